From an optimization exercise on the open Yosys and OpenROAD flow, aimed at small area, a short achievable clock period and few clock cycles; shortcuts taken in it are not production practice.
Where RTL was checked, it was by simulation tests only, not by an equivalence proof against the original.
Runs are listed by start time; runs that overlapped did not see each other's results, and the first one shown may already differ from the original design.
The series may have gaps, and a smaller design here may also do less where the tests do not look.
Function not checked in runs 1, 10 to 12, 18, 19, 28, 33, 34 and 36: the RTL went through the layout flow alone.
No activity file was given, so power comes from the tool's default toggle rates.

File: flow/run.sh
#!/bin/bash
# synth_recipe.tcl (not shown) runs the flow's synth.tcl, then flattens the netlist and writes it again
# the make line also repeats each setting of config.mk as NAME=value (left out here)
make -C /OpenROAD-flow-scripts/flow DESIGN_CONFIG=/design/flow/config.mk WORK_HOME=/design/flow/orfs CLKGATE_MAP_FILE= SYNTH_SCRIPT=/design/flow/synth_recipe.tcl finish
File: flow/config.mk
export PLATFORM = sky130hd
export DESIGN_NAME = LASER
export DESIGN_NICKNAME = LASER
export VERILOG_FILES = /design/flow/design.v
export SDC_FILE = /design/flow/constraint.sdc
export NUM_CORES = 4
export LEC_CHECK = 0
export CAP_MARGIN = 20
export CORE_MARGIN = 2
export CORE_UTILIZATION = 40
export SLEW_MARGIN = 20
File: flow/constraint.sdc
create_clock -name core_clock -period 11.0 [get_ports {CLK}]
set_input_delay 2.2000 -clock core_clock [delete_from_list [all_inputs] [get_ports {CLK}]]
set_output_delay 2.2000 -clock core_clock [all_outputs]
set_load 0.01 [all_outputs]
File: flow/design.v
module LASER (
    input CLK,
    input RST,
    input  [3:0] X,
    input  [3:0] Y,
    output reg [3:0] C1X,
    output reg [3:0] C1Y,
    output reg [3:0] C2X,
    output reg [3:0] C2Y,
    output reg DONE
);
reg [2:0] current_state, next_state;
localparam READ     = 3'd0;
localparam FIND_C1  = 3'd1;
localparam FIND_C2  = 3'd2;
localparam CHECK    = 3'd3; 
localparam FINISH   = 3'd4;
reg last_find_state;
localparam FROM_C1 = 1'b0;
localparam FROM_C2 = 1'b1;
reg  [5:0] cnt_input;
wire cnt_done = (cnt_input == 6'd39);
reg [3:0] mem_x [0:39];
reg [3:0] mem_y [0:39];
wire [3:0] current_x = mem_x[cnt_input];
wire [3:0] current_y = mem_y[cnt_input];
reg [3:0] scan_x, scan_y;
wire scan_done_row = (scan_x == 4'd15);
wire scan_done_all = (scan_y == 4'd15 && scan_x == 4'd15);  
wire [7:0] coord = {scan_y, scan_x};
reg [3:0] abs_x, abs_y;
reg [8:0] dist_sq;
wire is_inside_scan;
reg [7:0] coordinate1;
reg [7:0] coordinate2;
reg [7:0] best_coord_temp;
wire [3:0] fixed_x = (current_state == FIND_C1) ? coordinate2[3:0] : coordinate1[3:0];
wire [3:0] fixed_y = (current_state == FIND_C1) ? coordinate2[7:4] : coordinate1[7:4];
reg [3:0] dist_x_fixed, dist_y_fixed;
reg [8:0] dist_sq_fixed;
wire is_in_fixed;
reg [5:0] union_sum;
wire [5:0] union_sum_next;
reg [5:0] best_union_sum;
reg [5:0] prev_best_union_sum;
reg change_update; 
always @(posedge CLK) begin
    if (RST)
        current_state <= READ;
    else
        current_state <= next_state;
end
always @(*) begin
    case (current_state)
        READ:    next_state = cnt_done ? FIND_C1 : READ;
        FIND_C1: begin
            if (scan_done_all && cnt_done)
                next_state = CHECK;
            else
                next_state = FIND_C1;
        end
        FIND_C2: begin
            if (scan_done_all && cnt_done)
                next_state = CHECK;
            else
                next_state = FIND_C2;
        end
        CHECK: begin
            if (change_update) begin
                if (last_find_state == FROM_C1)
                    next_state = FIND_C2;
                else
                    next_state = FIND_C1;
            end else
                next_state = FINISH;
        end
        FINISH:  next_state = READ;
        default: next_state = READ;
    endcase
end
always @(posedge CLK) begin
    if (RST) 
        change_update <= 0;
    else if ((current_state == FIND_C1 || current_state == FIND_C2) && 
             (scan_x == 0 && scan_y == 0 && cnt_input == 0)) begin
        change_update <= 0;
    end else if ((current_state == FIND_C1 || current_state == FIND_C2) && 
        cnt_done && (union_sum_next > prev_best_union_sum)) begin
        change_update <= 1;
    end
end
always @(posedge CLK) begin
    if (RST)
        last_find_state <= FROM_C1;
    else if (current_state == FIND_C1 && next_state == CHECK)
        last_find_state <= FROM_C1;
    else if (current_state == FIND_C2 && next_state == CHECK)
        last_find_state <= FROM_C2;
end
always @(posedge CLK) begin
    if (RST) begin
        for (int i=0; i<40; i=i+1) begin
            mem_x[i] <= 0;
            mem_y[i] <= 0;      
        end
    end else if (current_state == READ) begin
        mem_x[cnt_input] <= X;
        mem_y[cnt_input] <= Y;
    end
end
always @(posedge CLK) begin
    if (RST)
        cnt_input <= 0;
    else if (current_state == READ || current_state == FIND_C1 || current_state == FIND_C2) begin
        if (cnt_done)
            cnt_input <= 0;
        else
            cnt_input <= cnt_input + 1;
    end else
        cnt_input <= 0;
end
always @(posedge CLK) begin
    if (RST) begin
        scan_x <= 0;
        scan_y <= 0;
    end else if (current_state == FIND_C1 || current_state == FIND_C2) begin 
        if (scan_done_all && cnt_done) begin  
            scan_x <= 0;
            scan_y <= 0;
        end else if (scan_done_row && cnt_done) begin
            scan_x <= 0;
            scan_y <= scan_y + 1;
        end else if (cnt_done)
            scan_x <= scan_x + 1;
    end else if (current_state == CHECK) begin
        scan_x <= 0;
        scan_y <= 0;
    end
end
always @(*) begin
    abs_x = (current_x > scan_x) ? (current_x - scan_x) : (scan_x - current_x);
    abs_y = (current_y > scan_y) ? (current_y - scan_y) : (scan_y - current_y);
    dist_sq = abs_x * abs_x + abs_y * abs_y;
end
assign is_inside_scan = (dist_sq <= 9'd16);
always @(*) begin
    dist_x_fixed = (current_x > fixed_x) ? (current_x - fixed_x) : (fixed_x - current_x);
    dist_y_fixed = (current_y > fixed_y) ? (current_y - fixed_y) : (fixed_y - current_y);
    dist_sq_fixed = dist_x_fixed * dist_x_fixed + dist_y_fixed * dist_y_fixed;
end
assign is_in_fixed = (dist_sq_fixed <= 9'd16);
wire valid = (is_inside_scan || is_in_fixed);
assign union_sum_next = union_sum + valid;
always @(posedge CLK) begin
    if (RST)
        union_sum <= 0;
    else if (current_state == FIND_C1 || current_state == FIND_C2) begin
        if (cnt_done) 
            union_sum <= 0;
        else
            union_sum <= union_sum_next;   
    end else
        union_sum <= 0;
end
always @(posedge CLK) begin
    if (RST) begin
        best_union_sum <= 0;
        best_coord_temp <= 0;
    end else if (current_state == FIND_C1 || current_state == FIND_C2) begin
        if (scan_x == 0 && scan_y == 0 && cnt_input == 0) begin
            best_union_sum <= 0;
            best_coord_temp <= 0;
        end else if (cnt_done && (union_sum_next > best_union_sum)) begin
            best_union_sum <= union_sum_next;
            best_coord_temp <= coord;
        end
    end
end
always @(posedge CLK) begin
    if (RST) begin
        coordinate1 <= 8'h00; 
        coordinate2 <= 8'h00;
        prev_best_union_sum <= 0;
    end else if (current_state == READ) begin
        coordinate1 <= 8'h00;
        coordinate2 <= 8'h00;
        prev_best_union_sum <= 0;
    end else if (current_state == CHECK) begin
        if (last_find_state == FROM_C1) begin
            if (best_coord_temp != coordinate1) begin
                coordinate1 <= best_coord_temp;
                prev_best_union_sum <= best_union_sum;
            end
        end else begin
            if (best_coord_temp != coordinate2) begin
                coordinate2 <= best_coord_temp;
                prev_best_union_sum <= best_union_sum;
            end
        end
    end
end
always @(posedge CLK) begin
    if (RST) begin
        C1X <= 0; C1Y <= 0;
        C2X <= 0; C2Y <= 0;
    end else if (current_state == FINISH) begin
        C1X <= coordinate1[3:0];
        C1Y <= coordinate1[7:4];
        C2X <= coordinate2[3:0];
        C2Y <= coordinate2[7:4];
    end
end
always @(posedge CLK) begin
    if (RST)
        DONE <= 0;
    else if (current_state == FINISH)
        DONE <= 1;
    else
        DONE <= 0;
end
endmodule
==> results of run 1 <==
metrics by stage:
stage / utilization [%] / cell area (sq um) / hold slack [ns] / std cells
after floorplan: - / 28500 / 0.464 / 2182
after global placement: 42.5 / 29900 / 0.443 / 3095
after detailed placement: 42.5 / 29900 / 0.447 / 3095
after CTS: 45.6 / 32000 / 0.456 / 3212
after global routing: 45.7 / 32100 / 0.470 / 3217
final: 45.7 / 32100 / 0.455 / 3218
metal layers:
layer  wire (um)  vias to the layer above  track usage (%)
met5          10                        -                0
met3        6610                      171             4.98
met4        2910                        2             7.71
met1       32500                     9106             28.3
li1            -                     8070                -
met2       38200                      791             35.7
cells in the mapped netlist (9+ instances only):
| cell type | count | area share (%) |
|---|---|---|
| a22oi_1 | 35 | 0.92 |
| mux2i_1 | 86 | 3.0 |
| mux2_2 | 26 | 1.0 |
| ha_1 | 83 | 3.6 |
| nand3_1 | 12 | 0.21 |
| and3_1 | 9 | 0.20 |
| o21a_1 | 9 | 0.24 |
| o21ai_0 | 34 | 0.60 |
| buf_2 | 26 | 0.46 |
| a221oi_1 | 48 | 1.5 |
| edfxtp_1 | 512 | 54 |
| o22ai_1 | 21 | 0.46 |
| and2_1 | 335 | 7.4 |
| a21oi_1 | 80 | 1.4 |
| xor2_1 | 16 | 0.49 |
| or2_2 | 48 | 1.1 |
| fa_1 | 30 | 2.1 |
| dfxtp_1 | 78 | 5.5 |
| nor2b_1 | 15 | 0.33 |
| nand4_1 | 14 | 0.31 |
| nor2_1 | 166 | 2.2 |
| clkbuf_1 | 80 | 1.1 |
| a22o_1 | 13 | 0.40 |
| inv_1 | 86 | 1.1 |
| mux4_2 | 52 | 4.1 |
| a21o_1 | 18 | 0.47 |
| xnor2_1 | 19 | 0.58 |
| nand2b_1 | 11 | 0.24 |
| nor3_1 | 11 | 0.19 |
| nand2_1 | 82 | 1.1 |
layout make-up:
cell class | instances | area (sq um) | share of cell area [%]
Timing Repair Buffer | 104 | 862 | 2.68
Clock buffer | 68 | 1550 | 4.83
Antenna cell | 1 | 2.50 | 0.00779
Tap cell | 940 | 1180 | 3.66
Inverter | 89 | 334 | 1.04
Sequential cell | 590 | 16900 | 52.7
Multi-Input combinational cell | 1378 | 10700 | 33.2
Clock inverter | 48 | 598 | 1.86
how the worst max path moves through the flow:
stage | start | end | cells after the start
2_1_floorplan | cnt_input[1]$_SDFF_PP0_ | best_union_sum[3]$_SDFFE_PP0P_ | 34
3_3_place_gp | cnt_input[0]$_SDFF_PP0_ | best_union_sum[2]$_SDFFE_PP0P_ | 34
3_5_place_dp | cnt_input[1]$_SDFF_PP0_ | best_union_sum[4]$_SDFFE_PP0P_ | 33
4_1_cts | cnt_input[1]$_SDFF_PP0_ | best_union_sum[4]$_SDFFE_PP0P_ | 35
5_1_grt | cnt_input[0]$_SDFF_PP0_ | best_union_sum[4]$_SDFFE_PP0P_ | 36
6_report | cnt_input[1]$_SDFF_PP0_ | best_union_sum[4]$_SDFFE_PP0P_ | 35
power by group through the flow:
stage               Clock (W)  Sequential (W)  Combinational, W
finish                0.00222         0.00250           0.00140
detailed placement          0         0.00255           0.00139
global placement            0         0.00255           0.00135
floorplan                   0         0.00253           0.00100
global route          0.00233         0.00250           0.00157
CTS                   0.00224         0.00250           0.00140
timing repair:
item	in CTS	in global routing
gates resized for setup	1	8
setup endpoints to repair	10	14
buffers inserted	1	5
state kept, by name, indices dropped and copies added (netlist names), 6 cells and up:
signal	flops
best_coord_temp	8
best_union_sum	6
cnt_input	6
coordinate1	8
coordinate2	8
mem_x	256
mem_y	256
prev_best_union_sum	6
union_sum	6
worst min-delay path, stage by stage (launching register included):
cell and delay (ns):
dfxtp_1 0.31, nand2_1 0.05, a21oi_1 0.05
layout by cell type, fill, tap and decap left out, drive strengths merged, types with 15 or more instances in the layout:
master	instances
o21ai	38
o22ai	21
a221oi	50
dfxtp	78
nand2	82
mux4	52
clkdlybuf4s50	17
xnor2	19
a22oi	35
edfxtp	512
ha	83
inv	91
xor2	16
clkbuf	68
fa	30
buf	87
nor2b	15
mux2i	86
clkinv	28
a21o	18
nor2	166
or2	49
and2	335
mux2	32
a21oi	81
cells by family after synthesis:
kind of cell / count (synthesis) / synth area share, %
buffers and inverters: 214 / 3.22
adders and majority gates: 113 / 5.75
muxes: 170 / 8.40
DFF: 590 / 59.5
and+or+nand+nor: 743 / 14.3
xor gates and xnor gates: 35 / 1.08
AOI/OAI and AO/OA: 317 / 7.77
==> run notes, run 1 <==
clk sinks 590; First-pass DRT Iterations 6; setup TNS 0 ns; Worst EP arrival 11.16 ns; Post-CTS Hold Fix Bufs 0; fin crit share 96.1%; CTS tree yes; clk root buf clkbuf_16; Hold Path Cell Cnt 2; fill count 6224; peak supply drop 0.000180 V; Syn Inst Count ~2200; initial DRC count 1869; Post-DRT Antenna Nets 0; Final Skew 0.0250 ns; clock latency (worst-skew pair) about 0.66 ns; min-delay src C1Y[2]$_SDFFE_PP0P_; Post-DP HPWL 53.2 mm; crit-path max FO 33; Leak between 10 and 15 nW; die width 271 um; Seq/Total Area, Yosys 59.5%; power per standard cell area about 190 mW/mm^2; ys async rst share 0%; P_int 0.00435 W; fin crit period approximately 11 ns; via count 18140; Worst-Margin Slew approximately 1.1 ns; total of max-cap violations 0; Final WS setup 0.432 ns; Core Region 0.0703 sq mm; Setup crit end kind flop; switching portion of total power 28.9%; # setup viols final 0; largest net degree at the start of global routing a little over 80; Nets about 2300; first-pass GRT wire length around 120 mm; aggregate global routing overflow 0; die height 271 um; clock buffer depth 3; Place WS -0.0334 ns; worst min path class flop to flop; row cnt 97; initial antenna violation count 1; io pins 27; Primary FF master, synth edfxtp_1; DRC 0; Routed Wire Length about 80 mm; post-synthesis net count approximately 2300; worst r2r path cells 35; Gate power share a little under a quarter; H-Tree Level Count 2; NetSw 0.00176 W; #FFs+latches synth 590; Tot Pwr 0.00611 W; Starting Density 40.5%; Crit path required time 11.59 ns; peak per-stage delay on the critical path just under 0.6 ns; Cell Area, Synth between 0.02 and 0.03 sq mm; Flop pwr share about 41%; placer congestion estimate 0.895; Hold EP C1Y[2]$_SDFFE_PP0P_; syn avg cell area 13.1 sq um; type of the worst setup path flop to flop; clock share of power 36.3%; status complete, no violations; Worst path slowest cell dfxtp_4; share of cells above drive strength 1 14.8%; Via density 5.64; vias in the first global route 18552; R2R Setup Slk 0.43 ns; CP delay by family, top adder cells; total track usage 21.8%; CP bufs+invs 2; Die ar. 0.0734 sq mm; Rel. slew slack between 20% and 30%; Area Growth Syn to Fin 12.8%; RSZ-0062 raised after global routing no; fmax approximately 95 MHz; Critical R2R Capture best_union_sum[4]$_SDFFE_PP0P_; final hold violations 0; cell mode on critical path ha_1; Warnings, synthesis 1; Worst-path clk slew 0.07 ns; max-slew violations 0; IO Port Bufs 26; TritonCTS Buffers 61; worst r2r src cnt_input[1]$_SDFF_PP0_; DR WL/cell 25.0 um; Startpoint Class flop; Netlist cell types 73; EDFF count, synth 512
==> run 2, diff against run 1 <==
==> flow/design.v (replaced) <==
module LASER (
    input CLK,
    input RST,
    input  [3:0] X,
    input  [3:0] Y,
    output [3:0] C1X,
    output [3:0] C1Y,
    output [3:0] C2X,
    output [3:0] C2Y,
    output reg DONE
);
reg        scan;           
reg  [5:0] cnt;            
reg        first;          
reg        force_chg;      
reg        pv;             
reg        role;           
reg  [7:0] A;              
reg  [7:0] F;              
wire       read_last = ~scan & (cnt == 6'd39);
wire       t_last    = scan & (cnt == 6'd16);
wire [3:0] t         = cnt[3:0];
wire       rot       = scan & ~cnt[4];           
reg [15:0] B [0:15];       
reg  [5:0] best_val;
reg  [7:0] best_pos;
reg  [5:0] mcur;
wire       change = force_chg | (best_val > mcur);
wire       stop   = scan & (cnt == 6'd0) & ~first & ~change;
integer i;
always @(posedge CLK) begin
    for (i = 0; i < 16; i = i + 1) begin
        if (RST | stop)
            B[i] <= 16'd0;
        else if (rot)
            B[i] <= B[(i + 1) % 16];
        else if (~scan && Y == i)
            B[i] <= B[i] | (16'd1 << X);
    end
end
wire [15:0] win [0:8];
genvar gd, gc;
generate
for (gd = 0; gd < 9; gd = gd + 1) begin : g_row
    localparam integer D = gd - 4;
    wire [5:0] lr = {2'b00, t} + (D + 16);                
    wire [5:0] fr = {2'b01, F[7:4]};
    wire valid = (lr[5:4] == 2'b01);
    wire [5:0] ae = (lr > fr) ? (lr - fr) : (fr - lr);
    wire s4 = (ae == 6'd0);
    wire s3 = (ae == 6'd1) | (ae == 6'd2);
    wire s2 = (ae == 6'd3);
    wire s0 = (ae == 6'd4);
    for (gc = 0; gc < 16; gc = gc + 1) begin : g_col
        wire [3:0] adx = (F[3:0] > gc) ? (F[3:0] - gc) : (gc - F[3:0]);
        wire covf = (s4 & (adx <= 4)) | (s3 & (adx <= 3)) |
                    (s2 & (adx <= 2)) | (s0 & (adx == 0));
        assign win[gd][gc] = B[(D + 16) % 16][gc] & valid & ~covf;
    end
end
endgenerate
wire [3:0] S0 [0:15];
wire [3:0] S2 [0:15];
wire [3:0] S3 [0:15];
wire [3:0] S4 [0:15];
generate
for (gc = 0; gc < 16; gc = gc + 1) begin : g_vs
    assign S0[gc] = {3'd0, win[4][gc]};
    assign S2[gc] = win[2][gc] + win[3][gc] + win[4][gc] + win[5][gc] + win[6][gc];
    assign S3[gc] = S2[gc] + win[1][gc] + win[7][gc];
    assign S4[gc] = S3[gc] + win[0][gc] + win[8][gc];
end
endgenerate
wire [3:0] P0 [0:23];
wire [3:0] P2 [0:23];
wire [3:0] P3 [0:23];
wire [3:0] P4 [0:23];
generate
for (gc = 0; gc < 24; gc = gc + 1) begin : g_pad
    if (gc < 4 || gc > 19) begin : g_z
        assign P0[gc] = 4'd0; assign P2[gc] = 4'd0;
        assign P3[gc] = 4'd0; assign P4[gc] = 4'd0;
    end else begin : g_v
        assign P0[gc] = S0[gc - 4]; assign P2[gc] = S2[gc - 4];
        assign P3[gc] = S3[gc - 4]; assign P4[gc] = S4[gc - 4];
    end
end
endgenerate
reg [5:0] cov_r [0:15];
wire [5:0] cov [0:15];
generate
for (gc = 0; gc < 16; gc = gc + 1) begin : g_cov
    assign cov[gc] = P4[gc + 4] + P3[gc + 3] + P3[gc + 5]
                   + P3[gc + 2] + P3[gc + 6] + P2[gc + 1]
                   + P2[gc + 7] + P0[gc] + P0[gc + 8];
end
endgenerate
reg [3:0] row_r;            
always @(posedge CLK) begin
    if (rot) begin
        for (i = 0; i < 16; i = i + 1)
            cov_r[i] <= cov[i];
        row_r <= t;
    end
end
reg [15:0] alive;
reg [5:0]  rmax;
reg [3:0]  rarg;
reg [15:0] hit;
integer b, k;
always @(*) begin
    alive = 16'hffff;
    for (b = 5; b >= 0; b = b - 1) begin
        for (k = 0; k < 16; k = k + 1)
            hit[k] = alive[k] & cov_r[k][b];
        rmax[b] = |hit;
        if (|hit) alive = hit;
    end
    rarg = 4'd0;
    for (k = 15; k >= 0; k = k - 1)
        if (alive[k]) rarg = k[3:0];
end
wire       s2_on    = scan & (cnt != 6'd0);                  
wire       take     = (cnt == 6'd1) | (rmax > best_val);
wire [7:0] best_pos_n = take ? {row_r, rarg} : best_pos;
always @(posedge CLK) begin
    if (s2_on) begin
        if (take) begin
            best_val <= rmax;
            best_pos <= {row_r, rarg};
        end
        if (row_r == A[7:4])
            mcur <= cov_r[A[3:0]];
    end
end
always @(posedge CLK) begin
    if (RST) begin
        scan <= 1'b0;
        cnt  <= 6'd0;
        DONE <= 1'b0;
    end else begin
        DONE <= stop;
        if (~scan) begin
            cnt  <= read_last ? 6'd0 : cnt + 6'd1;
            scan <= read_last;
        end else if (stop) begin
            cnt  <= 6'd0;
            scan <= 1'b0;
        end else begin
            cnt  <= t_last ? 6'd0 : cnt + 6'd1;
        end
    end
end
always @(posedge CLK) begin
    if (~scan) begin
        A <= 8'd0; F <= 8'd0; role <= 1'b0;
        first <= 1'b1; pv <= 1'b0; force_chg <= 1'b0;
    end else if (t_last) begin
        F         <= best_pos_n;
        A         <= F;
        role      <= ~role;
        first     <= 1'b0;
        pv        <= pv | (best_pos_n != A);
        force_chg <= ~pv;
    end
end
assign C1X = role ? F[3:0] : A[3:0];
assign C1Y = role ? F[7:4] : A[7:4];
assign C2X = role ? A[3:0] : F[3:0];
assign C2Y = role ? A[7:4] : F[7:4];
endmodule
==> run 2 against run 1 <==
Compared with the run above:
- critical endpoint is now cov_r[11][5]$_DFFE_PP_
- clock power decreased by 23%
- via count increased by 95%
- hold slack got worse by 0.0022 ns
- critical path type unchanged
==> run notes, run 2 <==
status complete, no violations; final hold violations 0 (unchanged); largest net degree at the start of global routing 209 (+150%); H-Tree Level Count 2 (unchanged); #FFs+latches synth 404 (-32%); share of cells above drive strength 1 6.94% (-7.9 points); TritonCTS Buffers 49 (-20%); ANT cells 0 (-1); Worst EP arrival 10.78 ns (-0.38 ns); Largest Register B; Worst-Margin Slew 1.23 ns (+0.155 ns); cell mode on critical path inv_1; commonest non-fill, non-tap cell in the layout nor2_1; Top Registers B: 256 flops, cov_r: 96 flops; Netlist cell types 84 (+15%); Area Growth Syn to Fin 10.1%; crit-path max FO 12 (-64%); Die ar. 0.0967 sq mm (+32%); initial DRC count 4591 (+150%); fill count 9356 (+50%); DR WL/cell 28.5 um (+14%); Leak 17.7 nW (+51%); Synth top area share 18.1% (-36 points); Rel. slew slack 17.0% (-11 points); type of the worst setup path flop to flop; setup TNS 0 ns (unchanged); worst min path class flop to flop; Core Region 0.0933 sq mm (+33%); Seq/Total Area, Yosys 24.6% (-35 points); met1 global-route usage 47.0% (+19 points); row cnt 112 (+15%); fin crit period 10.40 ns (-0.172 ns); ys async rst share 0% (unchanged); total of max-cap violations 0 (unchanged); IO Port Bufs 26 (unchanged); First-pass DRT Iterations 6 (unchanged); commonest cells after routing, fill and taps aside 586 x nor2_1, 577 x inv_1, 385 x a21oi_1, 340 x fa_1, 290 x nand2_1; peak supply drop 0.000122 V (-32%); clock buffer depth 3 (unchanged); peak per-stage delay on the critical path 0.61 ns (+0.02 ns); Crit path required time 11.39 ns (-0.20 ns); # setup viols final 0 (unchanged); clk root buf clkbuf_16; placer congestion estimate 1.14 (+27%); most crowded layer after global routing met2; CTS tree yes; Startpoint Class flop; Post-DRT Antenna Nets 0 (unchanged); max-slew violations 0 (unchanged); Post-DP HPWL 131 mm (+150%); clk sinks 404 (-32%); clock latency (worst-skew pair) 0.67 ns (about the same); die width 311 um (+15%); Final Skew 0.0595 ns (+0.0346 ns); aggregate global routing overflow 0 (unchanged); io pins 27 (unchanged); biggest area consumer among synthesized cells fa_1; top post-synthesis cells by area fa_1 18%, dfxtp_1 15%, edfxtp_1 9.6%, ha_1 7.3%, nor2_1 5.8%; initial antenna violation count 7 (+6); commonest cells in the netlist 586 x nor2_1, 578 x inv_1, 385 x a21oi_1; fmax 96.2 MHz (+1.7%); first-pass GRT wire length 241 mm (+100%); setup bufs post-CTS 0 (-1); post-synthesis net count 5117 (+120%); most frequent cell after synthesis nor2_1; worst r2r src cnt[2]$_SDFF_PP0_; Post-CTS Hold Fix Bufs 0 (unchanged); Warnings, synthesis 3 (+2); die height 311 um (+15%); met3 global-route usage 8.00% (+3.0 points); GR Layer Usage met2 49.0% (+13 points); vias in the first global route 33944 (+83%); Via density 6.09 (+8.0%); Syn Inst Count 4547 (+110%); Crit. Startpoint cnt[2]$_SDFF_PP0_; Nets 5099 (+120%); max reg flops 256; Cell Area, Synth 0.0377 sq mm (+32%); Primary FF master, synth dfxtp_1; total track usage 33.9% (+12 points); Routed Wire Length 166 mm (+110%); cts repair resizes 0 (-1); fin crit share 94.5% (-1.6 points); syn avg cell area 8.29 sq um (-36%); min-delay src first$_SDFFE_PN1P_; Worst-path clk slew 0.07 ns (about the same); power per standard cell area 96.4 mW/mm^2 (-49%); Worst path slowest cell a311oi_1; EDFF count, synth 120 (-77%); DRC 0 (unchanged); post-route cell area 0.0415 sq mm (+29%); dpl cell area 0.0398 sq mm (+33%); Setup crit end kind flop; RSZ-0062 raised after global routing no; Starting Density 40.4% (-0.14 points); via count 35459 (+95%)
run 2: cell count changes after synthesis, moves of 135 or more:
cell      delta
nand2_1    +208
a21oi_1    +305
nor3_1     +135
o22ai_1    +178
o21ai_0    +139
and2_1     -316
inv_1      +492
nor2_1     +420
clkbuf_1   +144
ha_1       +137
fa_1       +310
edfxtp_1   -392
dfxtp_1    +206
run 2: per-stage QoR:
step / utilization [%] / cells / hold WS, ns / setup slack [ns] / power [W]
after floorplan: - / 4547 / 0.423 / 1.48 / 0.00198
after global placement: 42.6 / 5731 / 0.435 / 0.956 / 0.00229
after detailed placement: 42.6 / 5732 / 0.439 / 0.750 / 0.00228
after CTS: 44.5 / 5824 / 0.451 / 0.734 / 0.00399
after global routing: 44.5 / 5824 / 0.472 / 0.0369 / 0.00411
final: 44.5 / 5824 / 0.453 / 0.605 / 0.00400
run 2: where the power goes:
group          total [W]  switching, W  internal, W
sequential       0.00154    0.00000520      0.00153
clock            0.00171      0.000724     0.000982
combinational   0.000759      0.000546     0.000212
total            0.00400       0.00128      0.00273
run 2: metal layers:
metal,vias up,routed length (um)
met5,-,51
met2,2055,69000
li1,15636,-
met4,6,10000
met3,434,17300
met1,17328,69700
run 2: worst paths after layout:
kind                       endpoint  slack (ns)  cells after the start
min reg2reg      first$_SDFFE_PN1P_        0.45                      2
max          cov_r[11][5]$_DFFE_PP_        0.60                     34
min              first$_SDFFE_PN1P_        0.45                      2
max reg2reg  cov_r[11][5]$_DFFE_PP_        0.60                     34
run 2: logic make-up after synthesis:
group           Yosys count  share of synthesized area (%)
simple gates           1302                           15.4
compound gates         1235                           20.9
buf+inv                 837                           8.50
fa+ha+maj               570                           25.6
flops                   404                           24.6
xor+xnor                138                           3.21
mux                      61                           1.68
run 2: critical path: cells and delay by family (launching register included):
kind	cells	cell delay, ns
fa+ha+maj	12	5.62
compound gates	7	1.42
simple gates	2	0.98
buf+inv	10	0.93
flops	1	0.48
mux	1	0.33
xor+xnor	2	0.32
run 2: layout make-up:
type	count	area, sq um	share of cell area, %
multi-input combinational	3306	25300	60.9
sequential	404	9290	22.4
tap	1254	1570	3.78
inverter	583	2190	5.28
clock inverter	24	260	0.627
clock buffer	68	1450	3.49
timing repair buffer	185	1470	3.53
Testbench counts for the RTL of run 2, summed over its fixed seeds: cycles 11,941.
==> run 3, diff against run 2 <==
==> flow/design.v (replaced) <==
module LASER (
    input CLK,
    input RST,
    input  [3:0] X,
    input  [3:0] Y,
    output [3:0] C1X,
    output [3:0] C1Y,
    output [3:0] C2X,
    output [3:0] C2Y,
    output reg DONE
);
reg        scan;           
reg  [5:0] cnt;            
reg  [3:0] ph;             
reg        first;          
reg        pv;             
reg        role;           
reg  [7:0] A;              
reg  [7:0] F;              
wire       read_last = ~scan & (cnt == 6'd39);
wire       t_last    = scan & (cnt == 6'd18);
reg  [5:0] best_val;
reg  [7:0] best_pos;
reg  [5:0] mcur;
reg        eqA;            
wire       change = ~pv | (best_val > mcur);
wire       stop   = scan & (cnt == 6'd0) & ~first & ~change;
wire       clr    = RST | stop;
reg  [15:0] B [0:15];
wire [3:0]  yrow = Y - ph - 4'd1;      
integer i;
always @(posedge CLK) begin
    for (i = 0; i < 16; i = i + 1) begin
        if (clr)
            B[i] <= 16'd0;
        else
            B[i] <= B[(i + 1) % 16] | ((~scan && yrow == i) ? (16'd1 << X) : 16'd0);
    end
end
wire [4:0] dfy = {1'b0, ph} - {1'b0, F[7:4]};         
wire [16:0] h;                                        
genvar gd, gc, gk;
generate
for (gk = 0; gk < 17; gk = gk + 1) begin : g_h
    assign h[gk] = (dfy == ((gk - 8) & 31));
end
endgenerate
wire [8:0] B_w [0:15];                               
generate
for (gd = 0; gd < 9; gd = gd + 1) begin : g_row
    localparam integer D = gd - 4;
    wire valid = (D < 0) ? (ph >= -D) : (ph <= 15 - D);
    wire s4 = h[8 - D];
    wire s3 = h[8 - D + 1] | h[8 - D - 1] | h[8 - D + 2] | h[8 - D - 2];
    wire s2 = h[8 - D + 3] | h[8 - D - 3];
    wire s0 = ((8 - D + 4) <= 16 ? h[(8 - D + 4) % 17] : 1'b0) |
              ((8 - D - 4) >= 0  ? h[(8 - D - 4 + 17) % 17] : 1'b0);
    for (gc = 0; gc < 16; gc = gc + 1) begin : g_col
        wire le4 = (F[3:0] + 4 >= gc) && (F[3:0] <= gc + 4);
        wire le3 = (F[3:0] + 3 >= gc) && (F[3:0] <= gc + 3);
        wire le2 = (F[3:0] + 2 >= gc) && (F[3:0] <= gc + 2);
        wire le0 = (F[3:0] == gc);
        wire covf = (s4 & le4) | (s3 & le3) | (s2 & le2) | (s0 & le0);
        assign B_w[gc][gd] = B[(D + 16) % 16][gc] & valid & ~covf;
    end
end
endgenerate
function [1:0] fa;             
    input a, b, c;
    fa = {(a & b) | (a & c) | (b & c), a ^ b ^ c};
endfunction
function [1:0] ha;
    input a, b;
    ha = {a & b, a ^ b};
endfunction
wire [2:0] S2n [0:15];
wire [2:0] S3n [0:15];
generate
for (gc = 0; gc < 16; gc = gc + 1) begin : g_vs
    wire [8:0] w = B_w[gc];
    wire [1:0] f1 = fa(w[2], w[3], w[5]);
    wire [1:0] f2 = fa(f1[0], w[4], w[6]);
    wire [1:0] h1 = ha(f1[1], f2[1]);
    assign S2n[gc] = {h1[1], h1[0], f2[0]};
    wire [1:0] f3 = fa(f2[0], w[1], w[7]);
    wire [1:0] h2 = ha(h1[0], f3[1]);
    assign S3n[gc] = {h1[1] | h2[1], h2[0], f3[0]};
end
endgenerate
reg [2:0] S2 [0:15];
reg [2:0] S3 [0:15];
reg [8:0] V_w [0:15];      
reg [3:0] row1;            
reg       wr1;             
reg [3:0] r0;              
always @(posedge CLK) begin
    for (i = 0; i < 16; i = i + 1) begin
        S2[i]  <= S2n[i];
        S3[i]  <= S3n[i];
        V_w[i] <= B_w[i] & 9'b100010001;
    end
    row1 <= ph;
    wr1  <= (cnt != 6'd0) && (ph < r0);
    if (cnt == 6'd0)
        r0 <= ph;
end
wire [5:0] cov [0:15];
generate
for (gc = 0; gc < 16; gc = gc + 1) begin : g_cov
    wire [15:0] c1;   
    wire [15:0] c2;   
    wire [15:0] c4;   
    assign c1[0] = S3[gc][0];
    assign c1[1] = V_w[gc][0];
    assign c1[2] = V_w[gc][8];
    assign c1[3] = (gc >= 1)  ? S3[(gc + 15) % 16][0] : 1'b0;
    assign c1[4] = (gc <= 14) ? S3[(gc + 1) % 16][0]  : 1'b0;
    assign c1[5] = (gc >= 2)  ? S3[(gc + 14) % 16][0] : 1'b0;
    assign c1[6] = (gc <= 13) ? S3[(gc + 2) % 16][0]  : 1'b0;
    assign c1[7] = (gc >= 3)  ? S2[(gc + 13) % 16][0] : 1'b0;
    assign c1[8] = (gc <= 12) ? S2[(gc + 3) % 16][0]  : 1'b0;
    assign c1[9] = (gc >= 4)  ? V_w[(gc + 12) % 16][4] : 1'b0;
    assign c1[10] = (gc <= 11) ? V_w[(gc + 4) % 16][4] : 1'b0;
    assign c1[15:11] = 5'd0;
    assign c2[0] = S3[gc][1];
    assign c2[1] = (gc >= 1)  ? S3[(gc + 15) % 16][1] : 1'b0;
    assign c2[2] = (gc <= 14) ? S3[(gc + 1) % 16][1]  : 1'b0;
    assign c2[3] = (gc >= 2)  ? S3[(gc + 14) % 16][1] : 1'b0;
    assign c2[4] = (gc <= 13) ? S3[(gc + 2) % 16][1]  : 1'b0;
    assign c2[5] = (gc >= 3)  ? S2[(gc + 13) % 16][1] : 1'b0;
    assign c2[6] = (gc <= 12) ? S2[(gc + 3) % 16][1]  : 1'b0;
    assign c2[15:7] = 9'd0;
    assign c4[0] = S3[gc][2];
    assign c4[1] = (gc >= 1)  ? S3[(gc + 15) % 16][2] : 1'b0;
    assign c4[2] = (gc <= 14) ? S3[(gc + 1) % 16][2]  : 1'b0;
    assign c4[3] = (gc >= 2)  ? S3[(gc + 14) % 16][2] : 1'b0;
    assign c4[4] = (gc <= 13) ? S3[(gc + 2) % 16][2]  : 1'b0;
    assign c4[5] = (gc >= 3)  ? S2[(gc + 13) % 16][2] : 1'b0;
    assign c4[6] = (gc <= 12) ? S2[(gc + 3) % 16][2]  : 1'b0;
    assign c4[15:7] = 9'd0;
    wire [1:0] a1 = fa(c1[0], c1[1], c1[2]);
    wire [1:0] a2 = fa(c1[3], c1[4], c1[5]);
    wire [1:0] a3 = fa(c1[6], c1[7], c1[8]);
    wire [1:0] a4 = fa(c1[9], c1[10], a1[0]);
    wire [1:0] a5 = fa(a2[0], a3[0], a4[0]);        
    wire [1:0] b1 = fa(c2[0], c2[1], c2[2]);
    wire [1:0] b2 = fa(c2[3], c2[4], c2[5]);
    wire [1:0] b3 = fa(c2[6], a1[1], a2[1]);
    wire [1:0] b4 = fa(a3[1], a4[1], a5[1]);
    wire [1:0] b5 = fa(b1[0], b2[0], b3[0]);
    wire [1:0] b6 = ha(b4[0], b5[0]);               
    wire [1:0] e1 = fa(c4[0], c4[1], c4[2]);
    wire [1:0] e2 = fa(c4[3], c4[4], c4[5]);
    wire [1:0] e3 = fa(c4[6], b1[1], b2[1]);
    wire [1:0] e4 = fa(b3[1], b4[1], b5[1]);
    wire [1:0] e5 = fa(e1[0], e2[0], e3[0]);
    wire [1:0] e6 = fa(e4[0], e5[0], b6[1]);        
    wire [1:0] g1 = fa(e1[1], e2[1], e3[1]);
    wire [1:0] g2 = fa(e4[1], e5[1], e6[1]);
    wire [1:0] g3 = ha(g1[0], g2[0]);               
    wire [1:0] k1 = fa(g1[1], g2[1], g3[1]);        
    assign cov[gc] = {k1[1], k1[0], g3[0], e6[0], b6[0], a5[0]};
end
endgenerate
reg [5:0] cov_r [0:15];
reg [3:0] row2;
reg       wr2;
always @(posedge CLK) begin
    for (i = 0; i < 16; i = i + 1)
        cov_r[i] <= cov[i];
    row2 <= row1;
    wr2  <= wr1;
end
function [7:0] pick;           
    input [7:0] a, b;
    pick = (b[7:2] > a[7:2]) ? b : a;
endfunction
reg [5:0] gv_r [0:3];
reg [1:0] gi_r [0:3];
reg [3:0] row3;
reg       wr3;
genvar gg;
generate
for (gg = 0; gg < 4; gg = gg + 1) begin : g_grp
    wire [7:0] p01 = pick({cov_r[4*gg],     2'd0}, {cov_r[4*gg + 1], 2'd1});
    wire [7:0] p23 = pick({cov_r[4*gg + 2], 2'd2}, {cov_r[4*gg + 3], 2'd3});
    wire [7:0] p   = pick(p01, p23);
    always @(posedge CLK) begin
        gv_r[gg] <= p[7:2];
        gi_r[gg] <= p[1:0];
    end
end
endgenerate
always @(posedge CLK) begin
    row3 <= row2;
    wr3  <= wr2;
    if (scan && cnt >= 6'd2 && row2 == A[7:4])
        mcur <= cov_r[A[3:0]];
end
function [9:0] pick4;          
    input [9:0] a, b;
    pick4 = (b[9:4] > a[9:4]) ? b : a;
endfunction
wire [9:0] q01  = pick4({gv_r[0], 2'd0, gi_r[0]}, {gv_r[1], 2'd1, gi_r[1]});
wire [9:0] q23  = pick4({gv_r[2], 2'd2, gi_r[2]}, {gv_r[3], 2'd3, gi_r[3]});
wire [9:0] q    = pick4(q01, q23);
wire [5:0] rmax = q[9:4];
wire [3:0] rarg = q[3:0];
reg        best_wr;        
wire       tb       = wr3 & ~best_wr;
wire       s2_on    = scan & (cnt >= 6'd3);                  
wire       take     = (cnt == 6'd3) | ({rmax, tb} > {best_val, 1'b0});
wire [7:0] best_pos_n = take ? {row3, rarg} : best_pos;
always @(posedge CLK) begin
    if (s2_on && take) begin
        best_val <= rmax;
        best_pos <= {row3, rarg};
        best_wr  <= wr3;
        eqA      <= ({row3, rarg} == A);
    end
end
always @(posedge CLK) begin
    if (RST) begin
        scan <= 1'b0;
        cnt  <= 6'd0;
        DONE <= 1'b0;
        ph   <= 4'd0;
    end else begin
        DONE <= stop;
        ph   <= ph + 4'd1;
        if (~scan) begin
            cnt  <= read_last ? 6'd0 : cnt + 6'd1;
            scan <= read_last;
        end else if (stop) begin
            cnt  <= 6'd0;
            scan <= 1'b0;
        end else begin
            cnt  <= t_last ? 6'd0 : cnt + 6'd1;
        end
    end
end
always @(posedge CLK) begin
    if (~scan) begin
        A <= 8'd0; F <= 8'd0; role <= 1'b0;
        first <= 1'b1; pv <= 1'b0;
    end else begin
        if (cnt == 6'd0 && ~first)
            pv <= pv | ~eqA;
        if (t_last) begin
            F     <= best_pos_n;
            A     <= F;
            role  <= ~role;
            first <= 1'b0;
        end
    end
end
assign C1X = role ? F[3:0] : A[3:0];
assign C1Y = role ? F[7:4] : A[7:4];
assign C2X = role ? A[3:0] : F[3:0];
assign C2Y = role ? A[7:4] : F[7:4];
endmodule
==> run 3 against run 2 <==
Compared with the run above:
- sequential power is about 50% higher
- final cell count is 16% lower
- via count is 23% lower
- critical path depth is 17 lower
- non-clock buffer count is 103 lower
- critical endpoint is now S3[0][1]$_DFF_P_
- largest power group is now sequential cells
==> run notes, run 3 <==
Starting Density 40.2% (-0.20 points); Cell Chain, Critical Path inv_1 > ha_1 > inv_1 > fa_1 > a21o_1 > nor3b_4 > nand3_4 > a21oi_2 > a211o_1 > o22a_1 > a211oi_1 > fa_1 > fa_1 > inv_1 > fa_1 > inv_1 > fa_1; Primary FF master, synth dfxtp_1; type of the worst setup path flop to flop; Setup crit end kind flop; Die ar. 0.0908 sq mm (-6.1%); Hold Path Cell Cnt 0 (-2); fin crit share 54.4% (-40 points); worst r2r src ph[0]$_SDFF_PP0_; max reg flops 256 (unchanged); aggregate global routing overflow 0 (unchanged); Critical R2R Capture S3[0][1]$_DFF_P_; IO Port Bufs 26 (unchanged); power per standard cell area 139 mW/mm^2 (+45%); R2R Setup Slk 5.02 ns (+4.41 ns); commonest non-fill, non-tap cell in the layout dfxtp_1; Hold EP row2[1]$_DFF_P_; setup bufs post-CTS 0 (unchanged); number of cells on the critical path 17 (-50%); die width 301 um (-3.1%); Largest Register B; Gate power share 15.4% (-3.6 points); clk root buf clkbuf_16; Crit. Startpoint ph[0]$_SDFF_PP0_; #FFs+latches synth 600 (+49%); TritonCTS Buffers 68 (+39%); io pins 27 (unchanged); DRC 0 (unchanged); Crit path required time 11.49 ns (+0.10 ns); commonest cells after routing, fill and taps aside 574 x dfxtp_1, 511 x inv_1, 403 x nor2_1, 351 x a21oi_1, 326 x fa_1; Core Region 0.0880 sq mm (-5.7%); Rel. slew slack 22.6% (+5.6 points); clock buffer depth 3 (unchanged); switching portion of total power 28.7% (-3.2 points); Area Growth Syn to Fin 10.6%; First-pass DRT Iterations 6 (unchanged); worst r2r path cells 17 (-50%); setup TNS 0 ns (unchanged); peak per-stage delay on the critical path 0.88 ns (+0.27 ns); Seq/Total Area, Yosys 34.7% (+10 points); Via density 5.55 (-8.8%); EDFF count, synth 26 (-78%); largest net degree at the start of global routing 223 (+6.7%); fill count 8420 (-10%); syn avg cell area 9.55 sq um (+15%); final hold violations 0 (unchanged); ys async rst share 0% (unchanged); clk sinks 600 (+49%); # setup viols final 0 (unchanged); status complete, no violations; Nets 4232 (-17%); Routed Wire Length 115 mm (-31%); area of the multi-input gates 0.0204 sq mm (-19%); most frequent cell after synthesis dfxtp_1; row cnt 109 (-2.7%); P_int 0.00389 W (+43%); Worst EP arrival 6.47 ns (-4.31 ns); RSZ-0062 raised after global routing no; post-synthesis net count 4260 (-17%); worst min path class flop to flop; fin crit period 5.98 ns (-4.41 ns); cts repair resizes 0 (unchanged); commonest cells in the netlist 574 x dfxtp_1, 511 x inv_1, 403 x nor2_1; Post-DP HPWL 90.6 mm (-31%); placer congestion estimate 1.03 (-9.6%); FF/Latch Area 0.0123 sq mm (+32%); Top Registers B: 256 flops, cov_r: 96 flops; DR WL/cell 23.4 um (-18%); H-Tree Level Count 3 (+1); Startpoint Class flop; die height 301 um (-3.1%); biggest area consumer among synthesized cells dfxtp_1; Post-DRT Antenna Nets 0 (unchanged); initial DRC count 3058 (-33%); peak supply drop 0.000119 V (-2.9%); CP delay by family, top adder cells; total of max-cap violations 0 (unchanged); clock share of power 42.3% (-0.3 points); Worst-path clk slew 0.06 ns (about the same); fmax 167 MHz (+74%); CP bufs+invs 4 (-6); max-slew violations 0 (unchanged); Worst path slowest cell a21oi_2; cell mode on critical path fa_1; Final Skew 0.0437 ns (-0.0158 ns); CTS tree yes; top post-synthesis cells by area dfxtp_1 33%, fa_1 18%, ha_1 7.8%, inv_1 5.4%, a21oi_1 5.0%; final hold slack 0.326 ns (-0.127 ns); Synth top area share 32.5% (+14 points); Post-CTS Hold Fix Bufs 0 (unchanged); min-delay src row1[1]$_DFF_P_; crit-path max FO 17 (+5); clock latency (worst-skew pair) 0.65 ns (-0.02 ns); Netlist cell types 90 (+7.1%); NetSw 0.00156 W (+22%); vias in the first global route 26785 (-21%); first-pass GRT wire length 172 mm (-29%); via count 27176 (-23%); initial antenna violation count 0 (-7); Cell Area, Synth 0.0354 sq mm (-6.2%); Warnings, synthesis 8 (+5); Worst-Margin Slew 1.16 ns (-0.0747 ns); Leak 16.6 nW (-6.2%); Syn Inst Count 3704 (-19%); share of cells above drive strength 1 7.03% (+0.089 points); Flop pwr share 42.3% (+3.9 points); total track usage 25.3% (-8.7 points)
## run 3: cells by family (layout without fill, tap and decap cells)
family / Yosys count / in the layout / synth area share, %
muxes: 109 / 109 / 3.25
AOI/OAI and AO/OA: 881 / 881 / 16.8
and+or+nand+nor: 841 / 841 / 10.5
other: 0 / 1 / 0
DFF: 600 / 600 / 34.7
buffers and inverters: 694 / 719 / 7.66
adders and majority gates: 546 / 546 / 26.2
xor gates and xnor gates: 33 / 33 / 0.839
## run 3: worst max path at each step
stage,end,slack [ns]
2_1_floorplan,best_pos[0]$_DFFE_PP_,5.96
3_3_place_gp,best_pos[4]$_DFFE_PP_,4.97
3_5_place_dp,best_pos[7]$_DFFE_PP_,4.89
4_1_cts,best_pos[7]$_DFFE_PP_,4.85
5_1_grt,best_pos[7]$_DFFE_PP_,4.68
6_report,S3[0][1]$_DFF_P_,5.02
## run 3: through the flow
stage,std cells,setup slack (ns),instance area (sq um),total power (W),utilization [%]
2_1_floorplan,3704,5.96,35400,0.00291,-
3_3_place_gp,4770,4.97,36800,0.00318,41.8
3_5_place_dp,4771,4.89,36800,0.00317,41.8
4_1_cts,4894,4.85,39100,0.00548,44.4
5_1_grt,4894,4.68,39100,0.00565,44.4
6_report,4895,5.02,39100,0.00545,44.4
## run 3: routing by layer
metal	global-route usage, %	up-vias	wire length [um]
met2	38.6	1334	49900
met5	0	-	0
met1	34.5	12974	50100
li1	-	12515	-
met3	4.88	353	8650
met4	11.8	0	5890
## run 3: worst reg2reg max path, delay by kind of cell, from the launching register on
kind / cells / cell delay, ns
AND/OR/NAND/NOR: 2 / 0.50
flip-flops: 1 / 0.39
adder cells (fa/ha/maj): 6 / 2.51
AO/OA/AOI/OAI: 5 / 2.10
buffers and inverters: 4 / 0.37
## run 3: layout make-up
type                    count  area share [%]
multi-input cells        2410            52.3
flip-flops and latches    600            31.4
clock buffers              93            5.01
inverters                 514            4.94
well taps                1165            3.73
repair buffers             82            1.77
clock inverters            30           0.842
diodes                      1         0.00640
## run 3: power groups by stage
stage	clock network [W]	registers, W	logic [W]
floorplan	0	0.00233	0.000583
global placement	0	0.00235	0.000827
detailed placement	0	0.00235	0.000820
CTS	0.00235	0.00231	0.000824
global route	0.00243	0.00231	0.000912
finish	0.00230	0.00231	0.000841
Testbench counts for the RTL of run 3, summed over its fixed seeds: cycles 12,767.
==> run 4, diff against run 3 <==
--- a/flow/design.v
+++ b/flow/design.v
@@ -13,17 +13,21 @@
 reg  [5:0] cnt;            
 reg  [3:0] ph;             
-reg        first;          
+reg  [3:0] icnt;           
+reg        isid;           
+reg  [3:0] r0;             
+reg  [7:0] Fm;             
 reg        pv;             
 reg        role;           
 reg  [7:0] A;              
 reg  [7:0] F;              
+reg        dec;            
 wire       read_last = ~scan & (cnt == 6'd39);
-wire       t_last    = scan & (cnt == 6'd18);
 reg  [5:0] best_val;
 reg  [7:0] best_pos;
-reg  [5:0] mcur;
+reg  [5:0] mcur;           
+reg  [5:0] mprev;          
 reg        eqA;            
-wire       change = ~pv | (best_val > mcur);
-wire       stop   = scan & (cnt == 6'd0) & ~first & ~change;
+wire       change = ~pv | (best_val > mprev);
+wire       stop   = dec & ~change;
 wire       clr    = RST | stop;
 reg  [15:0] B [0:15];
@@ -38,5 +42,5 @@
     end
 end
-wire [4:0] dfy = {1'b0, ph} - {1'b0, F[7:4]};         
+wire [4:0] dfy = {1'b0, ph} - {1'b0, Fm[7:4]};         
 wire [16:0] h;                                        
 genvar gd, gc, gk;
@@ -57,8 +61,8 @@
               ((8 - D - 4) >= 0  ? h[(8 - D - 4 + 17) % 17] : 1'b0);
     for (gc = 0; gc < 16; gc = gc + 1) begin : g_col
-        wire le4 = (F[3:0] + 4 >= gc) && (F[3:0] <= gc + 4);
-        wire le3 = (F[3:0] + 3 >= gc) && (F[3:0] <= gc + 3);
-        wire le2 = (F[3:0] + 2 >= gc) && (F[3:0] <= gc + 2);
-        wire le0 = (F[3:0] == gc);
+        wire le4 = (Fm[3:0] + 4 >= gc) && (Fm[3:0] <= gc + 4);
+        wire le3 = (Fm[3:0] + 3 >= gc) && (Fm[3:0] <= gc + 3);
+        wire le2 = (Fm[3:0] + 2 >= gc) && (Fm[3:0] <= gc + 2);
+        wire le0 = (Fm[3:0] == gc);
         wire covf = (s4 & le4) | (s3 & le3) | (s2 & le2) | (s0 & le0);
         assign B_w[gc][gd] = B[(D + 16) % 16][gc] & valid & ~covf;
@@ -92,6 +96,6 @@
 reg [8:0] V_w [0:15];      
 reg [3:0] row1;            
-reg       wr1;             
-reg [3:0] r0;              
+reg       v1, sid1, fst1, lst1, wr1;    
+wire      restart;
 always @(posedge CLK) begin
     for (i = 0; i < 16; i = i + 1) begin
@@ -101,6 +105,10 @@
     end
     row1 <= ph;
-    wr1  <= (cnt != 6'd0) && (ph < r0);
-    if (cnt == 6'd0)
+    v1   <= scan & ~clr & ~restart;
+    sid1 <= isid;
+    fst1 <= (icnt == 4'd0);
+    lst1 <= (icnt == 4'd15);
+    wr1  <= (icnt != 4'd0) && (ph < r0);
+    if (icnt == 4'd0)
         r0 <= ph;
 end
@@ -165,10 +173,11 @@
 reg [5:0] cov_r [0:15];
 reg [3:0] row2;
-reg       wr2;
+reg       v2, sid2, fst2, lst2, wr2;
 always @(posedge CLK) begin
     for (i = 0; i < 16; i = i + 1)
         cov_r[i] <= cov[i];
     row2 <= row1;
-    wr2  <= wr1;
+    v2   <= v1 & ~clr & ~(restart & (sid1 == isid));
+    sid2 <= sid1; fst2 <= fst1; lst2 <= lst1; wr2 <= wr1;
 end
 function [7:0] pick;           
@@ -192,9 +201,12 @@
 end
 endgenerate
+reg       v3, sid3, fst3, lst3;
+wire [7:0] Ac = (v3 & lst3) ? F : A;
 always @(posedge CLK) begin
     row3 <= row2;
-    wr3  <= wr2;
-    if (scan && cnt >= 6'd2 && row2 == A[7:4])
-        mcur <= cov_r[A[3:0]];
+    v3   <= v2 & ~clr & ~(restart & (sid2 == isid));
+    sid3 <= sid2; fst3 <= fst2; lst3 <= lst2; wr3 <= wr2;
+    if (v2 && row2 == Ac[7:4])
+        mcur <= cov_r[Ac[3:0]];
 end
 function [9:0] pick4;          
@@ -209,9 +221,9 @@
 reg        best_wr;        
 wire       tb       = wr3 & ~best_wr;
-wire       s2_on    = scan & (cnt >= 6'd3);                  
-wire       take     = (cnt == 6'd3) | ({rmax, tb} > {best_val, 1'b0});
+wire       take     = v3 & (fst3 | ({rmax, tb} > {best_val, 1'b0}));
 wire [7:0] best_pos_n = take ? {row3, rarg} : best_pos;
-always @(posedge CLK) begin
-    if (s2_on && take) begin
+assign     restart  = take & (sid3 != isid);
+always @(posedge CLK) begin
+    if (take) begin
         best_val <= rmax;
         best_pos <= {row3, rarg};
@@ -226,15 +238,14 @@
         DONE <= 1'b0;
         ph   <= 4'd0;
+        dec  <= 1'b0;
     end else begin
         DONE <= stop;
         ph   <= ph + 4'd1;
+        dec  <= v3 & lst3 & ~stop;
         if (~scan) begin
             cnt  <= read_last ? 6'd0 : cnt + 6'd1;
             scan <= read_last;
         end else if (stop) begin
-            cnt  <= 6'd0;
             scan <= 1'b0;
-        end else begin
-            cnt  <= t_last ? 6'd0 : cnt + 6'd1;
         end
     end
@@ -242,14 +253,29 @@
 always @(posedge CLK) begin
     if (~scan) begin
-        A <= 8'd0; F <= 8'd0; role <= 1'b0;
-        first <= 1'b1; pv <= 1'b0;
+        icnt <= 4'd0;
+        isid <= 1'b0;
+        Fm   <= 8'd0;
+    end else if (restart) begin
+        icnt <= 4'd0;
+        Fm   <= best_pos_n;
     end else begin
-        if (cnt == 6'd0 && ~first)
+        icnt <= icnt + 4'd1;
+        if (icnt == 4'd15) begin
+            isid <= ~isid;
+            Fm   <= best_pos_n;        
+        end
+    end
+end
+always @(posedge CLK) begin
+    if (~scan) begin
+        A <= 8'd0; F <= 8'd0; role <= 1'b0; pv <= 1'b0;
+    end else begin
+        if (dec)
             pv <= pv | ~eqA;
-        if (t_last) begin
+        if (v3 & lst3) begin
             F     <= best_pos_n;
             A     <= F;
             role  <= ~role;
-            first <= 1'b0;
+            mprev <= mcur;
         end
     end
--- a/flow/config.mk
+++ b/flow/config.mk
@@ -9,3 +9,4 @@
 export CORE_MARGIN = 2
 export CORE_UTILIZATION = 40
+export SETUP_SLACK_MARGIN = 5
 export SLEW_MARGIN = 20
==> run 4 against run 3 <==
Compared with the run above:
- largest cell class unchanged
- worst setup slack gained 0.16 ns
- maximum frequency increased by 2.7%
- final cell count rose by 3.2%
- register-to-register slack gained 0.16 ns
- hold slack better by 0.0020 ns
- largest power group is now the clock network
==> run notes, run 4 <==
status complete, no violations; Worst EP arrival 6.33 ns (-0.14 ns); Worst-path clk slew 0.06 ns (about the same); worst min path class flop to flop; Post-DP HPWL 95.6 mm (+5.6%); commonest cells in the netlist 607 x dfxtp_1, 523 x inv_1, 411 x nor2_1; initial DRC count 2804 (-8.3%); Cell Area, Synth 0.0367 sq mm (+3.8%); ys async rst share 0% (unchanged); via count 28355 (+4.3%); share of cells above drive strength 1 7.97% (+0.94 points); final hold violations 0 (unchanged); fill count 8680 (+3.1%); io pins 27 (unchanged); power per standard cell area 147 mW/mm^2 (+5.1%); Worst-Margin Slew 1.18 ns (+0.0176 ns); total track usage 26.2% (+0.91 points); die height 307 um (+1.8%); Die ar. 0.0942 sq mm (+3.7%); clock buffer depth 3 (unchanged); Seq/Total Area, Yosys 35.1% (+0.38 points); Hold Path Cell Cnt 0 (unchanged); worst r2r path cells 12 (-5); DR WL/cell 24.4 um (+4.4%); DRC 0 (unchanged); Adder-Cell Fraction of Synth Area 25.3% (-0.99 points); post-synthesis simple-gate area fraction 10.6% (+0.096 points); die width 307 um (+1.8%); fin crit share 53.0% (-1.4 points); main combinational cell family by area after synthesis adder cells; max reg flops 256 (unchanged); Startpoint Class flop; top post-synthesis cells by area dfxtp_1 33%, fa_1 18%, ha_1 7.5%, inv_1 5.4%, a21oi_1 4.7%; min-delay src lst2$_DFF_P_; Core Region 0.0912 sq mm (+3.7%); post-synthesis net count 4382 (+2.9%); crit-path max FO 16 (-1); xor and xnor fraction of the mapped netlist area 0.877% (+0.038 points); Post-CTS Hold Fix Bufs 0 (unchanged); fmax 172 MHz (+2.7%); Leak 17.5 nW (+5.4%); fin crit period 5.82 ns (-0.158 ns); Post-DRT Antenna Nets 0 (unchanged); Rel. slew slack 21.5% (-1.1 points); IO Port Bufs 26 (unchanged); Setup crit end kind flop; Crit path required time 11.51 ns (+0.02 ns); H-Tree Level Count 3 (unchanged); First-pass DRT Iterations 6 (unchanged); aggregate global routing overflow 0 (unchanged); initial antenna violation count 5 (+5); commonest cells after routing, fill and taps aside 607 x dfxtp_1, 523 x inv_1, 402 x nor2_1, 343 x a21oi_1, 326 x fa_1; Nets 4366 (+3.2%); Routed Wire Length 123 mm (+7.7%); peak supply drop 0.000149 V (+25%); CTS tree yes; clk root buf clkbuf_16; placer congestion estimate 1.01 (-1.7%); Largest Register B; commonest non-fill, non-tap cell in the layout dfxtp_1; most frequent cell after synthesis dfxtp_1; row cnt 111 (+1.8%); Area Growth Syn to Fin 11.1%; #FFs+latches synth 631 (+5.2%); type of the worst setup path flop to flop; Starting Density 40.2% (about the same); Critical R2R Capture S3[7][1]$_DFF_P_; vias in the first global route 28106 (+4.9%); compound-gate portion of the synthesized area 17.4% (+0.66 points); total of max-cap violations 0 (unchanged); Hold EP lst3$_DFF_P_; dpl cell area 0.0382 sq mm (+3.9%); # setup viols final 0 (unchanged); EDFF count, synth 24 (-7.7%); clock latency (worst-skew pair) 0.65 ns (about the same); largest net degree at the start of global routing 218 (-2.2%); Syn Inst Count 3827 (+3.3%); first-pass GRT wire length 184 mm (+6.8%); post-route cell area 0.0408 sq mm (+4.3%); R2R Setup Slk 5.18 ns (+0.16 ns); max-slew violations 0 (unchanged); Top Registers B: 256 flops, cov_r: 96 flops; clk sinks 631 (+5.2%); Via density 5.61 (+1.1%); Synth top area share 33.1% (+0.62 points); syn avg cell area 9.59 sq um (+0.43%); mux contribution to synthesized area 3.11% (-0.15 points); Netlist cell types 101 (+12%); TritonCTS Buffers 70 (+2.9%); setup TNS 0 ns (unchanged); biggest area consumer among synthesized cells dfxtp_1; Warnings, synthesis 8 (unchanged); RSZ-0062 raised after global routing no; Final Skew 0.0390 ns (-0.00470 ns); worst r2r src ph[3]$_SDFF_PP0_; Primary FF master, synth dfxtp_1
run 4: changes by cell type in the layout (fill, tap and decap cells not counted), moves of 13 or more:
cell / before / now
a211oi_1: 34 / 55
a22oi_1: 7 / 47
and2_1: 15 / 30
dfxtp_1: 574 / 607
nand2_1: 211 / 236
nor3_1: 32 / 12
o2111ai_1: 80 / 30
o221ai_2: 0 / 13
or3_1: 7 / 20
run 4: area by class of cell:
class	count	area (sq um)	share of cell area, %
clock inverters	37	512	1.26
repair buffers	94	796	1.95
clock buffers	89	1910	4.70
well taps	1186	1480	3.64
inverters	528	1980	4.87
flip-flops and latches	631	12900	31.6
diodes	1	2.50	0.00614
multi-input cells	2486	21200	52.0
run 4: kinds of logic after synthesis:
family,count (synthesis)
compound gates,918
xor+xnor,32
fa+ha+maj,545
buf+inv,710
flops,631
mux,109
simple gates,882
run 4: worst max-delay path by stage:
stage	startpoint	end	slack (ns)
after floorplan	gv_r[2][4]$_DFF_P_	Fm[2]$_SDFFE_PN0P_	6.02
after global placement	gv_r[2][4]$_DFF_P_	Fm[4]$_SDFFE_PN0P_	4.71
after detailed placement	ph[0]$_SDFF_PP0_	S3[10][1]$_DFF_P_	4.90
after CTS	gv_r[2][4]$_DFF_P_	F[4]$_SDFFE_PN0P_	5.13
after global routing	ph[0]$_SDFF_PP0_	S3[10][1]$_DFF_P_	5.04
final	ph[3]$_SDFF_PP0_	S3[7][1]$_DFF_P_	5.18
run 4: timing repair:
action                                  4_1_cts  5_1_grt
setup buffers                                 1        4
cloned                                        0        0
resized for setup                             1        8
endpoints found under the setup margin       16       55
run 4: worst max-delay path, stage by stage (launching register included):
cell       delay [ns]
dfxtp_1          0.62
ha_1             0.62
nor2b_1          0.23
a21boi_0         0.54
a2111oi_2        0.12
nand2_1          0.89
o22ai_1          0.18
or3_1            0.42
fa_1             0.58
inv_1            0.08
fa_1             0.50
fa_1             0.45
fa_1             0.45
run 4: metal layers:
metal	part of all wire (%)	up-vias	track usage, %
met3	7.0	374	4.56
met1	43	13761	35.1
met5	0.019	-	0
li1	-	12959	-
met4	5.2	4	12.3
met2	45	1257	41.2
run 4: through the flow:
stage          hold WS, ns  setup WS, ns  std cells  total power [W]  utilization, %
4_1_cts              0.329          5.13       5047          0.00601            44.6
6_report             0.328          5.18       5052          0.00597            44.7
2_1_floorplan        0.310          6.02       3827          0.00319               -
3_5_place_dp         0.313          4.90       4920          0.00355            41.9
5_1_grt              0.332          5.04       5051          0.00621            44.7
3_3_place_gp         0.313          4.71       4919          0.00355            41.9
run 4: where the power goes:
group	leakage (nW)	switching, W	total [W]	internal, W
Clock	1.18	0.00102	0.00245	0.00143
Sequential	5.14	0.0000495	0.00242	0.00237
Combinational	11.2	0.000729	0.00111	0.000379
Testbench counts for the RTL of run 4, summed over its fixed seeds: cycles 11,958.
==> run 5, diff against run 4 <==
--- a/flow/design.v
+++ b/flow/design.v
@@ -42,12 +42,31 @@
     end
 end
-wire [4:0] dfy = {1'b0, ph} - {1'b0, Fm[7:4]};         
-wire [16:0] h;                                        
-genvar gd, gc, gk;
-generate
-for (gk = 0; gk < 17; gk = gk + 1) begin : g_h
-    assign h[gk] = (dfy == ((gk - 8) & 31));
-end
-endgenerate
+reg  [16:0] h;
+reg  [15:0] fxh;           
+genvar gd, gc;
+function [16:0] hdec;          
+    input [3:0] p, fy;
+    reg [4:0] d;
+    integer k;
+    begin
+        d = {1'b0, p} - {1'b0, fy};
+        for (k = 0; k < 17; k = k + 1)
+            hdec[k] = (d == ((k - 8) & 31));
+    end
+endfunction
+function gt6;
+    input [5:0] a, b;
+    reg [5:0] g, l;
+    reg g10, l10, g32, l32, g54, l54, g30, l30;
+    begin
+        g = a & ~b;
+        l = ~a & b;
+        g10 = g[1] | (~l[1] & g[0]);  l10 = l[1] | (~g[1] & l[0]);
+        g32 = g[3] | (~l[3] & g[2]);  l32 = l[3] | (~g[3] & l[2]);
+        g54 = g[5] | (~l[5] & g[4]);  l54 = l[5] | (~g[5] & l[4]);
+        g30 = g32 | (~l32 & g10);     l30 = l32 | (~g32 & l10);
+        gt6 = g54 | (~l54 & g30);
+    end
+endfunction
 wire [8:0] B_w [0:15];                               
 generate
@@ -61,8 +80,8 @@
               ((8 - D - 4) >= 0  ? h[(8 - D - 4 + 17) % 17] : 1'b0);
     for (gc = 0; gc < 16; gc = gc + 1) begin : g_col
-        wire le4 = (Fm[3:0] + 4 >= gc) && (Fm[3:0] <= gc + 4);
-        wire le3 = (Fm[3:0] + 3 >= gc) && (Fm[3:0] <= gc + 3);
-        wire le2 = (Fm[3:0] + 2 >= gc) && (Fm[3:0] <= gc + 2);
-        wire le0 = (Fm[3:0] == gc);
+        wire le0 = fxh[gc];
+        wire le2 = |(fxh & (32'h1f << gc) >> 2);
+        wire le3 = |(fxh & (32'h7f << gc) >> 3);
+        wire le4 = |(fxh & (32'h1ff << gc) >> 4);
         wire covf = (s4 & le4) | (s3 & le3) | (s2 & le2) | (s0 & le0);
         assign B_w[gc][gd] = B[(D + 16) % 16][gc] & valid & ~covf;
@@ -181,21 +200,38 @@
     sid2 <= sid1; fst2 <= fst1; lst2 <= lst1; wr2 <= wr1;
 end
-function [7:0] pick;           
-    input [7:0] a, b;
-    pick = (b[7:2] > a[7:2]) ? b : a;
+function gt6c;
+    input [5:0] a, b;
+    input c;
+    reg [5:0] g, l;
+    reg g10, l10, g32, l32, g54, l54, g30, l30;
+    begin
+        g = a & ~b;
+        l = ~a & b;
+        g10 = g[1] | (~l[1] & (g[0] | (~l[0] & c)));  l10 = l[1] | (~g[1] & l[0]);
+        g32 = g[3] | (~l[3] & g[2]);  l32 = l[3] | (~g[3] & l[2]);
+        g54 = g[5] | (~l[5] & g[4]);  l54 = l[5] | (~g[5] & l[4]);
+        g30 = g32 | (~l32 & g10);     l30 = l32 | (~g32 & l10);
+        gt6c = g54 | (~l54 & g30);
+    end
 endfunction
-reg [5:0] gv_r [0:3];
-reg [1:0] gi_r [0:3];
+function [9:0] pick;           
+    input [9:0] a, b;
+    pick = gt6(b[9:4], a[9:4]) ? b : a;
+endfunction
+reg [5:0] gv_r [0:1];
+reg [2:0] gi_r [0:1];
 reg [3:0] row3;
 reg       wr3;
 genvar gg;
 generate
-for (gg = 0; gg < 4; gg = gg + 1) begin : g_grp
-    wire [7:0] p01 = pick({cov_r[4*gg],     2'd0}, {cov_r[4*gg + 1], 2'd1});
-    wire [7:0] p23 = pick({cov_r[4*gg + 2], 2'd2}, {cov_r[4*gg + 3], 2'd3});
-    wire [7:0] p   = pick(p01, p23);
+for (gg = 0; gg < 2; gg = gg + 1) begin : g_half
+    wire [9:0] p0 = pick({cov_r[8*gg],     4'd0}, {cov_r[8*gg + 1], 4'd1});
+    wire [9:0] p1 = pick({cov_r[8*gg + 2], 4'd2}, {cov_r[8*gg + 3], 4'd3});
+    wire [9:0] p2 = pick({cov_r[8*gg + 4], 4'd4}, {cov_r[8*gg + 5], 4'd5});
+    wire [9:0] p3 = pick({cov_r[8*gg + 6], 4'd6}, {cov_r[8*gg + 7], 4'd7});
+    wire [9:0] p  = pick(pick(p0, p1), pick(p2, p3));
     always @(posedge CLK) begin
-        gv_r[gg] <= p[7:2];
-        gi_r[gg] <= p[1:0];
+        gv_r[gg] <= p[9:4];
+        gi_r[gg] <= p[2:0];
     end
 end
@@ -210,16 +246,12 @@
         mcur <= cov_r[Ac[3:0]];
 end
-function [9:0] pick4;          
-    input [9:0] a, b;
-    pick4 = (b[9:4] > a[9:4]) ? b : a;
-endfunction
-wire [9:0] q01  = pick4({gv_r[0], 2'd0, gi_r[0]}, {gv_r[1], 2'd1, gi_r[1]});
-wire [9:0] q23  = pick4({gv_r[2], 2'd2, gi_r[2]}, {gv_r[3], 2'd3, gi_r[3]});
-wire [9:0] q    = pick4(q01, q23);
-wire [5:0] rmax = q[9:4];
-wire [3:0] rarg = q[3:0];
+wire       hi   = gt6(gv_r[1], gv_r[0]);
+wire [5:0] rmax = hi ? gv_r[1] : gv_r[0];
+wire [3:0] rarg = hi ? {1'b1, gi_r[1]} : {1'b0, gi_r[0]};
 reg        best_wr;        
 wire       tb       = wr3 & ~best_wr;
-wire       take     = v3 & (fst3 | ({rmax, tb} > {best_val, 1'b0}));
+wire       w0       = gt6c(gv_r[0], best_val, tb);
+wire       w1       = gt6c(gv_r[1], best_val, tb);
+wire       take     = v3 & (fst3 | (hi ? w1 : w0));
 wire [7:0] best_pos_n = take ? {row3, rarg} : best_pos;
 assign     restart  = take & (sid3 != isid);
@@ -251,4 +283,26 @@
     end
 end
+wire       fm_load = restart | (icnt == 4'd15);
+wire [3:0] ph1 = ph + 4'd1;
+always @(posedge CLK) begin
+    if (~scan)
+        fxh <= 16'd1;
+    else if (take & fm_load)
+        fxh <= 16'd1 << rarg;
+    else if (icnt == 4'd15)
+        fxh <= 16'd1 << best_pos[3:0];
+    else
+        fxh <= fxh;
+end
+always @(posedge CLK) begin
+    if (~scan)
+        h <= hdec(ph1, 4'd0);
+    else if (take & fm_load)
+        h <= hdec(ph1, row3);
+    else if (icnt == 4'd15)
+        h <= hdec(ph1, best_pos[7:4]);
+    else
+        h <= hdec(ph1, Fm[7:4]);
+end
 always @(posedge CLK) begin
     if (~scan) begin
==> run 5 against run 4 <==
Compared with the run above:
- final cell count decreased by 0.20%
- maximum frequency up 16%
- register-to-register slack better by 0.81 ns
- total power decreased by 10%
- sequential power rose by 2%
- die area shrank 1.9%
- via count down 2.7%
- sequential share of layout area is 1.6 points higher
- combinational power down 46%
- global-route usage decreased by 2.6 points
- largest cell class unchanged
==> run notes, run 5 <==
clock buffer depth 3 (unchanged); commonest non-fill, non-tap cell in the layout dfxtp_1; cts repair resizes 0 (-1); IO Port Bufs 26 (unchanged); #FFs+latches synth 646 (+2.4%); syn avg cell area 9.29 sq um (-3.0%); most frequent cell after synthesis dfxtp_1; Die ar. 0.0923 sq mm (-1.9%); Setup crit end kind flop; initial antenna violation count 2 (-3); worst min path class flop to flop; clock share of power 42.6% (+1.6 points); total of max-cap violations 0 (unchanged); worst r2r path cells 11 (-1); R2R Setup Slk 5.99 ns (+0.81 ns); Post-Layout Cell Count 5042 (-0.20%); Core Util, Final 44.7% (+0.067 points); fin crit period 5.01 ns (-0.813 ns); biggest area consumer among synthesized cells dfxtp_1; Worst path slowest cell nor2_1; peak per-stage delay on the critical path 0.60 ns (-0.29 ns); Largest Register B; Rel. slew slack 19.3% (-2.2 points); fmax 200 MHz (+16%); switching portion of total power 26.8% (-3.3 points); Starting Density 40.5% (+0.30 points); setup bufs post-CTS 0 (-1); clk sinks 646 (+2.4%); Worst-path clk slew 0.06 ns (about the same); Critical R2R Capture S3[4][1]$_DFF_P_; max-slew violations 0 (unchanged); Primary FF master, synth dfxtp_1; power per standard cell area 135 mW/mm^2 (-8.0%); status complete, no violations; crit-path max FO 15 (-1); Seq/Total Area, Yosys 36.6% (+1.5 points); crit path to S3[4][1]$_DFF_P_; placer congestion estimate 0.999 (-1.1%); Tot Pwr 0.00535 W (-10%); io pins 27 (unchanged); Synth top area share 34.6% (+1.5 points); largest net degree at the start of global routing 257 (+18%); Post-CTS Hold Fix Bufs 0 (unchanged); Crit path required time 11.48 ns (-0.03 ns); worst r2r src fxh[3]$_SDFFE_PN0P_; Startpoint Class flop; Crit. Startpoint fxh[3]$_SDFFE_PN0P_; Leak 17.0 nW (-3.3%); fin crit share 45.6% (-7.4 points); Post-DRT Antenna Nets 0 (unchanged); DR WL/cell 21.9 um (-11%); die height 304 um (-0.98%); Nets 4279 (-2.0%); vias in the first global route 26799 (-4.7%); Routed Wire Length 110 mm (-11%); aggregate global routing overflow 0 (unchanged); share of cells above drive strength 1 6.81% (-1.2 points); Flop pwr share 46.3% (+5.8 points); peak supply drop 0.000146 V (-1.5%); ys async rst share 0% (unchanged); fill count 8480 (-2.3%); clock latency (worst-skew pair) 0.63 ns (-0.02 ns); Area Growth Syn to Fin 10.4%; Cell Chain, Critical Path nor2_1 > nand2_1 > nor2_1 > nand2_1 > or2_2 > a221o_1 > fa_1 > fa_1 > fa_1 > inv_1 > fa_1; setup TNS 0 ns (unchanged); cell mode on critical path fa_1; top post-synthesis cells by area dfxtp_1 35%, fa_1 18%, inv_1 5.8%, a21oi_1 5.2%, nor2_1 4.5%; total track usage 23.6% (-2.6 points); RSZ-0062 raised after global routing no; post-synthesis net count 4322 (-1.4%); type of the worst setup path flop to flop; NetSw 0.00144 W (-20%); Syn Inst Count 3869 (+1.1%); Cell Area, Synth 0.0360 sq mm (-2.0%); commonest cells in the netlist 622 x dfxtp_1, 554 x inv_1, 434 x nor2_1; final hold violations 0 (unchanged); Worst EP arrival 5.49 ns (-0.84 ns); clk root buf clkbuf_16; First-pass DRT Iterations 8 (+2); H-Tree Level Count 3 (unchanged); DRC 0 (unchanged); die width 304 um (-0.98%); dpl cells 4920 (unchanged); Via density 5.47 (-2.5%); TritonCTS Buffers 67 (-4.3%); Worst-Margin Slew 1.20 ns (+0.0241 ns); Post-DP HPWL 86.8 mm (-9.2%); initial DRC count 2773 (-1.1%); P_int 0.00392 W (-6.2%); first-pass GRT wire length 168 mm (-8.9%); Gate power share 11.1% (-7.5 points); via count 27600 (-2.7%); Final Skew 0.0303 ns (-0.00875 ns); Netlist cell types 88 (-13%); EDFF count, synth 24 (unchanged); commonest cells after routing, fill and taps aside 622 x dfxtp_1, 554 x inv_1, 433 x nor2_1, 371 x a21oi_1, 328 x fa_1; Top Registers B: 256 flops, cov_r: 96 flops; Warnings, synthesis 8 (unchanged); row cnt 109 (-1.8%); # setup viols final 0 (unchanged); Core Region 0.0888 sq mm (-2.7%); CTS tree yes; max reg flops 256 (unchanged)
-- run 5: how the worst min path moves through the flow --
| stage | start | endpoint | cells after the start |
|---|---|---|---|
| after global placement | row1[1]$_DFF_P_ | row2[1]$_DFF_P_ | 0 |
| after CTS | fst2$_DFF_P_ | fst3$_DFF_P_ | 0 |
| after global routing | fst2$_DFF_P_ | fst3$_DFF_P_ | 0 |
| after floorplan | fst1$_DFF_P_ | fst2$_DFF_P_ | 0 |
| after detailed placement | fst2$_DFF_P_ | fst3$_DFF_P_ | 0 |
| final | fst2$_DFF_P_ | fst3$_DFF_P_ | 0 |
-- run 5: power groups by stage --
| stage | Clock, W | Sequential (W) | Combinational [W] |
|---|---|---|---|
| floorplan | 0 | 0.00249 | 0.000404 |
| global placement | 0 | 0.00253 | 0.000582 |
| detailed placement | 0 | 0.00253 | 0.000582 |
| CTS | 0.00233 | 0.00248 | 0.000584 |
| global route | 0.00241 | 0.00248 | 0.000645 |
| finish | 0.00228 | 0.00248 | 0.000594 |
-- run 5: cells by family (layout without fill, tap and decap cells) --
logic type	after synthesis	in the layout	share of synthesized area, %
buffers and inverters	755	762	7.90
adder cells (fa/ha/maj)	477	477	23.2
multiplexers	82	82	2.40
AO/OA/AOI/OAI	902	902	17.2
AND/OR/NAND/NOR	976	976	11.9
flip-flops	646	646	36.6
other	0	1	0
XOR/XNOR	31	31	0.755
-- run 5: layout make-up --
type | count | area (sq um) | area share (%)
repair buffers | 85 | 736 | 1.85
clock inverters | 21 | 193 | 0.485
flip-flops and latches | 646 | 13200 | 33.2
multi-input cells | 2468 | 20000 | 50.5
inverters | 558 | 2100 | 5.28
diodes | 1 | 2.50 | 0.00630
well taps | 1165 | 1460 | 3.67
clock buffers | 98 | 2010 | 5.05
-- run 5: through the flow --
stage,hold slack (ns),instance area (sq um),worst slack [ns]
5_1_grt,0.327,39700,5.74
3_5_place_dp,0.314,37400,6.13
2_1_floorplan,0.310,36000,6.53
3_3_place_gp,0.311,37400,6.13
6_report,0.324,39700,5.99
4_1_cts,0.324,39600,6.10
-- run 5: routing by layer --
layer	GRT usage (%)	vias up	wire length [um]
met5	0	-	11
met4	8.78	2	4410
met3	3.41	263	6870
met2	36.4	1075	48400
met1	33.5	13317	50400
li1	-	12943	-
-- run 5: critical path: cells and delay by family, from the launching register on --
family / cells / cell delay, ns
and+or+nand+nor: 5 / 1.94
buffers and inverters: 1 / 0.11
AOI/OAI and AO/OA: 1 / 0.40
DFF: 1 / 0.51
adders and majority gates: 4 / 1.90
Testbench counts for the RTL of run 5, summed over its fixed seeds: cycles 11,958.
==> run 6, diff against run 5 <==
--- a/flow/design.v
+++ b/flow/design.v
@@ -21,14 +21,12 @@
 reg  [7:0] A;              
 reg  [7:0] F;              
-reg        dec;            
 wire       read_last = ~scan & (cnt == 6'd39);
 reg  [5:0] best_val;
 reg  [7:0] best_pos;
 reg  [5:0] mcur;           
-reg  [5:0] mprev;          
 reg        eqA;            
-wire       change = ~pv | (best_val > mprev);
-wire       stop   = dec & ~change;
-wire       clr    = RST | stop;
+wire       stop;           
+wire       flush  = RST | stop;
+wire       clr    = RST | DONE;    
 reg  [15:0] B [0:15];
 wire [3:0]  yrow = Y - ph - 4'd1;      
@@ -36,8 +34,5 @@
 always @(posedge CLK) begin
     for (i = 0; i < 16; i = i + 1) begin
-        if (clr)
-            B[i] <= 16'd0;
-        else
-            B[i] <= B[(i + 1) % 16] | ((~scan && yrow == i) ? (16'd1 << X) : 16'd0);
+        B[i] <= (clr ? 16'd0 : B[(i + 1) % 16]) | ((~scan && ~RST && yrow == i) ? (16'd1 << X) : 16'd0);
     end
 end
@@ -124,5 +119,5 @@
     end
     row1 <= ph;
-    v1   <= scan & ~clr & ~restart;
+    v1   <= scan & ~flush & ~restart;
     sid1 <= isid;
     fst1 <= (icnt == 4'd0);
@@ -169,23 +164,20 @@
     wire [1:0] a2 = fa(c1[3], c1[4], c1[5]);
     wire [1:0] a3 = fa(c1[6], c1[7], c1[8]);
-    wire [1:0] a4 = fa(c1[9], c1[10], a1[0]);
-    wire [1:0] a5 = fa(a2[0], a3[0], a4[0]);        
     wire [1:0] b1 = fa(c2[0], c2[1], c2[2]);
     wire [1:0] b2 = fa(c2[3], c2[4], c2[5]);
-    wire [1:0] b3 = fa(c2[6], a1[1], a2[1]);
-    wire [1:0] b4 = fa(a3[1], a4[1], a5[1]);
-    wire [1:0] b5 = fa(b1[0], b2[0], b3[0]);
-    wire [1:0] b6 = ha(b4[0], b5[0]);               
     wire [1:0] e1 = fa(c4[0], c4[1], c4[2]);
     wire [1:0] e2 = fa(c4[3], c4[4], c4[5]);
-    wire [1:0] e3 = fa(c4[6], b1[1], b2[1]);
-    wire [1:0] e4 = fa(b3[1], b4[1], b5[1]);
-    wire [1:0] e5 = fa(e1[0], e2[0], e3[0]);
-    wire [1:0] e6 = fa(e4[0], e5[0], b6[1]);        
+    wire [1:0] a4 = fa(a1[0], a2[0], a3[0]);
+    wire [1:0] b3 = fa(b1[0], b2[0], c2[6]);
+    wire [1:0] b4 = fa(a1[1], a2[1], a3[1]);
+    wire [1:0] e3 = fa(e1[0], e2[0], c4[6]);
+    wire [1:0] a5 = fa(a4[0], c1[9], c1[10]);       
+    wire [1:0] b5 = fa(b3[0], b4[0], a4[1]);
+    wire [1:0] e4 = fa(e3[0], b1[1], b2[1]);
     wire [1:0] g1 = fa(e1[1], e2[1], e3[1]);
-    wire [1:0] g2 = fa(e4[1], e5[1], e6[1]);
-    wire [1:0] g3 = ha(g1[0], g2[0]);               
-    wire [1:0] k1 = fa(g1[1], g2[1], g3[1]);        
-    assign cov[gc] = {k1[1], k1[0], g3[0], e6[0], b6[0], a5[0]};
+    wire [1:0] e5 = fa(e4[0], b3[1], b4[1]);
+    wire [1:0] g2 = fa(g1[0], e4[1], e5[1]);
+    wire [4:0] hsum = {g1[1], g2[0], e5[0], b5[0]} + {g2[1], 1'b0, b5[1], a5[1]};
+    assign cov[gc] = {hsum, a5[0]};
 end
 endgenerate
@@ -197,5 +189,5 @@
         cov_r[i] <= cov[i];
     row2 <= row1;
-    v2   <= v1 & ~clr & ~(restart & (sid1 == isid));
+    v2   <= v1 & ~flush & ~(restart & (sid1 == isid));
     sid2 <= sid1; fst2 <= fst1; lst2 <= lst1; wr2 <= wr1;
 end
@@ -241,5 +233,5 @@
 always @(posedge CLK) begin
     row3 <= row2;
-    v3   <= v2 & ~clr & ~(restart & (sid2 == isid));
+    v3   <= v2 & ~flush & ~(restart & (sid2 == isid));
     sid3 <= sid2; fst3 <= fst2; lst3 <= lst2; wr3 <= wr2;
     if (v2 && row2 == Ac[7:4])
@@ -256,4 +248,9 @@
 wire [7:0] best_pos_n = take ? {row3, rarg} : best_pos;
 assign     restart  = take & (sid3 != isid);
+wire       m0       = gt6(gv_r[0], mcur);
+wire       m1       = gt6(gv_r[1], mcur);
+wire       change   = ~pv | gt6(best_val, mcur) | (take & (hi ? m1 : m0));
+wire       eqA_n    = take ? ({row3, rarg} == A) : eqA;
+assign     stop     = v3 & lst3 & ~change;
 always @(posedge CLK) begin
     if (take) begin
@@ -270,9 +267,7 @@
         DONE <= 1'b0;
         ph   <= 4'd0;
-        dec  <= 1'b0;
     end else begin
         DONE <= stop;
         ph   <= ph + 4'd1;
-        dec  <= v3 & lst3 & ~stop;
         if (~scan) begin
             cnt  <= read_last ? 6'd0 : cnt + 6'd1;
@@ -325,11 +320,9 @@
         A <= 8'd0; F <= 8'd0; role <= 1'b0; pv <= 1'b0;
     end else begin
-        if (dec)
-            pv <= pv | ~eqA;
         if (v3 & lst3) begin
+            pv    <= pv | ~eqA_n;
             F     <= best_pos_n;
             A     <= F;
             role  <= ~role;
-            mprev <= mcur;
         end
     end
==> run 6 against run 5 <==
Compared with the run above:
- register-to-register slack improved by 0.21 ns
- non-clock buffer count decreased by 24
- sequential cell count decreased by 7
- utilization decreased by 0.34 points
==> run notes, run 6 <==
status complete, no violations; setup TNS 0 ns (unchanged); post-synthesis net count 4215 (-2.5%); fin crit share 43.6% (-1.9 points); most frequent cell after synthesis dfxtp_1; total track usage 24.2% (+0.66 points); Seq/Total Area, Yosys 35.7% (-0.93 points); Largest Register B; TritonCTS Buffers 68 (+1.5%); IO Port Bufs 26 (unchanged); crit path to S3[4][1]$_DFF_P_; Flop pwr share 44.5% (-1.8 points); commonest cells in the netlist 622 x dfxtp_1, 534 x inv_1, 372 x nand2_1; Warnings, synthesis 8 (unchanged); Leak 16.7 nW (-1.5%); peak supply drop 0.000118 V (-19%); Gate power share 11.3% (+0.2 points); main combinational cell family by area after synthesis adder cells; worst r2r src fxh[3]$_SDFFE_PN0P_; Startpoint Class flop; Worst-Margin Slew 1.24 ns (+0.0425 ns); clock latency (worst-skew pair) 0.65 ns (+0.02 ns); Primary FF master, synth dfxtp_1; Worst EP arrival 5.30 ns (-0.19 ns); max reg flops 256 (unchanged); crit-path max FO 15 (unchanged); Core Region 0.0900 sq mm (+1.4%); R2R Setup Slk 6.20 ns (+0.21 ns); Crit path required time 11.50 ns (+0.02 ns); commonest non-fill, non-tap cell in the layout dfxtp_1; post-synthesis simple-gate area fraction 10.3% (-1.6 points); switching portion of total power 26.8% (-0.054 points); #FFs+latches synth 639 (-1.1%); Critical R2R Capture S3[4][1]$_DFF_P_; Rel. slew slack 17.2% (-2.1 points); cell mode on critical path fa_1; die height 305 um (+0.48%); syn avg cell area 9.64 sq um (+3.7%); Syn Inst Count 3768 (-2.6%); Final Skew 0.0409 ns (+0.0106 ns); CTS tree yes; commonest cells after routing, fill and taps aside 622 x dfxtp_1, 533 x inv_1, 372 x nand2_1, 312 x fa_1, 215 x nor2_1; placer congestion estimate 0.972 (-2.7%); type of the worst setup path flop to flop; Worst-path clk slew 0.07 ns (about the same); aggregate global routing overflow 0 (unchanged); biggest area consumer among synthesized cells dfxtp_1; Starting Density 40.3% (-0.17 points); Cell Chain, Critical Path nor2_1 > nand2_1 > nor2_1 > nand2_1 > or2_2 > a221o_1 > fa_1 > fa_1 > fa_1 > inv_1 > fa_1; Netlist cell types 93 (+5.7%); fin crit period 4.80 ns (-0.212 ns); Nets 4136 (-3.3%); Tot Pwr 0.00545 W (+1.9%); max-slew violations 0 (unchanged); total of max-cap violations 0 (unchanged); EDFF count, synth 17 (-29%); clock share of power 44.2% (+1.6 points); largest net degree at the start of global routing 257 (unchanged); P_int 0.00399 W (+1.9%); via count 27520 (-0.29%); DR WL/cell 23.2 um (+6.0%); top post-synthesis cells by area dfxtp_1 34%, fa_1 17%, inv_1 5.5%, a22o_1 4.5%, ha_1 4.3%; row cnt 110 (+0.92%); die width 305 um (+0.48%); Synth top area share 34.3% (-0.33 points); xor and xnor fraction of the mapped netlist area 1.50% (+0.74 points); peak per-stage delay on the critical path 0.57 ns (-0.03 ns); mux contribution to synthesized area 2.39% (-0.0092 points); compound-gate portion of the synthesized area 19.8% (+2.7 points); initial antenna violation count 3 (+1); share of cells above drive strength 1 7.24% (+0.43 points); Adder-Cell Fraction of Synth Area 22.6% (-0.66 points); CP delay by family, top adder cells; clk sinks 639 (-1.1%); power per standard cell area 136 mW/mm^2 (+1.2%); first-pass GRT wire length 172 mm (+2.6%); Crit. Startpoint fxh[3]$_SDFFE_PN0P_; final hold violations 0 (unchanged); Post-DP HPWL 90.0 mm (+3.7%); RSZ-0062 raised after global routing no; Post-DRT Antenna Nets 0 (unchanged); CP bufs+invs 1 (unchanged); DRC 0 (unchanged); NetSw 0.00146 W (+1.7%); vias in the first global route 26682 (-0.44%); worst r2r path cells 11 (unchanged); Post-CTS Hold Fix Bufs 0 (unchanged); cts repair resizes 0 (unchanged); number of cells on the critical path 11 (unchanged); worst min path class flop to flop; Routed Wire Length 114 mm (+3.4%); First-pass DRT Iterations 8 (unchanged); Cell Area, Synth 0.0363 sq mm (+0.97%); Die ar. 0.0932 sq mm (+0.95%); H-Tree Level Count 3 (unchanged); Area Growth Syn to Fin 10.0%; Via density 5.59 (+2.2%); io pins 27 (unchanged); fmax 208 MHz (+4.4%); Top Registers B: 256 flops, cov_r: 96 flops; clk root buf clkbuf_16; clock buffer depth 3 (unchanged); setup bufs post-CTS 0 (unchanged); Setup crit end kind flop; Worst path slowest cell fa_1; ys async rst share 0% (unchanged); initial DRC count 3427 (+24%); # setup viols final 0 (unchanged)
[run 6: cell count changes after synthesis, moves of 16 or more]
cell / before / now
a22o_1: 15 / 187
o21ai_0: 65 / 146
nor2_1: 434 / 224
fa_1: 328 / 312
a21oi_1: 371 / 96
xor2_1: 15 / 41
nand2_1: 282 / 372
inv_1: 554 / 534
o21ai_1: 24 / 6
[run 6: kinds of logic after synthesis]
group                    Yosys count
AO/OA/AOI/OAI                    931
AND/OR/NAND/NOR                  838
buffers and inverters            745
flip-flops                       639
adder cells (fa/ha/maj)          473
multiplexers                      80
XOR/XNOR                          62
[run 6: how the worst min path moves through the flow]
stage / slack [ns] / startpoint / cells after the start / end
6_report: 0.33 / lst2$_DFF_P_ / 0 / lst3$_DFF_P_
5_1_grt: 0.33 / row1[3]$_DFF_P_ / 0 / row2[3]$_DFF_P_
4_1_cts: 0.33 / lst1$_DFF_P_ / 0 / lst2$_DFF_P_
3_5_place_dp: 0.31 / lst1$_DFF_P_ / 0 / lst2$_DFF_P_
3_3_place_gp: 0.31 / lst2$_DFF_P_ / 0 / lst3$_DFF_P_
2_1_floorplan: 0.31 / fst1$_DFF_P_ / 0 / fst2$_DFF_P_
[run 6: power by group through the flow]
stage | Sequential, W | Clock [W] | Combinational [W]
finish | 0.00243 | 0.00241 | 0.000614
global route | 0.00243 | 0.00254 | 0.000660
CTS | 0.00243 | 0.00245 | 0.000603
detailed placement | 0.00248 | 0 | 0.000600
global placement | 0.00248 | 0 | 0.000602
floorplan | 0.00245 | 0 | 0.000428
[run 6: layout make-up]
| type | instances | area [sq um] |
|---|---|---|
| multi-input combinational | 2384 | 20600 |
| clock buffer | 84 | 1890 |
| antenna | 3 | 7.51 |
| timing repair buffer | 61 | 536 |
| inverter | 535 | 2010 |
| fill | 8609 | 50100 |
| sequential | 639 | 13000 |
| clock inverter | 39 | 473 |
| tap | 1176 | 1470 |
[run 6: per-layer routing]
| metal | share of wire, % | up-vias | GRT usage, % | wire length [um] |
|---|---|---|---|---|
| met1 | 45 | 13258 | 34.1 | 51000 |
| li1 | - | 12853 | - | - |
| met4 | 4.0 | 2 | 8.86 | 4510 |
| met5 | 0.011 | - | 0 | 13 |
| met2 | 44 | 1167 | 37.4 | 50100 |
| met3 | 7.3 | 240 | 4.04 | 8340 |
[run 6: through the flow]
stage,instance area (sq um),setup WS [ns],cells,utilization [%],hold WS (ns)
finish,40000,6.20,4921,44.4,0.326
global route,39900,5.95,4918,44.4,0.330
CTS,39900,6.30,4916,44.4,0.327
detailed placement,37600,5.79,4793,41.7,0.312
global placement,37600,5.87,4793,41.7,0.311
floorplan,36300,6.90,3768,-,0.310
Testbench counts for the RTL of run 6, summed over its fixed seeds: cycles 11,859.
==> run 7, diff against run 6 <==
--- a/flow/design.v
+++ b/flow/design.v
@@ -21,5 +21,5 @@
 reg  [7:0] A;              
 reg  [7:0] F;              
-wire       read_last = ~scan & (cnt == 6'd39);
+wire       read_last = ~scan & (cnt == 6'd40);    
 reg  [5:0] best_val;
 reg  [7:0] best_pos;
@@ -28,15 +28,28 @@
 wire       stop;           
 wire       flush  = RST | stop;
-wire       clr    = RST | DONE;    
+reg        RSTr;           
+wire       clr    = RSTr | DONE;   
 reg  [15:0] B [0:15];
-wire [3:0]  yrow = Y - ph - 4'd1;      
+reg  [3:0]  Xr, Yr;        
+reg         pt;            
+wire [3:0]  yrow = Yr - ph - 4'd1;     
 integer i;
 always @(posedge CLK) begin
+    RSTr <= RST;
+    Xr <= X;
+    Yr <= Y;
+    pt <= ~RST & ~scan & (cnt != 6'd40);
     for (i = 0; i < 16; i = i + 1) begin
-        B[i] <= (clr ? 16'd0 : B[(i + 1) % 16]) | ((~scan && ~RST && yrow == i) ? (16'd1 << X) : 16'd0);
+        B[i] <= (clr ? 16'd0 : B[(i + 1) % 16]) | ((pt && yrow == i) ? (16'd1 << Xr) : 16'd0);
     end
 end
 reg  [16:0] h;
 reg  [15:0] fxh;           
+reg  [8:0]  vrow;          
+wire [3:0]  ph_n = ph + 4'd1;
+integer vd;
+always @(posedge CLK)
+    for (vd = 0; vd < 9; vd = vd + 1)
+        vrow[vd] <= ({2'b00, ph_n} + vd >= 4) && ({2'b00, ph_n} + vd <= 19);
 genvar gd, gc;
 function [16:0] hdec;          
@@ -68,5 +81,5 @@
 for (gd = 0; gd < 9; gd = gd + 1) begin : g_row
     localparam integer D = gd - 4;
-    wire valid = (D < 0) ? (ph >= -D) : (ph <= 15 - D);
+    wire valid = vrow[gd];
     wire s4 = h[8 - D];
     wire s3 = h[8 - D + 1] | h[8 - D - 1] | h[8 - D + 2] | h[8 - D - 2];
==> flow/flow/run.sh (new file) <==
#!/bin/bash
set -e
cp standard.sh standard.sh.log.txt 2>/dev/null || true
sed -i 's/^export SETUP_SLACK_MARGIN.*$//' config.mk
echo "export SETUP_SLACK_MARGIN = ${MARGIN:-7}" >> config.mk
bash standard.sh > standard.log 2>&1
==> flow/standard.sh (new file) <==
#!/bin/bash
# synth_recipe.tcl (not shown) runs the flow's synth.tcl, then flattens the netlist and writes it again
# the make line also repeats each setting of config.mk as NAME=value (left out here)
make -C /OpenROAD-flow-scripts/flow DESIGN_CONFIG=/design/flow/config.mk WORK_HOME=/design/flow/orfs CLKGATE_MAP_FILE= SYNTH_SCRIPT=/design/flow/synth_recipe.tcl "${@:-finish}"
--- a/flow/config.mk
+++ b/flow/config.mk
@@ -9,4 +9,4 @@
 export CORE_MARGIN = 2
 export CORE_UTILIZATION = 40
-export SETUP_SLACK_MARGIN = 5
 export SLEW_MARGIN = 20
+export SETUP_SLACK_MARGIN = 7
removed: flow/run.sh
==> run 7 against run 6 <==
Compared with the run above:
- non-clock buffer count rose by 75
- sequential power rose by 5%
- count of clock-buffer cells in the layout rose by 9
- register-to-register slack improved by 0.82 ns
- final cell count rose by 5.2%
- critical path depth fell by 1
==> run notes, run 7 <==
initial DRC count 3210 (-6.3%); DR WL/cell 22.6 um (-2.3%); met3 global-route usage 3.89% (-0.15 points); Seq/Total Area, Yosys 35.7% (about the same); clock latency (worst-skew pair) 0.63 ns (-0.02 ns); power per standard cell area 140 mW/mm^2 (+2.2%); met1 global-route usage 33.4% (-0.70 points); peak supply drop 0.000123 V (+4.0%); Worst EP arrival 4.47 ns (-0.83 ns); RSZ-0062 raised after global routing yes; Leak 17.8 nW (+6.8%); total track usage 24.1% (-0.096 points); Rel. slew slack 19.3% (+2.0 points); TritonCTS Buffers 71 (+4.4%); Netlist cell types 83 (-11%); status complete, no violations; fmax 251 MHz (+21%); #FFs+latches synth 658 (+3.0%); fin crit share 36.2% (-7.4 points); EDFF count, synth 17 (unchanged); type of the worst setup path flop to flop; first-pass GRT wire length 175 mm (+2.0%); CTS tree yes; initial antenna violation count 2 (-1); Largest Register B; clock buffer depth 3 (unchanged); Top Registers B: 256 flops, cov_r: 96 flops; most crowded layer after global routing met2; fill count 8724 (+1.3%); Worst-path clk slew 0.07 ns (about the same); fin crit period 3.98 ns (-0.817 ns); Warnings, synthesis 8 (unchanged); Cell Area, Synth 0.0373 sq mm (+2.8%); GR Layer Usage met2 36.8% (-0.65 points); Post-DRT Antenna Nets 0 (unchanged); die width 310 um (+1.4%); Area Growth Syn to Fin 13.6%; Syn Inst Count 3886 (+3.1%); crit-path max FO 10 (-5); total of max-cap violations 0 (unchanged); setup TNS 0 ns (unchanged); Post-DP HPWL 90.0 mm (about the same); placer congestion estimate 1.01 (+3.7%); max reg flops 256 (unchanged); Via density 5.60 (+0.14%); commonest non-fill, non-tap cell in the layout dfxtp_1; most frequent cell after synthesis dfxtp_1; max-slew violations 0 (unchanged); clk root buf clkbuf_16; Final WS setup 7.02 ns (+0.817 ns); commonest cells in the netlist 641 x dfxtp_1, 537 x inv_1, 386 x nand2_1; Crit path required time 11.49 ns (about the same); Starting Density 40.2% (-0.15 points); commonest cells after routing, fill and taps aside 610 x dfxtp_1, 537 x inv_1, 377 x nand2_1, 312 x fa_1, 188 x a22o_1; Core Region 0.0929 sq mm (+3.2%); IO Port Bufs 26 (unchanged); top post-synthesis cells by area dfxtp_1 34%, fa_1 17%, inv_1 5.4%, ha_1 4.9%, a22o_1 4.4%; io pins 27 (unchanged); share of cells above drive strength 1 11.2% (+4.0 points); H-Tree Level Count 3 (unchanged); Routed Wire Length 117 mm (+2.8%); Final Skew 0.0333 ns (-0.00761 ns); vias in the first global route 27805 (+4.2%); Tot Pwr 0.00592 W (+8.5%); final hold violations 0 (unchanged); row cnt 112 (+1.8%); aggregate global routing overflow 0 (unchanged); Nets 4338 (+4.9%); Core Util, Final 45.6% (+1.3 points); post-synthesis net count 4354 (+3.3%); First-pass DRT Iterations 7 (-1); clk sinks 658 (+3.0%); Synth top area share 34.4% (+0.071 points); Startpoint Class flop; Place WS 6.01 ns (+0.220 ns); worst min path class flop to flop; die height 310 um (+1.4%); # setup viols final 0 (unchanged); worst r2r path cells 10 (-1); biggest area consumer among synthesized cells dfxtp_1; ANT cells 0 (-3); Hold Path Cell Cnt 0 (unchanged); via count 28997 (+5.4%); Die ar. 0.0958 sq mm (+2.8%); Primary FF master, synth dfxtp_1; final hold slack 0.325 ns (-0.000261 ns); largest net degree at the start of global routing 112 (-56%); ys async rst share 0% (unchanged); Setup crit end kind flop; syn avg cell area 9.61 sq um (-0.28%); DRC 0 (unchanged); Worst-Margin Slew 1.21 ns (-0.0319 ns)
[run 7: area by class of cell]
cell class / instances / area (sq um) / area share (%)
clock buffer: 93 / 1980 / 4.67
sequential: 658 / 13400 / 31.6
inverter: 540 / 2030 / 4.79
timing repair buffer: 136 / 1140 / 2.69
tap: 1254 / 1570 / 3.70
clock inverter: 34 / 534 / 1.26
multi-input combinational: 2463 / 21700 / 51.3
[run 7: through the flow]
stage          std cells  instance area, sq um
5_1_grt             5178                 42400
4_1_cts             5124                 41700
6_report            5178                 42400
3_5_place_dp        4976                 38700
3_3_place_gp        4976                 38700
2_1_floorplan       3886                 37400
[run 7: cell families (layout without fill, tap and decap cells)]
kind of cell	count (synthesis)	after routing	share of synthesized area, %
AOI/OAI and AO/OA	971	971	19.8
xor gates and xnor gates	69	69	1.62
adders and majority gates	497	497	22.7
buffers and inverters	765	803	7.73
DFF	658	658	35.7
muxes	79	79	2.27
and+or+nand+nor	847	847	10.2
[run 7: critical path, cell delays in order, from the launching register on]
cell and delay [ns]:
dfxtp_4 0.38, or2_4 0.29, nor4_4 0.45, buf_4 0.22
nand3_4 0.15, a221o_1 0.40, fa_1 0.56, fa_1 0.45
fa_1 0.42, inv_1 0.09, fa_1 0.42
[run 7: power breakdown]
part           internal, W  switching (W)
combinational     0.000299       0.000492
sequential         0.00245      0.0000975
clock              0.00154        0.00103
total              0.00429        0.00162
[run 7: final timing paths]
check	from	end	slack, ns
max	fxh[11]$_SDFFE_PN0P_	S3[10][1]$_DFF_P_	7.02
min	fst2$_DFF_P_	fst3$_DFF_P_	0.33
max reg2reg	fxh[11]$_SDFFE_PN0P_	S3[10][1]$_DFF_P_	7.02
min reg2reg	fst2$_DFF_P_	fst3$_DFF_P_	0.33
[run 7: timing repair]
action,CTS,global route
pin swaps,7,27
resized for setup,113,80
buffers inserted,21,51
hold buffers,0,0
gates cloned,0,2
endpoints found under the setup margin,109,54
[run 7: per-layer routing]
layer	vias to the layer above	routed length (um)	part of all wire [%]
met4	2	6190	5.3
li1	13407	-	-
met3	396	8450	7.2
met2	1418	50800	43
met5	-	13	0.011
met1	13774	51800	44
Testbench counts for the RTL of run 7, summed over its fixed seeds: cycles 11,952.
==> run 8, diff against run 7 <==
==> flow/run.sh (new file) <==
#!/bin/bash
# synth_recipe.tcl (not shown) runs the flow's synth.tcl, then flattens the netlist and writes it again
# the make line also repeats each setting of config.mk as NAME=value (left out here)
make -C /OpenROAD-flow-scripts/flow DESIGN_CONFIG=/design/flow/config.mk WORK_HOME=/design/flow/orfs CLKGATE_MAP_FILE= SYNTH_SCRIPT=/design/flow/synth_recipe.tcl finish
--- a/flow/config.mk
+++ b/flow/config.mk
@@ -9,4 +9,4 @@
 export CORE_MARGIN = 2
 export CORE_UTILIZATION = 40
+export SETUP_SLACK_MARGIN = 5
 export SLEW_MARGIN = 20
-export SETUP_SLACK_MARGIN = 7
removed: flow/flow/run.sh
removed: flow/standard.sh
==> run 8 against run 7 <==
Compared with the run above:
- clock power decreased by 4%
- combinational power decreased by 7.0%
- hold slack got worse by 0.0096 ns
- design area decreased by 2.9%
- largest cell class unchanged
- synthesized cell count unchanged
- first-iteration DRC count decreased by 1.3%
- critical path type unchanged
- via count decreased by 0.71%
- total power decreased by 2.8%
- final cell count decreased by 1.1%
- non-clock buffer count decreased by 60
==> run notes, run 8 <==
Nets 4279 (-1.4%); Top Registers B: 256 flops, cov_r: 96 flops; first-pass GRT wire length 181 mm (+3.3%); clock latency (worst-skew pair) 0.64 ns (about the same); Core Util, Final 44.3% (-1.3 points); Worst-Margin Slew 1.22 ns (+0.0117 ns); max-slew violations 0 (unchanged); biggest area consumer among synthesized cells dfxtp_1; clock buffer depth 3 (unchanged); cts repair resizes 0 (-100%); fin crit period 5.23 ns (+1.25 ns); TritonCTS Buffers 72 (+1.4%); Largest Register B; DRC 0 (unchanged); setup bufs post-CTS 0 (-100%); vias in the first global route 27866 (+0.22%); die height 310 um (unchanged); Post-CTS Hold Fix Bufs 0 (unchanged); Worst EP arrival 5.74 ns (+1.27 ns); # setup viols final 0 (unchanged); Syn Inst Count 3886 (unchanged); Setup crit end kind flop; placer congestion estimate 1.00 (-0.78%); syn avg cell area 9.61 sq um (unchanged); Cell Area, Synth 0.0373 sq mm (unchanged); ys async rst share 0% (unchanged); post-synthesis net count 4354 (unchanged); Hold Path Cell Cnt 0 (unchanged); Worst-path clk slew 0.06 ns (about the same); EDFF count, synth 17 (unchanged); final hold violations 0 (unchanged); Warnings, synthesis 8 (unchanged); crit-path max FO 17 (+7); type of the worst setup path flop to flop; Core Region 0.0929 sq mm (unchanged); max reg flops 256 (unchanged); worst r2r path cells 10 (unchanged); clk root buf clkbuf_16; RSZ-0062 raised after global routing no; io pins 27 (unchanged); share of cells above drive strength 1 6.98% (-4.3 points); fin crit share 47.6% (+11 points); status complete, no violations; IO Port Bufs 26 (unchanged); Final Skew 0.0399 ns (+0.00655 ns); commonest non-fill, non-tap cell in the layout dfxtp_1; row cnt 112 (unchanged); DR WL/cell 23.6 um (+4.4%); #FFs+latches synth 658 (unchanged); Post-DP HPWL 94.4 mm (+4.9%); via count 28792 (-0.71%); Post-DRT Antenna Nets 0 (unchanged); Crit path required time 11.51 ns (+0.02 ns); power per standard cell area 140 mW/mm^2 (about the same); top post-synthesis cells by area dfxtp_1 34%, fa_1 17%, inv_1 5.4%, ha_1 4.9%, a22o_1 4.4%; worst min path class flop to flop; initial DRC count 3168 (-1.3%); CTS tree yes; Starting Density 40.2% (unchanged); Seq/Total Area, Yosys 35.7% (unchanged); commonest cells in the netlist 641 x dfxtp_1, 537 x inv_1, 386 x nand2_1; total of max-cap violations 0 (unchanged); Primary FF master, synth dfxtp_1; Startpoint Class flop; peak supply drop 0.000121 V (-1.7%); commonest cells after routing, fill and taps aside 641 x dfxtp_1, 537 x inv_1, 386 x nand2_1, 312 x fa_1, 188 x a22o_1; Leak 17.3 nW (-3.3%); Rel. slew slack 18.5% (-0.78 points); setup TNS 0 ns (unchanged); Synth top area share 34.4% (unchanged); most frequent cell after synthesis dfxtp_1; Via density 5.62 (+0.40%); Netlist cell types 83 (unchanged); initial antenna violation count 0 (-2); die width 310 um (unchanged); Routed Wire Length 121 mm (+3.2%); First-pass DRT Iterations 6 (-1); total track usage 25.2% (+1.1 points); H-Tree Level Count 3 (unchanged); Die ar. 0.0958 sq mm (unchanged); aggregate global routing overflow 0 (unchanged); clk sinks 658 (unchanged); fmax 191 MHz (-24%); Area Growth Syn to Fin 10.3%; largest net degree at the start of global routing 117 (+4.5%); Tot Pwr 0.00575 W (-2.8%)
-- run 8: cell counts after synthesis --
No cell type changed its count.
-- run 8: final timing paths --
| path | start | to | slack (ns) |
|---|---|---|---|
| worst min register to register | lst1$_DFF_P_ | lst2$_DFF_P_ | 0.32 |
| worst max-delay path | fxh[8]$_SDFFE_PN0P_ | S3[9][1]$_DFF_P_ | 5.77 |
| worst min-delay path | lst1$_DFF_P_ | lst2$_DFF_P_ | 0.32 |
| worst max register to register | fxh[8]$_SDFFE_PN0P_ | S3[9][1]$_DFF_P_ | 5.77 |
-- run 8: per-stage QoR --
| step | setup WS (ns) | instance area, sq um | hold WS (ns) | cells |
|---|---|---|---|---|
| detailed placement | 5.88 | 38700 | 0.312 | 4988 |
| global route | 5.56 | 41200 | 0.316 | 5120 |
| finish | 5.77 | 41200 | 0.316 | 5121 |
| CTS | 5.87 | 41100 | 0.313 | 5117 |
| floorplan | 6.66 | 37300 | 0.310 | 3886 |
| global placement | 5.99 | 38700 | 0.311 | 4988 |
-- run 8: worst max-delay path: stages, from the launching register on --
cell     delay [ns]
dfxtp_1        0.51
nor3_1         0.59
nor2b_1        0.72
nand2_1        0.38
or3_1          0.53
a221o_1        0.42
fa_1           0.57
fa_1           0.46
fa_1           0.43
inv_1          0.08
fa_1           0.41
-- run 8: area by class of cell --
class / instances / area (sq um)
diodes: 1 / 2.50
clock buffers: 98 / 2070
clock inverters: 31 / 338
fillers: 8891 / 51700
inverters: 540 / 2030
multi-input cells: 2463 / 21200
flip-flops and latches: 658 / 13300
well taps: 1254 / 1570
repair buffers: 76 / 639
-- run 8: power breakdown --
group	switching, W	internal, W	total [W]
clock	0.00102	0.00145	0.00247
combinational	0.000482	0.000254	0.000736
sequential	0.0000920	0.00245	0.00255
-- run 8: metal layers --
metal | GRT usage (%) | share of wire [%] | vias to the layer above
met5 | 0 | 0 | -
met4 | 11.5 | 5.2 | 0
met3 | 4.71 | 6.8 | 338
met2 | 38.5 | 44 | 1208
met1 | 34.6 | 44 | 13952
li1 | - | - | 13294
-- run 8: cell families after synthesis --
group	after synthesis	share of synthesized area (%)
adders and majority gates	497	22.7
buffers and inverters	765	7.73
DFF	658	35.7
xor gates and xnor gates	69	1.62
muxes	79	2.27
AOI/OAI and AO/OA	971	19.8
and+or+nand+nor	847	10.2
==> run 9, diff against run 8 <==
==> flow/flow/run.sh (new file) <==
#!/bin/bash
set -e
cp standard.sh standard.sh.log.txt 2>/dev/null || true
sed -i 's/^export SETUP_SLACK_MARGIN.*$//' config.mk
echo "export SETUP_SLACK_MARGIN = ${MARGIN:-8}" >> config.mk
bash standard.sh > standard.log 2>&1
==> flow/standard.sh (new file) <==
#!/bin/bash
# synth_recipe.tcl (not shown) runs the flow's synth.tcl, then flattens the netlist and writes it again
# the make line also repeats each setting of config.mk as NAME=value (left out here)
make -C /OpenROAD-flow-scripts/flow DESIGN_CONFIG=/design/flow/config.mk WORK_HOME=/design/flow/orfs CLKGATE_MAP_FILE= SYNTH_SCRIPT=/design/flow/synth_recipe.tcl "${@:-finish}"
--- a/flow/config.mk
+++ b/flow/config.mk
@@ -9,4 +9,4 @@
 export CORE_MARGIN = 2
 export CORE_UTILIZATION = 40
-export SETUP_SLACK_MARGIN = 5
 export SLEW_MARGIN = 20
+export SETUP_SLACK_MARGIN = 8
removed: flow/run.sh
==> run 9 against run 8 <==
Compared with the run above:
- clock power shrank 3%
- synthesized cell count is the same
- first-iteration DRC count shrank 1.1%
- clock skew shrank 0.0015 ns
- sequential cell count is the same
- global-route usage grew 2.3 points
- largest power group unchanged
==> run notes, run 9 <==
type of the worst setup path flop to flop; H-Tree Level Count 3 (unchanged); xor and xnor fraction of the mapped netlist area 1.62% (unchanged); commonest cells after routing, fill and taps aside 537 x dfxtp_1, 447 x inv_1, 350 x nand2_1, 236 x buf_4, 221 x fa_1; worst min path class flop to flop; Routed Wire Length 136 mm (+12%); Post-DRT Antenna Nets 0 (unchanged); Worst-path clk slew 0.06 ns (about the same); ANT cells 0 (-1); DR WL/cell 24.9 um (+5.4%); post-synthesis net count 4354 (unchanged); Largest Register B; placer congestion estimate 0.998 (-0.23%); most frequent cell after synthesis dfxtp_1; status complete, no violations; TritonCTS Buffers 71 (-1.4%); fin crit share 34.2% (-13 points); #FFs+latches synth 658 (unchanged); mux contribution to synthesized area 2.27% (unchanged); syn avg cell area 9.61 sq um (unchanged); clock latency (worst-skew pair) 0.65 ns (about the same); Worst EP arrival 4.22 ns (-1.52 ns); Tot Pwr 0.00616 W (+7.1%); share of cells above drive strength 1 30.8% (+24 points); setup TNS 0 ns (unchanged); Nets 4613 (+7.8%); Cell Area, Synth 0.0373 sq mm (unchanged); aggregate global routing overflow 0 (unchanged); Core Region 0.0929 sq mm (unchanged); total of max-cap violations 0 (unchanged); Seq/Total Area, Yosys 35.7% (unchanged); Netlist cell types 83 (unchanged); Via density 5.71 (+1.6%); fin crit period 3.76 ns (-1.47 ns); top post-synthesis cells by area dfxtp_1 34%, fa_1 17%, inv_1 5.4%, ha_1 4.9%, a22o_1 4.4%; EDFF count, synth 17 (unchanged); Warnings, synthesis 8 (unchanged); Die ar. 0.0958 sq mm (unchanged); peak supply drop 0.000143 V (+19%); Crit path required time 11.46 ns (-0.05 ns); CTS tree yes; final hold violations 0 (unchanged); power per standard cell area 128 mW/mm^2 (-8.6%); Top Registers B: 256 flops, cov_r: 96 flops; via count 31169 (+8.3%); ys async rst share 0% (unchanged); main combinational cell family by area after synthesis adder cells; vias in the first global route 29954 (+7.5%); io pins 27 (unchanged); # setup viols final 0 (unchanged); max-slew violations 0 (unchanged); Adder-Cell Fraction of Synth Area 22.7% (unchanged); Final Skew 0.0384 ns (-0.00151 ns); first-pass GRT wire length 196 mm (+8.1%); Area Growth Syn to Fin 29.3%; Starting Density 40.2% (unchanged); IO Port Bufs 26 (unchanged); DRC 0 (unchanged); die width 310 um (unchanged); Worst-Margin Slew 1.27 ns (+0.0459 ns); die height 310 um (unchanged); Post-DP HPWL 96.1 mm (+1.8%); Setup crit end kind flop; RSZ-0062 raised after global routing yes; post-route cell area 0.0483 sq mm (+17%); max reg flops 256 (unchanged); Leak 19.6 nW (+14%); largest net degree at the start of global routing 211 (+80%); Rel. slew slack 15.4% (-3.1 points); fill count 8202 (-7.7%); Syn Inst Count 3886 (unchanged); dpl cell area 0.0396 sq mm (+2.2%); Startpoint Class flop; row cnt 112 (unchanged); total track usage 27.5% (+2.3 points); initial antenna violation count 1 (+1); clock buffer depth 3 (unchanged); initial DRC count 3134 (-1.1%); commonest cells in the netlist 641 x dfxtp_1, 537 x inv_1, 386 x nand2_1; fmax 266 MHz (+39%); commonest non-fill, non-tap cell in the layout dfxtp_1; Synth top area share 34.4% (unchanged); clk root buf clkbuf_16; post-synthesis simple-gate area fraction 10.2% (unchanged); clk sinks 658 (unchanged); First-pass DRT Iterations 6 (unchanged); crit-path max FO 5 (-12); compound-gate portion of the synthesized area 19.8% (unchanged); biggest area consumer among synthesized cells dfxtp_1; Primary FF master, synth dfxtp_1
[run 9: cell count changes in the layout (fill, tap and decap cells not counted), moves of 38 or more]
| cell | before | now |
|---|---|---|
| a21oi_1 | 128 | 88 |
| buf_4 | 49 | 236 |
| buf_6 | 1 | 109 |
| dfxtp_1 | 641 | 537 |
| dfxtp_2 | 0 | 62 |
| dfxtp_4 | 0 | 42 |
| fa_1 | 312 | 221 |
| fa_2 | 0 | 91 |
| inv_1 | 537 | 447 |
| inv_2 | 0 | 84 |
| nor2_1 | 183 | 133 |
| nor2_4 | 1 | 39 |
[run 9: final cells by class]
cell class | instances | area [sq um] | area share, %
Inverter | 540 | 2050 | 4.25
Clock inverter | 26 | 284 | 0.588
Clock buffer | 102 | 2060 | 4.26
Multi-Input combinational cell | 2472 | 24700 | 51.1
Tap cell | 1254 | 1570 | 3.25
Sequential cell | 658 | 13600 | 28.1
Timing Repair Buffer | 402 | 4060 | 8.41
[run 9: per-layer routing]
metal | wire [um] | track usage [%]
met1 | 56000 | 36.1
met2 | 60500 | 43.5
met3 | 9850 | 4.47
met4 | 9330 | 14.5
met5 | 13 | 0
[run 9: repair_timing]
action / 4_1_cts / 5_1_grt
endpoints found under the setup margin: 477 / 408
pin swaps: 295 / 206
hold buffers: 0 / 0
gates cloned: 14 / 2
gates resized for setup: 632 / 254
setup buffers: 244 / 97
[run 9: final timing paths]
check,startpoint,depth (start not counted),slack (ns),to
min reg2reg,wr2$_DFF_P_,0,0.33,wr3$_DFF_P_
max reg2reg,cov_r[12][0]$_DFF_P_,15,7.24,gv_r[1][3]$_DFF_P_
min,wr2$_DFF_P_,0,0.33,wr3$_DFF_P_
max,cov_r[12][0]$_DFF_P_,15,7.24,gv_r[1][3]$_DFF_P_
[run 9: cells by family (layout without fill, tap and decap cells)]
kind of cell    Yosys count  count (layout)
xor+xnor                 69              69
buf+inv                 765            1070
flops                   658             658
fa+ha+maj               497             499
compound gates          971             971
mux                      79              79
simple gates            847             854
[run 9: worst max-delay path: stages (launching register included)]
cell      delay, ns
dfxtp_2        0.39
nand4b_1       0.30
a211oi_2       0.34
buf_4          0.17
o31a_1         0.18
a211oi_1       0.07
maj3_2         0.35
a211oi_4       0.26
buf_6          0.14
mux2i_4        0.30
o211ai_1       0.14
a21o_1         0.21
buf_6          0.13
a21oi_4        0.18
nor4_4         0.05
a211o_1        0.39
[run 9: report_power, final]
group / total [W] / internal, W / switching (W)
combinational: 0.00119 / 0.000537 / 0.000654
sequential: 0.00257 / 0.00245 / 0.000115
clock: 0.00240 / 0.00139 / 0.00102
total: 0.00616 / 0.00437 / 0.00178
[run 9: through the flow]
step / utilization, % / cells / hold slack (ns) / worst slack [ns]
6_report: 52.0 / 5454 / 0.326 / 7.24
5_1_grt: 52.0 / 5454 / 0.331 / 7.12
4_1_cts: 49.9 / 5354 / 0.326 / 7.22
3_5_place_dp: 42.6 / 4968 / 0.312 / 6.34
3_3_place_gp: 42.6 / 4968 / 0.312 / 6.37
2_1_floorplan: - / 3886 / 0.310 / 7.22
==> run 10, diff against run 9 <==
--- a/flow/design.v
+++ b/flow/design.v
@@ -341,7 +341,17 @@
     end
 end
-assign C1X = role ? F[3:0] : A[3:0];
-assign C1Y = role ? F[7:4] : A[7:4];
-assign C2X = role ? A[3:0] : F[3:0];
-assign C2Y = role ? A[7:4] : F[7:4];
+reg [7:0] C1r, C2r;
+always @(posedge CLK) begin
+    if (~scan) begin
+        C1r <= 8'd0;
+        C2r <= 8'd0;
+    end else if (v3 & lst3) begin
+        if (role) C2r <= best_pos_n;
+        else      C1r <= best_pos_n;
+    end
+end
+assign C1X = C1r[3:0];
+assign C1Y = C1r[7:4];
+assign C2X = C2r[3:0];
+assign C2Y = C2r[7:4];
 endmodule
==> flow/flow/run.sh (replaced) <==
#!/bin/bash
set -e
cp standard.sh standard.sh.log.txt 2>/dev/null || true
sed -i 's/^export SETUP_SLACK_MARGIN.*$//' config.mk
echo "export SETUP_SLACK_MARGIN = ${MARGIN:-7}" >> config.mk
bash standard.sh > standard.log 2>&1
--- a/flow/config.mk
+++ b/flow/config.mk
@@ -10,3 +10,3 @@
 export CORE_UTILIZATION = 40
 export SLEW_MARGIN = 20
-export SETUP_SLACK_MARGIN = 8
+export SETUP_SLACK_MARGIN = 7
==> run 10 against run 9 <==
Compared with the run above:
- still clean
- hold slack worse by 0.00080 ns
- die area up 0.65%
- utilization shrank 6.6 points
- total power shrank 1.7%
- register-to-register slack got worse by 0.20 ns
- sequential cell count increased by 16
- clock power up about 10%
- combinational power down 35%
- non-clock buffer count is 318 lower
- largest cell class unchanged
==> run notes, run 10 <==
io pins 27 (unchanged); Rel. slew slack 20.1% (+4.7 points); Worst EP arrival 4.47 ns (+0.25 ns); Hold EP fst3$_DFF_P_; Routed Wire Length 114 mm (-16%); dpl cell area 0.0389 sq mm (-1.7%); total track usage 23.0% (-4.4 points); Core Util, Final 45.4% (-6.6 points); Top Registers B: 256 flops, cov_r: 96 flops; syn avg cell area 9.68 sq um (+0.74%); Post-CTS Hold Fix Bufs 0 (unchanged); min-delay src fst2$_DFF_P_; Cell Chain, Critical Path or2_4 > nor4_1 > buf_4 > nand2_4 > or3_4 > a221o_1 > fa_1 > fa_1 > fa_1 > inv_1 > fa_1; Crit path required time 11.51 ns (+0.05 ns); Post-DP HPWL 89.0 mm (-7.3%); crit-path max FO 13 (+8); clk sinks 674 (+2.4%); Area Growth Syn to Fin 12.5%; top post-synthesis cells by area dfxtp_1 35%, fa_1 17%, inv_1 5.3%, ha_1 4.6%, a22o_1 4.5%; post-route cell area 0.0423 sq mm (-12%); commonest non-fill, non-tap cell in the layout dfxtp_1; TritonCTS Buffers 75 (+5.6%); die height 311 um (+0.33%); fin crit period 3.96 ns (+0.199 ns); largest net degree at the start of global routing 240 (+14%); # setup viols final 0 (unchanged); Nets 4284 (-7.1%); #FFs+latches synth 674 (+2.4%); first-pass GRT wire length 172 mm (-12%); ys async rst share 0% (unchanged); vias in the first global route 27725 (-7.4%); share of cells above drive strength 1 9.51% (-21 points); Flop pwr share 43.6% (+1.9 points); Cell Area, Synth 0.0376 sq mm (+0.66%); Via density 5.52 (-3.4%); Syn Inst Count 3883 (-0.077%); Gate power share 12.8% (-6.5 points); met3 global-route usage 3.48% (-0.98 points); RSZ-0062 raised after global routing yes; status complete, no violations; most crowded layer after global routing met2; Leak 17.5 nW (-11%); Setup crit end kind flop; DR WL/cell 22.1 um (-11%); commonest cells after routing, fill and taps aside 636 x dfxtp_1, 528 x inv_1, 377 x nand2_1, 312 x fa_1, 193 x a22o_1; EDFF count, synth 17 (unchanged); type of the worst setup path flop to flop; IO Port Bufs 26 (unchanged); max reg flops 256 (unchanged); post-synthesis net count 4344 (-0.23%); initial antenna violation count 2 (+1); Tot Pwr 0.00606 W (-1.7%); Worst-path clk slew 0.06 ns (about the same); aggregate global routing overflow 0 (unchanged); total of max-cap violations 0 (unchanged); via count 28355 (-9.0%); Final Skew 0.0306 ns (-0.00774 ns); Synth top area share 35.0% (+0.63 points); max-slew violations 0 (unchanged); clock buffer depth 3 (unchanged); NetSw 0.00169 W (-5.4%); placer congestion estimate 0.970 (-2.8%); setup TNS 0 ns (unchanged); biggest area consumer among synthesized cells dfxtp_1; Worst-Margin Slew 1.20 ns (-0.0696 ns); Die ar. 0.0964 sq mm (+0.65%); die width 311 um (+0.33%); row cnt 112 (unchanged); worst r2r path cells 11 (-4); Warnings, synthesis 8 (unchanged); Final WS setup 7.04 ns (-0.199 ns); fin crit share 36.0% (+1.8 points); Startpoint Class flop; clk root buf clkbuf_16; clock share of power 43.6% (+4.6 points); Critical R2R Capture S3[7][1]$_DFF_P_; Starting Density 40.3% (+0.14 points); Largest Register B; DRC 0 (unchanged); met1 global-route usage 32.3% (-3.7 points); worst min path class flop to flop; H-Tree Level Count 3 (unchanged); P_int 0.00437 W (-0.15%); First-pass DRT Iterations 8 (+2); initial DRC count 2704 (-14%); clock latency (worst-skew pair) 0.65 ns (about the same); most frequent cell after synthesis dfxtp_1; Post-DRT Antenna Nets 0 (unchanged); peak per-stage delay on the critical path 0.56 ns (+0.17 ns); power per standard cell area 143 mW/mm^2 (+12%); final hold violations 0 (unchanged); GR Layer Usage met2 35.0% (-8.5 points); Seq/Total Area, Yosys 36.3% (+0.62 points); R2R Setup Slk 7.04 ns (-0.20 ns); peak supply drop 0.000136 V (-5.0%); Netlist cell types 93 (+12%); Core Region 0.0932 sq mm (+0.30%); CTS tree yes; Place WS 6.04 ns (-0.307 ns); fmax 252 MHz (-5.0%); Worst path slowest cell fa_1; worst r2r src fxh[11]$_SDFFE_PN0P_; Primary FF master, synth dfxtp_1; cell mode on critical path fa_1; Hold Path Cell Cnt 0 (unchanged); commonest cells in the netlist 657 x dfxtp_1, 529 x inv_1, 387 x nand2_1; switching portion of total power 27.9% (-1.1 points)
==> run 10: how the worst max path moves through the flow <==
stage,from,end,slack (ns)
final,fxh[11]$_SDFFE_PN0P_,S3[7][1]$_DFF_P_,7.04
after global routing,fxh[11]$_SDFFE_PN0P_,S3[7][1]$_DFF_P_,6.96
after CTS,fxh[10]$_SDFFE_PN0P_,S3[7][1]$_DFF_P_,6.86
after detailed placement,fxh[3]$_SDFFE_PN0P_,S3[5][1]$_DFF_P_,6.04
after global placement,fxh[3]$_SDFFE_PN0P_,S3[5][1]$_DFF_P_,6.12
after floorplan,fxh[10]$_SDFFE_PN0P_,S3[7][1]$_DFF_P_,7.01
==> run 10: layout make-up <==
class | instances | area, sq um
Fill cell | 8857 | 50900
Antenna cell | 1 | 2.50
Sequential cell | 674 | 13700
Inverter | 530 | 1990
Timing Repair Buffer | 84 | 736
Clock inverter | 33 | 504
Tap cell | 1254 | 1570
Multi-Input combinational cell | 2458 | 21700
Clock buffer | 102 | 2140
==> run 10: critical path: cells and delay by family, from the launching register on <==
kind | cells | cell delay [ns]
adder cells (fa/ha/maj) | 4 | 1.83
buffers and inverters | 2 | 0.25
flip-flops | 1 | 0.39
AO/OA/AOI/OAI | 1 | 0.36
AND/OR/NAND/NOR | 4 | 0.98
==> run 10: logic make-up after synthesis <==
family	after synthesis	synth area share (%)
adders and majority gates	485	22.2
muxes	60	1.70
buffers and inverters	751	7.53
AOI/OAI and AO/OA	981	20.3
xor gates and xnor gates	70	1.63
DFF	674	36.3
and+or+nand+nor	862	10.3
==> run 10: power groups by stage <==
stage               Clock, W  Combinational [W]  Sequential, W
floorplan                  0           0.000546        0.00261
global placement           0           0.000704        0.00269
detailed placement         0           0.000704        0.00269
CTS                  0.00269           0.000731        0.00263
global route         0.00279           0.000839        0.00264
finish               0.00264           0.000775        0.00264
==> run 10: repair_timing <==
action | 4_1_cts | 5_1_grt
hold endpoints to repair | 0 | 0
resized for setup | 65 | 56
setup buffers | 11 | 15
pin swaps | 8 | 13
endpoints found under the setup margin | 72 | 60
==> run 10: per-stage QoR <==
stage	cells	hold WS, ns
2_1_floorplan	3883	0.310
3_3_place_gp	4973	0.313
3_5_place_dp	4973	0.312
4_1_cts	5119	0.327
5_1_grt	5135	0.331
6_report	5136	0.325
==> run 10: per-layer routing <==
| metal | wire (um) | up-vias |
|---|---|---|
| li1 | - | 13339 |
| met1 | 52600 | 13622 |
| met2 | 49100 | 1097 |
| met3 | 6450 | 297 |
| met4 | 5380 | 0 |
| met5 | 0 | - |
==> run 11, diff against run 10 <==
--- a/flow/config.mk
+++ b/flow/config.mk
@@ -8,5 +8,5 @@
 export CAP_MARGIN = 20
 export CORE_MARGIN = 2
-export CORE_UTILIZATION = 40
+export CORE_UTILIZATION = 65
 export SLEW_MARGIN = 20
 export SETUP_SLACK_MARGIN = 7
==> run 11 against run 10 <==
Compared with the run above:
- combinational power is 3.1% higher
- wire length is 8.2% higher
- maximum frequency is 0.76% lower
- clock skew is 0.0081 ns higher
- sequential cell count stayed put
- sequential power hardly changed
- sequential share of layout area is 0.58 points higher
- critical path type unchanged
==> run notes, run 11 <==
max reg flops 256 (unchanged); P_int 0.00429 W (-1.7%); Routed Wire Length 123 mm (+8.2%); final hold violations 0 (unchanged); aggregate global routing overflow 0 (unchanged); final hold slack 0.328 ns (+0.00268 ns); Setup crit end kind flop; main combinational cell family by area after synthesis adder cells; NetSw 0.00167 W (-1.3%); initial antenna violation count 2 (unchanged); Core Util, Final 72.4% (+27 points); IO Port Bufs 26 (unchanged); die width 244 um (-21%); max-slew violations 0 (unchanged); clock latency (worst-skew pair) 0.63 ns (-0.02 ns); crit-path max FO 5 (-8); RSZ-0062 raised after global routing yes; # setup viols final 0 (unchanged); Place WS 6.21 ns (+0.178 ns); Starting Density 65.4% (+25 points); Crit path required time 11.49 ns (-0.02 ns); Primary FF master, synth dfxtp_1; post-synthesis net count 4344 (unchanged); Final Skew 0.0387 ns (+0.00806 ns); io pins 27 (unchanged); clock share of power 42.2% (-1.4 points); via count 30669 (+8.2%); Area Growth Syn to Fin 10.7%; Worst EP arrival 4.48 ns (about the same); total of max-cap violations 0 (unchanged); ys async rst share 0% (unchanged); clock buffer depth 3 (unchanged); Netlist cell types 93 (unchanged); dpl cell area 0.0383 sq mm (-1.7%); initial DRC count 3738 (+38%); top post-synthesis cells by area dfxtp_1 35%, fa_1 17%, inv_1 5.3%, ha_1 4.6%, a22o_1 4.5%; setup TNS 0 ns (unchanged); switching portion of total power 28.0% (+0.084 points); most frequent cell after synthesis dfxtp_1; Largest Register B; Syn Inst Count 3883 (unchanged); vias in the first global route 31065 (+12%); post-synthesis simple-gate area fraction 10.3% (unchanged); mux contribution to synthesized area 1.70% (unchanged); DR WL/cell 26.4 um (+20%); compound-gate portion of the synthesized area 20.3% (unchanged); EDFF count, synth 17 (unchanged); fmax 251 MHz (-0.76%); worst r2r path cells 14 (+3); Final WS setup 7.01 ns (-0.0304 ns); Adder-Cell Fraction of Synth Area 22.2% (unchanged); xor and xnor fraction of the mapped netlist area 1.63% (unchanged); row cnt 88 (-21%); Synth top area share 35.0% (unchanged); Via density 6.60 (+20%); commonest non-fill, non-tap cell in the layout dfxtp_1; placer congestion estimate 1.07 (+11%); biggest area consumer among synthesized cells dfxtp_1; first-pass GRT wire length 185 mm (+7.3%); Seq/Total Area, Yosys 36.3% (unchanged); DRC 0 (unchanged); power per standard cell area 143 mW/mm^2 (about the same); Hold Path Cell Cnt 0 (unchanged); H-Tree Level Count 3 (unchanged); Gate power share 13.4% (+0.6 points); Cell Area, Synth 0.0376 sq mm (unchanged); Warnings, synthesis 8 (unchanged); commonest cells in the netlist 657 x dfxtp_1, 529 x inv_1, 387 x nand2_1; Rel. slew slack 18.0% (-2.1 points); Post-CTS Hold Fix Bufs 0 (unchanged); worst min path class flop to flop; Post-DP HPWL 92.4 mm (+3.8%); largest net degree at the start of global routing 120 (-50%); Core Region 0.0575 sq mm (-38%); fin crit share 36.3% (+0.28 points); clk root buf clkbuf_16; First-pass DRT Iterations 7 (-1); Flop pwr share 44.4% (+0.8 points); Worst-Margin Slew 1.23 ns (+0.0304 ns); Startpoint Class flop; type of the worst setup path flop to flop; Leak 17.4 nW (-0.29%); #FFs+latches synth 674 (unchanged); syn avg cell area 9.68 sq um (unchanged); Nets 4288 (+0.093%); peak supply drop 0.000144 V (+5.7%); Worst-path clk slew 0.06 ns (about the same); CTS tree yes; Die ar. 0.0598 sq mm (-38%); TritonCTS Buffers 70 (-6.7%); Post-DRT Antenna Nets 0 (unchanged); clk sinks 674 (unchanged); commonest cells after routing, fill and taps aside 627 x dfxtp_1, 528 x inv_1, 379 x nand2_1, 312 x fa_1, 193 x a22o_1; die height 244 um (-21%); share of cells above drive strength 1 9.79% (+0.28 points); fin crit period 3.99 ns (+0.0304 ns); post-route cell area 0.0416 sq mm (-1.7%); status complete, no violations; Top Registers B: 256 flops, cov_r: 96 flops; total track usage 40.6% (+18 points)
[run 11: final timing paths]
check | startpoint | to | slack, ns
setup / recovery | cov_r[0][0]$_DFF_P_ | gv_r[0][0]$_DFF_P_ | 7.01
setup reg to reg | cov_r[0][0]$_DFF_P_ | gv_r[0][0]$_DFF_P_ | 7.01
hold reg to reg | fst1$_DFF_P_ | fst2$_DFF_P_ | 0.33
hold / removal | fst1$_DFF_P_ | fst2$_DFF_P_ | 0.33
[run 11: kinds of logic (layout without fill, tap and decap cells)]
logic type / after synthesis / count (layout)
mux: 60 / 60
flops: 674 / 674
other cells: 0 / 1
simple gates: 862 / 862
compound gates: 981 / 982
xor+xnor: 70 / 70
buf+inv: 751 / 748
fa+ha+maj: 485 / 485
[run 11: worst max-delay path, stage by stage (launching register included)]
cell and delay, ns:
dfxtp_2 0.35, nand2b_1 0.15, maj3_2 0.34, o211a_4 0.28, nor2_4 0.17, mux2_4 0.34
maj3_2 0.31, maj3_2 0.34, o21ai_4 0.19, buf_4 0.15, mux2_2 0.34, a22oi_2 0.23
o32ai_4 0.16, buf_4 0.17, mux2_4 0.33
[run 11: cell type report]
type	instances	area, sq um
multi-input combinational	2459	21700
fill	3922	15900
sequential	674	13700
clock buffer	95	2000
inverter	530	1990
tap	765	957
timing repair buffer	92	806
clock inverter	31	448
antenna	1	2.50
[run 11: through the flow]
step / cells / total power, W
after detailed placement: 4480 / 0.00339
final: 4647 / 0.00596
after floorplan: 3883 / 0.00315
after CTS: 4628 / 0.00591
after global placement: 4480 / 0.00337
after global routing: 4646 / 0.00612
[run 11: per-layer routing]
layer | global-route usage, % | routed length, um | vias up
li1 | - | - | 13368
met1 | 51.0 | 47400 | 14949
met2 | 66.5 | 57100 | 1853
met3 | 7.54 | 10400 | 499
met4 | 22.5 | 8040 | 0
met5 | 0 | 0 | -
[run 11: power by group through the flow]
stage / clock (W) / sequential [W] / combinational, W
2_1_floorplan: 0 / 0.00261 / 0.000546
3_3_place_gp: 0 / 0.00269 / 0.000679
3_5_place_dp: 0 / 0.00269 / 0.000701
4_1_cts: 0.00252 / 0.00264 / 0.000747
5_1_grt: 0.00262 / 0.00265 / 0.000853
6_report: 0.00251 / 0.00265 / 0.000799
[run 11: timing repair]
| action | in CTS | in global routing |
|---|---|---|
| gates resized for setup | 81 | 62 |
| pin swaps | 10 | 18 |
| gates cloned | 0 | 2 |
| setup endpoints to repair | 84 | 66 |
| setup buffers | 22 | 16 |
==> run 12, diff against run 11 <==
--- a/flow/design.v
+++ b/flow/design.v
@@ -231,12 +231,23 @@
 generate
 for (gg = 0; gg < 2; gg = gg + 1) begin : g_half
-    wire [9:0] p0 = pick({cov_r[8*gg],     4'd0}, {cov_r[8*gg + 1], 4'd1});
-    wire [9:0] p1 = pick({cov_r[8*gg + 2], 4'd2}, {cov_r[8*gg + 3], 4'd3});
-    wire [9:0] p2 = pick({cov_r[8*gg + 4], 4'd4}, {cov_r[8*gg + 5], 4'd5});
-    wire [9:0] p3 = pick({cov_r[8*gg + 6], 4'd6}, {cov_r[8*gg + 7], 4'd7});
-    wire [9:0] p  = pick(pick(p0, p1), pick(p2, p3));
+    reg [7:0] alive, hit;
+    reg [5:0] mx;
+    reg [2:0] ix;
+    integer bb, kk;
+    always @(*) begin
+        alive = 8'hff;
+        for (bb = 5; bb >= 0; bb = bb - 1) begin
+            for (kk = 0; kk < 8; kk = kk + 1)
+                hit[kk] = alive[kk] & cov_r[8*gg + kk][bb];
+            mx[bb] = |hit;
+            if (|hit) alive = hit;
+        end
+        ix = 3'd0;
+        for (kk = 7; kk >= 0; kk = kk - 1)
+            if (alive[kk]) ix = kk[2:0];
+    end
     always @(posedge CLK) begin
-        gv_r[gg] <= p[9:4];
-        gi_r[gg] <= p[2:0];
+        gv_r[gg] <= mx;
+        gi_r[gg] <= ix;
     end
 end
--- a/flow/config.mk
+++ b/flow/config.mk
@@ -8,5 +8,5 @@
 export CAP_MARGIN = 20
 export CORE_MARGIN = 2
-export CORE_UTILIZATION = 65
+export CORE_UTILIZATION = 40
 export SLEW_MARGIN = 20
 export SETUP_SLACK_MARGIN = 7
==> run 12 against run 11 <==
Compared with the run above:
- first-iteration DRC count decreased by 20%
- worst setup slack got worse by 0.80 ns
- die area increased by 59%
- critical endpoint is now gi_r[1][0]$_SDFF_PP0_
==> run notes, run 12 <==
clock latency (worst-skew pair) 0.65 ns (+0.02 ns); commonest non-fill, non-tap cell in the layout dfxtp_1; Crit path required time 11.57 ns (+0.08 ns); DRC 0 (unchanged); CTS tree yes; worst r2r path cells 20 (+6); P_int 0.00437 W (+1.9%); Syn Inst Count 3779 (-2.7%); Area Growth Syn to Fin 19.0%; Worst-path clk slew 0.06 ns (about the same); Worst EP arrival 5.37 ns (+0.89 ns); Setup crit end kind flop; Post-DP HPWL 92.1 mm (-0.34%); biggest area consumer among synthesized cells dfxtp_1; max-slew violations 0 (unchanged); Primary FF master, synth dfxtp_1; Nets 4331 (+1.0%); die width 308 um (+26%); commonest cells after routing, fill and taps aside 625 x dfxtp_1, 522 x inv_1, 344 x nand2_1, 304 x fa_1, 189 x a22o_1; Rel. slew slack 24.1% (+6.1 points); Leak 18.7 nW (+7.3%); fin crit share 43.6% (+7.3 points); TritonCTS Buffers 73 (+4.3%); R2R Setup Slk 6.20 ns (-0.80 ns); final hold violations 0 (unchanged); Top Registers B: 256 flops, cov_r: 96 flops; Die ar. 0.0949 sq mm (+59%); setup TNS 0 ns (unchanged); Starting Density 40.3% (-25 points); ys async rst share 0% (unchanged); power per standard cell area 139 mW/mm^2 (-3.1%); aggregate global routing overflow 0 (unchanged); vias in the first global route 28235 (-9.1%); worst min path class flop to flop; max reg flops 256 (unchanged); clk root buf clkbuf_16; Cell Area, Synth 0.0370 sq mm (-1.7%); total track usage 25.3% (-15 points); initial antenna violation count 4 (+2); share of cells above drive strength 1 17.3% (+7.5 points); Hold EP fst2$_DFF_P_; Synth top area share 35.6% (+0.59 points); Flop pwr share 43.0% (-1.4 points); #FFs+latches synth 674 (unchanged); H-Tree Level Count 3 (unchanged); first-pass GRT wire length 182 mm (-1.4%); dpl cell area 0.0383 sq mm (+0.16%); RSZ-0062 raised after global routing yes; worst r2r src cov_r[13][5]$_DFF_P_; Gate power share 15.6% (+2.2 points); DR WL/cell 23.7 um (-10%); Final Skew 0.0324 ns (-0.00627 ns); ANT cells 0 (-1); post-route cell area 0.0440 sq mm (+5.7%); fmax 209 MHz (-17%); IO Port Bufs 26 (unchanged); EDFF count, synth 17 (unchanged); Startpoint Class flop; clk sinks 674 (unchanged); clock buffer depth 3 (unchanged); crit-path max FO 8 (+3); Via density 5.69 (-14%); die height 308 um (+26%); most frequent cell after synthesis dfxtp_1; status complete, no violations; NetSw 0.00173 W (+3.9%); Hold Path Cell Cnt 0 (unchanged); Core Region 0.0917 sq mm (+59%); total of max-cap violations 0 (unchanged); peak supply drop 0.000112 V (-22%); Seq/Total Area, Yosys 37.0% (+0.61 points); switching portion of total power 28.4% (+0.39 points); # setup viols final 0 (unchanged); row cnt 111 (+26%); Worst-Margin Slew 1.13 ns (-0.0947 ns); placer congestion estimate 1.00 (-6.8%); post-synthesis net count 4240 (-2.4%); First-pass DRT Iterations 7 (unchanged); type of the worst setup path flop to flop; largest net degree at the start of global routing 97 (-19%); initial DRC count 2980 (-20%); Critical R2R Capture gi_r[1][0]$_SDFF_PP0_; via count 29082 (-5.2%); io pins 27 (unchanged); Routed Wire Length 121 mm (-1.3%); min-delay src fst1$_DFF_P_; commonest cells in the netlist 657 x dfxtp_1, 534 x inv_1, 367 x nand2_1; Warnings, synthesis 8 (unchanged); fin crit period 4.80 ns (+0.804 ns); clock share of power 41.4% (-0.8 points); Largest Register B; Netlist cell types 96 (+3.2%); Post-DRT Antenna Nets 0 (unchanged); syn avg cell area 9.78 sq um (+1.0%); top post-synthesis cells by area dfxtp_1 36%, fa_1 17%, inv_1 5.4%, ha_1 4.7%, a22o_1 4.5%
## run 12: cell types whose count changed in the layout (fill, tap and decap cells not counted), moves of 15 or more
cell,change
a21oi_1,-50
a221o_1,-15
buf_4,+113
buf_6,+28
dfxtp_4,+16
mux2_2,-15
mux2i_1,-19
nand2_1,-35
nand2b_1,-26
nor2_1,-45
o2111ai_1,-25
o211a_1,+21
## run 12: cell families after synthesis
group	after synthesis	share of synthesized area (%)
xor gates and xnor gates	69	1.63
buffers and inverters	776	8.06
AOI/OAI and AO/OA	954	20.2
and+or+nand+nor	810	10.3
adders and majority gates	478	22.3
DFF	674	37.0
muxes	18	0.494
## run 12: worst max-delay path by stage
| stage | from | endpoint | slack, ns | depth (start not counted) |
|---|---|---|---|---|
| after global placement | cov_r[3][5]$_DFF_P_ | gi_r[0][0]$_SDFF_PP0_ | 5.40 | 18 |
| after detailed placement | cov_r[3][5]$_DFF_P_ | gi_r[0][0]$_SDFF_PP0_ | 5.40 | 18 |
| after CTS | cov_r[0][5]$_DFF_P_ | gi_r[0][1]$_SDFF_PP0_ | 6.35 | 19 |
| after global routing | cov_r[8][5]$_DFF_P_ | gi_r[1][0]$_SDFF_PP0_ | 6.07 | 18 |
| after floorplan | cov_r[15][5]$_DFF_P_ | gi_r[1][0]$_SDFF_PP0_ | 6.49 | 21 |
| final | cov_r[13][5]$_DFF_P_ | gi_r[1][0]$_SDFF_PP0_ | 6.20 | 20 |
## run 12: per-stage QoR
step                hold slack (ns)  instances  utilization, %  setup WS (ns)  total power (W)
global route                  0.330       5115            48.0           6.07          0.00631
detailed placement            0.312       4792            41.8           5.40          0.00337
global placement              0.310       4792            41.8           5.40          0.00337
CTS                           0.325       5035            46.5           6.35          0.00602
finish                        0.325       5115            48.0           6.20          0.00610
floorplan                     0.310       3779               -           6.49          0.00315
## run 12: repair_timing
action                                  4_1_cts  5_1_grt
endpoints found under the setup margin      126       95
resized for setup                           227      153
setup buffers                               103       80
hold buffers                                  0        0
gates cloned                                  6        0
pin swaps                                    89      112
## run 12: area by class of cell
cell class | count | area (sq um)
timing repair buffer | 248 | 2260
fill | 8427 | 47700
clock inverter | 37 | 459
tap | 1186 | 1480
clock buffer | 97 | 2070
multi-input combinational | 2334 | 21900
sequential | 674 | 13800
inverter | 539 | 2030
## run 12: worst max-delay path, stage by stage, from the launching register on
cell and delay (ns):
dfxtp_4 0.36, or4_4 0.58, buf_12 0.16, nor2_8 0.12, o21ai_1 0.09, nor4_1 0.22, nor4_1 0.11, buf_4 0.16
and4_4 0.22, o211a_1 0.25, a2111oi_4 0.33, and4_4 0.34, o221a_2 0.27, a22oi_1 0.10, and4_4 0.22, o211a_4 0.26
a2111oi_4 0.33, buf_6 0.19, o221ai_4 0.11, a21boi_2 0.19, a2bb2oi_2 0.13
## run 12: metal layers
layer / GRT usage, % / routed length, um
met1: 34.6 / 52800
met2: 40.1 / 54300
met3: 4.13 / 8480
met4: 9.59 / 5720
met5: 0 / 13
## run 12: power groups by stage
stage / Sequential [W] / Clock, W / Combinational [W]
6_report: 0.00262 / 0.00253 / 0.000954
5_1_grt: 0.00262 / 0.00267 / 0.00102
4_1_cts: 0.00262 / 0.00258 / 0.000828
3_5_place_dp: 0.00268 / 0 / 0.000695
3_3_place_gp: 0.00268 / 0 / 0.000695
2_1_floorplan: 0.00261 / 0 / 0.000546
==> run 13, diff against run 12 <==
--- a/flow/design.v
+++ b/flow/design.v
@@ -19,6 +19,7 @@
 reg        pv;             
 reg        role;           
-reg  [7:0] A;              
-reg  [7:0] F;              
+reg  [7:0] C1r, C2r;       
+wire [7:0] A = role ? C2r : C1r;
+wire [7:0] F = role ? C1r : C2r;
 wire       read_last = ~scan & (cnt == 6'd40);    
 reg  [5:0] best_val;
@@ -45,5 +46,6 @@
 end
 reg  [16:0] h;
-reg  [15:0] fxh;           
+reg  [15:1] fxt;           
+wire [31:0] fge = {8'h00, fxt, 9'h1ff};
 reg  [8:0]  vrow;          
 wire [3:0]  ph_n = ph + 4'd1;
@@ -88,8 +90,8 @@
               ((8 - D - 4) >= 0  ? h[(8 - D - 4 + 17) % 17] : 1'b0);
     for (gc = 0; gc < 16; gc = gc + 1) begin : g_col
-        wire le0 = fxh[gc];
-        wire le2 = |(fxh & (32'h1f << gc) >> 2);
-        wire le3 = |(fxh & (32'h7f << gc) >> 3);
-        wire le4 = |(fxh & (32'h1ff << gc) >> 4);
+        wire le0 = fge[gc + 8]     & ~fge[gc + 8 + 1];
+        wire le2 = fge[gc + 8 - 2] & ~fge[gc + 8 + 3];
+        wire le3 = fge[gc + 8 - 3] & ~fge[gc + 8 + 4];
+        wire le4 = fge[gc + 8 - 4] & ~fge[gc + 8 + 5];
         wire covf = (s4 & le4) | (s3 & le3) | (s2 & le2) | (s0 & le0);
         assign B_w[gc][gd] = B[(D + 16) % 16][gc] & valid & ~covf;
@@ -122,7 +124,6 @@
 reg [2:0] S3 [0:15];
 reg [8:0] V_w [0:15];      
-reg [3:0] row1;            
 reg       v1, sid1, fst1, lst1, wr1;    
-wire      restart;
+reg       restart;         
 always @(posedge CLK) begin
     for (i = 0; i < 16; i = i + 1) begin
@@ -131,5 +132,4 @@
         V_w[i] <= B_w[i] & 9'b100010001;
     end
-    row1 <= ph;
     v1   <= scan & ~flush & ~restart;
     sid1 <= isid;
@@ -196,10 +196,9 @@
 endgenerate
 reg [5:0] cov_r [0:15];
-reg [3:0] row2;
+wire [3:0] row2 = ph - 4'd2;    
 reg       v2, sid2, fst2, lst2, wr2;
 always @(posedge CLK) begin
     for (i = 0; i < 16; i = i + 1)
         cov_r[i] <= cov[i];
-    row2 <= row1;
     v2   <= v1 & ~flush & ~(restart & (sid1 == isid));
     sid2 <= sid1; fst2 <= fst1; lst2 <= lst1; wr2 <= wr1;
@@ -226,35 +225,23 @@
 reg [5:0] gv_r [0:1];
 reg [2:0] gi_r [0:1];
-reg [3:0] row3;
+wire [3:0] row3 = ph - 4'd3;
 reg       wr3;
 genvar gg;
 generate
 for (gg = 0; gg < 2; gg = gg + 1) begin : g_half
-    reg [7:0] alive, hit;
-    reg [5:0] mx;
-    reg [2:0] ix;
-    integer bb, kk;
-    always @(*) begin
-        alive = 8'hff;
-        for (bb = 5; bb >= 0; bb = bb - 1) begin
-            for (kk = 0; kk < 8; kk = kk + 1)
-                hit[kk] = alive[kk] & cov_r[8*gg + kk][bb];
-            mx[bb] = |hit;
-            if (|hit) alive = hit;
-        end
-        ix = 3'd0;
-        for (kk = 7; kk >= 0; kk = kk - 1)
-            if (alive[kk]) ix = kk[2:0];
-    end
+    wire [9:0] p0 = pick({cov_r[8*gg],     4'd0}, {cov_r[8*gg + 1], 4'd1});
+    wire [9:0] p1 = pick({cov_r[8*gg + 2], 4'd2}, {cov_r[8*gg + 3], 4'd3});
+    wire [9:0] p2 = pick({cov_r[8*gg + 4], 4'd4}, {cov_r[8*gg + 5], 4'd5});
+    wire [9:0] p3 = pick({cov_r[8*gg + 6], 4'd6}, {cov_r[8*gg + 7], 4'd7});
+    wire [9:0] p  = pick(pick(p0, p1), pick(p2, p3));
     always @(posedge CLK) begin
-        gv_r[gg] <= mx;
-        gi_r[gg] <= ix;
+        gv_r[gg] <= p[9:4];
+        gi_r[gg] <= p[2:0];
     end
 end
 endgenerate
 reg       v3, sid3, fst3, lst3;
-wire [7:0] Ac = (v3 & lst3) ? F : A;
+wire [7:0] Ac = (v3e & lst3) ? F : A;
 always @(posedge CLK) begin
-    row3 <= row2;
     v3   <= v2 & ~flush & ~(restart & (sid2 == isid));
     sid3 <= sid2; fst3 <= fst2; lst3 <= lst2; wr3 <= wr2;
@@ -269,12 +256,14 @@
 wire       w0       = gt6c(gv_r[0], best_val, tb);
 wire       w1       = gt6c(gv_r[1], best_val, tb);
-wire       take     = v3 & (fst3 | (hi ? w1 : w0));
+wire       v3e      = v3 & ~(restart & (sid3 == isid));
+wire       take     = v3e & (fst3 | (hi ? w1 : w0));
 wire [7:0] best_pos_n = take ? {row3, rarg} : best_pos;
-assign     restart  = take & (sid3 != isid);
+always @(posedge CLK)
+    restart <= scan & ~flush & take & ((sid3 != isid) | (icnt == 4'd15));
 wire       m0       = gt6(gv_r[0], mcur);
 wire       m1       = gt6(gv_r[1], mcur);
 wire       change   = ~pv | gt6(best_val, mcur) | (take & (hi ? m1 : m0));
 wire       eqA_n    = take ? ({row3, rarg} == A) : eqA;
-assign     stop     = v3 & lst3 & ~change;
+assign     stop     = v3e & lst3 & ~change;
 always @(posedge CLK) begin
     if (take) begin
@@ -306,18 +295,13 @@
 always @(posedge CLK) begin
     if (~scan)
-        fxh <= 16'd1;
-    else if (take & fm_load)
-        fxh <= 16'd1 << rarg;
-    else if (icnt == 4'd15)
-        fxh <= 16'd1 << best_pos[3:0];
-    else
-        fxh <= fxh;
+        fxt <= 15'd0;
+    else if (fm_load)
+        for (vd = 1; vd < 16; vd = vd + 1)
+            fxt[vd] <= (best_pos[3:0] >= vd);
 end
 always @(posedge CLK) begin
     if (~scan)
         h <= hdec(ph1, 4'd0);
-    else if (take & fm_load)
-        h <= hdec(ph1, row3);
-    else if (icnt == 4'd15)
+    else if (fm_load)
         h <= hdec(ph1, best_pos[7:4]);
     else
@@ -331,10 +315,10 @@
     end else if (restart) begin
         icnt <= 4'd0;
-        Fm   <= best_pos_n;
+        Fm   <= best_pos;
     end else begin
         icnt <= icnt + 4'd1;
         if (icnt == 4'd15) begin
             isid <= ~isid;
-            Fm   <= best_pos_n;        
+            Fm   <= best_pos;          
         end
     end
@@ -342,20 +326,17 @@
 always @(posedge CLK) begin
     if (~scan) begin
-        A <= 8'd0; F <= 8'd0; role <= 1'b0; pv <= 1'b0;
+        role <= 1'b0; pv <= 1'b0;
     end else begin
-        if (v3 & lst3) begin
+        if (v3e & lst3) begin
             pv    <= pv | ~eqA_n;
-            F     <= best_pos_n;
-            A     <= F;
             role  <= ~role;
         end
     end
 end
-reg [7:0] C1r, C2r;
 always @(posedge CLK) begin
     if (~scan) begin
         C1r <= 8'd0;
         C2r <= 8'd0;
-    end else if (v3 & lst3) begin
+    end else if (v3e & lst3) begin
         if (role) C2r <= best_pos_n;
         else      C1r <= best_pos_n;
==> flow/flow/run.sh (replaced) <==
#!/bin/bash
set -e
cp standard.sh standard.sh.log.txt 2>/dev/null || true
sed -i 's/^export SETUP_SLACK_MARGIN.*$//' config.mk
echo "export SETUP_SLACK_MARGIN = ${MARGIN:-7.5}" >> config.mk
bash standard.sh > standard.log 2>&1
--- a/flow/config.mk
+++ b/flow/config.mk
@@ -10,3 +10,3 @@
 export CORE_UTILIZATION = 40
 export SLEW_MARGIN = 20
-export SETUP_SLACK_MARGIN = 7
+export SETUP_SLACK_MARGIN = 7.5
==> run 13 against run 12 <==
Compared with the run above:
- critical endpoint is now gv_r[0][0]$_DFF_P_
- synthesized area is 0.95% higher
- largest power group unchanged
- count of clock-buffer cells in the layout down 3
- design area rose by 1.5%
- maximum frequency increased by 29%
- utilization is 0.073 points higher
- clock skew rose by 0.00087 ns
==> run notes, run 13 <==
clk sinks 646 (-4.2%); P_int 0.00428 W (-2.1%); fill count 8677 (+3.0%); crit-path max FO 9 (+1); DR WL/cell 26.3 um (+11%); Post-DRT Antenna Nets 0 (unchanged); most frequent cell after synthesis dfxtp_1; clock buffer depth 3 (unchanged); IO Port Bufs 26 (unchanged); row cnt 112 (+0.90%); Worst EP arrival 4.24 ns (-1.13 ns); io pins 27 (unchanged); clock latency (worst-skew pair) 0.66 ns (about the same); peak supply drop 0.000203 V (+81%); fin crit share 33.9% (-9.7 points); Area Growth Syn to Fin 19.6%; Cell Area, Synth 0.0373 sq mm (+0.95%); share of cells above drive strength 1 19.1% (+1.8 points); setup TNS 0 ns (unchanged); Startpoint Class flop; First-pass DRT Iterations 6 (-1); Nets 4474 (+3.3%); H-Tree Level Count 3 (unchanged); Primary FF master, synth dfxtp_1; Rel. slew slack 12.8% (-11 points); commonest non-fill, non-tap cell in the layout dfxtp_1; initial DRC count 2847 (-4.5%); TritonCTS Buffers 70 (-4.1%); clock share of power 41.0% (-0.4 points); status complete, no violations; total track usage 28.4% (+3.1 points); Final Skew 0.0333 ns (+0.000865 ns); first-pass GRT wire length 201 mm (+10%); Synth top area share 33.7% (-1.8 points); peak per-stage delay on the critical path 0.43 ns (-0.15 ns); via count 30562 (+5.1%); largest net degree at the start of global routing 114 (+18%); total of max-cap violations 0 (unchanged); max-slew violations 0 (unchanged); Worst path slowest cell mux2i_2; Die ar. 0.0958 sq mm (+0.94%); cell mode on critical path a2111oi_4; Core Region 0.0929 sq mm (+1.4%); biggest area consumer among synthesized cells dfxtp_1; CTS tree yes; Routed Wire Length 140 mm (+15%); switching portion of total power 29.2% (+0.88 points); die height 309 um (+0.47%); Worst-path clk slew 0.06 ns (about the same); power per standard cell area 136 mW/mm^2 (-2.3%); Netlist cell types 108 (+13%); type of the worst setup path flop to flop; vias in the first global route 29648 (+5.0%); dpl cells 5056 (+5.5%); CP delay by family, top compound AO/OA/AOI/OAI gates; max reg flops 256 (unchanged); Starting Density 40.2% (-0.16 points); Gate power share 17.2% (+1.6 points); die width 309 um (+0.47%); initial antenna violation count 3 (-1); fmax 268 MHz (+29%); CP bufs+invs 0 (-3); Crit path required time 11.51 ns (-0.06 ns); Leak 18.3 nW (-2.2%); Largest Register B; NetSw 0.00177 W (+2.2%); Seq/Total Area, Yosys 35.1% (-1.9 points); syn avg cell area 9.50 sq um (-2.9%); most crowded layer after global routing met2; placer congestion estimate 1.01 (+0.69%); Tot Pwr 0.00605 W (-0.84%); worst min path class flop to flop; post-synthesis net count 4389 (+3.5%); commonest cells in the netlist 629 x dfxtp_1, 525 x inv_1, 311 x fa_1; Setup crit end kind flop; aggregate global routing overflow 0 (unchanged); Top Registers B: 256 flops, cov_r: 96 flops; top post-synthesis cells by area dfxtp_1 34%, fa_1 17%, inv_1 5.3%, ha_1 4.7%, a22o_1 4.5%; Via density 5.74 (+0.94%); Flop pwr share 41.8% (-1.2 points); DRC 0 (unchanged); fin crit period 3.73 ns (-1.06 ns); Cell Chain, Critical Path nand2b_1 > a21bo_1 > o22a_1 > nor2b_2 > a2111oi_4 > a2111oi_4 > a211oi_4 > mux2i_2 > o21ai_2 > maj3_2 > a31oi_4 > and2_4 > mux2_4; Post-Layout Cell Count 5325 (+4.1%); Warnings, synthesis 8 (unchanged); Worst-Margin Slew 1.28 ns (+0.142 ns); met1 global-route usage 37.2% (+2.6 points); final hold violations 0 (unchanged); Syn Inst Count 3928 (+3.9%); GR Layer Usage met2 44.7% (+4.6 points); #FFs+latches synth 646 (-4.2%); clk root buf clkbuf_16; Post-CTS Hold Fix Bufs 0 (unchanged); # setup viols final 0 (unchanged); ys async rst share 0% (unchanged); met3 global-route usage 4.30% (+0.17 points); RSZ-0062 raised after global routing yes; EDFF count, synth 17 (unchanged); commonest cells after routing, fill and taps aside 532 x dfxtp_1, 504 x inv_1, 294 x nand2_1, 287 x fa_1, 240 x nor2_1; Post-DP HPWL 105 mm (+14%)
run 13: path summary, 6_finish.rpt:
| kind | cells past startpoint | startpoint | endpoint | slack [ns] |
|---|---|---|---|---|
| min reg2reg | 0 | lst1$_DFF_P_ | lst2$_DFF_P_ | 0.33 |
| max | 13 | cov_r[2][5]$_DFF_P_ | gv_r[0][0]$_DFF_P_ | 7.27 |
| max reg2reg | 13 | cov_r[2][5]$_DFF_P_ | gv_r[0][0]$_DFF_P_ | 7.27 |
| min | 0 | lst1$_DFF_P_ | lst2$_DFF_P_ | 0.33 |
run 13: area by class of cell:
class,count,area (sq um),share of cell area [%]
Multi-Input combinational cell,2534,22900,51.3
Sequential cell,646,13300,29.9
Tap cell,1254,1570,3.51
Clock inverter,35,470,1.05
Inverter,533,2060,4.61
Timing Repair Buffer,228,2360,5.29
Clock buffer,94,1960,4.40
Antenna cell,1,2.50,0.00560
run 13: per-layer routing:
layer / part of all wire, % / vias to the layer above
met5: 0.0093 / -
met4: 7.0 / 2
met3: 6.8 / 436
met2: 45 / 1438
met1: 42 / 14967
li1: - / 13719
run 13: timing repair:
action,in CTS,in global routing
gates cloned,3,6
gates resized for setup,346,274
pin swaps,60,111
setup endpoints to repair,350,207
buffers inserted,76,53
run 13: power groups by stage:
stage          Sequential, W  Clock (W)  Combinational (W)
6_report             0.00253    0.00248            0.00104
5_1_grt              0.00253    0.00261            0.00109
4_1_cts              0.00253    0.00252           0.000880
3_5_place_dp         0.00258          0           0.000719
3_3_place_gp         0.00258          0           0.000721
2_1_floorplan        0.00250          0           0.000533
run 13: logic make-up (layout without fill, tap and decap cells):
kind of cell    count (synthesis)  in the layout  synth area share, %
other cells                     0              1                    0
flops                         646            646                 35.1
simple gates                  879            879                 11.0
compound gates               1028           1028                 20.3
fa+ha+maj                     489            489                 22.4
mux                            65             65                 1.83
buf+inv                       748            890                 7.63
xor+xnor                       73             73                 1.71
run 13: through the flow:
stage                     setup slack, ns  area, sq um  hold WS (ns)  utilization [%]
final                                7.27        44600         0.327             48.1
after global routing                 7.17        44600         0.338             48.1
after CTS                            7.36        43000         0.330             46.3
after detailed placement             6.76        38900         0.318             41.8
after global placement               6.73        38900         0.313             41.8
after floorplan                      7.32        37300         0.310                -
Testbench counts for the RTL of run 13, summed over its fixed seeds: cycles 12,021.
==> run 14, diff against run 13 <==
==> flow/flow/run.sh (replaced) <==
#!/bin/bash
set -e
cp standard.sh standard.sh.log.txt 2>/dev/null || true
sed -i 's/^export SETUP_SLACK_MARGIN.*$//' config.mk
echo "export SETUP_SLACK_MARGIN = ${MARGIN:-7}" >> config.mk
bash standard.sh > standard.log 2>&1
--- a/flow/config.mk
+++ b/flow/config.mk
@@ -10,3 +10,3 @@
 export CORE_UTILIZATION = 40
 export SLEW_MARGIN = 20
-export SETUP_SLACK_MARGIN = 7.5
+export SETUP_SLACK_MARGIN = 7
==> run 14 against run 13 <==
Compared with the run above:
- critical path type is now flop to output pin
- count of clock-buffer cells in the layout grew 9
- wire length fell by 8.3%
- register-to-register slack lost 0.22 ns
==> run notes, run 14 <==
Post-DRT Antenna Nets 0 (unchanged); Core Region 0.0929 sq mm (unchanged); clk sinks 646 (unchanged); row cnt 112 (unchanged); Area Growth Syn to Fin 11.3%; # setup viols final 0 (unchanged); peak per-stage delay on the critical path 0.61 ns (+0.18 ns); Final Skew 0.0258 ns (-0.00750 ns); Die ar. 0.0958 sq mm (unchanged); crit-path max FO 2 (-7); Worst-path clk slew 0.06 ns (about the same); Crit path required time 8.80 ns (-2.71 ns); share of cells above drive strength 1 8.72% (-10 points); commonest cells in the netlist 629 x dfxtp_1, 525 x inv_1, 311 x fa_1; vias in the first global route 28338 (-4.4%); H-Tree Level Count 3 (unchanged); total of max-cap violations 0 (unchanged); worst min path class flop to flop; commonest non-fill, non-tap cell in the layout dfxtp_1; Worst path slowest cell clkdlybuf4s50_1; Routed Wire Length 128 mm (-8.3%); clock buffer depth 3 (unchanged); main combinational cell family by area after synthesis adder cells; Warnings, synthesis 8 (unchanged); first-pass GRT wire length 189 mm (-5.5%); Leak 17.2 nW (-5.9%); DR WL/cell 24.7 um (-6.0%); CP bufs+invs 1 (+1); Netlist cell types 108 (unchanged); DRC 0 (unchanged); fmax 252 MHz (-6.0%); commonest cells after routing, fill and taps aside 619 x dfxtp_1, 525 x inv_1, 311 x fa_1, 298 x nand2_1, 261 x nor2_1; clock latency (worst-skew pair) 0.65 ns (about the same); compound-gate portion of the synthesized area 20.3% (unchanged); die height 309 um (unchanged); fin crit share 36.1% (+2.2 points); die width 309 um (unchanged); io pins 27 (unchanged); biggest area consumer among synthesized cells dfxtp_1; Post-DP HPWL 101 mm (-3.4%); status complete, no violations; Core Util, Final 44.7% (-3.3 points); Setup crit end kind output pin; aggregate global routing overflow 0 (unchanged); post-synthesis net count 4389 (unchanged); max-slew violations 0 (unchanged); CP delay by family, top buffers and inverters; Startpoint Class flop; Cell Area, Synth 0.0373 sq mm (unchanged); top post-synthesis cells by area dfxtp_1 34%, fa_1 17%, inv_1 5.3%, ha_1 4.7%, a22o_1 4.5%; max reg flops 256 (unchanged); IO Port Bufs 26 (unchanged); initial antenna violation count 3 (unchanged); Adder-Cell Fraction of Synth Area 22.4% (unchanged); TritonCTS Buffers 72 (+2.9%); Primary FF master, synth dfxtp_1; final hold violations 0 (unchanged); Largest Register B; clk root buf clkbuf_16; syn avg cell area 9.50 sq um (unchanged); Top Registers B: 256 flops, cov_r: 96 flops; EDFF count, synth 17 (unchanged); via count 29317 (-4.1%); total track usage 26.7% (-1.7 points); First-pass DRT Iterations 6 (unchanged); xor and xnor fraction of the mapped netlist area 1.71% (unchanged); ANT cells 0 (-1); Worst EP arrival 1.77 ns (-2.47 ns); Rel. slew slack 18.4% (+5.6 points); peak supply drop 0.000140 V (-31%); most frequent cell after synthesis dfxtp_1; Nets 4347 (-2.8%); Syn Inst Count 3928 (unchanged); Post-Layout Cell Count 5197 (-2.4%); dpl cells 5057 (+0.020%); mux contribution to synthesized area 1.83% (unchanged); initial DRC count 3334 (+17%); Cell Chain, Critical Path clkdlybuf4s50_1; type of the worst setup path flop to output pin; ys async rst share 0% (unchanged); power per standard cell area 138 mW/mm^2 (+1.7%); fin crit period 3.97 ns (+0.239 ns); Worst-Margin Slew 1.22 ns (-0.0556 ns); #FFs+latches synth 646 (unchanged); largest net degree at the start of global routing 226 (+98%); Seq/Total Area, Yosys 35.1% (unchanged); RSZ-0062 raised after global routing yes; Starting Density 40.2% (unchanged); setup TNS 0 ns (unchanged); placer congestion estimate 1.01 (+0.32%); Synth top area share 33.7% (unchanged); Via density 5.64 (-1.7%); post-synthesis simple-gate area fraction 11.0% (unchanged); CTS tree yes
==> run 14: cell counts after synthesis <==
Identical to the previous run, type by type.
==> run 14: worst paths after layout <==
path | startpoint | slack (ns) | end | depth (start not counted)
max | DONE$_SDFF_PP0_ | 7.03 | DONE | 1
min | fst2$_DFF_P_ | 0.33 | fst3$_DFF_P_ | 0
max reg2reg | h[5]$_SDFF_PN0_ | 7.05 | S3[14][1]$_DFF_P_ | 9
min reg2reg | fst2$_DFF_P_ | 0.33 | fst3$_DFF_P_ | 0
==> run 14: stage by stage <==
step / power, W / cell area, sq um / worst slack, ns / hold slack, ns
2_1_floorplan: 0.00302 / 37300 / 7.27 / 0.310
3_3_place_gp: 0.00328 / 38900 / 6.72 / 0.311
3_5_place_dp: 0.00328 / 38900 / 6.70 / 0.314
4_1_cts: 0.00574 / 41300 / 6.93 / 0.326
5_1_grt: 0.00592 / 41500 / 6.87 / 0.331
6_report: 0.00573 / 41500 / 7.03 / 0.326
==> run 14: routing by layer <==
layer | track usage (%) | share of wire (%) | up-vias
met2 | 41.6 | 44 | 1259
met3 | 4.26 | 6.5 | 398
li1 | - | - | 13439
met1 | 35.6 | 43 | 14217
met4 | 14.3 | 6.3 | 4
met5 | 0 | 0.023 | -
==> run 14: cell type report <==
cell class,count,area (sq um)
well taps,1254,1570
inverters,533,2000
flip-flops and latches,646,13100
multi-input cells,2534,21600
repair buffers,99,825
fillers,8940,51400
clock inverters,28,287
clock buffers,103,2140
==> run 14: worst reg2reg max path: stages (launching register included) <==
cell	delay [ns]
dfxtp_1	0.30
buf_4	0.23
inv_1	0.31
nand2_1	0.50
a221o_1	0.51
a221o_1	0.42
fa_1	0.58
fa_1	0.44
inv_1	0.12
fa_1	0.43
==> run 14: power by group <==
part	internal [W]	switching [W]
registers	0.00241	0.000113
logic	0.000272	0.000473
clock network	0.00144	0.00102
==> run 14: timing repair <==
item / 4_1_cts / 5_1_grt
hold buffers: 0 / 0
setup endpoints to repair: 102 / 83
gates cloned: 0 / 0
gates resized for setup: 12 / 44
pin swaps: 1 / 5
setup buffers: 0 / 9
hold endpoints to repair: 0 / 0
==> run 14: cells by family after synthesis <==
| kind of cell | count (synthesis) |
|---|---|
| AO/OA/AOI/OAI | 1028 |
| XOR/XNOR | 73 |
| adder cells (fa/ha/maj) | 489 |
| buffers and inverters | 748 |
| flip-flops | 646 |
| multiplexers | 65 |
| AND/OR/NAND/NOR | 879 |
==> run 15, diff against run 14 <==
--- a/flow/config.mk
+++ b/flow/config.mk
@@ -9,4 +9,5 @@
 export CORE_MARGIN = 2
 export CORE_UTILIZATION = 40
+export CTS_BUF_LIST = sky130_fd_sc_hd__clkbuf_4
 export SLEW_MARGIN = 20
 export SETUP_SLACK_MARGIN = 7
==> run 15 against run 14 <==
Compared with the run above:
- sequential power is essentially flat
- largest power group unchanged
- still clean on timing, DRC and antenna
- final cell count grew 3.1%
- global-route usage increased by 0.30 points
- critical path depth up 8
- synthesized area stayed put
==> run notes, run 15 <==
status complete, no violations; via count 30054 (+2.5%); Netlist cell types 108 (unchanged); Core Util, Final 44.5% (-0.25 points); total of max-cap violations 0 (unchanged); share of cells above drive strength 1 12.2% (+3.5 points); clock buffer depth 3 (unchanged); Gate power share 13.8% (+0.8 points); clock latency (worst-skew pair) 1.05 ns (+0.40 ns); row cnt 112 (unchanged); most crowded layer after global routing met2; met3 global-route usage 5.55% (+1.3 points); switching portion of total power 30.1% (+2.0 points); fin crit share 36.3% (+0.23 points); fmax 250 MHz (-0.64%); max-slew violations 0 (unchanged); clk root buf clkbuf_4; io pins 27 (unchanged); GR Layer Usage met2 41.7% (+0.052 points); Top Registers B: 256 flops, cov_r: 96 flops; CTS tree yes; Core Region 0.0929 sq mm (unchanged); fin crit period 4.00 ns (+0.0257 ns); biggest area consumer among synthesized cells dfxtp_1; first-pass GRT wire length 191 mm (+0.80%); # setup viols final 0 (unchanged); Nets 4447 (+2.3%); Crit path required time 11.91 ns (+3.11 ns); met1 global-route usage 35.4% (-0.22 points); Startpoint Class flop; die height 309 um (unchanged); Worst-Margin Slew 1.24 ns (+0.0178 ns); clock share of power 39.8% (-3.1 points); P_int 0.00380 W (-7.8%); Area Growth Syn to Fin 10.7%; Flop pwr share 46.4% (+2.3 points); Synth top area share 33.7% (unchanged); placer congestion estimate 1.01 (unchanged); Cell Area, Synth 0.0373 sq mm (unchanged); Syn Inst Count 3928 (unchanged); Post-CTS Hold Fix Bufs 0 (unchanged); TritonCTS Buffers 170 (+140%); total track usage 27.0% (+0.30 points); final hold slack 0.291 ns (-0.0350 ns); power per standard cell area 132 mW/mm^2 (-4.6%); largest net degree at the start of global routing 226 (unchanged); First-pass DRT Iterations 5 (-1); DRC 0 (unchanged); fill count 9045 (+1.2%); type of the worst setup path flop to flop; EDFF count, synth 17 (unchanged); initial DRC count 3274 (-1.8%); peak supply drop 0.000101 V (-27%); Leak 17.4 nW (+0.93%); Worst-path clk slew 0.07 ns (about the same); Routed Wire Length 130 mm (+1.0%); ys async rst share 0% (unchanged); NetSw 0.00163 W (+1.6%); worst min path class flop to flop; Final WS setup 7.00 ns (-0.0257 ns); vias in the first global route 29099 (+2.7%); RSZ-0062 raised after global routing yes; IO Port Bufs 26 (unchanged); top post-synthesis cells by area dfxtp_1 34%, fa_1 17%, inv_1 5.3%, ha_1 4.7%, a22o_1 4.5%; Warnings, synthesis 8 (unchanged); Via density 5.61 (-0.57%); clk sinks 646 (unchanged); Largest Register B; commonest non-fill, non-tap cell in the layout dfxtp_1; Final Skew 0.102 ns (+0.0762 ns); Starting Density 40.2% (unchanged); Post-DRT Antenna Nets 0 (unchanged); setup TNS 0 ns (unchanged); initial antenna violation count 6 (+3); Seq/Total Area, Yosys 35.1% (unchanged); Post-DP HPWL 101 mm (unchanged); commonest cells after routing, fill and taps aside 609 x dfxtp_1, 525 x inv_1, 311 x fa_1, 298 x nand2_1, 260 x nor2_1; Worst EP arrival 4.90 ns (+3.13 ns); Setup crit end kind flop; DR WL/cell 24.2 um (-2.0%); commonest cells in the netlist 629 x dfxtp_1, 525 x inv_1, 311 x fa_1; H-Tree Level Count 4 (+1); crit-path max FO 19 (+17); syn avg cell area 9.50 sq um (unchanged); Rel. slew slack 17.2% (-1.2 points); most frequent cell after synthesis dfxtp_1; Tot Pwr 0.00543 W (-5.1%); Primary FF master, synth dfxtp_1; post-synthesis net count 4389 (unchanged); max reg flops 256 (unchanged); final hold violations 0 (unchanged); die width 309 um (unchanged); Die ar. 0.0958 sq mm (unchanged); #FFs+latches synth 646 (unchanged); Place WS 6.70 ns (unchanged); aggregate global routing overflow 0 (unchanged)
## run 15: cell counts after synthesis
Identical to the previous run, type by type.
## run 15: metrics by stage
stage | cells | area [sq um]
4_1_cts | 5344 | 41100
3_5_place_dp | 5057 | 38900
2_1_floorplan | 3928 | 37300
6_report | 5358 | 41300
5_1_grt | 5357 | 41300
3_3_place_gp | 5057 | 38900
## run 15: worst max-delay path: stages, from the launching register on
cell and delay [ns]:
dfxtp_1 0.30, buf_4 0.23, inv_1 0.29, nand2_1 0.52
a221o_1 0.51, a221o_1 0.42, fa_1 0.58, fa_1 0.44
inv_1 0.11, fa_1 0.42
## run 15: path summary, 6_finish.rpt
path,from,to,slack [ns],cells past startpoint
min,lst1$_DFF_P_,lst2$_DFF_P_,0.29,0
min reg2reg,lst1$_DFF_P_,lst2$_DFF_P_,0.29,0
max,h[5]$_SDFF_PN0_,S3[14][1]$_DFF_P_,7.00,9
max reg2reg,h[5]$_SDFF_PN0_,S3[14][1]$_DFF_P_,7.00,9
## run 15: timing repair
| item | CTS | global route |
|---|---|---|
| pin swaps | 0 | 6 |
| setup buffers | 0 | 11 |
| resized for setup | 49 | 54 |
| gates cloned | 0 | 0 |
| endpoints found under the setup margin | 144 | 49 |
## run 15: cell type report
cell class                 count  area, sq um  share of cell area, %
clock buffer                 236         1770                   4.29
sequential                   646        13200                   31.8
clock inverter                51          409                  0.990
antenna                        3         7.51                 0.0182
multi-input combinational   2534        21600                   52.3
inverter                     533         2000                   4.85
tap                         1254         1570                   3.80
timing repair buffer         101          808                   1.96
## run 15: cells by family (layout without fill, tap and decap cells)
family                   Yosys count  count (layout)  synth area share, %
XOR/XNOR                          73              73                 1.71
multiplexers                      65              65                 1.83
other                              0               3                    0
adder cells (fa/ha/maj)          489             489                 22.4
AND/OR/NAND/NOR                  879             879                 11.0
buffers and inverters            748             921                 7.63
flip-flops                       646             646                 35.1
AO/OA/AOI/OAI                   1028            1028                 20.3
## run 15: power groups by stage
stage	combinational, W	clock (W)	sequential [W]
CTS	0.000707	0.00221	0.00252
detailed placement	0.000701	0	0.00257
floorplan	0.000527	0	0.00249
finish	0.000748	0.00216	0.00252
global placement	0.000704	0	0.00257
global route	0.000798	0.00234	0.00252
## run 15: per-layer routing
layer / part of all wire [%] / wire [um]
met5: 0.027 / 35
met2: 44 / 57500
met4: 5.9 / 7670
met3: 6.9 / 8890
met1: 43 / 55600
==> run 16, diff against run 15 <==
==> flow/flow/run.sh (replaced) <==
#!/bin/bash
set -e
sed -i 's/^export SETUP_SLACK_MARGIN.*$//' config.mk
echo "export SETUP_SLACK_MARGIN = 7" >> config.mk
echo "export BUFFER_PORTS_ARGS = -buffer_cell sky130_fd_sc_hd__buf_2" >> config.mk
bash standard.sh > standard.log 2>&1
--- a/flow/config.mk
+++ b/flow/config.mk
@@ -9,5 +9,7 @@
 export CORE_MARGIN = 2
 export CORE_UTILIZATION = 40
-export CTS_BUF_LIST = sky130_fd_sc_hd__clkbuf_4
+export CTS_BUF_LIST = sky130_fd_sc_hd__clkbuf_8
+export CTS_CLUSTER_SIZE = 30
 export SLEW_MARGIN = 20
 export SETUP_SLACK_MARGIN = 7
+export BUFFER_PORTS_ARGS = -buffer_cell sky130_fd_sc_hd__buf_2
==> run 16 against run 15 <==
Compared with the run above:
- final cell count down 1.8%
- largest power group unchanged
- hold slack better by 0.027 ns
- sequential cell count unchanged
- die area unchanged
- still clean on timing, DRC and antenna
- critical path type unchanged
- first-iteration DRC count down 1.3%
- sequential share of layout area down 0.13 points
- count of clock-buffer cells in the layout down 112
- highest routed layer unchanged
==> run notes, run 16 <==
crit-path max FO 22 (+3); top post-synthesis cells by area dfxtp_1 34%, fa_1 17%, inv_1 5.3%, ha_1 4.7%, a22o_1 4.5%; peak supply drop 0.000132 V (+30%); Cell Chain, Critical Path buf_4 > nor2_1 > o211ai_1 > a221oi_1 > o21ai_0 > fa_1 > fa_1 > inv_1 > fa_1; Hold Path Cell Cnt 0 (unchanged); initial DRC count 3231 (-1.3%); dpl cells 5050 (-0.14%); min-delay src lst1$_DFF_P_; Primary FF master, synth dfxtp_1; H-Tree Level Count 3 (-1); TritonCTS Buffers 103 (-39%); biggest area consumer among synthesized cells dfxtp_1; Worst-Margin Slew 1.29 ns (+0.0569 ns); worst r2r path cells 9 (unchanged); #FFs+latches synth 646 (unchanged); clk root buf clkbuf_8; ys async rst share 0% (unchanged); Post-Layout Cell Count 5259 (-1.8%); Leak 17.4 nW (about the same); Crit path required time 11.62 ns (-0.29 ns); Setup crit end kind flop; Largest Register B; Nets 4381 (-1.5%); Core Region 0.0929 sq mm (unchanged); commonest cells in the netlist 629 x dfxtp_1, 525 x inv_1, 311 x fa_1; Starting Density 40.2% (unchanged); First-pass DRT Iterations 8 (+3); setup TNS 0 ns (unchanged); RSZ-0062 raised after global routing yes; EDFF count, synth 17 (unchanged); post-synthesis net count 4389 (unchanged); R2R Setup Slk 6.97 ns (-0.03 ns); Critical R2R Capture S3[7][1]$_DFF_P_; Cell Area, Synth 0.0373 sq mm (unchanged); Startpoint Class flop; Worst path slowest cell nor2_1; max-slew violations 0 (unchanged); share of cells above drive strength 1 10.6% (-1.6 points); power per standard cell area 136 mW/mm^2 (+3.1%); DR WL/cell 24.6 um (+1.6%); Warnings, synthesis 8 (unchanged); Syn Inst Count 3928 (unchanged); vias in the first global route 28731 (-1.3%); Worst-path clk slew 0.07 ns (about the same); Die ar. 0.0958 sq mm (unchanged); Top Registers B: 256 flops, cov_r: 96 flops; fmax 248 MHz (-0.82%); total track usage 27.0% (about the same); clock latency (worst-skew pair) 0.77 ns (-0.28 ns); max reg flops 256 (unchanged); Post-DP HPWL 101 mm (-0.29%); Seq/Total Area, Yosys 35.1% (unchanged); type of the worst setup path flop to flop; via count 29555 (-1.7%); IO Port Bufs 26 (unchanged); Post-DRT Antenna Nets 0 (unchanged); die width 309 um (unchanged); io pins 27 (unchanged); CTS tree yes; worst r2r src h[10]$_DFF_P_; Synth top area share 33.7% (unchanged); initial antenna violation count 4 (-2); Final Skew 0.0318 ns (-0.0702 ns); status complete, no violations; Hold EP lst2$_DFF_P_; Area Growth Syn to Fin 11.0%; # setup viols final 0 (unchanged); cell mode on critical path fa_1; Worst EP arrival 4.65 ns (-0.25 ns); clk sinks 646 (unchanged); total of max-cap violations 0 (unchanged); Via density 5.62 (+0.19%); most frequent cell after synthesis dfxtp_1; first-pass GRT wire length 192 mm (+0.54%); fin crit period 4.03 ns (+0.0332 ns); placer congestion estimate 1.06 (+4.9%); fin crit share 36.6% (+0.30 points); commonest cells after routing, fill and taps aside 612 x dfxtp_1, 556 x inv_1, 311 x fa_1, 297 x nand2_1, 259 x nor2_1; Routed Wire Length 129 mm (-0.28%); final hold violations 0 (unchanged); DRC 0 (unchanged); Post-CTS Hold Fix Bufs 0 (unchanged); peak per-stage delay on the critical path 1.01 ns (+0.43 ns); Netlist cell types 108 (unchanged); worst min path class flop to flop; commonest non-fill, non-tap cell in the layout dfxtp_1; clock buffer depth 3 (unchanged); syn avg cell area 9.50 sq um (unchanged); Rel. slew slack 13.4% (-3.8 points); largest net degree at the start of global routing 256 (+13%); Tot Pwr 0.00562 W (+3.4%); row cnt 112 (unchanged); die height 309 um (unchanged); aggregate global routing overflow 0 (unchanged)
## run 16: cell types whose count changed in the layout (fill, tap and decap cells not counted), moves of 5 or more
cell | before | now
inv_1 | 525 | 556
dfxtp_4 | 9 | 1
dfxtp_2 | 11 | 16
clkinv_1 | 29 | 2
buf_2 | 0 | 26
dlygate4sd2_1 | 8 | 0
clkbuf_8 | 0 | 124
clkbuf_4 | 236 | 0
clkdlybuf4s50_1 | 9 | 0
bufinv_16 | 5 | 11
## run 16: how the worst max path moves through the flow
stage / slack (ns) / to / startpoint
global placement: 6.76 / C2r[5]$_SDFFE_PN0P_ / gv_r[1][0]$_DFF_P_
CTS: 7.00 / S3[14][1]$_DFF_P_ / h[7]$_SDFF_PN0_
global route: 6.97 / gi_r[1][0]$_DFF_P_ / cov_r[11][2]$_DFF_P_
floorplan: 7.27 / gv_r[0][0]$_DFF_P_ / cov_r[7][4]$_DFF_P_
detailed placement: 6.77 / C2r[5]$_SDFFE_PN0P_ / gv_r[1][0]$_DFF_P_
finish: 6.97 / S3[7][1]$_DFF_P_ / h[10]$_DFF_P_
## run 16: layout make-up
cell class / instances / area (sq um)
diodes: 2 / 5.00
clock buffers: 124 / 1710
clock inverters: 64 / 628
fillers: 9011 / 51500
inverters: 533 / 2010
multi-input cells: 2534 / 21600
flip-flops and latches: 646 / 13100
well taps: 1254 / 1570
repair buffers: 102 / 717
## run 16: report_power, final
group	leakage (nW)	switching (W)	internal [W]	total, W
combinational	10.8	0.000487	0.000284	0.000771
sequential	5.24	0.000112	0.00241	0.00252
clock	1.31	0.00103	0.00129	0.00232
## run 16: cell families after synthesis
group / count (synthesis) / synth area share (%)
adder cells (fa/ha/maj): 489 / 22.4
AND/OR/NAND/NOR: 879 / 11.0
AO/OA/AOI/OAI: 1028 / 20.3
buffers and inverters: 748 / 7.63
flip-flops: 646 / 35.1
XOR/XNOR: 73 / 1.71
multiplexers: 65 / 1.83
## run 16: per-stage QoR
step	worst slack, ns	util (%)	hold WS, ns	cell area [sq um]
final	6.97	44.6	0.318	41400
after global routing	6.97	44.6	0.323	41400
after CTS	7.00	44.2	0.316	41000
after detailed placement	6.77	41.6	0.314	38700
after global placement	6.76	41.6	0.311	38700
after floorplan	7.27	-	0.310	37300
## run 16: repair_timing
action,in CTS,in global routing
endpoints found under the hold margin,0,0
endpoints found under the setup margin,96,49
pin swaps,1,12
buffers inserted,1,17
gates resized for setup,14,57
## run 16: per-layer routing
metal / up-vias / routed length [um] / part of all wire (%) / track usage [%]
met3: 399 / 8470 / 6.5 / 4.86
li1: 13523 / - / - / -
met5: - / 12 / 0.0093 / 0
met2: 1281 / 57200 / 44 / 41.9
met1: 14350 / 55500 / 43 / 35.6
met4: 2 / 8290 / 6.4 / 15.3
## run 16: critical path, delay by kind of cell, from the launching register on
kind,cells,cell delay [ns]
buffers and inverters,2,0.31
flip-flops,1,0.30
AND/OR/NAND/NOR,1,1.01
adder cells (fa/ha/maj),3,1.39
AO/OA/AOI/OAI,3,0.89
==> run 17, diff against run 16 <==
--- a/flow/config.mk
+++ b/flow/config.mk
@@ -9,6 +9,4 @@
 export CORE_MARGIN = 2
 export CORE_UTILIZATION = 40
-export CTS_BUF_LIST = sky130_fd_sc_hd__clkbuf_8
-export CTS_CLUSTER_SIZE = 30
 export SLEW_MARGIN = 20
 export SETUP_SLACK_MARGIN = 7
==> run 17 against run 16 <==
Compared with the run above:
- still clean
- final cell count decreased by 1.2%
- sequential power about the same
- hold slack improved by 0.010 ns
- worst setup slack improved by 0.0034 ns
- synthesized area unchanged
- die area unchanged
- total power increased by 4.0%
- critical endpoint unchanged
==> run notes, run 17 <==
status complete, no violations; die height 309 um (unchanged); clock buffer depth 3 (unchanged); Die ar. 0.0958 sq mm (unchanged); share of cells above drive strength 1 9.74% (-0.85 points); # setup viols final 0 (unchanged); type of the worst setup path flop to flop; Core Region 0.0929 sq mm (unchanged); total track usage 27.0% (-0.076 points); peak supply drop 0.000122 V (-7.1%); worst min path class flop to flop; setup TNS 0 ns (unchanged); H-Tree Level Count 3 (unchanged); Largest Register B; Post-Layout Cell Count 5196 (-1.2%); area of the multi-input gates 0.0216 sq mm (about the same); Post-CTS Hold Fix Bufs 0 (unchanged); power per standard cell area 141 mW/mm^2 (+3.7%); dpl cell area 0.0387 sq mm (unchanged); Worst EP arrival 4.53 ns (-0.12 ns); CTS tree yes; fin crit period 4.03 ns (-0.00341 ns); Leak 17.3 nW (-0.55%); Via density 5.64 (+0.39%); clk root buf clkbuf_16; ys async rst share 0% (unchanged); aggregate global routing overflow 0 (unchanged); Top Registers B: 256 flops, cov_r: 96 flops; via count 29315 (-0.81%); Final WS setup 6.97 ns (+0.00341 ns); Nets 4348 (-0.75%); final hold violations 0 (unchanged); max reg flops 256 (unchanged); clock latency (worst-skew pair) 0.64 ns (-0.13 ns); post-route cell area 0.0416 sq mm (+0.36%); Cell Area, Synth 0.0373 sq mm (unchanged); DR WL/cell 24.8 um (+0.94%); placer congestion estimate 1.06 (unchanged); EDFF count, synth 17 (unchanged); DRC 0 (unchanged); commonest non-fill, non-tap cell in the layout dfxtp_1; vias in the first global route 28505 (-0.79%); Crit path required time 11.50 ns (-0.12 ns); largest net degree at the start of global routing 256 (unchanged); top post-synthesis cells by area dfxtp_1 34%, fa_1 17%, inv_1 5.3%, ha_1 4.7%, a22o_1 4.5%; Area Growth Syn to Fin 11.4%; GR Layer Usage met2 41.9% (about the same); total of max-cap violations 0 (unchanged); most frequent cell after synthesis dfxtp_1; die width 309 um (unchanged); crit-path max FO 22 (unchanged); clk sinks 646 (unchanged); row cnt 112 (unchanged); Post-DP HPWL 101 mm (unchanged); Starting Density 40.2% (unchanged); initial antenna violation count 1 (-3); IO Port Bufs 26 (unchanged); biggest area consumer among synthesized cells dfxtp_1; First-pass DRT Iterations 9 (+1); Warnings, synthesis 8 (unchanged); Setup crit end kind flop; Rel. slew slack 14.6% (+1.2 points); final hold slack 0.328 ns (+0.0103 ns); fill count 8973 (-0.42%); Routed Wire Length 129 mm (-0.27%); Worst-path clk slew 0.06 ns (about the same); Synth top area share 33.7% (unchanged); fin crit share 36.6% (about the same); #FFs+latches synth 646 (unchanged); Worst-Margin Slew 1.28 ns (-0.0180 ns); dpl cells 5050 (unchanged); syn avg cell area 9.50 sq um (unchanged); first-pass GRT wire length 192 mm (-0.25%); fmax 248 MHz (about the same); Netlist cell types 108 (unchanged); post-synthesis net count 4389 (unchanged); most crowded layer after global routing met2; initial DRC count 3232 (+0.031%); max-slew violations 0 (unchanged); RSZ-0062 raised after global routing yes; Startpoint Class flop; Place WS 6.77 ns (unchanged); met3 global-route usage 4.65% (-0.21 points); io pins 27 (unchanged); Final Skew 0.0290 ns (-0.00283 ns); met1 global-route usage 35.7% (+0.15 points); FF/Latch Area 0.0131 sq mm (unchanged); commonest cells in the netlist 629 x dfxtp_1, 525 x inv_1, 311 x fa_1; Seq/Total Area, Yosys 35.1% (unchanged); commonest cells after routing, fill and taps aside 612 x dfxtp_1, 524 x inv_1, 311 x fa_1, 297 x nand2_1, 259 x nor2_1; TritonCTS Buffers 70 (-32%); Post-DRT Antenna Nets 0 (unchanged); Syn Inst Count 3928 (unchanged); Primary FF master, synth dfxtp_1
==> run 17: cell types whose count changed in the layout (fill, tap and decap cells not counted), sizes merged <==
cell / delta
clkbuf: -30
bufinv: -1
clkinvlp: -1
clkinv: +2
diode: -1
inv: -32
==> run 17: metrics by stage <==
stage / total power [W] / utilization (%)
final: 0.00584 / 44.7
after CTS: 0.00583 / 44.4
after floorplan: 0.00302 / -
after global placement: 0.00328 / 41.6
after detailed placement: 0.00328 / 41.6
after global routing: 0.00603 / 44.7
==> run 17: final timing paths <==
kind / from / to / slack, ns / depth (start not counted)
min reg2reg: fst1$_DFF_P_ / fst2$_DFF_P_ / 0.33 / 0
max reg2reg: h[10]$_DFF_P_ / S3[7][1]$_DFF_P_ / 6.97 / 9
min: fst1$_DFF_P_ / fst2$_DFF_P_ / 0.33 / 0
max: h[10]$_DFF_P_ / S3[7][1]$_DFF_P_ / 6.97 / 9
==> run 17: routing by layer <==
layer,part of all wire (%),vias up,wire length [um]
li1,-,13446,-
met1,43,14191,55100
met2,44,1286,56700
met3,6.8,390,8810
met4,6.6,2,8490
met5,0.0093,-,12
==> run 17: cell type report <==
class	count	share of cell area, %
repair buffers	102	1.73
inverters	533	4.84
clock inverters	32	1.22
multi-input cells	2534	52.1
well taps	1254	3.78
clock buffers	94	4.78
flip-flops and latches	646	31.6
diodes	1	0.00602
==> run 17: power breakdown <==
group / switching (W) / internal, W
registers: 0.000112 / 0.00241
logic: 0.000487 / 0.000284
clock network: 0.00103 / 0.00152
total: 0.00163 / 0.00422
==> run 17: timing repair <==
action | CTS | global route
pin swaps | 2 | 9
buffers inserted | 2 | 16
setup endpoints to repair | 105 | 46
cloned | 0 | 0
gates resized for setup | 15 | 56
hold endpoints to repair | 0 | 0
==> run 17: worst max-delay path: stages, from the launching register on <==
cell	delay (ns)
dfxtp_1	0.30
buf_4	0.23
nor2_1	1.01
o211ai_1	0.22
a221oi_1	0.43
o21ai_0	0.23
fa_1	0.53
fa_1	0.44
inv_1	0.08
fa_1	0.42
==> run 17: cell families after synthesis <==
kind of cell,synth area share (%)
buffers and inverters,7.63
AOI/OAI and AO/OA,20.3
muxes,1.83
adders and majority gates,22.4
xor gates and xnor gates,1.71
and+or+nand+nor,11.0
DFF,35.1
==> run 18, diff against run 17 <==
--- a/flow/design.v
+++ b/flow/design.v
@@ -22,5 +22,5 @@
 wire [7:0] A = role ? C2r : C1r;
 wire [7:0] F = role ? C1r : C2r;
-wire       read_last = ~scan & (cnt == 6'd40);    
+wire       read_last = ~scan & (cnt == 6'd39);
 reg  [5:0] best_val;
 reg  [7:0] best_pos;
@@ -32,15 +32,10 @@
 wire       clr    = RSTr | DONE;   
 reg  [15:0] B [0:15];
-reg  [3:0]  Xr, Yr;        
-reg         pt;            
-wire [3:0]  yrow = Yr - ph - 4'd1;     
+wire [3:0]  yrow = Y - ph - 4'd1;      
 integer i;
 always @(posedge CLK) begin
     RSTr <= RST;
-    Xr <= X;
-    Yr <= Y;
-    pt <= ~RST & ~scan & (cnt != 6'd40);
     for (i = 0; i < 16; i = i + 1) begin
-        B[i] <= (clr ? 16'd0 : B[(i + 1) % 16]) | ((pt && yrow == i) ? (16'd1 << Xr) : 16'd0);
+        B[i] <= (clr ? 16'd0 : B[(i + 1) % 16]) | ((~scan && yrow == i) ? (16'd1 << X) : 16'd0);
     end
 end
--- a/flow/config.mk
+++ b/flow/config.mk
@@ -6,4 +6,5 @@
 export NUM_CORES = 4
 export LEC_CHECK = 0
+export ABC_AREA = 1
 export CAP_MARGIN = 20
 export CORE_MARGIN = 2
==> run 18 against run 17 <==
Compared with the run above:
- still clean on timing, DRC and antenna
- die area is 2.2% lower
- maximum frequency is 0.57% lower
- wire length is 3.1% lower
- final cell count is 6.7% higher
- worst setup slack worse by 0.023 ns
- non-clock buffer count is 23 lower
- via count is 1.1% higher
- critical endpoint is now S3[4][1]$_DFF_P_
==> run notes, run 18 <==
io pins 27 (unchanged); Primary FF master, synth dfxtp_1; Largest Register B; clk root buf clkbuf_16; met1 global-route usage 35.7% (-0.048 points); top post-synthesis cells by area dfxtp_1 34%, fa_1 17%, inv_1 9.9%, o22ai_1 5.9%, nand2_1 5.6%; commonest non-fill, non-tap cell in the layout inv_1; fmax 247 MHz (-0.57%); xor and xnor fraction of the mapped netlist area 1.34% (-0.37 points); Post-CTS Hold Fix Bufs 0 (unchanged); Worst-Margin Slew 1.24 ns (-0.0360 ns); clock latency (worst-skew pair) 0.64 ns (about the same); first-pass GRT wire length 185 mm (-3.2%); Via density 5.35 (-5.2%); TritonCTS Buffers 70 (unchanged); post-synthesis net count 4781 (+8.9%); # setup viols final 0 (unchanged); type of the worst setup path flop to flop; Tot Pwr 0.00655 W (+12%); syn avg cell area 8.44 sq um (-11%); Worst EP arrival 4.55 ns (+0.02 ns); Post-DP HPWL 96.0 mm (-4.9%); ANT cells 0 (-1); total of max-cap violations 0 (unchanged); Core Region 0.0901 sq mm (-3.0%); Core Util, Final 45.2% (+0.45 points); H-Tree Level Count 3 (unchanged); commonest cells in the netlist 962 x inv_1, 620 x dfxtp_1, 545 x nand2_1; row cnt 110 (-1.8%); met3 global-route usage 5.53% (+0.88 points); area of the multi-input gates 0.0195 sq mm (-10%); #FFs+latches synth 637 (-1.4%); most frequent cell after synthesis inv_1; Cell Area, Synth 0.0365 sq mm (-2.2%); max reg flops 256 (unchanged); IO Port Bufs 26 (unchanged); die width 306 um (-1.1%); compound-gate portion of the synthesized area 16.5% (-3.7 points); share of cells above drive strength 1 8.79% (-0.95 points); largest net degree at the start of global routing 115 (-55%); FF/Latch Area 0.0129 sq mm (-1.4%); Starting Density 40.5% (+0.31 points); total track usage 26.5% (-0.44 points); Place WS 6.22 ns (-0.556 ns); via count 29651 (+1.1%); commonest cells after routing, fill and taps aside 947 x inv_1, 609 x dfxtp_1, 538 x nand2_1, 344 x o22ai_1, 311 x fa_1; clock buffer depth 3 (unchanged); max-slew violations 0 (unchanged); fin crit period 4.05 ns (+0.0231 ns); most crowded layer after global routing met2; fin crit share 36.8% (+0.21 points); main combinational cell family by area after synthesis adder cells; Synth top area share 34.0% (+0.27 points); aggregate global routing overflow 0 (unchanged); Top Registers B: 256 flops, cov_r: 96 flops; Final WS setup 6.95 ns (-0.0231 ns); post-synthesis simple-gate area fraction 12.8% (+1.8 points); Setup crit end kind flop; ys async rst share 0% (unchanged); RSZ-0062 raised after global routing yes; final hold violations 0 (unchanged); DRC 0 (unchanged); Syn Inst Count 4323 (+10%); Post-DRT Antenna Nets 0 (unchanged); status complete, no violations; biggest area consumer among synthesized cells dfxtp_1; die height 306 um (-1.1%); setup TNS 0 ns (unchanged); EDFF count, synth 17 (unchanged); Area Growth Syn to Fin 11.6%; Startpoint Class flop; Routed Wire Length 125 mm (-3.1%); clk sinks 637 (-1.4%); CTS tree yes; placer congestion estimate 1.04 (-1.5%); Rel. slew slack 17.3% (+2.7 points); mux contribution to synthesized area 0.123% (-1.7 points); initial antenna violation count 11 (+10); DR WL/cell 22.5 um (-9.2%); Final Skew 0.0235 ns (-0.00548 ns); peak supply drop 0.000125 V (+2.5%); Netlist cell types 63 (-42%); Nets 4770 (+9.7%); vias in the first global route 29075 (+2.0%); R2R Setup Slk 6.95 ns (-0.02 ns); GR Layer Usage met2 41.0% (-0.91 points); fill count 8813 (-1.8%); Crit path required time 11.50 ns (about the same); Seq/Total Area, Yosys 35.4% (+0.31 points); power per standard cell area 161 mW/mm^2 (+14%); Warnings, synthesis 8 (unchanged); crit-path max FO 12 (-45%); First-pass DRT Iterations 7 (-2); Adder-Cell Fraction of Synth Area 21.8% (-0.68 points); Die ar. 0.0936 sq mm (-2.2%); worst min path class flop to flop; initial DRC count 3126 (-3.3%); Worst-path clk slew 0.07 ns (about the same); Leak 17.1 nW (-0.85%)
==> run 18: changes by cell type after synthesis, sizes merged, moves of 54 or more <==
| cell | previous run | this run |
|---|---|---|
| inv | 529 | 980 |
| o22ai | 37 | 344 |
| nand2 | 301 | 580 |
| a22o | 190 | 4 |
| nand2b | 72 | 0 |
| o2111ai | 18 | 82 |
| o211ai | 87 | 28 |
| nand3 | 35 | 89 |
==> run 18: worst max-delay path, stage by stage (launching register included) <==
cell and delay, ns:
dfxtp_1 0.38, nor2_1 0.41, inv_1 0.48, nand2_1 0.16
o2111ai_1 0.13, a221oi_1 1.00, fa_1 0.61, inv_1 0.10
fa_1 0.17, inv_1 0.05, fa_1 0.42
==> run 18: cell families after synthesis <==
group           Yosys count
buf+inv                1163
simple gates           1076
mux                       4
xor+xnor                 56
compound gates          939
flops                   637
fa+ha+maj               448
==> run 18: per-layer routing <==
metal,wire length (um),vias up,part of all wire (%)
li1,-,14038,-
met1,54800,14089,44
met2,54200,1178,43
met3,9650,338,7.7
met4,6280,8,5.0
met5,57,-,0.046
==> run 18: final timing paths <==
path / from / endpoint / cells past startpoint
worst max-delay path: h[12]$_DFF_P_ / S3[4][1]$_DFF_P_ / 10
worst min-delay path: fst1$_DFF_P_ / fst2$_DFF_P_ / 0
worst max register to register: h[12]$_DFF_P_ / S3[4][1]$_DFF_P_ / 10
worst min register to register: fst1$_DFF_P_ / fst2$_DFF_P_ / 0
==> run 18: area by class of cell <==
| cell class | instances | area share (%) |
|---|---|---|
| well taps | 1176 | 3.61 |
| inverters | 1001 | 9.41 |
| multi-input cells | 2523 | 47.8 |
| repair buffers | 79 | 1.43 |
| clock buffers | 93 | 4.99 |
| flip-flops and latches | 637 | 31.8 |
| clock inverters | 36 | 1.00 |
==> run 18: per-stage QoR <==
step	hold slack (ns)	instances	area (sq um)
detailed placement	0.312	5392	37700
global route	0.343	5545	40700
finish	0.320	5545	40700
floorplan	0.310	4323	36500
global placement	0.310	5392	37700
CTS	0.323	5528	40300
==> run 18: report_power, final <==
group | internal [W] | total [W] | switching, W
sequential | 0.00242 | 0.00254 | 0.000125
clock | 0.00144 | 0.00246 | 0.00102
combinational | 0.000454 | 0.00155 | 0.00109
total | 0.00431 | 0.00655 | 0.00224
==> run 18: repair_timing <==
item | in CTS | in global routing
buffers inserted | 7 | 15
endpoints found under the setup margin | 58 | 150
resized for setup | 43 | 61
==> run 19, diff against run 18 <==
==> flow/flow/run.sh (replaced) <==
#!/bin/bash
set -e
cp standard.sh standard.sh.log.txt 2>/dev/null || true
sed -i 's/^export SETUP_SLACK_MARGIN.*$//' config.mk
echo "export SETUP_SLACK_MARGIN = ${MARGIN:-7}" >> config.mk
bash standard.sh > standard.log 2>&1
--- a/flow/config.mk
+++ b/flow/config.mk
@@ -12,3 +12,2 @@
 export SLEW_MARGIN = 20
 export SETUP_SLACK_MARGIN = 7
-export BUFFER_PORTS_ARGS = -buffer_cell sky130_fd_sc_hd__buf_2
==> run 19 against run 18 <==
Compared with the run above:
- still clean
- hold slack gained 0.0052 ns
- wire length shrank 2.4%
- synthesized area is the same
- global-route usage shrank 0.67 points
- non-clock buffer count grew 22
- sequential power is essentially flat
==> run notes, run 19 <==
Leak 17.2 nW (+0.79%); # setup viols final 0 (unchanged); DR WL/cell 21.9 um (-2.8%); initial antenna violation count 5 (-6); Startpoint Class input pin; Cell Chain, Critical Path clkdlybuf4s50_1 > ha_1 > inv_1 > fa_1 > inv_1 > nor3_4 > nand2_2 > o22ai_1; Largest Register B; Post-Layout Cell Count 5563 (+0.32%); setup TNS 0 ns (unchanged); via count 29609 (-0.14%); WL met1 53.6 mm (-2.2%); initial DRC count 2914 (-6.8%); biggest area consumer among synthesized cells dfxtp_1; largest net degree at the start of global routing 103 (-10%); Routed Wire Length 122 mm (-2.4%); commonest cells after routing, fill and taps aside 947 x inv_1, 614 x dfxtp_1, 525 x nand2_1, 344 x o22ai_1, 311 x fa_1; post-synthesis net count 4781 (unchanged); IO Port Bufs 26 (unchanged); Rel. slew slack 31.6% (+14 points); Post-CTS Hold Fix Bufs 0 (unchanged); Area Growth Syn to Fin 12.5%; dpl cells 5401 (+0.17%); top sig layer met5; io pins 27 (unchanged); Die ar. 0.0936 sq mm (unchanged); crit-path max FO 16 (+4); H-Tree Level Count 3 (unchanged); commonest cells in the netlist 962 x inv_1, 620 x dfxtp_1, 545 x nand2_1; Via density 5.32 (-0.46%); EDFF count, synth 17 (unchanged); syn avg cell area 8.44 sq um (unchanged); Seq/Total Area, Yosys 35.4% (unchanged); ys async rst share 0% (unchanged); Worst EP arrival 4.57 ns (+0.02 ns); top post-synthesis cells by area dfxtp_1 34%, fa_1 17%, inv_1 9.9%, o22ai_1 5.9%, nand2_1 5.6%; vias in the first global route 28655 (-1.4%); first-pass GRT wire length 182 mm (-1.8%); fin crit share 36.8% (-0.040 points); Post-DP HPWL 94.7 mm (-1.4%); peak supply drop 0.000161 V (+28%); cell mode on critical path inv_1; clk sinks 637 (unchanged); Nets 4791 (+0.44%); DRC 0 (unchanged); type of the worst setup path input pin to flop; Worst-path clk slew 0.06 ns (about the same); row cnt 110 (unchanged); status complete, no violations; CP bufs+invs 3 (unchanged); peak per-stage delay on the critical path 0.68 ns (-0.32 ns); fill count 8716 (-1.1%); Met3 Routed Length 9.41 mm (-2.4%); Cell Area, Synth 0.0365 sq mm (unchanged); min-delay src lst1$_DFF_P_; power per standard cell area 158 mW/mm^2 (-2.0%); Worst path slowest cell fa_1; clock buffer depth 3 (unchanged); First-pass DRT Iterations 6 (-1); TritonCTS Buffers 69 (-1.4%); Top Registers B: 256 flops, cov_r: 96 flops; met2 routed WL 53.5 mm (-1.3%); Final Skew 0.0340 ns (+0.0105 ns); placer congestion estimate 1.05 (+0.18%); final hold violations 0 (unchanged); worst r2r src fxt[6]$_SDFFE_PN0N_; die height 306 um (unchanged); Setup crit end kind flop; CP delay by family, top adder cells; Core Region 0.0901 sq mm (unchanged); total of max-cap violations 0 (unchanged); Crit. Startpoint Y[0]; fmax 247 MHz (+0.11%); worst min path class flop to flop; Worst-Margin Slew 1.02 ns (-0.222 ns); die width 306 um (unchanged); commonest non-fill, non-tap cell in the layout inv_1; max reg flops 256 (unchanged); CTS tree yes; Starting Density 40.5% (unchanged); Syn Inst Count 4323 (unchanged); #FFs+latches synth 637 (unchanged); aggregate global routing overflow 0 (unchanged); Crit path required time 11.53 ns (+0.03 ns); Synth top area share 34.0% (unchanged); most frequent cell after synthesis inv_1; clk root buf clkbuf_16; Post-DRT Antenna Nets 0 (unchanged); share of cells above drive strength 1 8.87% (+0.080 points); Primary FF master, synth dfxtp_1; RSZ-0062 raised after global routing yes; total track usage 25.8% (-0.67 points); max-slew violations 0 (unchanged); Warnings, synthesis 8 (unchanged); clock latency (worst-skew pair) 0.64 ns (about the same); Netlist cell types 63 (unchanged); fin crit period 4.04 ns (-0.00436 ns)
run 19: cell count changes in the layout (fill, tap and decap cells not counted), sizes merged, moves of 3 or more:
cell	change
buf	-4
inv	+3
clkdlybuf4s50	+26
clkinvlp	+4
clkinv	-10
run 19: power breakdown:
group	total (W)	internal (W)	switching, W
Clock	0.00235	0.00136	0.000991
Combinational	0.00159	0.000476	0.00112
Sequential	0.00252	0.00242	0.000105
Total	0.00647	0.00426	0.00221
run 19: final timing paths:
kind                                    endpoint  slack (ns)  cells past startpoint
worst min-delay path                lst2$_DFF_P_        0.32                      0
worst max register to register  S3[2][1]$_DFF_P_        7.05                     10
worst min register to register      lst2$_DFF_P_        0.32                      0
worst max-delay path            B[13][0]$_DFF_P_        6.96                      8
run 19: timing repair:
action / in CTS / in global routing
endpoints found under the setup margin: 307 / 282
setup buffers: 12 / 23
gates resized for setup: 55 / 80
pin swaps: 0 / 4
run 19: stage by stage:
step           total power (W)  utilization (%)  cell area [sq um]  hold slack (ns)  setup slack, ns
6_report               0.00647             45.5              41100            0.325             6.96
5_1_grt                0.00679             45.5              41100            0.337             6.86
4_1_cts                0.00647             44.9              40500            0.327             6.82
3_5_place_dp           0.00411             42.1              37900            0.312             6.06
3_3_place_gp           0.00410             42.0              37900            0.310             6.08
2_1_floorplan          0.00360                -              36500            0.310             7.16
run 19: final cells by class:
class	count	area, sq um	area share, %
multi-input cells	2523	19600	47.7
flip-flops and latches	637	12900	31.5
inverters	1001	3830	9.34
clock buffers	92	1950	4.76
well taps	1176	1470	3.58
repair buffers	101	935	2.28
clock inverters	32	347	0.844
diodes	1	2.50	0.00610
run 19: worst reg2reg max path, stage by stage (launching register included):
cell and delay (ns):
dfxtp_1 0.31, buf_4 0.29, clkinvlp_4 0.34, buf_4 0.22
a221oi_1 0.30, o2111ai_1 0.20, fa_1 0.72, fa_1 0.52
fa_1 0.44, inv_1 0.09, fa_1 0.41
run 19: layer usage:
metal,GRT usage [%],vias to the layer above
met3,6.13,310
li1,-,14098
met4,10.7,2
met2,40.0,1164
met1,34.7,14035
met5,0,-
run 19: cells by family (layout without fill, tap and decap cells):
kind of cell	after synthesis	after routing	share of synthesized area, %
AO/OA/AOI/OAI	939	939	16.5
buffers and inverters	1163	1226	12.0
AND/OR/NAND/NOR	1076	1076	12.8
adder cells (fa/ha/maj)	448	448	21.8
other	0	1	0
XOR/XNOR	56	56	1.34
flip-flops	637	637	35.4
multiplexers	4	4	0.123
==> run 20, diff against run 19 <==
--- a/flow/design.v
+++ b/flow/design.v
@@ -22,5 +22,5 @@
 wire [7:0] A = role ? C2r : C1r;
 wire [7:0] F = role ? C1r : C2r;
-wire       read_last = ~scan & (cnt == 6'd39);
+wire       read_last = ~scan & (cnt == 6'd40);    
 reg  [5:0] best_val;
 reg  [7:0] best_pos;
@@ -32,10 +32,15 @@
 wire       clr    = RSTr | DONE;   
 reg  [15:0] B [0:15];
-wire [3:0]  yrow = Y - ph - 4'd1;      
+reg  [3:0]  Xr, Yr;        
+reg         pt;            
+wire [3:0]  yrow = Yr - ph - 4'd1;     
 integer i;
 always @(posedge CLK) begin
     RSTr <= RST;
+    Xr <= X;
+    Yr <= Y;
+    pt <= ~RST & ~scan & (cnt != 6'd40);
     for (i = 0; i < 16; i = i + 1) begin
-        B[i] <= (clr ? 16'd0 : B[(i + 1) % 16]) | ((~scan && yrow == i) ? (16'd1 << X) : 16'd0);
+        B[i] <= (clr ? 16'd0 : B[(i + 1) % 16]) | ((pt && yrow == i) ? (16'd1 << Xr) : 16'd0);
     end
 end
==> run 20 against run 19 <==
Compared with the run above:
- critical path type is now flop to flop
- clock power up 8%
- largest cell class unchanged
- clock skew up 0.016 ns
- utilization down 0.79 points
- first-iteration DRC count down 3.5%
- largest power group is now the clock network
- register-to-register slack better by 0.02 ns
- design area down 0.24%
- sequential power about the same
- worst setup slack better by 0.12 ns
==> run notes, run 20 <==
CP bufs+invs 5 (+2); Die ar. 0.0946 sq mm (+0.98%); Hold Path Cell Cnt 0 (unchanged); commonest non-fill, non-tap cell in the layout inv_1; Setup crit end kind flop; RSZ-0062 raised after global routing yes; die height 308 um (+0.49%); syn avg cell area 8.32 sq um (-1.5%); peak per-stage delay on the critical path 0.61 ns (-0.07 ns); CP delay by family, top adder cells; min-delay src fst1$_DFF_P_; final hold violations 0 (unchanged); Crit path required time 11.50 ns (-0.03 ns); DR WL/cell 22.1 um (+0.83%); Hold EP fst2$_DFF_P_; EDFF count, synth 17 (unchanged); First-pass DRT Iterations 6 (unchanged); Via density 5.33 (+0.11%); via count 30094 (+1.6%); worst r2r src h[8]$_DFF_P_; status complete, no violations; initial DRC count 2812 (-3.5%); Core Region 0.0915 sq mm (+1.5%); row cnt 111 (+0.91%); ys async rst share 0% (unchanged); # setup viols final 0 (unchanged); fmax 255 MHz (+3.0%); IO Port Bufs 26 (unchanged); Seq/Total Area, Yosys 35.6% (+0.14 points); most frequent cell after synthesis inv_1; fill count 9021 (+3.5%); Critical R2R Capture S3[5][1]$_DFF_P_; H-Tree Level Count 3 (unchanged); Cell Area, Synth 0.0368 sq mm (+0.99%); clk root buf clkbuf_16; post-synthesis net count 4892 (+2.3%); biggest area consumer among synthesized cells dfxtp_1; max-slew violations 0 (unchanged); peak supply drop 0.000124 V (-23%); worst r2r path cells 12 (+2); Cell Chain, Critical Path buf_4 > nor4_1 > buf_4 > clkinvlp_4 > buf_4 > a21oi_1 > nand4_1 > fa_1 > fa_1 > fa_1 > inv_1 > fa_1; Netlist cell types 61 (-3.2%); Starting Density 40.3% (-0.21 points); aggregate global routing overflow 0 (unchanged); cell mode on critical path fa_1; Top Registers B: 256 flops, cov_r: 96 flops; commonest cells in the netlist 989 x inv_1, 629 x dfxtp_1, 616 x nand2_1; fin crit period 3.93 ns (-0.117 ns); Worst EP arrival 4.42 ns (-0.15 ns); Synth top area share 34.2% (+0.15 points); clock buffer depth 3 (unchanged); share of cells above drive strength 1 6.48% (-2.4 points); fin crit share 35.7% (-1.1 points); clk sinks 646 (+1.4%); Post-DRT Antenna Nets 0 (unchanged); Final Skew 0.0501 ns (+0.0161 ns); total track usage 26.2% (+0.39 points); total of max-cap violations 0 (unchanged); first-pass GRT wire length 185 mm (+1.6%); #FFs+latches synth 646 (+1.4%); largest net degree at the start of global routing 104 (+0.97%); Post-DP HPWL 95.1 mm (+0.45%); Startpoint Class flop; Syn Inst Count 4431 (+2.5%); Warnings, synthesis 8 (unchanged); CTS tree yes; number of cells on the critical path 12 (+4); top post-synthesis cells by area dfxtp_1 34%, fa_1 17%, inv_1 10%, nand2_1 6.3%, o22ai_1 6.2%; TritonCTS Buffers 71 (+2.9%); die width 308 um (+0.49%); Rel. slew slack 19.3% (-12 points); type of the worst setup path flop to flop; final hold slack 0.324 ns (-0.000330 ns); Routed Wire Length 125 mm (+2.4%); commonest cells after routing, fill and taps aside 986 x inv_1, 626 x dfxtp_1, 612 x nand2_1, 368 x o22ai_1, 310 x fa_1; clock latency (worst-skew pair) 0.65 ns (about the same); Worst-Margin Slew 1.21 ns (+0.191 ns); DRC 0 (unchanged); R2R Setup Slk 7.07 ns (+0.02 ns); max reg flops 256 (unchanged); Leak 17.1 nW (-0.64%); setup TNS 0 ns (unchanged); vias in the first global route 29034 (+1.3%); worst min path class flop to flop; Worst-path clk slew 0.06 ns (about the same); crit-path max FO 21 (+5); Area Growth Syn to Fin 11.2%; Largest Register B; placer congestion estimate 1.02 (-2.4%); Worst path slowest cell fa_1; io pins 27 (unchanged); initial antenna violation count 3 (-2); Primary FF master, synth dfxtp_1; Nets 4867 (+1.6%); power per standard cell area 150 mW/mm^2 (-4.8%)
## run 20: cell count changes in the layout (fill, tap and decap cells not counted), sizes merged, moves of 19 or more
cell,change
a22oi,-19
buf,-37
inv,+37
nand2,+64
nand4,+64
nor2,+23
o2111ai,-54
o21ai,-40
o22ai,+24
## run 20: cell families (layout without fill, tap and decap cells)
| group | Yosys count | in the layout | share of synthesized area, % |
|---|---|---|---|
| fa+ha+maj | 451 | 451 | 21.6 |
| simple gates | 1242 | 1242 | 14.7 |
| compound gates | 841 | 841 | 14.4 |
| mux | 6 | 6 | 0.177 |
| flops | 646 | 646 | 35.6 |
| buf+inv | 1187 | 1217 | 12.1 |
| xor+xnor | 58 | 58 | 1.38 |
| other cells | 0 | 1 | 0 |
## run 20: worst max path at each step
| stage | from | end | slack [ns] |
|---|---|---|---|
| floorplan | h[9]$_DFF_P_ | S3[15][1]$_DFF_P_ | 7.11 |
| global placement | h[9]$_DFF_P_ | S3[13][1]$_DFF_P_ | 6.32 |
| detailed placement | h[9]$_DFF_P_ | S3[11][1]$_DFF_P_ | 6.29 |
| CTS | h[8]$_DFF_P_ | S3[15][1]$_DFF_P_ | 6.98 |
| global route | h[8]$_DFF_P_ | S3[9][1]$_DFF_P_ | 6.98 |
| finish | h[8]$_DFF_P_ | S3[5][1]$_DFF_P_ | 7.07 |
## run 20: routing by layer
| metal | track usage [%] | share of wire (%) | vias to the layer above |
|---|---|---|---|
| li1 | - | - | 14258 |
| met1 | 36.4 | 45 | 14211 |
| met2 | 40.2 | 44 | 1291 |
| met3 | 4.18 | 6.9 | 334 |
| met4 | 12.0 | 4.8 | 0 |
| met5 | 0 | 0 | - |
## run 20: timing repair
item,in CTS,in global routing
gates resized for setup,25,33
endpoints found under the setup margin,53,34
pin swaps,0,0
buffers inserted,0,7
hold buffers,0,0
## run 20: through the flow
step	instances	area [sq um]	power [W]	setup slack (ns)	utilization (%)
after global routing	5647	41000	0.00640	6.98	44.7
after detailed placement	5512	38200	0.00364	6.29	41.8
final	5648	41000	0.00615	7.07	44.8
after global placement	5512	38200	0.00363	6.32	41.8
after floorplan	4431	36800	0.00326	7.11	-
after CTS	5640	40800	0.00617	6.98	44.6
## run 20: final cells by class
cell class              count  area [sq um]  share of cell area, %
diodes                      1          2.50                0.00611
clock buffers              88          1940                   4.74
clock inverters            40           558                   1.36
inverters                1025          3890                   9.51
multi-input cells        2598         19400                   47.4
flip-flops and latches    646         13100                   32.0
well taps                1186          1480                   3.62
repair buffers             64           558                   1.36
## run 20: where the power goes
group	switching, W	total [W]	internal, W
registers	0.0000969	0.00252	0.00242
clock network	0.00103	0.00254	0.00151
logic	0.000781	0.00109	0.000311
total	0.00190	0.00615	0.00424
Testbench counts for the RTL of run 20, summed over its fixed seeds: cycles 12,021.
==> run 21, diff against run 20 <==
==> flow/flow/run.sh (replaced) <==
#!/bin/bash
set -e
cp standard.sh standard.sh.log.txt 2>/dev/null || true
sed -i 's/^export SETUP_SLACK_MARGIN.*$//' config.mk
echo "export SETUP_SLACK_MARGIN = ${MARGIN:-7.25}" >> config.mk
bash standard.sh > standard.log 2>&1
--- a/flow/config.mk
+++ b/flow/config.mk
@@ -11,3 +11,3 @@
 export CORE_UTILIZATION = 40
 export SLEW_MARGIN = 20
-export SETUP_SLACK_MARGIN = 7
+export SETUP_SLACK_MARGIN = 7.25
==> run 21 against run 20 <==
Compared with the run above:
- design area up 1.1%
- clock skew up 0.011 ns
- final cell count up 0.46%
- total power up 1.1%
- non-clock buffer count up 21
- sequential power about the same
- clock power up 2%
- utilization up 0.47 points
- count of clock-buffer cells in the layout up 8
- global-route usage down 0.13 points
- critical path depth down 3
- highest routed layer is now met5
==> run notes, run 21 <==
status complete, no violations; RSZ-0062 raised after global routing yes; Core Region 0.0915 sq mm (unchanged); Post-DP HPWL 94.1 mm (-1.1%); worst r2r src fxt[8]$_SDFFE_PN0N_; CTS tree yes; aggregate global routing overflow 0 (unchanged); setup TNS 0 ns (unchanged); Primary FF master, synth dfxtp_1; clk root buf clkbuf_16; die height 308 um (unchanged); Starting Density 40.3% (unchanged); clock latency (worst-skew pair) 0.66 ns (about the same); Via density 5.36 (+0.53%); clock buffer depth 3 (unchanged); initial antenna violation count 3 (unchanged); total of max-cap violations 0 (unchanged); fin crit share 34.1% (-1.6 points); Post-CTS Hold Fix Bufs 0 (unchanged); Warnings, synthesis 8 (unchanged); Seq/Total Area, Yosys 35.6% (unchanged); first-pass GRT wire length 184 mm (-0.46%); total track usage 26.1% (-0.13 points); Top Registers B: 256 flops, cov_r: 96 flops; Worst-path clk slew 0.06 ns (about the same); commonest cells in the netlist 989 x inv_1, 629 x dfxtp_1, 616 x nand2_1; final hold violations 0 (unchanged); Worst-Margin Slew 1.27 ns (+0.0603 ns); post-route cell area 0.0414 sq mm (+1.1%); io pins 27 (unchanged); type of the worst setup path flop to flop; TritonCTS Buffers 72 (+1.4%); Final Skew 0.0610 ns (+0.0110 ns); DRC 0 (unchanged); min-delay src fst1$_DFF_P_; DR WL/cell 22.0 um (-0.38%); Tot Pwr 0.00621 W (+1.1%); worst r2r path cells 9 (-3); Routed Wire Length 125 mm (about the same); commonest non-fill, non-tap cell in the layout inv_1; biggest area consumer among synthesized cells dfxtp_1; worst min path class flop to flop; post-synthesis net count 4892 (unchanged); fill count 8905 (-1.3%); post-synthesis simple-gate area fraction 14.7% (unchanged); die width 308 um (unchanged); max-slew violations 0 (unchanged); Hold Path Cell Cnt 0 (unchanged); Crit. Startpoint fxt[8]$_SDFFE_PN0N_; Post-DRT Antenna Nets 0 (unchanged); Setup crit end kind flop; Nets 4890 (+0.47%); Syn Inst Count 4431 (unchanged); Cell Area, Synth 0.0368 sq mm (unchanged); IO Port Bufs 26 (unchanged); placer congestion estimate 1.02 (+0.29%); Startpoint Class flop; #FFs+latches synth 646 (unchanged); R2R Setup Slk 7.25 ns (+0.18 ns); peak supply drop 0.000121 V (-2.5%); Worst EP arrival 4.24 ns (-0.18 ns); fmax 267 MHz (+4.8%); First-pass DRT Iterations 8 (+2); Synth top area share 34.2% (unchanged); fin crit period 3.75 ns (-0.180 ns); row cnt 111 (unchanged); crit-path max FO 16 (-24%); EDFF count, synth 17 (unchanged); compound-gate portion of the synthesized area 14.4% (unchanged); top post-synthesis cells by area dfxtp_1 34%, fa_1 17%, inv_1 10%, nand2_1 6.3%, o22ai_1 6.2%; ys async rst share 0% (unchanged); Hold EP fst2$_DFF_P_; Leak 17.3 nW (+1.2%); max reg flops 256 (unchanged); syn avg cell area 8.32 sq um (unchanged); share of cells above drive strength 1 8.05% (+1.6 points); most frequent cell after synthesis inv_1; Crit path required time 11.49 ns (about the same); mux contribution to synthesized area 0.177% (unchanged); dpl cell area 0.0383 sq mm (+0.16%); via count 30392 (+0.99%); main combinational cell family by area after synthesis adder cells; Rel. slew slack 15.3% (-4.0 points); H-Tree Level Count 3 (unchanged); Netlist cell types 61 (unchanged); vias in the first global route 29158 (+0.43%); Largest Register B; clk sinks 646 (unchanged); power per standard cell area 150 mW/mm^2 (about the same); largest net degree at the start of global routing 215 (+110%); # setup viols final 0 (unchanged); Critical R2R Capture S3[8][1]$_DFF_P_; Area Growth Syn to Fin 12.3%; Adder-Cell Fraction of Synth Area 21.6% (unchanged); initial DRC count 2888 (+2.7%); Die ar. 0.0946 sq mm (unchanged); commonest cells after routing, fill and taps aside 979 x inv_1, 614 x dfxtp_1, 609 x nand2_1, 368 x o22ai_1, 305 x fa_1; xor and xnor fraction of the mapped netlist area 1.38% (unchanged)
==> run 21: changes by cell type in the layout (fill, tap and decap cells not counted), moves of 8 or more <==
cell	previous run	this run
buf_4	37	53
dfxtp_1	626	614
clkdlybuf4s50_1	26	16
dlygate4sd2_1	0	10
nor2_1	274	265
dfxtp_2	3	11
==> run 21: per-stage QoR <==
stage | setup WS, ns | cells | hold slack, ns | util [%]
after CTS | 7.21 | 5652 | 0.328 | 44.8
final | 7.25 | 5674 | 0.324 | 45.2
after global placement | 6.27 | 5518 | 0.312 | 41.8
after detailed placement | 6.24 | 5518 | 0.314 | 41.8
after global routing | 7.17 | 5673 | 0.340 | 45.2
after floorplan | 7.43 | 4431 | 0.310 | -
==> run 21: logic make-up (layout without fill, tap and decap cells) <==
logic type                 count (synthesis)  in the layout
adders and majority gates                451            451
buffers and inverters                   1187           1243
other                                      0              1
AOI/OAI and AO/OA                        841            841
DFF                                      646            646
xor gates and xnor gates                  58             58
and+or+nand+nor                         1242           1242
muxes                                      6              6
==> run 21: worst max-delay path by stage <==
stage	end	slack, ns
floorplan	S3[15][1]$_DFF_P_	7.43
CTS	S3[13][1]$_DFF_P_	7.21
finish	S3[8][1]$_DFF_P_	7.25
global route	S3[8][1]$_DFF_P_	7.17
global placement	S3[15][1]$_DFF_P_	6.27
detailed placement	S3[13][1]$_DFF_P_	6.24
==> run 21: critical path, stage by stage, from the launching register on <==
cell,delay [ns]
dfxtp_4,0.51
clkinvlp_4,0.28
nor2_1,0.54
nand2_1,0.11
nand4_1,0.15
fa_2,0.52
fa_1,0.53
fa_1,0.44
inv_1,0.08
fa_1,0.42
==> run 21: report_power, final <==
part | leakage, nW | switching, W | internal [W]
sequential | 5.25 | 0.0000990 | 0.00242
clock | 1.25 | 0.00103 | 0.00155
combinational | 10.8 | 0.000790 | 0.000319
total | 17.3 | 0.00192 | 0.00429
==> run 21: timing repair <==
item	CTS	global route
gates resized for setup	67	68
gates cloned	0	2
pin swaps	4	16
buffers inserted	2	19
endpoints found under the setup margin	108	32
==> run 21: area by class of cell <==
| type | instances | area (sq um) | share of cell area (%) |
|---|---|---|---|
| multi-input combinational | 2598 | 19500 | 47.2 |
| sequential | 646 | 13100 | 31.7 |
| inverter | 1025 | 3930 | 9.50 |
| clock buffer | 96 | 2080 | 5.02 |
| tap | 1186 | 1480 | 3.59 |
| timing repair buffer | 85 | 747 | 1.80 |
| clock inverter | 36 | 473 | 1.14 |
| timing repair inverter | 1 | 5.00 | 0.0121 |
| antenna | 1 | 2.50 | 0.00605 |
==> run 21: per-layer routing <==
layer | part of all wire [%] | global-route usage (%)
met1 | 44 | 35.7
met2 | 43 | 40.1
met3 | 8.2 | 5.29
met4 | 4.7 | 11.1
met5 | 0.010 | 0
==> run 22, diff against run 21 <==
==> flow/flow/run.sh (replaced) <==
#!/bin/bash
set -e
cp standard.sh standard.sh.log.txt 2>/dev/null || true
sed -i 's/^export SETUP_SLACK_MARGIN.*$//' config.mk
echo "export SETUP_SLACK_MARGIN = ${MARGIN:-7.5}" >> config.mk
bash standard.sh > standard.log 2>&1
--- a/flow/config.mk
+++ b/flow/config.mk
@@ -11,3 +11,3 @@
 export CORE_UTILIZATION = 40
 export SLEW_MARGIN = 20
-export SETUP_SLACK_MARGIN = 7.25
+export SETUP_SLACK_MARGIN = 7.5
==> run 22 against run 21 <==
Compared with the run above:
- still clean on timing, DRC and antenna
- sequential cell count unchanged
- via count increased by 0.44%
- wire length is 3.8% higher
- combinational power rose by 5%
- synthesized cell count did not move
- non-clock buffer count increased by 34
- clock power down 4%
- clock skew fell by 0.025 ns
- critical path type unchanged
- critical endpoint is now S3[5][1]$_DFF_P_
- largest power group is now sequential cells
==> run notes, run 22 <==
#FFs+latches synth 646 (unchanged); TritonCTS Buffers 69 (-4.2%); Hold EP wr3$_DFF_P_; Worst-Margin Slew 1.26 ns (-0.00873 ns); aggregate global routing overflow 0 (unchanged); fin crit share 32.1% (-1.9 points); # setup viols final 0 (unchanged); Top Registers B: 256 flops, cov_r: 96 flops; Post-CTS Hold Fix Bufs 0 (unchanged); die height 308 um (unchanged); fill count 8921 (+0.18%); top post-synthesis cells by area dfxtp_1 34%, fa_1 17%, inv_1 10%, nand2_1 6.3%, o22ai_1 6.2%; Final Skew 0.0362 ns (-0.0248 ns); Hold Path Cell Cnt 0 (unchanged); worst r2r path cells 12 (+3); Starting Density 40.3% (unchanged); min-delay src wr2$_DFF_P_; Area Growth Syn to Fin 14.2%; status complete, no violations; Worst-path clk slew 0.06 ns (about the same); Tot Pwr 0.00615 W (-0.94%); Critical R2R Capture S3[5][1]$_DFF_P_; H-Tree Level Count 3 (unchanged); Die ar. 0.0946 sq mm (unchanged); Rel. slew slack 15.8% (+0.58 points); row cnt 111 (unchanged); First-pass DRT Iterations 6 (-2); R2R Setup Slk 7.47 ns (+0.21 ns); via count 30527 (+0.44%); Startpoint Class flop; Place WS 6.19 ns (-0.0511 ns); worst min path class flop to flop; final hold slack 0.328 ns (+0.00394 ns); power per standard cell area 146 mW/mm^2 (-2.6%); DR WL/cell 22.8 um (+3.4%); io pins 27 (unchanged); EDFF count, synth 17 (unchanged); setup TNS 0 ns (unchanged); vias in the first global route 29403 (+0.84%); Nets 4921 (+0.63%); final hold violations 0 (unchanged); Warnings, synthesis 8 (unchanged); area of the multi-input gates 0.0198 sq mm (+1.5%); Routed Wire Length 130 mm (+3.8%); Cell Area, Synth 0.0368 sq mm (unchanged); Worst EP arrival 4.03 ns (-0.21 ns); clk root buf clkbuf_16; RSZ-0062 raised after global routing yes; IO Port Bufs 26 (unchanged); Seq/Total Area, Yosys 35.6% (unchanged); placer congestion estimate 0.995 (-2.8%); fmax 283 MHz (+6.1%); max-slew violations 0 (unchanged); clock latency (worst-skew pair) 0.64 ns (-0.02 ns); initial DRC count 2788 (-3.5%); commonest non-fill, non-tap cell in the layout inv_1; clk sinks 646 (unchanged); total track usage 27.2% (+1.1 points); max reg flops 256 (unchanged); Largest Register B; Synth top area share 34.2% (unchanged); type of the worst setup path flop to flop; peak supply drop 0.000117 V (-3.1%); fin crit period 3.53 ns (-0.214 ns); biggest area consumer among synthesized cells dfxtp_1; ANT cells 0 (-1); Post-DRT Antenna Nets 0 (unchanged); CTS tree yes; Leak 17.6 nW (+1.3%); first-pass GRT wire length 191 mm (+3.6%); Primary FF master, synth dfxtp_1; largest net degree at the start of global routing 221 (+2.8%); Setup crit end kind flop; total of max-cap violations 0 (unchanged); Netlist cell types 61 (unchanged); most frequent cell after synthesis inv_1; crit-path max FO 6 (-10); commonest cells in the netlist 989 x inv_1, 629 x dfxtp_1, 616 x nand2_1; die width 308 um (unchanged); DRC 0 (unchanged); Syn Inst Count 4431 (unchanged); Via density 5.36 (about the same); Core Region 0.0915 sq mm (unchanged); post-synthesis net count 4892 (unchanged); Final WS setup 7.47 ns (+0.214 ns); FF/Latch Area 0.0132 sq mm (+0.51%); share of cells above drive strength 1 10.5% (+2.4 points); worst r2r src h[8]$_DFF_P_; ys async rst share 0% (unchanged); syn avg cell area 8.32 sq um (unchanged); initial antenna violation count 4 (+1); clock buffer depth 3 (unchanged); Post-DP HPWL 97.4 mm (+3.6%); commonest cells after routing, fill and taps aside 963 x inv_1, 607 x nand2_1, 589 x dfxtp_1, 362 x o22ai_1, 287 x fa_1; Crit path required time 11.50 ns (about the same)
## run 22: cell counts after synthesis
No cell type changed its count.
## run 22: critical path, cell delays in order, from the launching register on
cell and delay (ns):
dfxtp_4 0.36, buf_12 0.14, buf_12 0.13, clkinvlp_4 0.11, nand3_4 0.12, buf_6 0.17, a21oi_2 0.15, nand4_1 0.15
fa_1 0.65, fa_2 0.49, fa_1 0.44, inv_1 0.08, fa_1 0.41
## run 22: logic make-up after synthesis
logic type	synth area share, %
adders and majority gates	21.6
muxes	0.177
xor gates and xnor gates	1.38
AOI/OAI and AO/OA	14.4
and+or+nand+nor	14.7
buffers and inverters	12.1
DFF	35.6
## run 22: where the power goes
part	switching, W	internal [W]	leakage, nW
combinational	0.000812	0.000350	11.1
sequential	0.000110	0.00242	5.27
clock	0.000999	0.00147	1.16
total	0.00192	0.00423	17.6
## run 22: timing repair
item,in CTS,in global routing
buffers inserted,22,34
cloned,1,3
pin swaps,16,80
endpoints found under the setup margin,161,89
gates resized for setup,170,143
## run 22: worst max path at each step
stage	start	to	slack, ns	depth (start not counted)
floorplan	h[7]$_SDFF_PN0_	S3[4][1]$_DFF_P_	7.58	9
global placement	h[9]$_DFF_P_	S3[13][1]$_DFF_P_	6.25	11
detailed placement	h[9]$_DFF_P_	S3[13][1]$_DFF_P_	6.19	11
CTS	isid$_SDFFE_PN0P_	mcur[2]$_DFFE_PP_	7.39	16
global route	h[8]$_DFF_P_	S3[14][1]$_DFF_P_	7.39	12
finish	h[8]$_DFF_P_	S3[5][1]$_DFF_P_	7.47	12
## run 22: area by class of cell
class | instances | area share, %
timing repair inverter | 1 | 0.0119
clock buffer | 95 | 4.73
sequential | 646 | 31.4
clock inverter | 27 | 0.939
timing repair buffer | 119 | 2.81
tap | 1186 | 3.53
inverter | 1025 | 9.49
multi-input combinational | 2598 | 47.1
## run 22: metal layers
| layer | track usage (%) | routed length (um) | up-vias |
|---|---|---|---|
| met1 | 37.2 | 56800 | 14499 |
| met4 | 12.3 | 6560 | 0 |
| met2 | 42.2 | 56600 | 1300 |
| li1 | - | - | 14373 |
| met3 | 4.69 | 9730 | 355 |
| met5 | 0 | 0 | - |
## run 22: stage by stage
step           std cells  cell area (sq um)  utilization (%)
3_3_place_gp        5515              38300             41.8
5_1_grt             5697              42100             46.0
4_1_cts             5660              41300             45.1
6_report            5697              42100             46.0
2_1_floorplan       4431              36900                -
3_5_place_dp        5515              38300             41.8
==> run 23, diff against run 22 <==
--- a/flow/design.v
+++ b/flow/design.v
@@ -112,11 +112,12 @@
 for (gc = 0; gc < 16; gc = gc + 1) begin : g_vs
     wire [8:0] w = B_w[gc];
-    wire [1:0] f1 = fa(w[2], w[3], w[5]);
-    wire [1:0] f2 = fa(f1[0], w[4], w[6]);
+    wire [1:0] f1 = fa(w[2], w[3], w[4]);
+    wire [1:0] f2 = fa(f1[0], w[5], w[6]);
     wire [1:0] h1 = ha(f1[1], f2[1]);
     assign S2n[gc] = {h1[1], h1[0], f2[0]};
-    wire [1:0] f3 = fa(f2[0], w[1], w[7]);
-    wire [1:0] h2 = ha(h1[0], f3[1]);
-    assign S3n[gc] = {h1[1] | h2[1], h2[0], f3[0]};
+    wire [1:0] f3 = fa(w[1], w[7], w[5]);
+    wire [1:0] f4 = fa(f1[0], f3[0], w[6]);
+    wire [1:0] f5 = fa(f1[1], f3[1], f4[1]);
+    assign S3n[gc] = {f5[1], f5[0], f4[0]};
 end
 endgenerate
==> flow/flow/run.sh (replaced) <==
#!/bin/bash
set -e
cp standard.sh standard.sh.log.txt 2>/dev/null || true
sed -i 's/^export SETUP_SLACK_MARGIN.*$//' config.mk
echo "export SETUP_SLACK_MARGIN = ${MARGIN:-7.25}" >> config.mk
bash standard.sh > standard.log 2>&1
--- a/flow/config.mk
+++ b/flow/config.mk
@@ -11,3 +11,3 @@
 export CORE_UTILIZATION = 40
 export SLEW_MARGIN = 20
-export SETUP_SLACK_MARGIN = 7.5
+export SETUP_SLACK_MARGIN = 7.25
==> run 23 against run 22 <==
Compared with the run above:
- highest routed layer is now met5
- synthesized cell count rose by 1.6%
- critical endpoint is now S3[3][1]$_DFF_P_
- clock power is essentially flat
- final cell count is 1.5% higher
- wire length down 3.7%
- maximum frequency is 6.9% lower
- critical path type unchanged
==> run notes, run 23 <==
R2R Setup Slk 7.21 ns (-0.26 ns); Worst-path clk slew 0.06 ns (about the same); Critical R2R Capture S3[3][1]$_DFF_P_; status complete, no violations; dpl cells 5648 (+2.4%); NetSw 0.00192 W (-0.29%); crit-path max FO 21 (+15); syn avg cell area 8.32 sq um (about the same); die width 310 um (+0.81%); clk root buf clkbuf_16; cell mode on critical path fa_1; Post-DRT Antenna Nets 0 (unchanged); Cell Area, Synth 0.0375 sq mm (+1.6%); post-synthesis net count 4979 (+1.8%); worst r2r path cells 9 (-3); peak supply drop 0.000127 V (+8.2%); Top Registers B: 256 flops, cov_r: 96 flops; min-delay src fst2$_DFF_P_; IO Port Bufs 26 (unchanged); fin crit share 34.5% (+2.4 points); max reg flops 256 (unchanged); clk sinks 646 (unchanged); Gate power share 18.5% (-0.4 points); die height 310 um (+0.81%); io pins 27 (unchanged); Starting Density 40.3% (about the same); Seq/Total Area, Yosys 35.0% (-0.58 points); fill count 9199 (+3.1%); commonest non-fill, non-tap cell in the layout inv_1; number of cells on the critical path 9 (-3); Netlist cell types 60 (-1.6%); Routed Wire Length 125 mm (-3.7%); clock latency (worst-skew pair) 0.64 ns (about the same); worst r2r src h[7]$_SDFF_PN0_; Crit path required time 11.49 ns (about the same); CP delay by family, top adder cells; dpl cell area 0.0389 sq mm (+1.6%); max-slew violations 0 (unchanged); total of max-cap violations 0 (unchanged); Primary FF master, synth dfxtp_1; DRC 0 (unchanged); Worst EP arrival 4.28 ns (+0.25 ns); Synth top area share 33.6% (-0.55 points); worst min path class flop to flop; clock share of power 40.3% (+0.2 points); fmax 264 MHz (-6.9%); Worst path slowest cell a221oi_1; fin crit period 3.79 ns (+0.261 ns); total track usage 26.0% (-1.2 points); #FFs+latches synth 646 (unchanged); Warnings, synthesis 8 (unchanged); TritonCTS Buffers 71 (+2.9%); EDFF count, synth 17 (unchanged); Flop pwr share 41.2% (about the same); Largest Register B; RSZ-0062 raised after global routing yes; Hold Path Cell Cnt 0 (unchanged); P_int 0.00419 W (-1.1%); Via density 5.23 (-2.4%); type of the worst setup path flop to flop; share of cells above drive strength 1 6.31% (-4.2 points); clock buffer depth 3 (unchanged); Startpoint Class flop; Final Skew 0.0222 ns (-0.0141 ns); Core Region 0.0930 sq mm (+1.7%); H-Tree Level Count 3 (unchanged); peak per-stage delay on the critical path 0.63 ns (-0.02 ns); Setup crit end kind flop; via count 30245 (-0.92%); switching portion of total power 31.4% (+0.18 points); Post-Layout Cell Count 5785 (+1.5%); power per standard cell area 147 mW/mm^2 (+0.57%); first-pass GRT wire length 186 mm (-2.8%); most frequent cell after synthesis inv_1; Nets 4954 (+0.67%); DR WL/cell 21.6 um (-5.2%); commonest cells in the netlist 1046 x inv_1, 629 x dfxtp_1, 545 x nand2_1; top post-synthesis cells by area dfxtp_1 34%, fa_1 17%, inv_1 10%, o22ai_1 5.7%, nand2_1 5.5%; Post-CTS Hold Fix Bufs 0 (unchanged); Post-DP HPWL 98.4 mm (+0.98%); Worst-Margin Slew 1.22 ns (-0.0433 ns); Area Growth Syn to Fin 10.8%; CTS tree yes; initial DRC count 2970 (+6.5%); final hold violations 0 (unchanged); Leak 17.5 nW (-0.31%); placer congestion estimate 1.05 (+5.1%); aggregate global routing overflow 0 (unchanged); biggest area consumer among synthesized cells dfxtp_1; initial antenna violation count 4 (unchanged); commonest cells after routing, fill and taps aside 1037 x inv_1, 611 x dfxtp_1, 541 x nand2_1, 371 x nor2_1, 343 x o22ai_1; # setup viols final 0 (unchanged); ys async rst share 0% (unchanged); largest net degree at the start of global routing 165 (-25%); First-pass DRT Iterations 6 (unchanged); Core Util, Final 44.6% (-1.4 points); Cell Chain, Critical Path buf_4 > nor2_1 > inv_2 > nand2_1 > o2111ai_1 > a221oi_1 > fa_1 > fa_1 > fa_1; setup TNS 0 ns (unchanged); Syn Inst Count 4502 (+1.6%); Die ar. 0.0961 sq mm (+1.6%); CP bufs+invs 2 (-3); Hold EP fst3$_DFF_P_; vias in the first global route 29020 (-1.3%); Rel. slew slack 18.2% (+2.3 points); post-route cell area 0.0415 sq mm (-1.4%); row cnt 112 (+0.90%)
## run 23: changes by cell type in the layout (fill, tap and decap cells not counted), sizes merged, moves of 33 or more
| cell | delta |
|---|---|
| nor2 | +93 |
| nand2 | -70 |
| nand4 | -63 |
| buf | -58 |
| inv | +48 |
| a21oi | -39 |
| a211oi | +33 |
## run 23: cells by family after synthesis
| kind of cell | Yosys count | share of synthesized area, % |
|---|---|---|
| compound gates | 856 | 14.7 |
| xor+xnor | 57 | 1.33 |
| fa+ha+maj | 467 | 22.2 |
| buf+inv | 1228 | 12.4 |
| flops | 646 | 35.0 |
| mux | 5 | 0.147 |
| simple gates | 1243 | 14.3 |
## run 23: final cells by class
type	count	area [sq um]	area share (%)
antenna	1	2.50	0.00603
sequential	646	13100	31.6
clock inverter	37	415	1.00
inverter	1071	4060	9.79
timing repair buffer	59	512	1.23
clock buffer	89	1980	4.76
multi-input combinational	2628	19800	47.8
tap	1254	1570	3.78
## run 23: power by group through the flow
stage	combinational [W]	clock, W	sequential [W]
floorplan	0.000790	0	0.00251
global placement	0.00110	0	0.00257
detailed placement	0.00111	0	0.00256
CTS	0.00111	0.00251	0.00251
global route	0.00124	0.00260	0.00252
finish	0.00113	0.00246	0.00251
## run 23: per-stage QoR
stage	setup WS, ns	hold WS [ns]	power [W]
after floorplan	7.64	0.310	0.00330
after global placement	6.69	0.312	0.00367
after detailed placement	6.81	0.312	0.00367
after CTS	7.26	0.326	0.00614
after global routing	7.15	0.330	0.00635
final	7.21	0.326	0.00610
## run 23: per-layer routing
| metal | track usage, % | part of all wire [%] | wire length [um] |
|---|---|---|---|
| met4 | 12.2 | 5.4 | 6760 |
| met3 | 4.60 | 7.3 | 9080 |
| met1 | 35.5 | 44 | 55100 |
| met2 | 39.9 | 43 | 53800 |
| met5 | 0 | 0.037 | 46 |
## run 23: worst max-delay path by stage
stage                                    from                    to
final                         h[7]$_SDFF_PN0_      S3[3][1]$_DFF_P_
after global routing      fxt[7]$_SDFFE_PN0N_      S3[7][1]$_DFF_P_
after CTS                     h[7]$_SDFF_PN0_      S3[2][1]$_DFF_P_
after detailed placement  fxt[9]$_SDFFE_PN0N_      S3[9][1]$_DFF_P_
after global placement       ph[0]$_SDFF_PP0_         h[10]$_DFF_P_
after floorplan             S3[11][2]$_DFF_P_  cov_r[10][5]$_DFF_P_
## run 23: repair_timing
action,4_1_cts,5_1_grt
endpoints found under the hold margin,0,0
resized for setup,33,30
buffers inserted,4,6
setup endpoints to repair,163,75
Testbench counts for the RTL of run 23, summed over its fixed seeds: cycles 12,021.
==> run 24, diff against run 23 <==
--- a/flow/design.v
+++ b/flow/design.v
@@ -112,12 +112,11 @@
 for (gc = 0; gc < 16; gc = gc + 1) begin : g_vs
     wire [8:0] w = B_w[gc];
-    wire [1:0] f1 = fa(w[2], w[3], w[4]);
-    wire [1:0] f2 = fa(f1[0], w[5], w[6]);
+    wire [1:0] f1 = fa(w[2], w[3], w[5]);
+    wire [1:0] f2 = fa(f1[0], w[4], w[6]);
     wire [1:0] h1 = ha(f1[1], f2[1]);
     assign S2n[gc] = {h1[1], h1[0], f2[0]};
-    wire [1:0] f3 = fa(w[1], w[7], w[5]);
-    wire [1:0] f4 = fa(f1[0], f3[0], w[6]);
-    wire [1:0] f5 = fa(f1[1], f3[1], f4[1]);
-    assign S3n[gc] = {f5[1], f5[0], f4[0]};
+    wire [1:0] f3 = fa(f2[0], w[1], w[7]);
+    wire [1:0] h2 = ha(h1[0], f3[1]);
+    assign S3n[gc] = {h1[1] | h2[1], h2[0], f3[0]};
 end
 endgenerate
==> flow/flow/run.sh (replaced) <==
#!/bin/bash
set -e
cp standard.sh standard.sh.log.txt 2>/dev/null || true
sed -i 's/^export SETUP_SLACK_MARGIN.*$//' config.mk
echo "export SETUP_SLACK_MARGIN = ${MARGIN:-8}" >> config.mk
bash standard.sh > standard.log 2>&1
--- a/flow/config.mk
+++ b/flow/config.mk
@@ -11,3 +11,3 @@
 export CORE_UTILIZATION = 40
 export SLEW_MARGIN = 20
-export SETUP_SLACK_MARGIN = 7.25
+export SETUP_SLACK_MARGIN = 8
==> run 24 against run 23 <==
Compared with the run above:
- non-clock buffer count up 162
- sequential power about the same
- die area decreased by 1.6%
- largest cell class unchanged
- synthesized cell count down 1.6%
- total power is 4.2% higher
- hold slack worse by 0.0013 ns
==> run notes, run 24 <==
Tot Pwr 0.00635 W (+4.2%); max-slew violations 0 (unchanged); syn avg cell area 8.32 sq um (about the same); commonest cells in the netlist 989 x inv_1, 629 x dfxtp_1, 616 x nand2_1; Netlist cell types 61 (+1.7%); crit-path max FO 4 (-81%); largest net degree at the start of global routing 93 (-44%); setup TNS 0 ns (unchanged); Syn Inst Count 4431 (-1.6%); Largest Register B; Final Skew 0.0420 ns (+0.0198 ns); EDFF count, synth 17 (unchanged); Synth top area share 34.2% (+0.55 points); IO Port Bufs 26 (unchanged); Cell Area, Synth 0.0368 sq mm (-1.6%); vias in the first global route 30162 (+3.9%); Rel. slew slack 25.8% (+7.6 points); Hold EP fst3$_DFF_P_; Nets 5031 (+1.6%); Cell Chain, Critical Path fa_1 > fa_1 > inv_2 > fa_1 > fa_2 > inv_2 > ha_4 > nand2_2 > inv_2 > nor2_1 > nor2_1 > xor2_1; peak per-stage delay on the critical path 0.59 ns (-0.04 ns); Startpoint Class flop; final hold violations 0 (unchanged); top post-synthesis cells by area dfxtp_1 34%, fa_1 17%, inv_1 10%, nand2_1 6.3%, o22ai_1 6.2%; commonest non-fill, non-tap cell in the layout inv_1; DRC 0 (unchanged); CP bufs+invs 3 (+1); # setup viols final 0 (unchanged); Worst path slowest cell fa_2; Seq/Total Area, Yosys 35.6% (+0.58 points); max reg flops 256 (unchanged); dpl cell area 0.0386 sq mm (-0.82%); DR WL/cell 22.6 um (+4.8%); Hold Path Cell Cnt 0 (unchanged); Top Registers B: 256 flops, cov_r: 96 flops; Starting Density 40.3% (about the same); CP delay by family, top adder cells; total track usage 27.5% (+1.5 points); commonest cells after routing, fill and taps aside 887 x inv_1, 577 x nand2_1, 550 x dfxtp_1, 350 x o22ai_1, 226 x nor2_1; die height 308 um (-0.80%); initial DRC count 3063 (+3.1%); final hold slack 0.324 ns (-0.00126 ns); via count 31251 (+3.3%); Crit path required time 11.50 ns (about the same); Final WS setup 7.56 ns (+0.358 ns); fin crit share 31.2% (-3.3 points); RSZ-0062 raised after global routing yes; Die ar. 0.0946 sq mm (-1.6%); CTS tree yes; worst r2r path cells 12 (+3); ANT cells 0 (-1); placer congestion estimate 1.02 (-2.8%); min-delay src fst2$_DFF_P_; Warnings, synthesis 8 (unchanged); Via density 5.38 (+2.8%); Post-CTS Hold Fix Bufs 0 (unchanged); fin crit period 3.44 ns (-0.358 ns); post-synthesis net count 4892 (-1.7%); clk sinks 646 (unchanged); first-pass GRT wire length 194 mm (+4.7%); row cnt 111 (-0.89%); Post-DP HPWL 96.3 mm (-2.1%); Routed Wire Length 131 mm (+5.3%); Crit. Startpoint S3[7][2]$_DFF_P_; Core Region 0.0915 sq mm (-1.6%); Worst EP arrival 3.93 ns (-0.35 ns); Place WS 6.40 ns (-0.407 ns); ys async rst share 0% (unchanged); R2R Setup Slk 7.56 ns (+0.36 ns); fmax 291 MHz (+10%); total of max-cap violations 0 (unchanged); Worst-Margin Slew 1.11 ns (-0.107 ns); clk root buf clkbuf_16; First-pass DRT Iterations 6 (unchanged); Area Growth Syn to Fin 21.4%; clock buffer depth 3 (unchanged); aggregate global routing overflow 0 (unchanged); Critical R2R Capture cov_r[7][4]$_DFF_P_; biggest area consumer among synthesized cells dfxtp_1; most frequent cell after synthesis inv_1; type of the worst setup path flop to flop; clock latency (worst-skew pair) 0.66 ns (+0.02 ns); worst r2r src S3[7][2]$_DFF_P_; Post-DRT Antenna Nets 0 (unchanged); Worst-path clk slew 0.06 ns (about the same); #FFs+latches synth 646 (unchanged); worst min path class flop to flop; Primary FF master, synth dfxtp_1; io pins 27 (unchanged); power per standard cell area 142 mW/mm^2 (-3.4%); initial antenna violation count 2 (-2); TritonCTS Buffers 71 (unchanged); die width 308 um (-0.80%); Leak 18.3 nW (+4.2%); post-route cell area 0.0447 sq mm (+7.9%); H-Tree Level Count 3 (unchanged); Setup crit end kind flop; share of cells above drive strength 1 20.4% (+14 points); peak supply drop 0.000131 V (+3.2%); status complete, no violations
[run 24: worst max-delay path by stage]
| stage | endpoint | depth (start not counted) |
|---|---|---|
| detailed placement | S3[7][1]$_DFF_P_ | 9 |
| CTS | cov_r[7][4]$_DFF_P_ | 12 |
| global placement | S3[7][1]$_DFF_P_ | 9 |
| floorplan | S3[10][1]$_DFF_P_ | 11 |
| finish | cov_r[7][4]$_DFF_P_ | 12 |
| global route | cov_r[7][4]$_DFF_P_ | 12 |
[run 24: metal layers]
metal / GRT usage, % / part of all wire, %
met5: 0 / 0.0099
met1: 37.3 / 43
met4: 12.2 / 5.2
met2: 42.3 / 44
met3: 5.48 / 8.0
[run 24: layout make-up]
| cell class | count | area, sq um |
|---|---|---|
| multi-input cells | 2601 | 21200 |
| repair inverters | 4 | 35.0 |
| flip-flops and latches | 646 | 13300 |
| well taps | 1186 | 1480 |
| inverters | 1025 | 4070 |
| fillers | 8507 | 46800 |
| clock buffers | 103 | 2170 |
| repair buffers | 221 | 2180 |
| clock inverters | 27 | 350 |
[run 24: logic make-up (layout without fill, tap and decap cells)]
family                   count (synthesis)  count (layout)  synth area share, %
AND/OR/NAND/NOR                       1242            1245                 14.7
buffers and inverters                 1187            1380                 12.1
AO/OA/AOI/OAI                          841             841                 14.4
flip-flops                             646             646                 35.6
adder cells (fa/ha/maj)                451             451                 21.6
XOR/XNOR                                58              58                 1.38
multiplexers                             6               6                0.177
[run 24: metrics by stage]
step                utilization [%]  cells
floorplan                         -   4431
global placement               42.1   5509
detailed placement             42.1   5509
CTS                            47.5   5752
global route                   48.9   5813
finish                         48.9   5813
[run 24: where the power goes]
part	leakage, nW	internal [W]	switching, W	total [W]
clock	1.24	0.00151	0.00103	0.00254
combinational	11.7	0.000436	0.000880	0.00132
sequential	5.29	0.00241	0.0000824	0.00250
[run 24: what timing repair did]
| action | 4_1_cts | 5_1_grt |
|---|---|---|
| pin swaps | 137 | 131 |
| setup endpoints to repair | 471 | 374 |
| gates cloned | 5 | 3 |
| resized for setup | 467 | 224 |
| buffers inserted | 108 | 58 |
Testbench counts for the RTL of run 24, summed over its fixed seeds: cycles 12,021.
==> run 25, diff against run 24 <==
--- a/flow/design.v
+++ b/flow/design.v
@@ -112,11 +112,12 @@
 for (gc = 0; gc < 16; gc = gc + 1) begin : g_vs
     wire [8:0] w = B_w[gc];
-    wire [1:0] f1 = fa(w[2], w[3], w[5]);
-    wire [1:0] f2 = fa(f1[0], w[4], w[6]);
+    wire [1:0] f1 = fa(w[2], w[3], w[4]);
+    wire [1:0] f2 = fa(f1[0], w[5], w[6]);
     wire [1:0] h1 = ha(f1[1], f2[1]);
     assign S2n[gc] = {h1[1], h1[0], f2[0]};
-    wire [1:0] f3 = fa(f2[0], w[1], w[7]);
-    wire [1:0] h2 = ha(h1[0], f3[1]);
-    assign S3n[gc] = {h1[1] | h2[1], h2[0], f3[0]};
+    wire [1:0] f3 = fa(w[1], w[7], w[5]);
+    wire [1:0] f4 = fa(f1[0], f3[0], w[6]);
+    wire [1:0] f5 = fa(f1[1], f3[1], f4[1]);
+    assign S3n[gc] = {f5[1], f5[0], f4[0]};
 end
 endgenerate
==> run 25 against run 24 <==
Compared with the run above:
- clock skew down 0.015 ns
- largest cell class unchanged
- count of clock-buffer cells in the layout decreased by 5
- sequential cell count unchanged
- die area up 1.6%
- synthesized area rose by 1.6%
- wire length decreased by 1.0%
- critical path type unchanged
- still clean on timing, DRC and antenna
- critical path depth decreased by 1
==> run notes, run 25 <==
Final Skew 0.0268 ns (-0.0152 ns); Worst EP arrival 3.87 ns (-0.06 ns); first-pass GRT wire length 192 mm (-1.3%); Primary FF master, synth dfxtp_1; Core Region 0.0930 sq mm (+1.7%); GR Layer Usage met2 41.7% (-0.54 points); final hold slack 0.324 ns (-0.000132 ns); Leak 18.6 nW (+1.6%); status complete, no violations; Netlist cell types 60 (-1.6%); power per standard cell area 137 mW/mm^2 (-3.5%); First-pass DRT Iterations 6 (unchanged); die width 310 um (+0.81%); Seq/Total Area, Yosys 35.0% (-0.58 points); met1 global-route usage 36.4% (-0.92 points); final hold violations 0 (unchanged); TritonCTS Buffers 73 (+2.8%); peak supply drop 0.000143 V (+9.3%); post-synthesis net count 4979 (+1.8%); Cell Area, Synth 0.0375 sq mm (+1.6%); clk sinks 646 (unchanged); Via density 5.27 (-2.0%); CTS tree yes; DR WL/cell 21.7 um (-3.8%); placer congestion estimate 1.02 (+0.47%); NetSw 0.00197 W (-1.1%); initial DRC count 2976 (-2.8%); Final WS setup 7.65 ns (+0.0837 ns); Hold Path Cell Cnt 0 (unchanged); share of cells above drive strength 1 21.2% (+0.82 points); commonest cells in the netlist 1046 x inv_1, 629 x dfxtp_1, 545 x nand2_1; Post-CTS Hold Fix Bufs 0 (unchanged); crit-path max FO 5 (+1); Die ar. 0.0961 sq mm (+1.6%); Post-DRT Antenna Nets 0 (unchanged); Worst-Margin Slew 1.14 ns (+0.0248 ns); top post-synthesis cells by area dfxtp_1 34%, fa_1 17%, inv_1 10%, o22ai_1 5.7%, nand2_1 5.5%; commonest non-fill, non-tap cell in the layout inv_1; fin crit period 3.35 ns (-0.0837 ns); setup TNS 0 ns (unchanged); Warnings, synthesis 8 (unchanged); largest net degree at the start of global routing 104 (+12%); most frequent cell after synthesis inv_1; Top Registers B: 256 flops, cov_r: 96 flops; io pins 27 (unchanged); RSZ-0062 raised after global routing yes; worst r2r path cells 11 (-1); total track usage 26.7% (-0.71 points); clock buffer depth 3 (unchanged); die height 310 um (+0.81%); Rel. slew slack 23.7% (-2.1 points); H-Tree Level Count 3 (unchanged); met3 global-route usage 4.28% (-1.2 points); worst min path class flop to flop; initial antenna violation count 4 (+2); Nets 5155 (+2.5%); clk root buf clkbuf_16; type of the worst setup path flop to flop; fmax 298 MHz (+2.5%); commonest cells after routing, fill and taps aside 939 x inv_1, 532 x dfxtp_1, 511 x nand2_1, 333 x o22ai_1, 330 x nor2_1; peak per-stage delay on the critical path 0.57 ns (-0.02 ns); Place WS 6.98 ns (+0.576 ns); aggregate global routing overflow 0 (unchanged); biggest area consumer among synthesized cells dfxtp_1; via count 31525 (+0.88%); DRC 0 (unchanged); vias in the first global route 29953 (-0.69%); Cell Chain, Critical Path buf_6 > fa_1 > fa_1 > inv_1 > fa_1 > fa_2 > inv_2 > ha_4 > a21oi_2 > nor2_1 > xor2_1; Flop pwr share 40.1% (+0.8 points); clock share of power 39.2% (-0.8 points); Gate power share 20.7% (about the same); Syn Inst Count 4502 (+1.6%); Area Growth Syn to Fin 22.0%; row cnt 112 (+0.90%); syn avg cell area 8.32 sq um (about the same); P_int 0.00429 W (-1.5%); Largest Register B; Startpoint Class flop; most crowded layer after global routing met2; Routed Wire Length 130 mm (-1.0%); Post-DP HPWL 99.5 mm (+3.3%); EDFF count, synth 17 (unchanged); cell mode on critical path fa_1; switching portion of total power 31.5% (+0.085 points); Setup crit end kind flop; Starting Density 40.3% (about the same); Crit path required time 11.52 ns (+0.02 ns); # setup viols final 0 (unchanged); ANT cells 0 (unchanged); total of max-cap violations 0 (unchanged); max reg flops 256 (unchanged); fin crit share 30.5% (-0.76 points); post-route cell area 0.0457 sq mm (+2.1%); Worst-path clk slew 0.06 ns (about the same); Worst path slowest cell fa_2; IO Port Bufs 26 (unchanged); dpl cell area 0.0392 sq mm (+1.6%); max-slew violations 0 (unchanged); clock latency (worst-skew pair) 0.63 ns (-0.03 ns); Synth top area share 33.6% (-0.55 points); #FFs+latches synth 646 (unchanged); ys async rst share 0% (unchanged)
==> run 25: cell count changes after synthesis, moves of 22 or more <==
cell	delta
inv_1	+57
nor4_1	+22
a21oi_1	-40
o22ai_1	-25
nor2_1	+92
nand4_1	-63
nor3_1	+27
nand2_1	-71
a211oi_1	+33
==> run 25: per-layer routing <==
layer	vias to the layer above	part of all wire [%]
met5	-	0.0069
met2	1268	44
met4	2	5.5
met1	15083	44
met3	362	6.3
li1	14810	-
==> run 25: through the flow <==
| stage | power (W) | instances | utilization, % |
|---|---|---|---|
| 6_report | 0.00626 | 5984 | 49.1 |
| 3_3_place_gp | 0.00363 | 5656 | 42.1 |
| 5_1_grt | 0.00652 | 5984 | 49.1 |
| 2_1_floorplan | 0.00329 | 4502 | - |
| 3_5_place_dp | 0.00363 | 5657 | 42.1 |
| 4_1_cts | 0.00622 | 5918 | 47.7 |
==> run 25: critical path: cells and delay by family, from the launching register on <==
family / cells / cell delay [ns]
fa+ha+maj: 5 / 2.24
flops: 1 / 0.40
buf+inv: 3 / 0.25
xor+xnor: 1 / 0.16
compound gates: 1 / 0.12
simple gates: 1 / 0.07
==> run 25: final cells by class <==
cell class                      instances  area [sq um]
Clock buffer                           98          2110
Clock inverter                         29           282
Fill cell                            8868         47300
Inverter                             1071          4150
Multi-Input combinational cell       2631         21800
Sequential cell                       646         13300
Tap cell                             1254          1570
Timing Repair Buffer                  254          2520
Timing Repair inverter                  1          5.00
==> run 25: power by group through the flow <==
stage	combinational [W]	clock, W	sequential [W]
global placement	0.00107	0	0.00256
CTS	0.00120	0.00250	0.00251
detailed placement	0.00107	0	0.00256
finish	0.00130	0.00245	0.00251
global route	0.00141	0.00260	0.00251
floorplan	0.000790	0	0.00250
==> run 25: cell families after synthesis <==
logic type                 synth area share [%]
and+or+nand+nor                            14.3
buffers and inverters                      12.4
AOI/OAI and AO/OA                          14.7
DFF                                        35.0
adders and majority gates                  22.2
xor gates and xnor gates                   1.33
muxes                                     0.147
==> run 25: worst paths after layout <==
kind | endpoint | slack [ns] | start
setup / recovery | cov_r[5][4]$_DFF_P_ | 7.65 | S3[7][2]$_DFF_P_
hold reg to reg | fst2$_DFF_P_ | 0.32 | fst1$_DFF_P_
hold / removal | fst2$_DFF_P_ | 0.32 | fst1$_DFF_P_
setup reg to reg | cov_r[5][4]$_DFF_P_ | 7.65 | S3[7][2]$_DFF_P_
==> run 25: what timing repair did <==
| action | CTS | global route |
|---|---|---|
| pin swaps | 156 | 125 |
| gates resized for setup | 547 | 226 |
| setup endpoints to repair | 507 | 449 |
| gates cloned | 5 | 3 |
| setup buffers | 129 | 63 |
Testbench counts for the RTL of run 25, summed over its fixed seeds: cycles 12,021.
==> run 26, diff against run 25 <==
==> flow/flow/run.sh (replaced) <==
#!/bin/bash
set -e
sed -i 's/^export SETUP_SLACK_MARGIN.*$//' config.mk
echo "export SETUP_SLACK_MARGIN = 7.75" >> config.mk
echo "export BUFFER_PORTS_ARGS = -buffer_cell sky130_fd_sc_hd__buf_2" >> config.mk
bash standard.sh > standard.log 2>&1
--- a/flow/config.mk
+++ b/flow/config.mk
@@ -11,3 +11,4 @@
 export CORE_UTILIZATION = 40
 export SLEW_MARGIN = 20
-export SETUP_SLACK_MARGIN = 8
+export SETUP_SLACK_MARGIN = 7.75
+export BUFFER_PORTS_ARGS = -buffer_cell sky130_fd_sc_hd__buf_2
==> run 26 against run 25 <==
Compared with the run above:
- count of clock-buffer cells in the layout down 9
- clock skew up 0.0091 ns
- critical endpoint is now cov_r[7][4]$_DFF_P_
- via count down 1.6%
- largest cell class unchanged
==> run notes, run 26 <==
status complete, no violations; clk sinks 646 (unchanged); Starting Density 40.3% (unchanged); max-slew violations 0 (unchanged); Cell Chain, Critical Path buf_4 > fa_1 > fa_1 > inv_2 > fa_1 > fa_2 > fa_2 > nor2_1 > xor2_1; Netlist cell types 60 (unchanged); Leak 18.1 nW (-2.5%); Startpoint Class flop; max reg flops 256 (unchanged); Worst-path clk slew 0.06 ns (about the same); fin crit period 3.38 ns (+0.0263 ns); #FFs+latches synth 646 (unchanged); Area Growth Syn to Fin 17.5%; row cnt 112 (unchanged); Cell Area, Synth 0.0375 sq mm (unchanged); IO Port Bufs 26 (unchanged); commonest non-fill, non-tap cell in the layout inv_1; H-Tree Level Count 3 (unchanged); Post-CTS Hold Fix Bufs 0 (unchanged); commonest cells after routing, fill and taps aside 986 x inv_1, 571 x dfxtp_1, 533 x nand2_1, 343 x o22ai_1, 340 x nor2_1; Seq/Total Area, Yosys 35.0% (unchanged); setup TNS 0 ns (unchanged); Post-DP HPWL 98.6 mm (-0.91%); Critical R2R Capture cov_r[7][4]$_DFF_P_; ANT cells 0 (unchanged); worst r2r path cells 9 (-2); area of the multi-input gates 0.0209 sq mm (-3.7%); type of the worst setup path flop to flop; EDFF count, synth 17 (unchanged); most frequent cell after synthesis inv_1; initial DRC count 2975 (-0.034%); Crit path required time 11.49 ns (-0.03 ns); Core Region 0.0930 sq mm (unchanged); crit-path max FO 5 (unchanged); aggregate global routing overflow 0 (unchanged); commonest cells in the netlist 1046 x inv_1, 629 x dfxtp_1, 545 x nand2_1; met1 global-route usage 37.0% (+0.56 points); RSZ-0062 raised after global routing yes; TritonCTS Buffers 71 (-2.7%); # setup viols final 0 (unchanged); share of cells above drive strength 1 15.3% (-5.9 points); Nets 5070 (-1.6%); Top Registers B: 256 flops, cov_r: 96 flops; Die ar. 0.0961 sq mm (unchanged); io pins 27 (unchanged); cell mode on critical path fa_1; post-route cell area 0.0440 sq mm (-3.7%); GR Layer Usage met2 40.8% (-0.92 points); Syn Inst Count 4502 (unchanged); Post-DRT Antenna Nets 0 (unchanged); Routed Wire Length 130 mm (-0.33%); placer congestion estimate 1.06 (+3.5%); initial antenna violation count 0 (-4); peak supply drop 0.000147 V (+2.5%); Final Skew 0.0359 ns (+0.00915 ns); top post-synthesis cells by area dfxtp_1 34%, fa_1 17%, inv_1 10%, o22ai_1 5.7%, nand2_1 5.5%; fill count 9079 (+2.4%); CTS tree yes; Final WS setup 7.62 ns (-0.0263 ns); post-synthesis net count 4979 (unchanged); via count 31013 (-1.6%); Core Util, Final 47.3% (-1.8 points); Worst path slowest cell fa_2; R2R Setup Slk 7.62 ns (-0.03 ns); vias in the first global route 29721 (-0.77%); biggest area consumer among synthesized cells dfxtp_1; Place WS 6.85 ns (-0.130 ns); die width 310 um (unchanged); Synth top area share 33.6% (unchanged); first-pass GRT wire length 192 mm (-0.15%); worst r2r src S3[9][2]$_DFF_P_; min-delay src lst1$_DFF_P_; Setup crit end kind flop; Primary FF master, synth dfxtp_1; DRC 0 (unchanged); final hold slack 0.326 ns (+0.00163 ns); die height 310 um (unchanged); Crit. Startpoint S3[9][2]$_DFF_P_; final hold violations 0 (unchanged); clock buffer depth 3 (unchanged); Worst EP arrival 3.87 ns (about the same); ys async rst share 0% (unchanged); total track usage 26.8% (+0.087 points); Hold EP lst2$_DFF_P_; fmax 296 MHz (-0.78%); most crowded layer after global routing met2; FF/Latch Area 0.0132 sq mm (-0.52%); clk root buf clkbuf_16; largest net degree at the start of global routing 193 (+86%); DR WL/cell 22.0 um (+1.1%); Worst-Margin Slew 0.958 ns (-0.177 ns); power per standard cell area 141 mW/mm^2 (+3.0%); Warnings, synthesis 8 (unchanged); Hold Path Cell Cnt 0 (unchanged); fin crit share 30.7% (+0.24 points); Rel. slew slack 35.9% (+12 points); dpl cell area 0.0389 sq mm (-0.86%); syn avg cell area 8.32 sq um (unchanged); Via density 5.26 (-0.24%); worst min path class flop to flop; total of max-cap violations 0 (unchanged); First-pass DRT Iterations 6 (unchanged); met3 global-route usage 4.01% (-0.27 points); Largest Register B; peak per-stage delay on the critical path 0.60 ns (+0.03 ns); clock latency (worst-skew pair) 0.64 ns (about the same)
==> run 26: routing by layer <==
metal  share of wire [%]  up-vias
li1                    -    14628
met1                  44    14679
met2                  43     1305
met3                 6.6      401
met4                 6.0        0
met5                   0        -
==> run 26: cell type report <==
type                    instances  area share, %
well taps                    1254           3.56
flip-flops and latches        646           30.1
clock buffers                  89           4.47
multi-input cells            2628           47.6
inverters                    1071           9.35
repair buffers                175           3.87
clock inverters                38           1.06
==> run 26: worst max path at each step <==
stage          slack, ns  cells past startpoint                   end
4_1_cts             7.65                     13   cov_r[9][4]$_DFF_P_
5_1_grt             7.54                     13  cov_r[12][4]$_DFF_P_
2_1_floorplan       7.75                     12   cov_r[4][4]$_DFF_P_
3_5_place_dp        6.85                     13         h[11]$_DFF_P_
6_report            7.62                      9   cov_r[7][4]$_DFF_P_
3_3_place_gp        6.63                     12         h[11]$_DFF_P_
==> run 26: through the flow <==
step / total power (W) / cells
6_report: 0.00621 / 5901
4_1_cts: 0.00619 / 5864
5_1_grt: 0.00645 / 5901
2_1_floorplan: 0.00330 / 4502
3_5_place_dp: 0.00366 / 5653
3_3_place_gp: 0.00366 / 5653
==> run 26: timing repair <==
item                       CTS  global route
setup buffers               83            37
resized for setup          258           159
pin swaps                  119           129
setup endpoints to repair  457           234
hold endpoints to repair     0             0
gates cloned                 1             0
==> run 26: cells by family (layout without fill, tap and decap cells) <==
| group | Yosys count | after routing | share of synthesized area [%] |
|---|---|---|---|
| AND/OR/NAND/NOR | 1243 | 1243 | 14.3 |
| buffers and inverters | 1228 | 1373 | 12.4 |
| AO/OA/AOI/OAI | 856 | 856 | 14.7 |
| flip-flops | 646 | 646 | 35.0 |
| adder cells (fa/ha/maj) | 467 | 467 | 22.2 |
| XOR/XNOR | 57 | 57 | 1.33 |
| multiplexers | 5 | 5 | 0.147 |
==> run 26: worst max-delay path, delay by kind of cell, from the launching register on <==
family,cells,cell delay [ns]
fa+ha+maj,5,2.41
simple gates,1,0.07
xor+xnor,1,0.17
flops,1,0.39
buf+inv,2,0.19
==> run 26: power by group <==
group	leakage (nW)	switching [W]	total, W	internal, W
Clock	1.18	0.00101	0.00250	0.00149
Sequential	5.28	0.0000998	0.00252	0.00242
Combinational	11.6	0.000829	0.00119	0.000363
==> run 27, diff against run 26 <==
==> flow/flow/run.sh (replaced) <==
#!/bin/bash
set -e
cp standard.sh standard.sh.log.txt 2>/dev/null || true
sed -i 's/^export SETUP_SLACK_MARGIN.*$//' config.mk
echo "export SETUP_SLACK_MARGIN = ${MARGIN:-7.5}" >> config.mk
bash standard.sh > standard.log 2>&1
--- a/flow/config.mk
+++ b/flow/config.mk
@@ -11,4 +11,3 @@
 export CORE_UTILIZATION = 40
 export SLEW_MARGIN = 20
-export SETUP_SLACK_MARGIN = 7.75
-export BUFFER_PORTS_ARGS = -buffer_cell sky130_fd_sc_hd__buf_2
+export SETUP_SLACK_MARGIN = 7.5
==> run 27 against run 26 <==
Compared with the run above:
- design area is 4.4% lower
- still clean on timing, DRC and antenna
- sequential cell count unchanged
- total power fell by 1.4%
- synthesized area is the same
==> run notes, run 27 <==
Final Skew 0.0224 ns (-0.0135 ns); Critical R2R Capture S3[8][1]$_DFF_P_; xor and xnor fraction of the mapped netlist area 1.33% (unchanged); Post-DRT Antenna Nets 0 (unchanged); io pins 27 (unchanged); crit-path max FO 21 (+16); commonest cells in the netlist 1046 x inv_1, 629 x dfxtp_1, 545 x nand2_1; status complete, no violations; R2R Setup Slk 7.52 ns (-0.10 ns); placer congestion estimate 1.05 (-1.1%); total of max-cap violations 0 (unchanged); syn avg cell area 8.32 sq um (unchanged); Leak 17.6 nW (-2.5%); DR WL/cell 21.6 um (-1.6%); Cell Chain, Critical Path buf_4 > nor2_2 > clkinvlp_4 > buf_4 > a22oi_1 > o2111ai_1 > a21oi_2 > fa_1 > fa_1 > fa_1; max-slew violations 0 (unchanged); Post-CTS Hold Fix Bufs 0 (unchanged); Synth top area share 33.6% (unchanged); ys async rst share 0% (unchanged); FF/Latch Area 0.0132 sq mm (-0.40%); Primary FF master, synth dfxtp_1; Area Growth Syn to Fin 12.3%; H-Tree Level Count 3 (unchanged); #FFs+latches synth 646 (unchanged); clk root buf clkbuf_16; final hold slack 0.326 ns (-0.000161 ns); Worst-path clk slew 0.06 ns (about the same); cell mode on critical path fa_1; Setup crit end kind flop; post-synthesis simple-gate area fraction 14.3% (unchanged); aggregate global routing overflow 0 (unchanged); First-pass DRT Iterations 6 (unchanged); worst r2r path cells 10 (+1); final hold violations 0 (unchanged); Nets 4976 (-1.9%); IO Port Bufs 26 (unchanged); Core Region 0.0930 sq mm (unchanged); total track usage 26.0% (-0.83 points); Worst-Margin Slew 1.21 ns (+0.249 ns); initial DRC count 2931 (-1.5%); most frequent cell after synthesis inv_1; vias in the first global route 29038 (-2.3%); Worst path slowest cell fa_1; post-route cell area 0.0421 sq mm (-4.4%); max reg flops 256 (unchanged); Startpoint Class flop; setup TNS 0 ns (unchanged); top post-synthesis cells by area dfxtp_1 34%, fa_1 17%, inv_1 10%, o22ai_1 5.7%, nand2_1 5.5%; mux contribution to synthesized area 0.147% (unchanged); Post-DP HPWL 98.4 mm (-0.19%); Crit. Startpoint h[7]$_SDFF_PN0_; commonest cells after routing, fill and taps aside 1028 x inv_1, 593 x dfxtp_1, 539 x nand2_1, 367 x nor2_1, 343 x o22ai_1; clk sinks 646 (unchanged); die width 310 um (unchanged); dpl cell area 0.0389 sq mm (about the same); clock latency (worst-skew pair) 0.64 ns (about the same); Netlist cell types 60 (unchanged); first-pass GRT wire length 186 mm (-2.9%); Largest Register B; initial antenna violation count 3 (+3); fill count 9143 (+0.70%); Seq/Total Area, Yosys 35.0% (unchanged); peak per-stage delay on the critical path 0.49 ns (-0.11 ns); power per standard cell area 146 mW/mm^2 (+3.2%); main combinational cell family by area after synthesis adder cells; post-synthesis net count 4979 (unchanged); Adder-Cell Fraction of Synth Area 22.2% (unchanged); share of cells above drive strength 1 8.46% (-6.9 points); Warnings, synthesis 8 (unchanged); EDFF count, synth 17 (unchanged); compound-gate portion of the synthesized area 14.7% (unchanged); Via density 5.23 (-0.48%); largest net degree at the start of global routing 165 (-15%); Die ar. 0.0961 sq mm (unchanged); worst min path class flop to flop; area of the multi-input gates 0.0201 sq mm (-4.2%); fin crit period 3.48 ns (+0.103 ns); peak supply drop 0.000127 V (-14%); via count 30367 (-2.1%); DRC 0 (unchanged); fmax 287 MHz (-3.0%); Starting Density 40.3% (unchanged); clock buffer depth 3 (unchanged); row cnt 112 (unchanged); RSZ-0062 raised after global routing yes; biggest area consumer among synthesized cells dfxtp_1; type of the worst setup path flop to flop; Top Registers B: 256 flops, cov_r: 96 flops; Syn Inst Count 4502 (unchanged); fin crit share 31.7% (+0.94 points); commonest non-fill, non-tap cell in the layout inv_1; Crit path required time 11.51 ns (+0.02 ns); ANT cells 0 (unchanged); die height 310 um (unchanged); Routed Wire Length 126 mm (-3.2%); Rel. slew slack 18.8% (-17 points); TritonCTS Buffers 71 (unchanged); Worst EP arrival 3.99 ns (+0.12 ns); # setup viols final 0 (unchanged); Cell Area, Synth 0.0375 sq mm (unchanged); worst r2r src h[7]$_SDFF_PN0_; CTS tree yes; crit path to S3[8][1]$_DFF_P_
## run 27: cell counts after synthesis
Identical to the previous run, type by type.
## run 27: power breakdown
part           internal [W]  switching [W]  total (W)
logic              0.000337       0.000818    0.00116
clock network       0.00144        0.00101    0.00246
registers           0.00242      0.0000966    0.00251
total               0.00420        0.00193    0.00613
## run 27: worst min-delay path by stage
| stage | startpoint | end | slack (ns) | depth (start not counted) |
|---|---|---|---|---|
| after floorplan | fst1$_DFF_P_ | fst2$_DFF_P_ | 0.31 | 0 |
| after global placement | lst1$_DFF_P_ | lst2$_DFF_P_ | 0.31 | 0 |
| after detailed placement | lst1$_DFF_P_ | lst2$_DFF_P_ | 0.31 | 0 |
| after CTS | lst1$_DFF_P_ | lst2$_DFF_P_ | 0.33 | 0 |
| after global routing | fst2$_DFF_P_ | fst3$_DFF_P_ | 0.33 | 0 |
| final | fst2$_DFF_P_ | fst3$_DFF_P_ | 0.33 | 0 |
## run 27: timing repair
action	CTS	global route
pin swaps	3	18
gates resized for setup	100	90
hold endpoints to repair	0	0
cloned	0	2
setup buffers	15	15
setup endpoints to repair	409	97
## run 27: final cells by class
| class | instances | share of cell area [%] |
|---|---|---|
| Multi-Input combinational cell | 2628 | 47.7 |
| Sequential cell | 646 | 31.4 |
| Inverter | 1071 | 9.73 |
| Clock buffer | 89 | 4.70 |
| Tap cell | 1254 | 3.73 |
| Timing Repair Buffer | 79 | 1.78 |
| Clock inverter | 37 | 0.987 |
| Timing Repair inverter | 2 | 0.0238 |
## run 27: logic make-up after synthesis
kind of cell             Yosys count
adder cells (fa/ha/maj)          467
AND/OR/NAND/NOR                 1243
buffers and inverters           1228
XOR/XNOR                          57
multiplexers                       5
flip-flops                       646
AO/OA/AOI/OAI                    856
## run 27: layer usage
layer / track usage [%] / vias up / part of all wire [%]
met1: 35.5 / 14328 / 44
met3: 4.55 / 356 / 6.8
met2: 39.9 / 1248 / 43
met5: 0 / - / 0.037
met4: 12.5 / 6 / 5.5
li1: - / 14429 / -
## run 27: worst max-delay path: cells and delay by family (launching register included)
kind | cells | cell delay (ns)
buf+inv | 3 | 0.59
flops | 1 | 0.30
fa+ha+maj | 3 | 1.36
simple gates | 1 | 0.39
compound gates | 3 | 0.69
## run 27: stage by stage
step / setup slack, ns / std cells / total power, W / util [%]
after detailed placement: 6.81 / 5648 / 0.00367 / 41.8
after CTS: 7.47 / 5789 / 0.00614 / 44.7
after global placement: 6.69 / 5648 / 0.00367 / 41.8
final: 7.52 / 5806 / 0.00613 / 45.2
after floorplan: 7.64 / 4502 / 0.00330 / -
after global routing: 7.50 / 5806 / 0.00638 / 45.2
==> run 28, diff against run 27 <==
--- a/flow/design.v
+++ b/flow/design.v
@@ -45,5 +45,14 @@
     end
 end
-reg  [16:0] h;
+reg  [16:0] hn;
+reg  [8:0]  sc4, sc3, sc2, sc0;
+integer sd;
+always @(posedge CLK)
+    for (sd = 0; sd < 9; sd = sd + 1) begin
+        sc4[sd] <= hn[12 - sd];
+        sc3[sd] <= hn[12 - sd + 1] | hn[12 - sd - 1] | hn[12 - sd + 2] | hn[12 - sd - 2];
+        sc2[sd] <= hn[12 - sd + 3] | hn[12 - sd - 3];
+        sc0[sd] <= hn[16 - sd] | hn[8 - sd];
+    end
 reg  [15:1] fxt;           
 wire [31:0] fge = {8'h00, fxt, 9'h1ff};
@@ -84,9 +93,8 @@
     localparam integer D = gd - 4;
     wire valid = vrow[gd];
-    wire s4 = h[8 - D];
-    wire s3 = h[8 - D + 1] | h[8 - D - 1] | h[8 - D + 2] | h[8 - D - 2];
-    wire s2 = h[8 - D + 3] | h[8 - D - 3];
-    wire s0 = ((8 - D + 4) <= 16 ? h[(8 - D + 4) % 17] : 1'b0) |
-              ((8 - D - 4) >= 0  ? h[(8 - D - 4 + 17) % 17] : 1'b0);
+    wire s4 = sc4[gd];
+    wire s3 = sc3[gd];
+    wire s2 = sc2[gd];
+    wire s0 = sc0[gd];
     for (gc = 0; gc < 16; gc = gc + 1) begin : g_col
         wire le0 = fge[gc + 8]     & ~fge[gc + 8 + 1];
@@ -301,11 +309,11 @@
             fxt[vd] <= (best_pos[3:0] >= vd);
 end
-always @(posedge CLK) begin
+always @(*) begin
     if (~scan)
-        h <= hdec(ph1, 4'd0);
+        hn = hdec(ph1, 4'd0);
     else if (fm_load)
-        h <= hdec(ph1, best_pos[7:4]);
+        hn = hdec(ph1, best_pos[7:4]);
     else
-        h <= hdec(ph1, Fm[7:4]);
+        hn = hdec(ph1, Fm[7:4]);
 end
 always @(posedge CLK) begin
==> run 28 against run 27 <==
Compared with the run above:
- synthesized area increased by 0.77%
- final cell count rose by 0.43%
- maximum frequency decreased by 4.2%
- sequential share of layout area rose by 0.51 points
- clock skew up 0.021 ns
- worst setup slack got worse by 0.15 ns
- hold slack improved by 0.0017 ns
- synthesized cell count is 0.38% lower
- critical path type unchanged
- critical endpoint is now S3[5][1]$_DFF_P_
- largest cell class unchanged
- largest power group unchanged
==> run notes, run 28 <==
IO Port Bufs 26 (unchanged); syn avg cell area 8.42 sq um (+1.2%); clock buffer depth 3 (unchanged); fin crit period 3.64 ns (+0.153 ns); Rel. slew slack 22.2% (+3.3 points); Die ar. 0.0968 sq mm (+0.76%); cell mode on critical path fa_1; total of max-cap violations 0 (unchanged); min-delay src fst1$_DFF_P_; dpl cells 5664 (+0.28%); commonest non-fill, non-tap cell in the layout inv_1; largest net degree at the start of global routing 97 (-41%); Starting Density 40.4% (+0.13 points); Setup crit end kind flop; fmax 275 MHz (-4.2%); most frequent cell after synthesis inv_1; Top Registers B: 256 flops, cov_r: 96 flops; H-Tree Level Count 3 (unchanged); peak supply drop 0.000145 V (+15%); Final Skew 0.0439 ns (+0.0215 ns); EDFF count, synth 17 (unchanged); Crit path required time 11.50 ns (about the same); Via density 5.27 (+0.70%); top post-synthesis cells by area dfxtp_1 34%, fa_1 17%, inv_1 11%, o22ai_1 6.4%, nand2_1 5.5%; fin crit share 33.1% (+1.4 points); worst r2r src fxt[3]$_SDFFE_PN0N_; DRC 0 (unchanged); max reg flops 256 (unchanged); CP bufs+invs 2 (-1); setup TNS 0 ns (unchanged); Nets 4993 (+0.34%); die height 311 um (+0.38%); share of cells above drive strength 1 8.85% (+0.39 points); #FFs+latches synth 665 (+2.9%); First-pass DRT Iterations 6 (unchanged); Primary FF master, synth dfxtp_1; Netlist cell types 61 (+1.7%); RSZ-0062 raised after global routing yes; Worst EP arrival 4.13 ns (+0.14 ns); R2R Setup Slk 7.36 ns (-0.15 ns); final hold violations 0 (unchanged); biggest area consumer among synthesized cells dfxtp_1; CTS tree yes; Area Growth Syn to Fin 12.8%; initial DRC count 3035 (+3.5%); dpl cell area 0.0394 sq mm (+1.3%); worst min path class flop to flop; first-pass GRT wire length 194 mm (+4.3%); Worst path slowest cell a2111oi_1; post-synthesis net count 4962 (-0.34%); initial antenna violation count 1 (-2); ys async rst share 0% (unchanged); Largest Register B; max-slew violations 0 (unchanged); Crit. Startpoint fxt[3]$_SDFFE_PN0N_; Post-DP HPWL 104 mm (+5.3%); peak per-stage delay on the critical path 0.90 ns (+0.41 ns); Synth top area share 34.4% (+0.75 points); Core Region 0.0935 sq mm (+0.45%); Worst-Margin Slew 1.14 ns (-0.0695 ns); TritonCTS Buffers 74 (+4.2%); Cell Area, Synth 0.0377 sq mm (+0.77%); vias in the first global route 29395 (+1.2%); io pins 27 (unchanged); fill count 9222 (+0.86%); total track usage 26.7% (+0.67 points); Seq/Total Area, Yosys 35.7% (+0.74 points); Post-DRT Antenna Nets 0 (unchanged); aggregate global routing overflow 0 (unchanged); # setup viols final 0 (unchanged); die width 311 um (+0.38%); DR WL/cell 22.5 um (+3.8%); commonest cells in the netlist 1068 x inv_1, 648 x dfxtp_1, 556 x nand2_1; commonest cells after routing, fill and taps aside 1051 x inv_1, 614 x dfxtp_1, 546 x nand2_1, 385 x o22ai_1, 323 x fa_1; crit-path max FO 10 (-52%); Leak 18.0 nW (+2.0%); type of the worst setup path flop to flop; clk root buf clkbuf_16; Worst-path clk slew 0.06 ns (about the same); power per standard cell area 147 mW/mm^2 (+0.65%); Warnings, synthesis 8 (unchanged); via count 30710 (+1.1%); row cnt 112 (unchanged); post-route cell area 0.0426 sq mm (+1.2%); Routed Wire Length 131 mm (+4.3%); Syn Inst Count 4485 (-0.38%); placer congestion estimate 0.999 (-4.4%); clock latency (worst-skew pair) 0.65 ns (about the same); Startpoint Class flop; Post-Layout Cell Count 5831 (+0.43%); status complete, no violations; Cell Chain, Critical Path inv_4 > nor2_1 > inv_1 > o221ai_1 > a2111oi_1 > fa_1 > fa_1 > fa_1; CP delay by family, top adder cells; clk sinks 665 (+2.9%)
## run 28: layout make-up
cell class	instances	area (sq um)	area share (%)
antenna	1	2.50	0.00588
clock buffer	94	2010	4.72
clock inverter	42	534	1.26
inverter	1105	4200	9.86
multi-input combinational	2563	19800	46.5
sequential	665	13600	31.9
tap	1254	1570	3.69
timing repair buffer	106	905	2.13
timing repair inverter	1	5.00	0.0118
## run 28: cells by family (layout without fill, tap and decap cells)
logic type,Yosys count,count (layout),share of synthesized area [%]
AO/OA/AOI/OAI,913,913,15.4
XOR/XNOR,56,56,1.30
adder cells (fa/ha/maj),467,467,22.0
buffers and inverters,1257,1348,12.5
flip-flops,665,665,35.7
multiplexers,6,6,0.169
other,0,1,0
AND/OR/NAND/NOR,1121,1121,12.9
## run 28: worst reg2reg max path: stages (launching register included)
cell and delay [ns]:
dfxtp_1 0.43, inv_4 0.25, nor2_1 0.15, inv_1 0.23, o221ai_1 0.14, a2111oi_1 0.90
fa_1 0.59, fa_1 0.40, fa_1 0.43
## run 28: what timing repair did
item | in CTS | in global routing
endpoints found under the setup margin | 104 | 122
hold buffers | 0 | 0
setup buffers | 1 | 27
pin swaps | 0 | 16
gates cloned | 0 | 1
gates resized for setup | 91 | 67
## run 28: power by group
group / switching, W / leakage, nW / total (W) / internal [W]
Clock: 0.00106 / 1.22 / 0.00258 / 0.00152
Combinational: 0.000743 / 11.3 / 0.00105 / 0.000306
Sequential: 0.000114 / 5.43 / 0.00261 / 0.00250
Total: 0.00191 / 18.0 / 0.00624 / 0.00432
## run 28: per-layer routing
layer / vias to the layer above / global-route usage [%] / part of all wire, %
met1: 14620 / 37.3 / 45
li1: 14491 / - / -
met2: 1275 / 40.5 / 43
met5: - / 0 / 0
met3: 324 / 4.41 / 6.8
met4: 0 / 12.0 / 5.1
## run 28: per-stage QoR
step	utilization (%)	hold slack, ns	total power [W]	worst slack [ns]
3_5_place_dp	42.2	0.314	0.00368	6.85
6_report	45.5	0.327	0.00624	7.36
3_3_place_gp	42.1	0.311	0.00368	6.97
5_1_grt	45.5	0.336	0.00650	7.44
4_1_cts	45.1	0.328	0.00627	7.50
2_1_floorplan	-	0.310	0.00331	7.64
## run 28: worst paths after layout
kind,to,cells past startpoint
max,S3[5][1]$_DFF_P_,8
min,fst2$_DFF_P_,0
min reg2reg,fst2$_DFF_P_,0
max reg2reg,S3[5][1]$_DFF_P_,8
==> run 29, diff against run 28 <==
--- a/flow/design.v
+++ b/flow/design.v
@@ -45,14 +45,5 @@
     end
 end
-reg  [16:0] hn;
-reg  [8:0]  sc4, sc3, sc2, sc0;
-integer sd;
-always @(posedge CLK)
-    for (sd = 0; sd < 9; sd = sd + 1) begin
-        sc4[sd] <= hn[12 - sd];
-        sc3[sd] <= hn[12 - sd + 1] | hn[12 - sd - 1] | hn[12 - sd + 2] | hn[12 - sd - 2];
-        sc2[sd] <= hn[12 - sd + 3] | hn[12 - sd - 3];
-        sc0[sd] <= hn[16 - sd] | hn[8 - sd];
-    end
+reg  [16:0] h;
 reg  [15:1] fxt;           
 wire [31:0] fge = {8'h00, fxt, 9'h1ff};
@@ -93,8 +84,9 @@
     localparam integer D = gd - 4;
     wire valid = vrow[gd];
-    wire s4 = sc4[gd];
-    wire s3 = sc3[gd];
-    wire s2 = sc2[gd];
-    wire s0 = sc0[gd];
+    wire s4 = h[8 - D];
+    wire s3 = h[8 - D + 1] | h[8 - D - 1] | h[8 - D + 2] | h[8 - D - 2];
+    wire s2 = h[8 - D + 3] | h[8 - D - 3];
+    wire s0 = ((8 - D + 4) <= 16 ? h[(8 - D + 4) % 17] : 1'b0) |
+              ((8 - D - 4) >= 0  ? h[(8 - D - 4 + 17) % 17] : 1'b0);
     for (gc = 0; gc < 16; gc = gc + 1) begin : g_col
         wire le0 = fge[gc + 8]     & ~fge[gc + 8 + 1];
@@ -309,11 +301,11 @@
             fxt[vd] <= (best_pos[3:0] >= vd);
 end
-always @(*) begin
+always @(posedge CLK) begin
     if (~scan)
-        hn = hdec(ph1, 4'd0);
+        h <= hdec(ph1, 4'd0);
     else if (fm_load)
-        hn = hdec(ph1, best_pos[7:4]);
+        h <= hdec(ph1, best_pos[7:4]);
     else
-        hn = hdec(ph1, Fm[7:4]);
+        h <= hdec(ph1, Fm[7:4]);
 end
 always @(posedge CLK) begin
--- a/flow/config.mk
+++ b/flow/config.mk
@@ -10,4 +10,6 @@
 export CORE_MARGIN = 2
 export CORE_UTILIZATION = 40
+export CTS_CLUSTER_DIAMETER = 100
+export CTS_CLUSTER_SIZE = 24
 export SLEW_MARGIN = 20
 export SETUP_SLACK_MARGIN = 7.5
==> run 29 against run 28 <==
Compared with the run above:
- worst setup slack better by 0.093 ns
- largest cell class unchanged
- sequential share of layout area increased by 0.38 points
- critical endpoint is now S3[8][1]$_DFF_P_
- synthesized area fell by 0.76%
- largest power group unchanged
- global-route usage decreased by 0.98 points
- non-clock buffer count down 18
- sequential power is 4% lower
- critical path depth did not move
- design area down 3.8%
- total power fell by 16%
- synthesized cell count rose by 0.38%
- via count is 2.3% lower
- maximum frequency rose by 2.6%
==> run notes, run 29 <==
H-Tree Level Count 2 (-1); fin crit share 32.2% (-0.84 points); switching portion of total power 33.8% (+3.1 points); total track usage 25.7% (-0.98 points); Worst EP arrival 4.02 ns (-0.11 ns); Largest Register B; power per standard cell area 128 mW/mm^2 (-13%); dpl cell area 0.0389 sq mm (-1.3%); via count 30002 (-2.3%); placer congestion estimate 1.05 (+4.6%); crit-path max FO 21 (+11); largest net degree at the start of global routing 165 (+70%); Starting Density 40.3% (-0.13 points); Final WS setup 7.46 ns (+0.0926 ns); die width 310 um (-0.38%); die height 310 um (-0.38%); worst r2r path cells 8 (unchanged); NetSw 0.00177 W (-7.5%); Place WS 6.81 ns (-0.0439 ns); Post-CTS Hold Fix Bufs 0 (unchanged); # setup viols final 0 (unchanged); Flop pwr share 47.9% (+6.1 points); RSZ-0062 raised after global routing yes; status complete, no violations; EDFF count, synth 17 (unchanged); Worst-Margin Slew 1.23 ns (+0.0934 ns); Core Util, Final 44.0% (-1.5 points); DRC 0 (unchanged); clock buffer depth 3 (unchanged); Seq/Total Area, Yosys 35.0% (-0.74 points); DR WL/cell 21.6 um (-3.6%); Die ar. 0.0961 sq mm (-0.75%); fin crit period 3.54 ns (-0.0926 ns); commonest non-fill, non-tap cell in the layout inv_1; Netlist cell types 60 (-1.6%); Rel. slew slack 17.2% (-4.9 points); P_int 0.00347 W (-20%); Warnings, synthesis 8 (unchanged); clock latency (worst-skew pair) 0.62 ns (-0.03 ns); biggest area consumer among synthesized cells dfxtp_1; Syn Inst Count 4502 (+0.38%); CTS tree yes; max reg flops 256 (unchanged); Crit. Startpoint h[7]$_SDFF_PN0_; Startpoint Class flop; aggregate global routing overflow 0 (unchanged); clk root buf clkbuf_16; Via density 5.22 (-0.84%); TritonCTS Buffers 37 (-50%); Final Skew 0.0381 ns (-0.00575 ns); syn avg cell area 8.32 sq um (-1.1%); IO Port Bufs 26 (unchanged); clock share of power 30.0% (-11 points); First-pass DRT Iterations 6 (unchanged); Leak 17.1 nW (-4.9%); initial antenna violation count 2 (+1); post-synthesis net count 4979 (+0.34%); share of cells above drive strength 1 7.28% (-1.6 points); Synth top area share 33.6% (-0.75 points); Post-DP HPWL 98.4 mm (-5.0%); Top Registers B: 256 flops, cov_r: 96 flops; Critical R2R Capture S3[8][1]$_DFF_P_; peak supply drop 0.000145 V (-0.16%); total of max-cap violations 0 (unchanged); R2R Setup Slk 7.46 ns (+0.09 ns); Worst-path clk slew 0.10 ns (+0.04 ns); Routed Wire Length 124 mm (-5.1%); final hold violations 0 (unchanged); max-slew violations 0 (unchanged); worst min path class flop to flop; io pins 27 (unchanged); vias in the first global route 28543 (-2.9%); Core Region 0.0930 sq mm (-0.45%); first-pass GRT wire length 184 mm (-5.1%); setup TNS 0 ns (unchanged); Area Growth Syn to Fin 9.28%; crit path to S3[8][1]$_DFF_P_; Gate power share 22.1% (+5.3 points); Crit path required time 11.48 ns (-0.02 ns); commonest cells after routing, fill and taps aside 1027 x inv_1, 591 x dfxtp_1, 539 x nand2_1, 364 x nor2_1, 343 x o22ai_1; #FFs+latches synth 646 (-2.9%); row cnt 112 (unchanged); final hold slack 0.334 ns (+0.00639 ns); Primary FF master, synth dfxtp_1; top post-synthesis cells by area dfxtp_1 34%, fa_1 17%, inv_1 10%, o22ai_1 5.7%, nand2_1 5.5%; Setup crit end kind flop; Nets 4951 (-0.84%); initial DRC count 2969 (-2.2%); min-delay src lst1$_DFF_P_; post-route cell area 0.0409 sq mm (-3.8%); fmax 282 MHz (+2.6%); clk sinks 646 (-2.9%); commonest cells in the netlist 1046 x inv_1, 629 x dfxtp_1, 545 x nand2_1; Cell Area, Synth 0.0375 sq mm (-0.76%); ys async rst share 0% (unchanged); worst r2r src h[7]$_SDFF_PN0_; Post-DRT Antenna Nets 0 (unchanged); most frequent cell after synthesis inv_1; type of the worst setup path flop to flop
==> run 29: cell count changes after synthesis, sizes merged, moves of 19 or more <==
| cell | before | now |
|---|---|---|
| nor2 | 297 | 392 |
| o22ai | 385 | 343 |
| a211oi | 9 | 49 |
| a2111oi | 41 | 2 |
| a221oi | 8 | 43 |
| inv | 1091 | 1056 |
| o221ai | 31 | 7 |
| nand2 | 595 | 574 |
| a21oi | 144 | 124 |
| dfxtp | 648 | 629 |
| o21ai | 186 | 167 |
==> run 29: power by group through the flow <==
stage          clock network (W)  registers (W)  logic [W]
2_1_floorplan                  0        0.00251   0.000790
3_3_place_gp                   0        0.00257    0.00110
3_5_place_dp                   0        0.00256    0.00111
4_1_cts                  0.00161        0.00251    0.00112
5_1_grt                  0.00169        0.00252    0.00127
6_report                 0.00157        0.00251    0.00116
==> run 29: area by class of cell <==
cell class	count	area (sq um)
Tap cell	1254	1570
Fill cell	9259	52100
Timing Repair Buffer	88	783
Multi-Input combinational cell	2628	20100
Antenna cell	1	2.50
Inverter	1071	4100
Clock buffer	44	1030
Clock inverter	11	178
Sequential cell	646	13200
Timing Repair inverter	2	10.0
==> run 29: stage by stage <==
stage                     cells  power (W)
after floorplan            4502    0.00330
after global placement     5648    0.00367
after detailed placement   5648    0.00367
after CTS                  5721    0.00524
after global routing       5744    0.00547
final                      5745    0.00524
==> run 29: what timing repair did <==
item,4_1_cts,5_1_grt
setup buffers,18,21
gates resized for setup,103,85
endpoints found under the setup margin,418,99
pin swaps,5,25
gates cloned,0,2
==> run 29: worst min-delay path by stage <==
stage / slack [ns] / end / cells past startpoint
6_report: 0.33 / lst2$_DFF_P_ / 0
5_1_grt: 0.34 / fst3$_DFF_P_ / 0
4_1_cts: 0.33 / lst2$_DFF_P_ / 0
3_5_place_dp: 0.31 / lst2$_DFF_P_ / 0
3_3_place_gp: 0.31 / lst2$_DFF_P_ / 0
2_1_floorplan: 0.31 / fst2$_DFF_P_ / 0
==> run 29: metal layers <==
layer / track usage, % / wire, um
met3: 3.97 / 8490
met2: 39.8 / 54200
met4: 11.2 / 6200
met1: 35.6 / 55400
met5: 0 / 13
==> run 29: cells by family after synthesis <==
logic type,after synthesis,synth area share (%)
AOI/OAI and AO/OA,856,14.7
xor gates and xnor gates,57,1.33
adders and majority gates,467,22.2
buffers and inverters,1228,12.4
DFF,646,35.0
muxes,5,0.147
and+or+nand+nor,1243,14.3
==> run 29: critical path, stage by stage (launching register included) <==
cell and delay (ns):
dfxtp_1 0.31, buf_4 0.25, nor4_1 0.35, buf_4 0.28, inv_1 0.20, a211oi_1 0.58, fa_1 0.55, fa_1 0.43
fa_1 0.43
Testbench counts for the RTL of run 29, summed over its fixed seeds: cycles 12,021.
==> run 30, diff against run 29 <==
--- a/flow/config.mk
+++ b/flow/config.mk
@@ -11,5 +11,5 @@
 export CORE_UTILIZATION = 40
 export CTS_CLUSTER_DIAMETER = 100
-export CTS_CLUSTER_SIZE = 24
+export CTS_CLUSTER_SIZE = 20
 export SLEW_MARGIN = 20
 export SETUP_SLACK_MARGIN = 7.5
==> run 30 against run 29 <==
Compared with the run above:
- largest cell class unchanged
- critical path depth is 1 higher
- worst setup slack better by 0.050 ns
- critical endpoint unchanged
- still clean
- synthesized cell count did not move
- utilization is essentially flat
- non-clock buffer count grew 1
==> run notes, run 30 <==
status complete, no violations; final hold violations 0 (unchanged); io pins 27 (unchanged); Flop pwr share 47.9% (about the same); Starting Density 40.3% (unchanged); peak supply drop 0.000105 V (-27%); Post-DRT Antenna Nets 0 (unchanged); Worst-path clk slew 0.09 ns (about the same); max reg flops 256 (unchanged); Post-CTS Hold Fix Bufs 0 (unchanged); TritonCTS Buffers 41 (+11%); CTS tree yes; power per standard cell area 128 mW/mm^2 (about the same); Die ar. 0.0961 sq mm (unchanged); # setup viols final 0 (unchanged); IO Port Bufs 26 (unchanged); DRC 0 (unchanged); Top Registers B: 256 flops, cov_r: 96 flops; largest net degree at the start of global routing 165 (unchanged); total track usage 25.7% (+0.066 points); Post-DP HPWL 98.4 mm (unchanged); Setup crit end kind flop; Startpoint Class flop; final hold slack 0.321 ns (-0.0122 ns); worst min path class flop to flop; Crit path required time 11.47 ns (about the same); Worst-Margin Slew 1.17 ns (-0.0603 ns); CP bufs+invs 3 (unchanged); CP delay by family, top adder cells; Cell Area, Synth 0.0375 sq mm (unchanged); die width 310 um (unchanged); Synth top area share 33.6% (unchanged); clock latency (worst-skew pair) 0.62 ns (about the same); EDFF count, synth 17 (unchanged); total of max-cap violations 0 (unchanged); Worst EP arrival 3.97 ns (-0.05 ns); RSZ-0062 raised after global routing yes; Primary FF master, synth dfxtp_1; syn avg cell area 8.32 sq um (unchanged); placer congestion estimate 1.05 (unchanged); ys async rst share 0% (unchanged); top post-synthesis cells by area dfxtp_1 34%, fa_1 17%, inv_1 10%, o22ai_1 5.7%, nand2_1 5.5%; First-pass DRT Iterations 6 (unchanged); row cnt 112 (unchanged); clk sinks 646 (unchanged); Nets 4956 (+0.10%); commonest cells after routing, fill and taps aside 1028 x inv_1, 590 x dfxtp_1, 539 x nand2_1, 364 x nor2_1, 343 x o22ai_1; post-synthesis net count 4979 (unchanged); Cell Chain, Critical Path clkinvlp_4 > buf_4 > nor2_1 > inv_1 > o2111ai_1 > a21oi_1 > fa_1 > fa_1 > fa_1; first-pass GRT wire length 184 mm (+0.28%); Worst path slowest cell fa_1; max-slew violations 0 (unchanged); R2R Setup Slk 7.51 ns (+0.05 ns); die height 310 um (unchanged); switching portion of total power 33.5% (-0.26 points); Netlist cell types 60 (unchanged); fin crit period 3.49 ns (-0.0497 ns); setup TNS 0 ns (unchanged); Seq/Total Area, Yosys 35.0% (unchanged); aggregate global routing overflow 0 (unchanged); Final Skew 0.0410 ns (+0.00289 ns); Rel. slew slack 21.3% (+4.1 points); Routed Wire Length 124 mm (about the same); clk root buf clkbuf_16; via count 30145 (+0.48%); initial antenna violation count 4 (+2); share of cells above drive strength 1 7.41% (+0.13 points); crit-path max FO 12 (-43%); fin crit share 31.8% (-0.45 points); fmax 286 MHz (+1.4%); Largest Register B; Area Growth Syn to Fin 9.34% (about the same); biggest area consumer among synthesized cells dfxtp_1; Syn Inst Count 4502 (unchanged); Warnings, synthesis 8 (unchanged); cell mode on critical path fa_1; ANT cells 0 (-1); Gate power share 22.0% (about the same); #FFs+latches synth 646 (unchanged); vias in the first global route 28613 (+0.25%); H-Tree Level Count 2 (unchanged); Leak 17.1 nW (about the same); clock buffer depth 3 (unchanged); type of the worst setup path flop to flop; Via density 5.25 (+0.44%); commonest non-fill, non-tap cell in the layout inv_1; initial DRC count 2909 (-2.0%); peak per-stage delay on the critical path 0.55 ns (-0.03 ns); NetSw 0.00176 W (-0.76%); Core Region 0.0930 sq mm (unchanged); P_int 0.00348 W (+0.40%); most frequent cell after synthesis inv_1; commonest cells in the netlist 1046 x inv_1, 629 x dfxtp_1, 545 x nand2_1; DR WL/cell 21.6 um (about the same); clock share of power 30.1% (about the same)
## run 30: worst paths after layout
| kind | startpoint | endpoint | cells after the start |
|---|---|---|---|
| min | fst1$_DFF_P_ | fst2$_DFF_P_ | 0 |
| max | fxt[4]$_SDFFE_PN0N_ | S3[8][1]$_DFF_P_ | 9 |
| min reg2reg | fst1$_DFF_P_ | fst2$_DFF_P_ | 0 |
| max reg2reg | fxt[4]$_SDFFE_PN0N_ | S3[8][1]$_DFF_P_ | 9 |
## run 30: repair_timing
action                                  CTS  global route
setup buffers                            19            21
endpoints found under the setup margin  413            96
gates cloned                              0             2
resized for setup                       108            85
hold endpoints to repair                  0             0
pin swaps                                 3            28
## run 30: area by class of cell
cell class	instances	area [sq um]
clock buffer	48	1100
clock inverter	9	96.3
fill	9272	52100
inverter	1071	4100
multi-input combinational	2628	20100
sequential	646	13200
tap	1254	1570
timing repair buffer	89	795
timing repair inverter	2	10.0
## run 30: cell families (layout without fill, tap and decap cells)
group           after synthesis  after routing  synth area share, %
compound gates              856            856                 14.7
xor+xnor                     57             57                 1.33
fa+ha+maj                   467            467                 22.2
buf+inv                    1228           1219                 12.4
flops                       646            646                 35.0
mux                           5              5                0.147
simple gates               1243           1243                 14.3
## run 30: per-stage QoR
| step | instance area [sq um] | cells | utilization (%) | setup slack (ns) | total power [W] |
|---|---|---|---|---|---|
| 3_3_place_gp | 38900 | 5648 | 41.8 | 6.69 | 0.00367 |
| 3_5_place_dp | 38900 | 5648 | 41.8 | 6.81 | 0.00367 |
| 6_report | 41000 | 5747 | 44.0 | 7.51 | 0.00524 |
| 5_1_grt | 41000 | 5747 | 44.0 | 7.48 | 0.00547 |
| 2_1_floorplan | 37500 | 4502 | - | 7.64 | 0.00330 |
| 4_1_cts | 40500 | 5724 | 43.5 | 7.47 | 0.00524 |
## run 30: worst register-to-register path, delay by kind of cell, from the launching register on
kind / cells / cell delay (ns)
adder cells (fa/ha/maj): 3 / 1.41
buffers and inverters: 3 / 0.54
flip-flops: 1 / 0.53
AO/OA/AOI/OAI: 2 / 0.50
AND/OR/NAND/NOR: 1 / 0.37
## run 30: per-layer routing
metal	part of all wire (%)	GRT usage, %
met3	6.9	4.25
met4	5.5	11.5
met2	43	39.8
met5	0.047	0
met1	44	35.5
## run 30: power by group through the flow
stage | combinational [W] | sequential [W] | clock (W)
after floorplan | 0.000790 | 0.00251 | 0
after global placement | 0.00110 | 0.00257 | 0
after detailed placement | 0.00111 | 0.00256 | 0
after CTS | 0.00112 | 0.00251 | 0.00161
after global routing | 0.00127 | 0.00251 | 0.00169
final | 0.00115 | 0.00251 | 0.00158
==> run 31, diff against run 30 <==
--- a/flow/config.mk
+++ b/flow/config.mk
@@ -10,6 +10,6 @@
 export CORE_MARGIN = 2
 export CORE_UTILIZATION = 40
-export CTS_CLUSTER_DIAMETER = 100
-export CTS_CLUSTER_SIZE = 20
+export CTS_CLUSTER_DIAMETER = 80
+export CTS_CLUSTER_SIZE = 16
 export SLEW_MARGIN = 20
 export SETUP_SLACK_MARGIN = 7.5
==> run 31 against run 30 <==
Compared with the run above:
- wire length up 0.52%
- critical endpoint unchanged
- clock power up 12%
- still clean on timing, DRC and antenna
- utilization up 0.31 points
- die area unchanged
==> run notes, run 31 <==
fmax 283 MHz (-1.3%); Routed Wire Length 125 mm (+0.52%); Leak 17.2 nW (+0.68%); Cell Chain, Critical Path clkinvlp_4 > buf_4 > nor2_1 > inv_1 > o2111ai_1 > a21oi_2 > fa_1 > fa_1 > fa_1; Post-DRT Antenna Nets 0 (unchanged); peak supply drop 0.000137 V (+31%); worst min path class flop to flop; ys async rst share 0% (unchanged); Syn Inst Count 4502 (unchanged); main combinational cell family by area after synthesis adder cells; commonest cells in the netlist 1046 x inv_1, 629 x dfxtp_1, 545 x nand2_1; clock share of power 32.5% (+2.4 points); Flop pwr share 46.2% (-1.7 points); Critical R2R Capture S3[8][1]$_DFF_P_; initial antenna violation count 3 (-1); fin crit share 32.2% (+0.42 points); Core Region 0.0930 sq mm (unchanged); Adder-Cell Fraction of Synth Area 22.2% (unchanged); Die ar. 0.0961 sq mm (unchanged); Post-CTS Hold Fix Bufs 0 (unchanged); Gate power share 21.3% (-0.7 points); commonest cells after routing, fill and taps aside 1028 x inv_1, 590 x dfxtp_1, 539 x nand2_1, 365 x nor2_1, 343 x o22ai_1; most frequent cell after synthesis inv_1; row cnt 112 (unchanged); Hold EP lst2$_DFF_P_; top post-synthesis cells by area dfxtp_1 34%, fa_1 17%, inv_1 10%, o22ai_1 5.7%, nand2_1 5.5%; clock buffer depth 3 (unchanged); TritonCTS Buffers 50 (+22%); clock latency (worst-skew pair) 0.63 ns (about the same); Core Util, Final 44.3% (+0.31 points); commonest non-fill, non-tap cell in the layout inv_1; die width 310 um (unchanged); via count 30194 (+0.16%); max reg flops 256 (unchanged); crit-path max FO 12 (unchanged); largest net degree at the start of global routing 165 (unchanged); placer congestion estimate 1.05 (unchanged); clk root buf clkbuf_16; Rel. slew slack 17.4% (-3.9 points); # setup viols final 0 (unchanged); P_int 0.00363 W (+4.3%); First-pass DRT Iterations 6 (unchanged); Post-DP HPWL 98.4 mm (unchanged); total of max-cap violations 0 (unchanged); Worst-path clk slew 0.07 ns (-0.02 ns); setup TNS 0 ns (unchanged); dpl cell area 0.0389 sq mm (unchanged); Seq/Total Area, Yosys 35.0% (unchanged); Synth top area share 33.6% (unchanged); Top Registers B: 256 flops, cov_r: 96 flops; first-pass GRT wire length 185 mm (+0.16%); area of the multi-input gates 0.0201 sq mm (about the same); power per standard cell area 132 mW/mm^2 (+3.0%); clk sinks 646 (unchanged); peak per-stage delay on the critical path 0.54 ns (about the same); CTS tree yes; post-synthesis simple-gate area fraction 14.3% (unchanged); IO Port Bufs 26 (unchanged); xor and xnor fraction of the mapped netlist area 1.33% (unchanged); compound-gate portion of the synthesized area 14.7% (unchanged); Startpoint Class flop; post-route cell area 0.0412 sq mm (+0.70%); worst r2r path cells 9 (unchanged); share of cells above drive strength 1 7.70% (+0.29 points); final hold violations 0 (unchanged); Worst-Margin Slew 1.23 ns (+0.0581 ns); Warnings, synthesis 8 (unchanged); io pins 27 (unchanged); aggregate global routing overflow 0 (unchanged); Area Growth Syn to Fin 10.1%; worst r2r src fxt[4]$_SDFFE_PN0N_; initial DRC count 2970 (+2.1%); fill count 9213 (-0.64%); Worst path slowest cell dfxtp_2; status complete, no violations; #FFs+latches synth 646 (unchanged); EDFF count, synth 17 (unchanged); Final Skew 0.0358 ns (-0.00521 ns); biggest area consumer among synthesized cells dfxtp_1; Nets 4965 (+0.18%); cell mode on critical path fa_1; Final WS setup 7.46 ns (-0.0458 ns); Via density 5.24 (about the same); DRC 0 (unchanged); Setup crit end kind flop; H-Tree Level Count 2 (unchanged); syn avg cell area 8.32 sq um (unchanged); Tot Pwr 0.00543 W (+3.7%); post-synthesis net count 4979 (unchanged); vias in the first global route 28755 (+0.50%); die height 310 um (unchanged); Place WS 6.81 ns (unchanged); fin crit period 3.54 ns (+0.0458 ns); Crit path required time 11.49 ns (+0.02 ns); type of the worst setup path flop to flop; Worst EP arrival 4.03 ns (+0.06 ns); min-delay src lst1$_DFF_P_; total track usage 25.8% (about the same); Starting Density 40.3% (unchanged); FF/Latch Area 0.0132 sq mm (about the same); DR WL/cell 21.7 um (+0.26%); mux contribution to synthesized area 0.147% (unchanged); Largest Register B; Hold Path Cell Cnt 0 (unchanged); RSZ-0062 raised after global routing yes; switching portion of total power 33.2% (-0.34 points); max-slew violations 0 (unchanged); NetSw 0.00180 W (+2.7%); Netlist cell types 60 (unchanged); R2R Setup Slk 7.46 ns (-0.05 ns); Cell Area, Synth 0.0375 sq mm (unchanged); Primary FF master, synth dfxtp_1
run 31: cell counts after synthesis:
No cell type changed its count.
run 31: metrics by stage:
step	instances	hold WS (ns)
2_1_floorplan	4502	0.310
3_3_place_gp	5648	0.312
3_5_place_dp	5648	0.312
4_1_cts	5738	0.324
5_1_grt	5761	0.332
6_report	5762	0.323
run 31: area by class of cell:
class                      count  share of cell area, %
timing repair inverter         1                 0.0121
sequential                   646                   32.0
antenna                        1                0.00607
clock buffer                  60                   3.20
multi-input combinational   2628                   48.7
inverter                    1071                   9.92
timing repair buffer          90                   2.02
tap                         1254                   3.80
clock inverter                11                  0.343
run 31: worst max-delay path by stage:
stage	from	slack (ns)	cells after the start	end
after global placement	ph[0]$_SDFF_PP0_	6.69	12	h[10]$_DFF_P_
after floorplan	S3[11][2]$_DFF_P_	7.64	9	cov_r[10][5]$_DFF_P_
after detailed placement	fxt[9]$_SDFFE_PN0N_	6.81	9	S3[9][1]$_DFF_P_
after global routing	S3[8][2]$_DFF_P_	7.46	13	cov_r[10][4]$_DFF_P_
final	fxt[4]$_SDFFE_PN0N_	7.46	9	S3[8][1]$_DFF_P_
after CTS	DONE$_SDFF_PP0_	7.50	1	DONE
run 31: routing by layer:
metal	track usage [%]	up-vias	routed length, um
met3	4.07	323	8620
li1	-	14373	-
met4	12.2	4	6670
met1	35.5	14278	55200
met2	39.7	1216	54500
met5	0	-	27
run 31: critical path: cells and delay by family (launching register included):
| kind | cells | cell delay [ns] |
|---|---|---|
| buffers and inverters | 3 | 0.55 |
| AO/OA/AOI/OAI | 2 | 0.53 |
| adder cells (fa/ha/maj) | 3 | 1.39 |
| AND/OR/NAND/NOR | 1 | 0.37 |
| flip-flops | 1 | 0.54 |
run 31: logic make-up after synthesis:
group                    count (synthesis)
XOR/XNOR                                57
buffers and inverters                 1228
flip-flops                             646
AND/OR/NAND/NOR                       1243
adder cells (fa/ha/maj)                467
AO/OA/AOI/OAI                          856
multiplexers                             5
run 31: repair_timing:
item	4_1_cts	5_1_grt
endpoints found under the hold margin	0	0
pin swaps	4	22
setup buffers	19	22
gates cloned	0	1
setup endpoints to repair	412	96
resized for setup	117	85
run 31: power by group through the flow:
stage          clock network [W]  logic (W)  registers, W
4_1_cts                  0.00180    0.00112       0.00251
3_3_place_gp                   0    0.00110       0.00257
2_1_floorplan                  0   0.000790       0.00251
5_1_grt                  0.00188    0.00127       0.00251
3_5_place_dp                   0    0.00111       0.00256
6_report                 0.00177    0.00116       0.00251
==> run 32, diff against run 31 <==
==> flow/flow/run.sh (replaced) <==
#!/bin/bash
set -e
sed -i 's/^export SETUP_SLACK_MARGIN.*$//' config.mk
echo "export SETUP_SLACK_MARGIN = 7.5" >> config.mk
echo "export BUFFER_PORTS_ARGS = -buffer_cell sky130_fd_sc_hd__buf_2" >> config.mk
bash standard.sh > standard.log 2>&1
--- a/flow/config.mk
+++ b/flow/config.mk
@@ -10,6 +10,7 @@
 export CORE_MARGIN = 2
 export CORE_UTILIZATION = 40
-export CTS_CLUSTER_DIAMETER = 80
-export CTS_CLUSTER_SIZE = 16
+export CTS_CLUSTER_DIAMETER = 100
+export CTS_CLUSTER_SIZE = 20
 export SLEW_MARGIN = 20
 export SETUP_SLACK_MARGIN = 7.5
+export BUFFER_PORTS_ARGS = -buffer_cell sky130_fd_sc_hd__buf_2
==> run 32 against run 31 <==
Compared with the run above:
- combinational power is essentially flat
- synthesized area is the same
- largest power group unchanged
- non-clock buffer count grew 3
- still clean
- critical path type unchanged
- largest cell class unchanged
- maximum frequency is essentially flat
- register-to-register slack is essentially flat
- worst setup slack lost 0.0018 ns
- utilization shrank 0.40 points
- first-iteration DRC count shrank 9.9%
==> run notes, run 32 <==
Core Region 0.0930 sq mm (unchanged); top post-synthesis cells by area dfxtp_1 34%, fa_1 17%, inv_1 10%, o22ai_1 5.7%, nand2_1 5.5%; power per standard cell area 129 mW/mm^2 (-1.9%); Worst EP arrival 4.00 ns (-0.03 ns); worst min path class flop to flop; Post-DRT Antenna Nets 0 (unchanged); Post-CTS Hold Fix Bufs 0 (unchanged); Syn Inst Count 4502 (unchanged); die width 310 um (unchanged); fin crit period 3.54 ns (+0.00182 ns); syn avg cell area 8.32 sq um (unchanged); fmax 282 MHz (about the same); via count 30153 (-0.14%); fin crit share 32.2% (about the same); Setup crit end kind flop; Nets 4959 (-0.12%); area of the multi-input gates 0.0201 sq mm (+0.19%); Seq/Total Area, Yosys 35.0% (unchanged); Synth top area share 33.6% (unchanged); status complete, no violations; DR WL/cell 22.0 um (+1.2%); CP bufs+invs 5 (+2); vias in the first global route 28868 (+0.39%); post-synthesis net count 4979 (unchanged); Leak 17.1 nW (-0.51%); DRC 0 (unchanged); Final Skew 0.0478 ns (+0.0119 ns); io pins 27 (unchanged); Crit path required time 11.46 ns (-0.03 ns); Routed Wire Length 126 mm (+1.1%); peak per-stage delay on the critical path 0.63 ns (+0.09 ns); dpl cells 5653 (+0.089%); Post-DP HPWL 98.9 mm (+0.55%); Worst-path clk slew 0.09 ns (+0.02 ns); type of the worst setup path flop to flop; largest net degree at the start of global routing 102 (-38%); commonest cells after routing, fill and taps aside 1031 x inv_1, 598 x dfxtp_1, 537 x nand2_1, 363 x nor2_1, 343 x o22ai_1; aggregate global routing overflow 0 (unchanged); Warnings, synthesis 8 (unchanged); final hold violations 0 (unchanged); row cnt 112 (unchanged); setup TNS 0 ns (unchanged); die height 310 um (unchanged); initial antenna violation count 2 (-1); Die ar. 0.0961 sq mm (unchanged); total of max-cap violations 0 (unchanged); Post-Layout Cell Count 5753 (-0.16%); total track usage 26.2% (+0.44 points); #FFs+latches synth 646 (unchanged); H-Tree Level Count 2 (unchanged); clock latency (worst-skew pair) 0.62 ns (about the same); Rel. slew slack 30.0% (+13 points); Top Registers B: 256 flops, cov_r: 96 flops; most frequent cell after synthesis inv_1; fill count 9185 (-0.30%); CTS tree yes; initial DRC count 2675 (-9.9%); RSZ-0062 raised after global routing yes; biggest area consumer among synthesized cells dfxtp_1; first-pass GRT wire length 187 mm (+1.4%); placer congestion estimate 1.03 (-1.1%); FF/Latch Area 0.0132 sq mm (-0.15%); # setup viols final 0 (unchanged); TritonCTS Buffers 41 (-18%); Netlist cell types 60 (unchanged); First-pass DRT Iterations 6 (unchanged); cell mode on critical path fa_1; peak supply drop 0.000133 V (-3.4%); max reg flops 256 (unchanged); clk sinks 646 (unchanged); crit-path max FO 22 (+10); clk root buf clkbuf_16; commonest cells in the netlist 1046 x inv_1, 629 x dfxtp_1, 545 x nand2_1; commonest non-fill, non-tap cell in the layout inv_1; CP delay by family, top adder cells; Worst path slowest cell fa_1; Worst-Margin Slew 1.05 ns (-0.179 ns); Area Growth Syn to Fin 9.12%; Startpoint Class flop; Cell Area, Synth 0.0375 sq mm (unchanged); ys async rst share 0% (unchanged); Largest Register B; IO Port Bufs 26 (unchanged); Via density 5.24 (about the same); share of cells above drive strength 1 7.85% (+0.15 points); EDFF count, synth 17 (unchanged); Primary FF master, synth dfxtp_1; max-slew violations 0 (unchanged); clock buffer depth 3 (unchanged); Cell Chain, Critical Path buf_6 > nor4_4 > buf_6 > clkinvlp_4 > buf_4 > a21oi_2 > nand4_1 > fa_1 > inv_1 > fa_1 > fa_1; Starting Density 40.3% (unchanged)
[run 32: cell types whose count changed in the layout (fill, tap and decap cells not counted), moves of 7 or more]
cell,delta
buf_2,+26
buf_4,+8
clkbuf_16,-7
clkdlybuf4s15_1,-7
clkdlybuf4s50_1,-9
dfxtp_1,+8
[run 32: final timing paths]
check | start | end | slack, ns | depth (start not counted)
max | h[8]$_DFF_P_ | S3[9][1]$_DFF_P_ | 7.46 | 11
min | fst2$_DFF_P_ | fst3$_DFF_P_ | 0.33 | 0
max reg2reg | h[8]$_DFF_P_ | S3[9][1]$_DFF_P_ | 7.46 | 11
min reg2reg | fst2$_DFF_P_ | fst3$_DFF_P_ | 0.33 | 0
[run 32: layer usage]
layer | wire, um | track usage [%] | up-vias
met1 | 55800 | 35.8 | 14244
met4 | 6430 | 11.9 | 2
li1 | - | - | 14368
met3 | 8840 | 4.39 | 322
met5 | 13 | 0 | -
met2 | 55200 | 40.7 | 1217
[run 32: cells by family (layout without fill, tap and decap cells)]
group	count (synthesis)	after routing	synth area share, %
fa+ha+maj	467	467	22.2
compound gates	856	856	14.7
mux	5	5	0.147
xor+xnor	57	57	1.33
flops	646	646	35.0
other cells	0	2	0
buf+inv	1228	1223	12.4
simple gates	1243	1243	14.3
[run 32: through the flow]
step | area [sq um] | power [W] | util (%) | setup slack (ns) | hold WS, ns
floorplan | 37500 | 0.00330 | - | 7.64 | 0.310
global placement | 38800 | 0.00368 | 41.7 | 6.71 | 0.312
detailed placement | 38800 | 0.00369 | 41.7 | 6.81 | 0.313
CTS | 40400 | 0.00529 | 43.4 | 7.50 | 0.333
global route | 40900 | 0.00552 | 43.9 | 7.45 | 0.349
finish | 40900 | 0.00528 | 43.9 | 7.46 | 0.332
[run 32: final cells by class]
cell class | instances | area share (%)
flip-flops and latches | 646 | 32.3
multi-input cells | 2628 | 49.2
clock inverters | 10 | 0.373
inverters | 1071 | 9.99
diodes | 2 | 0.0122
repair inverters | 1 | 0.0122
well taps | 1254 | 3.84
repair buffers | 93 | 1.63
clock buffers | 48 | 2.68
[run 32: where the power goes]
part	leakage [nW]	switching, W	internal, W
Sequential	5.27	0.0000856	0.00241
Combinational	11.3	0.000839	0.000334
Clock	0.609	0.000841	0.000768
Total	17.1	0.00177	0.00352
[run 32: repair_timing]
| action | in CTS | in global routing |
|---|---|---|
| endpoints found under the setup margin | 386 | 150 |
| gates resized for setup | 68 | 85 |
| setup buffers | 15 | 24 |
| gates cloned | 0 | 1 |
| pin swaps | 1 | 22 |
==> run 33, diff against run 32 <==
--- a/flow/design.v
+++ b/flow/design.v
@@ -45,5 +45,14 @@
     end
 end
-reg  [16:0] h;
+reg  [16:0] hn;
+reg  [8:0]  sc4, sc3, sc2, sc0;
+integer sd;
+always @(posedge CLK)
+    for (sd = 0; sd < 9; sd = sd + 1) begin
+        sc4[sd] <= hn[12 - sd];
+        sc3[sd] <= hn[12 - sd + 1] | hn[12 - sd - 1] | hn[12 - sd + 2] | hn[12 - sd - 2];
+        sc2[sd] <= hn[12 - sd + 3] | hn[12 - sd - 3];
+        sc0[sd] <= hn[16 - sd] | hn[8 - sd];
+    end
 reg  [15:1] fxt;           
 wire [31:0] fge = {8'h00, fxt, 9'h1ff};
@@ -84,9 +93,8 @@
     localparam integer D = gd - 4;
     wire valid = vrow[gd];
-    wire s4 = h[8 - D];
-    wire s3 = h[8 - D + 1] | h[8 - D - 1] | h[8 - D + 2] | h[8 - D - 2];
-    wire s2 = h[8 - D + 3] | h[8 - D - 3];
-    wire s0 = ((8 - D + 4) <= 16 ? h[(8 - D + 4) % 17] : 1'b0) |
-              ((8 - D - 4) >= 0  ? h[(8 - D - 4 + 17) % 17] : 1'b0);
+    wire s4 = sc4[gd];
+    wire s3 = sc3[gd];
+    wire s2 = sc2[gd];
+    wire s0 = sc0[gd];
     for (gc = 0; gc < 16; gc = gc + 1) begin : g_col
         wire le0 = fge[gc + 8]     & ~fge[gc + 8 + 1];
@@ -301,11 +309,11 @@
             fxt[vd] <= (best_pos[3:0] >= vd);
 end
-always @(posedge CLK) begin
+always @(*) begin
     if (~scan)
-        h <= hdec(ph1, 4'd0);
+        hn = hdec(ph1, 4'd0);
     else if (fm_load)
-        h <= hdec(ph1, best_pos[7:4]);
+        hn = hdec(ph1, best_pos[7:4]);
     else
-        h <= hdec(ph1, Fm[7:4]);
+        hn = hdec(ph1, Fm[7:4]);
 end
 always @(posedge CLK) begin
==> run 33 against run 32 <==
Compared with the run above:
- hold slack about the same
- register-to-register slack worse by 0.04 ns
- clock skew down 0.0023 ns
- first-iteration DRC count up 29%
- design area up 0.17%
- synthesized area up 0.77%
- utilization down 0.12 points
- critical path depth down 3
- maximum frequency down 1.0%
- final cell count down 0.30%
- critical path type unchanged
==> run notes, run 33 <==
Worst EP arrival 4.07 ns (+0.07 ns); clk root buf clkbuf_16; fin crit share 32.5% (+0.34 points); Cell Area, Synth 0.0377 sq mm (+0.77%); most frequent cell after synthesis inv_1; commonest non-fill, non-tap cell in the layout inv_1; Hold Path Cell Cnt 0 (unchanged); Nets 4947 (-0.24%); Final Skew 0.0455 ns (-0.00225 ns); IO Port Bufs 26 (unchanged); #FFs+latches synth 665 (+2.9%); vias in the first global route 29094 (+0.78%); R2R Setup Slk 7.42 ns (-0.04 ns); max-slew violations 0 (unchanged); Synth top area share 34.4% (+0.75 points); Rel. slew slack 12.5% (-17 points); Post-Layout Cell Count 5736 (-0.30%); top post-synthesis cells by area dfxtp_1 34%, fa_1 17%, inv_1 11%, o22ai_1 6.4%, nand2_1 5.5%; peak supply drop 0.000112 V (-16%); setup TNS 0 ns (unchanged); First-pass DRT Iterations 8 (+2); Leak 17.2 nW (+0.58%); ys async rst share 0% (unchanged); worst r2r path cells 8 (-3); CTS tree yes; worst r2r src sc4[1]$_DFF_P_; commonest cells in the netlist 1068 x inv_1, 648 x dfxtp_1, 556 x nand2_1; placer congestion estimate 1.05 (+1.6%); Critical R2R Capture S3[1][1]$_DFF_P_; DR WL/cell 22.0 um (+0.33%); clock latency (worst-skew pair) 0.63 ns (about the same); Starting Density 40.4% (+0.13 points); largest net degree at the start of global routing 90 (-12%); initial DRC count 3451 (+29%); die height 311 um (+0.38%); max reg flops 256 (unchanged); fin crit period 3.58 ns (+0.0374 ns); first-pass GRT wire length 188 mm (+0.18%); via count 30332 (+0.59%); type of the worst setup path flop to flop; area of the multi-input gates 0.0198 sq mm (-1.6%); Die ar. 0.0968 sq mm (+0.76%); Worst-Margin Slew 1.28 ns (+0.228 ns); final hold violations 0 (unchanged); biggest area consumer among synthesized cells dfxtp_1; min-delay src fst2$_DFF_P_; fmax 279 MHz (-1.0%); Top Registers B: 256 flops, cov_r: 96 flops; syn avg cell area 8.42 sq um (+1.2%); Via density 5.29 (+0.89%); clock buffer depth 3 (unchanged); Primary FF master, synth dfxtp_1; Worst-path clk slew 0.08 ns (about the same); Place WS 6.97 ns (+0.162 ns); Post-DP HPWL 99.9 mm (+0.96%); FF/Latch Area 0.0136 sq mm (+2.8%); crit-path max FO 13 (-41%); status complete, no violations; TritonCTS Buffers 41 (unchanged); post-synthesis net count 4962 (-0.34%); Hold EP fst3$_DFF_P_; io pins 27 (unchanged); Setup crit end kind flop; Final WS setup 7.42 ns (-0.0374 ns); die width 311 um (+0.38%); EDFF count, synth 17 (unchanged); total track usage 25.6% (-0.63 points); power per standard cell area 128 mW/mm^2 (-1.1%); Area Growth Syn to Fin 8.47%; worst min path class flop to flop; Routed Wire Length 126 mm (about the same); Crit path required time 11.49 ns (+0.03 ns); DRC 0 (unchanged); Startpoint Class flop; H-Tree Level Count 2 (unchanged); ANT cells 0 (-2); row cnt 112 (unchanged); Netlist cell types 61 (+1.7%); Core Util, Final 43.8% (-0.12 points); clk sinks 665 (+2.9%); RSZ-0062 raised after global routing yes; initial antenna violation count 4 (+2); Largest Register B; fill count 9313 (+1.4%); commonest cells after routing, fill and taps aside 1045 x inv_1, 618 x dfxtp_1, 550 x nand2_1, 385 x o22ai_1, 322 x fa_1; Syn Inst Count 4485 (-0.38%); aggregate global routing overflow 0 (unchanged); # setup viols final 0 (unchanged); total of max-cap violations 0 (unchanged); share of cells above drive strength 1 7.56% (-0.29 points); Warnings, synthesis 8 (unchanged); Post-DRT Antenna Nets 0 (unchanged); Seq/Total Area, Yosys 35.7% (+0.74 points); Core Region 0.0935 sq mm (+0.45%); dpl cells 5649 (-0.071%)
[run 33: cell count changes in the layout (fill, tap and decap cells not counted), sizes merged, moves of 20 or more]
| cell | delta |
|---|---|
| o221ai | +24 |
| nand2 | +21 |
| a221oi | -35 |
| a21oi | +20 |
| nor2 | -95 |
| a2111oi | +39 |
| a211oi | -40 |
| inv | +32 |
| o22ai | +42 |
[run 33: logic make-up after synthesis]
group | count (synthesis) | share of synthesized area, %
buffers and inverters | 1257 | 12.5
muxes | 6 | 0.169
AOI/OAI and AO/OA | 913 | 15.4
and+or+nand+nor | 1121 | 12.9
DFF | 665 | 35.7
adders and majority gates | 467 | 22.0
xor gates and xnor gates | 56 | 1.30
[run 33: cell type report]
class	count	share of cell area, %
timing repair inverter	2	0.0244
timing repair buffer	92	1.54
tap	1254	3.83
clock inverter	10	0.324
clock buffer	45	2.54
multi-input combinational	2563	48.3
sequential	665	33.1
inverter	1105	10.3
[run 33: per-stage QoR]
stage	cell area, sq um	power, W	hold slack, ns
after global routing	40900	0.00546	0.347
after detailed placement	39200	0.00367	0.314
after CTS	40500	0.00524	0.335
after floorplan	37700	0.00331	0.310
after global placement	39100	0.00367	0.313
final	40900	0.00523	0.332
[run 33: worst max-delay path by stage]
stage | startpoint | end | slack, ns | cells past startpoint
4_1_cts | fxt[7]$_SDFFE_PN0N_ | S3[3][1]$_DFF_P_ | 7.51 | 10
3_3_place_gp | ph[1]$_SDFF_PP0_ | sc3[4]$_DFF_P_ | 6.98 | 19
6_report | sc4[1]$_DFF_P_ | S3[1][1]$_DFF_P_ | 7.42 | 8
5_1_grt | sc2[2]$_DFF_P_ | S3[13][1]$_DFF_P_ | 7.48 | 6
2_1_floorplan | S3[11][2]$_DFF_P_ | cov_r[10][5]$_DFF_P_ | 7.64 | 9
3_5_place_dp | ph[1]$_SDFF_PP0_ | sc3[4]$_DFF_P_ | 6.97 | 19
[run 33: power breakdown]
group | leakage [nW] | total, W | switching (W) | internal [W]
Sequential | 5.43 | 0.00261 | 0.000119 | 0.00249
Clock | 0.575 | 0.00158 | 0.000867 | 0.000716
Combinational | 11.2 | 0.00104 | 0.000733 | 0.000304
[run 33: critical path: stages, from the launching register on]
cell,delay (ns)
dfxtp_1,0.45
inv_1,0.58
o22ai_1,0.16
a21oi_1,0.15
o21ai_0,0.11
nor3_1,0.60
fa_1,0.55
fa_1,0.38
fa_1,0.45
[run 33: routing by layer]
metal,GRT usage [%],wire length [um]
met1,35.5,56100
met2,38.5,53300
met3,4.99,10100
met4,11.7,6810
met5,0,41
[run 33: timing repair]
action                                  CTS  global route
resized for setup                        51            80
endpoints found under the setup margin   89           157
cloned                                    0             2
setup buffers                             2            28
hold buffers                              0             0
pin swaps                                 0            15
==> run 34, diff against run 33 <==
--- a/flow/design.v
+++ b/flow/design.v
@@ -13,4 +13,5 @@
 reg  [5:0] cnt;            
 reg  [3:0] ph;             
+reg  [3:0] ph1;            
 reg  [3:0] icnt;           
 reg        isid;           
@@ -289,7 +290,9 @@
         DONE <= 1'b0;
         ph   <= 4'd0;
+        ph1  <= 4'd1;
     end else begin
         DONE <= stop;
         ph   <= ph + 4'd1;
+        ph1  <= ph1 + 4'd1;
         if (~scan) begin
             cnt  <= read_last ? 6'd0 : cnt + 6'd1;
@@ -301,5 +304,4 @@
 end
 wire       fm_load = restart | (icnt == 4'd15);
-wire [3:0] ph1 = ph + 4'd1;
 always @(posedge CLK) begin
     if (~scan)
==> run 34 against run 33 <==
Compared with the run above:
- sequential cell count grew 4
- clock power is essentially flat
- clock skew increased by 0.0039 ns
- die area is 0.57% higher
- final cell count increased by 0.44%
- critical endpoint is now S2[14][1]$_DFF_P_
- hold slack better by 0.0024 ns
- total power increased by 3.6%
- maximum frequency shrank 0.64%
- critical path depth decreased by 2
- still clean
- combinational power increased by 13%
==> run notes, run 34 <==
fin crit period 3.60 ns (+0.0230 ns); commonest cells in the netlist 1081 x inv_1, 652 x dfxtp_1, 553 x nand2_1; clock buffer depth 3 (unchanged); row cnt 112 (unchanged); Leak 17.4 nW (+0.97%); Largest Register B; clk root buf clkbuf_16; Critical R2R Capture S2[14][1]$_DFF_P_; Routed Wire Length 138 mm (+8.8%); Starting Density 40.5% (+0.11 points); Met3 Routed Length 9.59 mm (-5.1%); via count 30469 (+0.45%); Crit. Startpoint sc0[3]$_DFF_P_; Cell Area, Synth 0.0380 sq mm (+0.58%); Top Registers B: 256 flops, cov_r: 96 flops; Worst-Margin Slew 1.16 ns (-0.123 ns); Core Region 0.0937 sq mm (+0.30%); aggregate global routing overflow 0 (unchanged); fin crit share 32.7% (+0.21 points); commonest non-fill, non-tap cell in the layout inv_1; top post-synthesis cells by area dfxtp_1 34%, fa_1 17%, inv_1 11%, o22ai_1 6.4%, nand2_1 5.5%; Area Growth Syn to Fin 8.61%; post-synthesis net count 4991 (+0.58%); total track usage 27.7% (+2.1 points); die width 312 um (+0.29%); clk sinks 669 (+0.60%); Hold Path Cell Cnt 0 (unchanged); Post-DRT Antenna Nets 0 (unchanged); # setup viols final 0 (unchanged); Tot Pwr 0.00542 W (+3.6%); power per standard cell area 131 mW/mm^2 (+2.8%); worst r2r path cells 6 (-2); final hold slack 0.334 ns (+0.00243 ns); syn avg cell area 8.41 sq um (about the same); Final Skew 0.0494 ns (+0.00394 ns); crit-path max FO 9 (-4); Rel. slew slack 22.8% (+10 points); die height 312 um (+0.29%); worst min path class flop to flop; fmax 278 MHz (-0.64%); largest net degree at the start of global routing 198 (+120%); initial antenna violation count 3 (-1); Primary FF master, synth dfxtp_1; crit path to S2[14][1]$_DFF_P_; io pins 27 (unchanged); Warnings, synthesis 8 (unchanged); DRC 0 (unchanged); Worst EP arrival 4.06 ns (about the same); Die ar. 0.0974 sq mm (+0.57%); status complete, no violations; commonest cells after routing, fill and taps aside 1058 x inv_1, 622 x dfxtp_1, 552 x nand2_1, 389 x o22ai_1, 318 x fa_1; Nets 4968 (+0.42%); Syn Inst Count 4515 (+0.67%); EDFF count, synth 17 (unchanged); share of cells above drive strength 1 7.46% (-0.11 points); Via density 5.29 (about the same); type of the worst setup path flop to flop; worst r2r src sc0[3]$_DFF_P_; vias in the first global route 29483 (+1.3%); clock latency (worst-skew pair) 0.61 ns (-0.02 ns); H-Tree Level Count 2 (unchanged); RSZ-0062 raised after global routing yes; biggest area consumer among synthesized cells dfxtp_1; Netlist cell types 59 (-3.3%); R2R Setup Slk 7.40 ns (-0.02 ns); ys async rst share 0% (unchanged); setup TNS 0 ns (unchanged); peak supply drop 0.000113 V (+1.0%); total of max-cap violations 0 (unchanged); Seq/Total Area, Yosys 35.7% (about the same); final hold violations 0 (unchanged); max-slew violations 0 (unchanged); WL met1 60.8 mm (+8.4%); DR WL/cell 23.9 um (+8.4%); top sig layer met5; Setup crit end kind flop; First-pass DRT Iterations 6 (-2); most frequent cell after synthesis inv_1; Synth top area share 34.4% (about the same); Post-Layout Cell Count 5761 (+0.44%); max reg flops 256 (unchanged); Startpoint Class flop; Post-DP HPWL 106 mm (+6.4%); met2 routed WL 59.0 mm (+11%); first-pass GRT wire length 200 mm (+6.5%); CTS tree yes; dpl cells 5682 (+0.58%); placer congestion estimate 1.04 (-1.4%); Crit path required time 11.46 ns (-0.03 ns); fill count 9300 (-0.14%); #FFs+latches synth 669 (+0.60%); TritonCTS Buffers 42 (+2.4%); initial DRC count 3070 (-11%); Worst-path clk slew 0.09 ns (about the same); IO Port Bufs 26 (unchanged)
run 34: changes by cell type in the layout (fill, tap and decap cells not counted), sizes merged, moves of 5 or more:
| cell | previous run | this run |
|---|---|---|
| a211oi | 9 | 14 |
| o221ai | 31 | 18 |
| a21oi | 144 | 154 |
| nand4 | 34 | 26 |
| clkinvlp | 19 | 25 |
| nand3 | 74 | 87 |
| buf | 92 | 85 |
run 34: report_power, final:
part	internal (W)	switching [W]	total, W
logic	0.000323	0.000847	0.00117
registers	0.00251	0.000122	0.00263
clock network	0.000748	0.000867	0.00161
run 34: cell families after synthesis:
logic type,share of synthesized area [%]
multiplexers,0.198
flip-flops,35.7
buffers and inverters,12.6
AND/OR/NAND/NOR,12.9
XOR/XNOR,1.29
AO/OA/AOI/OAI,15.5
adder cells (fa/ha/maj),21.8
run 34: layout make-up:
| type | instances | area, sq um | share of cell area [%] |
|---|---|---|---|
| antenna | 2 | 5.00 | 0.0121 |
| timing repair buffer | 85 | 623 | 1.51 |
| inverter | 1110 | 4250 | 10.3 |
| clock inverter | 8 | 123 | 0.297 |
| timing repair inverter | 3 | 15.0 | 0.0364 |
| clock buffer | 49 | 1100 | 2.66 |
| tap | 1254 | 1570 | 3.81 |
| multi-input combinational | 2581 | 19900 | 48.3 |
| sequential | 669 | 13600 | 33.1 |
run 34: what timing repair did:
action	CTS	global route
buffers inserted	6	11
resized for setup	44	77
gates cloned	0	3
endpoints found under the setup margin	76	93
hold buffers	0	0
pin swaps	0	16
run 34: metrics by stage:
step	instance area, sq um	setup slack (ns)	utilization [%]
floorplan	38000	7.57	-
global placement	39400	7.02	42.0
detailed placement	39400	7.02	42.1
CTS	40800	7.50	43.5
global route	41200	7.44	44.0
finish	41200	7.40	44.0
run 34: worst min path at each step:
stage | from | to | slack [ns]
after floorplan | fst1$_DFF_P_ | fst2$_DFF_P_ | 0.31
after global placement | fst2$_DFF_P_ | fst3$_DFF_P_ | 0.31
after CTS | wr2$_DFF_P_ | wr3$_DFF_P_ | 0.33
after global routing | fst1$_DFF_P_ | fst2$_DFF_P_ | 0.34
after detailed placement | wr2$_DFF_P_ | wr3$_DFF_P_ | 0.31
final | wr2$_DFF_P_ | wr3$_DFF_P_ | 0.33
run 34: routing by layer:
layer	GRT usage, %	vias to the layer above
li1	-	14423
met1	38.2	14441
met2	42.4	1238
met3	4.66	365
met4	13.2	2
met5	0	-
run 34: worst max-delay path, cell delays in order (launching register included):
cell	delay (ns)
dfxtp_1	0.79
clkinv_1	0.73
o2111ai_1	0.65
fa_1	0.55
fa_1	0.43
inv_1	0.06
ha_1	0.22
==> run 35, diff against run 34 <==
--- a/flow/design.v
+++ b/flow/design.v
@@ -13,5 +13,4 @@
 reg  [5:0] cnt;            
 reg  [3:0] ph;             
-reg  [3:0] ph1;            
 reg  [3:0] icnt;           
 reg        isid;           
@@ -46,14 +45,5 @@
     end
 end
-reg  [16:0] hn;
-reg  [8:0]  sc4, sc3, sc2, sc0;
-integer sd;
-always @(posedge CLK)
-    for (sd = 0; sd < 9; sd = sd + 1) begin
-        sc4[sd] <= hn[12 - sd];
-        sc3[sd] <= hn[12 - sd + 1] | hn[12 - sd - 1] | hn[12 - sd + 2] | hn[12 - sd - 2];
-        sc2[sd] <= hn[12 - sd + 3] | hn[12 - sd - 3];
-        sc0[sd] <= hn[16 - sd] | hn[8 - sd];
-    end
+reg  [16:0] h;
 reg  [15:1] fxt;           
 wire [31:0] fge = {8'h00, fxt, 9'h1ff};
@@ -94,8 +84,9 @@
     localparam integer D = gd - 4;
     wire valid = vrow[gd];
-    wire s4 = sc4[gd];
-    wire s3 = sc3[gd];
-    wire s2 = sc2[gd];
-    wire s0 = sc0[gd];
+    wire s4 = h[8 - D];
+    wire s3 = h[8 - D + 1] | h[8 - D - 1] | h[8 - D + 2] | h[8 - D - 2];
+    wire s2 = h[8 - D + 3] | h[8 - D - 3];
+    wire s0 = ((8 - D + 4) <= 16 ? h[(8 - D + 4) % 17] : 1'b0) |
+              ((8 - D - 4) >= 0  ? h[(8 - D - 4 + 17) % 17] : 1'b0);
     for (gc = 0; gc < 16; gc = gc + 1) begin : g_col
         wire le0 = fge[gc + 8]     & ~fge[gc + 8 + 1];
@@ -290,9 +281,7 @@
         DONE <= 1'b0;
         ph   <= 4'd0;
-        ph1  <= 4'd1;
     end else begin
         DONE <= stop;
         ph   <= ph + 4'd1;
-        ph1  <= ph1 + 4'd1;
         if (~scan) begin
             cnt  <= read_last ? 6'd0 : cnt + 6'd1;
@@ -304,4 +293,5 @@
 end
 wire       fm_load = restart | (icnt == 4'd15);
+wire [3:0] ph1 = ph + 4'd1;
 always @(posedge CLK) begin
     if (~scan)
@@ -311,11 +301,11 @@
             fxt[vd] <= (best_pos[3:0] >= vd);
 end
-always @(*) begin
+always @(posedge CLK) begin
     if (~scan)
-        hn = hdec(ph1, 4'd0);
+        h <= hdec(ph1, 4'd0);
     else if (fm_load)
-        hn = hdec(ph1, best_pos[7:4]);
+        h <= hdec(ph1, best_pos[7:4]);
     else
-        hn = hdec(ph1, Fm[7:4]);
+        h <= hdec(ph1, Fm[7:4]);
 end
 always @(posedge CLK) begin
==> flow/flow/run.sh (replaced) <==
#!/bin/bash
set -e
cp standard.sh standard.sh.log.txt 2>/dev/null || true
sed -i 's/^export SETUP_SLACK_MARGIN.*$//' config.mk
echo "export SETUP_SLACK_MARGIN = ${MARGIN:-7.5}" >> config.mk
bash standard.sh > standard.log 2>&1
--- a/flow/config.mk
+++ b/flow/config.mk
@@ -7,10 +7,9 @@
 export LEC_CHECK = 0
 export ABC_AREA = 1
-export CAP_MARGIN = 20
+export CAP_MARGIN = 50
 export CORE_MARGIN = 2
 export CORE_UTILIZATION = 40
 export CTS_CLUSTER_DIAMETER = 100
 export CTS_CLUSTER_SIZE = 20
-export SLEW_MARGIN = 20
+export SLEW_MARGIN = 50
 export SETUP_SLACK_MARGIN = 7.5
-export BUFFER_PORTS_ARGS = -buffer_cell sky130_fd_sc_hd__buf_2
==> run 35 against run 34 <==
Compared with the run above:
- still clean
- hold slack got worse by 0.012 ns
- final cell count about the same
- sequential share of layout area decreased by 1.0 points
- critical endpoint is now S2[8][1]$_DFF_P_
- largest cell class unchanged
- largest power group unchanged
==> run notes, run 35 <==
TritonCTS Buffers 42 (unchanged); most frequent cell after synthesis inv_1; Die ar. 0.0961 sq mm (-1.3%); #FFs+latches synth 646 (-3.4%); fin crit period 3.51 ns (-0.0892 ns); die width 310 um (-0.66%); Post-DP HPWL 98.9 mm (-6.9%); Tot Pwr 0.00525 W (-3.1%); clk sinks 646 (-3.4%); IO Port Bufs 26 (unchanged); CP bufs+invs 4 (+2); cell mode on critical path inv_1; vias in the first global route 28727 (-2.6%); Leak 17.3 nW (-0.66%); Netlist cell types 60 (+1.7%); fmax 285 MHz (+2.5%); Final Skew 0.0432 ns (-0.00626 ns); ys async rst share 0% (unchanged); peak per-stage delay on the critical path 0.54 ns (-0.25 ns); Worst EP arrival 3.98 ns (-0.08 ns); share of cells above drive strength 1 7.90% (+0.44 points); Final WS setup 7.49 ns (+0.0892 ns); Warnings, synthesis 8 (unchanged); commonest non-fill, non-tap cell in the layout inv_1; Largest Register B; clock share of power 30.2% (+0.4 points); worst min path class flop to flop; max reg flops 256 (unchanged); aggregate global routing overflow 0 (unchanged); Via density 5.24 (-0.89%); H-Tree Level Count 2 (unchanged); EDFF count, synth 17 (unchanged); Top Registers B: 256 flops, cov_r: 96 flops; Startpoint Class flop; Primary FF master, synth dfxtp_1; io pins 27 (unchanged); CP delay by family, top adder cells; commonest cells in the netlist 1046 x inv_1, 629 x dfxtp_1, 545 x nand2_1; first-pass GRT wire length 184 mm (-7.7%); ANT cells 0 (-2); Gate power share 22.0% (+0.4 points); Worst-Margin Slew 0.779 ns (-0.377 ns); Core Util, Final 44.3% (+0.29 points); power per standard cell area 127 mW/mm^2 (-3.1%); final hold slack 0.322 ns (-0.0124 ns); fin crit share 31.9% (-0.81 points); # setup viols final 0 (unchanged); syn avg cell area 8.32 sq um (-1.0%); row cnt 112 (unchanged); max-slew violations 0 (unchanged); top post-synthesis cells by area dfxtp_1 34%, fa_1 17%, inv_1 10%, o22ai_1 5.7%, nand2_1 5.5%; Rel. slew slack 47.9% (+25 points); Seq/Total Area, Yosys 35.0% (-0.75 points); total of max-cap violations 0 (unchanged); Flop pwr share 47.8% (-0.8 points); Nets 4971 (+0.060%); via count 30207 (-0.86%); status complete, no violations; DRC 0 (unchanged); crit-path max FO 12 (+3); Syn Inst Count 4502 (-0.29%); die height 310 um (-0.66%); R2R Setup Slk 7.49 ns (+0.09 ns); post-synthesis net count 4979 (-0.24%); type of the worst setup path flop to flop; largest net degree at the start of global routing 165 (-17%); First-pass DRT Iterations 6 (unchanged); setup TNS 0 ns (unchanged); Place WS 6.86 ns (-0.162 ns); biggest area consumer among synthesized cells dfxtp_1; clk root buf clkbuf_16; P_int 0.00349 W (-2.7%); commonest cells after routing, fill and taps aside 1032 x inv_1, 591 x dfxtp_1, 526 x nand2_1, 365 x nor2_1, 343 x o22ai_1; Worst-path clk slew 0.09 ns (about the same); Core Region 0.0930 sq mm (-0.75%); final hold violations 0 (unchanged); switching portion of total power 33.6% (-0.32 points); Area Growth Syn to Fin 9.98%; Routed Wire Length 124 mm (-9.6%); clock buffer depth 3 (unchanged); clock latency (worst-skew pair) 0.61 ns (about the same); initial antenna violation count 5 (+2); Crit path required time 11.47 ns (about the same); CTS tree yes; DR WL/cell 21.6 um (-9.6%); Worst path slowest cell dfxtp_2; Cell Chain, Critical Path clkinvlp_4 > nor2_1 > inv_1 > o22ai_1 > a21oi_1 > nand4_1 > fa_2 > buf_4 > fa_1 > inv_1 > ha_1; peak supply drop 0.000101 V (-10%); Synth top area share 33.6% (-0.76 points); initial DRC count 2853 (-7.1%); total track usage 25.7% (-2.0 points); NetSw 0.00176 W (-4.0%); Setup crit end kind flop; Cell Area, Synth 0.0375 sq mm (-1.3%); placer congestion estimate 1.05 (+0.94%); Post-DRT Antenna Nets 0 (unchanged); RSZ-0062 raised after global routing no; Starting Density 40.3% (-0.24 points)
==> run 35: what timing repair did <==
item	4_1_cts	5_1_grt
setup buffers	10	20
hold buffers	0	0
resized for setup	92	82
pin swaps	2	26
cloned	0	1
endpoints found under the setup margin	350	91
==> run 35: final cells by class <==
type / count / area (sq um)
flip-flops and latches: 646 / 13200
inverters: 1071 / 4080
repair inverters: 1 / 5.00
multi-input cells: 2628 / 20100
repair buffers: 104 / 973
well taps: 1254 / 1570
clock buffers: 49 / 1110
fillers: 9299 / 51900
clock inverters: 10 / 119
==> run 35: power by group through the flow <==
stage | Sequential (W) | Combinational (W) | Clock [W]
global placement | 0.00257 | 0.00110 | 0
finish | 0.00251 | 0.00116 | 0.00158
detailed placement | 0.00256 | 0.00112 | 0
floorplan | 0.00251 | 0.000790 | 0
global route | 0.00252 | 0.00127 | 0.00170
CTS | 0.00251 | 0.00113 | 0.00163
==> run 35: per-stage QoR <==
| step | cell area [sq um] | cells |
|---|---|---|
| floorplan | 37500 | 4502 |
| global placement | 38900 | 5648 |
| detailed placement | 39100 | 5666 |
| CTS | 40600 | 5735 |
| global route | 41200 | 5763 |
| finish | 41200 | 5763 |
==> run 35: cells by family after synthesis <==
family / synth area share [%]
simple gates: 14.3
fa+ha+maj: 22.2
compound gates: 14.7
xor+xnor: 1.33
flops: 35.0
mux: 0.147
buf+inv: 12.4
==> run 35: worst register-to-register path: cells and delay by family, from the launching register on <==
kind	cells	cell delay, ns
adder cells (fa/ha/maj)	3	1.14
buffers and inverters	4	0.74
AND/OR/NAND/NOR	2	0.68
flip-flops	1	0.54
AO/OA/AOI/OAI	2	0.27
==> run 35: final timing paths <==
check                                         start                to  cells past startpoint
worst min-delay path                   fst1$_DFF_P_      fst2$_DFF_P_                      0
worst min register to register         fst1$_DFF_P_      fst2$_DFF_P_                      0
worst max register to register  fxt[4]$_SDFFE_PN0N_  S2[8][1]$_DFF_P_                     11
worst max-delay path            fxt[4]$_SDFFE_PN0N_  S2[8][1]$_DFF_P_                     11
==> run 35: layer usage <==
metal	GRT usage, %	up-vias	share of wire [%]
met5	0	-	0.051
met4	12.1	8	5.4
met3	3.49	324	6.5
met2	39.7	1196	43
met1	35.8	14270	45
li1	-	14409	-
Testbench counts for the RTL of run 35, summed over its fixed seeds: cycles 12,021.
==> run 36, diff against run 35 <==
--- a/flow/design.v
+++ b/flow/design.v
@@ -13,4 +13,5 @@
 reg  [5:0] cnt;            
 reg  [3:0] ph;             
+reg  [3:0] ph1;            
 reg  [3:0] icnt;           
 reg        isid;           
@@ -45,5 +46,14 @@
     end
 end
-reg  [16:0] h;
+reg  [16:0] hn;
+reg  [8:0]  sc4, sc3, sc2, sc0;
+integer sd;
+always @(posedge CLK)
+    for (sd = 0; sd < 9; sd = sd + 1) begin
+        sc4[sd] <= hn[12 - sd];
+        sc3[sd] <= hn[12 - sd + 1] | hn[12 - sd - 1] | hn[12 - sd + 2] | hn[12 - sd - 2];
+        sc2[sd] <= hn[12 - sd + 3] | hn[12 - sd - 3];
+        sc0[sd] <= hn[16 - sd] | hn[8 - sd];
+    end
 reg  [15:1] fxt;           
 wire [31:0] fge = {8'h00, fxt, 9'h1ff};
@@ -84,9 +94,8 @@
     localparam integer D = gd - 4;
     wire valid = vrow[gd];
-    wire s4 = h[8 - D];
-    wire s3 = h[8 - D + 1] | h[8 - D - 1] | h[8 - D + 2] | h[8 - D - 2];
-    wire s2 = h[8 - D + 3] | h[8 - D - 3];
-    wire s0 = ((8 - D + 4) <= 16 ? h[(8 - D + 4) % 17] : 1'b0) |
-              ((8 - D - 4) >= 0  ? h[(8 - D - 4 + 17) % 17] : 1'b0);
+    wire s4 = sc4[gd];
+    wire s3 = sc3[gd];
+    wire s2 = sc2[gd];
+    wire s0 = sc0[gd];
     for (gc = 0; gc < 16; gc = gc + 1) begin : g_col
         wire le0 = fge[gc + 8]     & ~fge[gc + 8 + 1];
@@ -281,7 +290,9 @@
         DONE <= 1'b0;
         ph   <= 4'd0;
+        ph1  <= 4'd1;
     end else begin
         DONE <= stop;
         ph   <= ph + 4'd1;
+        ph1  <= ph1 + 4'd1;
         if (~scan) begin
             cnt  <= read_last ? 6'd0 : cnt + 6'd1;
@@ -293,5 +304,4 @@
 end
 wire       fm_load = restart | (icnt == 4'd15);
-wire [3:0] ph1 = ph + 4'd1;
 always @(posedge CLK) begin
     if (~scan)
@@ -301,11 +311,11 @@
             fxt[vd] <= (best_pos[3:0] >= vd);
 end
-always @(posedge CLK) begin
+always @(*) begin
     if (~scan)
-        h <= hdec(ph1, 4'd0);
+        hn = hdec(ph1, 4'd0);
     else if (fm_load)
-        h <= hdec(ph1, best_pos[7:4]);
+        hn = hdec(ph1, best_pos[7:4]);
     else
-        h <= hdec(ph1, Fm[7:4]);
+        hn = hdec(ph1, Fm[7:4]);
 end
 always @(posedge CLK) begin
==> run 36 against run 35 <==
Compared with the run above:
- still clean on timing, DRC and antenna
- maximum frequency shrank 0.77%
- critical endpoint is now S3[0][1]$_DFF_P_
- die area up 1.3%
- critical path depth fell by 4
- sequential power is 5% higher
- count of clock-buffer cells in the layout did not move
- hold slack better by 0.0096 ns
- synthesized cell count is 0.29% higher
- design area rose by 1.3%
- synthesized area is 1.4% higher
==> run notes, run 36 <==
Final Skew 0.0584 ns (+0.0153 ns); EDFF count, synth 17 (unchanged); final hold violations 0 (unchanged); Warnings, synthesis 8 (unchanged); CP delay by family, top adder cells; syn avg cell area 8.41 sq um (+1.1%); Leak 17.6 nW (+2.0%); total track usage 27.1% (+1.4 points); First-pass DRT Iterations 6 (unchanged); fmax 283 MHz (-0.77%); dpl cell area 0.0399 sq mm (+2.0%); H-Tree Level Count 2 (unchanged); Routed Wire Length 135 mm (+8.6%); Netlist cell types 59 (-1.7%); commonest cells in the netlist 1081 x inv_1, 652 x dfxtp_1, 553 x nand2_1; Cell Chain, Critical Path clkinvlp_4 > o22ai_1 > a21oi_1 > and2_1 > fa_1 > fa_1 > fa_1; initial DRC count 3070 (+7.6%); biggest area consumer among synthesized cells dfxtp_1; clock latency (worst-skew pair) 0.63 ns (+0.02 ns); Syn Inst Count 4515 (+0.29%); min-delay src fst2$_DFF_P_; Core Util, Final 44.5% (+0.26 points); vias in the first global route 29668 (+3.3%); most frequent cell after synthesis inv_1; largest net degree at the start of global routing 100 (-39%); TritonCTS Buffers 43 (+2.4%); ANT cells 0 (unchanged); commonest non-fill, non-tap cell in the layout inv_1; Crit path required time 11.48 ns (about the same); Worst-Margin Slew 0.809 ns (+0.0298 ns); Top Registers B: 256 flops, cov_r: 96 flops; type of the worst setup path flop to flop; DR WL/cell 23.3 um (+8.1%); Crit. Startpoint sc3[5]$_DFF_P_; worst min path class flop to flop; clk sinks 669 (+3.6%); Largest Register B; Worst path slowest cell dfxtp_1; worst r2r src sc3[5]$_DFF_P_; ys async rst share 0% (unchanged); crit-path max FO 11 (-1); Startpoint Class flop; Setup crit end kind flop; total of max-cap violations 0 (unchanged); Starting Density 40.5% (+0.24 points); final hold slack 0.332 ns (+0.00962 ns); io pins 27 (unchanged); aggregate global routing overflow 0 (unchanged); CTS tree yes; clock buffer depth 3 (unchanged); post-route cell area 0.0417 sq mm (+1.3%); Post-DP HPWL 105 mm (+6.0%); max-slew violations 0 (unchanged); Area Growth Syn to Fin 9.97% (about the same); commonest cells after routing, fill and taps aside 1050 x inv_1, 616 x dfxtp_1, 539 x nand2_1, 389 x o22ai_1, 318 x fa_1; Worst EP arrival 4.02 ns (+0.04 ns); die height 312 um (+0.67%); # setup viols final 0 (unchanged); DRC 0 (unchanged); IO Port Bufs 26 (unchanged); die width 312 um (+0.67%); Primary FF master, synth dfxtp_1; initial antenna violation count 4 (-1); RSZ-0062 raised after global routing yes; via count 30806 (+2.0%); Seq/Total Area, Yosys 35.7% (+0.75 points); Post-Layout Cell Count 5790 (+0.47%); Nets 4997 (+0.52%); dpl cells 5706 (+0.71%); row cnt 112 (unchanged); Synth top area share 34.4% (+0.76 points); cell mode on critical path fa_1; Via density 5.32 (+1.5%); Worst-path clk slew 0.09 ns (about the same); top post-synthesis cells by area dfxtp_1 34%, fa_1 17%, inv_1 11%, o22ai_1 6.4%, nand2_1 5.5%; post-synthesis net count 4991 (+0.24%); clk root buf clkbuf_16; R2R Setup Slk 7.46 ns (-0.03 ns); first-pass GRT wire length 197 mm (+6.7%); placer congestion estimate 1.05 (+0.84%); power per standard cell area 131 mW/mm^2 (+2.5%); max reg flops 256 (unchanged); Core Region 0.0937 sq mm (+0.75%); Cell Area, Synth 0.0380 sq mm (+1.4%); status complete, no violations; Rel. slew slack 46.0% (-1.9 points); fin crit period 3.54 ns (+0.0273 ns); peak per-stage delay on the critical path 0.86 ns (+0.32 ns); Die ar. 0.0974 sq mm (+1.3%); CP bufs+invs 1 (-3); setup TNS 0 ns (unchanged); fin crit share 32.2% (+0.25 points); share of cells above drive strength 1 8.49% (+0.59 points); peak supply drop 0.000139 V (+37%); #FFs+latches synth 669 (+3.6%); Post-DRT Antenna Nets 0 (unchanged)
run 36: changes by cell type in the layout (fill, tap and decap cells not counted), sizes merged, moves of 30 or more:
cell     before  now
a221oi       43   10
o22ai       343  389
a21oi       124  154
a2111oi       2   45
nor2        392  301
a211oi       49   14
run 36: kinds of logic (layout without fill, tap and decap cells):
kind of cell               count (synthesis)  count (layout)  synth area share (%)
muxes                                      7               7                 0.198
and+or+nand+nor                         1125            1125                  12.9
xor gates and xnor gates                  56              56                  1.29
DFF                                      669             669                  35.7
AOI/OAI and AO/OA                        927             927                  15.5
adders and majority gates                466             466                  21.8
buffers and inverters                   1265            1286                  12.6
run 36: final timing paths:
kind	endpoint	cells after the start
max	S3[0][1]$_DFF_P_	7
min	fst3$_DFF_P_	0
max reg2reg	S3[0][1]$_DFF_P_	7
min reg2reg	fst3$_DFF_P_	0
run 36: routing by layer:
| layer | up-vias | global-route usage (%) | part of all wire, % |
|---|---|---|---|
| li1 | 14475 | - | - |
| met1 | 14545 | 37.2 | 43 |
| met2 | 1373 | 41.5 | 43 |
| met3 | 407 | 4.95 | 8.2 |
| met4 | 6 | 12.9 | 5.5 |
| met5 | - | 0 | 0.034 |
run 36: worst reg2reg max path, delay by kind of cell, from the launching register on:
kind | cells | cell delay [ns]
adders and majority gates | 3 | 1.36
DFF | 1 | 0.86
and+or+nand+nor | 1 | 0.20
buffers and inverters | 1 | 0.61
AOI/OAI and AO/OA | 2 | 0.35
run 36: layout make-up:
| cell class | instances | area [sq um] |
|---|---|---|
| repair buffers | 114 | 982 |
| clock inverters | 11 | 163 |
| repair inverters | 2 | 10.0 |
| fillers | 9223 | 52000 |
| clock buffers | 49 | 1120 |
| inverters | 1110 | 4220 |
| multi-input cells | 2581 | 20000 |
| well taps | 1254 | 1570 |
| flip-flops and latches | 669 | 13600 |
run 36: what timing repair did:
action,CTS,global route
gates resized for setup,68,56
hold buffers,0,0
buffers inserted,11,5
gates cloned,1,1
setup endpoints to repair,76,87
pin swaps,2,24
run 36: report_power, final:
part	switching [W]	internal, W
Sequential	0.000124	0.00251
Clock	0.000885	0.000768
Combinational	0.000836	0.000327
Total	0.00184	0.00361
run 36: stage by stage:
step | total power (W) | worst slack, ns
after floorplan | 0.00340 | 7.57
after global placement | 0.00380 | 7.11
after detailed placement | 0.00382 | 7.08
after CTS | 0.00546 | 7.50
after global routing | 0.00567 | 7.34
final | 0.00545 | 7.46
==> run 37, diff against run 36 <==
--- a/flow/design.v
+++ b/flow/design.v
@@ -13,5 +13,4 @@
 reg  [5:0] cnt;            
 reg  [3:0] ph;             
-reg  [3:0] ph1;            
 reg  [3:0] icnt;           
 reg        isid;           
@@ -46,14 +45,5 @@
     end
 end
-reg  [16:0] hn;
-reg  [8:0]  sc4, sc3, sc2, sc0;
-integer sd;
-always @(posedge CLK)
-    for (sd = 0; sd < 9; sd = sd + 1) begin
-        sc4[sd] <= hn[12 - sd];
-        sc3[sd] <= hn[12 - sd + 1] | hn[12 - sd - 1] | hn[12 - sd + 2] | hn[12 - sd - 2];
-        sc2[sd] <= hn[12 - sd + 3] | hn[12 - sd - 3];
-        sc0[sd] <= hn[16 - sd] | hn[8 - sd];
-    end
+reg  [16:0] h;
 reg  [15:1] fxt;           
 wire [31:0] fge = {8'h00, fxt, 9'h1ff};
@@ -94,8 +84,9 @@
     localparam integer D = gd - 4;
     wire valid = vrow[gd];
-    wire s4 = sc4[gd];
-    wire s3 = sc3[gd];
-    wire s2 = sc2[gd];
-    wire s0 = sc0[gd];
+    wire s4 = h[8 - D];
+    wire s3 = h[8 - D + 1] | h[8 - D - 1] | h[8 - D + 2] | h[8 - D - 2];
+    wire s2 = h[8 - D + 3] | h[8 - D - 3];
+    wire s0 = ((8 - D + 4) <= 16 ? h[(8 - D + 4) % 17] : 1'b0) |
+              ((8 - D - 4) >= 0  ? h[(8 - D - 4 + 17) % 17] : 1'b0);
     for (gc = 0; gc < 16; gc = gc + 1) begin : g_col
         wire le0 = fge[gc + 8]     & ~fge[gc + 8 + 1];
@@ -290,9 +281,7 @@
         DONE <= 1'b0;
         ph   <= 4'd0;
-        ph1  <= 4'd1;
     end else begin
         DONE <= stop;
         ph   <= ph + 4'd1;
-        ph1  <= ph1 + 4'd1;
         if (~scan) begin
             cnt  <= read_last ? 6'd0 : cnt + 6'd1;
@@ -304,4 +293,5 @@
 end
 wire       fm_load = restart | (icnt == 4'd15);
+wire [3:0] ph1 = ph + 4'd1;
 always @(posedge CLK) begin
     if (~scan)
@@ -311,11 +301,11 @@
             fxt[vd] <= (best_pos[3:0] >= vd);
 end
-always @(*) begin
+always @(posedge CLK) begin
     if (~scan)
-        hn = hdec(ph1, 4'd0);
+        h <= hdec(ph1, 4'd0);
     else if (fm_load)
-        hn = hdec(ph1, best_pos[7:4]);
+        h <= hdec(ph1, best_pos[7:4]);
     else
-        hn = hdec(ph1, Fm[7:4]);
+        h <= hdec(ph1, Fm[7:4]);
 end
 always @(posedge CLK) begin
==> flow/flow/run.sh (replaced) <==
#!/bin/bash
set -e
cp standard.sh standard.sh.log.txt 2>/dev/null || true
sed -i 's/^export SETUP_SLACK_MARGIN.*$//' config.mk
echo "export SETUP_SLACK_MARGIN = ${MARGIN:-7.4}" >> config.mk
bash standard.sh > standard.log 2>&1
--- a/flow/config.mk
+++ b/flow/config.mk
@@ -7,9 +7,9 @@
 export LEC_CHECK = 0
 export ABC_AREA = 1
-export CAP_MARGIN = 50
+export CAP_MARGIN = 20
 export CORE_MARGIN = 2
 export CORE_UTILIZATION = 40
 export CTS_CLUSTER_DIAMETER = 100
 export CTS_CLUSTER_SIZE = 20
-export SLEW_MARGIN = 50
-export SETUP_SLACK_MARGIN = 7.5
+export SLEW_MARGIN = 20
+export SETUP_SLACK_MARGIN = 7.4
==> run 37 against run 36 <==
Compared with the run above:
- critical endpoint is now S3[8][1]$_DFF_P_
- final cell count down 0.98%
- non-clock buffer count down 38
- wire length down 8.0%
- design area down 2.6%
==> run notes, run 37 <==
fin crit share 33.1% (+0.92 points); Leak 17.1 nW (-3.2%); Syn Inst Count 4502 (-0.29%); IO Port Bufs 26 (unchanged); Hold EP fst2$_DFF_P_; Warnings, synthesis 8 (unchanged); Place WS 6.81 ns (-0.276 ns); status complete, no violations; setup TNS 0 ns (unchanged); first-pass GRT wire length 184 mm (-6.6%); Startpoint Class flop; power per standard cell area 129 mW/mm^2 (-1.5%); Hold Path Cell Cnt 0 (unchanged); via count 30053 (-2.4%); worst min path class flop to flop; R2R Setup Slk 7.36 ns (-0.10 ns); # setup viols final 0 (unchanged); syn avg cell area 8.32 sq um (-1.0%); max-slew violations 0 (unchanged); commonest cells after routing, fill and taps aside 1035 x inv_1, 602 x dfxtp_1, 539 x nand2_1, 366 x nor2_1, 343 x o22ai_1; share of cells above drive strength 1 6.07% (-2.4 points); aggregate global routing overflow 0 (unchanged); area of the multi-input gates 0.0200 sq mm (-0.44%); vias in the first global route 28517 (-3.9%); initial antenna violation count 2 (-2); row cnt 112 (unchanged); dpl cell area 0.0389 sq mm (-2.5%); #FFs+latches synth 646 (-3.4%); Rel. slew slack 16.6% (-29 points); Crit path required time 11.47 ns (about the same); clk root buf clkbuf_16; crit-path max FO 21 (+10); Nets 4942 (-1.1%); fill count 9285 (+0.67%); Setup crit end kind flop; Worst-Margin Slew 1.24 ns (+0.433 ns); Via density 5.24 (-1.5%); Worst EP arrival 4.11 ns (+0.09 ns); Final WS setup 7.36 ns (-0.101 ns); ANT cells 0 (unchanged); clk sinks 646 (-3.4%); placer congestion estimate 1.05 (-0.83%); biggest area consumer among synthesized cells dfxtp_1; fmax 275 MHz (-2.8%); fin crit period 3.64 ns (+0.101 ns); Synth top area share 33.6% (-0.76 points); io pins 27 (unchanged); Netlist cell types 60 (+1.7%); Starting Density 40.3% (-0.24 points); Final Skew 0.0416 ns (-0.0168 ns); Post-DRT Antenna Nets 0 (unchanged); peak supply drop 0.000102 V (-26%); Primary FF master, synth dfxtp_1; clock buffer depth 3 (unchanged); worst r2r path cells 9 (+2); commonest cells in the netlist 1046 x inv_1, 629 x dfxtp_1, 545 x nand2_1; die width 310 um (-0.66%); First-pass DRT Iterations 9 (+3); FF/Latch Area 0.0132 sq mm (-3.5%); initial DRC count 2851 (-7.1%); H-Tree Level Count 2 (unchanged); Critical R2R Capture S3[8][1]$_DFF_P_; Core Util, Final 43.7% (-0.84 points); TritonCTS Buffers 41 (-4.7%); total of max-cap violations 0 (unchanged); Post-DP HPWL 98.4 mm (-6.2%); Top Registers B: 256 flops, cov_r: 96 flops; ys async rst share 0% (unchanged); DR WL/cell 21.7 um (-7.1%); die height 310 um (-0.66%); most frequent cell after synthesis inv_1; commonest non-fill, non-tap cell in the layout inv_1; DRC 0 (unchanged); largest net degree at the start of global routing 165 (+65%); Seq/Total Area, Yosys 35.0% (-0.75 points); CTS tree yes; Routed Wire Length 124 mm (-8.0%); RSZ-0062 raised after global routing yes; post-route cell area 0.0407 sq mm (-2.6%); post-synthesis net count 4979 (-0.24%); final hold violations 0 (unchanged); total track usage 25.7% (-1.5 points); Die ar. 0.0961 sq mm (-1.3%); max reg flops 256 (unchanged); Largest Register B; Cell Area, Synth 0.0375 sq mm (-1.3%); top post-synthesis cells by area dfxtp_1 34%, fa_1 17%, inv_1 10%, o22ai_1 5.7%, nand2_1 5.5%; clock latency (worst-skew pair) 0.62 ns (about the same); type of the worst setup path flop to flop; Core Region 0.0930 sq mm (-0.75%); min-delay src fst1$_DFF_P_; Worst-path clk slew 0.10 ns (about the same); EDFF count, synth 17 (unchanged); Area Growth Syn to Fin 8.53%; worst r2r src h[7]$_SDFF_PN0_
run 37: timing repair:
item                                    in CTS  in global routing
buffers inserted                            11                 15
endpoints found under the setup margin     289                 77
pin swaps                                    0                  7
hold buffers                                 0                  0
gates resized for setup                     68                 55
gates cloned                                 0                  2
run 37: worst max-delay path by stage:
stage	to	start	depth (start not counted)	slack, ns
detailed placement	S3[9][1]$_DFF_P_	fxt[9]$_SDFFE_PN0N_	9	6.81
floorplan	cov_r[10][5]$_DFF_P_	S3[11][2]$_DFF_P_	9	7.64
global placement	h[10]$_DFF_P_	ph[0]$_SDFF_PP0_	12	6.69
finish	S3[8][1]$_DFF_P_	h[7]$_SDFF_PN0_	9	7.36
CTS	S3[10][1]$_DFF_P_	fxt[7]$_SDFFE_PN0N_	8	7.40
global route	S3[11][1]$_DFF_P_	h[7]$_SDFF_PN0_	9	7.36
run 37: critical path, stage by stage, from the launching register on:
cell	delay [ns]
dfxtp_1	0.31
buf_4	0.24
nor2_2	0.34
inv_1	0.34
a22oi_1	0.26
o2111ai_1	0.19
a21oi_1	0.43
fa_1	0.52
fa_1	0.43
fa_1	0.43
run 37: final cells by class:
type	instances	share of cell area, %
clock buffer	48	2.72
sequential	646	32.4
multi-input combinational	2628	49.1
timing repair inverter	1	0.0123
clock inverter	9	0.237
inverter	1071	10.0
timing repair buffer	76	1.64
tap	1254	3.86
run 37: layer usage:
layer | global-route usage [%] | vias to the layer above | routed length (um)
met5 | 0 | - | 13
met4 | 11.3 | 2 | 6160
li1 | - | 14327 | -
met2 | 39.7 | 1224 | 54200
met1 | 35.6 | 14197 | 55600
met3 | 3.92 | 303 | 8340
run 37: metrics by stage:
stage	hold WS (ns)	instances	total power (W)
2_1_floorplan	0.310	4502	0.00330
3_3_place_gp	0.312	5648	0.00367
3_5_place_dp	0.312	5648	0.00367
4_1_cts	0.329	5716	0.00524
5_1_grt	0.329	5733	0.00547
6_report	0.321	5733	0.00523
run 37: where the power goes:
group | leakage [nW] | internal, W | switching (W)
Clock | 0.595 | 0.000729 | 0.000844
Combinational | 11.2 | 0.000334 | 0.000813
Sequential | 5.26 | 0.00242 | 0.0000954
Total | 17.1 | 0.00348 | 0.00175
run 37: kinds of logic after synthesis:
group           Yosys count  share of synthesized area, %
simple gates           1243                          14.3
buf+inv                1228                          12.4
compound gates          856                          14.7
flops                   646                          35.0
fa+ha+maj               467                          22.2
xor+xnor                 57                          1.33
mux                       5                         0.147
Testbench counts for the RTL of run 37, summed over its fixed seeds: cycles 12,021.
==> run 38, diff against run 37 <==
==> flow/flow/run.sh (replaced) <==
#!/bin/bash
set -e
cp standard.sh standard.sh.log.txt 2>/dev/null || true
sed -i 's/^export SETUP_SLACK_MARGIN.*$//' config.mk
echo "export SETUP_SLACK_MARGIN = ${MARGIN:-7.6}" >> config.mk
bash standard.sh > standard.log 2>&1
--- a/flow/config.mk
+++ b/flow/config.mk
@@ -13,3 +13,3 @@
 export CTS_CLUSTER_SIZE = 20
 export SLEW_MARGIN = 20
-export SETUP_SLACK_MARGIN = 7.4
+export SETUP_SLACK_MARGIN = 7.6
==> run 38 against run 37 <==
Compared with the run above:
- non-clock buffer count grew 49
- clock skew is essentially flat
- synthesized area is the same
- critical endpoint is now S3[11][1]$_DFF_P_
==> run notes, run 38 <==
IO Port Bufs 26 (unchanged); Tot Pwr 0.00525 W (+0.36%); io pins 27 (unchanged); Top Registers B: 256 flops, cov_r: 96 flops; Worst-Margin Slew 1.19 ns (-0.0505 ns); commonest cells after routing, fill and taps aside 1015 x inv_1, 579 x dfxtp_1, 535 x nand2_1, 357 x nor2_1, 343 x o22ai_1; Via density 5.24 (about the same); Post-DRT Antenna Nets 0 (unchanged); CP delay by family, top adder cells; CP bufs+invs 1 (-1); setup TNS 0 ns (unchanged); Flop pwr share 47.7% (-0.3 points); ys async rst share 0% (unchanged); clock latency (worst-skew pair) 0.62 ns (about the same); clock share of power 30.0% (about the same); ANT cells 0 (unchanged); clock buffer depth 3 (unchanged); placer congestion estimate 1.05 (unchanged); row cnt 112 (unchanged); total track usage 25.8% (+0.17 points); Worst path slowest cell dfxtp_1; peak per-stage delay on the critical path 0.77 ns (+0.25 ns); Worst-path clk slew 0.10 ns (about the same); crit-path max FO 10 (-52%); #FFs+latches synth 646 (unchanged); die width 310 um (unchanged); worst min path class flop to flop; Area Growth Syn to Fin 10.8%; Syn Inst Count 4502 (unchanged); worst r2r path cells 5 (-4); Gate power share 22.3% (+0.4 points); Post-DP HPWL 98.4 mm (unchanged); type of the worst setup path flop to flop; Startpoint Class flop; fin crit period 3.45 ns (-0.192 ns); largest net degree at the start of global routing 165 (unchanged); NetSw 0.00176 W (+0.56%); CTS tree yes; Post-CTS Hold Fix Bufs 0 (unchanged); number of cells on the critical path 5 (-4); first-pass GRT wire length 185 mm (+0.69%); EDFF count, synth 17 (unchanged); Nets 4992 (+1.0%); Primary FF master, synth dfxtp_1; share of cells above drive strength 1 10.0% (+4.0 points); Core Region 0.0930 sq mm (unchanged); clk sinks 646 (unchanged); vias in the first global route 28836 (+1.1%); RSZ-0062 raised after global routing yes; DR WL/cell 21.7 um (about the same); status complete, no violations; syn avg cell area 8.32 sq um (unchanged); max-slew violations 0 (unchanged); H-Tree Level Count 2 (unchanged); Synth top area share 33.6% (unchanged); top post-synthesis cells by area dfxtp_1 34%, fa_1 17%, inv_1 10%, o22ai_1 5.7%, nand2_1 5.5%; Starting Density 40.3% (unchanged); commonest non-fill, non-tap cell in the layout inv_1; peak supply drop 0.000104 V (+1.7%); post-synthesis net count 4979 (unchanged); First-pass DRT Iterations 6 (-3); final hold violations 0 (unchanged); Crit path required time 11.47 ns (about the same); Leak 17.3 nW (+1.4%); fin crit share 31.4% (-1.7 points); P_int 0.00349 W (+0.26%); Cell Area, Synth 0.0375 sq mm (unchanged); Rel. slew slack 20.0% (+3.4 points); initial antenna violation count 4 (+2); Routed Wire Length 125 mm (+0.94%); Final Skew 0.0411 ns (-0.000466 ns); Netlist cell types 60 (unchanged); Die ar. 0.0961 sq mm (unchanged); Setup crit end kind flop; TritonCTS Buffers 41 (unchanged); cell mode on critical path fa_1; # setup viols final 0 (unchanged); via count 30294 (+0.80%); Warnings, synthesis 8 (unchanged); biggest area consumer among synthesized cells dfxtp_1; total of max-cap violations 0 (unchanged); die height 310 um (unchanged); max reg flops 256 (unchanged); clk root buf clkbuf_16; aggregate global routing overflow 0 (unchanged); Worst EP arrival 3.92 ns (-0.19 ns); DRC 0 (unchanged); Largest Register B; initial DRC count 2835 (-0.56%); power per standard cell area 126 mW/mm^2 (-1.7%); Seq/Total Area, Yosys 35.0% (unchanged); most frequent cell after synthesis inv_1; commonest cells in the netlist 1046 x inv_1, 629 x dfxtp_1, 545 x nand2_1; fmax 290 MHz (+5.6%); Cell Chain, Critical Path clkinv_1 > nor3_1 > fa_1 > fa_1 > fa_1; Hold Path Cell Cnt 0 (unchanged); switching portion of total power 33.6% (+0.067 points)
run 38: power groups by stage:
| stage | logic [W] | registers [W] | clock network (W) |
|---|---|---|---|
| 2_1_floorplan | 0.000790 | 0.00251 | 0 |
| 3_3_place_gp | 0.00110 | 0.00257 | 0 |
| 3_5_place_dp | 0.00111 | 0.00256 | 0 |
| 4_1_cts | 0.00114 | 0.00251 | 0.00161 |
| 5_1_grt | 0.00128 | 0.00251 | 0.00169 |
| 6_report | 0.00117 | 0.00251 | 0.00157 |
run 38: stage by stage:
step           hold WS [ns]  cell area [sq um]  util [%]  std cells  worst slack [ns]
2_1_floorplan         0.310              37500         -       4502              7.64
3_3_place_gp          0.312              38900      41.8       5648              6.69
3_5_place_dp          0.312              38900      41.8       5648              6.81
4_1_cts               0.329              40800      43.9       5748              7.55
5_1_grt               0.329              41500      44.6       5783              7.55
6_report              0.321              41500      44.6       5783              7.55
run 38: timing repair:
action	CTS	global route
resized for setup	191	130
gates cloned	0	2
buffers inserted	43	33
endpoints found under the setup margin	447	141
pin swaps	20	64
hold endpoints to repair	0	0
run 38: path summary, 6_finish.rpt:
kind	startpoint	endpoint	slack, ns
worst max-delay path	vrow[7]$_DFF_P_	S3[11][1]$_DFF_P_	7.55
worst min register to register	fst1$_DFF_P_	fst2$_DFF_P_	0.32
worst min-delay path	fst1$_DFF_P_	fst2$_DFF_P_	0.32
worst max register to register	vrow[7]$_DFF_P_	S3[11][1]$_DFF_P_	7.55
run 38: metal layers:
layer | vias up | GRT usage, % | share of wire (%)
met4 | 6 | 11.4 | 5.1
met3 | 327 | 4.22 | 6.9
met5 | - | 0 | 0.033
met2 | 1228 | 40.0 | 44
li1 | 14432 | - | -
met1 | 14301 | 35.6 | 44
run 38: kinds of logic after synthesis:
logic type | synth area share, %
AOI/OAI and AO/OA | 14.7
xor gates and xnor gates | 1.33
adders and majority gates | 22.2
buffers and inverters | 12.4
DFF | 35.0
muxes | 0.147
and+or+nand+nor | 14.3
run 38: final cells by class:
| class | instances | area (sq um) |
|---|---|---|
| fill | 9207 | 51500 |
| sequential | 646 | 13200 |
| multi-input combinational | 2628 | 20300 |
| tap | 1254 | 1570 |
| timing repair inverter | 2 | 10.0 |
| clock buffer | 48 | 1100 |
| inverter | 1071 | 4100 |
| timing repair buffer | 125 | 1100 |
| clock inverter | 9 | 96.3 |
run 38: worst reg2reg max path, stage by stage, from the launching register on:
cell      delay [ns]
dfxtp_1         0.77
clkinv_1        0.64
nor3_1          0.52
fa_1            0.50
fa_1            0.41
fa_1            0.46
==> run 39, diff against run 38 <==
==> flow/flow/run.sh (replaced) <==
#!/bin/bash
set -e
cp standard.sh standard.sh.log.txt 2>/dev/null || true
sed -i 's/^export SETUP_SLACK_MARGIN.*$//' config.mk
echo "export SETUP_SLACK_MARGIN = ${MARGIN:-7.8}" >> config.mk
bash standard.sh > standard.log 2>&1
--- a/flow/config.mk
+++ b/flow/config.mk
@@ -13,3 +13,3 @@
 export CTS_CLUSTER_SIZE = 20
 export SLEW_MARGIN = 20
-export SETUP_SLACK_MARGIN = 7.6
+export SETUP_SLACK_MARGIN = 7.8
==> run 39 against run 38 <==
Compared with the run above:
- total power is 0.98% higher
- sequential power hardly changed
- count of clock-buffer cells in the layout is 3 lower
- critical endpoint is now cov_r[11][2]$_DFF_P_
==> run notes, run 39 <==
Core Util, Final 47.2% (+2.6 points); type of the worst setup path flop to flop; fmax 297 MHz (+2.3%); Startpoint Class flop; status complete, no violations; Top Registers B: 256 flops, cov_r: 96 flops; top sig layer met4; crit-path max FO 4 (-6); Crit. Startpoint S3[9][2]$_DFF_P_; Post-DP HPWL 99.5 mm (+1.1%); Worst EP arrival 3.87 ns (-0.05 ns); aggregate global routing overflow 0 (unchanged); Starting Density 40.3% (unchanged); TritonCTS Buffers 41 (unchanged); clock buffer depth 3 (unchanged); WL met1 57.8 mm (+4.1%); vias in the first global route 29684 (+2.9%); Leak 17.9 nW (+3.2%); die width 310 um (unchanged); peak supply drop 0.000118 V (+14%); crit path to cov_r[11][2]$_DFF_P_; Nets 5092 (+2.0%); Cell Area, Synth 0.0375 sq mm (unchanged); Worst path slowest cell fa_1; clock latency (worst-skew pair) 0.66 ns (+0.04 ns); via count 31221 (+3.1%); fin crit period 3.37 ns (-0.0778 ns); Cell Chain, Critical Path buf_4 > fa_1 > fa_1 > inv_1 > fa_1 > fa_2 > buf_4 > fa_2 > inv_1; first-pass GRT wire length 192 mm (+3.5%); Critical R2R Capture cov_r[11][2]$_DFF_P_; Die ar. 0.0961 sq mm (unchanged); Area Growth Syn to Fin 17.2%; placer congestion estimate 1.03 (-1.9%); Final Skew 0.0690 ns (+0.0279 ns); Warnings, synthesis 8 (unchanged); ys async rst share 0% (unchanged); max reg flops 256 (unchanged); share of cells above drive strength 1 17.0% (+6.9 points); CTS tree yes; commonest non-fill, non-tap cell in the layout inv_1; worst r2r src S3[9][2]$_DFF_P_; Crit path required time 11.50 ns (+0.03 ns); First-pass DRT Iterations 6 (unchanged); die height 310 um (unchanged); Worst-Margin Slew 1.10 ns (-0.0877 ns); initial DRC count 2976 (+5.0%); total track usage 26.9% (+1.0 points); commonest cells in the netlist 1046 x inv_1, 629 x dfxtp_1, 545 x nand2_1; power per standard cell area 121 mW/mm^2 (-4.5%); Post-DRT Antenna Nets 0 (unchanged); largest net degree at the start of global routing 100 (-39%); fin crit share 30.6% (-0.71 points); Via density 5.31 (+1.3%); Syn Inst Count 4502 (unchanged); Worst-path clk slew 0.09 ns (about the same); max-slew violations 0 (unchanged); #FFs+latches synth 646 (unchanged); syn avg cell area 8.32 sq um (unchanged); Routed Wire Length 133 mm (+5.7%); # setup viols final 0 (unchanged); total of max-cap violations 0 (unchanged); clk sinks 646 (unchanged); Setup crit end kind flop; Rel. slew slack 26.4% (+6.4 points); peak per-stage delay on the critical path 0.53 ns (-0.24 ns); IO Port Bufs 26 (unchanged); DRC 0 (unchanged); final hold slack 0.329 ns (+0.00827 ns); biggest area consumer among synthesized cells dfxtp_1; commonest cells after routing, fill and taps aside 968 x inv_1, 564 x dfxtp_1, 519 x nand2_1, 339 x o22ai_1, 335 x nor2_1; Largest Register B; setup TNS 0 ns (unchanged); H-Tree Level Count 2 (unchanged); io pins 27 (unchanged); clk root buf clkbuf_16; RSZ-0062 raised after global routing yes; Core Region 0.0930 sq mm (unchanged); cell mode on critical path fa_1; DR WL/cell 22.6 um (+4.0%); post-synthesis net count 4979 (unchanged); Post-CTS Hold Fix Bufs 0 (unchanged); R2R Setup Slk 7.63 ns (+0.08 ns); Primary FF master, synth dfxtp_1; final hold violations 0 (unchanged); fill count 9074 (-1.4%); Place WS 6.78 ns (-0.0246 ns); Synth top area share 33.6% (unchanged); top post-synthesis cells by area dfxtp_1 34%, fa_1 17%, inv_1 10%, o22ai_1 5.7%, nand2_1 5.5%; Seq/Total Area, Yosys 35.0% (unchanged); row cnt 112 (unchanged); worst min path class flop to flop; Final WS setup 7.63 ns (+0.0778 ns); EDFF count, synth 17 (unchanged); Met3 Routed Length 9.96 mm (+15%); worst r2r path cells 9 (+4); initial antenna violation count 4 (unchanged); Netlist cell types 60 (unchanged); most frequent cell after synthesis inv_1; met2 routed WL 58.4 mm (+6.6%)
==> run 39: cell counts after synthesis <==
Identical to the previous run, type by type.
==> run 39: where the power goes <==
part | internal, W | total, W | switching [W]
Sequential | 0.00241 | 0.00250 | 0.0000874
Combinational | 0.000391 | 0.00125 | 0.000859
Clock | 0.000695 | 0.00155 | 0.000858
==> run 39: worst min-delay path by stage <==
| stage | startpoint | to | slack (ns) | cells past startpoint |
|---|---|---|---|---|
| finish | sid1$_DFF_P_ | sid2$_DFF_P_ | 0.33 | 0 |
| global route | fst1$_DFF_P_ | fst2$_DFF_P_ | 0.34 | 0 |
| CTS | lst1$_DFF_P_ | lst2$_DFF_P_ | 0.33 | 0 |
| detailed placement | lst1$_DFF_P_ | lst2$_DFF_P_ | 0.31 | 0 |
| global placement | lst1$_DFF_P_ | lst2$_DFF_P_ | 0.31 | 0 |
| floorplan | fst1$_DFF_P_ | fst2$_DFF_P_ | 0.31 | 0 |
==> run 39: cell type report <==
cell class              instances  area, sq um  area share [%]
repair buffers                225         2280            5.19
flip-flops and latches        646        13300            30.2
inverters                    1071         4140            9.43
diodes                          1         2.50         0.00570
multi-input cells            2629        21500            48.9
clock inverters                10          135           0.308
clock buffers                  45         1040            2.37
repair inverters                1         5.00          0.0114
well taps                    1254         1570            3.58
==> run 39: critical path, delay by kind of cell (launching register included) <==
kind / cells / cell delay, ns
flops: 1 / 0.39
fa+ha+maj: 5 / 2.47
buf+inv: 4 / 0.38
==> run 39: kinds of logic after synthesis <==
logic type / share of synthesized area (%)
adders and majority gates: 22.2
AOI/OAI and AO/OA: 14.7
muxes: 0.147
and+or+nand+nor: 14.3
DFF: 35.0
buffers and inverters: 12.4
xor gates and xnor gates: 1.33
==> run 39: routing by layer <==
metal	track usage, %	vias up
met5	0	-
met4	11.2	0
met3	4.13	319
met2	42.1	1337
met1	37.1	14927
li1	-	14638
==> run 39: stage by stage <==
step | cell area [sq um] | cells | power (W)
after global routing | 43900 | 5881 | 0.00553
after floorplan | 37500 | 4502 | 0.00330
final | 43900 | 5882 | 0.00530
after CTS | 42200 | 5807 | 0.00525
after detailed placement | 39000 | 5653 | 0.00366
after global placement | 39000 | 5653 | 0.00366
==> run 39: repair_timing <==
action | 4_1_cts | 5_1_grt
resized for setup | 389 | 255
pin swaps | 114 | 172
buffers inserted | 97 | 70
gates cloned | 2 | 4
endpoints found under the setup margin | 477 | 393
==> run 40, diff against run 39 <==
==> flow/flow/run.sh (replaced) <==
#!/bin/bash
set -e
cp standard.sh standard.sh.log.txt 2>/dev/null || true
sed -i 's/^export SETUP_SLACK_MARGIN.*$//' config.mk
echo "export SETUP_SLACK_MARGIN = ${MARGIN:-7.7}" >> config.mk
bash standard.sh > standard.log 2>&1
--- a/flow/config.mk
+++ b/flow/config.mk
@@ -13,3 +13,3 @@
 export CTS_CLUSTER_SIZE = 20
 export SLEW_MARGIN = 20
-export SETUP_SLACK_MARGIN = 7.8
+export SETUP_SLACK_MARGIN = 7.7
==> run 40 against run 39 <==
Compared with the run above:
- still clean on timing, DRC and antenna
- critical path depth is 2 higher
- utilization is 1.7 points lower
- sequential power hardly changed
- wire length is 2.5% lower
- clock skew is 0.020 ns lower
- synthesized area stayed put
- maximum frequency is 1.2% higher
- final cell count is 1.3% lower
- design area is 3.6% lower
- critical endpoint is now cov_r[5][4]$_DFF_P_
- largest cell class unchanged
==> run notes, run 40 <==
status complete, no violations; DRC 0 (unchanged); aggregate global routing overflow 0 (unchanged); RSZ-0062 raised after global routing yes; Core Region 0.0930 sq mm (unchanged); # setup viols final 0 (unchanged); Synth top area share 33.6% (unchanged); Place WS 6.83 ns (+0.0488 ns); commonest cells in the netlist 1046 x inv_1, 629 x dfxtp_1, 545 x nand2_1; Cell Area, Synth 0.0375 sq mm (unchanged); Syn Inst Count 4502 (unchanged); fmax 300 MHz (+1.2%); crit-path max FO 4 (unchanged); Die ar. 0.0961 sq mm (unchanged); final hold violations 0 (unchanged); peak supply drop 0.000109 V (-8.1%); CP delay by family, top adder cells; First-pass DRT Iterations 6 (unchanged); Via density 5.27 (-0.67%); fin crit period 3.33 ns (-0.0398 ns); placer congestion estimate 1.05 (+2.4%); Primary FF master, synth dfxtp_1; Cell Chain, Critical Path buf_12 > fa_1 > fa_1 > inv_1 > fa_1 > fa_2 > inv_2 > ha_4 > a21oi_2 > nor2_1 > xor2_1; fin crit share 30.3% (-0.36 points); CP bufs+invs 3 (-1); Netlist cell types 60 (unchanged); commonest cells after routing, fill and taps aside 993 x inv_1, 572 x dfxtp_1, 525 x nand2_1, 345 x nor2_1, 343 x o22ai_1; Worst-Margin Slew 1.20 ns (+0.0977 ns); power per standard cell area 126 mW/mm^2 (+3.9%); Warnings, synthesis 8 (unchanged); clk root buf clkbuf_16; CTS tree yes; biggest area consumer among synthesized cells dfxtp_1; most frequent cell after synthesis inv_1; Final Skew 0.0491 ns (-0.0199 ns); via count 30615 (-1.9%); Rel. slew slack 19.9% (-6.4 points); Largest Register B; worst min path class flop to flop; H-Tree Level Count 2 (unchanged); switching portion of total power 33.0% (-1.0 points); Crit path required time 11.53 ns (+0.03 ns); post-synthesis net count 4979 (unchanged); Seq/Total Area, Yosys 35.0% (unchanged); die height 310 um (unchanged); ys async rst share 0% (unchanged); commonest non-fill, non-tap cell in the layout inv_1; die width 310 um (unchanged); syn avg cell area 8.32 sq um (unchanged); first-pass GRT wire length 191 mm (-0.59%); total track usage 26.6% (-0.30 points); Routed Wire Length 129 mm (-2.5%); clock share of power 30.3% (+1.0 points); share of cells above drive strength 1 12.6% (-4.4 points); Post-DP HPWL 99.6 mm (+0.10%); vias in the first global route 29506 (-0.60%); Gate power share 22.7% (-0.9 points); type of the worst setup path flop to flop; clk sinks 646 (unchanged); Final WS setup 7.67 ns (+0.0398 ns); Startpoint Class flop; Top Registers B: 256 flops, cov_r: 96 flops; initial antenna violation count 4 (unchanged); Leak 17.4 nW (-2.5%); largest net degree at the start of global routing 236 (+140%); top post-synthesis cells by area dfxtp_1 34%, fa_1 17%, inv_1 10%, o22ai_1 5.7%, nand2_1 5.5%; Post-DRT Antenna Nets 0 (unchanged); Nets 5017 (-1.5%); initial DRC count 2705 (-9.1%); Worst-path clk slew 0.08 ns (about the same); NetSw 0.00175 W (-2.8%); Starting Density 40.3% (unchanged); TritonCTS Buffers 40 (-2.4%); DR WL/cell 22.3 um (-1.3%); Worst EP arrival 3.86 ns (about the same); clock buffer depth 3 (unchanged); cell mode on critical path fa_1; #FFs+latches synth 646 (unchanged); max reg flops 256 (unchanged); Core Util, Final 45.5% (-1.7 points); row cnt 112 (unchanged); Flop pwr share 47.1% (about the same); Worst path slowest cell fa_2; total of max-cap violations 0 (unchanged); Area Growth Syn to Fin 12.9%; Setup crit end kind flop; clock latency (worst-skew pair) 0.63 ns (-0.03 ns); max-slew violations 0 (unchanged); IO Port Bufs 26 (unchanged); peak per-stage delay on the critical path 0.60 ns (+0.07 ns); ANT cells 0 (-1); io pins 27 (unchanged); Post-CTS Hold Fix Bufs 0 (unchanged); setup TNS 0 ns (unchanged); EDFF count, synth 17 (unchanged); P_int 0.00356 W (+1.7%)
## run 40: kinds of logic after synthesis
group / Yosys count / share of synthesized area [%]
flops: 646 / 35.0
fa+ha+maj: 467 / 22.2
mux: 5 / 0.147
buf+inv: 1228 / 12.4
simple gates: 1243 / 14.3
compound gates: 856 / 14.7
xor+xnor: 57 / 1.33
## run 40: area by class of cell
type | instances | area [sq um]
inverters | 1071 | 4130
multi-input cells | 2628 | 20700
repair buffers | 152 | 1410
repair inverters | 1 | 5.00
clock inverters | 9 | 181
fillers | 9227 | 50700
flip-flops and latches | 646 | 13200
well taps | 1254 | 1570
clock buffers | 46 | 1040
## run 40: per-stage QoR
stage,power (W),hold WS (ns),cells,instance area (sq um)
5_1_grt,0.00555,0.338,5807,42300
4_1_cts,0.00530,0.329,5767,41300
2_1_floorplan,0.00330,0.310,4502,37500
3_5_place_dp,0.00367,0.312,5657,39000
6_report,0.00531,0.331,5807,42300
3_3_place_gp,0.00367,0.313,5657,39000
## run 40: final timing paths
check	slack, ns	cells after the start	startpoint	end
worst min-delay path	0.33	0	fst1$_DFF_P_	fst2$_DFF_P_
worst min register to register	0.33	0	fst1$_DFF_P_	fst2$_DFF_P_
worst max register to register	7.67	11	S3[3][2]$_DFF_P_	cov_r[5][4]$_DFF_P_
worst max-delay path	7.67	11	S3[3][2]$_DFF_P_	cov_r[5][4]$_DFF_P_
## run 40: power by group through the flow
stage | logic, W | clock network (W) | registers, W
after floorplan | 0.000790 | 0 | 0.00251
after global placement | 0.00111 | 0 | 0.00256
final | 0.00120 | 0.00161 | 0.00250
after detailed placement | 0.00111 | 0 | 0.00256
after global routing | 0.00132 | 0.00172 | 0.00251
after CTS | 0.00115 | 0.00165 | 0.00250
## run 40: metal layers
metal	vias to the layer above	share of wire, %	global-route usage (%)
met5	-	0.0070	0
met4	2	5.1	10.7
met3	347	6.5	3.26
met2	1263	44	42.2
met1	14539	44	36.9
li1	14464	-	-
## run 40: timing repair
item | in CTS | in global routing
pin swaps | 67 | 77
buffers inserted | 54 | 39
cloned | 1 | 1
resized for setup | 252 | 187
endpoints found under the setup margin | 459 | 335
==> run 41, diff against run 40 <==
--- a/flow/config.mk
+++ b/flow/config.mk
@@ -7,9 +7,9 @@
 export LEC_CHECK = 0
 export ABC_AREA = 1
-export CAP_MARGIN = 20
+export CAP_MARGIN = 10
 export CORE_MARGIN = 2
 export CORE_UTILIZATION = 40
 export CTS_CLUSTER_DIAMETER = 100
 export CTS_CLUSTER_SIZE = 20
-export SLEW_MARGIN = 20
+export SLEW_MARGIN = 10
 export SETUP_SLACK_MARGIN = 7.7
==> run 41 against run 40 <==
Compared with the run above:
- wire length fell by 0.23%
- register-to-register slack got worse by 0.07 ns
- utilization rose by 0.23 points
- count of clock-buffer cells in the layout rose by 4
- global-route usage barely moved
==> run notes, run 41 <==
status complete, no violations; die width 310 um (unchanged); Cell Area, Synth 0.0375 sq mm (unchanged); Core Region 0.0930 sq mm (unchanged); Flop pwr share 46.8% (-0.3 points); Syn Inst Count 4502 (unchanged); clock latency (worst-skew pair) 0.61 ns (-0.02 ns); clk sinks 646 (unchanged); Largest Register B; initial antenna violation count 4 (unchanged); most frequent cell after synthesis inv_1; clock share of power 30.8% (+0.5 points); Post-DP HPWL 99.5 mm (about the same); CP bufs+invs 4 (+1); initial DRC count 2808 (+3.8%); final hold violations 0 (unchanged); Final Skew 0.0336 ns (-0.0155 ns); Setup crit end kind flop; Cell Chain, Critical Path buf_4 > fa_1 > fa_1 > inv_1 > fa_1 > fa_2 > inv_1 > ha_1 > nand2_1 > inv_1 > nor2_1 > nor2_1 > xor2_1; io pins 27 (unchanged); # setup viols final 0 (unchanged); fill count 9230 (+0.033%); Worst path slowest cell fa_2; commonest non-fill, non-tap cell in the layout inv_1; RSZ-0062 raised after global routing yes; placer congestion estimate 1.05 (unchanged); die height 310 um (unchanged); P_int 0.00357 W (+0.46%); Via density 5.26 (-0.23%); Area Growth Syn to Fin 13.5%; Netlist cell types 60 (unchanged); Leak 17.6 nW (+0.79%); DRC 0 (unchanged); Worst EP arrival 3.87 ns (about the same); power per standard cell area 126 mW/mm^2 (+0.19%); total track usage 26.6% (+0.037 points); TritonCTS Buffers 42 (+5.0%); Starting Density 40.3% (unchanged); max reg flops 256 (unchanged); aggregate global routing overflow 0 (unchanged); setup TNS 0 ns (unchanged); Worst-Margin Slew 1.26 ns (+0.0586 ns); post-synthesis net count 4979 (unchanged); Rel. slew slack 16.0% (-3.9 points); Top Registers B: 256 flops, cov_r: 96 flops; Post-CTS Hold Fix Bufs 0 (unchanged); commonest cells in the netlist 1046 x inv_1, 629 x dfxtp_1, 545 x nand2_1; IO Port Bufs 26 (unchanged); syn avg cell area 8.32 sq um (unchanged); CP delay by family, top adder cells; Worst-path clk slew 0.09 ns (about the same); EDFF count, synth 17 (unchanged); NetSw 0.00178 W (+1.2%); largest net degree at the start of global routing 236 (unchanged); crit-path max FO 3 (-1); vias in the first global route 29590 (+0.28%); H-Tree Level Count 2 (unchanged); fin crit share 30.9% (+0.61 points); #FFs+latches synth 646 (unchanged); Startpoint Class flop; worst min path class flop to flop; share of cells above drive strength 1 12.9% (+0.33 points); first-pass GRT wire length 190 mm (-0.16%); Crit path required time 11.47 ns (-0.06 ns); final hold slack 0.320 ns (-0.0106 ns); top post-synthesis cells by area dfxtp_1 34%, fa_1 17%, inv_1 10%, o22ai_1 5.7%, nand2_1 5.5%; ys async rst share 0% (unchanged); total of max-cap violations 0 (unchanged); Warnings, synthesis 8 (unchanged); type of the worst setup path flop to flop; peak supply drop 0.000108 V (-0.89%); clk root buf clkbuf_16; CTS tree yes; commonest cells after routing, fill and taps aside 991 x inv_1, 573 x dfxtp_1, 524 x nand2_1, 348 x nor2_1, 343 x o22ai_1; row cnt 112 (unchanged); biggest area consumer among synthesized cells dfxtp_1; DR WL/cell 22.2 um (-0.55%); clock buffer depth 3 (unchanged); Post-DRT Antenna Nets 0 (unchanged); dpl cells 5657 (unchanged); Synth top area share 33.6% (unchanged); fmax 294 MHz (-2.0%); Nets 5031 (+0.28%); peak per-stage delay on the critical path 0.56 ns (-0.04 ns); via count 30644 (+0.095%); Die ar. 0.0961 sq mm (unchanged); First-pass DRT Iterations 7 (+1); Gate power share 22.4% (-0.3 points); Post-Layout Cell Count 5826 (+0.33%); fin crit period 3.40 ns (+0.0670 ns); Seq/Total Area, Yosys 35.0% (unchanged); max-slew violations 0 (unchanged); Primary FF master, synth dfxtp_1; switching portion of total power 33.2% (+0.16 points); Routed Wire Length 129 mm (-0.23%)
run 41: layout make-up:
type	instances	area [sq um]	area share, %
Timing Repair Buffer	164	1550	3.65
Multi-Input combinational cell	2628	20700	48.8
Antenna cell	2	5.00	0.0118
Tap cell	1254	1570	3.69
Inverter	1071	4130	9.70
Sequential cell	646	13200	31.1
Clock inverter	10	191	0.450
Clock buffer	50	1100	2.59
Timing Repair inverter	1	5.00	0.0118
run 41: path summary, 6_finish.rpt:
check                                       from                   end  slack (ns)  depth (start not counted)
worst min register to register      fst1$_DFF_P_          fst2$_DFF_P_        0.32                          0
worst max register to register  S3[9][2]$_DFF_P_  cov_r[11][4]$_DFF_P_        7.60                         13
worst max-delay path            S3[9][2]$_DFF_P_  cov_r[11][4]$_DFF_P_        7.60                         13
worst min-delay path                fst1$_DFF_P_          fst2$_DFF_P_        0.32                          0
run 41: routing by layer:
| metal | track usage (%) | up-vias | share of wire, % |
|---|---|---|---|
| li1 | - | 14484 | - |
| met1 | 36.6 | 14523 | 44 |
| met2 | 41.5 | 1251 | 43 |
| met3 | 3.82 | 384 | 6.8 |
| met4 | 12.3 | 2 | 5.8 |
| met5 | 0 | - | 0.011 |
run 41: worst register-to-register path: stages, from the launching register on:
cell and delay, ns:
dfxtp_4 0.39, buf_4 0.16, fa_1 0.47, fa_1 0.49, inv_1 0.05, fa_1 0.47
fa_2 0.56, inv_1 0.04, ha_1 0.26, nand2_1 0.07, inv_1 0.04, nor2_1 0.08
nor2_1 0.06, xor2_1 0.13
run 41: repair_timing:
action                     CTS  global route
gates cloned                 1             3
buffers inserted            50            53
setup endpoints to repair  459           358
pin swaps                   42            88
gates resized for setup    248           202
run 41: power by group through the flow:
| stage | Sequential (W) | Combinational [W] | Clock [W] |
|---|---|---|---|
| floorplan | 0.00251 | 0.000790 | 0 |
| global placement | 0.00256 | 0.00111 | 0 |
| detailed placement | 0.00256 | 0.00111 | 0 |
| CTS | 0.00250 | 0.00115 | 0.00169 |
| global route | 0.00251 | 0.00132 | 0.00177 |
| finish | 0.00250 | 0.00120 | 0.00165 |
run 41: kinds of logic after synthesis:
family          Yosys count  share of synthesized area, %
simple gates           1243                          14.3
buf+inv                1228                          12.4
compound gates          856                          14.7
flops                   646                          35.0
fa+ha+maj               467                          22.2
xor+xnor                 57                          1.33
mux                       5                         0.147
run 41: metrics by stage:
| step | total power, W | utilization [%] | cell area (sq um) | setup WS, ns |
|---|---|---|---|---|
| finish | 0.00535 | 45.7 | 42500 | 7.60 |
| global route | 0.00559 | 45.7 | 42500 | 7.48 |
| floorplan | 0.00330 | - | 37500 | 7.72 |
| global placement | 0.00367 | 41.9 | 39000 | 6.83 |
| detailed placement | 0.00367 | 41.9 | 39000 | 6.86 |
| CTS | 0.00534 | 44.3 | 41200 | 7.62 |
==> run 42, diff against run 41 <==
==> flow/flow/run.sh (replaced) <==
#!/bin/bash
set -e
sed -i 's/^export SETUP_SLACK_MARGIN.*$//' config.mk
echo "export SETUP_SLACK_MARGIN = 7.7" >> config.mk
bash standard.sh > standard.log 2>&1
--- a/flow/config.mk
+++ b/flow/config.mk
@@ -7,9 +7,9 @@
 export LEC_CHECK = 0
 export ABC_AREA = 1
-export CAP_MARGIN = 10
+export CAP_MARGIN = 20
 export CORE_MARGIN = 2
 export CORE_UTILIZATION = 40
 export CTS_CLUSTER_DIAMETER = 100
 export CTS_CLUSTER_SIZE = 20
-export SLEW_MARGIN = 10
+export SLEW_MARGIN = 20
 export SETUP_SLACK_MARGIN = 7.7
==> run 42 against run 41 <==
Compared with the run above:
- utilization decreased by 0.23 points
- synthesized cell count did not move
- worst setup slack improved by 0.067 ns
- hold slack better by 0.011 ns
- first-iteration DRC count is 3.7% lower
- still clean
- design area fell by 0.51%
- largest power group unchanged
- clock power shrank 2%
- total power decreased by 0.69%
==> run notes, run 42 <==
status complete, no violations; clock buffer depth 3 (unchanged); ANT cells 0 (-2); RSZ-0062 raised after global routing yes; total of max-cap violations 0 (unchanged); Nets 5017 (-0.28%); initial antenna violation count 4 (unchanged); biggest area consumer among synthesized cells dfxtp_1; setup TNS 0 ns (unchanged); min-delay src fst1$_DFF_P_; Syn Inst Count 4502 (unchanged); IO Port Bufs 26 (unchanged); Startpoint Class flop; first-pass GRT wire length 191 mm (+0.16%); max-slew violations 0 (unchanged); DRC 0 (unchanged); peak supply drop 0.000109 V (+0.90%); fill count 9227 (-0.033%); Worst-path clk slew 0.08 ns (about the same); max reg flops 256 (unchanged); clk sinks 646 (unchanged); Warnings, synthesis 8 (unchanged); aggregate global routing overflow 0 (unchanged); Worst EP arrival 3.86 ns (about the same); Synth top area share 33.6% (unchanged); Setup crit end kind flop; vias in the first global route 29506 (-0.28%); initial DRC count 2705 (-3.7%); Crit. Startpoint S3[3][2]$_DFF_P_; FF/Latch Area 0.0132 sq mm (about the same); share of cells above drive strength 1 12.6% (-0.33 points); clock latency (worst-skew pair) 0.63 ns (+0.02 ns); final hold violations 0 (unchanged); io pins 27 (unchanged); worst min path class flop to flop; commonest non-fill, non-tap cell in the layout inv_1; Cell Area, Synth 0.0375 sq mm (unchanged); Worst-Margin Slew 1.20 ns (-0.0586 ns); Seq/Total Area, Yosys 35.0% (unchanged); power per standard cell area 126 mW/mm^2 (-0.19%); Post-CTS Hold Fix Bufs 0 (unchanged); Routed Wire Length 129 mm (+0.23%); total track usage 26.6% (-0.037 points); most frequent cell after synthesis inv_1; First-pass DRT Iterations 6 (-1); largest net degree at the start of global routing 236 (unchanged); post-synthesis net count 4979 (unchanged); commonest cells after routing, fill and taps aside 993 x inv_1, 572 x dfxtp_1, 525 x nand2_1, 345 x nor2_1, 343 x o22ai_1; placer congestion estimate 1.05 (unchanged); Core Util, Final 45.5% (-0.23 points); die height 310 um (unchanged); top post-synthesis cells by area dfxtp_1 34%, fa_1 17%, inv_1 10%, o22ai_1 5.7%, nand2_1 5.5%; die width 310 um (unchanged); # setup viols final 0 (unchanged); CTS tree yes; Primary FF master, synth dfxtp_1; Starting Density 40.3% (unchanged); Top Registers B: 256 flops, cov_r: 96 flops; worst r2r src S3[3][2]$_DFF_P_; Leak 17.4 nW (-0.78%); Via density 5.27 (+0.23%); EDFF count, synth 17 (unchanged); Post-DRT Antenna Nets 0 (unchanged); TritonCTS Buffers 40 (-4.8%); ys async rst share 0% (unchanged); via count 30615 (-0.095%); clk root buf clkbuf_16; area of the multi-input gates 0.0207 sq mm (about the same); Rel. slew slack 19.9% (+3.9 points); DR WL/cell 22.3 um (+0.56%); final hold slack 0.331 ns (+0.0106 ns); Crit path required time 11.53 ns (+0.06 ns); commonest cells in the netlist 1046 x inv_1, 629 x dfxtp_1, 545 x nand2_1; Die ar. 0.0961 sq mm (unchanged); Largest Register B; fin crit share 30.3% (-0.61 points); Final Skew 0.0491 ns (+0.0155 ns); fmax 300 MHz (+2.0%); row cnt 112 (unchanged); Post-DP HPWL 99.6 mm (about the same); H-Tree Level Count 2 (unchanged); crit-path max FO 4 (+1); type of the worst setup path flop to flop; #FFs+latches synth 646 (unchanged); Netlist cell types 60 (unchanged); Area Growth Syn to Fin 12.9%; syn avg cell area 8.32 sq um (unchanged); fin crit period 3.33 ns (-0.0670 ns); Core Region 0.0930 sq mm (unchanged)
-- run 42: worst paths after layout --
kind / to / slack (ns) / cells past startpoint
min: fst2$_DFF_P_ / 0.33 / 0
max: cov_r[5][4]$_DFF_P_ / 7.67 / 11
min reg2reg: fst2$_DFF_P_ / 0.33 / 0
max reg2reg: cov_r[5][4]$_DFF_P_ / 7.67 / 11
-- run 42: logic make-up (layout without fill, tap and decap cells) --
| group | count (synthesis) | in the layout | synth area share (%) |
|---|---|---|---|
| DFF | 646 | 646 | 35.0 |
| xor gates and xnor gates | 57 | 57 | 1.33 |
| muxes | 5 | 5 | 0.147 |
| AOI/OAI and AO/OA | 856 | 856 | 14.7 |
| adders and majority gates | 467 | 467 | 22.2 |
| buffers and inverters | 1228 | 1279 | 12.4 |
| and+or+nand+nor | 1243 | 1243 | 14.3 |
-- run 42: worst max-delay path, cell delays in order (launching register included) --
cell     delay, ns
dfxtp_4       0.38
buf_12        0.13
fa_1          0.48
fa_1          0.52
inv_1         0.05
fa_1          0.48
fa_2          0.60
inv_2         0.05
ha_4          0.26
a21oi_2       0.04
nor2_1        0.12
xor2_1        0.15
-- run 42: what timing repair did --
item | in CTS | in global routing
endpoints found under the setup margin | 459 | 335
gates cloned | 1 | 1
buffers inserted | 54 | 39
gates resized for setup | 252 | 187
pin swaps | 67 | 77
-- run 42: layout make-up --
cell class	count	share of cell area, %
Clock buffer	46	2.47
Clock inverter	9	0.429
Inverter	1071	9.75
Multi-Input combinational cell	2628	49.0
Sequential cell	646	31.3
Tap cell	1254	3.71
Timing Repair Buffer	152	3.33
Timing Repair inverter	1	0.0118
-- run 42: metal layers --
layer,GRT usage (%),part of all wire [%],vias to the layer above
li1,-,-,14464
met1,36.9,44,14539
met2,42.2,44,1263
met3,3.26,6.5,347
met4,10.7,5.1,2
met5,0,0.0070,-
-- run 42: stage by stage --
| stage | instances | cell area [sq um] | worst slack (ns) | total power, W |
|---|---|---|---|---|
| 4_1_cts | 5767 | 41300 | 7.65 | 0.00530 |
| 3_3_place_gp | 5657 | 39000 | 6.83 | 0.00367 |
| 6_report | 5807 | 42300 | 7.67 | 0.00531 |
| 2_1_floorplan | 4502 | 37500 | 7.72 | 0.00330 |
| 5_1_grt | 5807 | 42300 | 7.55 | 0.00555 |
| 3_5_place_dp | 5657 | 39000 | 6.83 | 0.00367 |
-- run 42: report_power, final --
group | switching [W] | total [W] | internal, W
combinational | 0.000838 | 0.00120 | 0.000366
sequential | 0.0000874 | 0.00250 | 0.00241
clock | 0.000829 | 0.00161 | 0.000779

port drivers added, routing unchanged:
The flow's constraints put no driver on any port. The routed layouts listed below were extracted and timed again, unchanged, in two steps. Step 1 sets driving cells, clkbuf_16 on the clock port and buf_2 on the other inputs (assumed; they add their load-dependent delay and slew). Step 2 also shifts input and output timing later by t, the mid clock arrival at the registers, as if the neighbouring blocks saw the same clock. a / b / c = no drivers / after step 1 / after step 2; a / b = the first two.
run | t, ns | setup WS [ns] | hold slack, ns
run 1 | 0.702 | 0.432 / 0.432 / 0.432 | 0.455 / 0.455 / 0.455
run 2 | 0.714 | 0.605 / 0.605 / 0.605 | 0.453 / 0.453 / 0.453
run 3 | 0.684 | 5.017 / 5.017 / 5.017 | 0.326 / 0.326 / 0.326
run 4 | 0.701 | 5.175 / 5.175 / 5.175 | 0.328 / 0.328 / 0.328
run 5 | 0.674 | 5.988 / 5.988 / 5.988 | 0.324 / 0.324 / 0.324
run 6 | 0.690 | 6.200 / 6.200 / 5.789 | 0.326 / 0.326 / 0.326
run 7 | 0.682 | 7.017 / 7.010 / 7.017 | 0.325 / 0.325 / 0.325
run 8 | 0.682 | 5.768 / 5.768 / 5.768 | 0.316 / 0.316 / 0.316
run 9 | 0.695 | 7.239 / 7.173 / 7.239 | 0.326 / 0.326 / 0.326
run 10 | 0.696 | 7.039 / 7.039 / 7.039 | 0.325 / 0.325 / 0.325
run 11 | 0.676 | 7.009 / 7.009 / 7.009 | 0.328 / 0.328 / 0.328
run 12 | 0.693 | 6.205 / 6.205 / 6.205 | 0.325 / 0.325 / 0.325
run 13 | 0.706 | 7.269 / 7.269 / 7.269 | 0.327 / 0.327 / 0.327
run 14 | 0.699 | 7.030 / 6.967 / 7.052 | 0.326 / 0.326 / 0.326
run 15 | 1.067 | 7.004 / 7.004 / 7.004 | 0.291 / 0.291 / 0.291
run 16 | 0.817 | 6.971 / 6.971 / 6.971 | 0.318 / 0.318 / 0.318
run 17 | 0.692 | 6.974 / 6.974 / 6.974 | 0.328 / 0.328 / 0.328
run 18 | 0.695 | 6.951 / 6.951 / 6.347 | 0.320 / 0.320 / 0.320
run 19 | 0.690 | 6.956 / 6.999 / 6.309 | 0.325 / 0.325 / 0.325
run 20 | 0.688 | 7.073 / 7.073 / 7.073 | 0.324 / 0.324 / 0.324
run 21 | 0.694 | 7.252 / 7.220 / 7.205 | 0.324 / 0.324 / 0.324
run 22 | 0.688 | 7.466 / 7.466 / 7.268 | 0.328 / 0.328 / 0.328
run 23 | 0.691 | 7.205 / 7.205 / 7.129 | 0.326 / 0.326 / 0.326
run 24 | 0.699 | 7.563 / 7.563 / 7.563 | 0.324 / 0.324 / 0.324
run 25 | 0.684 | 7.647 / 7.639 / 7.463 | 0.324 / 0.324 / 0.324
run 26 | 0.687 | 7.621 / 7.621 / 7.621 | 0.326 / 0.326 / 0.326
run 27 | 0.690 | 7.518 / 7.470 / 7.098 | 0.326 / 0.326 / 0.326
run 28 | 0.697 | 7.364 / 7.364 / 7.364 | 0.327 / 0.327 / 0.327
run 29 | 0.663 | 7.457 / 7.457 / 7.120 | 0.334 / 0.334 / 0.334
run 30 | 0.663 | 7.507 / 7.469 / 7.128 | 0.321 / 0.321 / 0.321
run 31 | 0.679 | 7.461 / 7.461 / 7.174 | 0.323 / 0.323 / 0.323
run 32 | 0.663 | 7.459 / 7.459 / 7.459 | 0.332 / 0.332 / 0.332
run 33 | 0.672 | 7.422 / 7.422 / 7.422 | 0.332 / 0.332 / 0.332
run 34 | 0.657 | 7.399 / 7.399 / 7.399 | 0.334 / 0.334 / 0.334
run 35 | 0.657 | 7.488 / 7.473 / 7.150 | 0.322 / 0.322 / 0.322
run 36 | 0.665 | 7.461 / 7.461 / 7.450 | 0.332 / 0.332 / 0.332
run 37 | 0.661 | 7.360 / 7.360 / 7.135 | 0.321 / 0.321 / 0.321
run 38 | 0.661 | 7.551 / 7.551 / 7.131 | 0.321 / 0.321 / 0.321
run 39 | 0.685 | 7.629 / 7.629 / 7.329 | 0.329 / 0.329 / 0.329
run 40 | 0.664 | 7.669 / 7.664 / 7.315 | 0.331 / 0.331 / 0.331
run 41 | 0.667 | 7.602 / 7.602 / 7.306 | 0.320 / 0.320 / 0.320
run 42 | 0.664 | 7.669 / 7.664 / 7.315 | 0.331 / 0.331 / 0.331
After both steps every run listed still meets setup and hold. The setup slack of run 19, which loses most, moves by +0.043 ns with the drivers and by -0.647 ns with both steps.
